What follows belongs to an exercise in optimizing a design on an open flow for small area; a production flow would make more cautious choices. At most, simulation tests tie the RTL to the original design; equivalence was not proved. Order is by start time. A run may have started before the one above it ended, and the first run may already hold edits. The series may have gaps, and a smaller design here may also do less where the tests do not look. No functional check of the RTL was part of runs 3 and 4. No activity file was given, so power comes from the tool's default toggle rates. No driver is modelled on the clock port, so clocking that relies on it looks cheaper here than on a real chip.

===== flow/run.sh =====
#!/bin/bash
# synth_recipe.tcl (not shown) runs the flow's synth.tcl, then flattens the netlist and writes it again
# the make line also repeats each setting of config.mk as NAME=value (left out here)
make -C /OpenROAD-flow-scripts/flow DESIGN_CONFIG=/design/flow/config.mk WORK_HOME=/design/flow/orfs CLKGATE_MAP_FILE= SYNTH_SCRIPT=/design/flow/synth_recipe.tcl finish

===== flow/config.mk =====
export PLATFORM = sky130hd
export DESIGN_NAME = GoBang
export DESIGN_NICKNAME = GoBang
export VERILOG_FILES = /design/flow/design.v
export SDC_FILE = /design/flow/constraint.sdc
export NUM_CORES = 4
export LEC_CHECK = 0
export CAP_MARGIN = 20
export CORE_MARGIN = 2
export CORE_UTILIZATION = 40
export SLEW_MARGIN = 20

===== flow/constraint.sdc =====
create_clock -name core_clock -period 10.0 [get_ports {CLOCK_50}]
set_input_delay 2.0000 -clock core_clock [delete_from_list [all_inputs] [get_ports {CLOCK_50}]]
set_output_delay 2.0000 -clock core_clock [all_outputs]
set_load 0.01 [all_outputs]

===== flow/design.v =====
module Hexdisplay(out, in);
    input [3:0] in;
    output [6:0] out;
    reg [6:0] num;
    always @ (*)
    begin
        case (in[3:0])
            4'b0000: num[6:0] = 7'b1000000;  
            4'b0001: num[6:0] = 7'b1111001;  
            4'b0010: num[6:0] = 7'b0100100;  
            4'b0011: num[6:0] = 7'b0110000;  
            4'b0100: num[6:0] = 7'b0011001;  
            4'b0101: num[6:0] = 7'b0010010;  
            4'b0110: num[6:0] = 7'b0000010;  
            4'b0111: num[6:0] = 7'b1111000;  
            4'b1000: num[6:0] = 7'b0000000;  
            4'b1001: num[6:0] = 7'b0010000;  
            4'b1010: num[6:0] = 7'b0001000;  
            4'b1011: num[6:0] = 7'b0000011;  
            4'b1100: num[6:0] = 7'b1000110;  
            4'b1101: num[6:0] = 7'b0100001;  
            4'b1110: num[6:0] = 7'b0000110;  
            4'b1111: num[6:0] = 7'b0001110;  
            default: num[6:0] = 7'b1111111;
       endcase
    end
    assign out[6:0] = num[6:0];
endmodule
module D_Flip_Flop(d, clock, write_enable, reset, q);
    input d, clock, reset, write_enable;
    output reg q;
    always@(posedge clock, negedge reset) begin
        if (reset == 1'b0)
            q <= 0;
        else if (write_enable)
            q <= d;
    end
endmodule
module PointInfor(d, clock, reset, write_enable, q);
    input [1:0] d;  
    input clock, reset, write_enable;  
    output [1:0] q;  
    D_Flip_Flop first_bit(.d(d[1]), .clock(clock), .write_enable(write_enable), .reset(reset), .q(q[1]));
    D_Flip_Flop second_bit(.d(d[0]), .clock(clock), .write_enable(write_enable), .reset(reset), .q(q[0]));
endmodule
module Enable_control(current_state, out);
    input [1:0] current_state;  
    output reg out;  
    always@(*)
    begin
        if(current_state[1:0] != 2'b00) out <= 0;
        else out <= 1;
    end
endmodule
module Enable_select(enable, select, out);
    input [3:0] select;  
    input enable;
    output [15:0] out;
    reg [15:0] reg_out;
    always @ (*)
    begin
        case (select[3:0])
            4'd0: reg_out[15:0] <= enable ? 16'b0000_0000_0000_0001 : 16'd0;  
            4'd1: reg_out[15:0] <= enable ? 16'b0000_0000_0000_0010 : 16'd0;  
            4'd2: reg_out[15:0] <= enable ? 16'b0000_0000_0000_0100 : 16'd0;  
            4'd3: reg_out[15:0] <= enable ? 16'b0000_0000_0000_1000 : 16'd0;  
            4'd4: reg_out[15:0] <= enable ? 16'b0000_0000_0001_0000 : 16'd0;  
            4'd5: reg_out[15:0] <= enable ? 16'b0000_0000_0010_0000 : 16'd0;  
            4'd6: reg_out[15:0] <= enable ? 16'b0000_0000_0100_0000 : 16'd0;  
            4'd7: reg_out[15:0] <= enable ? 16'b0000_0000_1000_0000 : 16'd0;  
            4'd8: reg_out[15:0] <= enable ? 16'b0000_0001_0000_0000 : 16'd0;  
            4'd9: reg_out[15:0] <= enable ? 16'b0000_0010_0000_0000 : 16'd0;  
            4'd10: reg_out[15:0] <= enable ? 16'b0000_0100_0000_0000 : 16'd0;  
            4'd11: reg_out[15:0] <= enable ? 16'b0000_1000_0000_0000 : 16'd0;  
            4'd12: reg_out[15:0] <= enable ? 16'b0001_0000_0000_0000 : 16'd0;  
            4'd13: reg_out[15:0] <= enable ? 16'b0010_0000_0000_0000 : 16'd0;  
            4'd14: reg_out[15:0] <= enable ? 16'b0100_0000_0000_0000 : 16'd0;  
            4'd15: reg_out[15:0] <= enable ? 16'b1000_0000_0000_0000 : 16'd0;  
       endcase
    end
    assign out[15:0] = reg_out[15:0];
endmodule
module Select16to1(in, select, out);
    input [31:0] in;  
    input [3:0] select;  
    output [1:0] out;  
    reg [1:0] reg_out;
    always @ (*)
    begin
        case (select[3:0])
            4'd0: reg_out[1:0] <= in[1:0];  
            4'd1: reg_out[1:0] <= in[3:2];  
            4'd2: reg_out[1:0] <= in[5:4];  
            4'd3: reg_out[1:0] <= in[7:6];  
            4'd4: reg_out[1:0] <= in[9:8];  
            4'd5: reg_out[1:0] <= in[11:10];  
            4'd6: reg_out[1:0] <= in[13:12];  
            4'd7: reg_out[1:0] <= in[15:14];  
            4'd8: reg_out[1:0] <= in[17:16];  
            4'd9: reg_out[1:0] <= in[19:18];  
            4'd10: reg_out[1:0] <= in[21:20];  
            4'd11: reg_out[1:0] <= in[23:22];  
            4'd12: reg_out[1:0] <= in[25:24];  
            4'd13: reg_out[1:0] <= in[27:26];  
            4'd14: reg_out[1:0] <= in[29:28];  
            4'd15: reg_out[1:0] <= in[31:30];  
       endcase
    end
    assign out[1:0] = reg_out[1:0];
endmodule
module Select1to16(in, select, out);
    input [1:0] in;  
    input [3:0] select;  
    output [31:0] out;
	 reg [31:0] reg_out;
    always @ (*)
    begin
        reg_out[31:0] <= 32'd0;  
        case (select[3:0])
            4'd0: reg_out[1:0] <= in[1:0];  
            4'd1: reg_out[3:2] <= in[1:0];  
            4'd2: reg_out[5:4] <= in[1:0];  
            4'd3: reg_out[7:6] <= in[1:0];  
            4'd4: reg_out[9:8] <= in[1:0];  
            4'd5: reg_out[11:10] <= in[1:0];  
            4'd6: reg_out[13:12] <= in[1:0];  
            4'd7: reg_out[15:14] <= in[1:0];  
            4'd8: reg_out[17:16] <= in[1:0];  
            4'd9: reg_out[19:18] <= in[1:0];  
            4'd10: reg_out[21:20] <= in[1:0];  
            4'd11: reg_out[23:22] <= in[1:0];  
            4'd12: reg_out[25:24] <= in[1:0];  
            4'd13: reg_out[27:26] <= in[1:0];  
            4'd14: reg_out[29:28] <= in[1:0];  
            4'd15: reg_out[31:30] <= in[1:0];  
       endcase
    end
    assign out[31:0] = reg_out[31:0];
endmodule
module Y_Coordinate_Select_Read(in, select, out);
    input [31:0] in;  
    input [3:0] select;  
    output [1:0] out;  
    Select16to1 getDataFromPoint(.in(in), .select(select), .out(out));
endmodule
module Y_Coordinate_Select_Write(in, select, out, clock, reset, write_enable);
    input [1:0] in;  
    input [3:0] select;  
    input clock, reset;  
    input write_enable;
    output [31:0] out;
    wire [31:0] data_out;
    wire [31:0] point_in;
    wire [15:0] enable;
    Select1to16 transDataToPoint(.in(in[1:0]), .select(select[3:0]), .out(point_in[31:0]));
    Enable_select enableEachPoint(.enable(write_enable), .select(select[3:0]), .out(enable[15:0]));
    PointInfor point0(.d(point_in[1:0]), .clock(clock), .reset(reset), .write_enable(enable[0]), .q(data_out[1:0]));
    PointInfor point1(.d(point_in[3:2]), .clock(clock), .reset(reset), .write_enable(enable[1]), .q(data_out[3:2]));
    PointInfor point2(.d(point_in[5:4]), .clock(clock), .reset(reset), .write_enable(enable[2]), .q(data_out[5:4]));
    PointInfor point3(.d(point_in[7:6]), .clock(clock), .reset(reset), .write_enable(enable[3]), .q(data_out[7:6]));
    PointInfor point4(.d(point_in[9:8]), .clock(clock), .reset(reset), .write_enable(enable[4]), .q(data_out[9:8]));
    PointInfor point5(.d(point_in[11:10]), .clock(clock), .reset(reset), .write_enable(enable[5]), .q(data_out[11:10]));
    PointInfor point6(.d(point_in[13:12]), .clock(clock), .reset(reset), .write_enable(enable[6]), .q(data_out[13:12]));
    PointInfor point7(.d(point_in[15:14]), .clock(clock), .reset(reset), .write_enable(enable[7]), .q(data_out[15:14]));
    PointInfor point8(.d(point_in[17:16]), .clock(clock), .reset(reset), .write_enable(enable[8]), .q(data_out[17:16]));
    PointInfor point9(.d(point_in[19:18]), .clock(clock), .reset(reset), .write_enable(enable[9]), .q(data_out[19:18]));
    PointInfor point10(.d(point_in[21:20]), .clock(clock), .reset(reset), .write_enable(enable[10]), .q(data_out[21:20]));
    PointInfor point11(.d(point_in[23:22]), .clock(clock), .reset(reset), .write_enable(enable[11]), .q(data_out[23:22]));
    PointInfor point12(.d(point_in[25:24]), .clock(clock), .reset(reset), .write_enable(enable[12]), .q(data_out[25:24]));
    PointInfor point13(.d(point_in[27:26]), .clock(clock), .reset(reset), .write_enable(enable[13]), .q(data_out[27:26]));
    PointInfor point14(.d(point_in[29:28]), .clock(clock), .reset(reset), .write_enable(enable[14]), .q(data_out[29:28]));
    PointInfor point15(.d(point_in[31:30]), .clock(clock), .reset(reset), .write_enable(enable[15]), .q(data_out[31:30]));
    assign out[31:0] = data_out[31:0];
endmodule
module Memory_Read(in, select, out);
    output [1:0] out; 
    input [7:0] select;
    input [511:0] in;
    wire [31:0] row_out;
    Y_Coordinate_Select_Read rowout0(.in(in[31:0]), .select(select[3:0]), .out(row_out[1:0]));
    Y_Coordinate_Select_Read rowout1(.in(in[63:32]), .select(select[3:0]), .out(row_out[3:2]));
    Y_Coordinate_Select_Read rowout2(.in(in[95:64]), .select(select[3:0]), .out(row_out[5:4]));
    Y_Coordinate_Select_Read rowout3(.in(in[127:96]), .select(select[3:0]), .out(row_out[7:6]));
    Y_Coordinate_Select_Read rowout4(.in(in[159:128]), .select(select[3:0]), .out(row_out[9:8]));
    Y_Coordinate_Select_Read rowout5(.in(in[191:160]), .select(select[3:0]), .out(row_out[11:10]));
    Y_Coordinate_Select_Read rowout6(.in(in[223:192]), .select(select[3:0]), .out(row_out[13:12]));
    Y_Coordinate_Select_Read rowout7(.in(in[255:224]), .select(select[3:0]), .out(row_out[15:14]));
    Y_Coordinate_Select_Read rowout8(.in(in[287:256]), .select(select[3:0]), .out(row_out[17:16]));
    Y_Coordinate_Select_Read rowout9(.in(in[319:288]), .select(select[3:0]), .out(row_out[19:18]));
    Y_Coordinate_Select_Read rowout10(.in(in[351:320]), .select(select[3:0]), .out(row_out[21:20]));
    Y_Coordinate_Select_Read rowout11(.in(in[383:352]), .select(select[3:0]), .out(row_out[23:22]));
    Y_Coordinate_Select_Read rowout12(.in(in[415:384]), .select(select[3:0]), .out(row_out[25:24]));
    Y_Coordinate_Select_Read rowout13(.in(in[447:416]), .select(select[3:0]), .out(row_out[27:26]));
    Y_Coordinate_Select_Read rowout14(.in(in[479:448]), .select(select[3:0]), .out(row_out[29:28]));
    Y_Coordinate_Select_Read rowout15(.in(in[511:480]), .select(select[3:0]), .out(row_out[31:30]));
    Select16to1 getDataFromRow(.in(row_out[31:0]), .select(select[7:4]), .out(out[1:0]));
endmodule
module Memory_Write(in, select, out, clock, reset, write_enable);
    input [1:0] in;
    input [7:0] select;
    input clock, reset, write_enable; 
    output [511:0] out;
    wire [511:0] data_out;
    wire [31:0] row_in;
    wire [15:0] enable;
    Select1to16 transDataToRow(.in(in[1:0]), .select(select[7:4]), .out(row_in[31:0]));
    Enable_select enableEachRow(.enable(write_enable), .select(select[7:4]), .out(enable[15:0]));
    Y_Coordinate_Select_Write rowin0(.in(row_in[1:0]), .select(select[3:0]), .out(data_out[31:0]), .clock(clock), .reset(reset), .write_enable(enable[0]));
    Y_Coordinate_Select_Write rowin1(.in(row_in[3:2]), .select(select[3:0]), .out(data_out[63:32]), .clock(clock), .reset(reset), .write_enable(enable[1]));
    Y_Coordinate_Select_Write rowin2(.in(row_in[5:4]), .select(select[3:0]), .out(data_out[95:64]), .clock(clock), .reset(reset), .write_enable(enable[2]));
    Y_Coordinate_Select_Write rowin3(.in(row_in[7:6]), .select(select[3:0]), .out(data_out[127:96]), .clock(clock), .reset(reset), .write_enable(enable[3]));
    Y_Coordinate_Select_Write rowin4(.in(row_in[9:8]), .select(select[3:0]), .out(data_out[159:128]), .clock(clock), .reset(reset), .write_enable(enable[4]));
    Y_Coordinate_Select_Write rowin5(.in(row_in[11:10]), .select(select[3:0]), .out(data_out[191:160]), .clock(clock), .reset(reset), .write_enable(enable[5]));
    Y_Coordinate_Select_Write rowin6(.in(row_in[13:12]), .select(select[3:0]), .out(data_out[223:192]), .clock(clock), .reset(reset), .write_enable(enable[6]));
    Y_Coordinate_Select_Write rowin7(.in(row_in[15:14]), .select(select[3:0]), .out(data_out[255:224]), .clock(clock), .reset(reset), .write_enable(enable[7]));
    Y_Coordinate_Select_Write rowin8(.in(row_in[17:16]), .select(select[3:0]), .out(data_out[287:256]), .clock(clock), .reset(reset), .write_enable(enable[8]));
    Y_Coordinate_Select_Write rowin9(.in(row_in[19:18]), .select(select[3:0]), .out(data_out[319:288]), .clock(clock), .reset(reset), .write_enable(enable[9]));
    Y_Coordinate_Select_Write rowin10(.in(row_in[21:20]), .select(select[3:0]), .out(data_out[351:320]), .clock(clock), .reset(reset), .write_enable(enable[10]));
    Y_Coordinate_Select_Write rowin11(.in(row_in[23:22]), .select(select[3:0]), .out(data_out[383:352]), .clock(clock), .reset(reset), .write_enable(enable[11]));
    Y_Coordinate_Select_Write rowin12(.in(row_in[25:24]), .select(select[3:0]), .out(data_out[415:384]), .clock(clock), .reset(reset), .write_enable(enable[12]));
    Y_Coordinate_Select_Write rowin13(.in(row_in[27:26]), .select(select[3:0]), .out(data_out[447:416]), .clock(clock), .reset(reset), .write_enable(enable[13]));
    Y_Coordinate_Select_Write rowin14(.in(row_in[29:28]), .select(select[3:0]), .out(data_out[479:448]), .clock(clock), .reset(reset), .write_enable(enable[14]));
    Y_Coordinate_Select_Write rowin15(.in(row_in[31:30]), .select(select[3:0]), .out(data_out[511:480]), .clock(clock), .reset(reset), .write_enable(enable[15]));
    assign out[511:0] = data_out[511:0];
endmodule
module Checker(a, b, c, d, e, ans);
    input [1:0] a,b,c,d,e;  
    output reg [1:0] ans;  
    always@(*)
    begin
        if((a==2'b01) && (b==2'b01) && (c==2'b01) && (d==2'b01) && (e==2'b01)) ans = 2'b01;
        else if ((a==2'b10) && (b==2'b10) && (c==2'b10) && (d==2'b10) && (e==2'b10)) ans = 2'b10;
        else ans = 2'b00;
    end
endmodule
module Summarize12(check_ans, out);
    input [23:0] check_ans;
    output reg [1:0] out;
    always@(*)
    begin
        if((check_ans[1:0] == 2'b00) && (check_ans[3:2] == 2'b00)  && (check_ans[5:4] == 2'b00) && (check_ans[7:6] == 2'b00)
           && (check_ans[9:8] == 2'b00) && (check_ans[11:10] == 2'b00) && (check_ans[13:12] == 2'b00) && (check_ans[15:14] == 2'b00)
           && (check_ans[17:16] == 2'b00) && (check_ans[19:18] == 2'b00) && (check_ans[21:20] == 2'b00) && (check_ans[23:22] == 2'b00))
            out = 2'b00;
        else if((check_ans[1:0] == 2'b01) || (check_ans[3:2] == 2'b01)  || (check_ans[5:4] == 2'b01) || (check_ans[7:6] == 2'b01)
            || (check_ans[9:8] == 2'b01) || (check_ans[11:10] == 2'b01) || (check_ans[13:12] == 2'b01) || (check_ans[15:14] == 2'b01)
            || (check_ans[17:16] == 2'b01) || (check_ans[19:18] == 2'b01) || (check_ans[21:20] == 2'b01) || (check_ans[23:22] == 2'b01))
           out = 2'b01;
        else 
           out = 2'b10;
    end
endmodule
module Summarize16(check_ans, out);
    input [31:0] check_ans;
    output reg [1:0] out;
    always@(*)
    begin
        if((check_ans[1:0] == 2'b00) && (check_ans[3:2] == 2'b00)  && (check_ans[5:4] == 2'b00) && (check_ans[7:6] == 2'b00)
            && (check_ans[9:8] == 2'b00) && (check_ans[11:10] == 2'b00) && (check_ans[13:12] == 2'b00) && (check_ans[15:14] == 2'b00)
            && (check_ans[17:16] == 2'b00) && (check_ans[19:18] == 2'b00) && (check_ans[21:20] == 2'b00) && (check_ans[23:22] == 2'b00)
            && (check_ans[25:24] == 2'b00) && (check_ans[27:26] == 2'b00) && (check_ans[29:28] == 2'b00) && (check_ans[31:30] == 2'b00))
           out = 2'b00;
        else if((check_ans[1:0] == 2'b10) || (check_ans[3:2] == 2'b10)  || (check_ans[5:4] == 2'b10) || (check_ans[7:6] == 2'b10)
                || (check_ans[9:8] == 2'b10) || (check_ans[11:10] == 2'b10) || (check_ans[13:12] == 2'b10) || (check_ans[15:14] == 2'b10)
                || (check_ans[17:16] == 2'b10) || (check_ans[19:18] == 2'b10) || (check_ans[21:20] == 2'b10) || (check_ans[23:22] == 2'b10)
                || (check_ans[25:24] == 2'b10) || (check_ans[27:26] == 2'b10) || (check_ans[29:28] == 2'b10) || (check_ans[31:30] == 2'b10))
           out = 2'b10;
        else out = 2'b01;
    end
endmodule
module All_Check(memory, ans);
    input [511:0] memory;  
    output reg [1:0] ans;  
    wire [383:0] row_ans, col_ans; 
    wire [31:0] row_sum, col_sum; 
    localparam  ROW_0 = 9'd0, ROW_1 = 9'd32, ROW_2 = 9'd64, ROW_3 = 9'd96, ROW_4 = 9'd128, 
                ROW_5 = 9'd160, ROW_6 = 9'd192, ROW_7 = 9'd224, ROW_8 = 9'd256, ROW_9  = 9'd288,
                ROW_10 = 9'd320, ROW_11 = 9'd352, ROW_12 = 9'd384, ROW_13 = 9'd416,
                ROW_14 = 9'd448, ROW_15   = 9'd480;
    localparam  COL_0 = 9'd0, COL_1 = 9'd2, COL_2 = 9'd4, COL_3 = 9'd6, COL_4 = 9'd8, 
                COL_5 = 9'd10, COL_6 = 9'd12, COL_7 = 9'd14, COL_8 = 9'd16, COL_9  = 9'd18,
                COL_10 = 9'd20, COL_11 = 9'd22, COL_12 = 9'd24, COL_13 = 9'd26,
                COL_14 = 9'd28, COL_15   = 9'd30;
    Checker row0_1(.a(memory[ROW_0+9'd1:ROW_0+9'd0]), .b(memory[ROW_0+9'd3:ROW_0+9'd2]), .c(memory[ROW_0+9'd5:ROW_0+9'd4]),
                   .d(memory[ROW_0+9'd7:ROW_0+9'd6]), .e(memory[ROW_0+9'd9:ROW_0+9'd8]), .ans(row_ans[1:0]));
    Checker row0_2(.a(memory[ROW_0+9'd11:ROW_0+9'd10]), .b(memory[ROW_0+9'd3:ROW_0+9'd2]), .c(memory[ROW_0+9'd5:ROW_0+9'd4]),
                   .d(memory[ROW_0+9'd7:ROW_0+9'd6]), .e(memory[ROW_0+9'd9:ROW_0+9'd8]), .ans(row_ans[3:2]));
    Checker row0_3(.a(memory[ROW_0+9'd11:ROW_0+9'd10]), .b(memory[ROW_0+9'd13:ROW_0+9'd12]), .c(memory[ROW_0+9'd5:ROW_0+9'd4]),
                   .d(memory[ROW_0+9'd7:ROW_0+9'd6]), .e(memory[ROW_0+9'd9:ROW_0+9'd8]), .ans(row_ans[5:4]));
    Checker row0_4(.a(memory[ROW_0+9'd11:ROW_0+9'd10]), .b(memory[ROW_0+9'd13:ROW_0+9'd12]), .c(memory[ROW_0+9'd15:ROW_0+9'd14]),
                   .d(memory[ROW_0+9'd7:ROW_0+9'd6]), .e(memory[ROW_0+9'd9:ROW_0+9'd8]), .ans(row_ans[7:6]));
    Checker row0_5(.a(memory[ROW_0+9'd11:ROW_0+9'd10]), .b(memory[ROW_0+9'd13:ROW_0+9'd12]), .c(memory[ROW_0+9'd15:ROW_0+9'd14]),
                   .d(memory[ROW_0+9'd17:ROW_0+9'd16]), .e(memory[ROW_0+9'd9:ROW_0+9'd8]), .ans(row_ans[9:8]));
    Checker row0_6(.a(memory[ROW_0+9'd11:ROW_0+9'd10]), .b(memory[ROW_0+9'd13:ROW_0+9'd12]), .c(memory[ROW_0+9'd15:ROW_0+9'd14]),
                   .d(memory[ROW_0+9'd17:ROW_0+9'd16]), .e(memory[ROW_0+9'd19:ROW_0+9'd18]), .ans(row_ans[11:10]));
    Checker row0_7(.a(memory[ROW_0+9'd21:ROW_0+9'd20]), .b(memory[ROW_0+9'd13:ROW_0+9'd12]), .c(memory[ROW_0+9'd15:ROW_0+9'd14]),
                   .d(memory[ROW_0+9'd17:ROW_0+9'd16]), .e(memory[ROW_0+9'd19:ROW_0+9'd18]), .ans(row_ans[13:12]));
    Checker row0_8(.a(memory[ROW_0+9'd21:ROW_0+9'd20]), .b(memory[ROW_0+9'd23:ROW_0+9'd22]), .c(memory[ROW_0+9'd15:ROW_0+9'd14]),
                   .d(memory[ROW_0+9'd17:ROW_0+9'd16]), .e(memory[ROW_0+9'd19:ROW_0+9'd18]), .ans(row_ans[15:14]));
    Checker row0_9(.a(memory[ROW_0+9'd21:ROW_0+9'd20]), .b(memory[ROW_0+9'd23:ROW_0+9'd22]), .c(memory[ROW_0+9'd25:ROW_0+9'd24]),
                   .d(memory[ROW_0+9'd17:ROW_0+9'd16]), .e(memory[ROW_0+9'd19:ROW_0+9'd18]), .ans(row_ans[17:16]));
    Checker row0_10(.a(memory[ROW_0+9'd21:ROW_0+9'd20]), .b(memory[ROW_0+9'd23:ROW_0+9'd22]), .c(memory[ROW_0+9'd25:ROW_0+9'd24]),
                   .d(memory[ROW_0+9'd27:ROW_0+9'd26]), .e(memory[ROW_0+9'd19:ROW_0+9'd18]), .ans(row_ans[19:18]));
    Checker row0_11(.a(memory[ROW_0+9'd21:ROW_0+9'd20]), .b(memory[ROW_0+9'd23:ROW_0+9'd22]), .c(memory[ROW_0+9'd25:ROW_0+9'd24]),
                   .d(memory[ROW_0+9'd27:ROW_0+9'd26]), .e(memory[ROW_0+9'd29:ROW_0+9'd28]), .ans(row_ans[21:20]));
    Checker row0_12(.a(memory[ROW_0+9'd31:ROW_0+9'd30]), .b(memory[ROW_0+9'd23:ROW_0+9'd22]), .c(memory[ROW_0+9'd25:ROW_0+9'd24]),
                   .d(memory[ROW_0+9'd27:ROW_0+9'd26]), .e(memory[ROW_0+9'd29:ROW_0+9'd28]), .ans(row_ans[23:22]));
    Summarize12 row0_sum(.check_ans(row_ans[23:0]), .out(row_sum[1:0]));
    Checker row1_1(.a(memory[ROW_1+9'd1:ROW_1+9'd0]), .b(memory[ROW_1+9'd3:ROW_1+9'd2]), .c(memory[ROW_1+9'd5:ROW_1+9'd4]),
                   .d(memory[ROW_1+9'd7:ROW_1+9'd6]), .e(memory[ROW_1+9'd9:ROW_1+9'd8]), .ans(row_ans[25:24]));
    Checker row1_2(.a(memory[ROW_1+9'd11:ROW_1+9'd10]), .b(memory[ROW_1+9'd3:ROW_1+9'd2]), .c(memory[ROW_1+9'd5:ROW_1+9'd4]),
                   .d(memory[ROW_1+9'd7:ROW_1+9'd6]), .e(memory[ROW_1+9'd9:ROW_1+9'd8]), .ans(row_ans[27:26]));
    Checker row1_3(.a(memory[ROW_1+9'd11:ROW_1+9'd10]), .b(memory[ROW_1+9'd13:ROW_1+9'd12]), .c(memory[ROW_1+9'd5:ROW_1+9'd4]),
                   .d(memory[ROW_1+9'd7:ROW_1+9'd6]), .e(memory[ROW_1+9'd9:ROW_1+9'd8]), .ans(row_ans[29:28]));
    Checker row1_4(.a(memory[ROW_1+9'd11:ROW_1+9'd10]), .b(memory[ROW_1+9'd13:ROW_1+9'd12]), .c(memory[ROW_1+9'd15:ROW_1+9'd14]),
                   .d(memory[ROW_1+9'd7:ROW_1+9'd6]), .e(memory[ROW_1+9'd9:ROW_1+9'd8]), .ans(row_ans[31:30]));
    Checker row1_5(.a(memory[ROW_1+9'd11:ROW_1+9'd10]), .b(memory[ROW_1+9'd13:ROW_1+9'd12]), .c(memory[ROW_1+9'd15:ROW_1+9'd14]),
                   .d(memory[ROW_1+9'd17:ROW_1+9'd16]), .e(memory[ROW_1+9'd9:ROW_1+9'd8]), .ans(row_ans[33:32]));
    Checker row1_6(.a(memory[ROW_1+9'd11:ROW_1+9'd10]), .b(memory[ROW_1+9'd13:ROW_1+9'd12]), .c(memory[ROW_1+9'd15:ROW_1+9'd14]),
                   .d(memory[ROW_1+9'd17:ROW_1+9'd16]), .e(memory[ROW_1+9'd19:ROW_1+9'd18]), .ans(row_ans[35:34]));
    Checker row1_7(.a(memory[ROW_1+9'd21:ROW_1+9'd20]), .b(memory[ROW_1+9'd13:ROW_1+9'd12]), .c(memory[ROW_1+9'd15:ROW_1+9'd14]),
                   .d(memory[ROW_1+9'd17:ROW_1+9'd16]), .e(memory[ROW_1+9'd19:ROW_1+9'd18]), .ans(row_ans[37:36]));
    Checker row1_8(.a(memory[ROW_1+9'd21:ROW_1+9'd20]), .b(memory[ROW_1+9'd23:ROW_1+9'd22]), .c(memory[ROW_1+9'd15:ROW_1+9'd14]),
                   .d(memory[ROW_1+9'd17:ROW_1+9'd16]), .e(memory[ROW_1+9'd19:ROW_1+9'd18]), .ans(row_ans[39:38]));
    Checker row1_9(.a(memory[ROW_1+9'd21:ROW_1+9'd20]), .b(memory[ROW_1+9'd23:ROW_1+9'd22]), .c(memory[ROW_1+9'd25:ROW_1+9'd24]),
                   .d(memory[ROW_1+9'd17:ROW_1+9'd16]), .e(memory[ROW_1+9'd19:ROW_1+9'd18]), .ans(row_ans[41:40]));
    Checker row1_10(.a(memory[ROW_1+9'd21:ROW_1+9'd20]), .b(memory[ROW_1+9'd23:ROW_1+9'd22]), .c(memory[ROW_1+9'd25:ROW_1+9'd24]),
                   .d(memory[ROW_1+9'd27:ROW_1+9'd26]), .e(memory[ROW_1+9'd19:ROW_1+9'd18]), .ans(row_ans[43:42]));
    Checker row1_11(.a(memory[ROW_1+9'd21:ROW_1+9'd20]), .b(memory[ROW_1+9'd23:ROW_1+9'd22]), .c(memory[ROW_1+9'd25:ROW_1+9'd24]),
                   .d(memory[ROW_1+9'd27:ROW_1+9'd26]), .e(memory[ROW_1+9'd29:ROW_1+9'd28]), .ans(row_ans[45:44]));
    Checker row1_12(.a(memory[ROW_1+9'd31:ROW_1+9'd30]), .b(memory[ROW_1+9'd23:ROW_1+9'd22]), .c(memory[ROW_1+9'd25:ROW_1+9'd24]),
                   .d(memory[ROW_1+9'd27:ROW_1+9'd26]), .e(memory[ROW_1+9'd29:ROW_1+9'd28]), .ans(row_ans[47:46]));
    Summarize12 row1_sum(.check_ans(row_ans[47:24]), .out(row_sum[3:2]));
    Checker row2_1(.a(memory[ROW_2+9'd1:ROW_2+9'd0]), .b(memory[ROW_2+9'd3:ROW_2+9'd2]), .c(memory[ROW_2+9'd5:ROW_2+9'd4]),
                   .d(memory[ROW_2+9'd7:ROW_2+9'd6]), .e(memory[ROW_2+9'd9:ROW_2+9'd8]), .ans(row_ans[49:48]));
    Checker row2_2(.a(memory[ROW_2+9'd11:ROW_2+9'd10]), .b(memory[ROW_2+9'd3:ROW_2+9'd2]), .c(memory[ROW_2+9'd5:ROW_2+9'd4]),
                   .d(memory[ROW_2+9'd7:ROW_2+9'd6]), .e(memory[ROW_2+9'd9:ROW_2+9'd8]), .ans(row_ans[51:50]));
    Checker row2_3(.a(memory[ROW_2+9'd11:ROW_2+9'd10]), .b(memory[ROW_2+9'd13:ROW_2+9'd12]), .c(memory[ROW_2+9'd5:ROW_2+9'd4]),
                   .d(memory[ROW_2+9'd7:ROW_2+9'd6]), .e(memory[ROW_2+9'd9:ROW_2+9'd8]), .ans(row_ans[53:52]));
    Checker row2_4(.a(memory[ROW_2+9'd11:ROW_2+9'd10]), .b(memory[ROW_2+9'd13:ROW_2+9'd12]), .c(memory[ROW_2+9'd15:ROW_2+9'd14]),
                   .d(memory[ROW_2+9'd7:ROW_2+9'd6]), .e(memory[ROW_2+9'd9:ROW_2+9'd8]), .ans(row_ans[55:54]));
    Checker row2_5(.a(memory[ROW_2+9'd11:ROW_2+9'd10]), .b(memory[ROW_2+9'd13:ROW_2+9'd12]), .c(memory[ROW_2+9'd15:ROW_2+9'd14]),
                   .d(memory[ROW_2+9'd17:ROW_2+9'd16]), .e(memory[ROW_2+9'd9:ROW_2+9'd8]), .ans(row_ans[57:56]));
    Checker row2_6(.a(memory[ROW_2+9'd11:ROW_2+9'd10]), .b(memory[ROW_2+9'd13:ROW_2+9'd12]), .c(memory[ROW_2+9'd15:ROW_2+9'd14]),
                   .d(memory[ROW_2+9'd17:ROW_2+9'd16]), .e(memory[ROW_2+9'd19:ROW_2+9'd18]), .ans(row_ans[59:58]));
    Checker row2_7(.a(memory[ROW_2+9'd21:ROW_2+9'd20]), .b(memory[ROW_2+9'd13:ROW_2+9'd12]), .c(memory[ROW_2+9'd15:ROW_2+9'd14]),
                   .d(memory[ROW_2+9'd17:ROW_2+9'd16]), .e(memory[ROW_2+9'd19:ROW_2+9'd18]), .ans(row_ans[61:60]));
    Checker row2_8(.a(memory[ROW_2+9'd21:ROW_2+9'd20]), .b(memory[ROW_2+9'd23:ROW_2+9'd22]), .c(memory[ROW_2+9'd15:ROW_2+9'd14]),
                   .d(memory[ROW_2+9'd17:ROW_2+9'd16]), .e(memory[ROW_2+9'd19:ROW_2+9'd18]), .ans(row_ans[63:62]));
    Checker row2_9(.a(memory[ROW_2+9'd21:ROW_2+9'd20]), .b(memory[ROW_2+9'd23:ROW_2+9'd22]), .c(memory[ROW_2+9'd25:ROW_2+9'd24]),
                   .d(memory[ROW_2+9'd17:ROW_2+9'd16]), .e(memory[ROW_2+9'd19:ROW_2+9'd18]), .ans(row_ans[65:64]));
    Checker row2_10(.a(memory[ROW_2+9'd21:ROW_2+9'd20]), .b(memory[ROW_2+9'd23:ROW_2+9'd22]), .c(memory[ROW_2+9'd25:ROW_2+9'd24]),
                   .d(memory[ROW_2+9'd27:ROW_2+9'd26]), .e(memory[ROW_2+9'd19:ROW_2+9'd18]), .ans(row_ans[67:66]));
    Checker row2_11(.a(memory[ROW_2+9'd21:ROW_2+9'd20]), .b(memory[ROW_2+9'd23:ROW_2+9'd22]), .c(memory[ROW_2+9'd25:ROW_2+9'd24]),
                   .d(memory[ROW_2+9'd27:ROW_2+9'd26]), .e(memory[ROW_2+9'd29:ROW_2+9'd28]), .ans(row_ans[69:68]));
    Checker row2_12(.a(memory[ROW_2+9'd31:ROW_2+9'd30]), .b(memory[ROW_2+9'd23:ROW_2+9'd22]), .c(memory[ROW_2+9'd25:ROW_2+9'd24]),
                   .d(memory[ROW_2+9'd27:ROW_2+9'd26]), .e(memory[ROW_2+9'd29:ROW_2+9'd28]), .ans(row_ans[71:70]));
    Summarize12 row2_sum(.check_ans(row_ans[71:48]), .out(row_sum[5:4]));
    Checker row3_1(.a(memory[ROW_3+9'd1:ROW_3+9'd0]), .b(memory[ROW_3+9'd3:ROW_3+9'd2]), .c(memory[ROW_3+9'd5:ROW_3+9'd4]),
                   .d(memory[ROW_3+9'd7:ROW_3+9'd6]), .e(memory[ROW_3+9'd9:ROW_3+9'd8]), .ans(row_ans[73:72]));
    Checker row3_2(.a(memory[ROW_3+9'd11:ROW_3+9'd10]), .b(memory[ROW_3+9'd3:ROW_3+9'd2]), .c(memory[ROW_3+9'd5:ROW_3+9'd4]),
                   .d(memory[ROW_3+9'd7:ROW_3+9'd6]), .e(memory[ROW_3+9'd9:ROW_3+9'd8]), .ans(row_ans[75:74]));
    Checker row3_3(.a(memory[ROW_3+9'd11:ROW_3+9'd10]), .b(memory[ROW_3+9'd13:ROW_3+9'd12]), .c(memory[ROW_3+9'd5:ROW_3+9'd4]),
                   .d(memory[ROW_3+9'd7:ROW_3+9'd6]), .e(memory[ROW_3+9'd9:ROW_3+9'd8]), .ans(row_ans[77:76]));
    Checker row3_4(.a(memory[ROW_3+9'd11:ROW_3+9'd10]), .b(memory[ROW_3+9'd13:ROW_3+9'd12]), .c(memory[ROW_3+9'd15:ROW_3+9'd14]),
                   .d(memory[ROW_3+9'd7:ROW_3+9'd6]), .e(memory[ROW_3+9'd9:ROW_3+9'd8]), .ans(row_ans[79:78]));
    Checker row3_5(.a(memory[ROW_3+9'd11:ROW_3+9'd10]), .b(memory[ROW_3+9'd13:ROW_3+9'd12]), .c(memory[ROW_3+9'd15:ROW_3+9'd14]),
                   .d(memory[ROW_3+9'd17:ROW_3+9'd16]), .e(memory[ROW_3+9'd9:ROW_3+9'd8]), .ans(row_ans[81:80]));
    Checker row3_6(.a(memory[ROW_3+9'd11:ROW_3+9'd10]), .b(memory[ROW_3+9'd13:ROW_3+9'd12]), .c(memory[ROW_3+9'd15:ROW_3+9'd14]),
                   .d(memory[ROW_3+9'd17:ROW_3+9'd16]), .e(memory[ROW_3+9'd19:ROW_3+9'd18]), .ans(row_ans[83:82]));
    Checker row3_7(.a(memory[ROW_3+9'd21:ROW_3+9'd20]), .b(memory[ROW_3+9'd13:ROW_3+9'd12]), .c(memory[ROW_3+9'd15:ROW_3+9'd14]),
                   .d(memory[ROW_3+9'd17:ROW_3+9'd16]), .e(memory[ROW_3+9'd19:ROW_3+9'd18]), .ans(row_ans[85:84]));
    Checker row3_8(.a(memory[ROW_3+9'd21:ROW_3+9'd20]), .b(memory[ROW_3+9'd23:ROW_3+9'd22]), .c(memory[ROW_3+9'd15:ROW_3+9'd14]),
                   .d(memory[ROW_3+9'd17:ROW_3+9'd16]), .e(memory[ROW_3+9'd19:ROW_3+9'd18]), .ans(row_ans[87:86]));
    Checker row3_9(.a(memory[ROW_3+9'd21:ROW_3+9'd20]), .b(memory[ROW_3+9'd23:ROW_3+9'd22]), .c(memory[ROW_3+9'd25:ROW_3+9'd24]),
                   .d(memory[ROW_3+9'd17:ROW_3+9'd16]), .e(memory[ROW_3+9'd19:ROW_3+9'd18]), .ans(row_ans[89:88]));
    Checker row3_10(.a(memory[ROW_3+9'd21:ROW_3+9'd20]), .b(memory[ROW_3+9'd23:ROW_3+9'd22]), .c(memory[ROW_3+9'd25:ROW_3+9'd24]),
                   .d(memory[ROW_3+9'd27:ROW_3+9'd26]), .e(memory[ROW_3+9'd19:ROW_3+9'd18]), .ans(row_ans[91:90]));
    Checker row3_11(.a(memory[ROW_3+9'd21:ROW_3+9'd20]), .b(memory[ROW_3+9'd23:ROW_3+9'd22]), .c(memory[ROW_3+9'd25:ROW_3+9'd24]),
                   .d(memory[ROW_3+9'd27:ROW_3+9'd26]), .e(memory[ROW_3+9'd29:ROW_3+9'd28]), .ans(row_ans[93:92]));
    Checker row3_12(.a(memory[ROW_3+9'd31:ROW_3+9'd30]), .b(memory[ROW_3+9'd23:ROW_3+9'd22]), .c(memory[ROW_3+9'd25:ROW_3+9'd24]),
                   .d(memory[ROW_3+9'd27:ROW_3+9'd26]), .e(memory[ROW_3+9'd29:ROW_3+9'd28]), .ans(row_ans[95:94]));
    Summarize12 row3_sum(.check_ans(row_ans[95:72]), .out(row_sum[7:6]));
    Checker row4_1(.a(memory[ROW_4+9'd1:ROW_4+9'd0]), .b(memory[ROW_4+9'd3:ROW_4+9'd2]), .c(memory[ROW_4+9'd5:ROW_4+9'd4]),
                   .d(memory[ROW_4+9'd7:ROW_4+9'd6]), .e(memory[ROW_4+9'd9:ROW_4+9'd8]), .ans(row_ans[97:96]));
    Checker row4_2(.a(memory[ROW_4+9'd11:ROW_4+9'd10]), .b(memory[ROW_4+9'd3:ROW_4+9'd2]), .c(memory[ROW_4+9'd5:ROW_4+9'd4]),
                   .d(memory[ROW_4+9'd7:ROW_4+9'd6]), .e(memory[ROW_4+9'd9:ROW_4+9'd8]), .ans(row_ans[99:98]));
    Checker row4_3(.a(memory[ROW_4+9'd11:ROW_4+9'd10]), .b(memory[ROW_4+9'd13:ROW_4+9'd12]), .c(memory[ROW_4+9'd5:ROW_4+9'd4]),
                   .d(memory[ROW_4+9'd7:ROW_4+9'd6]), .e(memory[ROW_4+9'd9:ROW_4+9'd8]), .ans(row_ans[101:100]));
    Checker row4_4(.a(memory[ROW_4+9'd11:ROW_4+9'd10]), .b(memory[ROW_4+9'd13:ROW_4+9'd12]), .c(memory[ROW_4+9'd15:ROW_4+9'd14]),
                   .d(memory[ROW_4+9'd7:ROW_4+9'd6]), .e(memory[ROW_4+9'd9:ROW_4+9'd8]), .ans(row_ans[103:102]));
    Checker row4_5(.a(memory[ROW_4+9'd11:ROW_4+9'd10]), .b(memory[ROW_4+9'd13:ROW_4+9'd12]), .c(memory[ROW_4+9'd15:ROW_4+9'd14]),
                   .d(memory[ROW_4+9'd17:ROW_4+9'd16]), .e(memory[ROW_4+9'd9:ROW_4+9'd8]), .ans(row_ans[105:104]));
    Checker row4_6(.a(memory[ROW_4+9'd11:ROW_4+9'd10]), .b(memory[ROW_4+9'd13:ROW_4+9'd12]), .c(memory[ROW_4+9'd15:ROW_4+9'd14]),
                   .d(memory[ROW_4+9'd17:ROW_4+9'd16]), .e(memory[ROW_4+9'd19:ROW_4+9'd18]), .ans(row_ans[107:106]));
    Checker row4_7(.a(memory[ROW_4+9'd21:ROW_4+9'd20]), .b(memory[ROW_4+9'd13:ROW_4+9'd12]), .c(memory[ROW_4+9'd15:ROW_4+9'd14]),
                   .d(memory[ROW_4+9'd17:ROW_4+9'd16]), .e(memory[ROW_4+9'd19:ROW_4+9'd18]), .ans(row_ans[109:108]));
    Checker row4_8(.a(memory[ROW_4+9'd21:ROW_4+9'd20]), .b(memory[ROW_4+9'd23:ROW_4+9'd22]), .c(memory[ROW_4+9'd15:ROW_4+9'd14]),
                   .d(memory[ROW_4+9'd17:ROW_4+9'd16]), .e(memory[ROW_4+9'd19:ROW_4+9'd18]), .ans(row_ans[111:110]));
    Checker row4_9(.a(memory[ROW_4+9'd21:ROW_4+9'd20]), .b(memory[ROW_4+9'd23:ROW_4+9'd22]), .c(memory[ROW_4+9'd25:ROW_4+9'd24]),
                   .d(memory[ROW_4+9'd17:ROW_4+9'd16]), .e(memory[ROW_4+9'd19:ROW_4+9'd18]), .ans(row_ans[113:112]));
    Checker row4_10(.a(memory[ROW_4+9'd21:ROW_4+9'd20]), .b(memory[ROW_4+9'd23:ROW_4+9'd22]), .c(memory[ROW_4+9'd25:ROW_4+9'd24]),
                   .d(memory[ROW_4+9'd27:ROW_4+9'd26]), .e(memory[ROW_4+9'd19:ROW_4+9'd18]), .ans(row_ans[115:114]));
    Checker row4_11(.a(memory[ROW_4+9'd21:ROW_4+9'd20]), .b(memory[ROW_4+9'd23:ROW_4+9'd22]), .c(memory[ROW_4+9'd25:ROW_4+9'd24]),
                   .d(memory[ROW_4+9'd27:ROW_4+9'd26]), .e(memory[ROW_4+9'd29:ROW_4+9'd28]), .ans(row_ans[117:116]));
    Checker row4_12(.a(memory[ROW_4+9'd31:ROW_4+9'd30]), .b(memory[ROW_4+9'd23:ROW_4+9'd22]), .c(memory[ROW_4+9'd25:ROW_4+9'd24]),
                   .d(memory[ROW_4+9'd27:ROW_4+9'd26]), .e(memory[ROW_4+9'd29:ROW_4+9'd28]), .ans(row_ans[119:118]));
    Summarize12 row4_sum(.check_ans(row_ans[119:96]), .out(row_sum[9:8]));
    Checker row5_1(.a(memory[ROW_5+9'd1:ROW_5+9'd0]), .b(memory[ROW_5+9'd3:ROW_5+9'd2]), .c(memory[ROW_5+9'd5:ROW_5+9'd4]),
                   .d(memory[ROW_5+9'd7:ROW_5+9'd6]), .e(memory[ROW_5+9'd9:ROW_5+9'd8]), .ans(row_ans[121:120]));
    Checker row5_2(.a(memory[ROW_5+9'd11:ROW_5+9'd10]), .b(memory[ROW_5+9'd3:ROW_5+9'd2]), .c(memory[ROW_5+9'd5:ROW_5+9'd4]),
                   .d(memory[ROW_5+9'd7:ROW_5+9'd6]), .e(memory[ROW_5+9'd9:ROW_5+9'd8]), .ans(row_ans[123:122]));
    Checker row5_3(.a(memory[ROW_5+9'd11:ROW_5+9'd10]), .b(memory[ROW_5+9'd13:ROW_5+9'd12]), .c(memory[ROW_5+9'd5:ROW_5+9'd4]),
                   .d(memory[ROW_5+9'd7:ROW_5+9'd6]), .e(memory[ROW_5+9'd9:ROW_5+9'd8]), .ans(row_ans[125:124]));
    Checker row5_4(.a(memory[ROW_5+9'd11:ROW_5+9'd10]), .b(memory[ROW_5+9'd13:ROW_5+9'd12]), .c(memory[ROW_5+9'd15:ROW_5+9'd14]),
                   .d(memory[ROW_5+9'd7:ROW_5+9'd6]), .e(memory[ROW_5+9'd9:ROW_5+9'd8]), .ans(row_ans[127:126]));
    Checker row5_5(.a(memory[ROW_5+9'd11:ROW_5+9'd10]), .b(memory[ROW_5+9'd13:ROW_5+9'd12]), .c(memory[ROW_5+9'd15:ROW_5+9'd14]),
                   .d(memory[ROW_5+9'd17:ROW_5+9'd16]), .e(memory[ROW_5+9'd9:ROW_5+9'd8]), .ans(row_ans[129:128]));
    Checker row5_6(.a(memory[ROW_5+9'd11:ROW_5+9'd10]), .b(memory[ROW_5+9'd13:ROW_5+9'd12]), .c(memory[ROW_5+9'd15:ROW_5+9'd14]),
                   .d(memory[ROW_5+9'd17:ROW_5+9'd16]), .e(memory[ROW_5+9'd19:ROW_5+9'd18]), .ans(row_ans[131:130]));
    Checker row5_7(.a(memory[ROW_5+9'd21:ROW_5+9'd20]), .b(memory[ROW_5+9'd13:ROW_5+9'd12]), .c(memory[ROW_5+9'd15:ROW_5+9'd14]),
                   .d(memory[ROW_5+9'd17:ROW_5+9'd16]), .e(memory[ROW_5+9'd19:ROW_5+9'd18]), .ans(row_ans[133:132]));
    Checker row5_8(.a(memory[ROW_5+9'd21:ROW_5+9'd20]), .b(memory[ROW_5+9'd23:ROW_5+9'd22]), .c(memory[ROW_5+9'd15:ROW_5+9'd14]),
                   .d(memory[ROW_5+9'd17:ROW_5+9'd16]), .e(memory[ROW_5+9'd19:ROW_5+9'd18]), .ans(row_ans[135:134]));
    Checker row5_9(.a(memory[ROW_5+9'd21:ROW_5+9'd20]), .b(memory[ROW_5+9'd23:ROW_5+9'd22]), .c(memory[ROW_5+9'd25:ROW_5+9'd24]),
                   .d(memory[ROW_5+9'd17:ROW_5+9'd16]), .e(memory[ROW_5+9'd19:ROW_5+9'd18]), .ans(row_ans[137:136]));
    Checker row5_10(.a(memory[ROW_5+9'd21:ROW_5+9'd20]), .b(memory[ROW_5+9'd23:ROW_5+9'd22]), .c(memory[ROW_5+9'd25:ROW_5+9'd24]),
                   .d(memory[ROW_5+9'd27:ROW_5+9'd26]), .e(memory[ROW_5+9'd19:ROW_5+9'd18]), .ans(row_ans[139:138]));
    Checker row5_11(.a(memory[ROW_5+9'd21:ROW_5+9'd20]), .b(memory[ROW_5+9'd23:ROW_5+9'd22]), .c(memory[ROW_5+9'd25:ROW_5+9'd24]),
                   .d(memory[ROW_5+9'd27:ROW_5+9'd26]), .e(memory[ROW_5+9'd29:ROW_5+9'd28]), .ans(row_ans[141:140]));
    Checker row5_12(.a(memory[ROW_5+9'd31:ROW_5+9'd30]), .b(memory[ROW_5+9'd23:ROW_5+9'd22]), .c(memory[ROW_5+9'd25:ROW_5+9'd24]),
                   .d(memory[ROW_5+9'd27:ROW_5+9'd26]), .e(memory[ROW_5+9'd29:ROW_5+9'd28]), .ans(row_ans[143:142]));
    Summarize12 row5_sum(.check_ans(row_ans[143:120]), .out(row_sum[11:10]));
    Checker row6_1(.a(memory[ROW_6+9'd1:ROW_6+9'd0]), .b(memory[ROW_6+9'd3:ROW_6+9'd2]), .c(memory[ROW_6+9'd5:ROW_6+9'd4]),
                   .d(memory[ROW_6+9'd7:ROW_6+9'd6]), .e(memory[ROW_6+9'd9:ROW_6+9'd8]), .ans(row_ans[145:144]));
    Checker row6_2(.a(memory[ROW_6+9'd11:ROW_6+9'd10]), .b(memory[ROW_6+9'd3:ROW_6+9'd2]), .c(memory[ROW_6+9'd5:ROW_6+9'd4]),
                   .d(memory[ROW_6+9'd7:ROW_6+9'd6]), .e(memory[ROW_6+9'd9:ROW_6+9'd8]), .ans(row_ans[147:146]));
    Checker row6_3(.a(memory[ROW_6+9'd11:ROW_6+9'd10]), .b(memory[ROW_6+9'd13:ROW_6+9'd12]), .c(memory[ROW_6+9'd5:ROW_6+9'd4]),
                   .d(memory[ROW_6+9'd7:ROW_6+9'd6]), .e(memory[ROW_6+9'd9:ROW_6+9'd8]), .ans(row_ans[149:148]));
    Checker row6_4(.a(memory[ROW_6+9'd11:ROW_6+9'd10]), .b(memory[ROW_6+9'd13:ROW_6+9'd12]), .c(memory[ROW_6+9'd15:ROW_6+9'd14]),
                   .d(memory[ROW_6+9'd7:ROW_6+9'd6]), .e(memory[ROW_6+9'd9:ROW_6+9'd8]), .ans(row_ans[151:150]));
    Checker row6_5(.a(memory[ROW_6+9'd11:ROW_6+9'd10]), .b(memory[ROW_6+9'd13:ROW_6+9'd12]), .c(memory[ROW_6+9'd15:ROW_6+9'd14]),
                   .d(memory[ROW_6+9'd17:ROW_6+9'd16]), .e(memory[ROW_6+9'd9:ROW_6+9'd8]), .ans(row_ans[153:152]));
    Checker row6_6(.a(memory[ROW_6+9'd11:ROW_6+9'd10]), .b(memory[ROW_6+9'd13:ROW_6+9'd12]), .c(memory[ROW_6+9'd15:ROW_6+9'd14]),
                   .d(memory[ROW_6+9'd17:ROW_6+9'd16]), .e(memory[ROW_6+9'd19:ROW_6+9'd18]), .ans(row_ans[155:154]));
    Checker row6_7(.a(memory[ROW_6+9'd21:ROW_6+9'd20]), .b(memory[ROW_6+9'd13:ROW_6+9'd12]), .c(memory[ROW_6+9'd15:ROW_6+9'd14]),
                   .d(memory[ROW_6+9'd17:ROW_6+9'd16]), .e(memory[ROW_6+9'd19:ROW_6+9'd18]), .ans(row_ans[157:156]));
    Checker row6_8(.a(memory[ROW_6+9'd21:ROW_6+9'd20]), .b(memory[ROW_6+9'd23:ROW_6+9'd22]), .c(memory[ROW_6+9'd15:ROW_6+9'd14]),
                   .d(memory[ROW_6+9'd17:ROW_6+9'd16]), .e(memory[ROW_6+9'd19:ROW_6+9'd18]), .ans(row_ans[159:158]));
    Checker row6_9(.a(memory[ROW_6+9'd21:ROW_6+9'd20]), .b(memory[ROW_6+9'd23:ROW_6+9'd22]), .c(memory[ROW_6+9'd25:ROW_6+9'd24]),
                   .d(memory[ROW_6+9'd17:ROW_6+9'd16]), .e(memory[ROW_6+9'd19:ROW_6+9'd18]), .ans(row_ans[161:160]));
    Checker row6_10(.a(memory[ROW_6+9'd21:ROW_6+9'd20]), .b(memory[ROW_6+9'd23:ROW_6+9'd22]), .c(memory[ROW_6+9'd25:ROW_6+9'd24]),
                   .d(memory[ROW_6+9'd27:ROW_6+9'd26]), .e(memory[ROW_6+9'd19:ROW_6+9'd18]), .ans(row_ans[163:162]));
    Checker row6_11(.a(memory[ROW_6+9'd21:ROW_6+9'd20]), .b(memory[ROW_6+9'd23:ROW_6+9'd22]), .c(memory[ROW_6+9'd25:ROW_6+9'd24]),
                   .d(memory[ROW_6+9'd27:ROW_6+9'd26]), .e(memory[ROW_6+9'd29:ROW_6+9'd28]), .ans(row_ans[165:164]));
    Checker row6_12(.a(memory[ROW_6+9'd31:ROW_6+9'd30]), .b(memory[ROW_6+9'd23:ROW_6+9'd22]), .c(memory[ROW_6+9'd25:ROW_6+9'd24]),
                   .d(memory[ROW_6+9'd27:ROW_6+9'd26]), .e(memory[ROW_6+9'd29:ROW_6+9'd28]), .ans(row_ans[167:166]));
    Summarize12 row6_sum(.check_ans(row_ans[167:144]), .out(row_sum[13:12]));
    Checker row7_1(.a(memory[ROW_7+9'd1:ROW_7+9'd0]), .b(memory[ROW_7+9'd3:ROW_7+9'd2]), .c(memory[ROW_7+9'd5:ROW_7+9'd4]),
                   .d(memory[ROW_7+9'd7:ROW_7+9'd6]), .e(memory[ROW_7+9'd9:ROW_7+9'd8]), .ans(row_ans[169:168]));
    Checker row7_2(.a(memory[ROW_7+9'd11:ROW_7+9'd10]), .b(memory[ROW_7+9'd3:ROW_7+9'd2]), .c(memory[ROW_7+9'd5:ROW_7+9'd4]),
                   .d(memory[ROW_7+9'd7:ROW_7+9'd6]), .e(memory[ROW_7+9'd9:ROW_7+9'd8]), .ans(row_ans[171:170]));
    Checker row7_3(.a(memory[ROW_7+9'd11:ROW_7+9'd10]), .b(memory[ROW_7+9'd13:ROW_7+9'd12]), .c(memory[ROW_7+9'd5:ROW_7+9'd4]),
                   .d(memory[ROW_7+9'd7:ROW_7+9'd6]), .e(memory[ROW_7+9'd9:ROW_7+9'd8]), .ans(row_ans[173:172]));
    Checker row7_4(.a(memory[ROW_7+9'd11:ROW_7+9'd10]), .b(memory[ROW_7+9'd13:ROW_7+9'd12]), .c(memory[ROW_7+9'd15:ROW_7+9'd14]),
                   .d(memory[ROW_7+9'd7:ROW_7+9'd6]), .e(memory[ROW_7+9'd9:ROW_7+9'd8]), .ans(row_ans[175:174]));
    Checker row7_5(.a(memory[ROW_7+9'd11:ROW_7+9'd10]), .b(memory[ROW_7+9'd13:ROW_7+9'd12]), .c(memory[ROW_7+9'd15:ROW_7+9'd14]),
                   .d(memory[ROW_7+9'd17:ROW_7+9'd16]), .e(memory[ROW_7+9'd9:ROW_7+9'd8]), .ans(row_ans[177:176]));
    Checker row7_6(.a(memory[ROW_7+9'd11:ROW_7+9'd10]), .b(memory[ROW_7+9'd13:ROW_7+9'd12]), .c(memory[ROW_7+9'd15:ROW_7+9'd14]),
                   .d(memory[ROW_7+9'd17:ROW_7+9'd16]), .e(memory[ROW_7+9'd19:ROW_7+9'd18]), .ans(row_ans[179:178]));
    Checker row7_7(.a(memory[ROW_7+9'd21:ROW_7+9'd20]), .b(memory[ROW_7+9'd13:ROW_7+9'd12]), .c(memory[ROW_7+9'd15:ROW_7+9'd14]),
                   .d(memory[ROW_7+9'd17:ROW_7+9'd16]), .e(memory[ROW_7+9'd19:ROW_7+9'd18]), .ans(row_ans[181:180]));
    Checker row7_8(.a(memory[ROW_7+9'd21:ROW_7+9'd20]), .b(memory[ROW_7+9'd23:ROW_7+9'd22]), .c(memory[ROW_7+9'd15:ROW_7+9'd14]),
                   .d(memory[ROW_7+9'd17:ROW_7+9'd16]), .e(memory[ROW_7+9'd19:ROW_7+9'd18]), .ans(row_ans[183:182]));
    Checker row7_9(.a(memory[ROW_7+9'd21:ROW_7+9'd20]), .b(memory[ROW_7+9'd23:ROW_7+9'd22]), .c(memory[ROW_7+9'd25:ROW_7+9'd24]),
                   .d(memory[ROW_7+9'd17:ROW_7+9'd16]), .e(memory[ROW_7+9'd19:ROW_7+9'd18]), .ans(row_ans[185:184]));
    Checker row7_10(.a(memory[ROW_7+9'd21:ROW_7+9'd20]), .b(memory[ROW_7+9'd23:ROW_7+9'd22]), .c(memory[ROW_7+9'd25:ROW_7+9'd24]),
                   .d(memory[ROW_7+9'd27:ROW_7+9'd26]), .e(memory[ROW_7+9'd19:ROW_7+9'd18]), .ans(row_ans[187:186]));
    Checker row7_11(.a(memory[ROW_7+9'd21:ROW_7+9'd20]), .b(memory[ROW_7+9'd23:ROW_7+9'd22]), .c(memory[ROW_7+9'd25:ROW_7+9'd24]),
                   .d(memory[ROW_7+9'd27:ROW_7+9'd26]), .e(memory[ROW_7+9'd29:ROW_7+9'd28]), .ans(row_ans[189:188]));
    Checker row7_12(.a(memory[ROW_7+9'd31:ROW_7+9'd30]), .b(memory[ROW_7+9'd23:ROW_7+9'd22]), .c(memory[ROW_7+9'd25:ROW_7+9'd24]),
                   .d(memory[ROW_7+9'd27:ROW_7+9'd26]), .e(memory[ROW_7+9'd29:ROW_7+9'd28]), .ans(row_ans[191:190]));
    Summarize12 row7_sum(.check_ans(row_ans[191:168]), .out(row_sum[15:14]));
    Checker row8_1(.a(memory[ROW_8+9'd1:ROW_8+9'd0]), .b(memory[ROW_8+9'd3:ROW_8+9'd2]), .c(memory[ROW_8+9'd5:ROW_8+9'd4]),
                   .d(memory[ROW_8+9'd7:ROW_8+9'd6]), .e(memory[ROW_8+9'd9:ROW_8+9'd8]), .ans(row_ans[193:192]));
    Checker row8_2(.a(memory[ROW_8+9'd11:ROW_8+9'd10]), .b(memory[ROW_8+9'd3:ROW_8+9'd2]), .c(memory[ROW_8+9'd5:ROW_8+9'd4]),
                   .d(memory[ROW_8+9'd7:ROW_8+9'd6]), .e(memory[ROW_8+9'd9:ROW_8+9'd8]), .ans(row_ans[195:194]));
    Checker row8_3(.a(memory[ROW_8+9'd11:ROW_8+9'd10]), .b(memory[ROW_8+9'd13:ROW_8+9'd12]), .c(memory[ROW_8+9'd5:ROW_8+9'd4]),
                   .d(memory[ROW_8+9'd7:ROW_8+9'd6]), .e(memory[ROW_8+9'd9:ROW_8+9'd8]), .ans(row_ans[197:196]));
    Checker row8_4(.a(memory[ROW_8+9'd11:ROW_8+9'd10]), .b(memory[ROW_8+9'd13:ROW_8+9'd12]), .c(memory[ROW_8+9'd15:ROW_8+9'd14]),
                   .d(memory[ROW_8+9'd7:ROW_8+9'd6]), .e(memory[ROW_8+9'd9:ROW_8+9'd8]), .ans(row_ans[199:198]));
    Checker row8_5(.a(memory[ROW_8+9'd11:ROW_8+9'd10]), .b(memory[ROW_8+9'd13:ROW_8+9'd12]), .c(memory[ROW_8+9'd15:ROW_8+9'd14]),
                   .d(memory[ROW_8+9'd17:ROW_8+9'd16]), .e(memory[ROW_8+9'd9:ROW_8+9'd8]), .ans(row_ans[201:200]));
    Checker row8_6(.a(memory[ROW_8+9'd11:ROW_8+9'd10]), .b(memory[ROW_8+9'd13:ROW_8+9'd12]), .c(memory[ROW_8+9'd15:ROW_8+9'd14]),
                   .d(memory[ROW_8+9'd17:ROW_8+9'd16]), .e(memory[ROW_8+9'd19:ROW_8+9'd18]), .ans(row_ans[203:202]));
    Checker row8_7(.a(memory[ROW_8+9'd21:ROW_8+9'd20]), .b(memory[ROW_8+9'd13:ROW_8+9'd12]), .c(memory[ROW_8+9'd15:ROW_8+9'd14]),
                   .d(memory[ROW_8+9'd17:ROW_8+9'd16]), .e(memory[ROW_8+9'd19:ROW_8+9'd18]), .ans(row_ans[205:204]));
    Checker row8_8(.a(memory[ROW_8+9'd21:ROW_8+9'd20]), .b(memory[ROW_8+9'd23:ROW_8+9'd22]), .c(memory[ROW_8+9'd15:ROW_8+9'd14]),
                   .d(memory[ROW_8+9'd17:ROW_8+9'd16]), .e(memory[ROW_8+9'd19:ROW_8+9'd18]), .ans(row_ans[207:206]));
    Checker row8_9(.a(memory[ROW_8+9'd21:ROW_8+9'd20]), .b(memory[ROW_8+9'd23:ROW_8+9'd22]), .c(memory[ROW_8+9'd25:ROW_8+9'd24]),
                   .d(memory[ROW_8+9'd17:ROW_8+9'd16]), .e(memory[ROW_8+9'd19:ROW_8+9'd18]), .ans(row_ans[209:208]));
    Checker row8_10(.a(memory[ROW_8+9'd21:ROW_8+9'd20]), .b(memory[ROW_8+9'd23:ROW_8+9'd22]), .c(memory[ROW_8+9'd25:ROW_8+9'd24]),
                   .d(memory[ROW_8+9'd27:ROW_8+9'd26]), .e(memory[ROW_8+9'd19:ROW_8+9'd18]), .ans(row_ans[211:210]));
    Checker row8_11(.a(memory[ROW_8+9'd21:ROW_8+9'd20]), .b(memory[ROW_8+9'd23:ROW_8+9'd22]), .c(memory[ROW_8+9'd25:ROW_8+9'd24]),
                   .d(memory[ROW_8+9'd27:ROW_8+9'd26]), .e(memory[ROW_8+9'd29:ROW_8+9'd28]), .ans(row_ans[213:212]));
    Checker row8_12(.a(memory[ROW_8+9'd31:ROW_8+9'd30]), .b(memory[ROW_8+9'd23:ROW_8+9'd22]), .c(memory[ROW_8+9'd25:ROW_8+9'd24]),
                   .d(memory[ROW_8+9'd27:ROW_8+9'd26]), .e(memory[ROW_8+9'd29:ROW_8+9'd28]), .ans(row_ans[215:214]));
    Summarize12 row8_sum(.check_ans(row_ans[215:192]), .out(row_sum[17:16]));
    Checker row9_1(.a(memory[ROW_9+9'd1:ROW_9+9'd0]), .b(memory[ROW_9+9'd3:ROW_9+9'd2]), .c(memory[ROW_9+9'd5:ROW_9+9'd4]),
                   .d(memory[ROW_9+9'd7:ROW_9+9'd6]), .e(memory[ROW_9+9'd9:ROW_9+9'd8]), .ans(row_ans[217:216]));
    Checker row9_2(.a(memory[ROW_9+9'd11:ROW_9+9'd10]), .b(memory[ROW_9+9'd3:ROW_9+9'd2]), .c(memory[ROW_9+9'd5:ROW_9+9'd4]),
                   .d(memory[ROW_9+9'd7:ROW_9+9'd6]), .e(memory[ROW_9+9'd9:ROW_9+9'd8]), .ans(row_ans[219:218]));
    Checker row9_3(.a(memory[ROW_9+9'd11:ROW_9+9'd10]), .b(memory[ROW_9+9'd13:ROW_9+9'd12]), .c(memory[ROW_9+9'd5:ROW_9+9'd4]),
                   .d(memory[ROW_9+9'd7:ROW_9+9'd6]), .e(memory[ROW_9+9'd9:ROW_9+9'd8]), .ans(row_ans[221:220]));
    Checker row9_4(.a(memory[ROW_9+9'd11:ROW_9+9'd10]), .b(memory[ROW_9+9'd13:ROW_9+9'd12]), .c(memory[ROW_9+9'd15:ROW_9+9'd14]),
                   .d(memory[ROW_9+9'd7:ROW_9+9'd6]), .e(memory[ROW_9+9'd9:ROW_9+9'd8]), .ans(row_ans[223:222]));
    Checker row9_5(.a(memory[ROW_9+9'd11:ROW_9+9'd10]), .b(memory[ROW_9+9'd13:ROW_9+9'd12]), .c(memory[ROW_9+9'd15:ROW_9+9'd14]),
                   .d(memory[ROW_9+9'd17:ROW_9+9'd16]), .e(memory[ROW_9+9'd9:ROW_9+9'd8]), .ans(row_ans[225:224]));
    Checker row9_6(.a(memory[ROW_9+9'd11:ROW_9+9'd10]), .b(memory[ROW_9+9'd13:ROW_9+9'd12]), .c(memory[ROW_9+9'd15:ROW_9+9'd14]),
                   .d(memory[ROW_9+9'd17:ROW_9+9'd16]), .e(memory[ROW_9+9'd19:ROW_9+9'd18]), .ans(row_ans[227:226]));
    Checker row9_7(.a(memory[ROW_9+9'd21:ROW_9+9'd20]), .b(memory[ROW_9+9'd13:ROW_9+9'd12]), .c(memory[ROW_9+9'd15:ROW_9+9'd14]),
                   .d(memory[ROW_9+9'd17:ROW_9+9'd16]), .e(memory[ROW_9+9'd19:ROW_9+9'd18]), .ans(row_ans[229:228]));
    Checker row9_8(.a(memory[ROW_9+9'd21:ROW_9+9'd20]), .b(memory[ROW_9+9'd23:ROW_9+9'd22]), .c(memory[ROW_9+9'd15:ROW_9+9'd14]),
                   .d(memory[ROW_9+9'd17:ROW_9+9'd16]), .e(memory[ROW_9+9'd19:ROW_9+9'd18]), .ans(row_ans[231:230]));
    Checker row9_9(.a(memory[ROW_9+9'd21:ROW_9+9'd20]), .b(memory[ROW_9+9'd23:ROW_9+9'd22]), .c(memory[ROW_9+9'd25:ROW_9+9'd24]),
                   .d(memory[ROW_9+9'd17:ROW_9+9'd16]), .e(memory[ROW_9+9'd19:ROW_9+9'd18]), .ans(row_ans[233:232]));
    Checker row9_10(.a(memory[ROW_9+9'd21:ROW_9+9'd20]), .b(memory[ROW_9+9'd23:ROW_9+9'd22]), .c(memory[ROW_9+9'd25:ROW_9+9'd24]),
                   .d(memory[ROW_9+9'd27:ROW_9+9'd26]), .e(memory[ROW_9+9'd19:ROW_9+9'd18]), .ans(row_ans[235:234]));
    Checker row9_11(.a(memory[ROW_9+9'd21:ROW_9+9'd20]), .b(memory[ROW_9+9'd23:ROW_9+9'd22]), .c(memory[ROW_9+9'd25:ROW_9+9'd24]),
                   .d(memory[ROW_9+9'd27:ROW_9+9'd26]), .e(memory[ROW_9+9'd29:ROW_9+9'd28]), .ans(row_ans[237:236]));
    Checker row9_12(.a(memory[ROW_9+9'd31:ROW_9+9'd30]), .b(memory[ROW_9+9'd23:ROW_9+9'd22]), .c(memory[ROW_9+9'd25:ROW_9+9'd24]),
                   .d(memory[ROW_9+9'd27:ROW_9+9'd26]), .e(memory[ROW_9+9'd29:ROW_9+9'd28]), .ans(row_ans[239:238]));
    Summarize12 row9_sum(.check_ans(row_ans[239:216]), .out(row_sum[19:18]));
    Checker row10_1(.a(memory[ROW_10+9'd1:ROW_10+9'd0]), .b(memory[ROW_10+9'd3:ROW_10+9'd2]), .c(memory[ROW_10+9'd5:ROW_10+9'd4]),
                   .d(memory[ROW_10+9'd7:ROW_10+9'd6]), .e(memory[ROW_10+9'd9:ROW_10+9'd8]), .ans(row_ans[241:240]));
    Checker row10_2(.a(memory[ROW_10+9'd11:ROW_10+9'd10]), .b(memory[ROW_10+9'd3:ROW_10+9'd2]), .c(memory[ROW_10+9'd5:ROW_10+9'd4]),
                   .d(memory[ROW_10+9'd7:ROW_10+9'd6]), .e(memory[ROW_10+9'd9:ROW_10+9'd8]), .ans(row_ans[243:242]));
    Checker row10_3(.a(memory[ROW_10+9'd11:ROW_10+9'd10]), .b(memory[ROW_10+9'd13:ROW_10+9'd12]), .c(memory[ROW_10+9'd5:ROW_10+9'd4]),
                   .d(memory[ROW_10+9'd7:ROW_10+9'd6]), .e(memory[ROW_10+9'd9:ROW_10+9'd8]), .ans(row_ans[245:244]));
    Checker row10_4(.a(memory[ROW_10+9'd11:ROW_10+9'd10]), .b(memory[ROW_10+9'd13:ROW_10+9'd12]), .c(memory[ROW_10+9'd15:ROW_10+9'd14]),
                   .d(memory[ROW_10+9'd7:ROW_10+9'd6]), .e(memory[ROW_10+9'd9:ROW_10+9'd8]), .ans(row_ans[247:246]));
    Checker row10_5(.a(memory[ROW_10+9'd11:ROW_10+9'd10]), .b(memory[ROW_10+9'd13:ROW_10+9'd12]), .c(memory[ROW_10+9'd15:ROW_10+9'd14]),
                   .d(memory[ROW_10+9'd17:ROW_10+9'd16]), .e(memory[ROW_10+9'd9:ROW_10+9'd8]), .ans(row_ans[249:248]));
    Checker row10_6(.a(memory[ROW_10+9'd11:ROW_10+9'd10]), .b(memory[ROW_10+9'd13:ROW_10+9'd12]), .c(memory[ROW_10+9'd15:ROW_10+9'd14]),
                   .d(memory[ROW_10+9'd17:ROW_10+9'd16]), .e(memory[ROW_10+9'd19:ROW_10+9'd18]), .ans(row_ans[251:250]));
    Checker row10_7(.a(memory[ROW_10+9'd21:ROW_10+9'd20]), .b(memory[ROW_10+9'd13:ROW_10+9'd12]), .c(memory[ROW_10+9'd15:ROW_10+9'd14]),
                   .d(memory[ROW_10+9'd17:ROW_10+9'd16]), .e(memory[ROW_10+9'd19:ROW_10+9'd18]), .ans(row_ans[253:252]));
    Checker row10_8(.a(memory[ROW_10+9'd21:ROW_10+9'd20]), .b(memory[ROW_10+9'd23:ROW_10+9'd22]), .c(memory[ROW_10+9'd15:ROW_10+9'd14]),
                   .d(memory[ROW_10+9'd17:ROW_10+9'd16]), .e(memory[ROW_10+9'd19:ROW_10+9'd18]), .ans(row_ans[255:254]));
    Checker row10_9(.a(memory[ROW_10+9'd21:ROW_10+9'd20]), .b(memory[ROW_10+9'd23:ROW_10+9'd22]), .c(memory[ROW_10+9'd25:ROW_10+9'd24]),
                   .d(memory[ROW_10+9'd17:ROW_10+9'd16]), .e(memory[ROW_10+9'd19:ROW_10+9'd18]), .ans(row_ans[257:256]));
    Checker row10_10(.a(memory[ROW_10+9'd21:ROW_10+9'd20]), .b(memory[ROW_10+9'd23:ROW_10+9'd22]), .c(memory[ROW_10+9'd25:ROW_10+9'd24]),
                   .d(memory[ROW_10+9'd27:ROW_10+9'd26]), .e(memory[ROW_10+9'd19:ROW_10+9'd18]), .ans(row_ans[259:258]));
    Checker row10_11(.a(memory[ROW_10+9'd21:ROW_10+9'd20]), .b(memory[ROW_10+9'd23:ROW_10+9'd22]), .c(memory[ROW_10+9'd25:ROW_10+9'd24]),
                   .d(memory[ROW_10+9'd27:ROW_10+9'd26]), .e(memory[ROW_10+9'd29:ROW_10+9'd28]), .ans(row_ans[261:260]));
    Checker row10_12(.a(memory[ROW_10+9'd31:ROW_10+9'd30]), .b(memory[ROW_10+9'd23:ROW_10+9'd22]), .c(memory[ROW_10+9'd25:ROW_10+9'd24]),
                   .d(memory[ROW_10+9'd27:ROW_10+9'd26]), .e(memory[ROW_10+9'd29:ROW_10+9'd28]), .ans(row_ans[263:262]));
    Summarize12 row10_sum(.check_ans(row_ans[263:240]), .out(row_sum[21:20]));
    Checker row11_1(.a(memory[ROW_11+9'd1:ROW_11+9'd0]), .b(memory[ROW_11+9'd3:ROW_11+9'd2]), .c(memory[ROW_11+9'd5:ROW_11+9'd4]),
                   .d(memory[ROW_11+9'd7:ROW_11+9'd6]), .e(memory[ROW_11+9'd9:ROW_11+9'd8]), .ans(row_ans[265:264]));
    Checker row11_2(.a(memory[ROW_11+9'd11:ROW_11+9'd10]), .b(memory[ROW_11+9'd3:ROW_11+9'd2]), .c(memory[ROW_11+9'd5:ROW_11+9'd4]),
                   .d(memory[ROW_11+9'd7:ROW_11+9'd6]), .e(memory[ROW_11+9'd9:ROW_11+9'd8]), .ans(row_ans[267:266]));
    Checker row11_3(.a(memory[ROW_11+9'd11:ROW_11+9'd10]), .b(memory[ROW_11+9'd13:ROW_11+9'd12]), .c(memory[ROW_11+9'd5:ROW_11+9'd4]),
                   .d(memory[ROW_11+9'd7:ROW_11+9'd6]), .e(memory[ROW_11+9'd9:ROW_11+9'd8]), .ans(row_ans[269:268]));
    Checker row11_4(.a(memory[ROW_11+9'd11:ROW_11+9'd10]), .b(memory[ROW_11+9'd13:ROW_11+9'd12]), .c(memory[ROW_11+9'd15:ROW_11+9'd14]),
                   .d(memory[ROW_11+9'd7:ROW_11+9'd6]), .e(memory[ROW_11+9'd9:ROW_11+9'd8]), .ans(row_ans[271:270]));
    Checker row11_5(.a(memory[ROW_11+9'd11:ROW_11+9'd10]), .b(memory[ROW_11+9'd13:ROW_11+9'd12]), .c(memory[ROW_11+9'd15:ROW_11+9'd14]),
                   .d(memory[ROW_11+9'd17:ROW_11+9'd16]), .e(memory[ROW_11+9'd9:ROW_11+9'd8]), .ans(row_ans[273:272]));
    Checker row11_6(.a(memory[ROW_11+9'd11:ROW_11+9'd10]), .b(memory[ROW_11+9'd13:ROW_11+9'd12]), .c(memory[ROW_11+9'd15:ROW_11+9'd14]),
                   .d(memory[ROW_11+9'd17:ROW_11+9'd16]), .e(memory[ROW_11+9'd19:ROW_11+9'd18]), .ans(row_ans[275:274]));
    Checker row11_7(.a(memory[ROW_11+9'd21:ROW_11+9'd20]), .b(memory[ROW_11+9'd13:ROW_11+9'd12]), .c(memory[ROW_11+9'd15:ROW_11+9'd14]),
                   .d(memory[ROW_11+9'd17:ROW_11+9'd16]), .e(memory[ROW_11+9'd19:ROW_11+9'd18]), .ans(row_ans[277:276]));
    Checker row11_8(.a(memory[ROW_11+9'd21:ROW_11+9'd20]), .b(memory[ROW_11+9'd23:ROW_11+9'd22]), .c(memory[ROW_11+9'd15:ROW_11+9'd14]),
                   .d(memory[ROW_11+9'd17:ROW_11+9'd16]), .e(memory[ROW_11+9'd19:ROW_11+9'd18]), .ans(row_ans[279:278]));
    Checker row11_9(.a(memory[ROW_11+9'd21:ROW_11+9'd20]), .b(memory[ROW_11+9'd23:ROW_11+9'd22]), .c(memory[ROW_11+9'd25:ROW_11+9'd24]),
                   .d(memory[ROW_11+9'd17:ROW_11+9'd16]), .e(memory[ROW_11+9'd19:ROW_11+9'd18]), .ans(row_ans[281:280]));
    Checker row11_10(.a(memory[ROW_11+9'd21:ROW_11+9'd20]), .b(memory[ROW_11+9'd23:ROW_11+9'd22]), .c(memory[ROW_11+9'd25:ROW_11+9'd24]),
                   .d(memory[ROW_11+9'd27:ROW_11+9'd26]), .e(memory[ROW_11+9'd19:ROW_11+9'd18]), .ans(row_ans[283:282]));
    Checker row11_11(.a(memory[ROW_11+9'd21:ROW_11+9'd20]), .b(memory[ROW_11+9'd23:ROW_11+9'd22]), .c(memory[ROW_11+9'd25:ROW_11+9'd24]),
                   .d(memory[ROW_11+9'd27:ROW_11+9'd26]), .e(memory[ROW_11+9'd29:ROW_11+9'd28]), .ans(row_ans[285:284]));
    Checker row11_12(.a(memory[ROW_11+9'd31:ROW_11+9'd30]), .b(memory[ROW_11+9'd23:ROW_11+9'd22]), .c(memory[ROW_11+9'd25:ROW_11+9'd24]),
                   .d(memory[ROW_11+9'd27:ROW_11+9'd26]), .e(memory[ROW_11+9'd29:ROW_11+9'd28]), .ans(row_ans[287:286]));
    Summarize12 row11_sum(.check_ans(row_ans[287:264]), .out(row_sum[23:22]));
    Checker row12_1(.a(memory[ROW_12+9'd1:ROW_12+9'd0]), .b(memory[ROW_12+9'd3:ROW_12+9'd2]), .c(memory[ROW_12+9'd5:ROW_12+9'd4]),
                   .d(memory[ROW_12+9'd7:ROW_12+9'd6]), .e(memory[ROW_12+9'd9:ROW_12+9'd8]), .ans(row_ans[289:288]));
    Checker row12_2(.a(memory[ROW_12+9'd11:ROW_12+9'd10]), .b(memory[ROW_12+9'd3:ROW_12+9'd2]), .c(memory[ROW_12+9'd5:ROW_12+9'd4]),
                   .d(memory[ROW_12+9'd7:ROW_12+9'd6]), .e(memory[ROW_12+9'd9:ROW_12+9'd8]), .ans(row_ans[291:290]));
    Checker row12_3(.a(memory[ROW_12+9'd11:ROW_12+9'd10]), .b(memory[ROW_12+9'd13:ROW_12+9'd12]), .c(memory[ROW_12+9'd5:ROW_12+9'd4]),
                   .d(memory[ROW_12+9'd7:ROW_12+9'd6]), .e(memory[ROW_12+9'd9:ROW_12+9'd8]), .ans(row_ans[293:292]));
    Checker row12_4(.a(memory[ROW_12+9'd11:ROW_12+9'd10]), .b(memory[ROW_12+9'd13:ROW_12+9'd12]), .c(memory[ROW_12+9'd15:ROW_12+9'd14]),
                   .d(memory[ROW_12+9'd7:ROW_12+9'd6]), .e(memory[ROW_12+9'd9:ROW_12+9'd8]), .ans(row_ans[295:294]));
    Checker row12_5(.a(memory[ROW_12+9'd11:ROW_12+9'd10]), .b(memory[ROW_12+9'd13:ROW_12+9'd12]), .c(memory[ROW_12+9'd15:ROW_12+9'd14]),
                   .d(memory[ROW_12+9'd17:ROW_12+9'd16]), .e(memory[ROW_12+9'd9:ROW_12+9'd8]), .ans(row_ans[297:296]));
    Checker row12_6(.a(memory[ROW_12+9'd11:ROW_12+9'd10]), .b(memory[ROW_12+9'd13:ROW_12+9'd12]), .c(memory[ROW_12+9'd15:ROW_12+9'd14]),
                   .d(memory[ROW_12+9'd17:ROW_12+9'd16]), .e(memory[ROW_12+9'd19:ROW_12+9'd18]), .ans(row_ans[299:298]));
    Checker row12_7(.a(memory[ROW_12+9'd21:ROW_12+9'd20]), .b(memory[ROW_12+9'd13:ROW_12+9'd12]), .c(memory[ROW_12+9'd15:ROW_12+9'd14]),
                   .d(memory[ROW_12+9'd17:ROW_12+9'd16]), .e(memory[ROW_12+9'd19:ROW_12+9'd18]), .ans(row_ans[301:300]));
    Checker row12_8(.a(memory[ROW_12+9'd21:ROW_12+9'd20]), .b(memory[ROW_12+9'd23:ROW_12+9'd22]), .c(memory[ROW_12+9'd15:ROW_12+9'd14]),
                   .d(memory[ROW_12+9'd17:ROW_12+9'd16]), .e(memory[ROW_12+9'd19:ROW_12+9'd18]), .ans(row_ans[303:302]));
    Checker row12_9(.a(memory[ROW_12+9'd21:ROW_12+9'd20]), .b(memory[ROW_12+9'd23:ROW_12+9'd22]), .c(memory[ROW_12+9'd25:ROW_12+9'd24]),
                   .d(memory[ROW_12+9'd17:ROW_12+9'd16]), .e(memory[ROW_12+9'd19:ROW_12+9'd18]), .ans(row_ans[305:304]));
    Checker row12_10(.a(memory[ROW_12+9'd21:ROW_12+9'd20]), .b(memory[ROW_12+9'd23:ROW_12+9'd22]), .c(memory[ROW_12+9'd25:ROW_12+9'd24]),
                   .d(memory[ROW_12+9'd27:ROW_12+9'd26]), .e(memory[ROW_12+9'd19:ROW_12+9'd18]), .ans(row_ans[307:306]));
    Checker row12_11(.a(memory[ROW_12+9'd21:ROW_12+9'd20]), .b(memory[ROW_12+9'd23:ROW_12+9'd22]), .c(memory[ROW_12+9'd25:ROW_12+9'd24]),
                   .d(memory[ROW_12+9'd27:ROW_12+9'd26]), .e(memory[ROW_12+9'd29:ROW_12+9'd28]), .ans(row_ans[309:308]));
    Checker row12_12(.a(memory[ROW_12+9'd31:ROW_12+9'd30]), .b(memory[ROW_12+9'd23:ROW_12+9'd22]), .c(memory[ROW_12+9'd25:ROW_12+9'd24]),
                   .d(memory[ROW_12+9'd27:ROW_12+9'd26]), .e(memory[ROW_12+9'd29:ROW_12+9'd28]), .ans(row_ans[311:310]));
    Summarize12 row12_sum(.check_ans(row_ans[311:288]), .out(row_sum[25:24]));
    Checker row13_1(.a(memory[ROW_13+9'd1:ROW_13+9'd0]), .b(memory[ROW_13+9'd3:ROW_13+9'd2]), .c(memory[ROW_13+9'd5:ROW_13+9'd4]),
                   .d(memory[ROW_13+9'd7:ROW_13+9'd6]), .e(memory[ROW_13+9'd9:ROW_13+9'd8]), .ans(row_ans[313:312]));
    Checker row13_2(.a(memory[ROW_13+9'd11:ROW_13+9'd10]), .b(memory[ROW_13+9'd3:ROW_13+9'd2]), .c(memory[ROW_13+9'd5:ROW_13+9'd4]),
                   .d(memory[ROW_13+9'd7:ROW_13+9'd6]), .e(memory[ROW_13+9'd9:ROW_13+9'd8]), .ans(row_ans[315:314]));
    Checker row13_3(.a(memory[ROW_13+9'd11:ROW_13+9'd10]), .b(memory[ROW_13+9'd13:ROW_13+9'd12]), .c(memory[ROW_13+9'd5:ROW_13+9'd4]),
                   .d(memory[ROW_13+9'd7:ROW_13+9'd6]), .e(memory[ROW_13+9'd9:ROW_13+9'd8]), .ans(row_ans[317:316]));
    Checker row13_4(.a(memory[ROW_13+9'd11:ROW_13+9'd10]), .b(memory[ROW_13+9'd13:ROW_13+9'd12]), .c(memory[ROW_13+9'd15:ROW_13+9'd14]),
                   .d(memory[ROW_13+9'd7:ROW_13+9'd6]), .e(memory[ROW_13+9'd9:ROW_13+9'd8]), .ans(row_ans[319:318]));
    Checker row13_5(.a(memory[ROW_13+9'd11:ROW_13+9'd10]), .b(memory[ROW_13+9'd13:ROW_13+9'd12]), .c(memory[ROW_13+9'd15:ROW_13+9'd14]),
                   .d(memory[ROW_13+9'd17:ROW_13+9'd16]), .e(memory[ROW_13+9'd9:ROW_13+9'd8]), .ans(row_ans[321:320]));
    Checker row13_6(.a(memory[ROW_13+9'd11:ROW_13+9'd10]), .b(memory[ROW_13+9'd13:ROW_13+9'd12]), .c(memory[ROW_13+9'd15:ROW_13+9'd14]),
                   .d(memory[ROW_13+9'd17:ROW_13+9'd16]), .e(memory[ROW_13+9'd19:ROW_13+9'd18]), .ans(row_ans[323:322]));
    Checker row13_7(.a(memory[ROW_13+9'd21:ROW_13+9'd20]), .b(memory[ROW_13+9'd13:ROW_13+9'd12]), .c(memory[ROW_13+9'd15:ROW_13+9'd14]),
                   .d(memory[ROW_13+9'd17:ROW_13+9'd16]), .e(memory[ROW_13+9'd19:ROW_13+9'd18]), .ans(row_ans[325:324]));
    Checker row13_8(.a(memory[ROW_13+9'd21:ROW_13+9'd20]), .b(memory[ROW_13+9'd23:ROW_13+9'd22]), .c(memory[ROW_13+9'd15:ROW_13+9'd14]),
                   .d(memory[ROW_13+9'd17:ROW_13+9'd16]), .e(memory[ROW_13+9'd19:ROW_13+9'd18]), .ans(row_ans[327:326]));
    Checker row13_9(.a(memory[ROW_13+9'd21:ROW_13+9'd20]), .b(memory[ROW_13+9'd23:ROW_13+9'd22]), .c(memory[ROW_13+9'd25:ROW_13+9'd24]),
                   .d(memory[ROW_13+9'd17:ROW_13+9'd16]), .e(memory[ROW_13+9'd19:ROW_13+9'd18]), .ans(row_ans[329:328]));
    Checker row13_10(.a(memory[ROW_13+9'd21:ROW_13+9'd20]), .b(memory[ROW_13+9'd23:ROW_13+9'd22]), .c(memory[ROW_13+9'd25:ROW_13+9'd24]),
                   .d(memory[ROW_13+9'd27:ROW_13+9'd26]), .e(memory[ROW_13+9'd19:ROW_13+9'd18]), .ans(row_ans[331:330]));
    Checker row13_11(.a(memory[ROW_13+9'd21:ROW_13+9'd20]), .b(memory[ROW_13+9'd23:ROW_13+9'd22]), .c(memory[ROW_13+9'd25:ROW_13+9'd24]),
                   .d(memory[ROW_13+9'd27:ROW_13+9'd26]), .e(memory[ROW_13+9'd29:ROW_13+9'd28]), .ans(row_ans[333:332]));
    Checker row13_12(.a(memory[ROW_13+9'd31:ROW_13+9'd30]), .b(memory[ROW_13+9'd23:ROW_13+9'd22]), .c(memory[ROW_13+9'd25:ROW_13+9'd24]),
                   .d(memory[ROW_13+9'd27:ROW_13+9'd26]), .e(memory[ROW_13+9'd29:ROW_13+9'd28]), .ans(row_ans[335:334]));
    Summarize12 row13_sum(.check_ans(row_ans[335:312]), .out(row_sum[27:26]));
    Checker row14_1(.a(memory[ROW_14+9'd1:ROW_14+9'd0]), .b(memory[ROW_14+9'd3:ROW_14+9'd2]), .c(memory[ROW_14+9'd5:ROW_14+9'd4]),
                   .d(memory[ROW_14+9'd7:ROW_14+9'd6]), .e(memory[ROW_14+9'd9:ROW_14+9'd8]), .ans(row_ans[337:336]));
    Checker row14_2(.a(memory[ROW_14+9'd11:ROW_14+9'd10]), .b(memory[ROW_14+9'd3:ROW_14+9'd2]), .c(memory[ROW_14+9'd5:ROW_14+9'd4]),
                   .d(memory[ROW_14+9'd7:ROW_14+9'd6]), .e(memory[ROW_14+9'd9:ROW_14+9'd8]), .ans(row_ans[339:338]));
    Checker row14_3(.a(memory[ROW_14+9'd11:ROW_14+9'd10]), .b(memory[ROW_14+9'd13:ROW_14+9'd12]), .c(memory[ROW_14+9'd5:ROW_14+9'd4]),
                   .d(memory[ROW_14+9'd7:ROW_14+9'd6]), .e(memory[ROW_14+9'd9:ROW_14+9'd8]), .ans(row_ans[341:340]));
    Checker row14_4(.a(memory[ROW_14+9'd11:ROW_14+9'd10]), .b(memory[ROW_14+9'd13:ROW_14+9'd12]), .c(memory[ROW_14+9'd15:ROW_14+9'd14]),
                   .d(memory[ROW_14+9'd7:ROW_14+9'd6]), .e(memory[ROW_14+9'd9:ROW_14+9'd8]), .ans(row_ans[343:342]));
    Checker row14_5(.a(memory[ROW_14+9'd11:ROW_14+9'd10]), .b(memory[ROW_14+9'd13:ROW_14+9'd12]), .c(memory[ROW_14+9'd15:ROW_14+9'd14]),
                   .d(memory[ROW_14+9'd17:ROW_14+9'd16]), .e(memory[ROW_14+9'd9:ROW_14+9'd8]), .ans(row_ans[345:344]));
    Checker row14_6(.a(memory[ROW_14+9'd11:ROW_14+9'd10]), .b(memory[ROW_14+9'd13:ROW_14+9'd12]), .c(memory[ROW_14+9'd15:ROW_14+9'd14]),
                   .d(memory[ROW_14+9'd17:ROW_14+9'd16]), .e(memory[ROW_14+9'd19:ROW_14+9'd18]), .ans(row_ans[347:346]));
    Checker row14_7(.a(memory[ROW_14+9'd21:ROW_14+9'd20]), .b(memory[ROW_14+9'd13:ROW_14+9'd12]), .c(memory[ROW_14+9'd15:ROW_14+9'd14]),
                   .d(memory[ROW_14+9'd17:ROW_14+9'd16]), .e(memory[ROW_14+9'd19:ROW_14+9'd18]), .ans(row_ans[349:348]));
    Checker row14_8(.a(memory[ROW_14+9'd21:ROW_14+9'd20]), .b(memory[ROW_14+9'd23:ROW_14+9'd22]), .c(memory[ROW_14+9'd15:ROW_14+9'd14]),
                   .d(memory[ROW_14+9'd17:ROW_14+9'd16]), .e(memory[ROW_14+9'd19:ROW_14+9'd18]), .ans(row_ans[351:350]));
    Checker row14_9(.a(memory[ROW_14+9'd21:ROW_14+9'd20]), .b(memory[ROW_14+9'd23:ROW_14+9'd22]), .c(memory[ROW_14+9'd25:ROW_14+9'd24]),
                   .d(memory[ROW_14+9'd17:ROW_14+9'd16]), .e(memory[ROW_14+9'd19:ROW_14+9'd18]), .ans(row_ans[353:352]));
    Checker row14_10(.a(memory[ROW_14+9'd21:ROW_14+9'd20]), .b(memory[ROW_14+9'd23:ROW_14+9'd22]), .c(memory[ROW_14+9'd25:ROW_14+9'd24]),
                   .d(memory[ROW_14+9'd27:ROW_14+9'd26]), .e(memory[ROW_14+9'd19:ROW_14+9'd18]), .ans(row_ans[355:354]));
    Checker row14_11(.a(memory[ROW_14+9'd21:ROW_14+9'd20]), .b(memory[ROW_14+9'd23:ROW_14+9'd22]), .c(memory[ROW_14+9'd25:ROW_14+9'd24]),
                   .d(memory[ROW_14+9'd27:ROW_14+9'd26]), .e(memory[ROW_14+9'd29:ROW_14+9'd28]), .ans(row_ans[357:356]));
    Checker row14_12(.a(memory[ROW_14+9'd31:ROW_14+9'd30]), .b(memory[ROW_14+9'd23:ROW_14+9'd22]), .c(memory[ROW_14+9'd25:ROW_14+9'd24]),
                   .d(memory[ROW_14+9'd27:ROW_14+9'd26]), .e(memory[ROW_14+9'd29:ROW_14+9'd28]), .ans(row_ans[359:358]));
    Summarize12 row14_sum(.check_ans(row_ans[359:336]), .out(row_sum[29:28]));
    Checker row15_1(.a(memory[ROW_15+9'd1:ROW_15+9'd0]), .b(memory[ROW_15+9'd3:ROW_15+9'd2]), .c(memory[ROW_15+9'd5:ROW_15+9'd4]),
                   .d(memory[ROW_15+9'd7:ROW_15+9'd6]), .e(memory[ROW_15+9'd9:ROW_15+9'd8]), .ans(row_ans[361:360]));
    Checker row15_2(.a(memory[ROW_15+9'd11:ROW_15+9'd10]), .b(memory[ROW_15+9'd3:ROW_15+9'd2]), .c(memory[ROW_15+9'd5:ROW_15+9'd4]),
                   .d(memory[ROW_15+9'd7:ROW_15+9'd6]), .e(memory[ROW_15+9'd9:ROW_15+9'd8]), .ans(row_ans[363:362]));
    Checker row15_3(.a(memory[ROW_15+9'd11:ROW_15+9'd10]), .b(memory[ROW_15+9'd13:ROW_15+9'd12]), .c(memory[ROW_15+9'd5:ROW_15+9'd4]),
                   .d(memory[ROW_15+9'd7:ROW_15+9'd6]), .e(memory[ROW_15+9'd9:ROW_15+9'd8]), .ans(row_ans[365:364]));
    Checker row15_4(.a(memory[ROW_15+9'd11:ROW_15+9'd10]), .b(memory[ROW_15+9'd13:ROW_15+9'd12]), .c(memory[ROW_15+9'd15:ROW_15+9'd14]),
                   .d(memory[ROW_15+9'd7:ROW_15+9'd6]), .e(memory[ROW_15+9'd9:ROW_15+9'd8]), .ans(row_ans[367:366]));
    Checker row15_5(.a(memory[ROW_15+9'd11:ROW_15+9'd10]), .b(memory[ROW_15+9'd13:ROW_15+9'd12]), .c(memory[ROW_15+9'd15:ROW_15+9'd14]),
                   .d(memory[ROW_15+9'd17:ROW_15+9'd16]), .e(memory[ROW_15+9'd9:ROW_15+9'd8]), .ans(row_ans[369:368]));
    Checker row15_6(.a(memory[ROW_15+9'd11:ROW_15+9'd10]), .b(memory[ROW_15+9'd13:ROW_15+9'd12]), .c(memory[ROW_15+9'd15:ROW_15+9'd14]),
                   .d(memory[ROW_15+9'd17:ROW_15+9'd16]), .e(memory[ROW_15+9'd19:ROW_15+9'd18]), .ans(row_ans[371:370]));
    Checker row15_7(.a(memory[ROW_15+9'd21:ROW_15+9'd20]), .b(memory[ROW_15+9'd13:ROW_15+9'd12]), .c(memory[ROW_15+9'd15:ROW_15+9'd14]),
                   .d(memory[ROW_15+9'd17:ROW_15+9'd16]), .e(memory[ROW_15+9'd19:ROW_15+9'd18]), .ans(row_ans[373:372]));
    Checker row15_8(.a(memory[ROW_15+9'd21:ROW_15+9'd20]), .b(memory[ROW_15+9'd23:ROW_15+9'd22]), .c(memory[ROW_15+9'd15:ROW_15+9'd14]),
                   .d(memory[ROW_15+9'd17:ROW_15+9'd16]), .e(memory[ROW_15+9'd19:ROW_15+9'd18]), .ans(row_ans[375:374]));
    Checker row15_9(.a(memory[ROW_15+9'd21:ROW_15+9'd20]), .b(memory[ROW_15+9'd23:ROW_15+9'd22]), .c(memory[ROW_15+9'd25:ROW_15+9'd24]),
                   .d(memory[ROW_15+9'd17:ROW_15+9'd16]), .e(memory[ROW_15+9'd19:ROW_15+9'd18]), .ans(row_ans[377:376]));
    Checker row15_10(.a(memory[ROW_15+9'd21:ROW_15+9'd20]), .b(memory[ROW_15+9'd23:ROW_15+9'd22]), .c(memory[ROW_15+9'd25:ROW_15+9'd24]),
                   .d(memory[ROW_15+9'd27:ROW_15+9'd26]), .e(memory[ROW_15+9'd19:ROW_15+9'd18]), .ans(row_ans[379:378]));
    Checker row15_11(.a(memory[ROW_15+9'd21:ROW_15+9'd20]), .b(memory[ROW_15+9'd23:ROW_15+9'd22]), .c(memory[ROW_15+9'd25:ROW_15+9'd24]),
                   .d(memory[ROW_15+9'd27:ROW_15+9'd26]), .e(memory[ROW_15+9'd29:ROW_15+9'd28]), .ans(row_ans[381:380]));
    Checker row15_12(.a(memory[ROW_15+9'd31:ROW_15+9'd30]), .b(memory[ROW_15+9'd23:ROW_15+9'd22]), .c(memory[ROW_15+9'd25:ROW_15+9'd24]),
                   .d(memory[ROW_15+9'd27:ROW_15+9'd26]), .e(memory[ROW_15+9'd29:ROW_15+9'd28]), .ans(row_ans[383:382]));
    Summarize12 row15_sum(.check_ans(row_ans[383:360]), .out(row_sum[31:30]));
    Checker col0_1(.a(memory[COL_0+9'd1:COL_0+9'd0]), .b(memory[COL_0+9'd33:COL_0+9'd32]), .c(memory[COL_0+9'd65:COL_0+9'd64]),
                   .d(memory[COL_0+9'd97:COL_0+9'd96]), .e(memory[COL_0+9'd129:COL_0+9'd128]), .ans(col_ans[1:0]));
    Checker col0_2(.a(memory[COL_0+9'd161:COL_0+9'd160]), .b(memory[COL_0+9'd33:COL_0+9'd32]), .c(memory[COL_0+9'd65:COL_0+9'd64]),
                   .d(memory[COL_0+9'd97:COL_0+9'd96]), .e(memory[COL_0+9'd129:COL_0+9'd128]), .ans(col_ans[3:2]));
    Checker col0_3(.a(memory[COL_0+9'd161:COL_0+9'd160]), .b(memory[COL_0+9'd193:COL_0+9'd192]), .c(memory[COL_0+9'd65:COL_0+9'd64]),
                   .d(memory[COL_0+9'd97:COL_0+9'd96]), .e(memory[COL_0+9'd129:COL_0+9'd128]), .ans(col_ans[5:4]));
    Checker col0_4(.a(memory[COL_0+9'd161:COL_0+9'd160]), .b(memory[COL_0+9'd193:COL_0+9'd192]), .c(memory[COL_0+9'd225:COL_0+9'd224]),
                   .d(memory[COL_0+9'd97:COL_0+9'd96]), .e(memory[COL_0+9'd129:COL_0+9'd128]), .ans(col_ans[7:6]));
    Checker col0_5(.a(memory[COL_0+9'd161:COL_0+9'd160]), .b(memory[COL_0+9'd193:COL_0+9'd192]), .c(memory[COL_0+9'd225:COL_0+9'd224]),
                   .d(memory[COL_0+9'd257:COL_0+9'd256]), .e(memory[COL_0+9'd129:COL_0+9'd128]), .ans(col_ans[9:8]));
    Checker col0_6(.a(memory[COL_0+9'd161:COL_0+9'd160]), .b(memory[COL_0+9'd193:COL_0+9'd192]), .c(memory[COL_0+9'd225:COL_0+9'd224]),
                   .d(memory[COL_0+9'd257:COL_0+9'd256]), .e(memory[COL_0+9'd289:COL_0+9'd288]), .ans(col_ans[11:10]));
    Checker col0_7(.a(memory[COL_0+9'd321:COL_0+9'd320]), .b(memory[COL_0+9'd193:COL_0+9'd192]), .c(memory[COL_0+9'd225:COL_0+9'd224]),
                   .d(memory[COL_0+9'd257:COL_0+9'd256]), .e(memory[COL_0+9'd289:COL_0+9'd288]), .ans(col_ans[13:12]));
    Checker col0_8(.a(memory[COL_0+9'd321:COL_0+9'd320]), .b(memory[COL_0+9'd353:COL_0+9'd352]), .c(memory[COL_0+9'd225:COL_0+9'd224]),
                   .d(memory[COL_0+9'd257:COL_0+9'd256]), .e(memory[COL_0+9'd289:COL_0+9'd288]), .ans(col_ans[15:14]));
    Checker col0_9(.a(memory[COL_0+9'd321:COL_0+9'd320]), .b(memory[COL_0+9'd353:COL_0+9'd352]), .c(memory[COL_0+9'd385:COL_0+9'd384]),
                   .d(memory[COL_0+9'd257:COL_0+9'd256]), .e(memory[COL_0+9'd289:COL_0+9'd288]), .ans(col_ans[17:16]));
    Checker col0_10(.a(memory[COL_0+9'd321:COL_0+9'd320]), .b(memory[COL_0+9'd353:COL_0+9'd352]), .c(memory[COL_0+9'd385:COL_0+9'd384]),
                   .d(memory[COL_0+9'd417:COL_0+9'd416]), .e(memory[COL_0+9'd289:COL_0+9'd288]), .ans(col_ans[19:18]));
    Checker col0_11(.a(memory[COL_0+9'd321:COL_0+9'd320]), .b(memory[COL_0+9'd353:COL_0+9'd352]), .c(memory[COL_0+9'd385:COL_0+9'd384]),
                   .d(memory[COL_0+9'd417:COL_0+9'd416]), .e(memory[COL_0+9'd449:COL_0+9'd448]), .ans(col_ans[21:20]));
    Checker col0_12(.a(memory[COL_0+9'd481:COL_0+9'd480]), .b(memory[COL_0+9'd353:COL_0+9'd352]), .c(memory[COL_0+9'd385:COL_0+9'd384]),
                   .d(memory[COL_0+9'd417:COL_0+9'd416]), .e(memory[COL_0+9'd449:COL_0+9'd448]), .ans(col_ans[23:22]));
    Summarize12 col0_sum(.check_ans(col_ans[23:0]), .out(col_sum[1:0]));
    Checker col1_1(.a(memory[COL_1+9'd1:COL_1+9'd0]), .b(memory[COL_1+9'd33:COL_1+9'd32]), .c(memory[COL_1+9'd65:COL_1+9'd64]),
                   .d(memory[COL_1+9'd97:COL_1+9'd96]), .e(memory[COL_1+9'd129:COL_1+9'd128]), .ans(col_ans[25:24]));
    Checker col1_2(.a(memory[COL_1+9'd161:COL_1+9'd160]), .b(memory[COL_1+9'd33:COL_1+9'd32]), .c(memory[COL_1+9'd65:COL_1+9'd64]),
                   .d(memory[COL_1+9'd97:COL_1+9'd96]), .e(memory[COL_1+9'd129:COL_1+9'd128]), .ans(col_ans[27:26]));
    Checker col1_3(.a(memory[COL_1+9'd161:COL_1+9'd160]), .b(memory[COL_1+9'd193:COL_1+9'd192]), .c(memory[COL_1+9'd65:COL_1+9'd64]),
                   .d(memory[COL_1+9'd97:COL_1+9'd96]), .e(memory[COL_1+9'd129:COL_1+9'd128]), .ans(col_ans[29:28]));
    Checker col1_4(.a(memory[COL_1+9'd161:COL_1+9'd160]), .b(memory[COL_1+9'd193:COL_1+9'd192]), .c(memory[COL_1+9'd225:COL_1+9'd224]),
                   .d(memory[COL_1+9'd97:COL_1+9'd96]), .e(memory[COL_1+9'd129:COL_1+9'd128]), .ans(col_ans[31:30]));
    Checker col1_5(.a(memory[COL_1+9'd161:COL_1+9'd160]), .b(memory[COL_1+9'd193:COL_1+9'd192]), .c(memory[COL_1+9'd225:COL_1+9'd224]),
                   .d(memory[COL_1+9'd257:COL_1+9'd256]), .e(memory[COL_1+9'd129:COL_1+9'd128]), .ans(col_ans[33:32]));
    Checker col1_6(.a(memory[COL_1+9'd161:COL_1+9'd160]), .b(memory[COL_1+9'd193:COL_1+9'd192]), .c(memory[COL_1+9'd225:COL_1+9'd224]),
                   .d(memory[COL_1+9'd257:COL_1+9'd256]), .e(memory[COL_1+9'd289:COL_1+9'd288]), .ans(col_ans[35:34]));
    Checker col1_7(.a(memory[COL_1+9'd321:COL_1+9'd320]), .b(memory[COL_1+9'd193:COL_1+9'd192]), .c(memory[COL_1+9'd225:COL_1+9'd224]),
                   .d(memory[COL_1+9'd257:COL_1+9'd256]), .e(memory[COL_1+9'd289:COL_1+9'd288]), .ans(col_ans[37:36]));
    Checker col1_8(.a(memory[COL_1+9'd321:COL_1+9'd320]), .b(memory[COL_1+9'd353:COL_1+9'd352]), .c(memory[COL_1+9'd225:COL_1+9'd224]),
                   .d(memory[COL_1+9'd257:COL_1+9'd256]), .e(memory[COL_1+9'd289:COL_1+9'd288]), .ans(col_ans[39:38]));
    Checker col1_9(.a(memory[COL_1+9'd321:COL_1+9'd320]), .b(memory[COL_1+9'd353:COL_1+9'd352]), .c(memory[COL_1+9'd385:COL_1+9'd384]),
                   .d(memory[COL_1+9'd257:COL_1+9'd256]), .e(memory[COL_1+9'd289:COL_1+9'd288]), .ans(col_ans[41:40]));
    Checker col1_10(.a(memory[COL_1+9'd321:COL_1+9'd320]), .b(memory[COL_1+9'd353:COL_1+9'd352]), .c(memory[COL_1+9'd385:COL_1+9'd384]),
                   .d(memory[COL_1+9'd417:COL_1+9'd416]), .e(memory[COL_1+9'd289:COL_1+9'd288]), .ans(col_ans[43:42]));
    Checker col1_11(.a(memory[COL_1+9'd321:COL_1+9'd320]), .b(memory[COL_1+9'd353:COL_1+9'd352]), .c(memory[COL_1+9'd385:COL_1+9'd384]),
                   .d(memory[COL_1+9'd417:COL_1+9'd416]), .e(memory[COL_1+9'd449:COL_1+9'd448]), .ans(col_ans[45:44]));
    Checker col1_12(.a(memory[COL_1+9'd481:COL_1+9'd480]), .b(memory[COL_1+9'd353:COL_1+9'd352]), .c(memory[COL_1+9'd385:COL_1+9'd384]),
                   .d(memory[COL_1+9'd417:COL_1+9'd416]), .e(memory[COL_1+9'd449:COL_1+9'd448]), .ans(col_ans[47:46]));
    Summarize12 col1_sum(.check_ans(col_ans[47:24]), .out(col_sum[3:2]));
    Checker col2_1(.a(memory[COL_2+9'd1:COL_2+9'd0]), .b(memory[COL_2+9'd33:COL_2+9'd32]), .c(memory[COL_2+9'd65:COL_2+9'd64]),
                   .d(memory[COL_2+9'd97:COL_2+9'd96]), .e(memory[COL_2+9'd129:COL_2+9'd128]), .ans(col_ans[49:48]));
    Checker col2_2(.a(memory[COL_2+9'd161:COL_2+9'd160]), .b(memory[COL_2+9'd33:COL_2+9'd32]), .c(memory[COL_2+9'd65:COL_2+9'd64]),
                   .d(memory[COL_2+9'd97:COL_2+9'd96]), .e(memory[COL_2+9'd129:COL_2+9'd128]), .ans(col_ans[51:50]));
    Checker col2_3(.a(memory[COL_2+9'd161:COL_2+9'd160]), .b(memory[COL_2+9'd193:COL_2+9'd192]), .c(memory[COL_2+9'd65:COL_2+9'd64]),
                   .d(memory[COL_2+9'd97:COL_2+9'd96]), .e(memory[COL_2+9'd129:COL_2+9'd128]), .ans(col_ans[53:52]));
    Checker col2_4(.a(memory[COL_2+9'd161:COL_2+9'd160]), .b(memory[COL_2+9'd193:COL_2+9'd192]), .c(memory[COL_2+9'd225:COL_2+9'd224]),
                   .d(memory[COL_2+9'd97:COL_2+9'd96]), .e(memory[COL_2+9'd129:COL_2+9'd128]), .ans(col_ans[55:54]));
    Checker col2_5(.a(memory[COL_2+9'd161:COL_2+9'd160]), .b(memory[COL_2+9'd193:COL_2+9'd192]), .c(memory[COL_2+9'd225:COL_2+9'd224]),
                   .d(memory[COL_2+9'd257:COL_2+9'd256]), .e(memory[COL_2+9'd129:COL_2+9'd128]), .ans(col_ans[57:56]));
    Checker col2_6(.a(memory[COL_2+9'd161:COL_2+9'd160]), .b(memory[COL_2+9'd193:COL_2+9'd192]), .c(memory[COL_2+9'd225:COL_2+9'd224]),
                   .d(memory[COL_2+9'd257:COL_2+9'd256]), .e(memory[COL_2+9'd289:COL_2+9'd288]), .ans(col_ans[59:58]));
    Checker col2_7(.a(memory[COL_2+9'd321:COL_2+9'd320]), .b(memory[COL_2+9'd193:COL_2+9'd192]), .c(memory[COL_2+9'd225:COL_2+9'd224]),
                   .d(memory[COL_2+9'd257:COL_2+9'd256]), .e(memory[COL_2+9'd289:COL_2+9'd288]), .ans(col_ans[61:60]));
    Checker col2_8(.a(memory[COL_2+9'd321:COL_2+9'd320]), .b(memory[COL_2+9'd353:COL_2+9'd352]), .c(memory[COL_2+9'd225:COL_2+9'd224]),
                   .d(memory[COL_2+9'd257:COL_2+9'd256]), .e(memory[COL_2+9'd289:COL_2+9'd288]), .ans(col_ans[63:62]));
    Checker col2_9(.a(memory[COL_2+9'd321:COL_2+9'd320]), .b(memory[COL_2+9'd353:COL_2+9'd352]), .c(memory[COL_2+9'd385:COL_2+9'd384]),
                   .d(memory[COL_2+9'd257:COL_2+9'd256]), .e(memory[COL_2+9'd289:COL_2+9'd288]), .ans(col_ans[65:64]));
    Checker col2_10(.a(memory[COL_2+9'd321:COL_2+9'd320]), .b(memory[COL_2+9'd353:COL_2+9'd352]), .c(memory[COL_2+9'd385:COL_2+9'd384]),
                   .d(memory[COL_2+9'd417:COL_2+9'd416]), .e(memory[COL_2+9'd289:COL_2+9'd288]), .ans(col_ans[67:66]));
    Checker col2_11(.a(memory[COL_2+9'd321:COL_2+9'd320]), .b(memory[COL_2+9'd353:COL_2+9'd352]), .c(memory[COL_2+9'd385:COL_2+9'd384]),
                   .d(memory[COL_2+9'd417:COL_2+9'd416]), .e(memory[COL_2+9'd449:COL_2+9'd448]), .ans(col_ans[69:68]));
    Checker col2_12(.a(memory[COL_2+9'd481:COL_2+9'd480]), .b(memory[COL_2+9'd353:COL_2+9'd352]), .c(memory[COL_2+9'd385:COL_2+9'd384]),
                   .d(memory[COL_2+9'd417:COL_2+9'd416]), .e(memory[COL_2+9'd449:COL_2+9'd448]), .ans(col_ans[71:70]));
    Summarize12 col2_sum(.check_ans(col_ans[71:48]), .out(col_sum[5:4]));
    Checker col3_1(.a(memory[COL_3+9'd1:COL_3+9'd0]), .b(memory[COL_3+9'd33:COL_3+9'd32]), .c(memory[COL_3+9'd65:COL_3+9'd64]),
                   .d(memory[COL_3+9'd97:COL_3+9'd96]), .e(memory[COL_3+9'd129:COL_3+9'd128]), .ans(col_ans[73:72]));
    Checker col3_2(.a(memory[COL_3+9'd161:COL_3+9'd160]), .b(memory[COL_3+9'd33:COL_3+9'd32]), .c(memory[COL_3+9'd65:COL_3+9'd64]),
                   .d(memory[COL_3+9'd97:COL_3+9'd96]), .e(memory[COL_3+9'd129:COL_3+9'd128]), .ans(col_ans[75:74]));
    Checker col3_3(.a(memory[COL_3+9'd161:COL_3+9'd160]), .b(memory[COL_3+9'd193:COL_3+9'd192]), .c(memory[COL_3+9'd65:COL_3+9'd64]),
                   .d(memory[COL_3+9'd97:COL_3+9'd96]), .e(memory[COL_3+9'd129:COL_3+9'd128]), .ans(col_ans[77:76]));
    Checker col3_4(.a(memory[COL_3+9'd161:COL_3+9'd160]), .b(memory[COL_3+9'd193:COL_3+9'd192]), .c(memory[COL_3+9'd225:COL_3+9'd224]),
                   .d(memory[COL_3+9'd97:COL_3+9'd96]), .e(memory[COL_3+9'd129:COL_3+9'd128]), .ans(col_ans[79:78]));
    Checker col3_5(.a(memory[COL_3+9'd161:COL_3+9'd160]), .b(memory[COL_3+9'd193:COL_3+9'd192]), .c(memory[COL_3+9'd225:COL_3+9'd224]),
                   .d(memory[COL_3+9'd257:COL_3+9'd256]), .e(memory[COL_3+9'd129:COL_3+9'd128]), .ans(col_ans[81:80]));
    Checker col3_6(.a(memory[COL_3+9'd161:COL_3+9'd160]), .b(memory[COL_3+9'd193:COL_3+9'd192]), .c(memory[COL_3+9'd225:COL_3+9'd224]),
                   .d(memory[COL_3+9'd257:COL_3+9'd256]), .e(memory[COL_3+9'd289:COL_3+9'd288]), .ans(col_ans[83:82]));
    Checker col3_7(.a(memory[COL_3+9'd321:COL_3+9'd320]), .b(memory[COL_3+9'd193:COL_3+9'd192]), .c(memory[COL_3+9'd225:COL_3+9'd224]),
                   .d(memory[COL_3+9'd257:COL_3+9'd256]), .e(memory[COL_3+9'd289:COL_3+9'd288]), .ans(col_ans[85:84]));
    Checker col3_8(.a(memory[COL_3+9'd321:COL_3+9'd320]), .b(memory[COL_3+9'd353:COL_3+9'd352]), .c(memory[COL_3+9'd225:COL_3+9'd224]),
                   .d(memory[COL_3+9'd257:COL_3+9'd256]), .e(memory[COL_3+9'd289:COL_3+9'd288]), .ans(col_ans[87:86]));
    Checker col3_9(.a(memory[COL_3+9'd321:COL_3+9'd320]), .b(memory[COL_3+9'd353:COL_3+9'd352]), .c(memory[COL_3+9'd385:COL_3+9'd384]),
                   .d(memory[COL_3+9'd257:COL_3+9'd256]), .e(memory[COL_3+9'd289:COL_3+9'd288]), .ans(col_ans[89:88]));
    Checker col3_10(.a(memory[COL_3+9'd321:COL_3+9'd320]), .b(memory[COL_3+9'd353:COL_3+9'd352]), .c(memory[COL_3+9'd385:COL_3+9'd384]),
                   .d(memory[COL_3+9'd417:COL_3+9'd416]), .e(memory[COL_3+9'd289:COL_3+9'd288]), .ans(col_ans[91:90]));
    Checker col3_11(.a(memory[COL_3+9'd321:COL_3+9'd320]), .b(memory[COL_3+9'd353:COL_3+9'd352]), .c(memory[COL_3+9'd385:COL_3+9'd384]),
                   .d(memory[COL_3+9'd417:COL_3+9'd416]), .e(memory[COL_3+9'd449:COL_3+9'd448]), .ans(col_ans[93:92]));
    Checker col3_12(.a(memory[COL_3+9'd481:COL_3+9'd480]), .b(memory[COL_3+9'd353:COL_3+9'd352]), .c(memory[COL_3+9'd385:COL_3+9'd384]),
                   .d(memory[COL_3+9'd417:COL_3+9'd416]), .e(memory[COL_3+9'd449:COL_3+9'd448]), .ans(col_ans[95:94]));
    Summarize12 col3_sum(.check_ans(col_ans[95:72]), .out(col_sum[7:6]));
    Checker col4_1(.a(memory[COL_4+9'd1:COL_4+9'd0]), .b(memory[COL_4+9'd33:COL_4+9'd32]), .c(memory[COL_4+9'd65:COL_4+9'd64]),
                   .d(memory[COL_4+9'd97:COL_4+9'd96]), .e(memory[COL_4+9'd129:COL_4+9'd128]), .ans(col_ans[97:96]));
    Checker col4_2(.a(memory[COL_4+9'd161:COL_4+9'd160]), .b(memory[COL_4+9'd33:COL_4+9'd32]), .c(memory[COL_4+9'd65:COL_4+9'd64]),
                   .d(memory[COL_4+9'd97:COL_4+9'd96]), .e(memory[COL_4+9'd129:COL_4+9'd128]), .ans(col_ans[99:98]));
    Checker col4_3(.a(memory[COL_4+9'd161:COL_4+9'd160]), .b(memory[COL_4+9'd193:COL_4+9'd192]), .c(memory[COL_4+9'd65:COL_4+9'd64]),
                   .d(memory[COL_4+9'd97:COL_4+9'd96]), .e(memory[COL_4+9'd129:COL_4+9'd128]), .ans(col_ans[101:100]));
    Checker col4_4(.a(memory[COL_4+9'd161:COL_4+9'd160]), .b(memory[COL_4+9'd193:COL_4+9'd192]), .c(memory[COL_4+9'd225:COL_4+9'd224]),
                   .d(memory[COL_4+9'd97:COL_4+9'd96]), .e(memory[COL_4+9'd129:COL_4+9'd128]), .ans(col_ans[103:102]));
    Checker col4_5(.a(memory[COL_4+9'd161:COL_4+9'd160]), .b(memory[COL_4+9'd193:COL_4+9'd192]), .c(memory[COL_4+9'd225:COL_4+9'd224]),
                   .d(memory[COL_4+9'd257:COL_4+9'd256]), .e(memory[COL_4+9'd129:COL_4+9'd128]), .ans(col_ans[105:104]));
    Checker col4_6(.a(memory[COL_4+9'd161:COL_4+9'd160]), .b(memory[COL_4+9'd193:COL_4+9'd192]), .c(memory[COL_4+9'd225:COL_4+9'd224]),
                   .d(memory[COL_4+9'd257:COL_4+9'd256]), .e(memory[COL_4+9'd289:COL_4+9'd288]), .ans(col_ans[107:106]));
    Checker col4_7(.a(memory[COL_4+9'd321:COL_4+9'd320]), .b(memory[COL_4+9'd193:COL_4+9'd192]), .c(memory[COL_4+9'd225:COL_4+9'd224]),
                   .d(memory[COL_4+9'd257:COL_4+9'd256]), .e(memory[COL_4+9'd289:COL_4+9'd288]), .ans(col_ans[109:108]));
    Checker col4_8(.a(memory[COL_4+9'd321:COL_4+9'd320]), .b(memory[COL_4+9'd353:COL_4+9'd352]), .c(memory[COL_4+9'd225:COL_4+9'd224]),
                   .d(memory[COL_4+9'd257:COL_4+9'd256]), .e(memory[COL_4+9'd289:COL_4+9'd288]), .ans(col_ans[111:110]));
    Checker col4_9(.a(memory[COL_4+9'd321:COL_4+9'd320]), .b(memory[COL_4+9'd353:COL_4+9'd352]), .c(memory[COL_4+9'd385:COL_4+9'd384]),
                   .d(memory[COL_4+9'd257:COL_4+9'd256]), .e(memory[COL_4+9'd289:COL_4+9'd288]), .ans(col_ans[113:112]));
    Checker col4_10(.a(memory[COL_4+9'd321:COL_4+9'd320]), .b(memory[COL_4+9'd353:COL_4+9'd352]), .c(memory[COL_4+9'd385:COL_4+9'd384]),
                   .d(memory[COL_4+9'd417:COL_4+9'd416]), .e(memory[COL_4+9'd289:COL_4+9'd288]), .ans(col_ans[115:114]));
    Checker col4_11(.a(memory[COL_4+9'd321:COL_4+9'd320]), .b(memory[COL_4+9'd353:COL_4+9'd352]), .c(memory[COL_4+9'd385:COL_4+9'd384]),
                   .d(memory[COL_4+9'd417:COL_4+9'd416]), .e(memory[COL_4+9'd449:COL_4+9'd448]), .ans(col_ans[117:116]));
    Checker col4_12(.a(memory[COL_4+9'd481:COL_4+9'd480]), .b(memory[COL_4+9'd353:COL_4+9'd352]), .c(memory[COL_4+9'd385:COL_4+9'd384]),
                   .d(memory[COL_4+9'd417:COL_4+9'd416]), .e(memory[COL_4+9'd449:COL_4+9'd448]), .ans(col_ans[119:118]));
    Summarize12 col4_sum(.check_ans(col_ans[119:96]), .out(col_sum[9:8]));
    Checker col5_1(.a(memory[COL_5+9'd1:COL_5+9'd0]), .b(memory[COL_5+9'd33:COL_5+9'd32]), .c(memory[COL_5+9'd65:COL_5+9'd64]),
                   .d(memory[COL_5+9'd97:COL_5+9'd96]), .e(memory[COL_5+9'd129:COL_5+9'd128]), .ans(col_ans[121:120]));
    Checker col5_2(.a(memory[COL_5+9'd161:COL_5+9'd160]), .b(memory[COL_5+9'd33:COL_5+9'd32]), .c(memory[COL_5+9'd65:COL_5+9'd64]),
                   .d(memory[COL_5+9'd97:COL_5+9'd96]), .e(memory[COL_5+9'd129:COL_5+9'd128]), .ans(col_ans[123:122]));
    Checker col5_3(.a(memory[COL_5+9'd161:COL_5+9'd160]), .b(memory[COL_5+9'd193:COL_5+9'd192]), .c(memory[COL_5+9'd65:COL_5+9'd64]),
                   .d(memory[COL_5+9'd97:COL_5+9'd96]), .e(memory[COL_5+9'd129:COL_5+9'd128]), .ans(col_ans[125:124]));
    Checker col5_4(.a(memory[COL_5+9'd161:COL_5+9'd160]), .b(memory[COL_5+9'd193:COL_5+9'd192]), .c(memory[COL_5+9'd225:COL_5+9'd224]),
                   .d(memory[COL_5+9'd97:COL_5+9'd96]), .e(memory[COL_5+9'd129:COL_5+9'd128]), .ans(col_ans[127:126]));
    Checker col5_5(.a(memory[COL_5+9'd161:COL_5+9'd160]), .b(memory[COL_5+9'd193:COL_5+9'd192]), .c(memory[COL_5+9'd225:COL_5+9'd224]),
                   .d(memory[COL_5+9'd257:COL_5+9'd256]), .e(memory[COL_5+9'd129:COL_5+9'd128]), .ans(col_ans[129:128]));
    Checker col5_6(.a(memory[COL_5+9'd161:COL_5+9'd160]), .b(memory[COL_5+9'd193:COL_5+9'd192]), .c(memory[COL_5+9'd225:COL_5+9'd224]),
                   .d(memory[COL_5+9'd257:COL_5+9'd256]), .e(memory[COL_5+9'd289:COL_5+9'd288]), .ans(col_ans[131:130]));
    Checker col5_7(.a(memory[COL_5+9'd321:COL_5+9'd320]), .b(memory[COL_5+9'd193:COL_5+9'd192]), .c(memory[COL_5+9'd225:COL_5+9'd224]),
                   .d(memory[COL_5+9'd257:COL_5+9'd256]), .e(memory[COL_5+9'd289:COL_5+9'd288]), .ans(col_ans[133:132]));
    Checker col5_8(.a(memory[COL_5+9'd321:COL_5+9'd320]), .b(memory[COL_5+9'd353:COL_5+9'd352]), .c(memory[COL_5+9'd225:COL_5+9'd224]),
                   .d(memory[COL_5+9'd257:COL_5+9'd256]), .e(memory[COL_5+9'd289:COL_5+9'd288]), .ans(col_ans[135:134]));
    Checker col5_9(.a(memory[COL_5+9'd321:COL_5+9'd320]), .b(memory[COL_5+9'd353:COL_5+9'd352]), .c(memory[COL_5+9'd385:COL_5+9'd384]),
                   .d(memory[COL_5+9'd257:COL_5+9'd256]), .e(memory[COL_5+9'd289:COL_5+9'd288]), .ans(col_ans[137:136]));
    Checker col5_10(.a(memory[COL_5+9'd321:COL_5+9'd320]), .b(memory[COL_5+9'd353:COL_5+9'd352]), .c(memory[COL_5+9'd385:COL_5+9'd384]),
                   .d(memory[COL_5+9'd417:COL_5+9'd416]), .e(memory[COL_5+9'd289:COL_5+9'd288]), .ans(col_ans[139:138]));
    Checker col5_11(.a(memory[COL_5+9'd321:COL_5+9'd320]), .b(memory[COL_5+9'd353:COL_5+9'd352]), .c(memory[COL_5+9'd385:COL_5+9'd384]),
                   .d(memory[COL_5+9'd417:COL_5+9'd416]), .e(memory[COL_5+9'd449:COL_5+9'd448]), .ans(col_ans[141:140]));
    Checker col5_12(.a(memory[COL_5+9'd481:COL_5+9'd480]), .b(memory[COL_5+9'd353:COL_5+9'd352]), .c(memory[COL_5+9'd385:COL_5+9'd384]),
                   .d(memory[COL_5+9'd417:COL_5+9'd416]), .e(memory[COL_5+9'd449:COL_5+9'd448]), .ans(col_ans[143:142]));
    Summarize12 col5_sum(.check_ans(col_ans[143:120]), .out(col_sum[11:10]));
    Checker col6_1(.a(memory[COL_6+9'd1:COL_6+9'd0]), .b(memory[COL_6+9'd33:COL_6+9'd32]), .c(memory[COL_6+9'd65:COL_6+9'd64]),
                   .d(memory[COL_6+9'd97:COL_6+9'd96]), .e(memory[COL_6+9'd129:COL_6+9'd128]), .ans(col_ans[145:144]));
    Checker col6_2(.a(memory[COL_6+9'd161:COL_6+9'd160]), .b(memory[COL_6+9'd33:COL_6+9'd32]), .c(memory[COL_6+9'd65:COL_6+9'd64]),
                   .d(memory[COL_6+9'd97:COL_6+9'd96]), .e(memory[COL_6+9'd129:COL_6+9'd128]), .ans(col_ans[147:146]));
    Checker col6_3(.a(memory[COL_6+9'd161:COL_6+9'd160]), .b(memory[COL_6+9'd193:COL_6+9'd192]), .c(memory[COL_6+9'd65:COL_6+9'd64]),
                   .d(memory[COL_6+9'd97:COL_6+9'd96]), .e(memory[COL_6+9'd129:COL_6+9'd128]), .ans(col_ans[149:148]));
    Checker col6_4(.a(memory[COL_6+9'd161:COL_6+9'd160]), .b(memory[COL_6+9'd193:COL_6+9'd192]), .c(memory[COL_6+9'd225:COL_6+9'd224]),
                   .d(memory[COL_6+9'd97:COL_6+9'd96]), .e(memory[COL_6+9'd129:COL_6+9'd128]), .ans(col_ans[151:150]));
    Checker col6_5(.a(memory[COL_6+9'd161:COL_6+9'd160]), .b(memory[COL_6+9'd193:COL_6+9'd192]), .c(memory[COL_6+9'd225:COL_6+9'd224]),
                   .d(memory[COL_6+9'd257:COL_6+9'd256]), .e(memory[COL_6+9'd129:COL_6+9'd128]), .ans(col_ans[153:152]));
    Checker col6_6(.a(memory[COL_6+9'd161:COL_6+9'd160]), .b(memory[COL_6+9'd193:COL_6+9'd192]), .c(memory[COL_6+9'd225:COL_6+9'd224]),
                   .d(memory[COL_6+9'd257:COL_6+9'd256]), .e(memory[COL_6+9'd289:COL_6+9'd288]), .ans(col_ans[155:154]));
    Checker col6_7(.a(memory[COL_6+9'd321:COL_6+9'd320]), .b(memory[COL_6+9'd193:COL_6+9'd192]), .c(memory[COL_6+9'd225:COL_6+9'd224]),
                   .d(memory[COL_6+9'd257:COL_6+9'd256]), .e(memory[COL_6+9'd289:COL_6+9'd288]), .ans(col_ans[157:156]));
    Checker col6_8(.a(memory[COL_6+9'd321:COL_6+9'd320]), .b(memory[COL_6+9'd353:COL_6+9'd352]), .c(memory[COL_6+9'd225:COL_6+9'd224]),
                   .d(memory[COL_6+9'd257:COL_6+9'd256]), .e(memory[COL_6+9'd289:COL_6+9'd288]), .ans(col_ans[159:158]));
    Checker col6_9(.a(memory[COL_6+9'd321:COL_6+9'd320]), .b(memory[COL_6+9'd353:COL_6+9'd352]), .c(memory[COL_6+9'd385:COL_6+9'd384]),
                   .d(memory[COL_6+9'd257:COL_6+9'd256]), .e(memory[COL_6+9'd289:COL_6+9'd288]), .ans(col_ans[161:160]));
    Checker col6_10(.a(memory[COL_6+9'd321:COL_6+9'd320]), .b(memory[COL_6+9'd353:COL_6+9'd352]), .c(memory[COL_6+9'd385:COL_6+9'd384]),
                   .d(memory[COL_6+9'd417:COL_6+9'd416]), .e(memory[COL_6+9'd289:COL_6+9'd288]), .ans(col_ans[163:162]));
    Checker col6_11(.a(memory[COL_6+9'd321:COL_6+9'd320]), .b(memory[COL_6+9'd353:COL_6+9'd352]), .c(memory[COL_6+9'd385:COL_6+9'd384]),
                   .d(memory[COL_6+9'd417:COL_6+9'd416]), .e(memory[COL_6+9'd449:COL_6+9'd448]), .ans(col_ans[165:164]));
    Checker col6_12(.a(memory[COL_6+9'd481:COL_6+9'd480]), .b(memory[COL_6+9'd353:COL_6+9'd352]), .c(memory[COL_6+9'd385:COL_6+9'd384]),
                   .d(memory[COL_6+9'd417:COL_6+9'd416]), .e(memory[COL_6+9'd449:COL_6+9'd448]), .ans(col_ans[167:166]));
    Summarize12 col6_sum(.check_ans(col_ans[167:144]), .out(col_sum[13:12]));
    Checker col7_1(.a(memory[COL_7+9'd1:COL_7+9'd0]), .b(memory[COL_7+9'd33:COL_7+9'd32]), .c(memory[COL_7+9'd65:COL_7+9'd64]),
                   .d(memory[COL_7+9'd97:COL_7+9'd96]), .e(memory[COL_7+9'd129:COL_7+9'd128]), .ans(col_ans[169:168]));
    Checker col7_2(.a(memory[COL_7+9'd161:COL_7+9'd160]), .b(memory[COL_7+9'd33:COL_7+9'd32]), .c(memory[COL_7+9'd65:COL_7+9'd64]),
                   .d(memory[COL_7+9'd97:COL_7+9'd96]), .e(memory[COL_7+9'd129:COL_7+9'd128]), .ans(col_ans[171:170]));
    Checker col7_3(.a(memory[COL_7+9'd161:COL_7+9'd160]), .b(memory[COL_7+9'd193:COL_7+9'd192]), .c(memory[COL_7+9'd65:COL_7+9'd64]),
                   .d(memory[COL_7+9'd97:COL_7+9'd96]), .e(memory[COL_7+9'd129:COL_7+9'd128]), .ans(col_ans[173:172]));
    Checker col7_4(.a(memory[COL_7+9'd161:COL_7+9'd160]), .b(memory[COL_7+9'd193:COL_7+9'd192]), .c(memory[COL_7+9'd225:COL_7+9'd224]),
                   .d(memory[COL_7+9'd97:COL_7+9'd96]), .e(memory[COL_7+9'd129:COL_7+9'd128]), .ans(col_ans[175:174]));
    Checker col7_5(.a(memory[COL_7+9'd161:COL_7+9'd160]), .b(memory[COL_7+9'd193:COL_7+9'd192]), .c(memory[COL_7+9'd225:COL_7+9'd224]),
                   .d(memory[COL_7+9'd257:COL_7+9'd256]), .e(memory[COL_7+9'd129:COL_7+9'd128]), .ans(col_ans[177:176]));
    Checker col7_6(.a(memory[COL_7+9'd161:COL_7+9'd160]), .b(memory[COL_7+9'd193:COL_7+9'd192]), .c(memory[COL_7+9'd225:COL_7+9'd224]),
                   .d(memory[COL_7+9'd257:COL_7+9'd256]), .e(memory[COL_7+9'd289:COL_7+9'd288]), .ans(col_ans[179:178]));
    Checker col7_7(.a(memory[COL_7+9'd321:COL_7+9'd320]), .b(memory[COL_7+9'd193:COL_7+9'd192]), .c(memory[COL_7+9'd225:COL_7+9'd224]),
                   .d(memory[COL_7+9'd257:COL_7+9'd256]), .e(memory[COL_7+9'd289:COL_7+9'd288]), .ans(col_ans[181:180]));
    Checker col7_8(.a(memory[COL_7+9'd321:COL_7+9'd320]), .b(memory[COL_7+9'd353:COL_7+9'd352]), .c(memory[COL_7+9'd225:COL_7+9'd224]),
                   .d(memory[COL_7+9'd257:COL_7+9'd256]), .e(memory[COL_7+9'd289:COL_7+9'd288]), .ans(col_ans[183:182]));
    Checker col7_9(.a(memory[COL_7+9'd321:COL_7+9'd320]), .b(memory[COL_7+9'd353:COL_7+9'd352]), .c(memory[COL_7+9'd385:COL_7+9'd384]),
                   .d(memory[COL_7+9'd257:COL_7+9'd256]), .e(memory[COL_7+9'd289:COL_7+9'd288]), .ans(col_ans[185:184]));
    Checker col7_10(.a(memory[COL_7+9'd321:COL_7+9'd320]), .b(memory[COL_7+9'd353:COL_7+9'd352]), .c(memory[COL_7+9'd385:COL_7+9'd384]),
                   .d(memory[COL_7+9'd417:COL_7+9'd416]), .e(memory[COL_7+9'd289:COL_7+9'd288]), .ans(col_ans[187:186]));
    Checker col7_11(.a(memory[COL_7+9'd321:COL_7+9'd320]), .b(memory[COL_7+9'd353:COL_7+9'd352]), .c(memory[COL_7+9'd385:COL_7+9'd384]),
                   .d(memory[COL_7+9'd417:COL_7+9'd416]), .e(memory[COL_7+9'd449:COL_7+9'd448]), .ans(col_ans[189:188]));
    Checker col7_12(.a(memory[COL_7+9'd481:COL_7+9'd480]), .b(memory[COL_7+9'd353:COL_7+9'd352]), .c(memory[COL_7+9'd385:COL_7+9'd384]),
                   .d(memory[COL_7+9'd417:COL_7+9'd416]), .e(memory[COL_7+9'd449:COL_7+9'd448]), .ans(col_ans[191:190]));
    Summarize12 col7_sum(.check_ans(col_ans[191:168]), .out(col_sum[15:14]));
    Checker col8_1(.a(memory[COL_8+9'd1:COL_8+9'd0]), .b(memory[COL_8+9'd33:COL_8+9'd32]), .c(memory[COL_8+9'd65:COL_8+9'd64]),
                   .d(memory[COL_8+9'd97:COL_8+9'd96]), .e(memory[COL_8+9'd129:COL_8+9'd128]), .ans(col_ans[193:192]));
    Checker col8_2(.a(memory[COL_8+9'd161:COL_8+9'd160]), .b(memory[COL_8+9'd33:COL_8+9'd32]), .c(memory[COL_8+9'd65:COL_8+9'd64]),
                   .d(memory[COL_8+9'd97:COL_8+9'd96]), .e(memory[COL_8+9'd129:COL_8+9'd128]), .ans(col_ans[195:194]));
    Checker col8_3(.a(memory[COL_8+9'd161:COL_8+9'd160]), .b(memory[COL_8+9'd193:COL_8+9'd192]), .c(memory[COL_8+9'd65:COL_8+9'd64]),
                   .d(memory[COL_8+9'd97:COL_8+9'd96]), .e(memory[COL_8+9'd129:COL_8+9'd128]), .ans(col_ans[197:196]));
    Checker col8_4(.a(memory[COL_8+9'd161:COL_8+9'd160]), .b(memory[COL_8+9'd193:COL_8+9'd192]), .c(memory[COL_8+9'd225:COL_8+9'd224]),
                   .d(memory[COL_8+9'd97:COL_8+9'd96]), .e(memory[COL_8+9'd129:COL_8+9'd128]), .ans(col_ans[199:198]));
    Checker col8_5(.a(memory[COL_8+9'd161:COL_8+9'd160]), .b(memory[COL_8+9'd193:COL_8+9'd192]), .c(memory[COL_8+9'd225:COL_8+9'd224]),
                   .d(memory[COL_8+9'd257:COL_8+9'd256]), .e(memory[COL_8+9'd129:COL_8+9'd128]), .ans(col_ans[201:200]));
    Checker col8_6(.a(memory[COL_8+9'd161:COL_8+9'd160]), .b(memory[COL_8+9'd193:COL_8+9'd192]), .c(memory[COL_8+9'd225:COL_8+9'd224]),
                   .d(memory[COL_8+9'd257:COL_8+9'd256]), .e(memory[COL_8+9'd289:COL_8+9'd288]), .ans(col_ans[203:202]));
    Checker col8_7(.a(memory[COL_8+9'd321:COL_8+9'd320]), .b(memory[COL_8+9'd193:COL_8+9'd192]), .c(memory[COL_8+9'd225:COL_8+9'd224]),
                   .d(memory[COL_8+9'd257:COL_8+9'd256]), .e(memory[COL_8+9'd289:COL_8+9'd288]), .ans(col_ans[205:204]));
    Checker col8_8(.a(memory[COL_8+9'd321:COL_8+9'd320]), .b(memory[COL_8+9'd353:COL_8+9'd352]), .c(memory[COL_8+9'd225:COL_8+9'd224]),
                   .d(memory[COL_8+9'd257:COL_8+9'd256]), .e(memory[COL_8+9'd289:COL_8+9'd288]), .ans(col_ans[207:206]));
    Checker col8_9(.a(memory[COL_8+9'd321:COL_8+9'd320]), .b(memory[COL_8+9'd353:COL_8+9'd352]), .c(memory[COL_8+9'd385:COL_8+9'd384]),
                   .d(memory[COL_8+9'd257:COL_8+9'd256]), .e(memory[COL_8+9'd289:COL_8+9'd288]), .ans(col_ans[209:208]));
    Checker col8_10(.a(memory[COL_8+9'd321:COL_8+9'd320]), .b(memory[COL_8+9'd353:COL_8+9'd352]), .c(memory[COL_8+9'd385:COL_8+9'd384]),
                   .d(memory[COL_8+9'd417:COL_8+9'd416]), .e(memory[COL_8+9'd289:COL_8+9'd288]), .ans(col_ans[211:210]));
    Checker col8_11(.a(memory[COL_8+9'd321:COL_8+9'd320]), .b(memory[COL_8+9'd353:COL_8+9'd352]), .c(memory[COL_8+9'd385:COL_8+9'd384]),
                   .d(memory[COL_8+9'd417:COL_8+9'd416]), .e(memory[COL_8+9'd449:COL_8+9'd448]), .ans(col_ans[213:212]));
    Checker col8_12(.a(memory[COL_8+9'd481:COL_8+9'd480]), .b(memory[COL_8+9'd353:COL_8+9'd352]), .c(memory[COL_8+9'd385:COL_8+9'd384]),
                   .d(memory[COL_8+9'd417:COL_8+9'd416]), .e(memory[COL_8+9'd449:COL_8+9'd448]), .ans(col_ans[215:214]));
    Summarize12 col8_sum(.check_ans(col_ans[215:192]), .out(col_sum[17:16]));
    Checker col9_1(.a(memory[COL_9+9'd1:COL_9+9'd0]), .b(memory[COL_9+9'd33:COL_9+9'd32]), .c(memory[COL_9+9'd65:COL_9+9'd64]),
                   .d(memory[COL_9+9'd97:COL_9+9'd96]), .e(memory[COL_9+9'd129:COL_9+9'd128]), .ans(col_ans[217:216]));
    Checker col9_2(.a(memory[COL_9+9'd161:COL_9+9'd160]), .b(memory[COL_9+9'd33:COL_9+9'd32]), .c(memory[COL_9+9'd65:COL_9+9'd64]),
                   .d(memory[COL_9+9'd97:COL_9+9'd96]), .e(memory[COL_9+9'd129:COL_9+9'd128]), .ans(col_ans[219:218]));
    Checker col9_3(.a(memory[COL_9+9'd161:COL_9+9'd160]), .b(memory[COL_9+9'd193:COL_9+9'd192]), .c(memory[COL_9+9'd65:COL_9+9'd64]),
                   .d(memory[COL_9+9'd97:COL_9+9'd96]), .e(memory[COL_9+9'd129:COL_9+9'd128]), .ans(col_ans[221:220]));
    Checker col9_4(.a(memory[COL_9+9'd161:COL_9+9'd160]), .b(memory[COL_9+9'd193:COL_9+9'd192]), .c(memory[COL_9+9'd225:COL_9+9'd224]),
                   .d(memory[COL_9+9'd97:COL_9+9'd96]), .e(memory[COL_9+9'd129:COL_9+9'd128]), .ans(col_ans[223:222]));
    Checker col9_5(.a(memory[COL_9+9'd161:COL_9+9'd160]), .b(memory[COL_9+9'd193:COL_9+9'd192]), .c(memory[COL_9+9'd225:COL_9+9'd224]),
                   .d(memory[COL_9+9'd257:COL_9+9'd256]), .e(memory[COL_9+9'd129:COL_9+9'd128]), .ans(col_ans[225:224]));
    Checker col9_6(.a(memory[COL_9+9'd161:COL_9+9'd160]), .b(memory[COL_9+9'd193:COL_9+9'd192]), .c(memory[COL_9+9'd225:COL_9+9'd224]),
                   .d(memory[COL_9+9'd257:COL_9+9'd256]), .e(memory[COL_9+9'd289:COL_9+9'd288]), .ans(col_ans[227:226]));
    Checker col9_7(.a(memory[COL_9+9'd321:COL_9+9'd320]), .b(memory[COL_9+9'd193:COL_9+9'd192]), .c(memory[COL_9+9'd225:COL_9+9'd224]),
                   .d(memory[COL_9+9'd257:COL_9+9'd256]), .e(memory[COL_9+9'd289:COL_9+9'd288]), .ans(col_ans[229:228]));
    Checker col9_8(.a(memory[COL_9+9'd321:COL_9+9'd320]), .b(memory[COL_9+9'd353:COL_9+9'd352]), .c(memory[COL_9+9'd225:COL_9+9'd224]),
                   .d(memory[COL_9+9'd257:COL_9+9'd256]), .e(memory[COL_9+9'd289:COL_9+9'd288]), .ans(col_ans[231:230]));
    Checker col9_9(.a(memory[COL_9+9'd321:COL_9+9'd320]), .b(memory[COL_9+9'd353:COL_9+9'd352]), .c(memory[COL_9+9'd385:COL_9+9'd384]),
                   .d(memory[COL_9+9'd257:COL_9+9'd256]), .e(memory[COL_9+9'd289:COL_9+9'd288]), .ans(col_ans[233:232]));
    Checker col9_10(.a(memory[COL_9+9'd321:COL_9+9'd320]), .b(memory[COL_9+9'd353:COL_9+9'd352]), .c(memory[COL_9+9'd385:COL_9+9'd384]),
                   .d(memory[COL_9+9'd417:COL_9+9'd416]), .e(memory[COL_9+9'd289:COL_9+9'd288]), .ans(col_ans[235:234]));
    Checker col9_11(.a(memory[COL_9+9'd321:COL_9+9'd320]), .b(memory[COL_9+9'd353:COL_9+9'd352]), .c(memory[COL_9+9'd385:COL_9+9'd384]),
                   .d(memory[COL_9+9'd417:COL_9+9'd416]), .e(memory[COL_9+9'd449:COL_9+9'd448]), .ans(col_ans[237:236]));
    Checker col9_12(.a(memory[COL_9+9'd481:COL_9+9'd480]), .b(memory[COL_9+9'd353:COL_9+9'd352]), .c(memory[COL_9+9'd385:COL_9+9'd384]),
                   .d(memory[COL_9+9'd417:COL_9+9'd416]), .e(memory[COL_9+9'd449:COL_9+9'd448]), .ans(col_ans[239:238]));
    Summarize12 col9_sum(.check_ans(col_ans[239:216]), .out(col_sum[19:18]));
    Checker col10_1(.a(memory[COL_10+9'd1:COL_10+9'd0]), .b(memory[COL_10+9'd33:COL_10+9'd32]), .c(memory[COL_10+9'd65:COL_10+9'd64]),
                    .d(memory[COL_10+9'd97:COL_10+9'd96]), .e(memory[COL_10+9'd129:COL_10+9'd128]), .ans(col_ans[241:240]));
    Checker col10_2(.a(memory[COL_10+9'd161:COL_10+9'd160]), .b(memory[COL_10+9'd33:COL_10+9'd32]), .c(memory[COL_10+9'd65:COL_10+9'd64]),
                    .d(memory[COL_10+9'd97:COL_10+9'd96]), .e(memory[COL_10+9'd129:COL_10+9'd128]), .ans(col_ans[243:242]));
    Checker col10_3(.a(memory[COL_10+9'd161:COL_10+9'd160]), .b(memory[COL_10+9'd193:COL_10+9'd192]), .c(memory[COL_10+9'd65:COL_10+9'd64]),
                    .d(memory[COL_10+9'd97:COL_10+9'd96]), .e(memory[COL_10+9'd129:COL_10+9'd128]), .ans(col_ans[245:244]));
    Checker col10_4(.a(memory[COL_10+9'd161:COL_10+9'd160]), .b(memory[COL_10+9'd193:COL_10+9'd192]), .c(memory[COL_10+9'd225:COL_10+9'd224]),
                    .d(memory[COL_10+9'd97:COL_10+9'd96]), .e(memory[COL_10+9'd129:COL_10+9'd128]), .ans(col_ans[247:246]));
    Checker col10_5(.a(memory[COL_10+9'd161:COL_10+9'd160]), .b(memory[COL_10+9'd193:COL_10+9'd192]), .c(memory[COL_10+9'd225:COL_10+9'd224]),
                    .d(memory[COL_10+9'd257:COL_10+9'd256]), .e(memory[COL_10+9'd129:COL_10+9'd128]), .ans(col_ans[249:248]));
    Checker col10_6(.a(memory[COL_10+9'd161:COL_10+9'd160]), .b(memory[COL_10+9'd193:COL_10+9'd192]), .c(memory[COL_10+9'd225:COL_10+9'd224]),
                    .d(memory[COL_10+9'd257:COL_10+9'd256]), .e(memory[COL_10+9'd289:COL_10+9'd288]), .ans(col_ans[251:250]));
    Checker col10_7(.a(memory[COL_10+9'd321:COL_10+9'd320]), .b(memory[COL_10+9'd193:COL_10+9'd192]), .c(memory[COL_10+9'd225:COL_10+9'd224]),
                    .d(memory[COL_10+9'd257:COL_10+9'd256]), .e(memory[COL_10+9'd289:COL_10+9'd288]), .ans(col_ans[253:252]));
    Checker col10_8(.a(memory[COL_10+9'd321:COL_10+9'd320]), .b(memory[COL_10+9'd353:COL_10+9'd352]), .c(memory[COL_10+9'd225:COL_10+9'd224]),
                    .d(memory[COL_10+9'd257:COL_10+9'd256]), .e(memory[COL_10+9'd289:COL_10+9'd288]), .ans(col_ans[255:254]));
    Checker col10_9(.a(memory[COL_10+9'd321:COL_10+9'd320]), .b(memory[COL_10+9'd353:COL_10+9'd352]), .c(memory[COL_10+9'd385:COL_10+9'd384]),
                    .d(memory[COL_10+9'd257:COL_10+9'd256]), .e(memory[COL_10+9'd289:COL_10+9'd288]), .ans(col_ans[257:256]));
    Checker col10_10(.a(memory[COL_10+9'd321:COL_10+9'd320]), .b(memory[COL_10+9'd353:COL_10+9'd352]), .c(memory[COL_10+9'd385:COL_10+9'd384]),
                     .d(memory[COL_10+9'd417:COL_10+9'd416]), .e(memory[COL_10+9'd289:COL_10+9'd288]), .ans(col_ans[259:258]));
    Checker col10_11(.a(memory[COL_10+9'd321:COL_10+9'd320]), .b(memory[COL_10+9'd353:COL_10+9'd352]), .c(memory[COL_10+9'd385:COL_10+9'd384]),
                     .d(memory[COL_10+9'd417:COL_10+9'd416]), .e(memory[COL_10+9'd449:COL_10+9'd448]), .ans(col_ans[261:260]));
    Checker col10_12(.a(memory[COL_10+9'd481:COL_10+9'd480]), .b(memory[COL_10+9'd353:COL_10+9'd352]), .c(memory[COL_10+9'd385:COL_10+9'd384]),
                     .d(memory[COL_10+9'd417:COL_10+9'd416]), .e(memory[COL_10+9'd449:COL_10+9'd448]), .ans(col_ans[263:262]));
    Summarize12 col10_sum(.check_ans(col_ans[263:240]), .out(col_sum[21:20]));
    Checker col11_1(.a(memory[COL_11+9'd1:COL_11+9'd0]), .b(memory[COL_11+9'd33:COL_11+9'd32]), .c(memory[COL_11+9'd65:COL_11+9'd64]),
                    .d(memory[COL_11+9'd97:COL_11+9'd96]), .e(memory[COL_11+9'd129:COL_11+9'd128]), .ans(col_ans[265:264]));
    Checker col11_2(.a(memory[COL_11+9'd161:COL_11+9'd160]), .b(memory[COL_11+9'd33:COL_11+9'd32]), .c(memory[COL_11+9'd65:COL_11+9'd64]),
                    .d(memory[COL_11+9'd97:COL_11+9'd96]), .e(memory[COL_11+9'd129:COL_11+9'd128]), .ans(col_ans[267:266]));
    Checker col11_3(.a(memory[COL_11+9'd161:COL_11+9'd160]), .b(memory[COL_11+9'd193:COL_11+9'd192]), .c(memory[COL_11+9'd65:COL_11+9'd64]),
                    .d(memory[COL_11+9'd97:COL_11+9'd96]), .e(memory[COL_11+9'd129:COL_11+9'd128]), .ans(col_ans[269:268]));
    Checker col11_4(.a(memory[COL_11+9'd161:COL_11+9'd160]), .b(memory[COL_11+9'd193:COL_11+9'd192]), .c(memory[COL_11+9'd225:COL_11+9'd224]),
                    .d(memory[COL_11+9'd97:COL_11+9'd96]), .e(memory[COL_11+9'd129:COL_11+9'd128]), .ans(col_ans[271:270]));
    Checker col11_5(.a(memory[COL_11+9'd161:COL_11+9'd160]), .b(memory[COL_11+9'd193:COL_11+9'd192]), .c(memory[COL_11+9'd225:COL_11+9'd224]),
                    .d(memory[COL_11+9'd257:COL_11+9'd256]), .e(memory[COL_11+9'd129:COL_11+9'd128]), .ans(col_ans[273:272]));
    Checker col11_6(.a(memory[COL_11+9'd161:COL_11+9'd160]), .b(memory[COL_11+9'd193:COL_11+9'd192]), .c(memory[COL_11+9'd225:COL_11+9'd224]),
                    .d(memory[COL_11+9'd257:COL_11+9'd256]), .e(memory[COL_11+9'd289:COL_11+9'd288]), .ans(col_ans[275:274]));
    Checker col11_7(.a(memory[COL_11+9'd321:COL_11+9'd320]), .b(memory[COL_11+9'd193:COL_11+9'd192]), .c(memory[COL_11+9'd225:COL_11+9'd224]),
                    .d(memory[COL_11+9'd257:COL_11+9'd256]), .e(memory[COL_11+9'd289:COL_11+9'd288]), .ans(col_ans[277:276]));
    Checker col11_8(.a(memory[COL_11+9'd321:COL_11+9'd320]), .b(memory[COL_11+9'd353:COL_11+9'd352]), .c(memory[COL_11+9'd225:COL_11+9'd224]),
                    .d(memory[COL_11+9'd257:COL_11+9'd256]), .e(memory[COL_11+9'd289:COL_11+9'd288]), .ans(col_ans[279:278]));
    Checker col11_9(.a(memory[COL_11+9'd321:COL_11+9'd320]), .b(memory[COL_11+9'd353:COL_11+9'd352]), .c(memory[COL_11+9'd385:COL_11+9'd384]),
                    .d(memory[COL_11+9'd257:COL_11+9'd256]), .e(memory[COL_11+9'd289:COL_11+9'd288]), .ans(col_ans[281:280]));
    Checker col11_10(.a(memory[COL_11+9'd321:COL_11+9'd320]), .b(memory[COL_11+9'd353:COL_11+9'd352]), .c(memory[COL_11+9'd385:COL_11+9'd384]),
                     .d(memory[COL_11+9'd417:COL_11+9'd416]), .e(memory[COL_11+9'd289:COL_11+9'd288]), .ans(col_ans[283:282]));
    Checker col11_11(.a(memory[COL_11+9'd321:COL_11+9'd320]), .b(memory[COL_11+9'd353:COL_11+9'd352]), .c(memory[COL_11+9'd385:COL_11+9'd384]),
                     .d(memory[COL_11+9'd417:COL_11+9'd416]), .e(memory[COL_11+9'd449:COL_11+9'd448]), .ans(col_ans[285:284]));
    Checker col11_12(.a(memory[COL_11+9'd481:COL_11+9'd480]), .b(memory[COL_11+9'd353:COL_11+9'd352]), .c(memory[COL_11+9'd385:COL_11+9'd384]),
                     .d(memory[COL_11+9'd417:COL_11+9'd416]), .e(memory[COL_11+9'd449:COL_11+9'd448]), .ans(col_ans[287:286]));
    Summarize12 col11_sum(.check_ans(col_ans[287:264]), .out(col_sum[23:22]));
    Checker col12_1(.a(memory[COL_12+9'd1:COL_12+9'd0]), .b(memory[COL_12+9'd33:COL_12+9'd32]), .c(memory[COL_12+9'd65:COL_12+9'd64]),
                    .d(memory[COL_12+9'd97:COL_12+9'd96]), .e(memory[COL_12+9'd129:COL_12+9'd128]), .ans(col_ans[289:288]));
    Checker col12_2(.a(memory[COL_12+9'd161:COL_12+9'd160]), .b(memory[COL_12+9'd33:COL_12+9'd32]), .c(memory[COL_12+9'd65:COL_12+9'd64]),
                    .d(memory[COL_12+9'd97:COL_12+9'd96]), .e(memory[COL_12+9'd129:COL_12+9'd128]), .ans(col_ans[291:290]));
    Checker col12_3(.a(memory[COL_12+9'd161:COL_12+9'd160]), .b(memory[COL_12+9'd193:COL_12+9'd192]), .c(memory[COL_12+9'd65:COL_12+9'd64]),
                    .d(memory[COL_12+9'd97:COL_12+9'd96]), .e(memory[COL_12+9'd129:COL_12+9'd128]), .ans(col_ans[293:292]));
    Checker col12_4(.a(memory[COL_12+9'd161:COL_12+9'd160]), .b(memory[COL_12+9'd193:COL_12+9'd192]), .c(memory[COL_12+9'd225:COL_12+9'd224]),
                    .d(memory[COL_12+9'd97:COL_12+9'd96]), .e(memory[COL_12+9'd129:COL_12+9'd128]), .ans(col_ans[295:294]));
    Checker col12_5(.a(memory[COL_12+9'd161:COL_12+9'd160]), .b(memory[COL_12+9'd193:COL_12+9'd192]), .c(memory[COL_12+9'd225:COL_12+9'd224]),
                    .d(memory[COL_12+9'd257:COL_12+9'd256]), .e(memory[COL_12+9'd129:COL_12+9'd128]), .ans(col_ans[297:296]));
    Checker col12_6(.a(memory[COL_12+9'd161:COL_12+9'd160]), .b(memory[COL_12+9'd193:COL_12+9'd192]), .c(memory[COL_12+9'd225:COL_12+9'd224]),
                    .d(memory[COL_12+9'd257:COL_12+9'd256]), .e(memory[COL_12+9'd289:COL_12+9'd288]), .ans(col_ans[299:298]));
    Checker col12_7(.a(memory[COL_12+9'd321:COL_12+9'd320]), .b(memory[COL_12+9'd193:COL_12+9'd192]), .c(memory[COL_12+9'd225:COL_12+9'd224]),
                    .d(memory[COL_12+9'd257:COL_12+9'd256]), .e(memory[COL_12+9'd289:COL_12+9'd288]), .ans(col_ans[301:300]));
    Checker col12_8(.a(memory[COL_12+9'd321:COL_12+9'd320]), .b(memory[COL_12+9'd353:COL_12+9'd352]), .c(memory[COL_12+9'd225:COL_12+9'd224]),
                    .d(memory[COL_12+9'd257:COL_12+9'd256]), .e(memory[COL_12+9'd289:COL_12+9'd288]), .ans(col_ans[303:302]));
    Checker col12_9(.a(memory[COL_12+9'd321:COL_12+9'd320]), .b(memory[COL_12+9'd353:COL_12+9'd352]), .c(memory[COL_12+9'd385:COL_12+9'd384]),
                    .d(memory[COL_12+9'd257:COL_12+9'd256]), .e(memory[COL_12+9'd289:COL_12+9'd288]), .ans(col_ans[305:304]));
    Checker col12_10(.a(memory[COL_12+9'd321:COL_12+9'd320]), .b(memory[COL_12+9'd353:COL_12+9'd352]), .c(memory[COL_12+9'd385:COL_12+9'd384]),
                     .d(memory[COL_12+9'd417:COL_12+9'd416]), .e(memory[COL_12+9'd289:COL_12+9'd288]), .ans(col_ans[307:306]));
    Checker col12_11(.a(memory[COL_12+9'd321:COL_12+9'd320]), .b(memory[COL_12+9'd353:COL_12+9'd352]), .c(memory[COL_12+9'd385:COL_12+9'd384]),
                     .d(memory[COL_12+9'd417:COL_12+9'd416]), .e(memory[COL_12+9'd449:COL_12+9'd448]), .ans(col_ans[309:308]));
    Checker col12_12(.a(memory[COL_12+9'd481:COL_12+9'd480]), .b(memory[COL_12+9'd353:COL_12+9'd352]), .c(memory[COL_12+9'd385:COL_12+9'd384]),
                     .d(memory[COL_12+9'd417:COL_12+9'd416]), .e(memory[COL_12+9'd449:COL_12+9'd448]), .ans(col_ans[311:310]));
    Summarize12 col12_sum(.check_ans(col_ans[311:288]), .out(col_sum[25:24]));
    Checker col13_1(.a(memory[COL_13+9'd1:COL_13+9'd0]), .b(memory[COL_13+9'd33:COL_13+9'd32]), .c(memory[COL_13+9'd65:COL_13+9'd64]),
                    .d(memory[COL_13+9'd97:COL_13+9'd96]), .e(memory[COL_13+9'd129:COL_13+9'd128]), .ans(col_ans[313:312]));
    Checker col13_2(.a(memory[COL_13+9'd161:COL_13+9'd160]), .b(memory[COL_13+9'd33:COL_13+9'd32]), .c(memory[COL_13+9'd65:COL_13+9'd64]),
                    .d(memory[COL_13+9'd97:COL_13+9'd96]), .e(memory[COL_13+9'd129:COL_13+9'd128]), .ans(col_ans[315:314]));
    Checker col13_3(.a(memory[COL_13+9'd161:COL_13+9'd160]), .b(memory[COL_13+9'd193:COL_13+9'd192]), .c(memory[COL_13+9'd65:COL_13+9'd64]),
                    .d(memory[COL_13+9'd97:COL_13+9'd96]), .e(memory[COL_13+9'd129:COL_13+9'd128]), .ans(col_ans[317:316]));
    Checker col13_4(.a(memory[COL_13+9'd161:COL_13+9'd160]), .b(memory[COL_13+9'd193:COL_13+9'd192]), .c(memory[COL_13+9'd225:COL_13+9'd224]),
                    .d(memory[COL_13+9'd97:COL_13+9'd96]), .e(memory[COL_13+9'd129:COL_13+9'd128]), .ans(col_ans[319:318]));
    Checker col13_5(.a(memory[COL_13+9'd161:COL_13+9'd160]), .b(memory[COL_13+9'd193:COL_13+9'd192]), .c(memory[COL_13+9'd225:COL_13+9'd224]),
                    .d(memory[COL_13+9'd257:COL_13+9'd256]), .e(memory[COL_13+9'd129:COL_13+9'd128]), .ans(col_ans[321:320]));
    Checker col13_6(.a(memory[COL_13+9'd161:COL_13+9'd160]), .b(memory[COL_13+9'd193:COL_13+9'd192]), .c(memory[COL_13+9'd225:COL_13+9'd224]),
                    .d(memory[COL_13+9'd257:COL_13+9'd256]), .e(memory[COL_13+9'd289:COL_13+9'd288]), .ans(col_ans[323:322]));
    Checker col13_7(.a(memory[COL_13+9'd321:COL_13+9'd320]), .b(memory[COL_13+9'd193:COL_13+9'd192]), .c(memory[COL_13+9'd225:COL_13+9'd224]),
                    .d(memory[COL_13+9'd257:COL_13+9'd256]), .e(memory[COL_13+9'd289:COL_13+9'd288]), .ans(col_ans[325:324]));
    Checker col13_8(.a(memory[COL_13+9'd321:COL_13+9'd320]), .b(memory[COL_13+9'd353:COL_13+9'd352]), .c(memory[COL_13+9'd225:COL_13+9'd224]),
                    .d(memory[COL_13+9'd257:COL_13+9'd256]), .e(memory[COL_13+9'd289:COL_13+9'd288]), .ans(col_ans[327:326]));
    Checker col13_9(.a(memory[COL_13+9'd321:COL_13+9'd320]), .b(memory[COL_13+9'd353:COL_13+9'd352]), .c(memory[COL_13+9'd385:COL_13+9'd384]),
                    .d(memory[COL_13+9'd257:COL_13+9'd256]), .e(memory[COL_13+9'd289:COL_13+9'd288]), .ans(col_ans[329:328]));
    Checker col13_10(.a(memory[COL_13+9'd321:COL_13+9'd320]), .b(memory[COL_13+9'd353:COL_13+9'd352]), .c(memory[COL_13+9'd385:COL_13+9'd384]),
                     .d(memory[COL_13+9'd417:COL_13+9'd416]), .e(memory[COL_13+9'd289:COL_13+9'd288]), .ans(col_ans[331:330]));
    Checker col13_11(.a(memory[COL_13+9'd321:COL_13+9'd320]), .b(memory[COL_13+9'd353:COL_13+9'd352]), .c(memory[COL_13+9'd385:COL_13+9'd384]),
                     .d(memory[COL_13+9'd417:COL_13+9'd416]), .e(memory[COL_13+9'd449:COL_13+9'd448]), .ans(col_ans[333:332]));
    Checker col13_12(.a(memory[COL_13+9'd481:COL_13+9'd480]), .b(memory[COL_13+9'd353:COL_13+9'd352]), .c(memory[COL_13+9'd385:COL_13+9'd384]),
                     .d(memory[COL_13+9'd417:COL_13+9'd416]), .e(memory[COL_13+9'd449:COL_13+9'd448]), .ans(col_ans[335:334]));
    Summarize12 col13_sum(.check_ans(col_ans[335:312]), .out(col_sum[27:26]));
    Checker col14_1(.a(memory[COL_14+9'd1:COL_14+9'd0]), .b(memory[COL_14+9'd33:COL_14+9'd32]), .c(memory[COL_14+9'd65:COL_14+9'd64]),
                    .d(memory[COL_14+9'd97:COL_14+9'd96]), .e(memory[COL_14+9'd129:COL_14+9'd128]), .ans(col_ans[337:336]));
    Checker col14_2(.a(memory[COL_14+9'd161:COL_14+9'd160]), .b(memory[COL_14+9'd33:COL_14+9'd32]), .c(memory[COL_14+9'd65:COL_14+9'd64]),
                    .d(memory[COL_14+9'd97:COL_14+9'd96]), .e(memory[COL_14+9'd129:COL_14+9'd128]), .ans(col_ans[339:338]));
    Checker col14_3(.a(memory[COL_14+9'd161:COL_14+9'd160]), .b(memory[COL_14+9'd193:COL_14+9'd192]), .c(memory[COL_14+9'd65:COL_14+9'd64]),
                    .d(memory[COL_14+9'd97:COL_14+9'd96]), .e(memory[COL_14+9'd129:COL_14+9'd128]), .ans(col_ans[341:340]));
    Checker col14_4(.a(memory[COL_14+9'd161:COL_14+9'd160]), .b(memory[COL_14+9'd193:COL_14+9'd192]), .c(memory[COL_14+9'd225:COL_14+9'd224]),
                    .d(memory[COL_14+9'd97:COL_14+9'd96]), .e(memory[COL_14+9'd129:COL_14+9'd128]), .ans(col_ans[343:342]));
    Checker col14_5(.a(memory[COL_14+9'd161:COL_14+9'd160]), .b(memory[COL_14+9'd193:COL_14+9'd192]), .c(memory[COL_14+9'd225:COL_14+9'd224]),
                    .d(memory[COL_14+9'd257:COL_14+9'd256]), .e(memory[COL_14+9'd129:COL_14+9'd128]), .ans(col_ans[345:344]));
    Checker col14_6(.a(memory[COL_14+9'd161:COL_14+9'd160]), .b(memory[COL_14+9'd193:COL_14+9'd192]), .c(memory[COL_14+9'd225:COL_14+9'd224]),
                    .d(memory[COL_14+9'd257:COL_14+9'd256]), .e(memory[COL_14+9'd289:COL_14+9'd288]), .ans(col_ans[347:346]));
    Checker col14_7(.a(memory[COL_14+9'd321:COL_14+9'd320]), .b(memory[COL_14+9'd193:COL_14+9'd192]), .c(memory[COL_14+9'd225:COL_14+9'd224]),
                    .d(memory[COL_14+9'd257:COL_14+9'd256]), .e(memory[COL_14+9'd289:COL_14+9'd288]), .ans(col_ans[349:348]));
    Checker col14_8(.a(memory[COL_14+9'd321:COL_14+9'd320]), .b(memory[COL_14+9'd353:COL_14+9'd352]), .c(memory[COL_14+9'd225:COL_14+9'd224]),
                    .d(memory[COL_14+9'd257:COL_14+9'd256]), .e(memory[COL_14+9'd289:COL_14+9'd288]), .ans(col_ans[351:350]));
    Checker col14_9(.a(memory[COL_14+9'd321:COL_14+9'd320]), .b(memory[COL_14+9'd353:COL_14+9'd352]), .c(memory[COL_14+9'd385:COL_14+9'd384]),
                    .d(memory[COL_14+9'd257:COL_14+9'd256]), .e(memory[COL_14+9'd289:COL_14+9'd288]), .ans(col_ans[353:352]));
    Checker col14_10(.a(memory[COL_14+9'd321:COL_14+9'd320]), .b(memory[COL_14+9'd353:COL_14+9'd352]), .c(memory[COL_14+9'd385:COL_14+9'd384]),
                     .d(memory[COL_14+9'd417:COL_14+9'd416]), .e(memory[COL_14+9'd289:COL_14+9'd288]), .ans(col_ans[355:354]));
    Checker col14_11(.a(memory[COL_14+9'd321:COL_14+9'd320]), .b(memory[COL_14+9'd353:COL_14+9'd352]), .c(memory[COL_14+9'd385:COL_14+9'd384]),
                     .d(memory[COL_14+9'd417:COL_14+9'd416]), .e(memory[COL_14+9'd449:COL_14+9'd448]), .ans(col_ans[357:356]));
    Checker col14_12(.a(memory[COL_14+9'd481:COL_14+9'd480]), .b(memory[COL_14+9'd353:COL_14+9'd352]), .c(memory[COL_14+9'd385:COL_14+9'd384]),
                     .d(memory[COL_14+9'd417:COL_14+9'd416]), .e(memory[COL_14+9'd449:COL_14+9'd448]), .ans(col_ans[359:358]));
    Summarize12 col14_sum(.check_ans(col_ans[359:336]), .out(col_sum[29:28]));
    Checker col15_1(.a(memory[COL_15+9'd1:COL_15+9'd0]), .b(memory[COL_15+9'd33:COL_15+9'd32]), .c(memory[COL_15+9'd65:COL_15+9'd64]),
                    .d(memory[COL_15+9'd97:COL_15+9'd96]), .e(memory[COL_15+9'd129:COL_15+9'd128]), .ans(col_ans[361:360]));
    Checker col15_2(.a(memory[COL_15+9'd161:COL_15+9'd160]), .b(memory[COL_15+9'd33:COL_15+9'd32]), .c(memory[COL_15+9'd65:COL_15+9'd64]),
                    .d(memory[COL_15+9'd97:COL_15+9'd96]), .e(memory[COL_15+9'd129:COL_15+9'd128]), .ans(col_ans[363:362]));
    Checker col15_3(.a(memory[COL_15+9'd161:COL_15+9'd160]), .b(memory[COL_15+9'd193:COL_15+9'd192]), .c(memory[COL_15+9'd65:COL_15+9'd64]),
                    .d(memory[COL_15+9'd97:COL_15+9'd96]), .e(memory[COL_15+9'd129:COL_15+9'd128]), .ans(col_ans[365:364]));
    Checker col15_4(.a(memory[COL_15+9'd161:COL_15+9'd160]), .b(memory[COL_15+9'd193:COL_15+9'd192]), .c(memory[COL_15+9'd225:COL_15+9'd224]),
                    .d(memory[COL_15+9'd97:COL_15+9'd96]), .e(memory[COL_15+9'd129:COL_15+9'd128]), .ans(col_ans[367:366]));
    Checker col15_5(.a(memory[COL_15+9'd161:COL_15+9'd160]), .b(memory[COL_15+9'd193:COL_15+9'd192]), .c(memory[COL_15+9'd225:COL_15+9'd224]),
                    .d(memory[COL_15+9'd257:COL_15+9'd256]), .e(memory[COL_15+9'd129:COL_15+9'd128]), .ans(col_ans[369:368]));
    Checker col15_6(.a(memory[COL_15+9'd161:COL_15+9'd160]), .b(memory[COL_15+9'd193:COL_15+9'd192]), .c(memory[COL_15+9'd225:COL_15+9'd224]),
                    .d(memory[COL_15+9'd257:COL_15+9'd256]), .e(memory[COL_15+9'd289:COL_15+9'd288]), .ans(col_ans[371:370]));
    Checker col15_7(.a(memory[COL_15+9'd321:COL_15+9'd320]), .b(memory[COL_15+9'd193:COL_15+9'd192]), .c(memory[COL_15+9'd225:COL_15+9'd224]),
                    .d(memory[COL_15+9'd257:COL_15+9'd256]), .e(memory[COL_15+9'd289:COL_15+9'd288]), .ans(col_ans[373:372]));
    Checker col15_8(.a(memory[COL_15+9'd321:COL_15+9'd320]), .b(memory[COL_15+9'd353:COL_15+9'd352]), .c(memory[COL_15+9'd225:COL_15+9'd224]),
                    .d(memory[COL_15+9'd257:COL_15+9'd256]), .e(memory[COL_15+9'd289:COL_15+9'd288]), .ans(col_ans[375:374]));
    Checker col15_9(.a(memory[COL_15+9'd321:COL_15+9'd320]), .b(memory[COL_15+9'd353:COL_15+9'd352]), .c(memory[COL_15+9'd385:COL_15+9'd384]),
                    .d(memory[COL_15+9'd257:COL_15+9'd256]), .e(memory[COL_15+9'd289:COL_15+9'd288]), .ans(col_ans[377:376]));
    Checker col15_10(.a(memory[COL_15+9'd321:COL_15+9'd320]), .b(memory[COL_15+9'd353:COL_15+9'd352]), .c(memory[COL_15+9'd385:COL_15+9'd384]),
                     .d(memory[COL_15+9'd417:COL_15+9'd416]), .e(memory[COL_15+9'd289:COL_15+9'd288]), .ans(col_ans[379:378]));
    Checker col15_11(.a(memory[COL_15+9'd321:COL_15+9'd320]), .b(memory[COL_15+9'd353:COL_15+9'd352]), .c(memory[COL_15+9'd385:COL_15+9'd384]),
                     .d(memory[COL_15+9'd417:COL_15+9'd416]), .e(memory[COL_15+9'd449:COL_15+9'd448]), .ans(col_ans[381:380]));
    Checker col15_12(.a(memory[COL_15+9'd481:COL_15+9'd480]), .b(memory[COL_15+9'd353:COL_15+9'd352]), .c(memory[COL_15+9'd385:COL_15+9'd384]),
                     .d(memory[COL_15+9'd417:COL_15+9'd416]), .e(memory[COL_15+9'd449:COL_15+9'd448]), .ans(col_ans[383:382]));
    Summarize12 col15_sum(.check_ans(col_ans[383:360]), .out(col_sum[31:30]));
    wire [3:0] sum_board;
    Summarize16 sum_rows(.check_ans(row_sum[31:0]), .out(sum_board[1:0]));
    Summarize16 sum_cols(.check_ans(col_sum[31:0]), .out(sum_board[3:2]));
    always@(*)
    begin
        if((sum_board[1:0] == 2'b00) && (sum_board[3:2] == 2'b00)) ans[1:0]=2'b00;
        else if((sum_board[1:0] == 2'b10) || (sum_board[3:2] == 2'b10)) ans[1:0]=2'b10;
        else ans[1:0]=2'b01;
    end
endmodule
module Color(clock, turn, resetn, out, change_enable);
    input clock;  
    input turn, change_enable;  
    input resetn;  
    output [1:0] out;  
    reg [1:0] color;
    always@(posedge clock, negedge resetn)
    begin
       if(!resetn) color <= 2'b01;
       else if (turn && color == 2'b01 && change_enable) color <= 2'b10;
       else if (turn && color == 2'b10 && change_enable) color <= 2'b01;
    end
    assign out = color;
endmodule
module control(clock, resetn, put, change_turn, change_able_read);
    input clock;  
    input resetn;  
    input put;  
    output reg change_turn;  
    output reg change_able_read; 
    localparam  INITIAL     = 3'd0,  
                CHOICE      = 3'd1,  
                PUT_WAIT    = 3'd2,  
                CHECK       = 3'd3,  
                CHANGE      = 3'd4;  
    reg [2:0] current_state, next_state; 
    always@(*)
    begin
        case (current_state)
            INITIAL: next_state = CHOICE;
            CHOICE: next_state = (put == 1'b0) ? PUT_WAIT : CHOICE;
            PUT_WAIT: next_state = (put == 1'b0) ? PUT_WAIT : CHECK;
            CHECK: next_state = CHANGE;
            CHANGE: next_state = CHOICE;
            default: next_state = INITIAL;
        endcase
    end  
    always @(*)
    begin
        case (current_state)
            CHOICE: begin
                change_turn = 1'b0;
                change_able_read = 1'b1;
            end
            CHANGE: begin
                change_turn = 1'b1;
                change_able_read = 1'b0;
            end
            default: begin
                change_turn = 1'b0;
                change_able_read = 1'b0;
            end
        endcase
    end
    always@(posedge clock, negedge resetn)
    begin
        if(!resetn)
            current_state <= INITIAL;
        else
            current_state <= next_state;
    end  
endmodule
module DataPath(coordi, resetn, put, turn_control, change_able_read, ledr, ledg, hex0, hex1, clock, point_out);
    input [7:0] coordi;  
    input resetn;  
    input put;  
    input turn_control;  
    input change_able_read;   
    input clock;  
    output [6:0] hex0, hex1;  
    output [7:0] ledg, ledr; 
    output [1:0] point_out;
    Hexdisplay row_display(.out(hex1), .in(coordi[7:4]));
    Hexdisplay col_display(.out(hex0), .in(coordi[3:0]));
    wire [511:0] memory;
    wire [1:0] current_state;
    wire write_enable;
    wire [1:0] color;  
    reg put_q;
    always@(posedge clock, negedge resetn)
    begin
       if(!resetn) put_q <= 1'b1;
       else put_q <= put;
    end
    wire put_rise = put & ~put_q;
    Memory_Write dataIn(.in(color[1:0]), .select(coordi[7:0]), .out(memory[511:0]), .clock(clock), .reset(resetn), .write_enable(write_enable & put_rise));
    Memory_Read dataOut(.in(memory[511:0]), .select(coordi[7:0]), .out(current_state[1:0]));
    Enable_control able(.current_state(current_state[1:0]), .out(write_enable));
    wire change_enable;  
    reg record;
    always@(posedge clock)
    begin
       if(change_able_read) record <= write_enable;
    end
    assign change_enable = record;
    Color getcolor(.clock(clock), .turn(turn_control), .resetn(resetn), .out(color), .change_enable(change_enable));
    wire [1:0] check_ans;
    All_Check checkBoard(.memory(memory[511:0]), .ans(check_ans[1:0]));
    reg dis_choice;
    always@(*)
    begin
        if(check_ans[1:0] != 2'b00) dis_choice = 1'b1;
        else dis_choice = 1'b0;
    end
    reg [7:0] lg, lr;
    always@(*)
    begin
        if(dis_choice) begin
            if(check_ans[1:0] == 2'b01) begin  
                lr[7] = 1'b1;
                lr[0] = 1'b0;
                lg[0] = 1'b0;
                lg[7] = 1'b0;
            end
            else begin   
                lr[7] = 1'b0;
                lr[0] = 1'b0;
                lg[0] = 1'b1;
                lg[7] = 1'b0;
            end
        end
        else begin
            if(color[1:0] == 2'b01) begin  
                lr[7] = 1'b0;
                lr[0] = 1'b1;
                lg[0] = 1'b0;
                lg[7] = 1'b0;
            end
            else begin   
                lr[7] = 1'b0;
                lr[0] = 1'b0;
                lg[0] = 1'b0;
                lg[7] = 1'b1;
            end
        end
    end
    assign point_out = current_state;
    assign ledr[7] = lr[7];
    assign ledr[0] = lr[0];
    assign ledg[7] = lg[7];
    assign ledg[0] = lg[0];
    assign ledr[5] = write_enable;
    assign ledr[6] = 1'b0;
    assign ledr[4:1] = 4'd0;
    assign ledg[6:1] = 6'd0;
endmodule
module GoBang(SW, RESETN, LEDR, LEDG, HEX0, HEX1, CELL, CLOCK_50);
    input [12:0] SW;  
    input RESETN;  
    input CLOCK_50;  
    output [6:0] HEX0, HEX1;  
    output [7:0] LEDG;  
    output [7:0] LEDR;
    output [1:0] CELL;  
    wire turn_control, change_able_read;  
    control ct(.clock(CLOCK_50), .resetn(RESETN), .put(SW[12]), .change_turn(turn_control), .change_able_read(change_able_read));
    DataPath board(.coordi(SW[7:0]), .resetn(RESETN), .put(SW[12]),
	           .turn_control(turn_control), .change_able_read(change_able_read), .ledr(LEDR[7:0]), .ledg(LEDG[7:0]),
		   .hex0(HEX0[6:0]), .hex1(HEX1[6:0]), .clock(CLOCK_50), .point_out(CELL[1:0]));
endmodule

==> impl_results.md, run 1 <==
* Max Clock Freq at 109.4 MHz
* Initial antenna violation count at 20
* First-pass GRT wire length at 303700 um
* Status: no timing/DRC/antenna violations
* Post-synth EDFFs at 1
* Worst reg2reg setup slack at 4.83 ns
* Footprint of the multi-input gates at 18530 um2
* CTS tree: yes
* CTS H-tree lvls at 2
* Post-CTS Resized at 0
* Largest net degree at the start of global routing at 189
* Worst setup SP type: primary input
* Layout cells sized above 1 at 0.1484
* Io pins at 47
* Drt initial violations at 6808
* Post-CTS Hold Fix Bufs at 0
* Hold Path Stages at 1
* Vias in the first global route at 33269
* Crit path max-delay cell type: nor2b_1
* Worst slew margin at 0.1140
* GPL Wtd Cong at 1.157
* Reg area at 13000 um2
* Reg-to-Reg End: board.dataIn.rowin8.point6.first_bit.q
* Cell Area, Synth at 33010 um2
* Die Area at 84830 um2
* Leak Pwr at 14.78 nW
* Min-delay src: board.dataIn.rowin4.point14.second_bit.q
* Largest Register: ct.current_state
* Crit path buf inv count at 6
* Yosys reg bits at 519
* Critical path cell sequence: clkdlybuf4s50_1 -> inv_1 -> ha_4 -> nor2b_1 -> buf_4 -> o2bb2ai_1 -> a21oi_1 -> a21oi_1 -> buf_4 -> nor4_1 -> o2111a_1 -> buf_12 -> a31oi_4 -> nor2_8 -> clkdlybuf4s50_1
* Post-Synthesis Cells at 3475
* Total Wirelength at 232200 um
* Syn_area_per_cell at 9.499 um2
* Minimum clock period at 9.140 ns
* Rows at 105
* Most frequent cells in the layout: 516 x dfrtp_1, 407 x nor2b_1, 334 x a31o_1
* Max cap viols at 0
* Met2 usage at 0.6985
* CP required at 8.00 ns
* Fin crit share at 0.9140
* Slew Viols, Final at 0
* DR vias at 36542
* GRT Overall Usage at 0.5320
* CTS Buf Count at 61
* PwrDens at 140.0 nW/um2
* Most common cell after layout, fill and taps aside: dfrtp_1
* RR Startpoint: board.dataIn.rowin3.point8.first_bit.q
* Core Area at 81850 um2
* IO buf count at 31
* R2r worst-path depth at 14
* Ys flop type: dfrtp_1
* Layer with the highest usage: met2
* Min-delay worst type: reg2reg
* First-pass detailed-route iteration total at 12
* Starting density of the core at 0.4033
* Power, Total at 5.187 mW
* Wirelength per Cell at 50.08 um
* GR Overflow Total at 0
* Element type at the critical path end: output port
* WHS Endpoint: board.dataIn.rowin4.point14.second_bit.q
* Largest registers: ct.current_state (3), board.getcolor.color (2)
* Root buffer cell: clkbuf_16
* HPWL after DPL at 178500 um
* Fin Hold WS at 0.4753 ns
* Vias per cell at 7.882
* Synth unique cells at 92
* Final Worst Setup Slack at 0.8600 ns
* Sink Count at 519
* Final ANT Viol Nets at 0
* Pre-CTS setup slack at 1.211 ns
* Peak supply drop at 312.4 uV
* Clock buffer depth at 3
* Synth warn at 13
* Sequential element share of the synthesized area at 0.3937
* Synth-to-Final Area Change at 12.23%
* CP Class: in2out
* Final nets at 3512
* Clock skew after layout at 0.03048 ns
* Worst path arrival time at 7.14 ns
* Measured slew at the worst slew-check pin at 1.311 ns
* Clk Latency, worst-skew pair at 0.69 ns
* Largest register FFs at 3
* RSZ-0062 raised after global routing: no
* Final hold violation count at 0
* Reg clk slew, reported paths at 0.06 ns
* Met3 GRT Util at 0.2719
* Die height at 291.3 um
* Kind of cell adding the most delay to the critical path: buffers and inverters
* Number of fill cells at 8114
* Die width at 291.3 um
* DRC Markers at 0
* Crit-path max cell delay at 0.92 ns
* Async SR Flop Fraction at 0.9981
* Crit-path max FO at 15
* Finish-stage setup viols at 0
* GRT met1 Usage at 0.6797
* Setup TNS at 0 ns
* Setup Buffers After CTS at 0
-- final cells by class --
type                    count  area share
diodes                     29    0.001959
multi-input cells        2638      0.5002
inverters                  71    0.007194
well taps                1070     0.03614
clock inverters            50     0.01682
clock buffers              65     0.04242
repair buffers            194     0.04452
flip-flops and latches    519      0.3508
-- worst reg2reg max path, delay by kind of cell, from the launching register on --
kind	cells	cell delay (ns)
DFF	1	0.46
AOI/OAI and AO/OA	7	2.56
buffers and inverters	5	1.64
and+or+nand+nor	2	0.46
-- cell usage after synthesis, types with 14 or more instances --
master | instances | share of area
buf_4 | 16 | 0.0036
nand2_1 | 154 | 0.018
a221oi_1 | 56 | 0.015
a31oi_1 | 38 | 0.0072
o22ai_1 | 33 | 0.0063
a31o_1 | 334 | 0.089
a31o_2 | 167 | 0.044
a21oi_1 | 167 | 0.025
a22oi_1 | 78 | 0.018
buf_2 | 33 | 0.0050
o211ai_1 | 68 | 0.015
o221ai_1 | 32 | 0.0085
buf_6 | 57 | 0.019
a221o_1 | 14 | 0.0042
and3_1 | 18 | 0.0034
clkbuf_1 | 131 | 0.015
mux2i_1 | 22 | 0.0067
nor2b_1 | 411 | 0.078
a211oi_1 | 39 | 0.0089
dfrtp_1 | 516 | 0.39
a2111oi_0 | 42 | 0.011
a222oi_1 | 24 | 0.0073
o21ai_0 | 136 | 0.021
nand2b_1 | 136 | 0.026
a311oi_1 | 15 | 0.0040
inv_1 | 69 | 0.0078
a22o_1 | 21 | 0.0056
buf_1 | 20 | 0.0023
nor3_1 | 53 | 0.0080
o2111ai_1 | 35 | 0.0093
nor4bb_1 | 58 | 0.018
a32oi_1 | 14 | 0.0037
nor4_1 | 15 | 0.0028
nand3_1 | 52 | 0.0079
and2_1 | 28 | 0.0053
nor2_1 | 152 | 0.017
-- routing by layer --
metal,routed length (um),part of all wire
met1,88460,0.38
met2,88110,0.38
met3,37130,0.16
met4,17890,0.077
met5,579,0.0025
-- through the flow --
step | utilization | instance area [um2] | instances
after global placement | 0.4236 | 34670 | 4486
after CTS | 0.4513 | 36940 | 4606
after global routing | 0.4518 | 36980 | 4610
after floorplan | - | 33050 | 3485
after detailed placement | 0.4245 | 34740 | 4491
final | 0.4526 | 37040 | 4636
-- power by group --
group | internal, mW | leakage [nW] | switching (mW)
Sequential | 2.11 | 7.24 | 0.00781
Clock | 1.42 | 1.05 | 1.07
Combinational | 0.110 | 6.49 | 0.479
-- logic make-up after synthesis --
group                    count (synthesis)  synth area share
AO/OA/AOI/OAI                         1427            0.3341
adder cells (fa/ha/maj)                 13          0.004852
buffers and inverters                  328           0.05333
flip-flops                             519            0.3937
multiplexers                            38           0.01315
other                                    1         0.0001136
AND/OR/NAND/NOR                       1149            0.2007
-- how the worst max path moves through the flow --
stage,from,to,slack (ns),cells past startpoint
CTS,SW[0],LEDR[5],1.19,16
global placement,SW[0],LEDR[5],1.23,16
floorplan,SW[0],LEDR[5],3.37,16
finish,SW[0],LEDR[5],0.86,15
detailed placement,SW[0],LEDR[5],1.21,16
global route,SW[0],LEDR[5],0.90,16
==> run 2: changes to the inputs <==
==> flow/design.v (replaced) <==
module GoBang(SW, RESETN, LEDR, LEDG, HEX0, HEX1, CELL, CLOCK_50);
    input [12:0] SW;
    input RESETN;
    input CLOCK_50;
    output [6:0] HEX0, HEX1;
    output [7:0] LEDG;
    output [7:0] LEDR;
    output [1:0] CELL;
    wire clk = CLOCK_50;
    wire [3:0] x = SW[7:4];
    wire [3:0] y = SW[3:0];
    wire put = SW[12];
    localparam INITIAL = 3'd0, CHOICE = 3'd1, PUT_WAIT = 3'd2, CHECK = 3'd3, CHANGE = 3'd4;
    reg [2:0] state;
    reg put_q;
    reg col1;       
    reg record;
    reg [255:0] pa, pb;
    reg [15:0] rflag, cflag;
    reg any01;
    wire [15:0] rsel = 16'd1 << x;
    wire [15:0] csel = 16'd1 << y;
    reg [15:0] rowa, rowb, cola, colb;
    integer k;
    always @(*) begin
        rowa = 16'd0; rowb = 16'd0;
        for (k = 0; k < 16; k = k + 1) begin
            rowa = rowa | (pa[k*16 +: 16] & {16{rsel[k]}});
            rowb = rowb | (pb[k*16 +: 16] & {16{rsel[k]}});
        end
        for (k = 0; k < 16; k = k + 1) begin
            cola[k] = |(pa[k*16 +: 16] & csel);
            colb[k] = |(pb[k*16 +: 16] & csel);
        end
    end
    wire cella = |(rowa & csel);
    wire cellb = |(rowb & csel);
    wire empty = ~(cella | cellb);
    wire wr = empty & put & ~put_q;
    wire wa = wr & ~col1;
    wire wb = wr & col1;
    wire [15:0] ca = csel & {16{wa}};
    wire [15:0] cb = csel & {16{wb}};
    wire [15:0] ra = rsel & {16{wa}};
    wire [15:0] rb = rsel & {16{wb}};
    wire [15:0] nrowa = rowa | ca;
    wire [15:0] nrowb = rowb | cb;
    wire [15:0] ncola = cola | ra;
    wire [15:0] ncolb = colb | rb;
    function five(input [15:0] v);
        reg [14:0] p;
        reg [12:0] q;
        begin
            p = v[14:0] & v[15:1];
            q = p[12:0] & p[14:2];
            five = |(q[11:0] & v[15:4]);
        end
    endfunction
    wire row5a = five(nrowa);
    wire row5b = five(nrowb);
    wire col5a = five(ncola);
    wire col5b = five(ncolb);
    genvar gi, gj;
    generate
        for (gi = 0; gi < 16; gi = gi + 1) begin : row
            for (gj = 0; gj < 16; gj = gj + 1) begin : pt
                always @(posedge clk, negedge RESETN) begin
                    if (!RESETN) begin
                        pa[gi*16+gj] <= 1'b0;
                        pb[gi*16+gj] <= 1'b0;
                    end else begin
                        pa[gi*16+gj] <= pa[gi*16+gj] | (rsel[gi] & ca[gj]);
                        pb[gi*16+gj] <= pb[gi*16+gj] | (rsel[gi] & cb[gj]);
                    end
                end
            end
        end
    endgenerate
    always @(posedge clk, negedge RESETN) begin
        if (!RESETN) begin
            rflag <= 16'd0;
            cflag <= 16'd0;
            any01 <= 1'b0;
        end else begin
            for (k = 0; k < 16; k = k + 1) begin
                if (rsel[k]) rflag[k] <= row5b & ~row5a;
                if (csel[k]) cflag[k] <= col5b & ~col5a;
            end
            any01 <= any01 | row5a | col5a;
        end
    end
    always @(posedge clk, negedge RESETN) begin
        if (!RESETN) begin
            state <= INITIAL;
            put_q <= 1'b1;
            col1 <= 1'b0;
        end else begin
            put_q <= put;
            case (state)
                INITIAL:  state <= CHOICE;
                CHOICE:   state <= put ? CHOICE : PUT_WAIT;
                PUT_WAIT: state <= put ? CHECK : PUT_WAIT;
                CHECK:    state <= CHANGE;
                CHANGE:   state <= CHOICE;
                default:  state <= INITIAL;
            endcase
            if (state == CHANGE && record) col1 <= ~col1;
        end
    end
    always @(posedge clk) begin
        if (state == CHOICE) record <= empty;
    end
    wire s10 = |{rflag, cflag};
    wire s01 = any01;
    wire idle = ~s10 & ~s01;
    assign LEDR = {~s10 & s01, 1'b0, empty, 4'd0, idle & ~col1};
    assign LEDG = {idle & col1, 6'd0, s10};
    assign CELL = {cellb, cella};
    function [6:0] seg(input [3:0] d);
        case (d)
            4'h0: seg = 7'b1000000;
            4'h1: seg = 7'b1111001;
            4'h2: seg = 7'b0100100;
            4'h3: seg = 7'b0110000;
            4'h4: seg = 7'b0011001;
            4'h5: seg = 7'b0010010;
            4'h6: seg = 7'b0000010;
            4'h7: seg = 7'b1111000;
            4'h8: seg = 7'b0000000;
            4'h9: seg = 7'b0010000;
            4'hA: seg = 7'b0001000;
            4'hB: seg = 7'b0000011;
            4'hC: seg = 7'b1000110;
            4'hD: seg = 7'b0100001;
            4'hE: seg = 7'b0000110;
            default: seg = 7'b0001110;
        endcase
    endfunction
    assign HEX0 = seg(y);
    assign HEX1 = seg(x);
endmodule
==> impl_results.md, run 2 <==
* Status: no timing/DRC/antenna violations
* Reg clk slew, reported paths at 0.06 ns (about the same)
* Slew Viols, Final at 0 (unchanged)
* Syn_area_per_cell at 10.68 um2 (+12%)
* Largest net degree at the start of global routing at 158 (-16%)
* Top-count cell post-synth: dfrtp_1
* Post-synth EDFFs at 1 (unchanged)
* HPWL after DPL at 79800 um (-55%)
* Synth warn at 1 (-12)
* Post-Synthesis Cells at 2566 (-26%)
* Io pins at 47 (unchanged)
* CTS H-tree lvls at 2 (unchanged)
* GPL Wtd Cong at 1.018 (-12%)
* Yosys reg bits at 551 (+6.2%)
* Leak Pwr at 12.85 nW (-13%)
* Starting density of the core at 0.4058 (+0.002532)
* Final nets at 2513 (-28%)
* Initial antenna violation count at 3 (-85%)
* Most common cell after layout, fill and taps aside: dfrtp_1
* Top cell type's share of synthesized area at 0.5014 (+0.1102)
* Cell Area, Synth at 27400 um2 (-17%)
* CTS Buf Count at 58 (-4.9%)
* Element type at the critical path end: output port
* Layout cells sized above 1 at 0.1152 (-0.03324)
* Power, Total at 5.348 mW (+3.1%)
* Fin crit share at 0.9096 (-0.004451)
* Wirelength per Cell at 37.15 um (-26%)
* CTS tree: yes
* Most frequent cells after synthesis: 549 x dfrtp_1, 499 x o21bai_1, 226 x a22oi_1, 178 x clkbuf_1, 136 x nand2_1
* CP required at 8.00 ns (about the same)
* Finish-stage setup viols at 0 (unchanged)
* Drt initial violations at 4920 (-28%)
* Ys flop type: dfrtp_1
* Post-CTS Hold Fix Bufs at 0 (unchanged)
* Max Clock Freq at 109.9 MHz (+0.49%)
* Max cap viols at 0 (unchanged)
* Layout Cells excl Fill at 3411 (-26%)
* Rows at 95 (-9.5%)
* Fin Hold WS at 0.4826 ns (+0.007304 ns)
* IO buf count at 31 (unchanged)
* Min-delay worst type: reg2reg
* GR Overflow Total at 0 (unchanged)
* Final hold violation count at 0 (unchanged)
* Sequential element share of the synthesized area at 0.5035 (+0.1098)
* Clk Latency, worst-skew pair at 0.66 ns (-0.03 ns)
* Most frequent cells in the layout: 549 x dfrtp_1, 499 x o21bai_1, 226 x a22oi_1
* Final Worst Setup Slack at 0.9045 ns (+0.04451 ns)
* Vias per cell at 7.456 (-5.4%)
* Pre-CTS setup slack at 1.176 ns (-0.03541 ns)
* Clock buffer depth at 3 (unchanged)
* Total Wirelength at 126700 um (-45%)
* Die width at 265.7 um (-8.8%)
* Post-CTS Resized at 0 (unchanged)
* Final ANT Viol Nets at 0 (unchanged)
* Worst path arrival time at 7.10 ns (-0.04 ns)
* Area contributors post-synth: dfrtp_1 50%, o21bai_1 14%, a22oi_1 6.2%
* DR vias at 25433 (-30%)
* Async SR Flop Fraction at 0.9982 (about the same)
* Placed Cells at 3300 (-27%)
* PwrDens at 174.7 nW/um2 (+25%)
* Vias in the first global route at 24388 (-27%)
* Die height at 265.7 um (-8.8%)
* Clock skew after layout at 0.02873 ns (-0.001755 ns)
* Worst setup SP type: primary input
* Synth-to-Final Area Change at 11.71%
* First-pass GRT wire length at 180800 um (-40%)
* First-pass detailed-route iteration total at 8 (-4)
* GRT Overall Usage at 0.3528 (-0.1792)
* CP Class: in2out
* Worst slew margin at 0.3064 (+0.1924)
* Root buffer cell: clkbuf_16
* Sink Count at 551 (+6.2%)
* Setup Buffers After CTS at 0 (unchanged)
* Die Area at 70610 um2 (-17%)
* DRC Markers at 0 (unchanged)
* Setup TNS at 0 ns (unchanged)
* Minimum clock period at 9.096 ns (-0.04451 ns)
* Core Area at 67510 um2 (-18%)
* Synth unique cells at 83 (-9.8%)
* Measured slew at the worst slew-check pin at 1.039 ns (-0.2722 ns)
* Peak supply drop at 141.7 uV (-55%)
* RSZ-0062 raised after global routing: no
* Synth area leader: dfrtp_1
* Largest registers: pa (256), pb (256)
* Crit-path max FO at 50 (+35)
run 2: area by class of cell:
type	instances	area, um2
flip-flops and latches	551	13790
fillers	6185	36910
clock inverters	34	445.4
clock buffers	74	1633
diodes	3	7.507
well taps	873	1092
inverters	18	67.56
multi-input cells	1727	12470
repair buffers	131	1101
run 2: routing by layer:
metal	vias to the layer above	wire, um	global-route usage
met3	585	18490	0.1192
met2	2350	51040	0.4862
met1	12687	47710	0.4761
met4	2	9455	0.2161
met5	-	9	0
li1	9809	-	-
run 2: power breakdown:
part	total, mW	internal, mW	switching [mW]	leakage, nW
logic	0.572	0.166	0.406	4.19
registers	2.40	2.31	0.0869	7.65
clock network	2.38	1.41	0.968	1.01
total	5.35	3.89	1.46	12.8
run 2: final timing paths:
kind,from,to,slack (ns),depth (start not counted)
min reg2reg,cflag[3],cflag[3],0.48,2
max reg2reg,pa[73],rflag[5],4.19,13
min,cflag[3],cflag[3],0.48,2
max,SW[5],LEDR[5],0.90,12
max in group asynchronous,RESETN,pa[133],6.64,3
min in group asynchronous,RESETN,pb[215],1.38,1
run 2: critical path: stages:
cell	delay [ns]
clkdlybuf4s50_1	0.60
inv_1	0.19
ha_4	0.42
buf_4	0.38
a222oi_1	0.44
nor2_1	0.11
a2111oi_0	0.66
o21ai_1	0.33
a22o_1	0.31
a221o_1	0.35
nor4_4	0.60
clkdlybuf4s50_1	0.65
run 2: cell families after synthesis:
logic type                 synth area share
other                             0.0001369
buffers and inverters               0.04813
adders and majority gates          0.005389
muxes                               0.02302
xor gates and xnor gates          0.0003197
and+or+nand+nor                     0.07325
DFF                                  0.5035
AOI/OAI and AO/OA                    0.3463
run 2: per-stage QoR:
step,utilization,cell area [um2]
after global routing,0.4532,30600
after CTS,0.4532,30600
after global placement,0.4224,28520
after floorplan,-,27440
after detailed placement,0.4225,28520
final,0.4534,30610
==> run 3: changes to the inputs <==
--- a/flow/design.v
+++ b/flow/design.v
@@ -16,21 +16,17 @@
     reg col1;       
     reg record;
     reg [255:0] pa, pb;
-    reg [15:0] rflag, cflag;
+    reg [15:0] rflag;
     reg any01;
     wire [15:0] rsel = 16'd1 << x;
     wire [15:0] csel = 16'd1 << y;
-    reg [15:0] rowa, rowb, cola, colb;
+    reg [15:0] rowa, rowb;
     integer k;
     always @(*) begin
         rowa = 16'd0; rowb = 16'd0;
         for (k = 0; k < 16; k = k + 1) begin
             rowa = rowa | (pa[k*16 +: 16] & {16{rsel[k]}});
             rowb = rowb | (pb[k*16 +: 16] & {16{rsel[k]}});
-        end
-        for (k = 0; k < 16; k = k + 1) begin
-            cola[k] = |(pa[k*16 +: 16] & csel);
-            colb[k] = |(pb[k*16 +: 16] & csel);
         end
     end
     wire cella = |(rowa & csel);
@@ -41,12 +37,8 @@
     wire wb = wr & col1;
     wire [15:0] ca = csel & {16{wa}};
     wire [15:0] cb = csel & {16{wb}};
-    wire [15:0] ra = rsel & {16{wa}};
-    wire [15:0] rb = rsel & {16{wb}};
     wire [15:0] nrowa = rowa | ca;
     wire [15:0] nrowb = rowb | cb;
-    wire [15:0] ncola = cola | ra;
-    wire [15:0] ncolb = colb | rb;
     function five(input [15:0] v);
         reg [14:0] p;
         reg [12:0] q;
@@ -58,8 +50,18 @@
     endfunction
     wire row5a = five(nrowa);
     wire row5b = five(nrowb);
-    wire col5a = five(ncola);
-    wire col5b = five(ncolb);
+    reg [15:0] c5a, c5b, va, vb;
+    integer i, j;
+    always @(*) begin
+        for (i = 0; i < 16; i = i + 1) begin
+            for (j = 0; j < 16; j = j + 1) begin
+                va[j] = pa[j*16+i];
+                vb[j] = pb[j*16+i];
+            end
+            c5a[i] = five(va);
+            c5b[i] = five(vb);
+        end
+    end
     genvar gi, gj;
     generate
         for (gi = 0; gi < 16; gi = gi + 1) begin : row
@@ -79,14 +81,12 @@
     always @(posedge clk, negedge RESETN) begin
         if (!RESETN) begin
             rflag <= 16'd0;
-            cflag <= 16'd0;
             any01 <= 1'b0;
         end else begin
             for (k = 0; k < 16; k = k + 1) begin
                 if (rsel[k]) rflag[k] <= row5b & ~row5a;
-                if (csel[k]) cflag[k] <= col5b & ~col5a;
             end
-            any01 <= any01 | row5a | col5a;
+            any01 <= any01 | row5a;
         end
     end
     always @(posedge clk, negedge RESETN) begin
@@ -110,8 +110,8 @@
     always @(posedge clk) begin
         if (state == CHOICE) record <= empty;
     end
-    wire s10 = |{rflag, cflag};
-    wire s01 = any01;
+    wire s10 = |{rflag, c5b & ~c5a};
+    wire s01 = any01 | (|c5a);
     wire idle = ~s10 & ~s01;
     assign LEDR = {~s10 & s01, 1'b0, empty, 4'd0, idle & ~col1};
     assign LEDG = {idle & col1, 6'd0, s10};
--- a/flow/config.mk
+++ b/flow/config.mk
@@ -5,7 +5,8 @@
 export SDC_FILE = /design/flow/constraint.sdc
 export NUM_CORES = 4
 export LEC_CHECK = 0
-export CAP_MARGIN = 20
+export CAP_MARGIN = 10
 export CORE_MARGIN = 2
 export CORE_UTILIZATION = 40
-export SLEW_MARGIN = 20
+export CTS_BUF_LIST = sky130_fd_sc_hd__clkbuf_8
+export SLEW_MARGIN = 10
==> impl_results.md, run 3 <==
* Footprint of the multi-input gates at 11780 um2 (-5.6%)
* Simple-gate area share of the yosys netlist at 0.08138 (+0.008132)
* Synth-to-Final Area Change at 11.33%
* First-pass GRT wire length at 151900 um (-16%)
* Layout cells sized above 1 at 0.1020 (-0.01323)
* Minimum clock period at 8.933 ns (-0.1626 ns)
* Peak supply drop at 79.83 uV (-44%)
* Most common cell after layout, fill and taps aside: dfrtp_1
* Yosys reg bits at 535 (-2.9%)
* Core Area at 64580 um2 (-4.3%)
* Worst setup SP type: primary input
* Synth unique cells at 89 (+7.2%)
* Ys flop type: dfrtp_1
* Post-synth EDFFs at 1 (unchanged)
* Post-Synth Adder-Cell Area at 0.005632 (+0.0002436)
* GR Overflow Total at 0 (unchanged)
* Element type at the critical path end: output port
* Max Clock Freq at 111.9 MHz (+1.8%)
* CTS Buf Count at 94 (+62%)
* Multiplexer share of the synthesized area at 0.007446 (-0.01557)
* Root buffer cell: clkbuf_8
* Cell Area, Synth at 26210 um2 (-4.3%)
* Drt initial violations at 3490 (-29%)
* Final ANT Viol Nets at 0 (unchanged)
* Sequential element share of the synthesized area at 0.5110 (+0.007483)
* Critical path cell sequence: clkdlybuf4s50_1 -> inv_1 -> ha_4 -> and3b_1 -> nand2_1 -> o21ai_0 -> a2111oi_2 -> o22a_1 -> nand3_1 -> nor2_2 -> inv_1 -> nor2_1 -> clkdlybuf4s50_1
* Async SR Flop Fraction at 0.9981 (about the same)
* Hold Path Stages at 2 (unchanged)
* Syn_area_per_cell at 10.56 um2 (-1.1%)
* Rows at 93 (-2.1%)
* Crit-path max cell delay at 0.78 ns (+0.12 ns)
* HPWL after DPL at 63280 um (-21%)
* WHS Endpoint: rflag[11]
* RSZ-0062 raised after global routing: no
* Post-CTS Hold Fix Bufs at 0 (unchanged)
* Initial antenna violation count at 3 (unchanged)
* Synth area leader: dfrtp_1
* Total Wirelength at 102100 um (-19%)
* Largest net degree at the start of global routing at 174 (+10%)
* Most frequent cells after synthesis: 533 x dfrtp_1, 509 x o21bai_1, 171 x nand2_1, 144 x a21oi_1, 123 x o21ai_0
* Synth warn at 1 (unchanged)
* Reg-to-Reg End: rflag[9]
* Fin Hold WS at 0.4830 ns (+0.0004090 ns)
* Post-Synthesis Cells at 2483 (-3.2%)
* Reg clk slew, reported paths at 0.06 ns (about the same)
* RR Startpoint: pb[159]
* Worst path arrival time at 6.93 ns (-0.17 ns)
* Measured slew at the worst slew-check pin at 1.315 ns (+0.2766 ns)
* Top cell type's share of synthesized area at 0.5088 (+0.007391)
* Vias in the first global route at 22131 (-9.3%)
* DR vias at 23122 (-9.1%)
* PwrDens at 169.7 nW/um2 (-2.9%)
* Setup TNS at 0 ns (unchanged)
* CP Class: in2out
* Post-CTS Resized at 0 (unchanged)
* Switching power at 1.350 mW (-7.6%)
* Final hold violation count at 0 (unchanged)
* Number of fill cells at 6046 (-2.2%)
* Die Area at 67600 um2 (-4.3%)
* Logic gate share of total power at 0.096 (-0.011)
* Seq pwr share at 0.471 (+0.022)
* Status: no timing/DRC/antenna violations
* Crit-path max FO at 56 (+12%)
* CTS H-tree lvls at 3 (+1)
* Internal at 3.603 mW (-7.3%)
* Sink Count at 535 (-2.9%)
* CTS tree: yes
* Fin crit share at 0.8933 (-0.01626)
* Max cap viols at 0 (unchanged)
* Top-count cell post-synth: dfrtp_1
* GPL Wtd Cong at 1.022 (+0.38%)
* R2r worst-path depth at 13 (unchanged)
* Clock skew after layout at 0.04148 ns (+0.01275 ns)
* Min-delay worst type: reg2reg
* DRC Markers at 0 (unchanged)
* CP required at 8.00 ns (about the same)
* Crit path max-delay cell type: and3b_1
* GRT Overall Usage at 0.3022 (-0.05059)
* Reg area at 13390 um2 (-2.9%)
* Die height at 260.0 um (-2.2%)
* Clk Latency, worst-skew pair at 0.72 ns (+0.06 ns)
* Main combinational cell family by area after synthesis: compound AO/OA/AOI/OAI gates
* Clock network power share at 0.433 (-0.012)
* Worst reg2reg setup slack at 4.84 ns (+0.65 ns)
* Synth Area in Compound Gates at 0.3499 (+0.003577)
* Slew Viols, Final at 0 (unchanged)
* First-pass detailed-route iteration total at 8 (unchanged)
* Finish-stage setup viols at 0 (unchanged)
* IO buf count at 31 (unchanged)
* Die width at 260.0 um (-2.2%)
* Largest registers: pa (256), pb (256), rflag (16)
* Most frequent cells in the layout: 533 x dfrtp_1, 509 x o21bai_1, 163 x nand2_1
* Setup Buffers After CTS at 0 (unchanged)
* Leak Pwr at 12.17 nW (-5.3%)
* Min-delay src: rflag[11]
* Io pins at 47 (unchanged)
* Worst slew margin at 0.1092 (-0.1972)
* Xor and xnor area share after synthesis at 0.0003341 (+0.00001445)
* Switching Share at 0.2725 (-0.0007413)
* Clock buffer depth at 3 (unchanged)
* Final nets at 2518 (+0.20%)
* Vias per cell at 6.767 (-9.2%)
* Area contributors post-synth: dfrtp_1 51%, o21bai_1 15%, a22oi_1 3.0%
* Starting density of the core at 0.4059 (about the same)
* Fin util at 0.4519 (-0.001470)
* Wirelength per Cell at 29.87 um (-20%)
## run 3: changes by cell type after synthesis, moves of 20 or more
cell | before | now
clkbuf_1 | 178 | 100
a221oi_1 | 80 | 50
o21ai_0 | 40 | 123
o2111ai_1 | 4 | 24
a21oi_1 | 66 | 144
a222oi_1 | 58 | 27
buf_1 | 30 | 5
nand2_1 | 136 | 171
mux2_2 | 28 | 2
a22oi_1 | 226 | 104
## run 3: how the worst max path moves through the flow
stage,start,endpoint,slack (ns),depth (start not counted)
floorplan,SW[5],LEDR[5],3.45,18
global placement,SW[4],LEDR[5],1.27,13
detailed placement,SW[4],LEDR[5],1.22,13
CTS,SW[4],LEDR[5],1.21,13
global route,SW[4],LEDR[5],1.01,14
finish,SW[4],LEDR[5],1.07,13
## run 3: cell families after synthesis
group / count (synthesis)
compound gates: 1255
flops: 535
simple gates: 438
buf+inv: 223
mux: 18
fa+ha+maj: 12
other cells: 1
xor+xnor: 1
## run 3: final cells by class
class / instances / area share
antenna: 2 / 0.0001715
clock buffer: 118 / 0.05565
clock inverter: 46 / 0.01175
inverter: 27 / 0.003473
multi-input combinational: 1735 / 0.4035
sequential: 535 / 0.4590
tap: 855 / 0.03666
timing repair buffer: 99 / 0.02984
## run 3: power groups by stage
stage	sequential (mW)	combinational, mW	clock [mW]
floorplan	2.34	0.263	0
global placement	2.36	0.455	0
detailed placement	2.36	0.464	0
CTS	2.33	0.465	2.17
global route	2.34	0.502	2.27
finish	2.33	0.474	2.15
## run 3: through the flow
stage | cells | total power, mW | worst slack (ns) | instance area, um2
after floorplan | 2493 | 2.602 | 3.449 | 26250
after global placement | 3251 | 2.818 | 1.273 | 27210
after detailed placement | 3251 | 2.829 | 1.222 | 27210
after CTS | 3415 | 4.963 | 1.211 | 29180
after global routing | 3416 | 5.117 | 1.015 | 29180
final | 3417 | 4.953 | 1.067 | 29180
## run 3: critical path, delay by kind of cell
family / cells / cell delay (ns)
buffers and inverters: 4 / 1.59
and+or+nand+nor: 5 / 1.65
AOI/OAI and AO/OA: 3 / 1.16
adders and majority gates: 1 / 0.48
## run 3: routing by layer
layer | routed length, um | GRT usage | vias to the layer above
li1 | - | - | 9549
met4 | 5323 | 0.1547 | 2
met1 | 43030 | 0.4326 | 11763
met3 | 10190 | 0.05643 | 276
met5 | 9 | 0 | -
met2 | 43500 | 0.4357 | 1532
==> run 4: changes to the inputs <==
==> flow/config.mk (replaced) <==
export PLATFORM = sky130hd
export DESIGN_NAME = GoBang
export DESIGN_NICKNAME = GoBang
export VERILOG_FILES = /design/flow/design.v
export SDC_FILE = /design/flow/constraint.sdc
export NUM_CORES = 4
export LEC_CHECK = 0
export CAP_MARGIN = 20
export CORE_MARGIN = 2
export CORE_UTILIZATION = 60
export CTS_BUF_LIST = sky130_fd_sc_hd__clkbuf_4
export CTS_CLUSTER_SIZE = 20
export PLACE_DENSITY = 0.7
export SLEW_MARGIN = 20
==> impl_results.md, run 4 <==
* Status: no timing/DRC/antenna violations
* CTS H-tree lvls at 4 (+1)
* Yosys reg bits at 535 (unchanged)
* Sink Count at 535 (unchanged)
* Crit-path max cell delay at 0.68 ns (-0.10 ns)
* Leak Pwr at 12.07 nW (-0.80%)
* Multiplexer share of the synthesized area at 0.007446 (unchanged)
* Xor and xnor area share after synthesis at 0.0003341 (unchanged)
* CP required at 8.00 ns (about the same)
* Peak supply drop at 129.3 uV (+62%)
* Minimum clock period at 9.057 ns (+0.1240 ns)
* CP Class: in2out
* Placed Cells at 2986 (-8.2%)
* Starting density of the core at 0.6085 (+0.2026)
* DR vias at 23871 (+3.2%)
* Async SR Flop Fraction at 0.9981 (unchanged)
* Layer with the highest usage: met1
* Area after detailed placement at 26920 um2 (-1.1%)
* Layout Cells excl Fill at 3221 (-5.7%)
* Core Area at 43080 um2 (-33%)
* GPL Wtd Cong at 1.015 (-0.73%)
* Final Worst Setup Slack at 0.9431 ns (-0.1240 ns)
* Post-CTS Resized at 0 (unchanged)
* Largest net degree at the start of global routing at 167 (-4.0%)
* R2r worst-path depth at 12 (-1)
* Top cell type's share of synthesized area at 0.5088 (unchanged)
* Fin crit share at 0.9057 (+0.01240)
* Largest registers: pa (256), pb (256), rflag (16)
* Worst reg2reg setup slack at 4.60 ns (-0.24 ns)
* WHS Endpoint: any01
* Finish-stage setup viols at 0 (unchanged)
* Total Wirelength at 99160 um (-2.8%)
* Post-CTS Hold Fix Bufs at 0 (unchanged)
* Element type at the critical path end: output port
* HPWL after DPL at 60910 um (-3.8%)
* Main combinational cell family by area after synthesis: compound AO/OA/AOI/OAI gates
* Setup Buffers After CTS at 0 (unchanged)
* Die height at 213.0 um (-18%)
* GRT Overall Usage at 0.4463 (+0.1441)
* Met2 usage at 0.6131 (+0.1773)
* Post-Synth Adder-Cell Area at 0.005632 (unchanged)
* Post-synth EDFFs at 1 (unchanged)
* Final hold violation count at 0 (unchanged)
* RSZ-0062 raised after global routing: no
* Min-delay src: any01
* Io pins at 47 (unchanged)
* DRC Markers at 0 (unchanged)
* Fin area at 28590 um2 (-2.0%)
* Setup TNS at 0 ns (unchanged)
* Die width at 213.0 um (-18%)
* CTS tree: yes
* Power, Total at 4.672 mW (-5.7%)
* Die Area at 45380 um2 (-33%)
* Worst slew margin at 0.1659 (+0.05669)
* Synth unique cells at 89 (unchanged)
* RR Startpoint: pa[230]
* Reg-to-Reg End: rflag[9]
* Most frequent cells after synthesis: 533 x dfrtp_1, 509 x o21bai_1, 171 x nand2_1, 144 x a21oi_1, 123 x o21ai_0
* Crit path max-delay cell type: clkdlybuf4s50_1
* Slew Viols, Final at 0 (unchanged)
* Synth Area in Compound Gates at 0.3499 (unchanged)
* Hold Path Stages at 1 (-1)
* Worst setup SP type: primary input
* Worst path arrival time at 7.06 ns (+0.13 ns)
* Vias per cell at 7.411 (+9.5%)
* IO buf count at 31 (unchanged)
* Simple-gate area share of the yosys netlist at 0.08138 (unchanged)
* PwrDens at 163.4 nW/um2 (-3.7%)
* Switching power at 1.337 mW (-0.94%)
* Root buffer cell: clkbuf_4
* Synth warn at 1 (unchanged)
* Pre-CTS setup slack at 1.208 ns (-0.01332 ns)
* Initial antenna violation count at 3 (unchanged)
* Met3 GRT Util at 0.1472 (+0.09079)
* Max Clock Freq at 110.4 MHz (-1.4%)
* First-pass detailed-route iteration total at 7 (-1)
* Synth area leader: dfrtp_1
* Seq pwr share at 0.499 (+0.028)
* Top-count cell post-synth: dfrtp_1
* Clock buffer depth at 3 (unchanged)
* Reg clk slew, reported paths at 0.07 ns (about the same)
* Clk Latency, worst-skew pair at 1.02 ns (+0.30 ns)
* Cell Area, Synth at 26210 um2 (unchanged)
* Logic gate share of total power at 0.101 (+0.005)
* Clock skew after layout at 0.04083 ns (-0.0006539 ns)
* Syn_area_per_cell at 10.56 um2 (unchanged)
* Switching Share at 0.2862 (+0.01368)
* Rows at 76 (-18%)
* Most common cell after layout, fill and taps aside: dfrtp_1
* First-pass GRT wire length at 146600 um (-3.5%)
* Clock network power share at 0.400 (-0.033)
* GRT met1 Usage at 0.6195 (+0.1869)
* Crit-path max FO at 31 (-45%)
* CTS Buf Count at 138 (+47%)
* GR Overflow Total at 0 (unchanged)
* Internal at 3.335 mW (-7.4%)
* Measured slew at the worst slew-check pin at 1.247 ns (-0.06885 ns)
* Post-Synthesis Cells at 2483 (unchanged)
* Max cap viols at 0 (unchanged)
* Area contributors post-synth: dfrtp_1 51%, o21bai_1 15%, a22oi_1 3.0%
* Sequential element share of the synthesized area at 0.5110 (unchanged)
* Critical path cell sequence: clkdlybuf4s50_1 -> inv_1 -> ha_4 -> and3b_1 -> buf_4 -> a221oi_1 -> o211ai_1 -> a22oi_1 -> o2111a_1 -> and3_1 -> inv_1 -> nor2_1 -> clkdlybuf4s50_1
* Most frequent cells in the layout: 533 x dfrtp_1, 509 x o21bai_1, 194 x clkbuf_4
* Final ANT Viol Nets at 0 (unchanged)
* Min-delay worst type: reg2reg
* Vias in the first global route at 22496 (+1.6%)
* Final nets at 2567 (+1.9%)
* Synth-to-Final Area Change at 9.050%
* Ys flop type: dfrtp_1
* Drt initial violations at 4088 (+17%)
* Layout cells sized above 1 at 0.1284 (+0.02642)
* Wirelength per Cell at 30.79 um (+3.1%)
-- run 4: cell count changes in the layout (fill, tap and decap cells not counted), sizes merged --
| cell | previous run | this run |
|---|---|---|
| buf | 71 | 76 |
| bufinv | 6 | 2 |
| clkbuf | 118 | 194 |
| clkinv | 10 | 30 |
| diode | 2 | 3 |
| inv | 57 | 33 |
-- run 4: area by class of cell --
type	instances	area (um2)
antenna	3	7.507
clock buffer	194	1456
clock inverter	38	201.4
fill	3489	14490
inverter	27	101.3
multi-input combinational	1735	11780
sequential	535	13390
tap	585	732.0
timing repair buffer	104	918.4
-- run 4: routing by layer --
layer | wire, um | vias up
li1 | - | 9689
met1 | 38730 | 11884
met2 | 41210 | 1930
met3 | 13620 | 366
met4 | 5589 | 2
met5 | 11 | -
-- run 4: power by group through the flow --
stage / clock network (mW) / logic, mW / registers (mW)
after floorplan: 0 / 0.263 / 2.34
after CTS: 1.89 / 0.456 / 2.33
after detailed placement: 0 / 0.456 / 2.36
after global routing: 2.02 / 0.494 / 2.34
after global placement: 0 / 0.446 / 2.36
final: 1.87 / 0.470 / 2.33
-- run 4: critical path: cells and delay by family --
family          cells  cell delay (ns)
simple gates        3             1.52
fa+ha+maj           1             0.36
compound gates      4             1.16
buf+inv             5             1.96
-- run 4: stage by stage --
stage	util	hold slack (ns)
2_1_floorplan	-	0.4406
3_3_place_gp	0.6248	0.4534
3_5_place_dp	0.6250	0.4574
4_1_cts	0.6634	0.4742
5_1_grt	0.6636	0.5021
6_report	0.6636	0.4818
-- run 4: worst max path at each step --
stage	startpoint	end	slack, ns	depth (start not counted)
after floorplan	SW[5]	LEDR[5]	3.45	18
after global placement	SW[4]	LEDR[5]	1.20	13
after detailed placement	SW[4]	LEDR[5]	1.21	13
after CTS	SW[4]	LEDR[5]	1.19	13
after global routing	SW[4]	LEDR[5]	0.87	13
final	SW[4]	LEDR[5]	0.94	13
-- run 4: cells by family after synthesis --
family          count (synthesis)
compound gates               1255
flops                         535
simple gates                  438
buf+inv                       223
mux                            18
fa+ha+maj                      12
other cells                     1
xor+xnor                        1
==> run 5: changes to the inputs <==
--- a/flow/design.v
+++ b/flow/design.v
@@ -20,17 +20,22 @@
     reg any01;
     wire [15:0] rsel = 16'd1 << x;
     wire [15:0] csel = 16'd1 << y;
-    reg [15:0] rowa, rowb;
-    integer k;
-    always @(*) begin
-        rowa = 16'd0; rowb = 16'd0;
-        for (k = 0; k < 16; k = k + 1) begin
-            rowa = rowa | (pa[k*16 +: 16] & {16{rsel[k]}});
-            rowb = rowb | (pb[k*16 +: 16] & {16{rsel[k]}});
+    wire [15:0] rowa, rowb;
+    genvar gm, gn;
+    generate
+        for (gm = 0; gm < 16; gm = gm + 1) begin : rmux
+            wire [15:0] da, db;
+            for (gn = 0; gn < 16; gn = gn + 1) begin : c
+                assign da[gn] = pa[gn*16+gm];
+                assign db[gn] = pb[gn*16+gm];
+            end
+            Mux16 ma(.d(da), .s(rsel), .y(rowa[gm]));
+            Mux16 mb(.d(db), .s(rsel), .y(rowb[gm]));
         end
-    end
-    wire cella = |(rowa & csel);
-    wire cellb = |(rowb & csel);
+    endgenerate
+    wire cella, cellb;
+    Mux16 mca(.d(rowa), .s(csel), .y(cella));
+    Mux16 mcb(.d(rowb), .s(csel), .y(cellb));
     wire empty = ~(cella | cellb);
     wire wr = empty & put & ~put_q;
     wire wa = wr & ~col1;
@@ -39,29 +44,22 @@
     wire [15:0] cb = csel & {16{wb}};
     wire [15:0] nrowa = rowa | ca;
     wire [15:0] nrowb = rowb | cb;
-    function five(input [15:0] v);
-        reg [14:0] p;
-        reg [12:0] q;
-        begin
-            p = v[14:0] & v[15:1];
-            q = p[12:0] & p[14:2];
-            five = |(q[11:0] & v[15:4]);
+    wire row5a, row5b;
+    Five16 fra(.v(nrowa), .f(row5a));
+    Five16 frb(.v(nrowb), .f(row5b));
+    wire [15:0] c5a, c5b;
+    generate
+        for (gm = 0; gm < 16; gm = gm + 1) begin : ccol
+            wire [15:0] va, vb;
+            for (gn = 0; gn < 16; gn = gn + 1) begin : c
+                assign va[gn] = pa[gn*16+gm];
+                assign vb[gn] = pb[gn*16+gm];
+            end
+            Five16 fa(.v(va), .f(c5a[gm]));
+            Five16 fb(.v(vb), .f(c5b[gm]));
         end
-    endfunction
-    wire row5a = five(nrowa);
-    wire row5b = five(nrowb);
-    reg [15:0] c5a, c5b, va, vb;
-    integer i, j;
-    always @(*) begin
-        for (i = 0; i < 16; i = i + 1) begin
-            for (j = 0; j < 16; j = j + 1) begin
-                va[j] = pa[j*16+i];
-                vb[j] = pb[j*16+i];
-            end
-            c5a[i] = five(va);
-            c5b[i] = five(vb);
-        end
-    end
+    endgenerate
+    integer k;
     genvar gi, gj;
     generate
         for (gi = 0; gi < 16; gi = gi + 1) begin : row
@@ -139,3 +137,37 @@
     assign HEX0 = seg(y);
     assign HEX1 = seg(x);
 endmodule
+module Mux16(d, s, y);
+    input [15:0] d, s;
+    output y;
+    wire [5:0] n;
+    Aoi222 g0(.a0(d[0]), .s0(s[0]), .a1(d[1]), .s1(s[1]), .a2(d[2]), .s2(s[2]), .y(n[0]));
+    Aoi222 g1(.a0(d[3]), .s0(s[3]), .a1(d[4]), .s1(s[4]), .a2(d[5]), .s2(s[5]), .y(n[1]));
+    Aoi222 g2(.a0(d[6]), .s0(s[6]), .a1(d[7]), .s1(s[7]), .a2(d[8]), .s2(s[8]), .y(n[2]));
+    Aoi222 g3(.a0(d[9]), .s0(s[9]), .a1(d[10]), .s1(s[10]), .a2(d[11]), .s2(s[11]), .y(n[3]));
+    Aoi222 g4(.a0(d[12]), .s0(s[12]), .a1(d[13]), .s1(s[13]), .a2(d[14]), .s2(s[14]), .y(n[4]));
+    Nand2 g5(.a(d[15]), .b(s[15]), .y(n[5]));
+    Nand6 g6(.a(n), .y(y));
+endmodule
+module Aoi222(a0, s0, a1, s1, a2, s2, y);
+    input a0, s0, a1, s1, a2, s2;
+    output y;
+    assign y = ~((a0 & s0) | (a1 & s1) | (a2 & s2));
+endmodule
+module Nand2(a, b, y);
+    input a, b;
+    output y;
+    assign y = ~(a & b);
+endmodule
+module Nand6(a, y);
+    input [5:0] a;
+    output y;
+    assign y = ~(&a);
+endmodule
+module Five16(v, f);
+    input [15:0] v;
+    output f;
+    wire [14:0] p = v[14:0] & v[15:1];
+    wire [12:0] q = p[12:0] & p[14:2];
+    assign f = |(q[11:0] & v[15:4]);
+endmodule
==> flow/flow/run.sh (new file) <==
#!/bin/bash
# The standard layout (standard.sh), with two changes: clock tree synthesis without dummy
# loads, and plain buf_1 cells as the port buffers.
set -euo pipefail
export CTS_ARGS="-sink_clustering_enable -repair_clock_nets -sink_clustering_size 28 -sink_clustering_max_diameter 60 -buf_list sky130_fd_sc_hd__clkbuf_16 -dont_use_dummy_load"
export BUFFER_PORTS_ARGS="-buffer_cell sky130_fd_sc_hd__buf_1"
bash standard.sh > standard_make.log 2>&1
==> flow/standard.sh (new file) <==
#!/bin/bash
# synth_recipe.tcl (not shown) runs the flow's synth.tcl, then flattens the netlist and writes it again
# the make line also repeats each setting of config.mk as NAME=value (left out here)
make -C /OpenROAD-flow-scripts/flow DESIGN_CONFIG=/design/flow/config.mk WORK_HOME=/design/flow/orfs CLKGATE_MAP_FILE= SYNTH_SCRIPT=/design/flow/synth_recipe.tcl "${@:-finish}"
--- a/flow/config.mk
+++ b/flow/config.mk
@@ -8,7 +8,10 @@
 export CAP_MARGIN = 20
 export CORE_MARGIN = 2
 export CORE_UTILIZATION = 60
-export CTS_BUF_LIST = sky130_fd_sc_hd__clkbuf_4
-export CTS_CLUSTER_SIZE = 20
+export CTS_BUF_LIST = sky130_fd_sc_hd__clkbuf_16
+export CTS_CLUSTER_DIAMETER = 60
+export CTS_CLUSTER_SIZE = 28
 export PLACE_DENSITY = 0.7
 export SLEW_MARGIN = 20
+export SYNTH_HIERARCHICAL = 1
+export SYNTH_MINIMUM_KEEP_SIZE = 0
removed: flow/run.sh
==> impl_results.md, run 5 <==
* Max Clock Freq at 119.0 MHz (+7.8%)
* Pre-CTS setup slack at 1.198 ns (-0.01066 ns)
* Syn_area_per_cell at 11.34 um2 (+7.4%)
* Top-count cell post-synth: dfrtp_1
* Vias per cell at 7.212 (-2.7%)
* Fin Hold WS at 0.4803 ns (-0.001549 ns)
* Die height at 206.2 um (-3.2%)
* Xor and xnor area share after synthesis at 0.0003570 (+0.00002287)
* Root buffer cell: clkbuf_16
* Clock skew after layout at 0.07118 ns (+0.03035 ns)
* Die width at 206.2 um (-3.2%)
* Worst path arrival time at 8.86 ns (+1.80 ns)
* Setup Buffers After CTS at 0 (unchanged)
* Synth warn at 7 (+6)
* Cell Area, Synth at 24530 um2 (-6.4%)
* Worst slew margin at 0.2661 (+0.1002)
* Max cap viols at 0 (unchanged)
* Clk Latency, worst-skew pair at 0.60 ns (-0.42 ns)
* Reg-to-Reg End: rflag[11]
* Sink Count at 535 (unchanged)
* CP required at 10.46 ns (+2.46 ns)
* Fin area at 26230 um2 (-8.2%)
* Crit-path max FO at 33 (+6.5%)
* Clock buffer depth at 3 (unchanged)
* GRT Overall Usage at 0.3500 (-0.09632)
* Wirelength per Cell at 26.92 um (-13%)
* Most frequent cells in the layout: 533 x dfrtp_1, 277 x nand2_1, 256 x a21o_1, 256 x o21bai_1, 170 x a222oi_1
* Most common cell on crit path: nand3_1
* Most common cell after layout, fill and taps aside: dfrtp_1
* GR Overflow Total at 0 (unchanged)
* Yosys reg bits at 535 (unchanged)
* Largest net degree at the start of global routing at 183 (+9.6%)
* Layout cells sized above 1 at 0.09419 (-0.03418)
* Post-synth EDFFs at 1 (unchanged)
* Finish-stage setup viols at 0 (unchanged)
* Core Area at 40550 um2 (-5.9%)
* Minimum clock period at 8.400 ns (-0.6569 ns)
* Crit-path max cell delay at 0.61 ns (-0.07 ns)
* Hold Path Stages at 1 (unchanged)
* First-pass detailed-route iteration total at 10 (+3)
* Worst setup SP type: primary input
* Final nets at 2214 (-14%)
* Post-Synthesis Cells at 2163 (-13%)
* Io pins at 47 (unchanged)
* Sequential element share of the synthesized area at 0.5459 (+0.03497)
* Total Wirelength at 73290 um (-26%)
* CTS H-tree lvls at 2 (-2)
* Fin crit share at 0.8400 (-0.06569)
* Largest registers: pa (256), pb (256), rflag (16)
* Final ANT Viol Nets at 0 (unchanged)
* DRC Markers at 0 (unchanged)
* Crit path buf inv count at 4 (-1)
* Final Worst Setup Slack at 1.600 ns (+0.6569 ns)
* Footprint of the multi-input gates at 10490 um2 (-11%)
* Async SR Flop Fraction at 0.9981 (unchanged)
* Post-Synth Adder-Cell Area at 0.005508 (-0.0001245)
* Status: no timing/DRC/antenna violations
* Post-CTS Hold Fix Bufs at 0 (unchanged)
* RR Startpoint: pb[110]
* Die Area at 42520 um2 (-6.3%)
* CTS tree: yes
* Area contributors post-synth: dfrtp_1 54%, a21o_1 7.8%, o21bai_1 7.8%
* CTS Buf Count at 40 (-71%)
* Synth unique cells at 48 (-46%)
* Final hold violation count at 0 (unchanged)
* Area after detailed placement at 25220 um2 (-6.3%)
* Element type at the critical path end: register
* Measured slew at the worst slew-check pin at 1.099 ns (-0.1473 ns)
* PwrDens at 157.2 nW/um2 (-3.8%)
* GPL Wtd Cong at 0.9389 (-7.5%)
* Ys flop type: dfrtp_1
* Top cell type's share of synthesized area at 0.5436 (+0.03482)
* HPWL after DPL at 44720 um (-27%)
* Min-delay worst type: reg2reg
* Multiplexer share of the synthesized area at 0.003060 (-0.004386)
* Synth area leader: dfrtp_1
* Setup TNS at 0 ns (unchanged)
* Slew Viols, Final at 0 (unchanged)
* WHS Endpoint: any01
* Initial antenna violation count at 1 (-2)
* DR vias at 19630 (-18%)
* Drt initial violations at 2949 (-28%)
* Most frequent cells after synthesis: 533 x dfrtp_1, 277 x nand2_1, 256 x a21o_1, 256 x o21bai_1, 170 x a222oi_1
* Number of fill cells at 3265 (-6.4%)
* CP Class: in2reg
* Crit path max-delay cell type: nor4b_4
* Reg clk slew, reported paths at 0.08 ns (about the same)
* Critical path cell sequence: buf_1 -> nor2b_1 -> nand2_1 -> buf_4 -> inv_2 -> a222oi_1 -> and4_1 -> nand3_1 -> a222oi_1 -> and4_1 -> nand3_1 -> nor4b_4 -> and2_1 -> buf_4 -> nand3_1 -> nand2b_1 -> nand2_1 -> a211oi_1 -> a31oi_1 -> o21ai_1 -> nand2b_1 -> o21ai_0
* Rows at 74 (-2.6%)
* Starting density of the core at 0.6050 (-0.003553)
* Synth-to-Final Area Change at 6.910%
* Leak Pwr at 14.09 nW (+17%)
* Simple-gate area share of the yosys netlist at 0.09378 (+0.01240)
* IO buf count at 31 (unchanged)
* First-pass GRT wire length at 112000 um (-24%)
* Vias in the first global route at 18723 (-17%)
* RSZ-0062 raised after global routing: no
* Reg area at 13390 um2 (unchanged)
* Post-CTS Resized at 0 (unchanged)
* Main combinational cell family by area after synthesis: compound AO/OA/AOI/OAI gates
* Worst reg2reg setup slack at 4.44 ns (-0.16 ns)
* R2r worst-path depth at 17 (+5)
* Kind of cell adding the most delay to the critical path: simple AND/OR/NAND/NOR gates
* Peak supply drop at 163.2 uV (+26%)
* Min-delay src: any01
* Synth Area in Compound Gates at 0.3232 (-0.02670)
==> run 5: cell count changes in the layout (fill, tap and decap cells not counted), sizes merged, moves of 35 or more <==
cell	change
a22o	-35
a21o	+250
o21bai	-253
a222oi	+143
o21ai	-35
o211ai	+38
clkbuf	-154
a22oi	-105
nor2	-57
nand2	+115
a221oi	-52
a21oi	-134
==> run 5: where the power goes <==
| part | switching, mW | leakage [nW] | total (mW) | internal (mW) |
|---|---|---|---|---|
| registers | 0.111 | 7.41 | 2.37 | 2.26 |
| logic | 0.207 | 6.18 | 0.310 | 0.102 |
| clock network | 0.733 | 0.493 | 1.44 | 0.707 |
==> run 5: kinds of logic (layout without fill, tap and decap cells) <==
| family | count (synthesis) | count (layout) |
|---|---|---|
| compound gates | 994 | 994 |
| fa+ha+maj | 11 | 11 |
| mux | 5 | 5 |
| simple gates | 470 | 470 |
| flops | 535 | 535 |
| other cells | 1 | 14 |
| xor+xnor | 1 | 1 |
| buf+inv | 146 | 160 |
==> run 5: layer usage <==
| metal | up-vias | routed length [um] | GRT usage | part of all wire |
|---|---|---|---|---|
| met2 | 985 | 33280 | 0.5373 | 0.45 |
| met4 | 0 | 2815 | 0.1367 | 0.038 |
| li1 | 8417 | - | - | - |
| met5 | - | 0 | 0 | 0 |
| met1 | 10044 | 30350 | 0.5011 | 0.41 |
| met3 | 184 | 6837 | 0.05881 | 0.093 |
==> run 5: worst register-to-register path: stages, from the launching register on <==
cell	delay, ns
dfrtp_1	0.42
a222oi_1	0.38
and4_1	0.28
nand3_1	0.20
a222oi_1	0.40
and4_1	0.28
nand3_1	0.29
nor4b_4	0.61
and2_1	0.22
buf_4	0.34
nand3_1	0.58
nand2b_1	0.33
nand2_1	0.11
a211oi_1	0.26
a31oi_1	0.07
o21ai_1	0.08
nand2b_1	0.32
o21ai_0	0.32
==> run 5: layout make-up <==
cell class | instances | share of cell area
diodes | 3 | 0.0002862
multi-input cells | 1492 | 0.3999
well taps | 532 | 0.02538
repair buffers | 79 | 0.01975
inverters | 41 | 0.005867
flip-flops and latches | 535 | 0.5106
clock buffers | 40 | 0.03816
==> run 5: modules after synthesis (local to each module, per instance), a selection <==
module	cells	flops+latches	copies in the design	cell area [um2]
Nand6	2	0	34	13.76
Five16	14	0	34	86.33
Aoi222	1	0	170	10.01
GoBang	1415	535	1	19300
Nand2	1	0	34	3.754
==> run 5: how the worst max path moves through the flow <==
stage,from,to,cells past startpoint
5_1_grt,SW[6],rflag[5],22
4_1_cts,SW[6],rflag[11],22
6_report,SW[6],rflag[11],22
3_5_place_dp,SW[6],rflag[11],22
2_1_floorplan,SW[4],LEDR[5],14
3_3_place_gp,SW[6],rflag[15],22
==> run 5: per-stage QoR <==
stage                     power, mW    util  std cells
after floorplan               2.568       -       2173
after global placement        2.706  0.6219       2679
after detailed placement      2.719  0.6219       2679
after CTS                     4.139  0.6466       2719
after global routing          4.264  0.6466       2719
final                         4.124  0.6468       2722
==> run 6: changes to the inputs <==
==> flow/run.sh (new file) <==
#!/bin/bash
# synth_recipe.tcl (not shown) runs the flow's synth.tcl, then flattens the netlist and writes it again
# the make line also repeats each setting of config.mk as NAME=value (left out here)
make -C /OpenROAD-flow-scripts/flow DESIGN_CONFIG=/design/flow/config.mk WORK_HOME=/design/flow/orfs CLKGATE_MAP_FILE= SYNTH_SCRIPT=/design/flow/synth_recipe.tcl finish
removed: flow/flow/run.sh
removed: flow/standard.sh
==> impl_results.md, run 6 <==
* DR vias at 19785 (+0.79%)
* GRT Overall Usage at 0.3530 (+0.002988)
* Final ANT Viol Nets at 0 (unchanged)
* Kind of cell adding the most delay to the critical path: buffers and inverters
* Io pins at 47 (unchanged)
* Critical path cell sequence: clkdlybuf4s50_1 -> nor2b_1 -> nand2_1 -> buf_4 -> inv_2 -> buf_12 -> a222oi_1 -> and4_1 -> nand3_1 -> a222oi_1 -> and4_1 -> nand3_1 -> nor2_1 -> clkdlybuf4s50_1
* Sink Count at 535 (unchanged)
* Crit path max-delay cell type: clkdlybuf4s50_1
* Vias in the first global route at 18758 (+0.19%)
* Cell Area, Synth at 24530 um2 (unchanged)
* Synth-to-Final Area Change at 9.434%
* HPWL after DPL at 44680 um (-0.11%)
* Top cell type's share of synthesized area at 0.5436 (unchanged)
* Max Clock Freq at 112.9 MHz (-5.2%)
* Crit path buf inv count at 5 (+1)
* CP Class: in2out
* Element type at the critical path end: output port
* Clk Latency, worst-skew pair at 0.60 ns (about the same)
* Reg clk slew, reported paths at 0.08 ns (about the same)
* Most common cell after layout, fill and taps aside: dfrtp_1
* Synth unique cells at 48 (unchanged)
* Min-delay worst type: reg2reg
* Async SR Flop Fraction at 0.9981 (unchanged)
* Sequential element share of the synthesized area at 0.5459 (unchanged)
* Die height at 206.2 um (unchanged)
* Ys flop type: dfrtp_1
* Largest net degree at the start of global routing at 174 (-4.9%)
* CTS Buf Count at 39 (-2.5%)
* GR Overflow Total at 0 (unchanged)
* RSZ-0062 raised after global routing: no
* Total Wirelength at 74250 um (+1.3%)
* Most frequent cells in the layout: 533 x dfrtp_1, 277 x nand2_1, 256 x a21o_1, 256 x o21bai_1, 170 x a222oi_1
* Final Worst Setup Slack at 1.143 ns (-0.4571 ns)
* Setup crit start: SW[6]
* Reg-to-Reg End: rflag[14]
* Clock skew after layout at 0.03738 ns (-0.03380 ns)
* Worst reg2reg setup slack at 4.36 ns (-0.08 ns)
* R2r worst-path depth at 16 (-1)
* Min-delay src: pa[249]
* Pre-CTS setup slack at 0.8641 ns (-0.3335 ns)
* Minimum clock period at 8.857 ns (+0.4571 ns)
* Finish-stage setup viols at 0 (unchanged)
* DRC Markers at 0 (unchanged)
* Layout cells sized above 1 at 0.1072 (+0.01301)
* N_diodes at 0 (-3)
* Drt initial violations at 3213 (+9.0%)
* Die Area at 42520 um2 (unchanged)
* Fin Hold WS at 0.4817 ns (+0.001434 ns)
* Crit-path max FO at 30 (-9.1%)
* Worst path arrival time at 6.86 ns (-2.00 ns)
* Vias per cell at 7.189 (-0.31%)
* Worst setup SP type: primary input
* Die width at 206.2 um (unchanged)
* Number of fill cells at 3152 (-3.5%)
* Final hold violation count at 0 (unchanged)
* First-pass detailed-route iteration total at 7 (-3)
* Top-count cell post-synth: dfrtp_1
* Post-Synthesis Cells at 2163 (unchanged)
* Measured slew at the worst slew-check pin at 1.122 ns (+0.02286 ns)
* Yosys reg bits at 535 (unchanged)
* Core Area at 40550 um2 (unchanged)
* Root buffer cell: clkbuf_16
* Rows at 74 (unchanged)
* Critical Path Sink: LEDR[5]
* Most frequent cells after synthesis: 533 x dfrtp_1, 277 x nand2_1, 256 x a21o_1, 256 x o21bai_1, 170 x a222oi_1
* Placed Cells at 2681 (+0.075%)
* Power, Total at 4.460 mW (+8.1%)
* Fin util at 0.6621 (+0.01527)
* Largest registers: pa (256), pb (256), rflag (16)
* Post-CTS Resized at 0 (unchanged)
* Setup Buffers After CTS at 0 (unchanged)
* Starting density of the core at 0.6050 (unchanged)
* CTS H-tree lvls at 2 (unchanged)
* Wirelength per Cell at 26.98 um (+0.20%)
* Peak supply drop at 163.3 uV (about the same)
* Crit path depth at 14 (-36%)
* RR Startpoint: pa[105]
* Fin area at 26850 um2 (+2.4%)
* PwrDens at 166.1 nW/um2 (+5.7%)
* First-pass GRT wire length at 112300 um (+0.28%)
* Layout Cells excl Fill at 2752 (+1.1%)
* Synth warn at 7 (unchanged)
* Slew Viols, Final at 0 (unchanged)
* CTS tree: yes
* Leak Pwr at 14.37 nW (+2.0%)
* Crit-path max cell delay at 0.81 ns (+0.20 ns)
* Post-CTS Hold Fix Bufs at 0 (unchanged)
* Area after detailed placement at 25430 um2 (+0.83%)
* Synth area leader: dfrtp_1
* Syn_area_per_cell at 11.34 um2 (unchanged)
* GPL Wtd Cong at 0.9298 (-0.97%)
* Final nets at 2215 (+0.045%)
* Worst slew margin at 0.2508 (-0.01526)
* Initial antenna violation count at 0 (-1)
* Max cap viols at 0 (unchanged)
* Area contributors post-synth: dfrtp_1 54%, a21o_1 7.8%, o21bai_1 7.8%
* CP required at 8.00 ns (-2.46 ns)
* Clock buffer depth at 3 (unchanged)
* IO buf count at 31 (unchanged)
* Setup TNS at 0 ns (unchanged)
* Status: no timing/DRC/antenna violations
* Post-synth EDFFs at 1 (unchanged)
* Fin crit share at 0.8857 (+0.04571)
==> run 6: Yosys stat by module, one instance, submodules excluded, excerpt <==
| module | flip-flops and latches | cells | times used |
|---|---|---|---|
| GoBang | 535 | 1415 | 1 |
| Five16 | 0 | 14 | 34 |
| Nand6 | 0 | 2 | 34 |
| Aoi222 | 0 | 1 | 170 |
| Nand2 | 0 | 1 | 34 |
==> run 6: how the worst min path moves through the flow <==
stage	end	slack [ns]	cells after the start
2_1_floorplan	any01	0.44	1
3_3_place_gp	any01	0.46	1
3_5_place_dp	pa[249]	0.47	1
4_1_cts	pa[234]	0.49	1
5_1_grt	pa[225]	0.50	1
6_report	pa[249]	0.48	1
==> run 6: cell type report <==
class,instances,area (um2),area share
Tap cell,532,665.6,0.02479
Clock inverter,30,387.9,0.01445
Sequential cell,535,13390,0.4989
Inverter,41,153.9,0.005732
Multi-Input combinational cell,1492,10490,0.3907
Timing Repair Buffer,81,732.0,0.02726
Clock buffer,41,1026,0.03821
==> run 6: logic make-up (layout without fill, tap and decap cells) <==
group | count (synthesis) | in the layout | synth area share
XOR/XNOR | 1 | 1 | 0.0003570
buffers and inverters | 146 | 193 | 0.02805
AO/OA/AOI/OAI | 994 | 994 | 0.3232
other | 1 | 11 | 0.0001528
AND/OR/NAND/NOR | 470 | 470 | 0.09378
flip-flops | 535 | 535 | 0.5459
adder cells (fa/ha/maj) | 11 | 11 | 0.005508
multiplexers | 5 | 5 | 0.003060
==> run 6: power breakdown <==
| part | switching, mW | total, mW | internal, mW |
|---|---|---|---|
| Combinational | 0.211 | 0.328 | 0.117 |
| Clock | 0.899 | 1.76 | 0.859 |
| Sequential | 0.112 | 2.37 | 2.26 |
| Total | 1.22 | 4.46 | 3.24 |
==> run 6: metal layers <==
layer	wire length (um)	share of wire	GRT usage
met3	8885	0.12	0.09114
met2	31510	0.42	0.4970
met4	3150	0.042	0.1531
met5	0	0	0
met1	30710	0.41	0.5172
==> run 7: changes to the inputs <==
==> flow/flow/run.sh (new file) <==
#!/bin/bash
# The standard layout (standard.sh), with two changes: clock tree synthesis without dummy
# loads, and plain buf_1 cells as the port buffers.
set -euo pipefail
export CTS_ARGS="-sink_clustering_enable -repair_clock_nets -sink_clustering_size 30 -sink_clustering_max_diameter 150 -buf_list sky130_fd_sc_hd__clkbuf_16 -dont_use_dummy_load"
export BUFFER_PORTS_ARGS="-buffer_cell sky130_fd_sc_hd__buf_1"
bash standard.sh > standard_make.log 2>&1
==> flow/standard.sh (new file) <==
#!/bin/bash
# synth_recipe.tcl (not shown) runs the flow's synth.tcl, then flattens the netlist and writes it again
# the make line also repeats each setting of config.mk as NAME=value (left out here)
make -C /OpenROAD-flow-scripts/flow DESIGN_CONFIG=/design/flow/config.mk WORK_HOME=/design/flow/orfs CLKGATE_MAP_FILE= SYNTH_SCRIPT=/design/flow/synth_recipe.tcl "${@:-finish}"
==> flow/config.mk (replaced) <==
export PLATFORM = sky130hd
export DESIGN_NAME = GoBang
export DESIGN_NICKNAME = GoBang
export VERILOG_FILES = /design/flow/design.v
export SDC_FILE = /design/flow/constraint.sdc
export NUM_CORES = 4
export LEC_CHECK = 0
export CAP_MARGIN = 20
export CORE_MARGIN = 2
export CORE_UTILIZATION = 70
export PLACE_DENSITY = 0.8
export SLEW_MARGIN = 20
export SYNTH_HIERARCHICAL = 1
export SYNTH_MINIMUM_KEEP_SIZE = 0
removed: flow/run.sh
==> impl_results.md, run 7 <==
* Status: no timing/DRC/antenna violations
* Wirelength per Cell at 26.93 um (-0.16%)
* Final nets at 2199 (-0.72%)
* Clock skew after layout at 0.03554 ns (-0.001837 ns)
* Power, Total at 3.712 mW (-17%)
* N_diodes at 0 (unchanged)
* Critical Path Sink: rflag[1]
* Drt initial violations at 2729 (-15%)
* Worst reg2reg setup slack at 4.03 ns (-0.33 ns)
* Slew Viols, Final at 0 (unchanged)
* IO buf count at 31 (unchanged)
* CP Class: in2reg
* Most frequent cells after synthesis: 533 x dfrtp_1, 277 x nand2_1, 256 x a21o_1, 256 x o21bai_1, 170 x a222oi_1
* DR vias at 19727 (-0.29%)
* Most common cell after layout, fill and taps aside: dfrtp_1
* Most common cell on crit path: nand3_1
* Area contributors post-synth: dfrtp_1 54%, a21o_1 7.8%, o21bai_1 7.8%
* Reg-to-Reg End: rflag[1]
* Element type at the critical path end: register
* Min-delay worst type: reg2reg
* Yosys reg bits at 535 (unchanged)
* Fin Hold WS at 0.4907 ns (+0.008967 ns)
* Fin crit share at 0.8690 (-0.01675)
* Synth warn at 7 (unchanged)
* Critical path cell sequence: buf_1 -> nor2_1 -> nand2_1 -> buf_4 -> inv_2 -> buf_4 -> a222oi_1 -> nand3_1 -> a222oi_1 -> and4_1 -> nand3_1 -> nor4b_4 -> and2_1 -> nand3_1 -> nand2b_1 -> nand2_1 -> a211oi_1 -> a31oi_1 -> o21ai_1 -> nand2b_1 -> o21ai_0
* Syn_area_per_cell at 11.34 um2 (unchanged)
* Largest net degree at the start of global routing at 81 (-53%)
* Post-Synthesis Cells at 2163 (unchanged)
* CTS Buf Count at 21 (-46%)
* GPL Wtd Cong at 1.027 (+10%)
* Cell Area, Synth at 24530 um2 (unchanged)
* Kind of cell adding the most delay to the critical path: simple AND/OR/NAND/NOR gates
* HPWL after DPL at 44230 um (-0.99%)
* Post-synth EDFFs at 1 (unchanged)
* Setup crit start: SW[6]
* Setup Buffers After CTS at 0 (unchanged)
* Synth unique cells at 48 (unchanged)
* Crit-path max cell delay at 0.77 ns (-0.04 ns)
* Post-CTS Resized at 0 (unchanged)
* Largest registers: pa (256), pb (256), rflag (16)
* Max Clock Freq at 115.1 MHz (+1.9%)
* Placed Cells at 2606 (-2.8%)
* First-pass detailed-route iteration total at 10 (+3)
* CTS H-tree lvls at 1 (-1)
* Max cap viols at 0 (unchanged)
* Worst setup SP type: primary input
* Io pins at 47 (unchanged)
* Final hold violation count at 0 (unchanged)
* Leak Pwr at 13.88 nW (-3.4%)
* Clk Latency, worst-skew pair at 0.59 ns (about the same)
* CTS tree: yes
* Clock buffer depth at 3 (unchanged)
* Top-count cell post-synth: dfrtp_1
* Die height at 191.2 um (-7.3%)
* Finish-stage setup viols at 0 (unchanged)
* PwrDens at 144.3 nW/um2 (-13%)
* RR Startpoint: pb[156]
* GR Overflow Total at 0 (unchanged)
* CP required at 10.49 ns (+2.49 ns)
* First-pass GRT wire length at 110500 um (-1.6%)
* Initial antenna violation count at 2 (+2)
* Final ANT Viol Nets at 0 (unchanged)
* Reg clk slew, reported paths at 0.11 ns (+0.03 ns)
* Ys flop type: dfrtp_1
* Sink Count at 535 (unchanged)
* Total Wirelength at 70760 um (-4.7%)
* Measured slew at the worst slew-check pin at 0.9844 ns (-0.1377 ns)
* Layout cells sized above 1 at 0.08794 (-0.01927)
* Post-CTS Hold Fix Bufs at 0 (unchanged)
* Rows at 68 (-8.1%)
* R2r worst-path depth at 16 (unchanged)
* Starting density of the core at 0.7103 (+0.1053)
* Sequential element share of the synthesized area at 0.5459 (unchanged)
* Top cell type's share of synthesized area at 0.5436 (unchanged)
* Die width at 191.2 um (-7.3%)
* Crit path buf inv count at 4 (-1)
* Layout Cells excl Fill at 2627 (-4.5%)
* Worst path arrival time at 9.18 ns (+2.32 ns)
* Crit path depth at 21 (+7)
* Vias in the first global route at 19274 (+2.8%)
* Async SR Flop Fraction at 0.9981 (unchanged)
* Crit-path max FO at 26 (-13%)
* Die Area at 36560 um2 (-14%)
* Synth-to-Final Area Change at 4.875%
* GRT Overall Usage at 0.3955 (+0.04251)
* Core Area at 34540 um2 (-15%)
* Peak supply drop at 140.8 uV (-14%)
* Minimum clock period at 8.690 ns (-0.1675 ns)
* DRC Markers at 0 (unchanged)
* RSZ-0062 raised after global routing: no
* Setup TNS at 0 ns (unchanged)
* Synth area leader: dfrtp_1
* Fin util at 0.7449 (+0.08282)
* Vias per cell at 7.509 (+4.5%)
* Root buffer cell: clkbuf_16
* Most frequent cells in the layout: 533 x dfrtp_1, 277 x nand2_1, 256 x a21o_1, 256 x o21bai_1, 170 x a222oi_1
* Crit path max-delay cell type: and2_1
* Worst slew margin at 0.3437 (+0.09290)
[run 7: cell counts after synthesis]
Identical to the previous run, type by type.
[run 7: power breakdown]
group          switching (mW)  internal [mW]  total [mW]
Sequential              0.112           2.26        2.37
Clock                   0.643          0.381        1.02
Combinational           0.210          0.104       0.314
[run 7: modules after synthesis (local to each module, per instance), excerpt]
module | copies in the design | flip-flops and latches | cell area (um2)
Nand6 | 34 | 0 | 13.76
Five16 | 34 | 0 | 86.33
Nand2 | 34 | 0 | 3.754
Aoi222 | 170 | 0 | 10.01
GoBang | 1 | 535 | 19300
[run 7: kinds of logic (layout without fill, tap and decap cells)]
| group | count (synthesis) | in the layout | synth area share |
|---|---|---|---|
| AO/OA/AOI/OAI | 994 | 994 | 0.3232 |
| XOR/XNOR | 1 | 1 | 0.0003570 |
| adder cells (fa/ha/maj) | 11 | 11 | 0.005508 |
| buffers and inverters | 146 | 145 | 0.02805 |
| flip-flops | 535 | 535 | 0.5459 |
| multiplexers | 5 | 5 | 0.003060 |
| other | 1 | 11 | 0.0001528 |
| AND/OR/NAND/NOR | 470 | 470 | 0.09378 |
[run 7: layer usage]
layer  global-route usage  vias to the layer above  share of wire  routed length [um]
li1                     -                     8403              -                   -
met1               0.5538                     9914           0.39               27460
met2               0.6187                     1166           0.46               32330
met3              0.06609                      240           0.11                7627
met4               0.1672                        4          0.047                3315
met5                    0                        -        0.00033                  23
[run 7: stage by stage]
step / cell area, um2 / setup slack, ns
CTS: 25730 / 1.600
global placement: 25210 / 1.303
global route: 25730 / 0.9148
detailed placement: 25210 / 1.056
floorplan: 24570 / 3.060
finish: 25730 / 1.310
[run 7: worst min-delay path by stage]
stage               startpoint       end  slack (ns)  cells past startpoint
floorplan                any01     any01        0.44                      1
global placement       pa[236]   pa[236]        0.46                      1
detailed placement      pa[60]    pa[60]        0.47                      1
CTS                   rflag[6]  rflag[6]        0.49                      2
global route           pa[247]   pa[247]        0.51                      1
finish                rflag[0]  rflag[0]        0.49                      2
[run 7: layout make-up]
class	instances	area, um2
tap	455	569.3
sequential	535	13390
clock buffer	21	525.5
multi-input combinational	1492	10490
fill	2411	8812
inverter	41	153.9
timing repair buffer	83	598.1
[run 7: worst register-to-register path, delay by kind of cell, from the launching register on]
family / cells / cell delay, ns
AND/OR/NAND/NOR: 10 / 3.89
AO/OA/AOI/OAI: 6 / 1.54
flip-flops: 1 / 0.44
==> run 8: changes to the inputs <==
==> flow/flow/run.sh (replaced) <==
#!/bin/bash
# The standard layout (standard.sh), with two changes: clock tree synthesis without dummy
# loads, and plain buf_1 cells as the port buffers.
set -euo pipefail
export CTS_ARGS="-sink_clustering_enable -repair_clock_nets -sink_clustering_size 24 -sink_clustering_max_diameter 150 -buf_list sky130_fd_sc_hd__clkbuf_16 -dont_use_dummy_load"
export BUFFER_PORTS_ARGS="-buffer_cell sky130_fd_sc_hd__buf_1"
bash standard.sh > standard_make.log 2>&1
--- a/flow/config.mk
+++ b/flow/config.mk
@@ -7,8 +7,8 @@
 export LEC_CHECK = 0
 export CAP_MARGIN = 20
 export CORE_MARGIN = 2
-export CORE_UTILIZATION = 70
-export PLACE_DENSITY = 0.8
+export CORE_UTILIZATION = 60
+export PLACE_DENSITY = 0.7
 export SLEW_MARGIN = 20
 export SYNTH_HIERARCHICAL = 1
 export SYNTH_MINIMUM_KEEP_SIZE = 0
==> impl_results.md, run 8 <==
* Vias per cell at 7.255 (-3.4%)
* Total Wirelength at 73030 um (+3.2%)
* First-pass GRT wire length at 111400 um (+0.82%)
* Layout cells sized above 1 at 0.08836 (+0.0004197)
* Most common cell after layout, fill and taps aside: dfrtp_1
* Synth area leader: dfrtp_1
* DR vias at 19640 (-0.44%)
* Element type at the critical path end: register
* Top cell type's share of synthesized area at 0.5436 (unchanged)
* Area after detailed placement at 25220 um2 (about the same)
* Reg clk slew, reported paths at 0.10 ns (about the same)
* Final ANT Viol Nets at 0 (unchanged)
* Drt initial violations at 2899 (+6.2%)
* Largest registers: pa (256), pb (256), rflag (16)
* Switching Share at 0.2605 (+0.0004674)
* Max cap viols at 0 (unchanged)
* Wirelength per Cell at 26.98 um (+0.16%)
* Clk Latency, worst-skew pair at 0.61 ns (+0.02 ns)
* Worst setup SP type: primary input
* Worst path arrival time at 8.90 ns (-0.28 ns)
* CTS Buf Count at 26 (+24%)
* Slew Viols, Final at 0 (unchanged)
* Clock buffer depth at 3 (unchanged)
* Io pins at 47 (unchanged)
* GPL Wtd Cong at 0.9389 (-8.5%)
* Fin area at 25880 um2 (+0.57%)
* GR Overflow Total at 0 (unchanged)
* Max Clock Freq at 119.2 MHz (+3.6%)
* Number of fill cells at 3304 (+37%)
* Ys flop type: dfrtp_1
* Seq pwr share at 0.620 (-0.020)
* First-pass detailed-route iteration total at 10 (unchanged)
* Leak Pwr at 13.92 nW (+0.25%)
* Core Area at 40550 um2 (+17%)
* Layout Cells excl Fill at 2707 (+3.0%)
* Yosys reg bits at 535 (unchanged)
* Status: no timing/DRC/antenna violations
* Die height at 206.2 um (+7.8%)
* RSZ-0062 raised after global routing: no
* CP Class: in2reg
* IO buf count at 31 (unchanged)
* Largest net degree at the start of global routing at 183 (+130%)
* PwrDens at 147.9 nW/um2 (+2.5%)
* Switching power at 996.8 uW (+3.3%)
* Starting density of the core at 0.6050 (-0.1053)
* Synth-to-Final Area Change at 5.472%
* Min-delay worst type: reg2reg
* Internal at 2.829 mW (+3.0%)
* Sequential element share of the synthesized area at 0.5459 (unchanged)
* Top-count cell post-synth: dfrtp_1
* CTS tree: yes
* Most frequent cells after synthesis: 533 x dfrtp_1, 277 x nand2_1, 256 x a21o_1, 256 x o21bai_1, 170 x a222oi_1
* Crit-path max FO at 33 (+27%)
* Minimum clock period at 8.390 ns (-0.2998 ns)
* Vias in the first global route at 18565 (-3.7%)
* Setup Buffers After CTS at 0 (unchanged)
* Clock network power share at 0.299 (+0.023)
* Measured slew at the worst slew-check pin at 1.088 ns (+0.1039 ns)
* Post-synth EDFFs at 1 (unchanged)
* GRT Overall Usage at 0.3464 (-0.04910)
* Synth unique cells at 48 (unchanged)
* Post-CTS Resized at 0 (unchanged)
* Cell Area, Synth at 24530 um2 (unchanged)
* Peak supply drop at 139.2 uV (-1.2%)
* Root buffer cell: clkbuf_16
* CP required at 10.51 ns (+0.02 ns)
* Fin util at 0.6381 (-0.1068)
* Initial antenna violation count at 1 (-1)
* Logic gate share of total power at 0.081 (-0.004)
* Setup TNS at 0 ns (unchanged)
* Most frequent cells in the layout: 533 x dfrtp_1, 277 x nand2_1, 256 x a21o_1, 256 x o21bai_1, 170 x a222oi_1
* Async SR Flop Fraction at 0.9981 (unchanged)
* Die width at 206.2 um (+7.8%)
* Placed Cells at 2679 (+2.8%)
* Final nets at 2200 (+0.045%)
* Power, Total at 3.826 mW (+3.1%)
* Syn_area_per_cell at 11.34 um2 (unchanged)
* DRC Markers at 0 (unchanged)
* Finish-stage setup viols at 0 (unchanged)
* Die Area at 42520 um2 (+16%)
* HPWL after DPL at 44720 um (+1.1%)
* Rows at 74 (+8.8%)
* Sink Count at 535 (unchanged)
* Worst slew margin at 0.2744 (-0.06928)
* Fin crit share at 0.8390 (-0.02998)
* Synth warn at 7 (unchanged)
* Post-Synthesis Cells at 2163 (unchanged)
* Post-CTS Hold Fix Bufs at 0 (unchanged)
* Clock skew after layout at 0.05574 ns (+0.02020 ns)
* Final hold violation count at 0 (unchanged)
* CTS H-tree lvls at 1 (unchanged)
* Area contributors post-synth: dfrtp_1 54%, a21o_1 7.8%, o21bai_1 7.8%
## run 8: cell counts after synthesis
Identical to the previous run, type by type.
## run 8: Yosys stat by module, one instance, submodules excluded, a selection
module / cells / times used / flip-flops and latches
Nand2: 1 / 34 / 0
Nand6: 2 / 34 / 0
GoBang: 1415 / 1 / 535
Five16: 14 / 34 / 0
Aoi222: 1 / 170 / 0
## run 8: per-stage QoR
step,hold slack [ns],setup WS (ns)
2_1_floorplan,0.4410,3.060
3_3_place_gp,0.4624,1.357
3_5_place_dp,0.4683,1.198
4_1_cts,0.4894,1.807
5_1_grt,0.5074,1.077
6_report,0.4879,1.610
## run 8: layout make-up
| type | count | area [um2] | area share |
|---|---|---|---|
| antenna | 2 | 5.005 | 0.0001934 |
| clock buffer | 26 | 650.6 | 0.02514 |
| inverter | 41 | 153.9 | 0.005947 |
| multi-input combinational | 1492 | 10490 | 0.4054 |
| sequential | 535 | 13390 | 0.5176 |
| tap | 532 | 665.6 | 0.02572 |
| timing repair buffer | 79 | 518.0 | 0.02002 |
## run 8: worst max-delay path, cell delays in order
cell and delay, ns:
buf_1 0.50, nor2b_1 0.20, nand2_1 0.11, buf_4 0.38, inv_2 0.51, a222oi_1 0.46
and4_1 0.27, nand3_1 0.20, a222oi_1 0.39, and4_1 0.27, nand3_1 0.30, nor4b_4 0.60
and2_1 0.22, buf_4 0.34, nand3_1 0.59, nand2b_1 0.34, nand2_1 0.11, a211oi_1 0.26
a31oi_1 0.07, o21ai_1 0.09, nand2b_1 0.33, o21ai_0 0.30
## run 8: cells by family after synthesis
kind of cell | count (synthesis) | share of synthesized area
XOR/XNOR | 1 | 0.0003570
AO/OA/AOI/OAI | 994 | 0.3232
buffers and inverters | 146 | 0.02805
AND/OR/NAND/NOR | 470 | 0.09378
other | 1 | 0.0001528
adder cells (fa/ha/maj) | 11 | 0.005508
flip-flops | 535 | 0.5459
multiplexers | 5 | 0.003060
## run 8: worst paths after layout
check,startpoint,to,slack (ns),cells past startpoint
worst max-delay path,SW[6],rflag[15],1.61,22
min in group asynchronous,RESETN,pb[149],1.60,1
worst min-delay path,pa[252],pa[252],0.49,1
max in group asynchronous,RESETN,pa[73],6.83,2
worst max register to register,pb[110],rflag[15],4.41,17
worst min register to register,pa[252],pa[252],0.49,1
## run 8: metal layers
| layer | part of all wire | up-vias | global-route usage |
|---|---|---|---|
| met5 | 0 | - | 0 |
| met4 | 0.034 | 0 | 0.1117 |
| met3 | 0.092 | 141 | 0.05550 |
| met2 | 0.46 | 1039 | 0.5366 |
| met1 | 0.42 | 10077 | 0.5034 |
| li1 | - | 8383 | - |
## run 8: power groups by stage
stage,Combinational [mW],Clock (mW),Sequential [mW]
after floorplan,0.185,0,2.38
after global placement,0.298,0,2.41
after detailed placement,0.308,0,2.41
after CTS,0.308,1.16,2.37
after global routing,0.339,1.23,2.39
final,0.309,1.14,2.37
==> run 9: changes to the inputs <==
--- a/flow/config.mk
+++ b/flow/config.mk
@@ -7,8 +7,9 @@
 export LEC_CHECK = 0
 export CAP_MARGIN = 20
 export CORE_MARGIN = 2
-export CORE_UTILIZATION = 60
-export PLACE_DENSITY = 0.7
+export CORE_UTILIZATION = 70
+export GPL_TIMING_DRIVEN = 0
+export PLACE_DENSITY = 0.8
 export SLEW_MARGIN = 20
 export SYNTH_HIERARCHICAL = 1
 export SYNTH_MINIMUM_KEEP_SIZE = 0
==> impl_results.md, run 9 <==
* Status: no timing/DRC/antenna violations
* CTS H-tree lvls at 1 (unchanged)
* Finish-stage setup viols at 0 (unchanged)
* CP required at 10.43 ns (-0.08 ns)
* GR Overflow Total at 0 (unchanged)
* Wirelength per Cell at 28.02 um (+3.9%)
* Pre-CTS setup slack at 0.1673 ns (-1.030 ns)
* Post-CTS Hold Fix Bufs at 0 (unchanged)
* Starting density of the core at 0.7103 (+0.1053)
* Final hold violation count at 0 (unchanged)
* Root buffer cell: clkbuf_16
* Synth warn at 7 (unchanged)
* Vias per cell at 7.569 (+4.3%)
* Layout Cells excl Fill at 2705 (-0.074%)
* CTS Buf Count at 26 (unchanged)
* Leak Pwr at 14.15 nW (+1.7%)
* GRT Overall Usage at 0.4218 (+0.07544)
* Post-Synthesis Cells at 2163 (unchanged)
* Area contributors post-synth: dfrtp_1 54%, a21o_1 7.8%, o21bai_1 7.8%
* Hold Path Stages at 1 (unchanged)
* Max cap viols at 0 (unchanged)
* Setup Buffers After CTS at 0 (unchanged)
* Worst slew margin at 0.2528 (-0.02167)
* Most common cell after layout, fill and taps aside: dfrtp_1
* Async SR Flop Fraction at 0.9981 (unchanged)
* Post-synth EDFFs at 1 (unchanged)
* Yosys reg bits at 535 (unchanged)
* Rows at 68 (-8.1%)
* Area after detailed placement at 25720 um2 (+2.0%)
* R2r worst-path depth at 17 (unchanged)
* Top cell type's share of synthesized area at 0.5436 (unchanged)
* Placed Cells at 2677 (-0.075%)
* Die width at 191.2 um (-7.3%)
* Clock buffer depth at 3 (unchanged)
* Initial antenna violation count at 3 (+2)
* PwrDens at 146.0 nW/um2 (-1.2%)
* Sequential element share of the synthesized area at 0.5459 (unchanged)
* Crit-path max cell delay at 0.68 ns (+0.08 ns)
* Most frequent cells after synthesis: 533 x dfrtp_1, 277 x nand2_1, 256 x a21o_1, 256 x o21bai_1, 170 x a222oi_1
* Ys flop type: dfrtp_1
* Setup TNS at 0 ns (unchanged)
* Clk Latency, worst-skew pair at 0.60 ns (about the same)
* Sink Count at 535 (unchanged)
* Element type at the critical path end: register
* Power, Total at 3.851 mW (+0.66%)
* First-pass detailed-route iteration total at 12 (+2)
* IO buf count at 30 (-3.2%)
* Measured slew at the worst slew-check pin at 1.121 ns (+0.03251 ns)
* DR vias at 20475 (+4.3%)
* Clock skew after layout at 0.04828 ns (-0.007465 ns)
* Final ANT Viol Nets at 0 (unchanged)
* Slew Viols, Final at 0 (unchanged)
* Peak supply drop at 142.1 uV (+2.1%)
* Crit path max-delay cell type: clkbuf_4
* Final nets at 2275 (+3.4%)
* Critical path cell sequence: buf_1 -> inv_1 -> ha_1 -> clkbuf_1 -> nand3_1 -> clkinv_1 -> clkbuf_4 -> a222oi_1 -> and4_1 -> nand3_1 -> a222oi_1 -> and4_1 -> nand3_1 -> nor4b_4 -> nand2_1 -> nor2_1 -> or2_2 -> nand2_1 -> a211oi_1 -> a31oi_1 -> o21ai_1 -> nand2b_1 -> clkbuf_1 -> o21ai_0
* Total Wirelength at 75800 um (+3.8%)
* Min-delay worst type: reg2reg
* Top-count cell post-synth: dfrtp_1
* Synth area leader: dfrtp_1
* GPL Wtd Cong at 0.9457 (+0.72%)
* Minimum clock period at 9.628 ns (+1.238 ns)
* Io pins at 47 (unchanged)
* DRC Markers at 0 (unchanged)
* Crit-path max FO at 41 (+24%)
* Fin util at 0.7635 (+0.1254)
* Fin area at 26370 um2 (+1.9%)
* First-pass GRT wire length at 116600 um (+4.7%)
* Fin crit share at 0.9628 (+0.1238)
* Die height at 191.2 um (-7.3%)
* Final Worst Setup Slack at 0.3722 ns (-1.238 ns)
* RSZ-0062 raised after global routing: no
* Syn_area_per_cell at 11.34 um2 (unchanged)
* Largest registers: pa (256), pb (256), rflag (16)
* Worst path arrival time at 10.06 ns (+1.16 ns)
* Worst setup SP type: primary input
* CTS tree: yes
* Most common cell on crit path: nand3_1
* Core Area at 34540 um2 (-15%)
* Max Clock Freq at 103.9 MHz (-13%)
* Synth-to-Final Area Change at 7.496%
* HPWL after DPL at 46930 um (+4.9%)
* Synth unique cells at 48 (unchanged)
* Reg clk slew, reported paths at 0.09 ns (about the same)
* Post-CTS Resized at 0 (unchanged)
* Fin Hold WS at 0.4874 ns (-0.0004230 ns)
* Cell Area, Synth at 24530 um2 (unchanged)
* Layout cells sized above 1 at 0.09742 (+0.009063)
* Drt initial violations at 3616 (+25%)
* Die Area at 36560 um2 (-14%)
* Largest net degree at the start of global routing at 42 (-77%)
* Most frequent cells in the layout: 533 x dfrtp_1, 277 x nand2_1, 256 x a21o_1, 256 x o21bai_1, 170 x a222oi_1
* CP Class: in2reg
* Vias in the first global route at 19895 (+7.2%)
run 9: layer usage:
| metal | GRT usage | share of wire | vias to the layer above |
|---|---|---|---|
| met4 | 0.1888 | 0.056 | 0 |
| met5 | 0 | 0 | - |
| li1 | - | - | 8536 |
| met1 | 0.6115 | 0.38 | 10108 |
| met3 | 0.1006 | 0.14 | 306 |
| met2 | 0.6097 | 0.42 | 1525 |
run 9: final timing paths:
kind / from / slack [ns] / to
worst min-delay path: any01 / 0.49 / any01
worst min register to register: any01 / 0.49 / any01
min in group asynchronous: RESETN / 1.40 / pb[0]
worst max register to register: pb[156] / 4.12 / rflag[4]
max in group asynchronous: RESETN / 7.07 / pb[78]
worst max-delay path: SW[4] / 0.37 / rflag[4]
run 9: kinds of logic (layout without fill, tap and decap cells):
| kind of cell | count (synthesis) | in the layout | synth area share |
|---|---|---|---|
| mux | 5 | 5 | 0.003060 |
| fa+ha+maj | 11 | 11 | 0.005508 |
| flops | 535 | 535 | 0.5459 |
| compound gates | 994 | 994 | 0.3232 |
| buf+inv | 146 | 221 | 0.02805 |
| simple gates | 470 | 470 | 0.09378 |
| xor+xnor | 1 | 1 | 0.0003570 |
| other cells | 1 | 13 | 0.0001528 |
run 9: modules after synthesis, one instance, submodules excluded, excerpt:
module  flip-flops and latches  cells inside  copies in the design  cell area [um2]
GoBang                     535          1415                     1            19300
Five16                       0            14                    34            86.33
Nand2                        0             1                    34            3.754
Aoi222                       0             1                   170            10.01
Nand6                        0             2                    34            13.76
run 9: power breakdown:
part           total [mW]  switching, mW  leakage (nW)  internal, mW
Clock                1.13          0.667         0.320         0.464
Sequential           2.38          0.114          7.41          2.26
Combinational       0.345          0.223          6.42         0.121
Total                3.85           1.00          14.1          2.85
run 9: layout make-up:
type,count,area (um2)
fill,2280,8169
timing repair buffer,49,516.7
buffer,105,594.3
multi-input combinational,1492,10490
clock buffer,26,650.6
inverter,41,153.9
antenna,2,5.005
sequential,535,13390
tap,455,569.3
run 9: critical path: cells and delay by family:
kind	cells	cell delay, ns
buffers and inverters	6	2.17
AO/OA/AOI/OAI	6	1.60
adder cells (fa/ha/maj)	1	0.22
AND/OR/NAND/NOR	11	4.05
==> run 10: changes to the inputs <==
==> flow/flow/run.sh (replaced) <==
#!/bin/bash
# The standard layout (standard.sh), with these changes: clock tree synthesis without dummy
# loads, plain buf_1 cells as the port buffers, and power recovery (downsizing of
# non-critical cells) after global routing.
set -euo pipefail
export CTS_ARGS="-sink_clustering_enable -repair_clock_nets -sink_clustering_size 24 -sink_clustering_max_diameter 150 -buf_list sky130_fd_sc_hd__clkbuf_16 -dont_use_dummy_load"
export BUFFER_PORTS_ARGS="-buffer_cell sky130_fd_sc_hd__buf_1"
export RECOVER_POWER=100
bash standard.sh > standard_make.log 2>&1
--- a/flow/config.mk
+++ b/flow/config.mk
@@ -7,9 +7,8 @@
 export LEC_CHECK = 0
 export CAP_MARGIN = 20
 export CORE_MARGIN = 2
-export CORE_UTILIZATION = 70
-export GPL_TIMING_DRIVEN = 0
-export PLACE_DENSITY = 0.8
+export CORE_UTILIZATION = 60
+export PLACE_DENSITY = 0.7
 export SLEW_MARGIN = 20
 export SYNTH_HIERARCHICAL = 1
 export SYNTH_MINIMUM_KEEP_SIZE = 0
==> impl_results.md, run 10 <==
* Status: failed layout checks
* SO Viols: max-capacitance violations, max-slew violations
* Worst slew margin at -1.492 (-1.744)
* Crit-path max FO at 33 (-20%)
* Worst path arrival time at 9.23 ns (-0.83 ns)
* Starting density of the core at 0.6050 (-0.1053)
* Wirelength per Cell at 26.91 um (-4.0%)
* Max cap viols at 6 (+6)
* Seq pwr share at 0.621 (+0.004)
* Fin util at 0.6341 (-0.1294)
* Most frequent cells after synthesis: 533 x dfrtp_1, 277 x nand2_1, 256 x a21o_1, 256 x o21bai_1, 170 x a222oi_1
* Root buffer cell: clkbuf_16
* Synth-to-Final Area Change at 4.819%
* Final nets at 2200 (-3.3%)
* Min-delay worst type: reg2reg
* Minimum clock period at 8.836 ns (-0.7921 ns)
* CTS H-tree lvls at 1 (unchanged)
* DR vias at 19582 (-4.4%)
* Synth warn at 7 (unchanged)
* Critical path cell sequence: clkbuf_1 -> nor2b_1 -> nand2_1 -> buf_4 -> inv_2 -> clkbuf_1 -> a222oi_1 -> and4_1 -> nand3_1 -> a222oi_1 -> nand3_1 -> nor4b_4 -> nand2_1 -> nor2_1 -> clkbuf_1 -> or2_2 -> o21ai_0 -> nand2_1 -> a32oi_1 -> o21ai_0 -> nand2b_1 -> o21ai_0
* Most frequent cells in the layout: 533 x dfrtp_1, 287 x nand2_1, 256 x a21o_1, 256 x o21bai_1, 170 x a222oi_1
* Finish-stage setup viols at 0 (unchanged)
* Clock buffer depth at 3 (unchanged)
* Core Area at 40550 um2 (+17%)
* Reg-to-Reg End: rflag[11]
* Fin crit share at 0.8836 (-0.07921)
* IO buf count at 31 (+3.3%)
* Io pins at 47 (unchanged)
* CP required at 10.39 ns (-0.04 ns)
* RSZ-0062 raised after global routing: no
* Async SR Flop Fraction at 0.9981 (unchanged)
* Layout cells sized above 1 at 0.07593 (-0.02149)
* PwrDens at 148.5 nW/um2 (+1.7%)
* DRC Markers at 0 (unchanged)
* Syn_area_per_cell at 11.34 um2 (unchanged)
* Initial antenna violation count at 1 (-2)
* Logic gate share of total power at 0.079 (-0.011)
* Switching Share at 0.2600 (-0.0006811)
* Setup TNS at 0 ns (unchanged)
* Post-synth EDFFs at 1 (unchanged)
* Post-CTS Hold Fix Bufs at 0 (unchanged)
* Clk Latency, worst-skew pair at 0.61 ns (about the same)
* Vias in the first global route at 18565 (-6.7%)
* Sequential element share of the synthesized area at 0.5459 (unchanged)
* RR Startpoint: pb[110]
* Most common cell after layout, fill and taps aside: dfrtp_1
* Hold Path Stages at 1 (unchanged)
* Synth unique cells at 48 (unchanged)
* Clock network power share at 0.299 (+0.005)
* CTS tree: yes
* Die width at 206.2 um (+7.8%)
* First-pass GRT wire length at 111400 um (-4.5%)
* GR Overflow Total at 0 (unchanged)
* HPWL after DPL at 44720 um (-4.7%)
* GPL Wtd Cong at 0.9389 (-0.72%)
* Top-count cell post-synth: dfrtp_1
* Slew Viols, Final at 417 (+417)
* Switching power at 993.1 uW (-1.1%)
* GRT Overall Usage at 0.3464 (-0.07544)
* Cell Area, Synth at 24530 um2 (unchanged)
* Reg clk slew, reported paths at 0.09 ns (about the same)
* Sink Count at 535 (unchanged)
* Min-delay src: pa[252]
* Max Clock Freq at 113.2 MHz (+9.0%)
* Internal at 2.826 mW (-0.74%)
* Final hold violation count at 0 (unchanged)
* Clock skew after layout at 0.05355 ns (+0.005279 ns)
* Post-Synthesis Cells at 2163 (unchanged)
* Worst setup SP type: primary input
* Crit-path max cell delay at 0.65 ns (-0.03 ns)
* Drt initial violations at 3051 (-16%)
* Top cell type's share of synthesized area at 0.5436 (unchanged)
* Largest registers: pa (256), pb (256), rflag (16)
* Measured slew at the worst slew-check pin at 3.737 ns (+2.617 ns)
* Rows at 74 (+8.8%)
* WHS Endpoint: pa[252]
* CP Class: in2reg
* Total Wirelength at 72890 um (-3.8%)
* R2r worst-path depth at 17 (unchanged)
* Kind of cell adding the most delay to the critical path: simple AND/OR/NAND/NOR gates
* Peak supply drop at 138.0 uV (-2.8%)
* Final ANT Viol Nets at 0 (unchanged)
* Die height at 206.2 um (+7.8%)
* Post-CTS Resized at 0 (unchanged)
* Leak Pwr at 13.72 nW (-3.1%)
* Crit path buf inv count at 5 (-1)
* Die Area at 42520 um2 (+16%)
* Area contributors post-synth: dfrtp_1 54%, a21o_1 7.8%, o21bai_1 7.8%
* Ys flop type: dfrtp_1
* Setup Buffers After CTS at 0 (unchanged)
* First-pass detailed-route iteration total at 8 (-4)
* Crit path max-delay cell type: clkbuf_1
* Largest net degree at the start of global routing at 183 (+340%)
* Synth area leader: dfrtp_1
* Yosys reg bits at 535 (unchanged)
* Element type at the critical path end: register
* Vias per cell at 7.228 (-4.5%)
* Worst reg2reg setup slack at 4.22 ns (+0.10 ns)
* CTS Buf Count at 26 (unchanged)
[run 10: cell types whose count changed in the layout (fill, tap and decap cells not counted), sizes merged]
cell / before / now
buf: 109 / 57
clkbuf: 71 / 48
clkinv: 16 / 0
inv: 25 / 41
diode: 2 / 4
[run 10: power by group through the flow]
stage / Sequential [mW] / Clock, mW / Combinational, mW
6_report: 2.37 / 1.14 / 0.303
3_5_place_dp: 2.41 / 0 / 0.308
3_3_place_gp: 2.41 / 0 / 0.298
4_1_cts: 2.37 / 1.16 / 0.308
2_1_floorplan: 2.38 / 0 / 0.185
5_1_grt: 2.39 / 1.23 / 0.331
[run 10: cell type report]
| class | count | area [um2] |
|---|---|---|
| Clock buffer | 26 | 650.6 |
| Inverter | 41 | 153.9 |
| Fill cell | 3345 | 14840 |
| Multi-Input combinational cell | 1492 | 10420 |
| Sequential cell | 535 | 13390 |
| Tap cell | 532 | 665.6 |
| Antenna cell | 4 | 10.01 |
| Timing Repair Buffer | 79 | 427.9 |
[run 10: kinds of logic (layout without fill, tap and decap cells)]
| logic type | Yosys count | count (layout) | synth area share |
|---|---|---|---|
| AO/OA/AOI/OAI | 994 | 994 | 0.3232 |
| flip-flops | 535 | 535 | 0.5459 |
| AND/OR/NAND/NOR | 470 | 470 | 0.09378 |
| buffers and inverters | 146 | 146 | 0.02805 |
| adder cells (fa/ha/maj) | 11 | 11 | 0.005508 |
| multiplexers | 5 | 5 | 0.003060 |
| other | 1 | 15 | 0.0001528 |
| XOR/XNOR | 1 | 1 | 0.0003570 |
[run 10: layer usage]
metal / GRT usage / vias up / part of all wire
met5: 0 / - / 0
met4: 0.1117 / 0 / 0.034
met3: 0.05550 / 148 / 0.094
met2: 0.5366 / 1004 / 0.46
met1: 0.5034 / 10036 / 0.42
li1: - / 8394 / -
[run 10: through the flow]
| stage | cell area [um2] | hold slack, ns | cells | worst slack, ns | power, mW |
|---|---|---|---|---|---|
| floorplan | 24570 | 0.4410 | 2173 | 3.060 | 2.568 |
| global placement | 25220 | 0.4624 | 2679 | 1.357 | 2.706 |
| detailed placement | 25220 | 0.4683 | 2679 | 1.198 | 2.719 |
| CTS | 25870 | 0.4894 | 2705 | 1.807 | 3.841 |
| global route | 25710 | 0.5074 | 2705 | 0.6048 | 3.953 |
| finish | 25720 | 0.4893 | 2709 | 1.164 | 3.819 |
[run 10: worst max path at each step]
stage	depth (start not counted)	from	end	slack [ns]
global route	22	SW[6]	rflag[11]	0.60
detailed placement	22	SW[6]	rflag[11]	1.20
global placement	22	SW[6]	rflag[15]	1.36
CTS	22	SW[6]	rflag[11]	1.81
floorplan	14	SW[4]	LEDR[5]	3.06
finish	22	SW[6]	rflag[11]	1.16
[run 10: modules after synthesis (local to each module, per instance), excerpt]
module | flip-flops and latches | cells inside | cell area, um2
GoBang | 535 | 1415 | 19300
Five16 | 0 | 14 | 86.33
Aoi222 | 0 | 1 | 10.01
Nand6 | 0 | 2 | 13.76
Nand2 | 0 | 1 | 3.754
==> run 11: changes to the inputs <==
--- a/flow/design.v
+++ b/flow/design.v
@@ -167,7 +167,16 @@
 module Five16(v, f);
     input [15:0] v;
     output f;
-    wire [14:0] p = v[14:0] & v[15:1];
-    wire [12:0] q = p[12:0] & p[14:2];
-    assign f = |(q[11:0] & v[15:4]);
+    wire n7, m7, k7;
+    Run7 a(.v0(v[0]), .v1(v[1]), .v2(v[2]), .v5(v[5]), .v6(v[6]), .v7(v[7]), .y(n7));
+    Run7 b(.v0(v[4]), .v1(v[5]), .v2(v[6]), .v5(v[9]), .v6(v[10]), .v7(v[11]), .y(m7));
+    Run7 c(.v0(v[15]), .v1(v[14]), .v2(v[13]), .v5(v[10]), .v6(v[9]), .v7(v[8]), .y(k7));
+    assign f = (v[3] & v[4] & n7) | (v[7] & v[8] & m7) | (v[11] & v[12] & k7);
 endmodule
+module Run7(v0, v1, v2, v5, v6, v7, y);
+    input v0, v1, v2, v5, v6, v7;
+    output y;
+    wire p = v1 & v2;
+    wire q = v5 & v6;
+    assign y = (p & (v0 | v5)) | (q & (v2 | v7));
+endmodule
==> flow/flow/run.sh (replaced) <==
#!/bin/bash
# The standard layout (standard.sh), with two changes: clock tree synthesis without dummy
# loads, and plain buf_1 cells as the port buffers.
set -euo pipefail
export CTS_ARGS="-sink_clustering_enable -repair_clock_nets -sink_clustering_size 27 -sink_clustering_max_diameter 150 -buf_list sky130_fd_sc_hd__clkbuf_16 -dont_use_dummy_load"
export BUFFER_PORTS_ARGS="-buffer_cell sky130_fd_sc_hd__buf_1"
bash standard.sh > standard_make.log 2>&1
--- a/flow/config.mk
+++ b/flow/config.mk
@@ -7,8 +7,8 @@
 export LEC_CHECK = 0
 export CAP_MARGIN = 20
 export CORE_MARGIN = 2
-export CORE_UTILIZATION = 60
-export PLACE_DENSITY = 0.7
+export CORE_UTILIZATION = 70
+export PLACE_DENSITY = 0.8
 export SLEW_MARGIN = 20
 export SYNTH_HIERARCHICAL = 1
 export SYNTH_MINIMUM_KEEP_SIZE = 0
==> impl_results.md, run 11 <==
* Status: no timing/DRC/antenna violations
* Ys flop type: dfrtp_1
* Drt initial violations at 2873 (-5.8%)
* Worst setup SP type: primary input
* Leak Pwr at 13.75 nW (+0.24%)
* Sink Count at 535 (unchanged)
* Synth area leader: dfrtp_1
* Final ANT Viol Nets at 0 (unchanged)
* Post-CTS Hold Fix Bufs at 0 (unchanged)
* PwrDens at 147.5 nW/um2 (-0.65%)
* Die height at 189.9 um (-7.9%)
* Min-delay worst type: reg2reg
* Power, Total at 3.748 mW (-1.9%)
* Post-CTS Resized at 0 (unchanged)
* Most frequent cells in the layout: 533 x dfrtp_1, 256 x a21o_1, 256 x o21bai_1
* Area contributors post-synth: dfrtp_1 55%, a21o_1 7.9%, o21bai_1 7.9%
* Finish-stage setup viols at 0 (unchanged)
* Sequential element share of the synthesized area at 0.5536 (+0.007679)
* Max Clock Freq at 120.8 MHz (+6.7%)
* Die width at 189.9 um (-7.9%)
* Kind of cell adding the most delay to the critical path: simple AND/OR/NAND/NOR gates
* IO buf count at 31 (unchanged)
* CP Class: in2reg
* Core Area at 34290 um2 (-15%)
* Top cell type's share of synthesized area at 0.5513 (+0.007647)
* Peak supply drop at 146.9 uV (+6.4%)
* Placed Cells at 2570 (-4.1%)
* Final nets at 2165 (-1.6%)
* Yosys reg bits at 535 (unchanged)
* Layout Cells excl Fill at 2593 (-4.3%)
* Critical path cell sequence: buf_1 -> inv_1 -> ha_1 -> nand3_1 -> buf_4 -> inv_2 -> buf_4 -> a222oi_1 -> and4_1 -> nand3_1 -> a222oi_1 -> and4_1 -> nand3_1 -> nor4b_4 -> and2_1 -> buf_4 -> nand2_1 -> nand2b_1 -> o211ai_1 -> nand2_1 -> nand3_1 -> nand3_1 -> nand2b_1 -> o21ai_0
* Worst path arrival time at 8.74 ns (-0.49 ns)
* Crit-path max FO at 40 (+21%)
* Setup Buffers After CTS at 0 (unchanged)
* CTS H-tree lvls at 1 (unchanged)
* Most common cell on crit path: nand3_1
* HPWL after DPL at 43510 um (-2.7%)
* Measured slew at the worst slew-check pin at 1.118 ns (-2.620 ns)
* Layout cells sized above 1 at 0.05753 (-0.01840)
* Most frequent cells after synthesis: 533 x dfrtp_1, 256 x a21o_1, 256 x o21bai_1, 204 x o211ai_1, 181 x nand3_1
* Clk Latency, worst-skew pair at 0.58 ns (-0.03 ns)
* Largest registers: pa (256), pb (256), rflag (16)
* Max cap viols at 0 (-6)
* Syn_area_per_cell at 11.36 um2 (+0.19%)
* Vias in the first global route at 18716 (+0.81%)
* Reg clk slew, reported paths at 0.10 ns (about the same)
* Clock buffer depth at 3 (unchanged)
* Final hold violation count at 0 (unchanged)
* Multiplexer share of the synthesized area at 0.003103 (+0.00004304)
* Synth-to-Final Area Change at 4.985%
* Total Wirelength at 70960 um (-2.6%)
* RSZ-0062 raised after global routing: no
* Min-delay src: pa[204]
* Root buffer cell: clkbuf_16
* Main combinational cell family by area after synthesis: compound AO/OA/AOI/OAI gates
* Minimum clock period at 8.279 ns (-0.5564 ns)
* Fin crit share at 0.8279 (-0.05564)
* Die Area at 36070 um2 (-15%)
* Setup crit start: SW[4]
* Async SR Flop Fraction at 0.9981 (unchanged)
* RR Startpoint: pb[153]
* GPL Wtd Cong at 0.9563 (+1.9%)
* Cell Area, Synth at 24190 um2 (-1.4%)
* Synth unique cells at 44 (-8.3%)
* Wirelength per Cell at 27.37 um (+1.7%)
* Reg area at 13390 um2 (unchanged)
* DRC Markers at 0 (unchanged)
* Setup TNS at 0 ns (unchanged)
* Slew Viols, Final at 0 (-100%)
* Xor and xnor area share after synthesis at 0.0003620 (+0.000005021)
* Footprint of the multi-input gates at 10150 um2 (-2.5%)
* Crit path buf inv count at 6 (+1)
* Post-synth EDFFs at 1 (unchanged)
* Initial antenna violation count at 0 (-1)
* CP required at 10.46 ns (+0.07 ns)
* Clock skew after layout at 0.02688 ns (-0.02668 ns)
* Post-Synth Adder-Cell Area at 0.005585 (+0.00007747)
* N_diodes at 0 (-4)
* Crit-path max cell delay at 0.67 ns (+0.02 ns)
* Largest net degree at the start of global routing at 171 (-6.6%)
* Rows at 68 (-8.1%)
* Most common cell after layout, fill and taps aside: dfrtp_1
* Synth warn at 7 (unchanged)
* Synth Area in Compound Gates at 0.3013 (-0.02183)
* GRT Overall Usage at 0.3988 (+0.05240)
* Vias per cell at 7.587 (+5.0%)
* CTS Buf Count at 23 (-12%)
* CTS tree: yes
* First-pass detailed-route iteration total at 9 (+1)
* First-pass GRT wire length at 109900 um (-1.3%)
* Fin util at 0.7408 (+0.1067)
* Io pins at 47 (unchanged)
* Top-count cell post-synth: dfrtp_1
* Number of fill cells at 2411 (-28%)
* Starting density of the core at 0.7056 (+0.1006)
* GR Overflow Total at 0 (unchanged)
* Element type at the critical path end: register
* Crit path max-delay cell type: nor4b_4
* DR vias at 19672 (+0.46%)
* Simple-gate area share of the yosys netlist at 0.1074 (+0.01363)
* Worst slew margin at 0.2548 (+1.746)
* Post-Synthesis Cells at 2129 (-1.6%)
-- run 11: changes by cell type after synthesis --
cell,previous run,this run
a211oi_1,34,0
a31oi_1,34,0
a32oi_1,34,0
nand2_1,277,175
nand3_1,45,181
o211ai_1,0,204
o211ai_2,68,0
o21ai_0,59,25
o21ai_1,34,0
o22ai_1,36,2
-- run 11: final cells by class --
cell class                 count  share of cell area
timing repair buffer          81             0.02197
sequential                   535              0.5273
multi-input combinational   1458              0.3996
clock buffer                  23             0.02266
inverter                      41            0.006059
tap                          455             0.02241
-- run 11: metrics by stage --
| step | worst slack, ns | hold slack (ns) | area [um2] |
|---|---|---|---|
| 2_1_floorplan | 3.060 | 0.4410 | 24230 |
| 3_3_place_gp | 1.512 | 0.4611 | 24830 |
| 3_5_place_dp | 1.353 | 0.4676 | 24830 |
| 4_1_cts | 1.885 | 0.4911 | 25400 |
| 5_1_grt | 1.318 | 0.5072 | 25400 |
| 6_report | 1.721 | 0.4936 | 25400 |
-- run 11: final timing paths --
kind,end,slack (ns),cells past startpoint
max,rflag[1],1.72,24
min,pa[204],0.49,1
max reg2reg,rflag[1],4.46,17
min reg2reg,pa[204],0.49,1
min in group asynchronous,pa[129],1.56,1
max in group asynchronous,pa[13],6.98,2
-- run 11: power by group --
group          internal, mW  switching (mW)  total, mW
registers              2.26           0.111       2.37
logic                 0.101           0.208      0.309
clock network         0.414           0.652       1.07
-- run 11: Yosys stat by module, one instance, submodules excluded, excerpt --
module,times used,flops+latches,cells,cell area (um2)
GoBang,1,535,1415,19300
Five16,34,0,4,20.02
Run7,102,0,3,18.77
Nand2,34,0,1,3.754
Nand6,34,0,2,13.76
Aoi222,170,0,1,10.01
-- run 11: logic make-up (layout without fill, tap and decap cells) --
logic type | after synthesis | count (layout)
other | 1 | 11
AND/OR/NAND/NOR | 504 | 504
XOR/XNOR | 1 | 1
adder cells (fa/ha/maj) | 11 | 11
AO/OA/AOI/OAI | 926 | 926
flip-flops | 535 | 535
multiplexers | 5 | 5
buffers and inverters | 146 | 145
-- run 11: worst register-to-register path: cells and delay by family (launching register included) --
family          cells  cell delay (ns)
buf+inv             1             0.34
flops               1             0.44
simple gates       12             3.42
compound gates      4             1.23
-- run 11: per-layer routing --
metal | global-route usage | routed length, um | vias to the layer above
met5 | 0 | 0 | -
li1 | - | - | 8301
met4 | 0.1327 | 2700 | 0
met2 | 0.5911 | 30880 | 1263
met1 | 0.5868 | 28200 | 9908
met3 | 0.09463 | 9185 | 200
==> run 12: changes to the inputs <==
==> flow/flow/run.sh (replaced) <==
#!/bin/bash
# The standard layout (standard.sh), with two changes: clock tree synthesis without dummy
# loads, and plain buf_1 cells as the port buffers.
set -euo pipefail
export CTS_ARGS="-sink_clustering_enable -repair_clock_nets -sink_clustering_size 24 -sink_clustering_max_diameter 150 -buf_list sky130_fd_sc_hd__clkbuf_16 -dont_use_dummy_load"
export BUFFER_PORTS_ARGS="-buffer_cell sky130_fd_sc_hd__buf_1"
bash standard.sh > standard_make.log 2>&1
--- a/flow/config.mk
+++ b/flow/config.mk
@@ -7,8 +7,8 @@
 export LEC_CHECK = 0
 export CAP_MARGIN = 20
 export CORE_MARGIN = 2
-export CORE_UTILIZATION = 70
-export PLACE_DENSITY = 0.8
+export CORE_UTILIZATION = 60
+export PLACE_DENSITY = 0.7
 export SLEW_MARGIN = 20
 export SYNTH_HIERARCHICAL = 1
 export SYNTH_MINIMUM_KEEP_SIZE = 0
==> impl_results.md, run 12 <==
* Die height at 204.8 um (+7.8%)
* Yosys reg bits at 535 (unchanged)
* Wirelength per Cell at 26.73 um (-2.3%)
* Logic gate share of total power at 0.079 (-0.003)
* Largest registers: pa (256), pb (256), rflag (16)
* DR vias at 19271 (-2.0%)
* Worst path arrival time at 8.85 ns (+0.11 ns)
* Async SR Flop Fraction at 0.9981 (unchanged)
* Sequential element share of the synthesized area at 0.5536 (unchanged)
* Max Clock Freq at 119.8 MHz (-0.82%)
* Top-count cell post-synth: dfrtp_1
* Most common cell on crit path: nand3_1
* Placed Cells at 2638 (+2.6%)
* Top cell type's share of synthesized area at 0.5513 (unchanged)
* Initial antenna violation count at 1 (+1)
* Final ANT Viol Nets at 0 (unchanged)
* Largest net degree at the start of global routing at 177 (+3.5%)
* Clk Latency, worst-skew pair at 0.59 ns (about the same)
* GPL Wtd Cong at 0.8979 (-6.1%)
* CTS Buf Count at 26 (+13%)
* Finish-stage setup viols at 0 (unchanged)
* GRT Overall Usage at 0.3448 (-0.05402)
* Worst reg2reg setup slack at 4.42 ns (-0.04 ns)
* Peak supply drop at 134.5 uV (-8.4%)
* Vias in the first global route at 18396 (-1.7%)
* Max cap viols at 0 (unchanged)
* Worst setup SP type: primary input
* PwrDens at 149.0 nW/um2 (+1.0%)
* Minimum clock period at 8.348 ns (+0.06825 ns)
* Setup TNS at 0 ns (unchanged)
* Fin crit share at 0.8348 (+0.006825)
* Synth unique cells at 44 (unchanged)
* Starting density of the core at 0.6089 (-0.09668)
* Clock buffer depth at 3 (unchanged)
* Syn_area_per_cell at 11.36 um2 (unchanged)
* Min-delay worst type: reg2reg
* Post-CTS Resized at 0 (unchanged)
* DRC Markers at 0 (unchanged)
* Seq pwr share at 0.623 (-0.010)
* Post-CTS Hold Fix Bufs at 0 (unchanged)
* Most common cell after layout, fill and taps aside: dfrtp_1
* Area after detailed placement at 24870 um2 (+0.20%)
* Clock network power share at 0.298 (+0.013)
* Fin area at 25530 um2 (+0.52%)
* Power, Total at 3.805 mW (+1.5%)
* Final hold violation count at 0 (unchanged)
* Layout Cells excl Fill at 2666 (+2.8%)
* RSZ-0062 raised after global routing: no
* Element type at the critical path end: register
* IO buf count at 31 (unchanged)
* Slew Viols, Final at 0 (unchanged)
* Measured slew at the worst slew-check pin at 1.045 ns (-0.07259 ns)
* Reg clk slew, reported paths at 0.09 ns (about the same)
* Worst slew margin at 0.3014 (+0.04663)
* HPWL after DPL at 43610 um (+0.22%)
* Crit path max-delay cell type: nand3_1
* Internal at 2.826 mW (+1.8%)
* Drt initial violations at 3130 (+8.9%)
* Pre-CTS setup slack at 1.193 ns (-0.1605 ns)
* CTS tree: yes
* Kind of cell adding the most delay to the critical path: simple AND/OR/NAND/NOR gates
* Footprint of the multi-input gates at 10150 um2 (about the same)
* Synth warn at 7 (unchanged)
* Setup Buffers After CTS at 0 (unchanged)
* Crit-path max cell delay at 0.72 ns (+0.05 ns)
* Final nets at 2166 (+0.046%)
* Rows at 73 (+7.4%)
* Synth-to-Final Area Change at 5.533%
* Vias per cell at 7.228 (-4.7%)
* CP required at 10.50 ns (+0.04 ns)
* Leak Pwr at 13.77 nW (+0.13%)
* Cell Area, Synth at 24190 um2 (unchanged)
* Most frequent cells in the layout: 533 x dfrtp_1, 256 x a21o_1, 256 x o21bai_1
* First-pass GRT wire length at 110400 um (+0.46%)
* Io pins at 47 (unchanged)
* Final Worst Setup Slack at 1.652 ns (-0.06825 ns)
* Die width at 204.8 um (+7.8%)
* Most frequent cells after synthesis: 533 x dfrtp_1, 256 x a21o_1, 256 x o21bai_1, 204 x o211ai_1, 181 x nand3_1
* GR Overflow Total at 0 (unchanged)
* Post-synth EDFFs at 1 (unchanged)
* First-pass detailed-route iteration total at 10 (+1)
* Area contributors post-synth: dfrtp_1 55%, a21o_1 7.9%, o21bai_1 7.9%
* CP Class: in2reg
* Root buffer cell: clkbuf_16
* Total Wirelength at 71280 um (+0.44%)
* Ys flop type: dfrtp_1
* Crit-path max FO at 35 (-13%)
* CTS H-tree lvls at 1 (unchanged)
* Switching power at 979.4 uW (+0.88%)
* Crit path buf inv count at 5 (-1)
* Number of fill cells at 3190 (+32%)
* Critical path cell sequence: buf_1 -> inv_1 -> ha_1 -> nand3_1 -> buf_4 -> inv_2 -> buf_4 -> a222oi_1 -> and4_1 -> nand3_1 -> a222oi_1 -> and4_1 -> nand3_1 -> nor4b_4 -> and2_1 -> nand3_1 -> nand2b_1 -> o211ai_1 -> nand2_1 -> nand3_1 -> nand3_1 -> nand2b_1 -> o21ai_0
* Reg area at 13390 um2 (unchanged)
* Post-Synthesis Cells at 2129 (unchanged)
* Synth area leader: dfrtp_1
* Status: no timing/DRC/antenna violations
* Die Area at 41950 um2 (+16%)
* Layout cells sized above 1 at 0.05797 (+0.0004406)
* Sink Count at 535 (unchanged)
* Switching Share at 0.2574 (-0.001663)
* Core Area at 39730 um2 (+16%)
* Clock skew after layout at 0.04660 ns (+0.01973 ns)
[run 12: cell count changes in the layout (fill, tap and decap cells not counted)]
cell / change
buf_6: +1
a2111oi_0: -1
buf_4: -1
clkbuf_16: +3
diode_2: +2
a2111oi_1: +1
buf_12: -2
[run 12: stage by stage]
stage | hold WS, ns | util
finish | 0.4860 | 0.6426
global route | 0.4919 | 0.6425
CTS | 0.4832 | 0.6424
detailed placement | 0.4621 | 0.6260
global placement | 0.4546 | 0.6260
floorplan | 0.4410 | -
[run 12: final cells by class]
type	count	share of cell area
antenna	2	0.0001960
clock buffer	26	0.02548
inverter	41	0.006027
multi-input combinational	1458	0.3976
sequential	535	0.5246
tap	525	0.02573
timing repair buffer	79	0.02043
[run 12: modules after synthesis (local to each module, per instance), a selection]
module	area, um2	flip-flops and latches	times used
Five16	20.02	0	34
Aoi222	10.01	0	170
Run7	18.77	0	102
GoBang	19300	535	1
Nand2	3.754	0	34
Nand6	13.76	0	34
[run 12: worst paths after layout]
| path | end | start | cells past startpoint |
|---|---|---|---|
| setup / recovery | rflag[6] | SW[4] | 23 |
| hold / removal | pa[48] | pa[48] | 1 |
| setup reg to reg | rflag[6] | pb[153] | 16 |
| hold reg to reg | pa[48] | pa[48] | 1 |
| max in group asynchronous | pb[154] | RESETN | 2 |
| min in group asynchronous | pb[148] | RESETN | 1 |
[run 12: power by group through the flow]
| stage | clock network (mW) | logic [mW] | registers [mW] |
|---|---|---|---|
| floorplan | 0 | 0.181 | 2.38 |
| global placement | 0 | 0.294 | 2.40 |
| detailed placement | 0 | 0.302 | 2.41 |
| CTS | 1.14 | 0.302 | 2.37 |
| global route | 1.23 | 0.332 | 2.38 |
| finish | 1.13 | 0.302 | 2.37 |
[run 12: logic make-up (layout without fill, tap and decap cells)]
family,after synthesis,count (layout),share of synthesized area
AO/OA/AOI/OAI,926,926,0.3013
flip-flops,535,535,0.5536
AND/OR/NAND/NOR,504,504,0.1074
buffers and inverters,146,146,0.02844
adder cells (fa/ha/maj),11,11,0.005585
multiplexers,5,5,0.003103
other,1,13,0.0001550
XOR/XNOR,1,1,0.0003621
[run 12: routing by layer]
metal  global-route usage  part of all wire
met5                    0                 0
met2               0.5390              0.46
met3              0.05409              0.10
met1               0.4882              0.40
met4               0.1317             0.037

separate check: timing with driven ports:
Ports are ideal in the flow. The routed layouts listed here were re-timed in OpenROAD.
Step 1 sets driving cells, clkbuf_16 on the clock port and buf_2 on the other inputs (assumed; they add their load-dependent delay and slew).
Step 2 times the ports against the registers' clock, not the clock port: input delays grow and output delays shrink by t, the midpoint of the rising clock arrivals with the driver on.
Slacks: ideal ports / drivers / drivers and shift; pairs: ideal ports / drivers.
run | t (ns) | slack for setup (ns) | worst register clock-pin slew, ns
run 1 | 0.748 | 0.860 / 0.834 / 0.834 | 0.07 / 0.07
run 2 | 0.708 | 0.904 / 0.879 / 0.879 | 0.07 / 0.07
run 3 | 0.761 | 1.067 / 1.035 / 1.035 | 0.07 / 0.07
run 4 | 1.055 | 0.943 / 0.916 / 0.916 | 0.08 / 0.08
run 5 | 0.621 | 1.600 / 1.591 / 0.970 | 0.11 / 0.11
run 6 | 0.641 | 1.143 / 1.102 / 0.627 | 0.10 / 0.10
run 7 | 0.623 | 1.310 / 1.341 / 0.718 | 0.12 / 0.12
run 8 | 0.638 | 1.610 / 1.603 / 0.965 | 0.11 / 0.11
run 9 | 0.627 | 0.372 / 0.404 / -0.224 | 0.10 / 0.10
run 10 | 0.637 | 1.164 / 1.157 / 0.520 | 0.11 / 0.11
run 11 | 0.627 | 1.721 / 1.760 / 1.132 | 0.11 / 0.11
run 12 | 0.626 | 1.652 / 1.673 / 1.047 | 0.10 / 0.10
Met with ideal ports but missed after step 2: setup timing in run 9. The setup slack of run 8, which loses most, moves by -0.007 ns with the drivers and by -0.645 ns with both steps.
